This is an optimization exercise on Yosys and OpenROAD, whose aim is small area and a short achievable clock period, not a production implementation. RTL that was checked went through simulation tests only; none was proved equivalent to the original. Order is by start time. A run may have started before the one above it ended, and the first run may already hold edits. Some runs may be left out. An edit can pass the tests and still lose a function that they never use. The RTL of runs 11, 12, 15 to 22, 32, 42 and 43 was laid out without a check of its function. Power and IR drop assume default switching activity.

--- flow/run.sh ---
#!/bin/bash
# synth_recipe.tcl (not shown) runs the flow's synth.tcl, then flattens the netlist and writes it again
# the make line also repeats each setting of config.mk as NAME=value (left out here)
make -C /OpenROAD-flow-scripts/flow DESIGN_CONFIG=/design/flow/config.mk WORK_HOME=/design/flow/orfs CLKGATE_MAP_FILE= SYNTH_SCRIPT=/design/flow/synth_recipe.tcl finish
--- flow/design.v ---
module PID
# (parameter fast_sim=1)
(
input clk, rst_n, 
input vld, pwr_up, rider_off,
input logic signed [15:0] ptch,
input logic signed [15:0] ptch_rt,
output logic signed [11:0] PID_cntrl,
output logic [7:0] ss_tmr 
);
wire signed [9:0]  ptch_err_sat;
wire signed [12:0] differential_err;
wire signed [14:0] P_term;
wire signed [14:0] I_term;
wire signed [12:0] D_term;
wire signed [15:0] PID_sum;
reg signed [17:0] integrator;
wire signed [17:0] ptch_err_sat_extend;
wire signed [17:0] sum_integrator;
wire signed [17:0] integrator_in;
wire ov;
localparam P_COEFF = 5'h09;
assign ptch_err_sat = (!ptch[15] && |ptch[14:9]) ? 10'h1FF : 
                      (ptch[15] && !( &ptch[14:9])) ? 10'h200 : 
                        ptch[9:0];
assign P_term = ptch_err_sat*$signed(P_COEFF);
assign ptch_err_sat_extend = {{8{ptch_err_sat[9]}},ptch_err_sat[9:0]};
assign sum_integrator = ptch_err_sat_extend[17:0] + integrator[17:0];
assign ov = (integrator[17] ^ ptch_err_sat_extend[17]) ? 0 : integrator[17] ^ sum_integrator[17];
assign integrator_in = rider_off ? 18'h00000 : 
                       (vld & ~(ov)) ? sum_integrator : 
                       integrator;
always_ff @(posedge clk, negedge rst_n) begin
  if (!rst_n)
    integrator <= 18'h00000;
  else
    integrator <= integrator_in;
end
wire signed [14:0] I_term_fast_sim;
assign I_term_fast_sim = (!integrator[17] && |integrator[17:15]) ? 15'h3FFF :
                         (integrator[17] && !(&integrator[17:15])) ? 15'h4000 :
                         integrator[15:1];
generate
    if (fast_sim) begin : USE_FAST
        assign I_term = I_term_fast_sim;
    end else begin : USE_SLOW
        assign I_term = {{3{integrator[17]}}, integrator[17:6]};
    end
endgenerate
assign differential_err={{3{ptch_rt[15]}},ptch_rt[15:6]};
assign D_term = ~differential_err+1'b1;
assign PID_sum = {{1{P_term[14]}},P_term[14:0]} + 
                 {{1{I_term[14]}},I_term[14:0]} +
                 {{3{D_term[12]}},D_term[12:0]};
assign PID_cntrl = (!PID_sum[15] && |PID_sum[14:11]) ? 12'h7FF : 
                    (PID_sum[15] && !( &PID_sum[14:11])) ? 12'h800 : 
                    PID_sum[11:0]; 
reg [26:0] long_tmr;
logic [26:0] add_term;
generate if (fast_sim) begin :USE_FAST_ss
    assign add_term = 27'd256;
end
else begin: USE_SLOW_ss
    assign add_term = 27'd1;
end
endgenerate
always_ff @(posedge clk, negedge rst_n) begin
  if (!rst_n)
    long_tmr <= 27'h0000000;
  else 
    long_tmr <= ~(pwr_up) ? 27'h0000000 :
                &(long_tmr[26:19]) ? long_tmr [26:0] : 
                long_tmr + add_term;
end
assign ss_tmr = long_tmr[26:19];
endmodule
module SegwayMath(
    input logic signed [11:0] PID_cntrl,
    input logic [7:0] ss_tmr,
    input logic [11:0] steer_pot,
    input logic en_steer,
    input logic pwr_up,
    output logic signed [11:0] lft_spd,
    output logic signed [11:0] rght_spd,
    output logic too_fast
);
wire signed [19:0] PID_soft;
wire signed [11:0] PID_ss;
wire signed [12:0] PID_ss_extend;
wire signed [12:0] lft_torque;
wire signed [12:0] rght_torque;
wire [11:0] steer_pot_limit;
wire signed [11:0] steer_pot_sig;
wire signed [11:0] steering_input;
wire signed [12:0] steering_input_extend;
wire signed[12:0] lft_unit;
wire signed [12:0] rght_unit;
localparam MIN_DUTY = 13'h0A8;
localparam LOW_TORQUE_BAND = 7'h2A;
localparam GAIN_MULT = 4'h4;
assign PID_soft = PID_cntrl*($signed({1'b0,ss_tmr}));
assign PID_ss = PID_soft>>>8;
assign steer_pot_limit = (steer_pot > 12'hE00) ? 12'hE00 :
                         (steer_pot < 12'h200) ? 12'h200 :
                         steer_pot;
assign steer_pot_sig= $signed(steer_pot_limit)-$signed(12'h7FF);
assign steering_input= (steer_pot_sig>>>3) + (steer_pot_sig>>>4);  
assign steering_input_extend = {steering_input[11],steering_input};  
assign PID_ss_extend = {PID_ss[11],PID_ss[11:0]};  
assign lft_unit = PID_ss_extend + steering_input_extend ;
assign rght_unit = PID_ss_extend - steering_input_extend ;
assign lft_torque = en_steer ? lft_unit : PID_ss_extend;
assign rght_torque = en_steer ? rght_unit : PID_ss_extend;
wire signed [12:0] left_torque_comp;
wire signed [12:0] right_torque_comp;
wire [12:0] abs_torque_lft;
wire [12:0] abs_torque_rght;
wire signed [12:0] left_torque_inter;
wire signed [12:0] right_torque_inter;
wire signed [12:0] lft_shaped;
wire signed [12:0] rght_shaped;
assign left_torque_comp = lft_torque[12] ? lft_torque - MIN_DUTY : lft_torque + MIN_DUTY;
assign abs_torque_lft = lft_torque[12] ? -lft_torque : lft_torque;                                 
assign left_torque_inter = (abs_torque_lft > LOW_TORQUE_BAND) ? left_torque_comp : lft_torque * $signed(GAIN_MULT);
assign lft_shaped = pwr_up ? left_torque_inter : 13'h0000;
assign right_torque_comp = rght_torque[12] ? rght_torque - MIN_DUTY : rght_torque + MIN_DUTY;
assign abs_torque_rght = rght_torque[12] ? -rght_torque : rght_torque;                                 
assign right_torque_inter = (abs_torque_rght > LOW_TORQUE_BAND) ? right_torque_comp : rght_torque * $signed(GAIN_MULT);
assign rght_shaped = pwr_up ? right_torque_inter : 13'h0000;
assign lft_spd = (~lft_shaped[12] & lft_shaped[11]) ? 12'h7FF : 
                 (lft_shaped[12] & ~lft_shaped[11])  ? 12'h800 : 
                 lft_shaped[11:0];
assign rght_spd = (~rght_shaped[12] & rght_shaped[11]) ? 12'h7FF : 
                 (rght_shaped[12] & ~rght_shaped[11])  ? 12'h800 : 
                 rght_shaped[11:0];
assign too_fast = (lft_spd>$signed(12'd1536)) | (rght_spd>$signed(12'd1536));
endmodule
module balance_cntrl
# (parameter fast_sim=1)
(
input clk, rst_n, 
input vld, pwr_up, rider_off,
input logic signed [15:0] ptch,
input logic signed [15:0] ptch_rt,
input logic [11:0] steer_pot,
input logic en_steer,
output logic signed [11:0] lft_spd,
output logic signed [11:0] rght_spd,
output logic too_fast
);
logic signed [11:0] PID_cntrl;
logic [7:0] ss_tmr;
PID #(.fast_sim(fast_sim)) PID_balance ( .clk (clk), .rst_n(rst_n), .vld(vld), .pwr_up(pwr_up), .rider_off(rider_off),
           .ptch(ptch), .ptch_rt(ptch_rt), .PID_cntrl(PID_cntrl), .ss_tmr(ss_tmr) );
SegwayMath SegwayMath_balance ( .PID_cntrl(PID_cntrl), .ss_tmr(ss_tmr), .steer_pot(steer_pot), .en_steer(en_steer),
                  .pwr_up(pwr_up), .lft_spd(lft_spd), .rght_spd(rght_spd),.too_fast(too_fast));
endmodule
--- flow/config.mk ---
export PLATFORM = sky130hd
export DESIGN_NAME = balance_cntrl
export DESIGN_NICKNAME = balance_cntrl
export VERILOG_FILES = /design/flow/design.v
export SDC_FILE = /design/flow/constraint.sdc
export NUM_CORES = 4
export LEC_CHECK = 0
export CAP_MARGIN = 20
export CORE_MARGIN = 2
export CORE_UTILIZATION = 40
export SLEW_MARGIN = 20
--- flow/constraint.sdc ---
create_clock -name core_clock -period 35.0 [get_ports {clk}]
set_input_delay 7.0000 -clock core_clock [delete_from_list [all_inputs] [get_ports {clk}]]
set_output_delay 7.0000 -clock core_clock [all_outputs]
set_load 0.01 [all_outputs]
==> results.json, run 1 <==
{
  "skew_ps": 3.946,
  "cts_root_buffer": "clkbuf_16",
  "crit_required_ps": 28000,
  "clkTransAtPathRegs_ps": 50,
  "grt-ovfl-total": 0,
  "max_slew.worst_pin.slew_ps": 1039,
  "die-area_sq_mm": 0.03165,
  "cts_max_level": 2,
  "critPathMaxStageDelay_ps": 900,
  "die_w_um": 177.9,
  "regArea_sq_um": 925.9,
  "placedCellCount": 1995,
  "crit_path_end_kind": "output pin",
  "numCtsBuffers": 5,
  "synth.avg_cell_area_sq_um": 7.618,
  "cts_hold_buf": 0,
  "cts.sinks": 37,
  "hp-class": "reg2reg",
  "synth_seq_area_share": 0.07654,
  "synth_edf_count": 0,
  "coreArea_sq_mm": 0.02972,
  "startpoint_type": "input pin",
  "fin_crit_sh": 0.9110,
  "clock_latency_ps": 280,
  "initial_utilization": 0.4071,
  "grt_pass1_vias": 10451,
  "fin_setup_tns_ps": 0,
  "synth_nets": 1888,
  "synthTopCellsByArea": "fa_1 (17%), ha_1 (15%), dfrtp_1 (7.7%), inv_1 (6.3%), a21oi_1 (4.7%)",
  "syn2layout_area_growth_pct": 9.123,
  "report.final.slew_viol_count": 0,
  "maxCapViolCount": 0,
  "rows": 63,
  "crit_top_cell": "inv_1",
  "postRouteAntennaNets": 0,
  "wirelength_um": 30070,
  "instances_no_fill": 2001,
  "cts_tree": "yes",
  "total_power_uw": 525.9,
  "vias": 10773,
  "vias_per_cell": 5.384,
  "setup_violations": 0,
  "yosysTopAreaCellShare": 0.1705,
  "final_layout_size_suffix_gt1_frac": 0.03476,
  "multi_input_area_sq_mm": 0.01019,
  "slew_headroom": 0.2896,
  "antenna_found_initial": 0,
  "grt_max_degree": 47,
  "gp_congestion": 0.8682,
  "ys_warn_count": 1,
  "synth_common_cells": "inv_1 (204), ha_1 (147), nand2_1 (145), nor2_1 (145), a21oi_1 (114)",
  "power_density_mw_per_mm2": 39.84,
  "power.leakage_nw": 6.386,
  "dp_slack_ps": 3257,
  "dr.pass1.iters": 5,
  "holdWs_ps": 534.7,
  "synthArstFlopShare": 1.000,
  "nets": 1912,
  "dieHeight_um": 177.9,
  "period_needed_ps": 31890,
  "track_usage": 0.1957,
  "grt_pass1_wl_um": 50980,
  "slowest_stage": "clkdlybuf4s50_1",
  "dp_hpwl_um": 24620,
  "path_max_fanout": 19,
  "ir_drop_v": 0.00005521,
  "synthCells": 1588,
  "num_antenna_cells": 0,
  "fmax_mhz": 31.36,
  "wl_per_cell_um": 15.03,
  "yosys.cell_types.count": 88,
  "syn_area_sq_mm": 0.01210,
  "drcViolationCount": 0,
  "cp_data_arrival_time_ps": 24890,
  "first_iter_violations": 643,
  "ios": 75,
  "yosysMostFrequentCell": "inv_1",
  "io_buffers": 68,
  "ctsResizeCount": 0,
  "synthFlopType": "dfrtp_1",
  "status": "no timing/DRC/antenna violations",
  "rsz0062_at_grt": "false",
  "synth_top_area_cell": "fa_1",
  "finalHoldViolCount": 0,
  "cts_buffer_depth": 2,
  "ys_ff_latch": 37,
  "cts_setup_buffers": 0,
  "fill_cells": 2982,
  "finalWorstSetupSlack_ps": 3113,
  "path_class": "in2out"
}
[kinds of logic after synthesis]
kind of cell,count (synthesis),share of synthesized area
flops,37,0.07654
buf+inv,261,0.08347
mux,27,0.02338
compound gates,378,0.2075
xor+xnor,93,0.06796
fa+ha+maj,250,0.3225
simple gates,542,0.2187
[worst max-delay path, delay by kind of cell]
kind,cells,cell delay (ps)
compound gates,27,7380
xor+xnor,1,710
buf+inv,9,1920
fa+ha+maj,12,5130
simple gates,12,2710
[cell type report]
type	instances	area share
clock buffers	5	0.009479
clock inverters	1	0.0003791
inverters	207	0.05886
multi-input cells	1290	0.7717
flip-flops and latches	37	0.07014
well taps	390	0.03697
repair buffers	71	0.05251
[flip-flops by register name, indices dropped and copies added, names as in the netlist]
register,count
PID_balance.long_tmr,19
PID_balance.integrator,18
[placed cells by master, fill, tap and decap left out, types with 4 or more instances in the layout]
cell type        Yosys  final
a21oi_1            114    114
fa_1               103    103
nor3_1              35     35
mux2i_1             20     20
and3_1              18     18
o21ai_0             73     73
ha_1               147    147
o31a_1               5      5
nor2_1             145    145
clkbuf_16            0      5
nor3b_1              4      4
xor2_1              29     29
and2_1              57     57
nand2_1            145    145
nor2b_1             21     21
nor4_1               9      9
a211o_1              8      8
dfrtp_1             37     37
a31oi_1             16     16
o21bai_1            14     14
or3_1                8      8
a21boi_0            13     13
o21a_1              26     26
inv_1              204    204
or2_2                4      4
mux2_2               6      6
o211ai_1            12     12
a21o_1              27     27
o21ai_1              4      4
a21boi_1             4      4
xnor2_1             63     63
clkdlybuf4s50_1      0     66
a211oi_1            18     18
nand4_1             15     15
nand2b_1            24     24
nand3_1             37     37
[layer usage]
metal	vias up	global-route usage	part of all wire
met1	5109	0.2951	0.51
li1	5448	-	-
met2	204	0.3182	0.44
met3	12	0.008141	0.036
met5	-	0	0
met4	0	0.02186	0.0049
[worst paths after layout]
kind / from / endpoint / slack (ps) / depth (start not counted)
setup / recovery: ptch[15] / too_fast / 3110 / 61
hold / removal: PID_balance.integrator[0] / PID_balance.integrator[0] / 530 / 2
setup reg to reg: PID_balance.integrator[1] / PID_balance.integrator[8] / 30380 / 18
hold reg to reg: PID_balance.integrator[0] / PID_balance.integrator[0] / 530 / 2
min in group asynchronous: rst_n / PID_balance.long_tmr[9] / 6840 / 1
max in group asynchronous: rst_n / PID_balance.integrator[11] / 27610 / 1
[stage by stage]
stage	cell area, sq um	util
final	13200	0.4442
after global routing	13200	0.4442
after CTS	13190	0.4439
after detailed placement	13060	0.4396
after global placement	13060	0.4396
after floorplan	12100	-
[power by group]
part	internal (mW)	switching, mW
Combinational	0.158	0.273
Sequential	0.0464	0.00670
Clock	0.0254	0.0156
==> run 2, diff against run 1 <==
==> flow/design.v (replaced) <==
module PID(
input clk, rst_n,
input pwr_up,
input logic [17:0] integrator_in,
output logic signed [17:0] integrator,
output logic [7:0] ss_tmr
);
logic [10:0] pre;
logic [10:0] pre_inc;
logic [7:0] ss_inc;
logic [11:0] pc;
logic [8:0] sc;
always_comb begin
  pc[0] = 1'b1;
  for (int k = 0; k < 11; k++) begin
    pre_inc[k] = pre[k] ^ pc[k];
    pc[k+1] = pc[k] & pre[k];
  end
  sc[0] = pc[11] & !(&ss_tmr);
  for (int k = 0; k < 8; k++) begin
    ss_inc[k] = ss_tmr[k] ^ sc[k];
    sc[k+1] = sc[k] & ss_tmr[k];
  end
end
always_ff @(posedge clk, negedge rst_n) begin
  if (!rst_n)
    integrator <= 18'h00000;
  else
    integrator <= integrator_in;
end
always_ff @(posedge clk, negedge rst_n) begin
  if (!rst_n) begin
    pre <= 11'h000;
    ss_tmr <= 8'h00;
  end else if (!pwr_up) begin
    pre <= 11'h000;
    ss_tmr <= 8'h00;
  end else begin
    pre <= pre_inc;
    ss_tmr <= ss_inc;
  end
end
endmodule
module SegwayMath(
input vld, pwr_up, rider_off,
input logic signed [15:0] ptch,
input logic signed [15:0] ptch_rt,
input logic [11:0] steer_pot,
input logic en_steer,
input logic signed [17:0] integrator,
input logic [7:0] ss_tmr,
output logic [17:0] integrator_in,
output logic signed [11:0] lft_spd,
output logic signed [11:0] rght_spd,
output logic too_fast
);
wire e_pos = !ptch[15] && |ptch[14:9];
wire e_neg = ptch[15] && !(&ptch[14:9]);
wire [9:0] e = e_pos ? 10'h1FF : e_neg ? 10'h200 : ptch[9:0];
wire [17:0] isum;
wire ov = (integrator[17] == e[9]) && (isum[17] != integrator[17]);
assign integrator_in = rider_off ? 18'h00000 : (vld && !ov) ? isum : integrator;
wire i_pos = !integrator[17] && |integrator[16:15];
wire i_neg = integrator[17] && !(&integrator[16:15]);
wire [14:0] I_term = i_pos ? 15'h3FFF : i_neg ? 15'h4000 : integrator[15:1];
wire [9:0] r = ptch_rt[15:6];
wire pot_hi = (&steer_pot[11:9]) && (|steer_pot[8:0]);
wire pot_lo = !(|steer_pot[11:9]);
wire [11:0] lim = pot_hi ? 12'hE00 : pot_lo ? 12'h200 : steer_pot;
wire [9:0] st3;
wire [9:0] st = en_steer ? st3 : 10'h000;
wire [15:0] PID_sum;
wire pos_sat = !PID_sum[15] && |PID_sum[14:11];
wire neg_sat = PID_sum[15] && !(&PID_sum[14:11]);
wire [11:0] X = pos_sat ? 12'h7FF : neg_sat ? 12'h800 : PID_sum[11:0];
wire [12:0] lt, rt;
wire [8:0] lap, lam, rap, ram;
wire l_hi, l_pos, l_sm, l_lo, l_fast, r_hi, r_pos, r_sm, r_lo, r_fast;
wire n1 = integrator[0] ^ e[0];
wire n2 = integrator[0] & e[0];
wire n3 = integrator[1] ^ e[1] ^ n2;
wire n4 = (integrator[1] & e[1]) | (integrator[1] & n2) | (e[1] & n2);
wire n5 = integrator[2] ^ e[2] ^ n4;
wire n6 = (integrator[2] & e[2]) | (integrator[2] & n4) | (e[2] & n4);
wire n7 = integrator[3] ^ e[3] ^ n6;
wire n8 = (integrator[3] & e[3]) | (integrator[3] & n6) | (e[3] & n6);
wire n9 = integrator[4] ^ e[4] ^ n8;
wire n10 = (integrator[4] & e[4]) | (integrator[4] & n8) | (e[4] & n8);
wire n11 = integrator[5] ^ e[5] ^ n10;
wire n12 = (integrator[5] & e[5]) | (integrator[5] & n10) | (e[5] & n10);
wire n13 = integrator[6] ^ e[6] ^ n12;
wire n14 = (integrator[6] & e[6]) | (integrator[6] & n12) | (e[6] & n12);
wire n15 = integrator[7] ^ e[7] ^ n14;
wire n16 = (integrator[7] & e[7]) | (integrator[7] & n14) | (e[7] & n14);
wire n17 = integrator[8] ^ e[8] ^ n16;
wire n18 = (integrator[8] & e[8]) | (integrator[8] & n16) | (e[8] & n16);
wire n19 = integrator[9] ^ e[9] ^ n18;
wire n20 = (integrator[9] & e[9]) | (integrator[9] & n18) | (e[9] & n18);
wire n21 = integrator[10] ^ e[9] ^ n20;
wire n22 = (integrator[10] & e[9]) | (integrator[10] & n20) | (e[9] & n20);
wire n23 = integrator[11] ^ e[9] ^ n22;
wire n24 = (integrator[11] & e[9]) | (integrator[11] & n22) | (e[9] & n22);
wire n25 = integrator[12] ^ e[9] ^ n24;
wire n26 = (integrator[12] & e[9]) | (integrator[12] & n24) | (e[9] & n24);
wire n27 = integrator[13] ^ e[9] ^ n26;
wire n28 = (integrator[13] & e[9]) | (integrator[13] & n26) | (e[9] & n26);
wire n29 = integrator[14] ^ e[9] ^ n28;
wire n30 = (integrator[14] & e[9]) | (integrator[14] & n28) | (e[9] & n28);
wire n31 = integrator[15] ^ e[9] ^ n30;
wire n32 = (integrator[15] & e[9]) | (integrator[15] & n30) | (e[9] & n30);
wire n33 = integrator[16] ^ e[9] ^ n32;
wire n34 = (integrator[16] & e[9]) | (integrator[16] & n32) | (e[9] & n32);
wire n35 = integrator[17] ^ e[9] ^ n34;
wire n36 = (integrator[17] & e[9]) | (integrator[17] & n34) | (e[9] & n34);
wire n37 = I_term[0] ^ e[0];
wire n38 = I_term[0] | e[0];
wire n39 = I_term[1] ^ e[1] ^ n38;
wire n40 = (I_term[1] & e[1]) | (I_term[1] & n38) | (e[1] & n38);
wire n41 = ~r[2];
wire n42 = I_term[2] ^ n41 ^ e[2];
wire n43 = (I_term[2] & n41) | (I_term[2] & e[2]) | (n41 & e[2]);
wire n44 = I_term[3] ^ e[3] ^ e[0];
wire n45 = (I_term[3] & e[3]) | (I_term[3] & e[0]) | (e[3] & e[0]);
wire n46 = ~r[3];
wire n47 = n46 ^ n43 ^ n44;
wire n48 = (n46 & n43) | (n46 & n44) | (n43 & n44);
wire n49 = I_term[4] ^ e[4] ^ e[1];
wire n50 = (I_term[4] & e[4]) | (I_term[4] & e[1]) | (e[4] & e[1]);
wire n51 = ~r[4];
wire n52 = n51 ^ n45 ^ n49;
wire n53 = (n51 & n45) | (n51 & n49) | (n45 & n49);
wire n54 = I_term[5] ^ e[5] ^ e[2];
wire n55 = (I_term[5] & e[5]) | (I_term[5] & e[2]) | (e[5] & e[2]);
wire n56 = ~r[5];
wire n57 = n56 ^ n50 ^ n54;
wire n58 = (n56 & n50) | (n56 & n54) | (n50 & n54);
wire n59 = I_term[6] ^ e[6] ^ e[3];
wire n60 = (I_term[6] & e[6]) | (I_term[6] & e[3]) | (e[6] & e[3]);
wire n61 = ~r[6];
wire n62 = n61 ^ n55 ^ n59;
wire n63 = (n61 & n55) | (n61 & n59) | (n55 & n59);
wire n64 = I_term[7] ^ e[7] ^ e[4];
wire n65 = (I_term[7] & e[7]) | (I_term[7] & e[4]) | (e[7] & e[4]);
wire n66 = ~r[7];
wire n67 = n66 ^ n60 ^ n64;
wire n68 = (n66 & n60) | (n66 & n64) | (n60 & n64);
wire n69 = I_term[8] ^ e[8] ^ e[5];
wire n70 = (I_term[8] & e[8]) | (I_term[8] & e[5]) | (e[8] & e[5]);
wire n71 = ~r[8];
wire n72 = n71 ^ n65 ^ n69;
wire n73 = (n71 & n65) | (n71 & n69) | (n65 & n69);
wire n74 = I_term[9] ^ r[9] ^ e[6];
wire n75 = (I_term[9] & r[9]) | (I_term[9] & e[6]) | (r[9] & e[6]);
wire n76 = ~e[9];
wire n77 = n76 ^ n70 ^ n74;
wire n78 = (n76 & n70) | (n76 & n74) | (n70 & n74);
wire n79 = I_term[10] ^ e[7];
wire n80 = I_term[10] | e[7];
wire n81 = ~n79;
wire n82 = n81 ^ n75 ^ n78;
wire n83 = (n81 & n75) | (n81 & n78) | (n75 & n78);
wire n84 = I_term[11] ^ e[8];
wire n85 = I_term[11] | e[8];
wire n86 = ~n84;
wire n87 = n80 ^ n86 ^ n83;
wire n88 = (n80 & n86) | (n80 & n83) | (n86 & n83);
wire n89 = ~e[9];
wire n90 = I_term[12] ^ n89 ^ n85;
wire n91 = (I_term[12] & n89) | (I_term[12] & n85) | (n89 & n85);
wire n92 = I_term[13] ^ n91;
wire n93 = I_term[13] | n91;
wire n94 = r[0] ^ n37;
wire n95 = ~r[0] & ~n37;
wire n96 = r[1] ^ n39;
wire n97 = ~r[1] & n39;
wire n98 = n40 ^ n42;
wire n99 = n40 & n42;
wire n100 = n48 ^ n52;
wire n101 = n48 & n52;
wire n102 = n53 ^ n57;
wire n103 = n53 & n57;
wire n104 = n58 ^ n62;
wire n105 = n58 & n62;
wire n106 = n63 ^ n67;
wire n107 = n63 & n67;
wire n108 = n68 ^ n72;
wire n109 = n68 & n72;
wire n110 = n73 ^ n77;
wire n111 = n73 & n77;
wire n112 = n88 ^ n90;
wire n113 = n88 & n90;
wire n114 = I_term[14] ^ n93;
wire n115 = ~I_term[14] & n93;
wire n116 = n98 & n97;
wire n117 = n99 | n116;
wire n118 = n98 & ~n96;
wire n119 = n100 & n47;
wire n120 = n104 & n103;
wire n121 = n105 | n120;
wire n122 = n104 & n102;
wire n123 = n108 & n107;
wire n124 = n109 | n123;
wire n125 = n108 & n106;
wire n126 = n82 & n111;
wire n127 = n82 & n110;
wire n128 = n112 & n87;
wire n129 = ~n114 & ~n92;
wire n130 = ~n96 & n95;
wire n131 = n97 | n130;
wire n132 = n118 & n95;
wire n133 = n117 | n132;
wire n134 = n102 & n101;
wire n135 = n103 | n134;
wire n136 = n102 & n119;
wire n137 = n122 & n101;
wire n138 = n121 | n137;
wire n139 = n122 & n119;
wire n140 = n110 & n124;
wire n141 = n111 | n140;
wire n142 = n110 & n125;
wire n143 = n127 & n124;
wire n144 = n126 | n143;
wire n145 = n127 & n125;
wire n146 = ~n92 & n113;
wire n147 = ~n92 & n128;
wire n148 = n129 & n113;
wire n149 = n115 | n148;
wire n150 = n129 & n128;
wire n151 = n47 & n133;
wire n152 = n119 & n133;
wire n153 = n101 | n152;
wire n154 = n136 & n133;
wire n155 = n135 | n154;
wire n156 = n139 & n133;
wire n157 = n138 | n156;
wire n158 = n87 & n144;
wire n159 = n87 & n145;
wire n160 = n128 & n144;
wire n161 = n113 | n160;
wire n162 = n128 & n145;
wire n163 = n147 & n144;
wire n164 = n146 | n163;
wire n165 = n147 & n145;
wire n166 = n150 & n144;
wire n167 = n149 | n166;
wire n168 = n150 & n145;
wire n169 = n106 & n157;
wire n170 = n107 | n169;
wire n171 = n125 & n157;
wire n172 = n124 | n171;
wire n173 = n142 & n157;
wire n174 = n141 | n173;
wire n175 = n145 & n157;
wire n176 = n144 | n175;
wire n177 = n159 & n157;
wire n178 = n158 | n177;
wire n179 = n162 & n157;
wire n180 = n161 | n179;
wire n181 = n165 & n157;
wire n182 = n164 | n181;
wire n183 = n168 & n157;
wire n184 = n167 | n183;
wire n185 = n96 ^ n95;
wire n186 = n98 ^ n131;
wire n187 = n47 ^ n133;
wire n188 = n100 ^ n151;
wire n189 = n102 ^ n153;
wire n190 = n104 ^ n155;
wire n191 = n106 ^ n157;
wire n192 = n108 ^ n170;
wire n193 = n110 ^ n172;
wire n194 = n82 ^ n174;
wire n195 = n87 ^ n176;
wire n196 = n112 ^ n178;
wire n197 = n92 ^ n180;
wire n198 = n114 ^ n182;
wire n199 = ~(ss_tmr[0] & X[0]);
wire n200 = ~(ss_tmr[0] & X[1]);
wire n201 = ~(ss_tmr[0] & X[2]);
wire n202 = ~(ss_tmr[0] & X[3]);
wire n203 = ~(ss_tmr[0] & X[4]);
wire n204 = ~(ss_tmr[0] & X[5]);
wire n205 = ~(ss_tmr[0] & X[6]);
wire n206 = ~(ss_tmr[0] & X[7]);
wire n207 = ~(ss_tmr[0] & X[8]);
wire n208 = ~(ss_tmr[0] & X[9]);
wire n209 = ~(ss_tmr[0] & X[10]);
wire n210 = ~(ss_tmr[0] & X[11]);
wire n211 = ~(ss_tmr[1] & X[0]);
wire n212 = ~(ss_tmr[1] & X[1]);
wire n213 = ~(ss_tmr[1] & X[2]);
wire n214 = ~(ss_tmr[1] & X[3]);
wire n215 = ~(ss_tmr[1] & X[4]);
wire n216 = ~(ss_tmr[1] & X[5]);
wire n217 = ~(ss_tmr[1] & X[6]);
wire n218 = ~(ss_tmr[1] & X[7]);
wire n219 = ~(ss_tmr[1] & X[8]);
wire n220 = ~(ss_tmr[1] & X[9]);
wire n221 = ~(ss_tmr[1] & X[10]);
wire n222 = ~(ss_tmr[1] & X[11]);
wire n223 = ~(ss_tmr[2] & X[0]);
wire n224 = ~(ss_tmr[2] & X[1]);
wire n225 = ~(ss_tmr[2] & X[2]);
wire n226 = ~(ss_tmr[2] & X[3]);
wire n227 = ~(ss_tmr[2] & X[4]);
wire n228 = ~(ss_tmr[2] & X[5]);
wire n229 = ~(ss_tmr[2] & X[6]);
wire n230 = ~(ss_tmr[2] & X[7]);
wire n231 = ~(ss_tmr[2] & X[8]);
wire n232 = ~(ss_tmr[2] & X[9]);
wire n233 = ~(ss_tmr[2] & X[10]);
wire n234 = ~(ss_tmr[2] & X[11]);
wire n235 = ~(ss_tmr[3] & X[0]);
wire n236 = ~(ss_tmr[3] & X[1]);
wire n237 = ~(ss_tmr[3] & X[2]);
wire n238 = ~(ss_tmr[3] & X[3]);
wire n239 = ~(ss_tmr[3] & X[4]);
wire n240 = ~(ss_tmr[3] & X[5]);
wire n241 = ~(ss_tmr[3] & X[6]);
wire n242 = ~(ss_tmr[3] & X[7]);
wire n243 = ~(ss_tmr[3] & X[8]);
wire n244 = ~(ss_tmr[3] & X[9]);
wire n245 = ~(ss_tmr[3] & X[10]);
wire n246 = ~(ss_tmr[3] & X[11]);
wire n247 = ~(ss_tmr[4] & X[0]);
wire n248 = ~(ss_tmr[4] & X[1]);
wire n249 = ~(ss_tmr[4] & X[2]);
wire n250 = ~(ss_tmr[4] & X[3]);
wire n251 = ~(ss_tmr[4] & X[4]);
wire n252 = ~(ss_tmr[4] & X[5]);
wire n253 = ~(ss_tmr[4] & X[6]);
wire n254 = ~(ss_tmr[4] & X[7]);
wire n255 = ~(ss_tmr[4] & X[8]);
wire n256 = ~(ss_tmr[4] & X[9]);
wire n257 = ~(ss_tmr[4] & X[10]);
wire n258 = ~(ss_tmr[4] & X[11]);
wire n259 = ~(ss_tmr[5] & X[0]);
wire n260 = ~(ss_tmr[5] & X[1]);
wire n261 = ~(ss_tmr[5] & X[2]);
wire n262 = ~(ss_tmr[5] & X[3]);
wire n263 = ~(ss_tmr[5] & X[4]);
wire n264 = ~(ss_tmr[5] & X[5]);
wire n265 = ~(ss_tmr[5] & X[6]);
wire n266 = ~(ss_tmr[5] & X[7]);
wire n267 = ~(ss_tmr[5] & X[8]);
wire n268 = ~(ss_tmr[5] & X[9]);
wire n269 = ~(ss_tmr[5] & X[10]);
wire n270 = ~(ss_tmr[5] & X[11]);
wire n271 = ~(ss_tmr[6] & X[0]);
wire n272 = ~(ss_tmr[6] & X[1]);
wire n273 = ~(ss_tmr[6] & X[2]);
wire n274 = ~(ss_tmr[6] & X[3]);
wire n275 = ~(ss_tmr[6] & X[4]);
wire n276 = ~(ss_tmr[6] & X[5]);
wire n277 = ~(ss_tmr[6] & X[6]);
wire n278 = ~(ss_tmr[6] & X[7]);
wire n279 = ~(ss_tmr[6] & X[8]);
wire n280 = ~(ss_tmr[6] & X[9]);
wire n281 = ~(ss_tmr[6] & X[10]);
wire n282 = ~(ss_tmr[6] & X[11]);
wire n283 = ~(ss_tmr[7] & X[0]);
wire n284 = ~(ss_tmr[7] & X[1]);
wire n285 = ~(ss_tmr[7] & X[2]);
wire n286 = ~(ss_tmr[7] & X[3]);
wire n287 = ~(ss_tmr[7] & X[4]);
wire n288 = ~(ss_tmr[7] & X[5]);
wire n289 = ~(ss_tmr[7] & X[6]);
wire n290 = ~(ss_tmr[7] & X[7]);
wire n291 = ~(ss_tmr[7] & X[8]);
wire n292 = ~(ss_tmr[7] & X[9]);
wire n293 = ~(ss_tmr[7] & X[10]);
wire n294 = ~(ss_tmr[7] & X[11]);
wire n295 = n201 ^ n212 ^ n223;
wire n296 = (n201 & n212) | (n201 & n223) | (n212 & n223);
wire n297 = n202 ^ n213 ^ n224;
wire n298 = (n202 & n213) | (n202 & n224) | (n213 & n224);
wire n299 = n235 ^ n296 ^ n297;
wire n300 = (n235 & n296) | (n235 & n297) | (n296 & n297);
wire n301 = n203 ^ n214 ^ n225;
wire n302 = (n203 & n214) | (n203 & n225) | (n214 & n225);
wire n303 = n236 ^ n247 ^ n298;
wire n304 = (n236 & n247) | (n236 & n298) | (n247 & n298);
wire n305 = n301 ^ n300 ^ n303;
wire n306 = (n301 & n300) | (n301 & n303) | (n300 & n303);
wire n307 = n204 ^ n215 ^ n226;
wire n308 = (n204 & n215) | (n204 & n226) | (n215 & n226);
wire n309 = n237 ^ n248 ^ n259;
wire n310 = (n237 & n248) | (n237 & n259) | (n248 & n259);
wire n311 = n302 ^ n307 ^ n309;
wire n312 = (n302 & n307) | (n302 & n309) | (n307 & n309);
wire n313 = n304 ^ n311 ^ n306;
wire n314 = (n304 & n311) | (n304 & n306) | (n311 & n306);
wire n315 = n205 ^ n216 ^ n227;
wire n316 = (n205 & n216) | (n205 & n227) | (n216 & n227);
wire n317 = n238 ^ n249 ^ n260;
wire n318 = (n238 & n249) | (n238 & n260) | (n249 & n260);
wire n319 = n271 ^ n308 ^ n310;
wire n320 = (n271 & n308) | (n271 & n310) | (n308 & n310);
wire n321 = n315 ^ n317 ^ n312;
wire n322 = (n315 & n317) | (n315 & n312) | (n317 & n312);
wire n323 = n319 ^ n321 ^ n314;
wire n324 = (n319 & n321) | (n319 & n314) | (n321 & n314);
wire n325 = n206 ^ n217 ^ n228;
wire n326 = (n206 & n217) | (n206 & n228) | (n217 & n228);
wire n327 = n239 ^ n250 ^ n261;
wire n328 = (n239 & n250) | (n239 & n261) | (n250 & n261);
wire n329 = n272 ^ n283 ^ n316;
wire n330 = (n272 & n283) | (n272 & n316) | (n283 & n316);
wire n331 = n318 ^ n325 ^ n327;
wire n332 = (n318 & n325) | (n318 & n327) | (n325 & n327);
wire n333 = n320 ^ n329 ^ n331;
wire n334 = (n320 & n329) | (n320 & n331) | (n329 & n331);
wire n335 = n322 ^ n333 ^ n324;
wire n336 = (n322 & n333) | (n322 & n324) | (n333 & n324);
wire n337 = n200 ^ n211;
wire n338 = ~n200 & ~n211;
wire n339 = ~n295 & n338;
wire n340 = ~n295 & n337;
wire n341 = ~n305 & ~n299;
wire n342 = ~n323 & ~n313;
wire n343 = n342 & n341;
wire n344 = n343 & n339;
wire n345 = ~n335 & n344;
wire n346 = lim[1] & lim[0];
wire n347 = lim[2] & n346;
wire n348 = lim[3] & n347;
wire n349 = lim[4] & n348;
wire n350 = lim[5] & n349;
wire n351 = lim[6] & n350;
wire n352 = lim[7] & n351;
wire n353 = lim[8] & n352;
wire n354 = lim[9] & n353;
wire n355 = lim[10] & n354;
wire n356 = lim[11] & n355;
wire n357 = lim[1] ^ lim[0];
wire n358 = lim[2] ^ n346;
wire n359 = lim[3] ^ n347;
wire n360 = lim[4] ^ n348;
wire n361 = lim[5] ^ n349;
wire n362 = lim[6] ^ n350;
wire n363 = lim[7] ^ n351;
wire n364 = lim[8] ^ n352;
wire n365 = lim[9] ^ n353;
wire n366 = lim[10] ^ n354;
wire n367 = lim[11] ^ n355;
wire n368 = n359 ^ n360;
wire n369 = n359 & n360;
wire n370 = n360 ^ n361;
wire n371 = n360 & n361;
wire n372 = n361 ^ n362;
wire n373 = n361 & n362;
wire n374 = n362 ^ n363;
wire n375 = n362 & n363;
wire n376 = n363 ^ n364;
wire n377 = n363 & n364;
wire n378 = n364 ^ n365;
wire n379 = n364 & n365;
wire n380 = n365 ^ n366;
wire n381 = n365 & n366;
wire n382 = n366 ^ n367;
wire n383 = n366 & ~n367;
wire n384 = n367 ^ n367;
wire n385 = ~n367 & ~n367;
wire n386 = n367 ^ n367;
wire n387 = ~n367 & ~n367;
wire n388 = n370 & n369;
wire n389 = n371 | n388;
wire n390 = n372 & n389;
wire n391 = n373 | n390;
wire n392 = n374 & n391;
wire n393 = n375 | n392;
wire n394 = n376 & n393;
wire n395 = n377 | n394;
wire n396 = n378 & n395;
wire n397 = n379 | n396;
wire n398 = n380 & n397;
wire n399 = n381 | n398;
wire n400 = ~n382 & n399;
wire n401 = n383 | n400;
wire n402 = n384 & n401;
wire n403 = n385 | n402;
wire n404 = n386 & n403;
wire n405 = n387 | n404;
wire n406 = n370 ^ n369;
wire n407 = n372 ^ n389;
wire n408 = n374 ^ n391;
wire n409 = n376 ^ n393;
wire n410 = n378 ^ n395;
wire n411 = n380 ^ n397;
wire n412 = n382 ^ n399;
wire n413 = n384 ^ n401;
wire n414 = n386 ^ n403;
wire n415 = n207 ^ n218 ^ n229;
wire n416 = (n207 & n218) | (n207 & n229) | (n218 & n229);
wire n417 = n240 ^ n251 ^ n262;
wire n418 = (n240 & n251) | (n240 & n262) | (n251 & n262);
wire n419 = n273 ^ n284 ^ n326;
wire n420 = (n273 & n284) | (n273 & n326) | (n284 & n326);
wire n421 = ~st[0];
wire n422 = n421 ^ n328 ^ n415;
wire n423 = (n421 & n328) | (n421 & n415) | (n328 & n415);
wire n424 = n417 ^ n330 ^ n332;
wire n425 = (n417 & n330) | (n417 & n332) | (n330 & n332);
wire n426 = n419 ^ n422 ^ n334;
wire n427 = (n419 & n422) | (n419 & n334) | (n422 & n334);
wire n428 = n424 ^ n426 ^ n336;
wire n429 = (n424 & n426) | (n424 & n336) | (n426 & n336);
wire n430 = n208 ^ n219 ^ n230;
wire n431 = (n208 & n219) | (n208 & n230) | (n219 & n230);
wire n432 = n241 ^ n252 ^ n263;
wire n433 = (n241 & n252) | (n241 & n263) | (n252 & n263);
wire n434 = n274 ^ n285 ^ n416;
wire n435 = (n274 & n285) | (n274 & n416) | (n285 & n416);
wire n436 = ~st[1];
wire n437 = n436 ^ n418 ^ n430;
wire n438 = (n436 & n418) | (n436 & n430) | (n418 & n430);
wire n439 = n432 ^ n420 ^ n423;
wire n440 = (n432 & n420) | (n432 & n423) | (n420 & n423);
wire n441 = n434 ^ n437 ^ n425;
wire n442 = (n434 & n437) | (n434 & n425) | (n437 & n425);
wire n443 = n439 ^ n427 ^ n441;
wire n444 = (n439 & n427) | (n439 & n441) | (n427 & n441);
wire n445 = n209 ^ n220 ^ n231;
wire n446 = (n209 & n220) | (n209 & n231) | (n220 & n231);
wire n447 = n242 ^ n253 ^ n264;
wire n448 = (n242 & n253) | (n242 & n264) | (n253 & n264);
wire n449 = n275 ^ n286 ^ n431;
wire n450 = (n275 & n286) | (n275 & n431) | (n286 & n431);
wire n451 = ~st[2];
wire n452 = n451 ^ n433 ^ n445;
wire n453 = (n451 & n433) | (n451 & n445) | (n433 & n445);
wire n454 = n447 ^ n435 ^ n438;
wire n455 = (n447 & n435) | (n447 & n438) | (n435 & n438);
wire n456 = n449 ^ n452 ^ n440;
wire n457 = (n449 & n452) | (n449 & n440) | (n452 & n440);
wire n458 = n454 ^ n442 ^ n456;
wire n459 = (n454 & n442) | (n454 & n456) | (n442 & n456);
wire n460 = n210 ^ n221;
wire n461 = n210 | ~n221;
wire n462 = n232 ^ n243 ^ n254;
wire n463 = (n232 & n243) | (n232 & n254) | (n243 & n254);
wire n464 = n265 ^ n276 ^ n287;
wire n465 = (n265 & n276) | (n265 & n287) | (n276 & n287);
wire n466 = ~n446;
wire n467 = n460 ^ st[3] ^ n466;
wire n468 = (n460 & st[3]) | (n460 & n466) | (st[3] & n466);
wire n469 = n448 ^ n462 ^ n464;
wire n470 = (n448 & n462) | (n448 & n464) | (n462 & n464);
wire n471 = n450 ^ n453 ^ n469;
wire n472 = (n450 & n453) | (n450 & n469) | (n453 & n469);
wire n473 = ~n467;
wire n474 = n473 ^ n455 ^ n471;
wire n475 = (n473 & n455) | (n473 & n471) | (n455 & n471);
wire n476 = n457 ^ n474 ^ n459;
wire n477 = (n457 & n474) | (n457 & n459) | (n474 & n459);
wire n478 = ~n222;
wire n479 = n478 ^ n233 ^ n244;
wire n480 = (n478 & n233) | (n478 & n244) | (n233 & n244);
wire n481 = n255 ^ n266 ^ n277;
wire n482 = (n255 & n266) | (n255 & n277) | (n266 & n277);
wire n483 = n288 ^ n463 ^ n465;
wire n484 = (n288 & n463) | (n288 & n465) | (n463 & n465);
wire n485 = ~n481;
wire n486 = n461 ^ st[4] ^ n485;
wire n487 = (n461 & st[4]) | (n461 & n485) | (st[4] & n485);
wire n488 = n479 ^ n470 ^ n483;
wire n489 = (n479 & n470) | (n479 & n483) | (n470 & n483);
wire n490 = ~n472;
wire n491 = n468 ^ n486 ^ n490;
wire n492 = (n468 & n486) | (n468 & n490) | (n486 & n490);
wire n493 = ~n491;
wire n494 = n488 ^ n475 ^ n493;
wire n495 = (n488 & n475) | (n488 & n493) | (n475 & n493);
wire n496 = ~n234;
wire n497 = n496 ^ n245 ^ n256;
wire n498 = (n496 & n245) | (n496 & n256) | (n245 & n256);
wire n499 = n267 ^ n278 ^ n289;
wire n500 = (n267 & n278) | (n267 & n289) | (n278 & n289);
wire n501 = ~st[5];
wire n502 = n501 ^ n482 ^ n499;
wire n503 = (n501 & n482) | (n501 & n499) | (n482 & n499);
wire n504 = n480 ^ n497 ^ n484;
wire n505 = (n480 & n497) | (n480 & n484) | (n497 & n484);
wire n506 = n502 ^ n489 ^ n504;
wire n507 = (n502 & n489) | (n502 & n504) | (n489 & n504);
wire n508 = ~n506;
wire n509 = n487 ^ n508 ^ n492;
wire n510 = (n487 & n508) | (n487 & n492) | (n508 & n492);
wire n511 = ~n246;
wire n512 = n511 ^ n257 ^ n268;
wire n513 = (n511 & n257) | (n511 & n268) | (n257 & n268);
wire n514 = n279 ^ n290 ^ n500;
wire n515 = (n279 & n290) | (n279 & n500) | (n290 & n500);
wire n516 = ~st[6];
wire n517 = n516 ^ n498 ^ n512;
wire n518 = (n516 & n498) | (n516 & n512) | (n498 & n512);
wire n519 = n503 ^ n514 ^ n517;
wire n520 = (n503 & n514) | (n503 & n517) | (n514 & n517);
wire n521 = n505 ^ n519 ^ n507;
wire n522 = (n505 & n519) | (n505 & n507) | (n519 & n507);
wire n523 = ~n258;
wire n524 = n523 ^ n269 ^ n280;
wire n525 = (n523 & n269) | (n523 & n280) | (n269 & n280);
wire n526 = n291 ^ n513 ^ n524;
wire n527 = (n291 & n513) | (n291 & n524) | (n513 & n524);
wire n528 = ~st[7];
wire n529 = n528 ^ n515 ^ n518;
wire n530 = (n528 & n515) | (n528 & n518) | (n515 & n518);
wire n531 = n526 ^ n520 ^ n529;
wire n532 = (n526 & n520) | (n526 & n529) | (n520 & n529);
wire n533 = ~n270;
wire n534 = n533 ^ n281 ^ n292;
wire n535 = (n533 & n281) | (n533 & n292) | (n281 & n292);
wire n536 = ~st[8];
wire n537 = n536 ^ n525 ^ n534;
wire n538 = (n536 & n525) | (n536 & n534) | (n525 & n534);
wire n539 = n527 ^ n537 ^ n530;
wire n540 = (n527 & n537) | (n527 & n530) | (n537 & n530);
wire n541 = n282 ^ n293;
wire n542 = n282 | ~n293;
wire n543 = ~n541;
wire n544 = n543 ^ st[9] ^ n535;
wire n545 = (n543 & st[9]) | (n543 & n535) | (st[9] & n535);
wire n546 = n538 ^ n544 ^ n540;
wire n547 = (n538 & n544) | (n538 & n540) | (n544 & n540);
wire n548 = n294 ^ n542;
wire n549 = n294 | n542;
wire n550 = n548 ^ n545 ^ n547;
wire n551 = (n548 & n545) | (n548 & n547) | (n545 & n547);
wire n552 = n345 ^ n428;
wire n553 = n345 & ~n428;
wire n554 = n429 ^ n443;
wire n555 = ~n429 & ~n443;
wire n556 = n444 ^ n458;
wire n557 = ~n444 & ~n458;
wire n558 = n477 ^ n494;
wire n559 = ~n477 & ~n494;
wire n560 = n495 ^ n509;
wire n561 = ~n495 & n509;
wire n562 = n510 ^ n521;
wire n563 = n510 & ~n521;
wire n564 = n522 ^ n531;
wire n565 = ~n522 & ~n531;
wire n566 = n532 ^ n539;
wire n567 = ~n532 & ~n539;
wire n568 = n549 ^ n551;
wire n569 = n549 & ~n551;
wire n570 = n554 & n553;
wire n571 = n555 | n570;
wire n572 = n556 & n571;
wire n573 = n557 | n572;
wire n574 = ~n476 & n573;
wire n575 = n558 & n574;
wire n576 = n559 | n575;
wire n577 = ~n560 & n576;
wire n578 = n561 | n577;
wire n579 = ~n562 & n578;
wire n580 = n563 | n579;
wire n581 = n564 & n580;
wire n582 = n565 | n581;
wire n583 = n566 & n582;
wire n584 = n567 | n583;
wire n585 = ~n546 & n584;
wire n586 = ~n550 & n585;
wire n587 = ~n568 & n586;
wire n588 = n569 | n587;
wire n589 = n554 ^ n553;
wire n590 = n556 ^ n571;
wire n591 = n476 ^ n573;
wire n592 = n558 ^ n574;
wire n593 = n560 ^ n576;
wire n594 = n562 ^ n578;
wire n595 = n564 ^ n580;
wire n596 = n566 ^ n582;
wire n597 = n546 ^ n584;
wire n598 = n550 ^ n585;
wire n599 = n568 ^ n586;
wire n600 = lt[4] & lt[3];
wire n601 = ~lt[5] & n600;
wire n602 = lt[5] | n601;
wire n603 = lt[6] & n602;
wire n604 = ~lt[7] & n603;
wire n605 = lt[7] | n604;
wire n606 = lt[8] & n605;
wire n607 = lt[9] & n606;
wire n608 = lt[10] & n607;
wire n609 = lt[11] & n608;
wire n610 = lt[4] ^ lt[3];
wire n611 = lt[5] ^ n600;
wire n612 = lt[6] ^ n602;
wire n613 = lt[7] ^ n603;
wire n614 = lt[8] ^ n605;
wire n615 = lt[9] ^ n606;
wire n616 = lt[10] ^ n607;
wire n617 = lt[11] ^ n608;
wire n618 = ~lt[4] & lt[3];
wire n619 = lt[4] | n618;
wire n620 = lt[5] & n619;
wire n621 = ~lt[6] & n620;
wire n622 = lt[6] | n621;
wire n623 = lt[7] & n622;
wire n624 = ~lt[8] & n623;
wire n625 = lt[8] | n624;
wire n626 = ~lt[9] & n625;
wire n627 = lt[9] | n626;
wire n628 = ~lt[10] & n627;
wire n629 = lt[10] | n628;
wire n630 = ~lt[11] & n629;
wire n631 = lt[11] | n630;
wire n632 = lt[4] ^ lt[3];
wire n633 = lt[5] ^ n619;
wire n634 = lt[6] ^ n620;
wire n635 = lt[7] ^ n622;
wire n636 = lt[8] ^ n623;
wire n637 = lt[9] ^ n625;
wire n638 = lt[10] ^ n627;
wire n639 = lt[11] ^ n629;
wire n640 = (lt[9] & (lt[8] & (lt[7] | (lt[6] & (lt[5] | (lt[4] & lt[3]))))));
wire n641 = (lt[6] | (lt[5] & (lt[4] | (lt[3] & (lt[2] | (lt[1] & lt[0]))))));
wire n642 = (lt[7] & (lt[6] & (lt[5] | (lt[4] & (lt[3] | (lt[2] & lt[1]))))));
wire n643 = (lt[9] | (lt[8] | (lt[7] & (lt[6] | (lt[5] & (lt[4] | lt[3]))))));
wire n644 = (lt[6] & (lt[5] | (lt[4] & (lt[3] & (lt[2] | (lt[1] | lt[0]))))));
wire n645 = n207 ^ n218;
wire n646 = ~n207 | ~n218;
wire n647 = n229 ^ n240 ^ n251;
wire n648 = (n229 & n240) | (n229 & n251) | (n240 & n251);
wire n649 = n262 ^ n273 ^ n284;
wire n650 = (n262 & n273) | (n262 & n284) | (n273 & n284);
wire n651 = n645 ^ st[0] ^ n326;
wire n652 = (n645 & st[0]) | (n645 & n326) | (st[0] & n326);
wire n653 = n328 ^ n647 ^ n649;
wire n654 = (n328 & n647) | (n328 & n649) | (n647 & n649);
wire n655 = n330 ^ n332 ^ n651;
wire n656 = (n330 & n332) | (n330 & n651) | (n332 & n651);
wire n657 = n653 ^ n334 ^ n655;
wire n658 = (n653 & n334) | (n653 & n655) | (n334 & n655);
wire n659 = ~n345;
wire n660 = n657 ^ n336 ^ n659;
wire n661 = (n657 & n336) | (n657 & n659) | (n336 & n659);
wire n662 = n208 ^ n219 ^ n230;
wire n663 = (n208 & n219) | (n208 & n230) | (n219 & n230);
wire n664 = n241 ^ n252 ^ n263;
wire n665 = (n241 & n252) | (n241 & n263) | (n252 & n263);
wire n666 = n274 ^ n285 ^ st[1];
wire n667 = (n274 & n285) | (n274 & st[1]) | (n285 & st[1]);
wire n668 = ~n646;
wire n669 = n668 ^ n648 ^ n650;
wire n670 = (n668 & n648) | (n668 & n650) | (n648 & n650);
wire n671 = n662 ^ n664 ^ n666;
wire n672 = (n662 & n664) | (n662 & n666) | (n664 & n666);
wire n673 = n652 ^ n654 ^ n669;
wire n674 = (n652 & n654) | (n652 & n669) | (n654 & n669);
wire n675 = n671 ^ n656 ^ n673;
wire n676 = (n671 & n656) | (n671 & n673) | (n656 & n673);
wire n677 = n658 ^ n675 ^ n661;
wire n678 = (n658 & n675) | (n658 & n661) | (n675 & n661);
wire n679 = n209 ^ n220 ^ n231;
wire n680 = (n209 & n220) | (n209 & n231) | (n220 & n231);
wire n681 = n242 ^ n253 ^ n264;
wire n682 = (n242 & n253) | (n242 & n264) | (n253 & n264);
wire n683 = n275 ^ n286 ^ st[2];
wire n684 = (n275 & n286) | (n275 & st[2]) | (n286 & st[2]);
wire n685 = n663 ^ n665 ^ n679;
wire n686 = (n663 & n665) | (n663 & n679) | (n665 & n679);
wire n687 = n681 ^ n667 ^ n683;
wire n688 = (n681 & n667) | (n681 & n683) | (n667 & n683);
wire n689 = n670 ^ n685 ^ n672;
wire n690 = (n670 & n685) | (n670 & n672) | (n685 & n672);
wire n691 = n687 ^ n674 ^ n689;
wire n692 = (n687 & n674) | (n687 & n689) | (n674 & n689);
wire n693 = n676 ^ n691 ^ n678;
wire n694 = (n676 & n691) | (n676 & n678) | (n691 & n678);
wire n695 = n210 ^ n221;
wire n696 = n210 | ~n221;
wire n697 = n232 ^ n243 ^ n254;
wire n698 = (n232 & n243) | (n232 & n254) | (n243 & n254);
wire n699 = n265 ^ n276 ^ n287;
wire n700 = (n265 & n276) | (n265 & n287) | (n276 & n287);
wire n701 = ~n695;
wire n702 = n701 ^ st[3] ^ n680;
wire n703 = (n701 & st[3]) | (n701 & n680) | (st[3] & n680);
wire n704 = n682 ^ n697 ^ n699;
wire n705 = (n682 & n697) | (n682 & n699) | (n697 & n699);
wire n706 = n684 ^ n686 ^ n702;
wire n707 = (n684 & n686) | (n684 & n702) | (n686 & n702);
wire n708 = n704 ^ n688 ^ n706;
wire n709 = (n704 & n688) | (n704 & n706) | (n688 & n706);
wire n710 = n690 ^ n708 ^ n692;
wire n711 = (n690 & n708) | (n690 & n692) | (n708 & n692);
wire n712 = ~n222;
wire n713 = n712 ^ n233 ^ n244;
wire n714 = (n712 & n233) | (n712 & n244) | (n233 & n244);
wire n715 = n255 ^ n266 ^ n277;
wire n716 = (n255 & n266) | (n255 & n277) | (n266 & n277);
wire n717 = n288 ^ st[4] ^ n698;
wire n718 = (n288 & st[4]) | (n288 & n698) | (st[4] & n698);
wire n719 = ~n696;
wire n720 = n719 ^ n700 ^ n715;
wire n721 = (n719 & n700) | (n719 & n715) | (n700 & n715);
wire n722 = n713 ^ n703 ^ n705;
wire n723 = (n713 & n703) | (n713 & n705) | (n703 & n705);
wire n724 = n717 ^ n720 ^ n707;
wire n725 = (n717 & n720) | (n717 & n707) | (n720 & n707);
wire n726 = n722 ^ n709 ^ n724;
wire n727 = (n722 & n709) | (n722 & n724) | (n709 & n724);
wire n728 = ~n234;
wire n729 = n728 ^ n245 ^ n256;
wire n730 = (n728 & n245) | (n728 & n256) | (n245 & n256);
wire n731 = n267 ^ n278 ^ n289;
wire n732 = (n267 & n278) | (n267 & n289) | (n278 & n289);
wire n733 = st[5] ^ n716 ^ n731;
wire n734 = (st[5] & n716) | (st[5] & n731) | (n716 & n731);
wire n735 = n714 ^ n729 ^ n718;
wire n736 = (n714 & n729) | (n714 & n718) | (n729 & n718);
wire n737 = n721 ^ n733 ^ n723;
wire n738 = (n721 & n733) | (n721 & n723) | (n733 & n723);
wire n739 = n735 ^ n725 ^ n737;
wire n740 = (n735 & n725) | (n735 & n737) | (n725 & n737);
wire n741 = ~n246;
wire n742 = n741 ^ n257 ^ n268;
wire n743 = (n741 & n257) | (n741 & n268) | (n257 & n268);
wire n744 = n279 ^ n290 ^ st[6];
wire n745 = (n279 & n290) | (n279 & st[6]) | (n290 & st[6]);
wire n746 = n732 ^ n730 ^ n742;
wire n747 = (n732 & n730) | (n732 & n742) | (n730 & n742);
wire n748 = n744 ^ n734 ^ n746;
wire n749 = (n744 & n734) | (n744 & n746) | (n734 & n746);
wire n750 = n736 ^ n748 ^ n738;
wire n751 = (n736 & n748) | (n736 & n738) | (n748 & n738);
wire n752 = ~n258;
wire n753 = n752 ^ n269 ^ n280;
wire n754 = (n752 & n269) | (n752 & n280) | (n269 & n280);
wire n755 = n291 ^ st[7] ^ n743;
wire n756 = (n291 & st[7]) | (n291 & n743) | (st[7] & n743);
wire n757 = n753 ^ n745 ^ n747;
wire n758 = (n753 & n745) | (n753 & n747) | (n745 & n747);
wire n759 = n755 ^ n749 ^ n757;
wire n760 = (n755 & n749) | (n755 & n757) | (n749 & n757);
wire n761 = ~n270;
wire n762 = n761 ^ n281 ^ n292;
wire n763 = (n761 & n281) | (n761 & n292) | (n281 & n292);
wire n764 = st[8] ^ n754 ^ n762;
wire n765 = (st[8] & n754) | (st[8] & n762) | (n754 & n762);
wire n766 = n756 ^ n764 ^ n758;
wire n767 = (n756 & n764) | (n756 & n758) | (n764 & n758);
wire n768 = n282 ^ n293;
wire n769 = n282 | ~n293;
wire n770 = ~n763;
wire n771 = n768 ^ st[9] ^ n770;
wire n772 = (n768 & st[9]) | (n768 & n770) | (st[9] & n770);
wire n773 = ~n771;
wire n774 = n765 ^ n773 ^ n767;
wire n775 = (n765 & n773) | (n765 & n767) | (n773 & n767);
wire n776 = n294 ^ n769;
wire n777 = n294 | n769;
wire n778 = ~n772;
wire n779 = n776 ^ n778 ^ n775;
wire n780 = (n776 & n778) | (n776 & n775) | (n778 & n775);
wire n781 = n694 ^ n710;
wire n782 = ~n694 & ~n710;
wire n783 = n711 ^ n726;
wire n784 = ~n711 & ~n726;
wire n785 = n727 ^ n739;
wire n786 = ~n727 & ~n739;
wire n787 = n740 ^ n750;
wire n788 = ~n740 & ~n750;
wire n789 = n751 ^ n759;
wire n790 = ~n751 & ~n759;
wire n791 = n760 ^ n766;
wire n792 = ~n760 & ~n766;
wire n793 = n777 ^ n780;
wire n794 = n777 & ~n780;
wire n795 = n783 & n782;
wire n796 = n784 | n795;
wire n797 = n785 & n796;
wire n798 = n786 | n797;
wire n799 = n787 & n798;
wire n800 = n788 | n799;
wire n801 = n789 & n800;
wire n802 = n790 | n801;
wire n803 = n791 & n802;
wire n804 = n792 | n803;
wire n805 = ~n774 & n804;
wire n806 = ~n779 & n805;
wire n807 = ~n793 & n806;
wire n808 = n794 | n807;
wire n809 = n783 ^ n782;
wire n810 = n785 ^ n796;
wire n811 = n787 ^ n798;
wire n812 = n789 ^ n800;
wire n813 = n791 ^ n802;
wire n814 = n774 ^ n804;
wire n815 = n779 ^ n805;
wire n816 = n793 ^ n806;
wire n817 = rt[4] & rt[3];
wire n818 = ~rt[5] & n817;
wire n819 = rt[5] | n818;
wire n820 = rt[6] & n819;
wire n821 = ~rt[7] & n820;
wire n822 = rt[7] | n821;
wire n823 = rt[8] & n822;
wire n824 = rt[9] & n823;
wire n825 = rt[10] & n824;
wire n826 = rt[11] & n825;
wire n827 = rt[4] ^ rt[3];
wire n828 = rt[5] ^ n817;
wire n829 = rt[6] ^ n819;
wire n830 = rt[7] ^ n820;
wire n831 = rt[8] ^ n822;
wire n832 = rt[9] ^ n823;
wire n833 = rt[10] ^ n824;
wire n834 = rt[11] ^ n825;
wire n835 = ~rt[4] & rt[3];
wire n836 = rt[4] | n835;
wire n837 = rt[5] & n836;
wire n838 = ~rt[6] & n837;
wire n839 = rt[6] | n838;
wire n840 = rt[7] & n839;
wire n841 = ~rt[8] & n840;
wire n842 = rt[8] | n841;
wire n843 = ~rt[9] & n842;
wire n844 = rt[9] | n843;
wire n845 = ~rt[10] & n844;
wire n846 = rt[10] | n845;
wire n847 = ~rt[11] & n846;
wire n848 = rt[11] | n847;
wire n849 = rt[4] ^ rt[3];
wire n850 = rt[5] ^ n836;
wire n851 = rt[6] ^ n837;
wire n852 = rt[7] ^ n839;
wire n853 = rt[8] ^ n840;
wire n854 = rt[9] ^ n842;
wire n855 = rt[10] ^ n844;
wire n856 = rt[11] ^ n846;
wire n857 = (rt[9] & (rt[8] & (rt[7] | (rt[6] & (rt[5] | (rt[4] & rt[3]))))));
wire n858 = (rt[6] | (rt[5] & (rt[4] | (rt[3] & (rt[2] | (rt[1] & rt[0]))))));
wire n859 = (rt[7] & (rt[6] & (rt[5] | (rt[4] & (rt[3] | (rt[2] & rt[1]))))));
wire n860 = (rt[9] | (rt[8] | (rt[7] & (rt[6] | (rt[5] & (rt[4] | rt[3]))))));
wire n861 = (rt[6] & (rt[5] | (rt[4] & (rt[3] & (rt[2] | (rt[1] | rt[0]))))));
assign isum[0] = n1;
assign isum[1] = n3;
assign isum[2] = n5;
assign isum[3] = n7;
assign isum[4] = n9;
assign isum[5] = n11;
assign isum[6] = n13;
assign isum[7] = n15;
assign isum[8] = n17;
assign isum[9] = n19;
assign isum[10] = n21;
assign isum[11] = n23;
assign isum[12] = n25;
assign isum[13] = n27;
assign isum[14] = n29;
assign isum[15] = n31;
assign isum[16] = n33;
assign isum[17] = n35;
assign PID_sum[0] = n94;
assign PID_sum[1] = ~n185;
assign PID_sum[2] = n186;
assign PID_sum[3] = n187;
assign PID_sum[4] = n188;
assign PID_sum[5] = n189;
assign PID_sum[6] = n190;
assign PID_sum[7] = n191;
assign PID_sum[8] = n192;
assign PID_sum[9] = n193;
assign PID_sum[10] = n194;
assign PID_sum[11] = n195;
assign PID_sum[12] = n196;
assign PID_sum[13] = ~n197;
assign PID_sum[14] = ~n198;
assign PID_sum[15] = ~n184;
assign st3[0] = n368;
assign st3[1] = n406;
assign st3[2] = n407;
assign st3[3] = n408;
assign st3[4] = n409;
assign st3[5] = n410;
assign st3[6] = n411;
assign st3[7] = ~n412;
assign st3[8] = n413;
assign st3[9] = n414;
assign lt[0] = ~n552;
assign lt[1] = n589;
assign lt[2] = n590;
assign lt[3] = ~n591;
assign lt[4] = n592;
assign lt[5] = ~n593;
assign lt[6] = ~n594;
assign lt[7] = n595;
assign lt[8] = n596;
assign lt[9] = ~n597;
assign lt[10] = ~n598;
assign lt[11] = ~n599;
assign lt[12] = ~n588;
assign lap[0] = ~lt[3];
assign lam[0] = ~lt[3];
assign lap[1] = n610;
assign lam[1] = ~n632;
assign lap[2] = ~n611;
assign lam[2] = n633;
assign lap[3] = n612;
assign lam[3] = ~n634;
assign lap[4] = ~n613;
assign lam[4] = n635;
assign lap[5] = n614;
assign lam[5] = ~n636;
assign lap[6] = n615;
assign lam[6] = ~n637;
assign lap[7] = n616;
assign lam[7] = ~n638;
assign lap[8] = n617;
assign lam[8] = ~n639;
assign l_hi = (lt[11] | (lt[10] & n640));
assign l_pos = (lt[11] | (lt[10] | (lt[9] | (lt[8] | (lt[7] | n641)))));
assign l_sm = (lt[11] & (lt[10] & (lt[9] & (lt[8] & n642))));
assign l_lo = (lt[11] & (lt[10] | n643));
assign l_fast = (lt[11] | (lt[10] & (lt[9] | (lt[8] & (lt[7] | n644)))));
assign rt[0] = ~n660;
assign rt[1] = ~n677;
assign rt[2] = ~n693;
assign rt[3] = n781;
assign rt[4] = n809;
assign rt[5] = n810;
assign rt[6] = n811;
assign rt[7] = n812;
assign rt[8] = n813;
assign rt[9] = ~n814;
assign rt[10] = ~n815;
assign rt[11] = ~n816;
assign rt[12] = ~n808;
assign rap[0] = ~rt[3];
assign ram[0] = ~rt[3];
assign rap[1] = n827;
assign ram[1] = ~n849;
assign rap[2] = ~n828;
assign ram[2] = n850;
assign rap[3] = n829;
assign ram[3] = ~n851;
assign rap[4] = ~n830;
assign ram[4] = n852;
assign rap[5] = n831;
assign ram[5] = ~n853;
assign rap[6] = n832;
assign ram[6] = ~n854;
assign rap[7] = n833;
assign ram[7] = ~n855;
assign rap[8] = n834;
assign ram[8] = ~n856;
assign r_hi = (rt[11] | (rt[10] & n857));
assign r_pos = (rt[11] | (rt[10] | (rt[9] | (rt[8] | (rt[7] | n858)))));
assign r_sm = (rt[11] & (rt[10] & (rt[9] & (rt[8] & n859))));
assign r_lo = (rt[11] & (rt[10] | n860));
assign r_fast = (rt[11] | (rt[10] & (rt[9] | (rt[8] & (rt[7] | n861)))));
wire [11:0] l_y = !lt[12] ? (l_hi ? 12'h7FF : l_pos ? {lap, lt[2:0]} : {lt[9:0], 2'b00})
                          : (l_sm ? {lt[9:0], 2'b00} : l_lo ? {lam, lt[2:0]} : 12'h800);
wire [11:0] r_y = !rt[12] ? (r_hi ? 12'h7FF : r_pos ? {rap, rt[2:0]} : {rt[9:0], 2'b00})
                          : (r_sm ? {rt[9:0], 2'b00} : r_lo ? {ram, rt[2:0]} : 12'h800);
assign lft_spd = pwr_up ? l_y : 12'h000;
assign rght_spd = pwr_up ? r_y : 12'h000;
assign too_fast = pwr_up && ((!lt[12] && l_fast) || (!rt[12] && r_fast));
endmodule
module balance_cntrl
# (parameter fast_sim=1)
(
input clk, rst_n,
input vld, pwr_up, rider_off,
input logic signed [15:0] ptch,
input logic signed [15:0] ptch_rt,
input logic [11:0] steer_pot,
input logic en_steer,
output logic signed [11:0] lft_spd,
output logic signed [11:0] rght_spd,
output logic too_fast
);
logic signed [17:0] integrator;
logic [17:0] integrator_in;
logic [7:0] ss_tmr;
PID PID_balance (.clk(clk), .rst_n(rst_n), .pwr_up(pwr_up), .integrator_in(integrator_in),
                 .integrator(integrator), .ss_tmr(ss_tmr));
SegwayMath SegwayMath_balance (.vld(vld), .pwr_up(pwr_up), .rider_off(rider_off), .ptch(ptch),
                 .ptch_rt(ptch_rt), .steer_pot(steer_pot), .en_steer(en_steer),
                 .integrator(integrator), .ss_tmr(ss_tmr), .integrator_in(integrator_in),
                 .lft_spd(lft_spd), .rght_spd(rght_spd), .too_fast(too_fast));
endmodule
--- a/flow/config.mk
+++ b/flow/config.mk
@@ -7,2 +7,3 @@
 export LEC_CHECK = 0
+export ABC_AREA = 1
 export CAP_MARGIN = 20
==> run 2 against run 1 <==
  * Still clean on timing, DRC and antenna
  * Area after synthesis fell by 24%
  * Clock skew rose by 2.8 ps
  * Count of clock-buffer cells in the layout rose by 1
  * Worst hold slack got worse by 94 ps
  * Synthesized cell count fell by 28%
==> results.json, run 2 <==
{
  "cts_setup_buffers": 0,
  "yosysMostFrequentCell": "inv_1",
  "finalInstanceArea_sq_mm": 0.01027,
  "yosys.cell_types.count": 43,
  "cts.sinks": 37,
  "reg2regPathDepth": 28,
  "hp-class": "reg2reg",
  "rrSetupSlack_ps": 27590,
  "synth_nets": 1448,
  "synthFlopType": "dfrtp_1",
  "fin_setup_tns_ps": 0,
  "rsz0062_at_grt": "false",
  "maxCapViolCount": 0,
  "yosysTopAreaCellShare": 0.3814,
  "syn2layout_area_growth_pct": 11.82,
  "max_slew.worst_pin.slew_ps": 873.2,
  "antenna_found_initial": 0,
  "cp_data_arrival_time_ps": 20910,
  "track_usage": 0.1803,
  "fin_crit_sh": 0.7973,
  "coreArea_sq_mm": 0.02257,
  "path_max_fanout": 13,
  "p_comb_frac": 0.831,
  "crit_start": "ptch[15]",
  "fmax_mhz": 35.83,
  "dieHeight_um": 155.5,
  "ios": 75,
  "status": "no timing/DRC/antenna violations",
  "ir_drop_v": 0.00004639,
  "die-area_sq_mm": 0.02419,
  "report.final.slew_viol_count": 0,
  "first_iter_violations": 433,
  "power.leakage_nw": 5.352,
  "nets": 1502,
  "dpl_cell_area_sq_mm": 0.01012,
  "synth_seq_area_share": 0.1008,
  "synth_common_cells": "inv_1 (330), nand2_1 (180), fa_1 (175), ha_1 (82), nor2_1 (62)",
  "final_layout_size_suffix_gt1_frac": 0.04181,
  "cts_root_buffer": "clkbuf_16",
  "dp_slack_ps": 6975,
  "fill_cells": 2263,
  "cts_hold_buf": 0,
  "pwr-share-seq": 0.087,
  "wl_per_cell_um": 13.73,
  "synth.avg_cell_area_sq_um": 8.051,
  "dp_hpwl_um": 17530,
  "grt_max_degree": 38,
  "initial_utilization": 0.4070,
  "ys_ff_latch": 37,
  "critPathMaxStageDelay_ps": 750,
  "crit_required_ps": 28000,
  "layout_common_cells": "inv_1 (330), nand2_1 (180), fa_1 (175)",
  "ys_warn_count": 1,
  "crit_path_end_kind": "output pin",
  "p_int_uw": 244.8,
  "gp_congestion": 0.8604,
  "cts_tree": "yes",
  "path_class": "in2out",
  "rows": 55,
  "largest_reg_flops": 18,
  "slew_headroom": 0.4179,
  "grt_pass1_wl_um": 35650,
  "postRouteAntennaNets": 0,
  "synthTopCellsByArea": "fa_1 (38%), inv_1 (13%), ha_1 (11%), dfrtp_1 (10%), nand2_1 (7.4%)",
  "finalHoldViolCount": 0,
  "finalWorstSetupSlack_ps": 7094,
  "clock_latency_ps": 280,
  "regArea_sq_um": 925.9,
  "clockPowerShare": 0.082,
  "num_antenna_cells": 0,
  "syn_area_sq_mm": 0.009186,
  "io_buffers": 68,
  "die_w_um": 155.5,
  "power_density_mw_per_mm2": 54.25,
  "cts_buffer_depth": 2,
  "crit_top_cell": "fa_1",
  "drcViolationCount": 0,
  "numCtsBuffers": 5,
  "vias": 7129,
  "grt_pass1_vias": 7512,
  "p_switching_uw": 312.5,
  "wirelength_um": 20330,
  "multi_input_area_sq_mm": 0.006893,
  "layout_commonest_cell": "inv_1",
  "cts_max_level": 2,
  "slowest_stage": "clkdlybuf4s50_1",
  "r2r-start": "PID_balance.integrator[0]",
  "grt-ovfl-total": 0,
  "vias_per_cell": 4.814,
  "ctsResizeCount": 0,
  "rr_endpoint": "PID_balance.integrator[12]",
  "top_register": "PID_balance.integrator",
  "cp-endpoint": "lft_spd[3]",
  "clkTransAtPathRegs_ps": 60,
  "synthCells": 1141,
  "dr.pass1.iters": 5,
  "skew_ps": 6.737,
  "synth_edf_count": 0,
  "synth_top_area_cell": "fa_1",
  "setup_violations": 0,
  "switching_share": 0.5607,
  "reg.largest.list": "PID_balance.integrator x18, PID_balance.pre x11, PID_balance.ss_tmr x8",
  "startpoint_type": "input pin",
  "synthArstFlopShare": 1.000,
  "period_needed_ps": 27910
}
[run 2: power groups by stage]
stage	clock network, mW	registers, mW	logic, mW
after detailed placement	0	0.0493	0.460
after global placement	0	0.0491	0.456
after global routing	0.0487	0.0490	0.529
after CTS	0.0470	0.0485	0.464
final	0.0458	0.0484	0.463
after floorplan	0	0.0487	0.340
[run 2: cell families after synthesis]
family	count (synthesis)	synth area share
XOR/XNOR	9	0.008581
flip-flops	37	0.1008
AO/OA/AOI/OAI	151	0.09289
adder cells (fa/ha/maj)	257	0.4931
buffers and inverters	358	0.1489
AND/OR/NAND/NOR	329	0.1558
[run 2: through the flow]
stage | power, mW | cells | hold WS [ps] | utilization
after floorplan | 0.3884 | 1141 | 409.9 | -
after CTS | 0.5597 | 1481 | 446.4 | 0.4551
after detailed placement | 0.5097 | 1473 | 434.2 | 0.4483
after global routing | 0.6262 | 1481 | 461.3 | 0.4551
final | 0.5572 | 1481 | 440.8 | 0.4551
after global placement | 0.5056 | 1473 | 422.7 | 0.4483
[run 2: area by class of cell]
type                            instances  share of cell area
Clock buffer                            6             0.01352
Clock inverter                          2            0.001340
Inverter                              336              0.1228
Multi-Input combinational cell        746              0.6710
Sequential cell                        37             0.09013
Tap cell                              285             0.03471
Timing Repair Buffer                   69             0.06650
[run 2: worst min-delay path by stage]
stage	from	endpoint	slack, ps	depth (start not counted)
after global placement	PID_balance.pre[0]	PID_balance.pre[0]	420	1
after floorplan	PID_balance.pre[0]	PID_balance.pre[0]	410	1
final	PID_balance.pre[0]	PID_balance.pre[0]	440	1
after detailed placement	PID_balance.pre[0]	PID_balance.pre[0]	430	1
after CTS	PID_balance.pre[0]	PID_balance.pre[0]	450	1
after global routing	PID_balance.pre[0]	PID_balance.pre[0]	460	1
[run 2: critical path: cells and delay by family]
kind                     cells  cell delay (ps)
buffers and inverters       15             2560
AND/OR/NAND/NOR             13             1840
adder cells (fa/ha/maj)     22             7300
AO/OA/AOI/OAI                6             2190
[run 2: metal layers]
metal  vias to the layer above  share of wire  wire (um)  global-route usage
li1                       3521              -          -                   -
met4                         0         0.0040         82             0.01616
met5                         -              0          0                   0
met2                       150           0.49       9913              0.3224
met1                      3452           0.47       9571              0.2495
met3                         6          0.038        766             0.01444
==> run 3, diff against run 2 <==
==> flow/flow/run.sh (new file) <==
#!/bin/bash
# Standard layout with a larger setup-repair target (repair_timing -setup_margin).
bash standard.sh SETUP_SLACK_MARGIN=14 finish > standard.log 2>&1
==> flow/standard.sh (new file) <==
#!/bin/bash
# synth_recipe.tcl (not shown) runs the flow's synth.tcl, then flattens the netlist and writes it again
# the make line also repeats each setting of config.mk as NAME=value (left out here)
make -C /OpenROAD-flow-scripts/flow DESIGN_CONFIG=/design/flow/config.mk WORK_HOME=/design/flow/orfs CLKGATE_MAP_FILE= SYNTH_SCRIPT=/design/flow/synth_recipe.tcl "${@:-finish}"
removed: flow/run.sh
==> run 3 against run 2 <==
  * Maximum frequency is 12% higher
  * Count of clock-buffer cells in the layout is 1 lower
  * Critical path depth is 7 higher
  * Worst hold slack worse by 6.0 ps
  * Via count is 5.6% higher
  * Critical path type unchanged
==> results.json, run 3 <==
{
  "wirelength_um": 22430,
  "instances_no_fill": 1535,
  "cts_hold_buf": 0,
  "track_usage": 0.1983,
  "multi_input_area_sq_mm": 0.007704,
  "syn_area_sq_mm": 0.009186,
  "startpoint_type": "input pin",
  "maxCapViolCount": 0,
  "synthArstFlopShare": 1.000,
  "die_w_um": 155.5,
  "num_antenna_cells": 0,
  "antenna_found_initial": 0,
  "synthCells": 1141,
  "drt-met1-wl_um": 10570,
  "ir_drop_v": 0.00003490,
  "clkTransAtPathRegs_ps": 60,
  "fin_crit_sh": 0.7101,
  "die-area_sq_mm": 0.02419,
  "ys_ff_latch": 37,
  "path_class": "in2out",
  "finalHoldViolCount": 0,
  "coreArea_sq_mm": 0.02257,
  "cts_tree": "yes",
  "dp_hpwl_um": 18120,
  "critPathMaxStageDelay_ps": 570,
  "synth_edf_count": 0,
  "rsz0062_at_grt": "true",
  "initial_utilization": 0.4070,
  "wl_met2_um": 10880,
  "final_util": 0.5067,
  "yosysTopAreaCellShare": 0.3814,
  "layout_commonest_cell": "inv_1",
  "synth.avg_cell_area_sq_um": 8.051,
  "crit_top_cell": "fa_2",
  "synth_common_cells": "inv_1 (330), nand2_1 (180), fa_1 (175), ha_1 (82), nor2_1 (62)",
  "grt_pass1_wl_um": 38870,
  "gp_congestion": 0.8831,
  "dr.pass1.iters": 5,
  "reg.largest.list": "PID_balance.integrator x18, PID_balance.pre x11, PID_balance.ss_tmr x8",
  "nets": 1556,
  "layout_common_cells": "inv_1 (300), nand2_1 (158), fa_1 (146)",
  "clock_latency_ps": 280,
  "numCtsBuffers": 5,
  "hold_start": "PID_balance.pre[0]",
  "fin_setup_tns_ps": 0,
  "fill_cells": 2186,
  "reg2regPathDepth": 28,
  "power_density_mw_per_mm2": 62.59,
  "holdWs_ps": 434.9,
  "regArea_sq_um": 925.9,
  "synth_nets": 1448,
  "syn2layout_area_growth_pct": 24.50,
  "vias_per_cell": 4.903,
  "top_layer_used": "met4",
  "report.final.slew_viol_count": 0,
  "slew_headroom": 0.3883,
  "cts.sinks": 37,
  "wl_met3_um": 827,
  "status": "no timing/DRC/antenna violations",
  "grt_pass1_vias": 8114,
  "placedCellCount": 1473,
  "synth_seq_area_share": 0.1008,
  "power.leakage_nw": 5.759,
  "crit_required_ps": 28000,
  "fmax_mhz": 40.24,
  "synthTopCellsByArea": "fa_1 (38%), inv_1 (13%), ha_1 (11%), dfrtp_1 (10%), nand2_1 (7.4%)",
  "skew_ps": 2.614,
  "cp_data_arrival_time_ps": 17850,
  "cts_root_buffer": "clkbuf_16",
  "hold_end": "PID_balance.pre[0]",
  "hp-class": "reg2reg",
  "synthFlopType": "dfrtp_1",
  "period_needed_ps": 24850,
  "cts_buffer_depth": 2,
  "max_slew.worst_pin.slew_ps": 912.0,
  "final_layout_size_suffix_gt1_frac": 0.2392,
  "finalWorstSetupSlack_ps": 10150,
  "largest_reg_flops": 18,
  "grt-ovfl-total": 0,
  "wl_per_cell_um": 14.61,
  "setup_violations": 0,
  "vias": 7526,
  "postRouteAntennaNets": 0,
  "dieHeight_um": 155.5,
  "rr_endpoint": "PID_balance.integrator[1]",
  "ys_warn_count": 1,
  "grt_max_degree": 38,
  "top_register": "PID_balance.integrator",
  "cts_max_level": 2,
  "yosysMostFrequentCell": "inv_1",
  "io_buffers": 68,
  "yosys.cell_types.count": 43,
  "r2r-start": "PID_balance.integrator[0]",
  "slowest_stage": "fa_1",
  "drcViolationCount": 0,
  "crit_path_end_kind": "output pin",
  "dp_slack_ps": 7566,
  "holdPathStages": 1,
  "rrSetupSlack_ps": 27590,
  "rows": 55,
  "path_max_fanout": 7,
  "synth_top_area_cell": "fa_1",
  "first_iter_violations": 376,
  "ios": 75
}
==> run 3: power by group <==
| part | switching (mW) | total [mW] | internal [mW] |
|---|---|---|---|
| sequential | 0.00204 | 0.0485 | 0.0464 |
| combinational | 0.375 | 0.624 | 0.249 |
| clock | 0.0177 | 0.0438 | 0.0261 |
==> run 3: per-stage QoR <==
step | instance area [sq um] | power, mW
6_report | 11440 | 0.7159
5_1_grt | 11440 | 0.7887
4_1_cts | 11180 | 0.6767
3_5_place_dp | 10490 | 0.5480
3_3_place_gp | 10490 | 0.5427
2_1_floorplan | 9579 | 0.4228
==> run 3: what timing repair did <==
item	4_1_cts	5_1_grt
gates cloned	1	1
buffers inserted	43	9
resized for setup	235	41
setup endpoints to repair	25	25
pin swaps	59	24
endpoints found under the hold margin	0	0
==> run 3: worst max path at each step <==
stage          startpoint          end  slack [ps]  cells past startpoint
6_report         ptch[13]  rght_spd[4]       10150                     63
5_1_grt          ptch[13]  rght_spd[4]        9700                     62
4_1_cts          ptch[14]   lft_spd[4]       10150                     59
3_5_place_dp     ptch[15]   lft_spd[3]        7570                     58
3_3_place_gp     ptch[15]   lft_spd[3]        7640                     56
2_1_floorplan    ptch[14]  rght_spd[4]       10810                     58
==> run 3: layer usage <==
metal  vias up  global-route usage
met5         -                   0
met4         0             0.02534
met3        17             0.01972
met2       152              0.3422
met1      3714              0.2795
li1       3643                   -
==> run 3: kinds of logic (layout without fill, tap and decap cells) <==
family / count (synthesis) / after routing / share of synthesized area
adders and majority gates: 257 / 257 / 0.4931
DFF: 37 / 37 / 0.1008
AOI/OAI and AO/OA: 151 / 151 / 0.09289
xor gates and xnor gates: 9 / 9 / 0.008581
and+or+nand+nor: 329 / 330 / 0.1558
buffers and inverters: 358 / 466 / 0.1489
==> run 3: final cells by class <==
type	instances	area share
clock buffers	5	0.01094
clock inverters	3	0.001532
inverters	336	0.1126
multi-input cells	747	0.6736
flip-flops and latches	37	0.08095
well taps	285	0.03118
repair buffers	122	0.08927
==> run 3: critical path, delay by kind of cell <==
kind                     cells  cell delay [ps]
AO/OA/AOI/OAI                5              860
adder cells (fa/ha/maj)     21             6760
buffers and inverters       19             1550
AND/OR/NAND/NOR             18             1660
==> run 4, diff against run 3 <==
==> flow/flow/run.sh (replaced) <==
#!/bin/bash
# Standard layout with a larger setup-repair target (repair_timing -setup_margin).
bash standard.sh SETUP_SLACK_MARGIN=10 finish > standard.log 2>&1
==> run 4 against run 3 <==
  * First-iteration DRC count fell by 9.6%
  * Sequential power hardly changed
  * Clock power up 4.6%
  * Worst hold slack better by 5.6 ps
  * Combinational power up 5.4%
  * Die area is the same
  * Design area increased by 0.45%
  * Sequential cell count unchanged
  * Non-clock buffer count rose by 6
  * Power is 5.1% higher
  * Wire length decreased by 1.9%
==> results.json, run 4 <==
{
  "holdWs_ps": 440.5,
  "cp-endpoint": "lft_spd[2]",
  "final_util": 0.5090,
  "clkTransAtPathRegs_ps": 60,
  "grt-ovfl-total": 0,
  "r2r-start": "PID_balance.integrator[0]",
  "ys_ff_latch": 37,
  "crit_top_cell": "fa_2",
  "hp-class": "reg2reg",
  "wirelength_um": 21990,
  "synth.avg_cell_area_sq_um": 8.051,
  "first_iter_violations": 340,
  "gp_congestion": 0.8604,
  "die_w_um": 155.5,
  "antenna_found_initial": 0,
  "io_buffers": 68,
  "synth_top_area_cell": "fa_1",
  "period_needed_ps": 25020,
  "report.final.slew_viol_count": 0,
  "ios": 75,
  "cts_root_buffer": "clkbuf_16",
  "max_slew.worst_pin.slew_ps": 869.4,
  "vias": 7517,
  "nets": 1562,
  "postRouteAntennaNets": 0,
  "startpoint_type": "input pin",
  "initial_utilization": 0.4070,
  "skew_ps": 5.560,
  "synth_edf_count": 0,
  "cts_tree": "yes",
  "final_layout_size_suffix_gt1_frac": 0.2333,
  "critPathMaxStageDelay_ps": 540,
  "crit_start": "ptch[13]",
  "layout_commonest_cell": "inv_1",
  "rsz0062_at_grt": "true",
  "clock_latency_ps": 280,
  "synthFlopType": "dfrtp_1",
  "fin_crit_sh": 0.7150,
  "cts_hold_buf": 0,
  "syn2layout_area_growth_pct": 25.06,
  "status": "no timing/DRC/antenna violations",
  "synthCells": 1141,
  "coreArea_sq_mm": 0.02257,
  "die-area_sq_mm": 0.02419,
  "ys_warn_count": 1,
  "path_max_fanout": 5,
  "synth_common_cells": "inv_1 (330), nand2_1 (180), fa_1 (175), ha_1 (82), nor2_1 (62)",
  "dp_hpwl_um": 17530,
  "drcViolationCount": 0,
  "syn_area_sq_mm": 0.009186,
  "yosys.cell_types.count": 43,
  "largest_reg_flops": 18,
  "path_class": "in2out",
  "layout_common_cells": "inv_1 (300), nand2_1 (151), fa_1 (146)",
  "fin_setup_tns_ps": 0,
  "yosysTopAreaCellShare": 0.3814,
  "slowest_stage": "fa_1",
  "wl_per_cell_um": 14.27,
  "top_register": "PID_balance.integrator",
  "vias_per_cell": 4.878,
  "num_antenna_cells": 0,
  "power.leakage_nw": 5.787,
  "power_density_mw_per_mm2": 65.51,
  "reg.largest.list": "PID_balance.integrator x18, PID_balance.pre x11, PID_balance.ss_tmr x8",
  "dieHeight_um": 155.5,
  "crit_required_ps": 28000,
  "track_usage": 0.1910,
  "rr_endpoint": "PID_balance.integrator[12]",
  "slew_headroom": 0.4204,
  "synthTopCellsByArea": "fa_1 (38%), inv_1 (13%), ha_1 (11%), dfrtp_1 (10%), nand2_1 (7.4%)",
  "grt_pass1_wl_um": 37700,
  "reg2regPathDepth": 28,
  "synth_seq_area_share": 0.1008,
  "rows": 55,
  "cp_data_arrival_time_ps": 18020,
  "dr.pass1.iters": 5,
  "rrSetupSlack_ps": 27600,
  "maxCapViolCount": 0,
  "synthArstFlopShare": 1.000,
  "ir_drop_v": 0.00005575,
  "cts.sinks": 37,
  "fmax_mhz": 39.96,
  "grt_max_degree": 38,
  "yosysMostFrequentCell": "inv_1",
  "cts_buffer_depth": 2,
  "numCtsBuffers": 5,
  "grt_pass1_vias": 7953,
  "cts_max_level": 2,
  "synth_nets": 1448,
  "crit_path_end_kind": "output pin",
  "finalHoldViolCount": 0,
  "setup_violations": 0
}
==> run 4: cell counts after synthesis <==
No cell type changed its count.
==> run 4: worst max-delay path: cells and delay by family <==
kind / cells / cell delay [ps]
AND/OR/NAND/NOR: 12 / 1150
buffers and inverters: 17 / 1440
AO/OA/AOI/OAI: 6 / 1030
adder cells (fa/ha/maj): 23 / 7390
==> run 4: kinds of logic (layout without fill, tap and decap cells) <==
| logic type | Yosys count | after routing | synth area share |
|---|---|---|---|
| buffers and inverters | 358 | 472 | 0.1489 |
| and+or+nand+nor | 329 | 330 | 0.1558 |
| adders and majority gates | 257 | 257 | 0.4931 |
| AOI/OAI and AO/OA | 151 | 151 | 0.09289 |
| DFF | 37 | 37 | 0.1008 |
| xor gates and xnor gates | 9 | 9 | 0.008581 |
==> run 4: how the worst min path moves through the flow <==
| stage | from | end | slack [ps] | cells after the start |
|---|---|---|---|---|
| 6_report | PID_balance.pre[0] | PID_balance.pre[0] | 440 | 1 |
| 3_5_place_dp | PID_balance.pre[0] | PID_balance.pre[0] | 430 | 1 |
| 4_1_cts | PID_balance.pre[0] | PID_balance.pre[0] | 450 | 1 |
| 3_3_place_gp | PID_balance.pre[0] | PID_balance.pre[0] | 420 | 1 |
| 2_1_floorplan | PID_balance.pre[0] | PID_balance.pre[0] | 410 | 1 |
| 5_1_grt | PID_balance.pre[0] | PID_balance.pre[0] | 460 | 1 |
==> run 4: area by class of cell <==
class / instances / area [sq um]
clock buffers: 6 / 138.9
clock inverters: 2 / 13.76
fillers: 2143 / 11080
inverters: 336 / 1280
multi-input cells: 747 / 7649
flip-flops and latches: 37 / 925.9
well taps: 285 / 356.6
repair buffers: 128 / 1125
==> run 4: metal layers <==
metal,part of all wire,wire [um],up-vias,global-route usage
li1,-,-,3653,-
met4,0.0085,188,0,0.02490
met3,0.034,758,17,0.01694
met5,0,0,-,0
met1,0.46,10170,3699,0.2621
met2,0.49,10870,148,0.3390
==> run 4: where the power goes <==
group	switching (mW)	internal (mW)	total, mW
registers	0.00202	0.0464	0.0485
logic	0.380	0.278	0.658
clock network	0.0175	0.0283	0.0458
total	0.400	0.353	0.753
==> run 4: through the flow <==
| stage | worst slack (ps) | total power, mW | instance area [sq um] | instances |
|---|---|---|---|---|
| 6_report | 9976 | 0.7526 | 11490 | 1541 |
| 4_1_cts | 9879 | 0.6880 | 11070 | 1529 |
| 3_3_place_gp | 7051 | 0.5056 | 10120 | 1473 |
| 3_5_place_dp | 6975 | 0.5097 | 10120 | 1473 |
| 5_1_grt | 9559 | 0.8268 | 11490 | 1541 |
| 2_1_floorplan | 10090 | 0.3884 | 9186 | 1141 |
==> run 4: what timing repair did <==
item	4_1_cts	5_1_grt
cloned	2	0
setup endpoints to repair	25	25
pin swaps	70	72
gates resized for setup	254	127
buffers inserted	46	12
## Run 5: large edit since run 4, in outline
flow/design.v: 1086 -> 983 lines; modules unchanged: 2
  SegwayMath: edited, 1020 -> 917 lines, shown in part
==> module SegwayMath as of run 5, first 42 of 917 lines <==
module SegwayMath(
input vld, pwr_up, rider_off,
input logic signed [15:0] ptch,
input logic signed [15:0] ptch_rt,
input logic [11:0] steer_pot,
input logic en_steer,
input logic signed [17:0] integrator,
input logic [7:0] ss_tmr,
output logic [17:0] integrator_in,
output logic signed [11:0] lft_spd,
output logic signed [11:0] rght_spd,
output logic too_fast
);
wire e_pos = !ptch[15] && |ptch[14:9];
wire e_neg = ptch[15] && !(&ptch[14:9]);
wire [9:0] e = e_pos ? 10'h1FF : e_neg ? 10'h200 : ptch[9:0];
wire [17:0] isum;
wire ov = (integrator[17] == e[9]) && (isum[17] != integrator[17]);
assign integrator_in = rider_off ? 18'h00000 : (vld && !ov) ? isum : integrator;
wire i_pos = !integrator[17] && |integrator[16:15];
wire i_neg = integrator[17] && !(&integrator[16:15]);
wire [14:0] I_term = i_pos ? 15'h3FFF : i_neg ? 15'h4000 : integrator[15:1];
wire [9:0] r = ptch_rt[15:6];
wire pot_hi = (&steer_pot[11:9]) && (|steer_pot[8:0]);
wire pot_lo = !(|steer_pot[11:9]);
wire [11:0] lim = pot_hi ? 12'hE00 : pot_lo ? 12'h200 : steer_pot;
wire [9:0] st3;
wire [9:0] st = en_steer ? st3 : 10'h000;
wire [15:0] PID_sum;
wire pos_sat = !PID_sum[15] && |PID_sum[14:11];
wire neg_sat = PID_sum[15] && !(&PID_sum[14:11]);
wire [11:0] X = pos_sat ? 12'h7FF : neg_sat ? 12'h800 : PID_sum[11:0];
wire [12:0] lt, rt;
wire [8:0] lap, lam, rap, ram;
wire l_hi, l_pos, l_sm, l_lo, l_fast, r_hi, r_pos, r_sm, r_lo, r_fast;
wire n1 = integrator[0] ^ e[0];
wire n2 = integrator[0] & e[0];
wire n3 = integrator[1] ^ e[1] ^ n2;
wire n4 = (integrator[1] & e[1]) | (integrator[1] & n2) | (e[1] & n2);
wire n5 = integrator[2] ^ e[2] ^ n4;
wire n6 = (integrator[2] & e[2]) | (integrator[2] & n4) | (e[2] & n4);
wire n7 = integrator[3] ^ e[3] ^ n6;
removed: flow/flow/run.sh
removed: flow/standard.sh
==> flow/run.sh (new file) <==
#!/bin/bash
# synth_recipe.tcl (not shown) runs the flow's synth.tcl, then flattens the netlist and writes it again
# the make line also repeats each setting of config.mk as NAME=value (left out here)
make -C /OpenROAD-flow-scripts/flow DESIGN_CONFIG=/design/flow/config.mk WORK_HOME=/design/flow/orfs CLKGATE_MAP_FILE= SYNTH_SCRIPT=/design/flow/synth_recipe.tcl finish
==> run 5 against run 4 <==
  * Still clean
  * Clock skew is 3.7 ps higher
  * Power decreased by 15%
  * Sequential power increased by 6.6%
  * Design area fell by 17%
  * Utilization decreased by 5.3 points
  * Maximum frequency down 10%
  * Global-route usage decreased by 1.2 points
==> results.json, run 5 <==
{
  "status": "no timing/DRC/antenna violations",
  "total_power_uw": 636.9,
  "cp_data_arrival_time_ps": 20910,
  "vias": 6785,
  "clkTransAtPathRegs_ps": 60,
  "cts_root_buffer": "clkbuf_16",
  "p_comb_frac": 0.843,
  "synth_top_area_cell": "fa_1",
  "p_int_uw": 257.9,
  "maxCapViolCount": 0,
  "grt_max_degree": 43,
  "clock_latency_ps": 280,
  "grt_pass1_wl_um": 32340,
  "path_max_fanout": 13,
  "dieHeight_um": 149.2,
  "fin_crit_sh": 0.7974,
  "synth.avg_cell_area_sq_um": 7.948,
  "ctsResizeCount": 0,
  "synthTopCellsByArea": "fa_1 (34%), ha_1 (12%), inv_1 (12%), dfrtp_1 (11%), nand2_1 (7.6%)",
  "path_delay_family": "adder cells",
  "layout_commonest_cell": "inv_1",
  "slowest_stage": "clkdlybuf4s50_1",
  "ys_warn_count": 1,
  "postRouteAntennaNets": 0,
  "dpl_cell_area_sq_mm": 0.009360,
  "pwr-share-seq": 0.081,
  "hp-class": "reg2reg",
  "initial_utilization": 0.4037,
  "skew_ps": 9.302,
  "antenna_found_initial": 0,
  "dr.pass1.iters": 5,
  "cts_setup_buffers": 0,
  "rsz0062_at_grt": "false",
  "period_needed_ps": 27910,
  "yosys.cell_types.count": 39,
  "track_usage": 0.1792,
  "slew_headroom": 0.4203,
  "cp.buffers_inverters": 16,
  "coreArea_sq_mm": 0.02089,
  "first_iter_violations": 303,
  "ios": 75,
  "synth_seq_area_share": 0.1098,
  "dp_hpwl_um": 15640,
  "die_w_um": 149.2,
  "syn_area_sq_mm": 0.008433,
  "synthFlopType": "dfrtp_1",
  "reg.largest.list": "PID_balance.integrator x18, PID_balance.pre x11, PID_balance.ss_tmr x8",
  "crit_top_cell": "fa_1",
  "vias_per_cell": 4.878,
  "largest_reg_flops": 18,
  "power_density_mw_per_mm2": 66.89,
  "startpoint_type": "input pin",
  "regArea_sq_um": 925.9,
  "report.final.slew_viol_count": 0,
  "wl_per_cell_um": 13.32,
  "multi_input_area_sq_mm": 0.006375,
  "critPathMaxStageDelay_ps": 720,
  "numCtsBuffers": 5,
  "final_layout_size_suffix_gt1_frac": 0.03763,
  "drcViolationCount": 0,
  "fmax_mhz": 35.83,
  "synth_nets": 1339,
  "crit_required_ps": 28000,
  "wirelength_um": 18530,
  "cts.sinks": 37,
  "synthCells": 1061,
  "cts_buffer_depth": 2,
  "clockPowerShare": 0.076,
  "die-area_sq_mm": 0.02226,
  "synthArstFlopShare": 1.000,
  "path_class": "in2out",
  "io_buffers": 68,
  "grt-ovfl-total": 0,
  "fin_setup_tns_ps": 0,
  "syn2layout_area_growth_pct": 12.91,
  "switching_share": 0.5951,
  "max_slew.worst_pin.slew_ps": 869.6,
  "setup_violations": 0,
  "rows": 53,
  "top_register": "PID_balance.integrator",
  "fill_cells": 2150,
  "gp_congestion": 0.8784,
  "cts_hold_buf": 0,
  "crit_path_end_kind": "output pin",
  "yosysTopAreaCellShare": 0.3418,
  "finalInstanceArea_sq_mm": 0.009522,
  "cts_tree": "yes",
  "holdWs_ps": 441.2,
  "grt_pass1_vias": 6851,
  "cts_max_level": 2,
  "synth_common_cells": "inv_1 (272), nand2_1 (171), fa_1 (144), ha_1 (84), nor2_1 (70)",
  "finalHoldViolCount": 0,
  "synth_edf_count": 0,
  "num_antenna_cells": 0,
  "nets": 1393,
  "layout_common_cells": "inv_1 (272), nand2_1 (171), fa_1 (144)",
  "p_switching_uw": 379.0,
  "yosysMostFrequentCell": "inv_1",
  "ir_drop_v": 0.00004479,
  "power.leakage_nw": 4.721,
  "ys_ff_latch": 37,
  "final_util": 0.4558
}
## run 5: cell types whose count changed in the layout (fill, tap and decap cells not counted), moves of 26 or more
| cell | change |
|---|---|
| buf_2 | -26 |
| fa_2 | -29 |
| clkdlybuf4s50_1 | +32 |
| buf_4 | -39 |
| inv_2 | -28 |
| inv_1 | -28 |
## run 5: layout make-up
cell class | count | area share
multi-input combinational | 728 | 0.6695
inverter | 273 | 0.1076
sequential | 37 | 0.09724
timing repair buffer | 70 | 0.07254
tap | 275 | 0.03614
clock buffer | 7 | 0.01603
clock inverter | 1 | 0.0009198
## run 5: final timing paths
kind | slack (ps) | start | end | cells past startpoint
setup reg to reg | 27310 | PID_balance.integrator[0] | PID_balance.integrator[8] | 30
max in group asynchronous | 27620 | rst_n | PID_balance.ss_tmr[0] | 1
setup / recovery | 7090 | ptch[15] | rght_spd[6] | 59
hold / removal | 440 | PID_balance.pre[0] | PID_balance.pre[0] | 1
hold reg to reg | 440 | PID_balance.pre[0] | PID_balance.pre[0] | 1
min in group asynchronous | 6830 | rst_n | PID_balance.integrator[17] | 1
## run 5: cells by family (layout without fill, tap and decap cells)
family | Yosys count | in the layout | synth area share
AO/OA/AOI/OAI | 151 | 151 | 0.1022
XOR/XNOR | 13 | 13 | 0.01350
adder cells (fa/ha/maj) | 228 | 228 | 0.4665
buffers and inverters | 296 | 351 | 0.1343
flip-flops | 37 | 37 | 0.1098
AND/OR/NAND/NOR | 336 | 336 | 0.1737
## run 5: per-layer routing
metal | track usage | routed length [um] | share of wire | vias to the layer above
met1 | 0.2335 | 8316 | 0.45 | 3245
met3 | 0.01223 | 701 | 0.038 | 20
li1 | - | - | - | 3361
met4 | 0.04238 | 333 | 0.018 | 0
met5 | 0 | 0 | 0 | -
met2 | 0.3258 | 9179 | 0.50 | 159
## run 5: worst reg2reg max path: cells and delay by family (launching register included)
family | cells | cell delay, ps
and+or+nand+nor | 10 | 1390
DFF | 1 | 350
AOI/OAI and AO/OA | 2 | 450
adders and majority gates | 15 | 5240
buffers and inverters | 3 | 220
## run 5: per-stage QoR
stage          setup slack, ps  cells
6_report                  7089   1391
5_1_grt                   5990   1391
4_1_cts                   7039   1391
3_5_place_dp              7073   1383
3_3_place_gp              7171   1383
2_1_floorplan             9734   1061
## run 5: power by group through the flow
stage / sequential, mW / clock (mW) / combinational (mW)
global route: 0.0524 / 0.0522 / 0.615
global placement: 0.0523 / 0 / 0.531
CTS: 0.0519 / 0.0505 / 0.538
finish: 0.0517 / 0.0484 / 0.537
floorplan: 0.0516 / 0 / 0.416
detailed placement: 0.0527 / 0 / 0.534
==> run 6: too many edits to list; what changed since run 5 <==
flow/design.v: 983 -> 960 lines; modules unchanged: 2
  SegwayMath: edited, 917 -> 894 lines, shown in part
==> module SegwayMath as of run 6, first 42 of 894 lines <==
module SegwayMath(
input vld, pwr_up, rider_off,
input logic signed [15:0] ptch,
input logic signed [15:0] ptch_rt,
input logic [11:0] steer_pot,
input logic en_steer,
input logic signed [17:0] integrator,
input logic [7:0] ss_tmr,
output logic [17:0] integrator_in,
output logic signed [11:0] lft_spd,
output logic signed [11:0] rght_spd,
output logic too_fast
);
wire e_pos = !ptch[15] && |ptch[14:9];
wire e_neg = ptch[15] && !(&ptch[14:9]);
wire [9:0] e = e_pos ? 10'h1FF : e_neg ? 10'h200 : ptch[9:0];
wire [17:0] isum;
wire ov = (integrator[17] == e[9]) && (isum[17] != integrator[17]);
assign integrator_in = rider_off ? 18'h00000 : (vld && !ov) ? isum : integrator;
wire i_pos = !integrator[17] && |integrator[16:15];
wire i_neg = integrator[17] && !(&integrator[16:15]);
wire [14:0] I_term = i_pos ? 15'h3FFF : i_neg ? 15'h4000 : integrator[15:1];
wire [9:0] r = ptch_rt[15:6];
wire pot_hi = (&steer_pot[11:9]) && (|steer_pot[8:0]);
wire pot_lo = !(|steer_pot[11:9]);
wire [11:0] lim = pot_hi ? 12'hE00 : pot_lo ? 12'h200 : steer_pot;
wire [9:0] st3;
wire [9:0] st = en_steer ? st3 : 10'h000;
wire [15:0] PID_sum;
wire pos_sat = !PID_sum[15] && |PID_sum[14:11];
wire neg_sat = PID_sum[15] && !(&PID_sum[14:11]);
wire [11:0] X = pos_sat ? 12'h7FF : neg_sat ? 12'h800 : PID_sum[11:0];
wire [12:0] lt, rt;
wire [8:0] lap, lam, rap, ram;
wire l_hi, l_pos, l_sm, l_lo, l_fast, r_hi, r_pos, r_sm, r_lo, r_fast;
wire n1 = integrator[0] ^ e[0];
wire n2 = integrator[0] & e[0];
wire n3 = integrator[1] ^ e[1] ^ n2;
wire n4 = (integrator[1] & e[1]) | (integrator[1] & n2) | (e[1] & n2);
wire n5 = integrator[2] ^ e[2] ^ n4;
wire n6 = (integrator[2] & e[2]) | (integrator[2] & n4) | (e[2] & n4);
wire n7 = integrator[3] ^ e[3] ^ n6;
==> run 6 against run 5 <==
  * Still clean
  * Combinational power is 2% lower
  * Count of clock-buffer cells in the layout is 2 lower
  * Sequential cell count stayed put
  * Power is 0.66% lower
  * Clock power is 7.6% higher
  * Maximum frequency is 0.47% higher
  * Global-route usage is 0.31 points lower
  * Critical endpoint is now lft_spd[6]
  * Largest cell class unchanged
  * Largest power group unchanged
==> results.json, run 6 <==
{
  "slowest_stage": "clkdlybuf4s50_1",
  "fin_setup_tns_ps": 0,
  "rows": 53,
  "max_slew.worst_pin.slew_ps": 847.5,
  "power.leakage_nw": 4.908,
  "cp_data_arrival_time_ps": 20780,
  "rrSetupSlack_ps": 27500,
  "busiest_layer": "met2",
  "synth_edf_count": 0,
  "top_register": "PID_balance.integrator",
  "synth_top_area_cell": "fa_1",
  "fin_crit_sh": 0.7937,
  "track_usage": 0.1761,
  "synth_top_family_by_area": "adder cells",
  "num_antenna_cells": 0,
  "crit_path_end_kind": "output pin",
  "cts_buffer_depth": 2,
  "power_density_mw_per_mm2": 65.88,
  "grt_pass1_wl_um": 32380,
  "gp_congestion": 0.8541,
  "dr.pass1.iters": 5,
  "cts_tree": "yes",
  "startpoint_type": "input pin",
  "vias": 6852,
  "synthFlopType": "dfrtp_1",
  "use_met1": 0.2400,
  "path_max_fanout": 28,
  "reg.largest.list": "PID_balance.integrator x18, PID_balance.pre x11, PID_balance.ss_tmr x8",
  "regArea_sq_um": 925.9,
  "yosysMostFrequentCell": "inv_1",
  "grt_pass1_vias": 7017,
  "hp-class": "reg2reg",
  "largest_reg_flops": 18,
  "grt_use_met3": 0.007317,
  "initial_utilization": 0.4057,
  "multi_input_area_sq_mm": 0.006432,
  "cts.sinks": 37,
  "drcViolationCount": 0,
  "crit_required_ps": 28000,
  "synth_xor_area_frac": 0.01030,
  "synthSimpleGateAreaFrac": 0.1759,
  "cts_hold_buf": 0,
  "grt_max_degree": 38,
  "synth_nets": 1369,
  "final_layout_size_suffix_gt1_frac": 0.03062,
  "fmax_mhz": 36.00,
  "status": "no timing/DRC/antenna violations",
  "cts_root_buffer": "clkbuf_16",
  "io_buffers": 68,
  "syn_area_sq_mm": 0.008501,
  "syn2layout_area_growth_pct": 12.98,
  "layout_common_cells": "inv_1 (275), nand2_1 (175), fa_1 (137)",
  "ys_warn_count": 1,
  "critPathMaxStageDelay_ps": 630,
  "rr_endpoint": "PID_balance.integrator[7]",
  "rsz0062_at_grt": "false",
  "maxCapViolCount": 0,
  "nets": 1425,
  "wl_per_cell_um": 12.96,
  "numCtsBuffers": 5,
  "dp_hpwl_um": 15630,
  "synth-compound-area-share": 0.1066,
  "synth_common_cells": "inv_1 (275), nand2_1 (175), fa_1 (137), nor2_1 (97), ha_1 (96)",
  "period_needed_ps": 27780,
  "grt-ovfl-total": 0,
  "hold_start": "PID_balance.pre[0]",
  "die_w_um": 149.8,
  "layout_commonest_cell": "inv_1",
  "wirelength_um": 18380,
  "clkTransAtPathRegs_ps": 60,
  "finalHoldViolCount": 0,
  "synth.avg_cell_area_sq_um": 7.827,
  "crit_start": "ptch[15]",
  "grtUsageMet2": 0.3158,
  "ys_ff_latch": 37,
  "reg2regPathDepth": 28,
  "clock_latency_ps": 290,
  "synthAdderAreaFrac": 0.4639,
  "dieHeight_um": 149.8,
  "fill_cells": 2164,
  "antenna_found_initial": 0,
  "ir_drop_v": 0.00004886,
  "path_class": "in2out",
  "synthCells": 1086,
  "skew_ps": 4.645,
  "hold_end": "PID_balance.pre[0]",
  "cts_setup_buffers": 0,
  "synthMuxAreaShare": 0,
  "synthTopCellsByArea": "fa_1 (32%), ha_1 (14%), inv_1 (12%), dfrtp_1 (11%), nand2_1 (7.7%)",
  "die-area_sq_mm": 0.02243,
  "report.final.slew_viol_count": 0,
  "yosysTopAreaCellShare": 0.3226,
  "r2r-start": "PID_balance.integrator[0]",
  "vias_per_cell": 4.832,
  "cts_max_level": 2,
  "yosys.cell_types.count": 41,
  "slew_headroom": 0.4350,
  "crit_top_cell": "fa_1",
  "postRouteAntennaNets": 0,
  "synth_seq_area_share": 0.1089,
  "ios": 75,
  "setup_violations": 0,
  "holdWs_ps": 434.5,
  "synthArstFlopShare": 1.000,
  "ctsResizeCount": 0,
  "coreArea_sq_mm": 0.02096,
  "first_iter_violations": 288,
  "holdPathStages": 1
}
==> run 6: where the power goes <==
part	internal [mW]	total (mW)	switching (mW)	leakage [nW]
Clock	0.0337	0.0521	0.0184	0.0800
Combinational	0.184	0.528	0.345	4.33
Sequential	0.0490	0.0524	0.00340	0.501
==> run 6: per-layer routing <==
layer	vias up	wire length (um)
met5	-	0
met4	0	182
met3	14	633
met2	130	9034
met1	3264	8532
li1	3444	-
==> run 6: worst max-delay path by stage <==
stage                       to  cells after the start
finish              lft_spd[6]                     57
global route        lft_spd[6]                     55
CTS                 lft_spd[6]                     55
detailed placement  lft_spd[5]                     53
global placement    lft_spd[6]                     55
floorplan           lft_spd[4]                     55
==> run 6: critical path: cells and delay by family <==
family / cells / cell delay (ps)
compound gates: 3 / 890
fa+ha+maj: 22 / 7730
simple gates: 16 / 2250
buf+inv: 16 / 2880
==> run 6: logic make-up after synthesis <==
family                   Yosys count
flip-flops                        37
XOR/XNOR                          10
adder cells (fa/ha/maj)          233
AO/OA/AOI/OAI                    153
AND/OR/NAND/NOR                  353
buffers and inverters            300
==> run 6: final cells by class <==
class	instances	area share
Multi-Input combinational cell	749	0.6698
Sequential cell	37	0.09640
Inverter	281	0.1098
Timing Repair Buffer	68	0.07035
Tap cell	275	0.03583
Clock buffer	5	0.01303
Clock inverter	3	0.004820
==> run 6: per-stage QoR <==
step,util,cells,power (mW),instance area (sq um),setup WS (ps)
final,0.4583,1418,0.6327,9604,7220
after global routing,0.4583,1418,0.7149,9604,6182
after CTS,0.4583,1418,0.6365,9604,7153
after detailed placement,0.4501,1410,0.5805,9433,7078
after global placement,0.4501,1410,0.5756,9433,7189
after floorplan,-,1086,0.4563,8501,9864
==> run 7, diff against run 6 <==
==> flow/design.v: back to that of run 5 <==
==> flow/flow/run.sh (new file) <==
#!/bin/bash
# Layout flow: the standard synthesis, then an inverter clean-up around the
# full-adder cells (polarity.py) and a re-map of the remaining gates
# (remap.tcl, ABC area script), then the standard layout steps.
set -euo pipefail
MARGIN=8
R=orfs/results/sky130hd/balance_cntrl/base
bash standard.sh synth > 1_standard_synth.log 2>&1
cp $R/1_2_yosys.v std_1_2_yosys.v
python3 flow/polarity.py std_1_2_yosys.v pol.v > 2_polarity.log 2>&1
export REMAP_IN=pol.v REMAP_OUT=remap.v
export REMAP_LIB=$FLOW_HOME/platforms/sky130hd/lib/sky130_fd_sc_hd__tt_025C_1v80.lib
export REMAP_ABC_SCRIPT=$FLOW_HOME/scripts/abc_area.script
export REMAP_DONT_USE="$(sed -n '/DONT_USE_CELLS += /,/^$/p' $FLOW_HOME/platforms/sky130hd/config.mk | grep -o 'sky130_fd_sc_hd__[a-z0-9_]*' | tr '\n' ' ')"
yosys -c flow/remap.tcl > 3_remap.log 2>&1
cp remap.v $R/1_2_yosys.v
rm -f $R/1_synth.odb $R/1_synth.sdc
if [ "$MARGIN" = "none" ]; then
  bash standard.sh finish > 4_standard_finish.log 2>&1
else
  bash standard.sh SETUP_SLACK_MARGIN=$MARGIN finish > 4_standard_finish.log 2>&1
fi
==> flow/flow/polarity.py (new file) <==
#!/usr/bin/env python3
"""Inverter clean-up around full adders in a flat sky130 gate netlist.

A full adder is self-dual: FA(~a, ~b, ~c) = (~sum, ~cout).  Each fa cell may
therefore run in inverted polarity.  This pass picks a polarity per fa cell
that needs the fewest inverters, removes the design's free inverters and adds
back one inverter per net whose complement some pin still needs.
Usage: polarity.py in.v out.v"""
import re, sys, collections

src = open(sys.argv[1]).read()
INV = re.compile(r'sky130_fd_sc_hd__(inv|clkinv)_\d+$')
FA = re.compile(r'sky130_fd_sc_hd__fa_\d+$')
OUTP = {'X', 'Y', 'Q', 'Q_N', 'SUM', 'COUT', 'HI', 'LO'}

m = re.search(r'\bmodule\s+(\w+)\s*\((.*?)\);(.*)\bendmodule', src, re.S)
top, portlist, body = m.group(1), m.group(2), m.group(3)
stmts = [s.strip() for s in body.split(';')]
cells = []      # [typ, name, {pin: net}]
other = []      # non-cell statements, kept verbatim
cre = re.compile(r'^(sky130_fd_sc_hd__\w+)\s+(\S+)\s*\((.*)\)$', re.S)
for s in stmts:
    if not s:
        continue
    mm = cre.match(s)
    if mm:
        pins = {p: n.strip() for p, n in re.findall(r'\.(\w+)\(([^()]*)\)', mm.group(3))}
        cells.append([mm.group(1), mm.group(2), pins])
    else:
        other.append(s)

# nets used by non-cell statements (assigns, ports) stay fixed
fixed_nets = set()
for s in other:
    if s.startswith('assign'):
        for tok in re.findall(r'\\\S+|[A-Za-z_][\w$]*(?:\[\d+\])?', s[len('assign'):]):
            fixed_nets.add(tok)
ports = set()
for s in other:
    mm = re.match(r'^(input|output|inout)\s*(\[(\d+):(\d+)\])?\s*(.*)$', s, re.S)
    if mm:
        names = [x.strip() for x in mm.group(5).split(',')]
        for n in names:
            if mm.group(2):
                a, b = int(mm.group(3)), int(mm.group(4))
                for i in range(min(a, b), max(a, b) + 1):
                    ports.add('%s[%d]' % (n, i))
            ports.add(n)
fixed_nets |= ports

driver = {}
for c in cells:
    for p, n in c[2].items():
        if p in OUTP:
            driver[n] = c

def is_free_inv(c):
    return INV.match(c[0]) and c[2]['Y'] not in fixed_nets

def root(n):
    par = 0
    seen = 0
    while n in driver and is_free_inv(driver[n]) and seen < 100:
        n = driver[n][2]['A']
        par ^= 1
        seen += 1
    return n, par

fas = [c for c in cells if FA.match(c[0])]
fa_idx = {c[1]: i for i, c in enumerate(fas)}
out_of = {}    # net -> fa index (physical driver)
for i, c in enumerate(fas):
    out_of[c[2]['SUM']] = i
    out_of[c[2]['COUT']] = i

# consumers: (cell, pin, root, parity, fa_index or None)
cons = []
for c in cells:
    if is_free_inv(c):
        continue
    for p, n in c[2].items():
        if p in OUTP:
            continue
        r, k = root(n)
        cons.append((c, p, r, k, fa_idx.get(c[1]) if FA.match(c[0]) else None))

f = [0] * len(fas)
def need(ci):
    c, p, r, k, w = cons[ci]
    ph = f[out_of[r]] if r in out_of else 0
    return k ^ ph ^ (f[w] if w is not None else 0)

by_root = collections.defaultdict(list)
for i, cc in enumerate(cons):
    by_root[cc[2]].append(i)
touch = collections.defaultdict(set)
for i, cc in enumerate(cons):
    if cc[4] is not None:
        touch[cc[4]].add(cc[2])
for i, c in enumerate(fas):
    touch[i].add(c[2]['SUM'])
    touch[i].add(c[2]['COUT'])

def cost_root(r):
    return 1 if any(need(i) for i in by_root[r]) else 0

def total():
    return sum(cost_root(r) for r in by_root)

before = total()
improved = True
it = 0
while improved and it < 50:
    improved = False
    it += 1
    for i in range(len(fas)):
        rs = touch[i]
        c0 = sum(cost_root(r) for r in rs)
        f[i] ^= 1
        c1 = sum(cost_root(r) for r in rs)
        if c1 < c0:
            improved = True
        else:
            f[i] ^= 1
after = total()

# rebuild
new_cells = [c for c in cells if not is_free_inv(c)]
old_inv = len(cells) - len(new_cells)
inv_net = {}
extra = []
wires = []
k = 0
for i, cc in enumerate(cons):
    c, p, r, par, w = cc
    if need(i):
        if r not in inv_net:
            k += 1
            nn = 'polinv_%d' % k
            inv_net[r] = nn
            wires.append(nn)
            extra.append(['sky130_fd_sc_hd__inv_1', 'polinv_cell_%d' % k, {'A': r, 'Y': nn}])
        c[2][p] = inv_net[r]
    else:
        c[2][p] = r

def emit(c):
    pins = ',\n'.join('    .%s(%s)' % (p, n + (' ' if n.startswith('\\') else '')) for p, n in c[2].items())
    return '  %s %s (\n%s\n  );' % (c[0], c[1], pins)

out = ['module %s(%s);' % (top, portlist)]
for s in other:
    out.append('  ' + s + ' ;')
for w_ in wires:
    out.append('  wire %s;' % w_)
for c in new_cells + extra:
    out.append(emit(c))
out.append('endmodule')
head = src[:m.start()]
open(sys.argv[2], 'w').write(head + '\n'.join(out) + '\n')
sys.stderr.write('polarity: %d fa cells, %d flipped, inverters %d -> %d (cost %d -> %d)\n'
                 % (len(fas), sum(f), old_inv, len(extra), before, after))
==> flow/flow/remap.tcl (new file) <==
# Re-map the random logic around the kept adder cells and flip-flops.
# env: REMAP_IN, REMAP_OUT, REMAP_LIB, REMAP_ABC_SCRIPT, REMAP_DONT_USE
yosys -import
set L $::env(REMAP_LIB)
read_liberty -ignore_miss_func -ignore_buses $L
read_verilog -defer $::env(REMAP_IN)
hierarchy -top balance_cntrl
foreach c {fa_1 fa_2 fa_4 dfrtp_1 dfrtp_2 dfrtp_4 dfxtp_1 conb_1} {
  catch { blackbox sky130_fd_sc_hd__$c }
}
flatten
opt_clean -purge
techmap
opt -fast
set dont_use {}
foreach c $::env(REMAP_DONT_USE) { lappend dont_use -dont_use $c }
abc -script $::env(REMAP_ABC_SCRIPT) -liberty $L {*}$dont_use
opt_clean -purge

stat -liberty $L
write_verilog -noattr -noexpr -nohex -nodec -selected $::env(REMAP_OUT)
==> flow/standard.sh (new file) <==
#!/bin/bash
# synth_recipe.tcl (not shown) runs the flow's synth.tcl, then flattens the netlist and writes it again
# the make line also repeats each setting of config.mk as NAME=value (left out here)
make -C /OpenROAD-flow-scripts/flow DESIGN_CONFIG=/design/flow/config.mk WORK_HOME=/design/flow/orfs CLKGATE_MAP_FILE= SYNTH_SCRIPT=/design/flow/synth_recipe.tcl "${@:-finish}"
removed: flow/run.sh
==> run 7 against run 6 <==
  * Maximum frequency is 5.5% higher
  * Clock power is 11% lower
  * Synthesized cell count is 5.6% lower
  * Worst hold slack better by 23 ps
  * Area after synthesis is 8.7% lower
  * Sequential power is 1% lower
  * Utilization is 3.1 points higher
  * Largest power group unchanged
  * First-iteration DRC count is 43% higher
  * Sequential cell count stayed put
  * Power is 8.5% lower
  * Global-route usage is 2.7 points higher
  * Worst setup slack better by 1500 ps
==> results.json, run 7 <==
{
  "cts_root_buffer": "clkbuf_16",
  "critPathMaxStageDelay_ps": 570,
  "coreArea_sq_mm": 0.01889,
  "wl_per_cell_um": 14.09,
  "placedCellCount": 1347,
  "power.leakage_nw": 3.961,
  "reg2regPathDepth": 28,
  "slowest_stage": "clkdlybuf4s50_1",
  "path_class": "in2out",
  "die-area_sq_mm": 0.02054,
  "slew_headroom": 0.3477,
  "crit_path_end_kind": "output pin",
  "numCtsBuffers": 5,
  "grt_pass1_wl_um": 33380,
  "cts_max_level": 2,
  "dieHeight_um": 143.3,
  "synthCells": 1025,
  "startpoint_type": "input pin",
  "fill_cells": 1943,
  "status": "no timing/DRC/antenna violations",
  "initial_utilization": 0.4109,
  "ir_drop_v": 0.00004058,
  "report.final.slew_viol_count": 0,
  "syn2layout_area_growth_pct": 19.12,
  "hold_end": "PID_balance.pre[6]",
  "fin_crit_sh": 0.7521,
  "grt_pass1_vias": 6980,
  "gp_congestion": 0.9143,
  "rsz0062_at_grt": "true",
  "period_needed_ps": 26320,
  "vias": 6851,
  "die_w_um": 143.3,
  "wirelength_um": 19440,
  "rrSetupSlack_ps": 27210,
  "instances_no_fill": 1379,
  "cts_tree": "yes",
  "clock_latency_ps": 290,
  "synth.avg_cell_area_sq_um": 7.573,
  "nets": 1312,
  "maxCapViolCount": 0,
  "cts_buffer_depth": 2,
  "dp_hpwl_um": 16130,
  "fin_setup_tns_ps": 0,
  "antenna_found_initial": 0,
  "clkTransAtPathRegs_ps": 60,
  "layout_common_cells": "nand2_1 (204), inv_1 (188), fa_1 (132)",
  "crit_top_cell": "fa_1",
  "dp_slack_ps": 6344,
  "rr_endpoint": "PID_balance.integrator[5]",
  "largest_reg_flops": 18,
  "track_usage": 0.2029,
  "io_buffers": 68,
  "multi_input_area_sq_mm": 0.006215,
  "cts_hold_buf": 0,
  "crit_start": "ptch[11]",
  "syn_area_sq_mm": 0.007762,
  "first_iter_violations": 413,
  "holdWs_ps": 457.3,
  "setup_violations": 0,
  "power_density_mw_per_mm2": 62.62,
  "ys_warn_count": 1,
  "finalWorstSetupSlack_ps": 8675,
  "grt-ovfl-total": 0,
  "reg.largest.list": "PID_balance.integrator x18, PID_balance.pre x11, PID_balance.ss_tmr x8",
  "final_layout_size_suffix_gt1_frac": 0.1224,
  "dr.pass1.iters": 7,
  "cts.sinks": 37,
  "rows": 50,
  "drcViolationCount": 0,
  "cp_data_arrival_time_ps": 19320,
  "total_power_uw": 579.0,
  "layout_commonest_cell": "nand2_1",
  "crit_required_ps": 28000,
  "r2r-start": "PID_balance.integrator[0]",
  "num_antenna_cells": 0,
  "holdPathStages": 1,
  "regArea_sq_um": 925.9,
  "postRouteAntennaNets": 0,
  "hold_start": "PID_balance.pre[6]",
  "path_max_fanout": 5,
  "max_slew.worst_pin.slew_ps": 968.2,
  "skew_ps": 7.546,
  "vias_per_cell": 4.968,
  "fmax_mhz": 37.99,
  "top_register": "PID_balance.integrator",
  "grt_max_degree": 38,
  "hp-class": "reg2reg",
  "finalHoldViolCount": 0,
  "ios": 75,
  "synth_nets": 1219
}
==> run 7: cell count changes in the layout (fill, tap and decap cells not counted), moves of 14 or more <==
cell	before	now
nand2_2	6	28
buf_4	0	24
ha_1	96	0
clkdlybuf4s50_1	67	53
nor2_1	97	114
nand2_1	175	204
inv_1	275	188
==> run 7: how the worst max path moves through the flow <==
stage	cells after the start	to
floorplan	53	rght_spd[2]
global placement	59	rght_spd[5]
detailed placement	59	rght_spd[2]
CTS	58	rght_spd[3]
global route	60	rght_spd[6]
finish	57	lft_spd[8]
==> run 7: critical path, delay by kind of cell <==
family                     cells  cell delay (ps)
buffers and inverters          9             1650
AOI/OAI and AO/OA              2              210
and+or+nand+nor               27             2800
adders and majority gates     19             7630
==> run 7: power breakdown <==
group	switching [mW]	internal, mW	total [mW]
sequential	0.00372	0.0481	0.0518
combinational	0.303	0.178	0.481
clock	0.0199	0.0265	0.0464
==> run 7: final cells by class <==
| cell class | count | share of cell area |
|---|---|---|
| Clock inverter | 3 | 0.002300 |
| Inverter | 199 | 0.08200 |
| Tap cell | 260 | 0.03518 |
| Clock buffer | 5 | 0.01353 |
| Timing Repair Buffer | 93 | 0.09472 |
| Sequential cell | 37 | 0.1001 |
| Multi-Input combinational cell | 782 | 0.6721 |
==> run 7: metrics by stage <==
step | util | instance area, sq um
2_1_floorplan | - | 7762
3_3_place_gp | 0.4617 | 8722
3_5_place_dp | 0.4617 | 8722
4_1_cts | 0.4768 | 9009
5_1_grt | 0.4894 | 9246
6_report | 0.4894 | 9246
==> run 7: routing by layer <==
metal / up-vias / track usage / wire [um]
met5: - / 0 / 0
met4: 0 / 0.03612 / 143
met3: 11 / 0.02799 / 1110
met2: 167 / 0.3201 / 8791
met1: 3284 / 0.3025 / 9390
li1: 3389 / - / -
==> run 7: repair_timing <==
action	4_1_cts	5_1_grt
gates cloned	0	0
buffers inserted	11	13
pin swaps	4	17
setup endpoints to repair	24	23
resized for setup	22	52
==> run 8, diff against run 7 <==
--- a/flow/flow/run.sh
+++ b/flow/flow/run.sh
@@ -5,3 +5,3 @@
 set -euo pipefail
-MARGIN=8
+MARGIN=none
 R=orfs/results/sky130hd/balance_cntrl/base
==> run 8 against run 7 <==
  * Still clean
  * Sequential cell count unchanged
  * First-iteration DRC count down 4.8%
  * Worst hold slack got worse by 0.57 ps
  * Largest cell class unchanged
  * Largest power group unchanged
==> results.json, run 8 <==
{
  "status": "no timing/DRC/antenna violations",
  "startpoint_type": "input pin",
  "skew_ps": 7.399,
  "cp.buffers_inverters": 12,
  "crit_start": "ptch[15]",
  "wl_per_cell_um": 13.97,
  "dieHeight_um": 143.3,
  "grt_pass1_vias": 6888,
  "fmax_mhz": 34.95,
  "placedCellCount": 1347,
  "syn2layout_area_growth_pct": 14.25,
  "instances_no_fill": 1355,
  "slew_headroom": 0.3472,
  "largest_reg_flops": 18,
  "ys_warn_count": 1,
  "maxCapViolCount": 0,
  "clkTransAtPathRegs_ps": 60,
  "fin_crit_sh": 0.8174,
  "crit_path_end_kind": "output pin",
  "setup_violations": 0,
  "gp_congestion": 0.9143,
  "hold_start": "PID_balance.pre[6]",
  "grt-ovfl-total": 0,
  "cts_root_buffer": "clkbuf_16",
  "final_layout_size_suffix_gt1_frac": 0.06301,
  "cts_setup_buffers": 0,
  "path_max_fanout": 13,
  "cts_tree": "yes",
  "report.final.slew_viol_count": 0,
  "layout_common_cells": "nand2_1 (211), inv_1 (191), fa_1 (144)",
  "antenna_found_initial": 0,
  "synth.avg_cell_area_sq_um": 7.573,
  "track_usage": 0.2003,
  "syn_area_sq_mm": 0.007762,
  "max_slew.worst_pin.slew_ps": 969.0,
  "grt_max_degree": 38,
  "path_class": "in2out",
  "ir_drop_v": 0.00003837,
  "clock_latency_ps": 290,
  "cts_buffer_depth": 2,
  "path_delay_family": "adder cells",
  "io_buffers": 68,
  "power_density_mw_per_mm2": 59.61,
  "layout_commonest_cell": "nand2_1",
  "synth_nets": 1219,
  "cts_hold_buf": 0,
  "first_iter_violations": 393,
  "crit_required_ps": 28000,
  "die_w_um": 143.3,
  "ios": 75,
  "drcViolationCount": 0,
  "die-area_sq_mm": 0.02054,
  "nets": 1288,
  "dr.pass1.iters": 5,
  "numCtsBuffers": 5,
  "wirelength_um": 18930,
  "vias_per_cell": 4.978,
  "coreArea_sq_mm": 0.01889,
  "cts_max_level": 2,
  "period_needed_ps": 28610,
  "num_antenna_cells": 0,
  "ctsResizeCount": 0,
  "fin_setup_tns_ps": 0,
  "power.leakage_nw": 3.694,
  "dp_hpwl_um": 16130,
  "reg.largest.list": "PID_balance.integrator x18, PID_balance.pre x11, PID_balance.ss_tmr x8",
  "crit_top_cell": "fa_1",
  "critPathMaxStageDelay_ps": 630,
  "cp_data_arrival_time_ps": 21610,
  "top_register": "PID_balance.integrator",
  "vias": 6745,
  "rsz0062_at_grt": "false",
  "slowest_stage": "clkdlybuf4s50_1",
  "postRouteAntennaNets": 0,
  "finalHoldViolCount": 0,
  "r2r-start": "PID_balance.integrator[0]",
  "initial_utilization": 0.4109,
  "synthCells": 1025,
  "rows": 50,
  "hp-class": "reg2reg",
  "cts.sinks": 37,
  "grt_pass1_wl_um": 32970
}
==> run 8: area by class of cell <==
cell class                      count  area (sq um)
Timing Repair Buffer               69         683.2
Sequential cell                    37         925.9
Fill cell                        1962         10020
Tap cell                          260         325.3
Clock inverter                      3         21.27
Clock buffer                        5         125.1
Inverter                          199         752.0
Multi-Input combinational cell    782          6036
==> run 8: worst paths after layout <==
check | endpoint | slack (ps) | cells after the start
setup / recovery | rght_spd[5] | 6390 | 59
hold / removal | PID_balance.pre[6] | 460 | 1
setup reg to reg | PID_balance.integrator[5] | 27170 | 28
hold reg to reg | PID_balance.pre[6] | 460 | 1
max in group asynchronous | PID_balance.ss_tmr[0] | 27620 | 1
min in group asynchronous | PID_balance.integrator[15] | 6830 | 1
==> run 8: worst reg2reg max path, delay by kind of cell, from the launching register on <==
| kind | cells | cell delay (ps) |
|---|---|---|
| AOI/OAI and AO/OA | 5 | 750 |
| adders and majority gates | 14 | 5280 |
| buffers and inverters | 3 | 230 |
| DFF | 1 | 360 |
| and+or+nand+nor | 6 | 1130 |
==> run 8: report_power, final <==
part           switching [mW]  internal (mW)
clock                  0.0198         0.0265
combinational           0.284          0.147
sequential            0.00365         0.0481
==> run 8: through the flow <==
step	hold slack [ps]	setup slack (ps)	util	power, mW	cell area, sq um
after floorplan	433.0	9139	-	0.3879	7762
after global placement	445.2	6388	0.4617	0.4795	8722
after detailed placement	451.7	6344	0.4617	0.4827	8722
after CTS	460.2	6398	0.4694	0.5310	8869
after global routing	483.7	5265	0.4694	0.5961	8869
final	456.8	6390	0.4694	0.5287	8869
==> run 8: layer usage <==
metal	track usage	vias to the layer above	part of all wire
met1	0.2985	3261	0.50
met5	0	-	0
met2	0.3181	132	0.45
met4	0.03096	0	0.0063
met3	0.02832	9	0.045
li1	-	3343	-
==> run 9, diff against run 8 <==
--- a/flow/flow/run.sh
+++ b/flow/flow/run.sh
@@ -5,3 +5,3 @@
 set -euo pipefail
-MARGIN=none
+MARGIN=12
 R=orfs/results/sky130hd/balance_cntrl/base
==> run 9 against run 8 <==
  * Utilization increased by 5.7 points
  * First-iteration DRC count increased by 23%
  * Critical endpoint is now rght_spd[2]
  * Highest routed layer unchanged
  * Still clean
  * Synthesized cell count unchanged
  * Largest cell class unchanged
  * Clock power decreased by 2%
  * Non-clock buffer count increased by 64
==> results.json, run 9 <==
{
  "status": "no timing/DRC/antenna violations",
  "dp_hpwl_um": 16130,
  "fin_crit_sh": 0.7181,
  "final_layout_size_suffix_gt1_frac": 0.2657,
  "reg.largest.list": "PID_balance.integrator x18, PID_balance.pre x11, PID_balance.ss_tmr x8",
  "die_w_um": 143.3,
  "ir_drop_v": 0.00004907,
  "io_buffers": 68,
  "crit_path_end_kind": "output pin",
  "clkTransAtPathRegs_ps": 60,
  "rsz0062_at_grt": "true",
  "gp_congestion": 0.9038,
  "path_class": "in2out",
  "layout_common_cells": "nand2_1 (191), inv_1 (173), fa_1 (114)",
  "layout_commonest_cell": "nand2_1",
  "clock_latency_ps": 290,
  "startpoint_type": "input pin",
  "coreArea_sq_mm": 0.01889,
  "postRouteAntennaNets": 0,
  "dr.pass1.iters": 5,
  "wl_per_cell_um": 14.48,
  "cts_buffer_depth": 2,
  "total_power_uw": 663.6,
  "nets": 1352,
  "hp-class": "reg2reg",
  "path_max_fanout": 5,
  "ys_warn_count": 1,
  "slowest_stage": "fa_2",
  "largest_reg_flops": 18,
  "synthCells": 1025,
  "fmax_mhz": 39.79,
  "crit_required_ps": 28000,
  "synth_nets": 1219,
  "synth.avg_cell_area_sq_um": 7.573,
  "grt_pass1_wl_um": 34150,
  "vias": 7113,
  "vias_per_cell": 5.013,
  "die-area_sq_mm": 0.02054,
  "rows": 50,
  "setup_violations": 0,
  "power_density_mw_per_mm2": 66.77,
  "fin_setup_tns_ps": 0,
  "track_usage": 0.2072,
  "max_slew.worst_pin.slew_ps": 926.9,
  "crit_top_cell": "fa_2",
  "critPathMaxStageDelay_ps": 590,
  "cts_root_buffer": "clkbuf_16",
  "first_iter_violations": 483,
  "initial_utilization": 0.4109,
  "numCtsBuffers": 5,
  "num_antenna_cells": 0,
  "dieHeight_um": 143.3,
  "maxCapViolCount": 0,
  "cts.sinks": 37,
  "drcViolationCount": 0,
  "fill_cells": 1848,
  "grt_max_degree": 38,
  "skew_ps": 8.270,
  "top_register": "PID_balance.integrator",
  "grt-ovfl-total": 0,
  "report.final.slew_viol_count": 0,
  "cts_max_level": 2,
  "syn_area_sq_mm": 0.007762,
  "period_needed_ps": 25130,
  "slew_headroom": 0.3755,
  "cp_data_arrival_time_ps": 18130,
  "finalHoldViolCount": 0,
  "final_util": 0.5260,
  "power.leakage_nw": 4.153,
  "cts_tree": "yes",
  "ios": 75,
  "grt_pass1_vias": 7092,
  "antenna_found_initial": 0,
  "wirelength_um": 20550,
  "holdWs_ps": 457.1,
  "syn2layout_area_growth_pct": 28.03
}
-- run 9: critical path: cells and delay by family --
family,cells,cell delay (ps)
AO/OA/AOI/OAI,4,630
AND/OR/NAND/NOR,26,2360
adder cells (fa/ha/maj),19,7340
buffers and inverters,7,800
-- run 9: report_power, final --
part           internal [mW]  leakage [nW]  switching, mW
Sequential            0.0481         0.502        0.00383
Clock                 0.0265        0.0738         0.0190
Combinational          0.219          3.58          0.347
Total                  0.294          4.15          0.370
-- run 9: worst paths after layout --
check                      slack [ps]                    endpoint  depth (start not counted)                      start
max in group asynchronous       27600       PID_balance.ss_tmr[0]                          1                      rst_n
hold reg to reg                   460          PID_balance.pre[6]                          1         PID_balance.pre[6]
min in group asynchronous        6830  PID_balance.integrator[15]                          1                      rst_n
setup reg to reg                27200   PID_balance.integrator[5]                         28  PID_balance.integrator[0]
setup / recovery                 9870                 rght_spd[2]                         56                   ptch[12]
hold / removal                    460          PID_balance.pre[6]                          1         PID_balance.pre[6]
-- run 9: final cells by class --
type | instances | area, sq um | share of cell area
Multi-Input combinational cell | 782 | 6675 | 0.6717
Timing Repair Buffer | 133 | 1096 | 0.1103
Sequential cell | 37 | 925.9 | 0.09316
Inverter | 199 | 768.2 | 0.07730
Tap cell | 260 | 325.3 | 0.03273
Clock buffer | 5 | 125.1 | 0.01259
Clock inverter | 3 | 22.52 | 0.002266
-- run 9: per-layer routing --
metal / GRT usage / wire length (um)
met2: 0.3314 / 9493
met5: 0 / 0
met4: 0.02477 / 133
met1: 0.3129 / 9865
met3: 0.02466 / 1060
-- run 9: what timing repair did --
action,in CTS,in global routing
setup endpoints to repair,25,25
gates resized for setup,156,93
pin swaps,41,33
hold buffers,0,0
hold endpoints to repair,0,0
setup buffers,44,20
-- run 9: metrics by stage --
stage | setup WS, ps | area [sq um] | instances
2_1_floorplan | 10330 | 8021 | 1025
3_3_place_gp | 7664 | 8981 | 1347
3_5_place_dp | 7543 | 8981 | 1347
4_1_cts | 9512 | 9609 | 1399
5_1_grt | 9339 | 9938 | 1419
6_report | 9866 | 9938 | 1419
==> run 10, diff against run 9 <==
--- a/flow/flow/run.sh
+++ b/flow/flow/run.sh
@@ -5,3 +5,3 @@
 set -euo pipefail
-MARGIN=12
+MARGIN=10
 R=orfs/results/sky130hd/balance_cntrl/base
==> run 10 against run 9 <==
  * Still clean on timing, DRC and antenna
  * Clock power up 0.9%
  * Die area is the same
  * Critical path type unchanged
  * Largest power group unchanged
  * Combinational power grew 11%
  * Highest routed layer unchanged
  * Maximum frequency fell by 0.32%
  * Cell count barely moved
  * Non-clock buffer count shrank 2
  * First-iteration DRC count is 9.3% lower
==> results.json, run 10 <==
{
  "crit_path_end_kind": "output pin",
  "finalInstanceArea_sq_mm": 0.009977,
  "wl_per_cell_um": 14.17,
  "dp_hpwl_um": 15970,
  "coreArea_sq_mm": 0.01889,
  "top_register": "PID_balance.integrator",
  "gp_congestion": 0.9044,
  "slowest_stage": "fa_1",
  "die-area_sq_mm": 0.02054,
  "first_iter_violations": 438,
  "nets": 1351,
  "die_w_um": 143.3,
  "crit_required_ps": 28000,
  "grt_use_met3": 0.02666,
  "maxCapViolCount": 0,
  "startpoint_type": "input pin",
  "grt_pass1_vias": 7089,
  "setup_violations": 0,
  "power.leakage_nw": 4.175,
  "antenna_found_initial": 0,
  "synth_nets": 1219,
  "finalHoldViolCount": 0,
  "postRouteAntennaNets": 0,
  "grt-ovfl-total": 0,
  "fill_cells": 1846,
  "cts_hold_buf": 0,
  "cts_root_buffer": "clkbuf_16",
  "io_buffers": 68,
  "syn_area_sq_mm": 0.007762,
  "vias": 7208,
  "hp-class": "reg2reg",
  "total_power_uw": 726.4,
  "wirelength_um": 20090,
  "final_layout_size_suffix_gt1_frac": 0.2478,
  "numCtsBuffers": 5,
  "power_density_mw_per_mm2": 72.81,
  "drcViolationCount": 0,
  "holdWs_ps": 461.2,
  "crit_top_cell": "fa_2",
  "cts_buffer_depth": 2,
  "vias_per_cell": 5.083,
  "layout_commonest_cell": "nand2_1",
  "synthCells": 1025,
  "path_class": "in2out",
  "cts_tree": "yes",
  "num_antenna_cells": 0,
  "clkTransAtPathRegs_ps": 60,
  "cts.sinks": 37,
  "largest_reg_flops": 18,
  "r2r-start": "PID_balance.integrator[0]",
  "fin_setup_tns_ps": 0,
  "critPathMaxStageDelay_ps": 520,
  "hold_start": "PID_balance.pre[6]",
  "period_needed_ps": 25210,
  "ir_drop_v": 0.00005546,
  "track_usage": 0.2062,
  "fin_crit_sh": 0.7204,
  "layout_common_cells": "nand2_1 (183), inv_1 (176), fa_1 (119)",
  "max_slew.worst_pin.slew_ps": 938.1,
  "use_met1": 0.3120,
  "synth.avg_cell_area_sq_um": 7.573,
  "final_util": 0.5281,
  "grt_pass1_wl_um": 34050,
  "fmax_mhz": 39.66,
  "rsz0062_at_grt": "true",
  "cts_max_level": 2,
  "dr.pass1.iters": 5,
  "grtUsageMet2": 0.3296,
  "busiest_layer": "met2",
  "status": "no timing/DRC/antenna violations",
  "skew_ps": 7.345,
  "cp_data_arrival_time_ps": 18210,
  "clock_latency_ps": 280,
  "dpl_cell_area_sq_mm": 0.008818,
  "report.final.slew_viol_count": 0,
  "ios": 75,
  "path_max_fanout": 6,
  "grt_max_degree": 38,
  "slew_headroom": 0.3680,
  "dieHeight_um": 143.3,
  "syn2layout_area_growth_pct": 28.53,
  "rows": 50,
  "ys_warn_count": 1,
  "reg.largest.list": "PID_balance.integrator x18, PID_balance.pre x11, PID_balance.ss_tmr x8",
  "crit_start": "ptch_rt[15]",
  "initial_utilization": 0.4109
}
==> run 10: cell type report <==
| cell class | instances | area, sq um | share of cell area |
|---|---|---|---|
| clock buffer | 5 | 125.1 | 0.01254 |
| clock inverter | 3 | 21.27 | 0.002132 |
| inverter | 199 | 763.2 | 0.07650 |
| multi-input combinational | 783 | 6665 | 0.6680 |
| sequential | 37 | 925.9 | 0.09280 |
| tap | 260 | 325.3 | 0.03261 |
| timing repair buffer | 131 | 1151 | 0.1154 |
==> run 10: through the flow <==
stage	worst slack (ps)	cells
floorplan	10020	1025
global route	9258	1418
CTS	9449	1397
global placement	7418	1347
detailed placement	7373	1347
finish	9785	1418
==> run 10: per-layer routing <==
| metal | up-vias | routed length, um |
|---|---|---|
| met3 | 14 | 1048 |
| li1 | 3477 | - |
| met4 | 0 | 123 |
| met1 | 3533 | 9651 |
| met2 | 184 | 9271 |
| met5 | - | 0 |
==> run 10: path summary, 6_finish.rpt <==
kind,slack [ps],to,depth (start not counted)
max,9790,rght_spd[2],53
min,460,PID_balance.pre[6],1
max reg2reg,27210,PID_balance.integrator[5],28
min reg2reg,460,PID_balance.pre[6],1
max in group asynchronous,27620,PID_balance.integrator[5],1
min in group asynchronous,6830,PID_balance.integrator[14],1
==> run 10: power breakdown <==
| group | switching (mW) | internal, mW | total, mW | leakage (nW) |
|---|---|---|---|---|
| sequential | 0.00368 | 0.0481 | 0.0518 | 0.502 |
| combinational | 0.369 | 0.259 | 0.629 | 3.60 |
| clock | 0.0193 | 0.0265 | 0.0459 | 0.0702 |
==> run 10: critical path, delay by kind of cell <==
family	cells	cell delay [ps]
AO/OA/AOI/OAI	4	520
adder cells (fa/ha/maj)	19	7280
buffers and inverters	8	1160
AND/OR/NAND/NOR	22	2270
==> run 10: repair_timing <==
item / in CTS / in global routing
endpoints found under the setup margin: 25 / 24
pin swaps: 47 / 55
gates resized for setup: 198 / 79
gates cloned: 1 / 0
buffers inserted: 41 / 21
--- run 11: outline of the changes from run 10 ---
flow/design.v: 983 -> 1094 lines; modules unchanged: 2
  SegwayMath: edited, 917 -> 1028 lines, shown in part
==> module SegwayMath as of run 11, first 42 of 1028 lines <==
module SegwayMath(
input vld, pwr_up, rider_off,
input logic signed [15:0] ptch,
input logic signed [15:0] ptch_rt,
input logic [11:0] steer_pot,
input logic en_steer,
input logic signed [17:0] integrator,
input logic [7:0] ss_tmr,
output logic [17:0] integrator_in,
output logic signed [11:0] lft_spd,
output logic signed [11:0] rght_spd,
output logic too_fast
);
wire e_pos = !ptch[15] && |ptch[14:9];
wire e_neg = ptch[15] && !(&ptch[14:9]);
wire [9:0] e = e_pos ? 10'h1FF : e_neg ? 10'h200 : ptch[9:0];
wire [17:0] isum;
wire ov = (integrator[17] == e[9]) && (isum[17] != integrator[17]);
assign integrator_in = rider_off ? 18'h00000 : (vld && !ov) ? isum : integrator;
wire i_pos = !integrator[17] && |integrator[16:15];
wire i_neg = integrator[17] && !(&integrator[16:15]);
wire [14:0] I_term = i_pos ? 15'h3FFF : i_neg ? 15'h4000 : integrator[15:1];
wire [9:0] r = ptch_rt[15:6];
wire pot_hi = (&steer_pot[11:9]) && (|steer_pot[8:0]);
wire pot_lo = !(|steer_pot[11:9]);
wire [11:0] lim = pot_hi ? 12'hE00 : pot_lo ? 12'h200 : steer_pot;
wire [9:0] st3;
wire [9:0] st = en_steer ? st3 : 10'h000;
wire [15:0] PID_sum;
wire pos_sat = !PID_sum[15] && |PID_sum[14:11];
wire neg_sat = PID_sum[15] && !(&PID_sum[14:11]);
wire [11:0] X = pos_sat ? 12'h7FF : neg_sat ? 12'h800 : PID_sum[11:0];
wire [12:0] lt, rt;
wire [8:0] lap, lam, rap, ram;
wire l_hi, l_pos, l_sm, l_lo, l_fast, r_hi, r_pos, r_sm, r_lo, r_fast;
wire n1 = integrator[0] ^ e[0];
wire n2 = integrator[0] & e[0];
wire n3 = integrator[1] ^ e[1] ^ n2;
wire n4 = (integrator[1] & e[1]) | (integrator[1] & n2) | (e[1] & n2);
wire n5 = integrator[2] ^ e[2] ^ n4;
wire n6 = (integrator[2] & e[2]) | (integrator[2] & n4) | (e[2] & n4);
wire n7 = integrator[3] ^ e[3] ^ n6;
==> run 11 against run 10 <==
  * Worst setup slack gained 960 ps
  * Critical path type unchanged
  * Die area grew 13%
  * Sequential cell count is the same
  * Register-to-register slack gained 280 ps
  * Maximum frequency grew 4.0%
  * Largest cell class unchanged
  * Non-clock buffer count shrank 51
  * Sequential power shrank 2%
  * Clock skew shrank 2.9 ps
  * Cell count grew 20%
  * Wire length grew 6.6%
==> results.json, run 11 <==
{
  "crit_top_cell": "fa_1",
  "syn_area_sq_mm": 0.008816,
  "maxCapViolCount": 0,
  "fmax_mhz": 41.23,
  "clock_latency_ps": 280,
  "synth_nets": 1511,
  "drcViolationCount": 0,
  "cts_tree": "yes",
  "largest_reg_flops": 18,
  "power_density_mw_per_mm2": 56.55,
  "cts_hold_buf": 0,
  "layout_commonest_cell": "nand2_1",
  "r2r-start": "PID_balance.integrator[0]",
  "num_antenna_cells": 0,
  "ir_drop_v": 0.00004151,
  "use_met1": 0.2617,
  "p_comb_frac": 0.809,
  "cts_max_level": 2,
  "ios": 75,
  "dp_slack_ps": 9500,
  "syn2layout_area_growth_pct": 15.70,
  "coreArea_sq_mm": 0.02176,
  "cts.sinks": 37,
  "skew_ps": 4.406,
  "rsz0062_at_grt": "false",
  "postRouteAntennaNets": 0,
  "crit_start": "ptch[10]",
  "fin_setup_tns_ps": 0,
  "final_util": 0.4688,
  "dp_hpwl_um": 17680,
  "wirelength_um": 21420,
  "grt_max_degree": 44,
  "reg.largest.list": "PID_balance.integrator x18, PID_balance.pre x11, PID_balance.ss_tmr x8",
  "slowest_stage": "fa_1",
  "critPathMaxStageDelay_ps": 610,
  "final_layout_size_suffix_gt1_frac": 0.1070,
  "status": "no timing/DRC/antenna violations",
  "first_iter_violations": 355,
  "grtUsageMet2": 0.3293,
  "initial_utilization": 0.4052,
  "holdPathStages": 1,
  "placedCellCount": 1682,
  "synth.avg_cell_area_sq_um": 6.584,
  "fill_cells": 2265,
  "dpl_cell_area_sq_mm": 0.009816,
  "finalWorstSetupSlack_ps": 10750,
  "cts_buffer_depth": 2,
  "grt-ovfl-total": 0,
  "nets": 1592,
  "reg2regPathDepth": 28,
  "wl_per_cell_um": 12.59,
  "layout_common_cells": "nand2_1 (315), inv_1 (231), nor2_1 (218)",
  "crit_path_end_kind": "output pin",
  "busiest_layer": "met2",
  "power.leakage_nw": 5.121,
  "p_switching_uw": 322.5,
  "path_class": "in2out",
  "antenna_found_initial": 0,
  "cp_data_arrival_time_ps": 17250,
  "rows": 54,
  "gp_congestion": 0.8605,
  "grt_pass1_vias": 8175,
  "grt_use_met3": 0.01365,
  "ys_warn_count": 1,
  "p_int_uw": 254.4,
  "fin_crit_sh": 0.6929,
  "dr.pass1.iters": 4,
  "switching_share": 0.5590,
  "cts_root_buffer": "clkbuf_16",
  "slew_headroom": 0.4255,
  "die-area_sq_mm": 0.02324,
  "die_w_um": 152.5,
  "top_register": "PID_balance.integrator",
  "hold_start": "PID_balance.pre[0]",
  "finalHoldViolCount": 0,
  "io_buffers": 68,
  "vias_per_cell": 4.917,
  "path_max_fanout": 8,
  "synthCells": 1339,
  "numCtsBuffers": 5,
  "dieHeight_um": 152.5,
  "startpoint_type": "input pin",
  "clockPowerShare": 0.103,
  "report.final.slew_viol_count": 0,
  "instances_no_fill": 1701,
  "finalInstanceArea_sq_mm": 0.01020,
  "setup_violations": 0,
  "hp-class": "reg2reg",
  "crit_required_ps": 28000,
  "track_usage": 0.1873,
  "grt_pass1_wl_um": 37200,
  "clkTransAtPathRegs_ps": 60,
  "period_needed_ps": 24250,
  "pwr-share-seq": 0.088,
  "vias": 8363,
  "max_slew.worst_pin.slew_ps": 861.8
}
-- run 11: final timing paths --
kind                                              endpoint  slack, ps
worst max register to register   PID_balance.integrator[0]      27490
worst max-delay path                           rght_spd[5]      10750
min in group asynchronous        PID_balance.integrator[0]       6820
max in group asynchronous       PID_balance.integrator[11]      27630
worst min-delay path                    PID_balance.pre[0]        460
worst min register to register          PID_balance.pre[0]        460
-- run 11: worst max-delay path, delay by kind of cell --
kind | cells | cell delay, ps
adder cells (fa/ha/maj) | 9 | 4260
XOR/XNOR | 1 | 300
AND/OR/NAND/NOR | 17 | 2430
buffers and inverters | 10 | 1750
AO/OA/AOI/OAI | 8 | 1490
-- run 11: cell type report --
type                            count  area, sq um  area share
Clock buffer                        5        125.1     0.01227
Clock inverter                      3        65.06    0.006379
Inverter                          250        964.7     0.09458
Multi-Input combinational cell   1046         7008      0.6871
Sequential cell                    37        925.9     0.09078
Tap cell                          280        350.3     0.03435
Timing Repair Buffer               80        760.7     0.07458
-- run 11: power by group through the flow --
stage               combinational, mW  clock (mW)  sequential, mW
global placement                0.428           0          0.0516
floorplan                       0.334           0          0.0509
CTS                             0.435      0.0602          0.0511
global route                    0.528      0.0615          0.0516
finish                          0.466      0.0594          0.0510
detailed placement              0.432           0          0.0518
-- run 11: stage by stage --
stage / power, mW / hold slack (ps)
floorplan: 0.3850 / 420.5
global placement: 0.4800 / 438.8
detailed placement: 0.4838 / 443.9
CTS: 0.5460 / 460.2
global route: 0.6411 / 476.1
finish: 0.5768 / 457.9
-- run 11: routing by layer --
layer  vias to the layer above  share of wire
met1                      3956           0.49
met4                         0         0.0088
met5                         -              0
met3                        14          0.032
li1                       4261              -
met2                       132           0.47
-- run 11: timing repair --
action                     in CTS  in global routing
setup endpoints to repair      23                 23
resized for setup               4                 23
pin swaps                       0                  6
setup buffers                   1                  9
cloned                          0                  1
--- run 12: outline of the changes from run 11 ---
flow/design.v: 1094 -> 960 lines; modules unchanged: 2
  SegwayMath: edited, 1028 -> 894 lines, shown in part
==> module SegwayMath, changes in run 12, first 68 of 630 lines <==
@@ -594,312 +594,178 @@
 wire n559 = ~n526 & n481;
-wire n560 = n529 ^ n527;
-wire n561 = ~n529 & ~n527;
-wire n562 = n532 ^ n530;
-wire n563 = ~n532 & ~n530;
-wire n564 = n535 ^ n533;
-wire n565 = ~n535 & ~n533;
-wire n566 = n538 ^ n536;
-wire n567 = ~n538 & ~n536;
-wire n568 = n541 ^ n539;
-wire n569 = n541 & ~n539;
-wire n570 = n544 ^ n542;
-wire n571 = n544 & n542;
-wire n572 = n547 ^ n545;
-wire n573 = ~n547 & n545;
-wire n574 = n550 ^ n548;
-wire n575 = ~n550 & ~n548;
-wire n576 = n553 ^ n551;
-wire n577 = ~n553 & ~n551;
-wire n578 = n556 ^ n554;
-wire n579 = n556 & ~n554;
-wire n580 = st[9] ^ n557;
-wire n581 = ~st[9] & n557;
-wire n582 = st[9] ^ st[9];
-wire n583 = ~st[9] & st[9];
-wire n584 = n562 & n561;
-wire n585 = n563 | n584;
-wire n586 = n562 & n560;
-wire n587 = n566 & n565;
-wire n588 = n567 | n587;
-wire n589 = n566 & n564;
-wire n590 = n570 & n569;
-wire n591 = n571 | n590;
-wire n592 = n570 & ~n568;
-wire n593 = n574 & n573;
-wire n594 = n575 | n593;
-wire n595 = n574 & ~n572;
-wire n596 = ~n578 & n577;
-wire n597 = n579 | n596;
-wire n598 = ~n578 & n576;
-wire n599 = ~n582 & n581;
-wire n600 = n583 | n599;
-wire n601 = ~n582 & ~n580;
-wire n602 = n560 & n559;
-wire n603 = n561 | n602;
-wire n604 = n586 & n559;
-wire n605 = n585 | n604;
-wire n606 = ~n568 & n588;
-wire n607 = n569 | n606;
-wire n608 = ~n568 & n589;
-wire n609 = n592 & n588;
-wire n610 = n591 | n609;
-wire n611 = n592 & n589;
-wire n612 = n576 & n594;
-wire n613 = n577 | n612;
-wire n614 = n576 & n595;
-wire n615 = n598 & n594;
-wire n616 = n597 | n615;
-wire n617 = n598 & n595;
-wire n618 = n564 & n605;
-wire n619 = n565 | n618;
-wire n620 = n589 & n605;
-wire n621 = n588 | n620;
-wire n622 = n608 & n605;
-wire n623 = n607 | n622;
-wire n624 = n611 & n605;
-wire n625 = n610 | n624;
--- a/flow/flow/run.sh
+++ b/flow/flow/run.sh
@@ -5,3 +5,3 @@
 set -euo pipefail
-MARGIN=10
+MARGIN=8
 R=orfs/results/sky130hd/balance_cntrl/base
==> run 12 against run 11 <==
  * Critical path type unchanged
  * Largest cell class unchanged
  * Cell count decreased by 15%
  * First-iteration DRC count decreased by 0.28%
  * Synthesized cell count decreased by 18%
  * Maximum frequency decreased by 7.7%
  * Power decreased by 9.7%
  * Sequential cell count unchanged
  * Worst hold slack got worse by 5.0 ps
  * Count of clock-buffer cells in the layout unchanged
  * Clock power decreased by 22%
==> results.json, run 12 <==
{
  "status": "no timing/DRC/antenna violations",
  "max_slew.worst_pin.slew_ps": 909.6,
  "total_power_uw": 521.1,
  "layout_commonest_cell": "nand2_1",
  "numCtsBuffers": 5,
  "dr.pass1.iters": 5,
  "initial_utilization": 0.4086,
  "path_class": "in2out",
  "fmax_mhz": 38.08,
  "cp_data_arrival_time_ps": 19260,
  "finalHoldViolCount": 0,
  "synth.avg_cell_area_sq_um": 7.272,
  "setup_violations": 0,
  "num_antenna_cells": 0,
  "layout_common_cells": "nand2_1 (214), inv_1 (208), nor2_1 (177)",
  "nets": 1370,
  "wirelength_um": 19760,
  "ios": 75,
  "grt_pass1_wl_um": 34040,
  "grt_pass1_vias": 7218,
  "switching_share": 0.5732,
  "cts.sinks": 37,
  "largest_reg_flops": 18,
  "grt-ovfl-total": 0,
  "slowest_stage": "clkdlybuf4s50_1",
  "grt_max_degree": 38,
  "cts_tree": "yes",
  "gp_congestion": 0.8834,
  "ys_warn_count": 1,
  "hp-class": "reg2reg",
  "crit_path_end_kind": "output pin",
  "path_max_fanout": 12,
  "clockPowerShare": 0.088,
  "fin_crit_sh": 0.7504,
  "holdPathStages": 1,
  "vias": 7069,
  "startpoint_type": "input pin",
  "synth_nets": 1289,
  "dp_hpwl_um": 16310,
  "p_int_uw": 222.4,
  "clkTransAtPathRegs_ps": 60,
  "maxCapViolCount": 0,
  "skew_ps": 8.250,
  "syn2layout_area_growth_pct": 18.10,
  "crit_top_cell": "fa_1",
  "first_iter_violations": 354,
  "p_switching_uw": 298.7,
  "power.leakage_nw": 4.558,
  "top_register": "PID_balance.integrator",
  "die-area_sq_mm": 0.02109,
  "track_usage": 0.1933,
  "power_density_mw_per_mm2": 55.31,
  "slew_headroom": 0.3936,
  "crit_required_ps": 28000,
  "coreArea_sq_mm": 0.01953,
  "period_needed_ps": 26260,
  "postRouteAntennaNets": 0,
  "critPathMaxStageDelay_ps": 590,
  "dieHeight_um": 145.2,
  "die_w_um": 145.2,
  "synthCells": 1097,
  "cts_buffer_depth": 2,
  "fin_setup_tns_ps": 0,
  "reg.largest.list": "PID_balance.integrator x18, PID_balance.pre x11, PID_balance.ss_tmr x8",
  "cts_max_level": 2,
  "cts_hold_buf": 0,
  "report.final.slew_viol_count": 0,
  "wl_per_cell_um": 13.68,
  "final_layout_size_suffix_gt1_frac": 0.1052,
  "rsz0062_at_grt": "true",
  "vias_per_cell": 4.895,
  "p_comb_frac": 0.815,
  "syn_area_sq_mm": 0.007978,
  "cts_root_buffer": "clkbuf_16",
  "clock_latency_ps": 280,
  "pwr-share-seq": 0.097,
  "rows": 51,
  "ir_drop_v": 0.00004531,
  "io_buffers": 68,
  "drcViolationCount": 0,
  "antenna_found_initial": 0,
  "reg2regPathDepth": 28
}
==> run 12: cell type report <==
class	count	area [sq um]
clock buffer	5	125.1
tap	265	331.6
fill	1991	10100
timing repair buffer	81	793.3
multi-input combinational	826	6352
sequential	37	925.9
clock inverter	3	21.27
inverter	227	872.1
==> run 12: critical path, delay by kind of cell <==
kind | cells | cell delay (ps)
adder cells (fa/ha/maj) | 18 | 6870
buffers and inverters | 14 | 2160
AO/OA/AOI/OAI | 4 | 740
AND/OR/NAND/NOR | 21 | 2480
==> run 12: metal layers <==
metal | global-route usage | share of wire | wire length (um) | vias to the layer above
met5 | 0 | 0 | 0 | -
met4 | 0.02598 | 0.0066 | 131 | 0
met3 | 0.02044 | 0.053 | 1046 | 14
met2 | 0.3192 | 0.47 | 9199 | 161
met1 | 0.2825 | 0.47 | 9385 | 3374
li1 | - | - | - | 3520
==> run 12: path summary, 6_finish.rpt <==
check,end,slack (ps),startpoint
setup / recovery,lft_spd[8],8740,ptch[9]
hold / removal,PID_balance.pre[0],450,PID_balance.pre[0]
setup reg to reg,PID_balance.integrator[3],27010,PID_balance.integrator[0]
hold reg to reg,PID_balance.pre[0],450,PID_balance.pre[0]
max in group asynchronous,PID_balance.ss_tmr[5],27580,rst_n
min in group asynchronous,PID_balance.integrator[11],6840,rst_n
==> run 12: power groups by stage <==
stage	Combinational [mW]	Clock, mW	Sequential (mW)
after floorplan	0.302	0	0.0506
after global placement	0.394	0	0.0512
after detailed placement	0.397	0	0.0514
after CTS	0.410	0.0471	0.0506
after global routing	0.483	0.0490	0.0511
final	0.424	0.0461	0.0506
==> run 12: repair_timing <==
item                                    CTS  global route
gates resized for setup                  20            51
endpoints found under the setup margin   24            23
buffers inserted                          6             6
pin swaps                                 2             4
endpoints found under the hold margin     0             0
==> run 12: through the flow <==
stage	instances	setup WS, ps	utilization	instance area, sq um	hold WS (ps)
floorplan	1097	9312	-	7978	420.5
global placement	1424	6908	0.4584	8951	442.2
detailed placement	1424	6761	0.4584	8951	446.1
CTS	1438	8006	0.4711	9199	457.4
global route	1444	7904	0.4825	9422	471.4
finish	1444	8737	0.4825	9422	452.9
==> run 13, diff against run 12 <==
==> flow/design.v: back to that of run 5 <==
--- a/flow/flow/run.sh
+++ b/flow/flow/run.sh
@@ -3,3 +3,4 @@
 # full-adder cells (polarity.py) and a re-map of the remaining gates
-# (remap.tcl, ABC area script), then the standard layout steps.
+# (remap.tcl, ABC area script), then the standard layout steps with plain
+# buf_1 port buffers and a setup-repair target of MARGIN ns.
 set -euo pipefail
@@ -17,6 +18,6 @@
 rm -f $R/1_synth.odb $R/1_synth.sdc
-if [ "$MARGIN" = "none" ]; then
-  bash standard.sh finish > 4_standard_finish.log 2>&1
-else
-  bash standard.sh SETUP_SLACK_MARGIN=$MARGIN finish > 4_standard_finish.log 2>&1
+ARGS=("BUFFER_PORTS_ARGS=-buffer_cell sky130_fd_sc_hd__buf_1")
+if [ "$MARGIN" != "none" ]; then
+  ARGS+=("SETUP_SLACK_MARGIN=$MARGIN")
 fi
+bash standard.sh "${ARGS[@]}" finish > 4_standard_finish.log 2>&1
==> run 13 against run 12 <==
  * Die area is 2.6% lower
  * Highest routed layer unchanged
  * Maximum frequency is 0.47% higher
  * Cell count is 4.6% lower
  * Count of clock-buffer cells in the layout stayed put
  * Worst hold slack better by 5.0 ps
  * Global-route usage is 0.35 points higher
  * Wire length is 3.5% lower
  * Non-clock buffer count is 10 higher
  * First-iteration DRC count is 13% higher
==> results.json, run 13 <==
{
  "status": "no timing/DRC/antenna violations",
  "crit_path_end_kind": "output pin",
  "top_register": "PID_balance.integrator",
  "grt_max_degree": 38,
  "antenna_found_initial": 0,
  "hp-class": "reg2reg",
  "instances_no_fill": 1378,
  "coreArea_sq_mm": 0.01889,
  "largest_reg_flops": 18,
  "grt_pass1_vias": 6913,
  "drcViolationCount": 0,
  "holdPathStages": 1,
  "power_density_mw_per_mm2": 65.62,
  "wl_per_cell_um": 13.84,
  "io_buffers": 68,
  "vias_per_cell": 5.001,
  "cts_tree": "yes",
  "power.leakage_nw": 3.649,
  "critPathMaxStageDelay_ps": 510,
  "wirelength_um": 19070,
  "crit_required_ps": 28000,
  "synth_nets": 1219,
  "startpoint_type": "input pin",
  "placedCellCount": 1347,
  "rows": 50,
  "busiest_layer": "met2",
  "fill_cells": 2029,
  "ir_drop_v": 0.00004367,
  "use_met1": 0.2939,
  "cts_max_level": 2,
  "cts.sinks": 37,
  "cp_data_arrival_time_ps": 19140,
  "dieHeight_um": 143.3,
  "rsz0062_at_grt": "false",
  "synthCells": 1025,
  "gp_congestion": 0.8788,
  "synth.avg_cell_area_sq_um": 7.573,
  "reg.largest.list": "PID_balance.integrator x18, PID_balance.pre x11, PID_balance.ss_tmr x8",
  "cts_buffer_depth": 2,
  "report.final.slew_viol_count": 0,
  "syn2layout_area_growth_pct": 12.83,
  "path_max_fanout": 6,
  "maxCapViolCount": 0,
  "max_slew.worst_pin.slew_ps": 1043,
  "cts_hold_buf": 0,
  "final_layout_size_suffix_gt1_frac": 0.1047,
  "grtUsageMet2": 0.3145,
  "ios": 75,
  "cts_root_buffer": "clkbuf_16",
  "dr.pass1.iters": 5,
  "initial_utilization": 0.4109,
  "setup_violations": 0,
  "ys_warn_count": 1,
  "grt_pass1_wl_um": 32650,
  "dp_hpwl_um": 15740,
  "vias": 6892,
  "track_usage": 0.1968,
  "crit_top_cell": "fa_1",
  "nets": 1311,
  "grt_use_met3": 0.02399,
  "skew_ps": 4.234,
  "num_antenna_cells": 0,
  "postRouteAntennaNets": 0,
  "fin_crit_sh": 0.7469,
  "clock_latency_ps": 290,
  "die-area_sq_mm": 0.02054,
  "period_needed_ps": 26140,
  "grt-ovfl-total": 0,
  "fin_setup_tns_ps": 0,
  "fmax_mhz": 38.25,
  "layout_commonest_cell": "nand2_1",
  "slowest_stage": "fa_1",
  "finalHoldViolCount": 0,
  "die_w_um": 143.3,
  "syn_area_sq_mm": 0.007762,
  "slew_headroom": 0.2976,
  "layout_common_cells": "nand2_1 (207), inv_1 (188), fa_1 (141)",
  "numCtsBuffers": 5,
  "first_iter_violations": 399,
  "clkTransAtPathRegs_ps": 60,
  "reg2regPathDepth": 28,
  "path_class": "in2out"
}
## run 13: cell types whose count changed in the layout (fill, tap and decap cells not counted), moves of 10 or more
| cell | delta |
|---|---|
| buf_1 | +66 |
| dlymetal6s2s_1 | -10 |
| inv_1 | -20 |
| o21ai_0 | +20 |
| nor2_1 | -60 |
| buf_4 | +10 |
| clkdlybuf4s50_1 | -55 |
## run 13: what timing repair did
item | in CTS | in global routing
buffers inserted | 1 | 21
pin swaps | 0 | 7
endpoints found under the setup margin | 22 | 23
cloned | 0 | 1
resized for setup | 6 | 27
## run 13: layout make-up
| type | count | area [sq um] | share of cell area |
|---|---|---|---|
| sequential | 37 | 925.9 | 0.1057 |
| tap | 260 | 325.3 | 0.03714 |
| multi-input combinational | 783 | 6171 | 0.7046 |
| clock buffer | 5 | 125.1 | 0.01429 |
| inverter | 199 | 759.5 | 0.08671 |
| clock inverter | 3 | 21.27 | 0.002429 |
| timing repair buffer | 91 | 430.4 | 0.04914 |
## run 13: path summary, 6_finish.rpt
path,start,end,slack [ps]
worst max-delay path,ptch[15],lft_spd[6],8860
worst min-delay path,PID_balance.pre[6],PID_balance.pre[6],460
worst max register to register,PID_balance.integrator[0],PID_balance.integrator[5],27150
worst min register to register,PID_balance.pre[6],PID_balance.pre[6],460
max in group asynchronous,rst_n,PID_balance.ss_tmr[0],27610
min in group asynchronous,rst_n,PID_balance.integrator[14],6830
## run 13: where the power goes
part,internal (mW),switching [mW]
logic,0.170,0.306
registers,0.0481,0.00369
clock network,0.0265,0.0199
## run 13: per-stage QoR
stage               utilization  hold slack [ps]  cell area, sq um  power (mW)  setup WS (ps)
finish                   0.4636            457.9              8758      0.5747           8859
global route             0.4636            496.1              8758      0.6426           7944
CTS                      0.4491            464.9              8486      0.5220           8033
detailed placement       0.4395            461.8              8303      0.4706           7082
global placement         0.4395            447.3              8303      0.4673           7176
floorplan                     -            433.0              7762      0.3879           9139
## run 13: critical path, delay by kind of cell
kind	cells	cell delay, ps
AO/OA/AOI/OAI	8	970
adder cells (fa/ha/maj)	18	7460
buffers and inverters	12	1370
AND/OR/NAND/NOR	20	2340
## run 13: layer usage
layer / routed length, um / share of wire
met1: 9095 / 0.48
met5: 0 / 0
met3: 1046 / 0.055
met4: 158 / 0.0083
met2: 8768 / 0.46
==> run 14, diff against run 13 <==
--- a/flow/config.mk
+++ b/flow/config.mk
@@ -10,3 +10,3 @@
 export CORE_MARGIN = 2
-export CORE_UTILIZATION = 40
+export CORE_UTILIZATION = 65
 export SLEW_MARGIN = 20
==> run 14 against run 13 <==
  * Still clean
  * Sequential power is essentially flat
  * Power down 2.2%
  * Die area decreased by 38%
==> results.json, run 14 <==
{
  "ir_drop_v": 0.00004911,
  "instances_no_fill": 1248,
  "first_iter_violations": 669,
  "grt_use_met3": 0.04874,
  "cts_tree": "yes",
  "status": "no timing/DRC/antenna violations",
  "startpoint_type": "input pin",
  "placedCellCount": 1230,
  "cts_max_level": 2,
  "finalHoldViolCount": 0,
  "slowest_stage": "fa_1",
  "cts_root_buffer": "clkbuf_16",
  "dr.pass1.iters": 8,
  "num_antenna_cells": 0,
  "cp_data_arrival_time_ps": 19270,
  "power_density_mw_per_mm2": 66.05,
  "numCtsBuffers": 5,
  "drcViolationCount": 0,
  "coreArea_sq_mm": 0.01152,
  "clock_latency_ps": 280,
  "grt-ovfl-total": 0,
  "crit_required_ps": 28000,
  "grt_pass1_wl_um": 31330,
  "syn_area_sq_mm": 0.007762,
  "report.final.slew_viol_count": 0,
  "track_usage": 0.3020,
  "crit_top_cell": "fa_1",
  "clkTransAtPathRegs_ps": 50,
  "final_layout_size_suffix_gt1_frac": 0.09321,
  "die_w_um": 113.3,
  "layout_commonest_cell": "nand2_1",
  "grt_pass1_vias": 6825,
  "crit_path_end_kind": "output pin",
  "ys_warn_count": 1,
  "use_met1": 0.4387,
  "holdWs_ps": 465.4,
  "setup_violations": 0,
  "rsz0062_at_grt": "false",
  "antenna_found_initial": 0,
  "largest_reg_flops": 18,
  "cp.buffers_inverters": 9,
  "vias": 6963,
  "dp_hpwl_um": 14800,
  "vias_per_cell": 5.579,
  "path_max_fanout": 12,
  "dieHeight_um": 113.3,
  "max_slew.worst_pin.slew_ps": 950.0,
  "fmax_mhz": 38.07,
  "synth.avg_cell_area_sq_um": 7.573,
  "path_delay_family": "adder cells",
  "nets": 1298,
  "grt_max_degree": 38,
  "io_buffers": 68,
  "path_class": "in2out",
  "power.leakage_nw": 3.591,
  "slew_headroom": 0.3600,
  "maxCapViolCount": 0,
  "grtUsageMet2": 0.4958,
  "wirelength_um": 18090,
  "critPathMaxStageDelay_ps": 590,
  "top_register": "PID_balance.integrator",
  "total_power_uw": 562.2,
  "gp_congestion": 0.9689,
  "layout_common_cells": "nand2_1 (207), inv_1 (187), fa_1 (142)",
  "final_util": 0.7391,
  "ios": 75,
  "initial_utilization": 0.6741,
  "reg.largest.list": "PID_balance.integrator x18, PID_balance.pre x11, PID_balance.ss_tmr x8",
  "hp-class": "reg2reg",
  "cts.sinks": 37,
  "skew_ps": 3.943,
  "period_needed_ps": 26270,
  "syn2layout_area_growth_pct": 9.655,
  "fin_crit_sh": 0.7505,
  "fin_setup_tns_ps": 0,
  "die-area_sq_mm": 0.01283,
  "synth_nets": 1219,
  "cts_buffer_depth": 2,
  "wl_per_cell_um": 14.50,
  "busiest_layer": "met2",
  "postRouteAntennaNets": 0,
  "rows": 39,
  "synthCells": 1025
}
[run 14: metal layers]
layer  wire length [um]  up-vias
li1                   -     3350
met2               8425      310
met5                  0        -
met4                162        0
met3               1532       18
met1               7972     3285
[run 14: report_power, final]
group          total [mW]  internal [mW]  switching [mW]
Clock              0.0534         0.0355          0.0178
Combinational       0.457          0.156           0.301
Sequential         0.0519         0.0481         0.00375
[run 14: worst paths after layout]
kind,depth (start not counted),startpoint,slack (ps),end
worst max register to register,28,PID_balance.integrator[0],27270,PID_balance.integrator[5]
worst min-delay path,1,PID_balance.pre[0],470,PID_balance.pre[0]
max in group asynchronous,1,rst_n,27620,PID_balance.pre[0]
min in group asynchronous,1,rst_n,6820,PID_balance.integrator[3]
worst max-delay path,59,ptch[11],8730,rght_spd[6]
worst min register to register,1,PID_balance.pre[0],470,PID_balance.pre[0]
[run 14: repair_timing]
action / in CTS / in global routing
buffers inserted: 3 / 7
resized for setup: 6 / 24
setup endpoints to repair: 21 / 23
hold buffers: 0 / 0
pin swaps: 0 / 5
[run 14: cell type report]
cell class	instances	area (sq um)
clock buffers	6	138.9
clock inverters	2	37.54
fillers	935	3004
inverters	199	755.7
multi-input cells	782	6131
flip-flops and latches	37	925.9
well taps	143	178.9
repair buffers	79	344.1
[run 14: metrics by stage]
step	setup WS (ps)	area [sq um]
after detailed placement	7033	8157
after CTS	8005	8382
after global routing	7982	8512
final	8733	8512
after floorplan	9139	7762
after global placement	7286	8157
==> run 15: too many edits to list; what changed since run 14 <==
flow/design.v: 983 -> 947 lines; modules unchanged: 2
  SegwayMath: edited, 917 -> 877 lines, shown in part
  fa_cell: new, 4 lines
==> module SegwayMath as of run 15, first 45 of 877 lines <==
module SegwayMath(
input vld, pwr_up, rider_off,
input logic signed [15:0] ptch,
input logic signed [15:0] ptch_rt,
input logic [11:0] steer_pot,
input logic en_steer,
input logic signed [17:0] integrator,
input logic [7:0] ss_tmr,
output logic [17:0] integrator_in,
output logic signed [11:0] lft_spd,
output logic signed [11:0] rght_spd,
output logic too_fast
);
wire e_pos = !ptch[15] && |ptch[14:9];
wire e_neg = ptch[15] && !(&ptch[14:9]);
wire [9:0] e = e_pos ? 10'h1FF : e_neg ? 10'h200 : ptch[9:0];
wire [17:0] isum;
wire ov = (integrator[17] == e[9]) && (isum[17] != integrator[17]);
assign integrator_in = rider_off ? 18'h00000 : (vld && !ov) ? isum : integrator;
wire i_pos = !integrator[17] && |integrator[16:15];
wire i_neg = integrator[17] && !(&integrator[16:15]);
wire [14:0] I_term = i_pos ? 15'h3FFF : i_neg ? 15'h4000 : integrator[15:1];
wire [9:0] r = ptch_rt[15:6];
wire pot_hi = (&steer_pot[11:9]) && (|steer_pot[8:0]);
wire pot_lo = !(|steer_pot[11:9]);
wire [11:0] lim = pot_hi ? 12'hE00 : pot_lo ? 12'h200 : steer_pot;
wire [9:0] st3;
wire [9:0] st = en_steer ? st3 : 10'h000;
wire [15:0] PID_sum;
wire pos_sat = !PID_sum[15] && |PID_sum[14:11];
wire neg_sat = PID_sum[15] && !(&PID_sum[14:11]);
wire [11:0] X = pos_sat ? 12'h7FF : neg_sat ? 12'h800 : PID_sum[11:0];
wire [12:0] lt, rt;
wire [12:0] PID_ss;
wire [8:0] lap, lam, rap, ram;
wire l_hi, l_pos, l_sm, l_lo, l_fast, r_hi, r_pos, r_sm, r_lo, r_fast;
wire n1 = integrator[0] ^ e[0];
wire n2 = integrator[0] & e[0];
wire n3, n4;
fa_cell un3 (.a(integrator[1]), .b(e[1]), .c(n2), .s(n3), .co(n4));
wire n5, n6;
fa_cell un5 (.a(integrator[2]), .b(e[2]), .c(n4), .s(n5), .co(n6));
wire n7, n8;
fa_cell un7 (.a(integrator[3]), .b(e[3]), .c(n6), .s(n7), .co(n8));
wire n9, n10;
==> module fa_cell as of run 15 <==
module fa_cell(input a, b, c, output s, co);
assign s = a ^ b ^ c;
assign co = (a & b) | (a & c) | (b & c);
endmodule
--- a/flow/flow/run.sh
+++ b/flow/flow/run.sh
@@ -8,3 +8,3 @@
 R=orfs/results/sky130hd/balance_cntrl/base
-bash standard.sh synth > 1_standard_synth.log 2>&1
+bash standard.sh SYNTH_KEEP_MODULES=fa_cell synth > 1_standard_synth.log 2>&1
 cp $R/1_2_yosys.v std_1_2_yosys.v
@@ -18,3 +18,3 @@
 rm -f $R/1_synth.odb $R/1_synth.sdc
-ARGS=("BUFFER_PORTS_ARGS=-buffer_cell sky130_fd_sc_hd__buf_1")
+ARGS=(SYNTH_KEEP_MODULES=fa_cell "BUFFER_PORTS_ARGS=-buffer_cell sky130_fd_sc_hd__buf_1")
 if [ "$MARGIN" != "none" ]; then
==> run 15 against run 14 <==
  * Count of clock-buffer cells in the layout decreased by 1
  * Design area up 7.2%
  * Largest power group unchanged
  * Cell count up 1.4%
  * Sequential cell count stayed put
  * Area after synthesis down 1.6%
  * Worst hold slack better by 7.0 ps
  * Register-to-register slack lost 1700 ps
  * Wire length grew 14%
  * Highest routed layer unchanged
  * Combinational power increased by 67%
  * Critical endpoint is now lft_spd[2]
==> results.json, run 15 <==
{
  "path_class": "in2out",
  "syn_area_sq_mm": 0.007641,
  "numCtsBuffers": 5,
  "nets": 1313,
  "clockPowerShare": 0.067,
  "path_max_fanout": 9,
  "initial_utilization": 0.6663,
  "ir_drop_v": 0.0001598,
  "slew_headroom": 0.3232,
  "fmax_mhz": 37.31,
  "ios": 75,
  "cts_tree": "yes",
  "cp.buffers_inverters": 10,
  "max_slew.worst_pin.slew_ps": 1015,
  "slowest_stage": "fa_2",
  "reg.largest.list": "PID_balance.integrator x18, PID_balance.pre x11, PID_balance.ss_tmr x8",
  "crit_required_ps": 28000,
  "synth_nets": 1200,
  "skew_ps": 5.856,
  "synth.avg_cell_area_sq_um": 7.580,
  "die_w_um": 112.4,
  "period_needed_ps": 26800,
  "num_antenna_cells": 0,
  "report.final.slew_viol_count": 0,
  "antenna_found_initial": 0,
  "dp_hpwl_um": 14430,
  "drt-met1-wl_um": 8441,
  "layout_common_cells": "nand2_1 (190), inv_1 (155), nor2_1 (113)",
  "maxCapViolCount": 0,
  "dr.pass1.iters": 6,
  "largest_reg_flops": 18,
  "postRouteAntennaNets": 0,
  "ys_warn_count": 1,
  "fin_crit_sh": 0.7658,
  "syn2layout_area_growth_pct": 19.45,
  "final_layout_size_suffix_gt1_frac": 0.2175,
  "cp_data_arrival_time_ps": 19800,
  "pwr-share-seq": 0.073,
  "synthCells": 1008,
  "vias": 7282,
  "first_iter_violations": 728,
  "switching_share": 0.5922,
  "vias_per_cell": 5.757,
  "finalHoldViolCount": 0,
  "critPathMaxStageDelay_ps": 640,
  "rsz0062_at_grt": "true",
  "path_delay_family": "adder cells",
  "coreArea_sq_mm": 0.01147,
  "clock_latency_ps": 290,
  "status": "no timing/DRC/antenna violations",
  "drcViolationCount": 0,
  "power.leakage_nw": 3.925,
  "top_register": "PID_balance.integrator",
  "p_comb_frac": 0.860,
  "hp-class": "reg2reg",
  "crit_path_end_kind": "output pin",
  "io_buffers": 68,
  "rows": 39,
  "grt-ovfl-total": 0,
  "p_switching_uw": 526.4,
  "gp_congestion": 0.9461,
  "cts_buffer_depth": 2,
  "p_int_uw": 362.4,
  "wl_met3_um": 1349,
  "layout_commonest_cell": "nand2_1",
  "track_usage": 0.3162,
  "grt_pass1_vias": 7036,
  "top_layer_used": "met4",
  "cts_max_level": 2,
  "wirelength_um": 20560,
  "die-area_sq_mm": 0.01264,
  "cts_root_buffer": "clkbuf_16",
  "holdWs_ps": 472.4,
  "crit_top_cell": "fa_2",
  "grt_pass1_wl_um": 32510,
  "grt_max_degree": 38,
  "startpoint_type": "input pin",
  "setup_violations": 0,
  "dieHeight_um": 112.4,
  "power_density_mw_per_mm2": 97.38,
  "fill_cells": 815,
  "fin_setup_tns_ps": 0,
  "clkTransAtPathRegs_ps": 60,
  "cts.sinks": 37,
  "wl_per_cell_um": 16.25,
  "wl_met2_um": 10110
}
==> run 15: power by group through the flow <==
stage	clock [mW]	combinational, mW	sequential [mW]
floorplan	0	0.470	0.0628
global placement	0	0.578	0.0646
detailed placement	0	0.584	0.0649
CTS	0.0597	0.647	0.0644
global route	0.0619	0.833	0.0665
finish	0.0596	0.765	0.0647
==> run 15: worst register-to-register path, delay by kind of cell, from the launching register on <==
kind,cells,cell delay (ps)
adders and majority gates,17,6980
and+or+nand+nor,4,1270
AOI/OAI and AO/OA,2,490
DFF,1,380
buffers and inverters,2,160
==> run 15: timing repair <==
action                                  CTS  global route
pin swaps                                14            34
endpoints found under the setup margin   25            25
setup buffers                            23            25
gates resized for setup                  75           108
hold buffers                              0             0
==> run 15: path summary, 6_finish.rpt <==
| check | start | endpoint | slack, ps | depth (start not counted) |
|---|---|---|---|---|
| hold / removal | PID_balance.pre[9] | PID_balance.pre[9] | 470 | 1 |
| max in group asynchronous | rst_n | PID_balance.ss_tmr[7] | 27490 | 1 |
| setup reg to reg | PID_balance.integrator[0] | PID_balance.integrator[0] | 25610 | 25 |
| hold reg to reg | PID_balance.pre[9] | PID_balance.pre[9] | 470 | 1 |
| min in group asynchronous | rst_n | PID_balance.pre[1] | 6870 | 1 |
| setup / recovery | ptch[11] | lft_spd[2] | 8200 | 63 |
==> run 15: stage by stage <==
stage | setup WS [ps] | total power [mW] | instances | util | area, sq um
4_1_cts | 8000 | 0.7712 | 1240 | 0.7506 | 8607
5_1_grt | 7769 | 0.9610 | 1265 | 0.7960 | 9128
2_1_floorplan | 7985 | 0.5331 | 1008 | - | 7656
3_3_place_gp | 5608 | 0.6428 | 1209 | 0.7013 | 8041
3_5_place_dp | 5545 | 0.6491 | 1209 | 0.7013 | 8041
6_report | 8197 | 0.8889 | 1265 | 0.7960 | 9128
==> run 15: layout make-up <==
cell class,instances,area (sq um),share of cell area
clock buffer,5,125.1,0.01371
clock inverter,3,65.06,0.007128
inverter,183,706.9,0.07745
multi-input combinational,777,6409,0.7021
sequential,37,925.9,0.1014
tap,143,178.9,0.01960
timing repair buffer,117,716.9,0.07855
==> run 15: layer usage <==
| metal | GRT usage | vias to the layer above |
|---|---|---|
| li1 | - | 3392 |
| met3 | 0.03240 | 63 |
| met5 | 0 | - |
| met4 | 0.1033 | 0 |
| met1 | 0.4492 | 3483 |
| met2 | 0.5189 | 344 |
## Run 16: large edit since run 15, in outline
flow/design.v: 947 -> 978 lines; modules unchanged: 1
  PID: edited, 43 -> 38 lines
  SegwayMath: edited, 877 -> 917 lines, not shown
  removed: fa_cell
==> module PID, changes in run 16 <==
@@ -8,13 +8,8 @@
 logic [10:0] pre;
-logic [10:0] pre_inc;
 logic [7:0] ss_inc;
-logic [11:0] pc;
 logic [8:0] sc;
+wire pre_fb = ~(pre[10] ^ pre[8]) ^ (&pre[9:0]);
+wire pre_wrap = pre[10] && !(|pre[9:0]);
 always_comb begin
-  pc[0] = 1'b1;
-  for (int k = 0; k < 11; k++) begin
-    pre_inc[k] = pre[k] ^ pc[k];
-    pc[k+1] = pc[k] & pre[k];
-  end
-  sc[0] = pc[11] & !(&ss_tmr);
+  sc[0] = pre_wrap & !(&ss_tmr);
   for (int k = 0; k < 8; k++) begin
@@ -38,3 +33,3 @@
   end else begin
-    pre <= pre_inc;
+    pre <= {pre[9:0], pre_fb};
     ss_tmr <= ss_inc;
--- a/flow/flow/run.sh
+++ b/flow/flow/run.sh
@@ -8,3 +8,3 @@
 R=orfs/results/sky130hd/balance_cntrl/base
-bash standard.sh SYNTH_KEEP_MODULES=fa_cell synth > 1_standard_synth.log 2>&1
+bash standard.sh  synth > 1_standard_synth.log 2>&1
 cp $R/1_2_yosys.v std_1_2_yosys.v
@@ -18,3 +18,3 @@
 rm -f $R/1_synth.odb $R/1_synth.sdc
-ARGS=(SYNTH_KEEP_MODULES=fa_cell "BUFFER_PORTS_ARGS=-buffer_cell sky130_fd_sc_hd__buf_1")
+ARGS=( "BUFFER_PORTS_ARGS=-buffer_cell sky130_fd_sc_hd__buf_1")
 if [ "$MARGIN" != "none" ]; then
==> run 16 against run 15 <==
  * Die area grew 1.7%
  * Maximum frequency grew 2.3%
  * Critical path depth shrank 4
  * Register-to-register slack gained 1600 ps
  * Area after synthesis grew 1.8%
  * Non-clock buffer count shrank 39
  * Global-route usage shrank 1.5 points
  * Sequential power shrank 22%
  * Critical path type unchanged
  * Largest cell class unchanged
  * Largest power group unchanged
==> results.json, run 16 <==
{
  "report.final.slew_viol_count": 0,
  "ir_drop_v": 0.00006318,
  "clock_latency_ps": 280,
  "power_density_mw_per_mm2": 61.15,
  "fin_setup_tns_ps": 0,
  "startpoint_type": "input pin",
  "skew_ps": 8.227,
  "grt_pass1_wl_um": 31280,
  "vias_per_cell": 5.544,
  "grt_pass1_vias": 6729,
  "vias": 6985,
  "dieHeight_um": 113.4,
  "grt-ovfl-total": 0,
  "finalHoldViolCount": 0,
  "postRouteAntennaNets": 0,
  "cts_buffer_depth": 2,
  "slowest_stage": "fa_1",
  "top_register": "PID_balance.integrator",
  "cts_max_level": 2,
  "numCtsBuffers": 5,
  "hp-class": "reg2reg",
  "slew_headroom": 0.3323,
  "fmax_mhz": 38.15,
  "cts.sinks": 37,
  "gp_congestion": 0.9721,
  "grt_max_degree": 38,
  "critPathMaxStageDelay_ps": 530,
  "syn_area_sq_mm": 0.007776,
  "rsz0062_at_grt": "false",
  "cts_tree": "yes",
  "total_power_uw": 518.9,
  "setup_violations": 0,
  "track_usage": 0.3010,
  "num_antenna_cells": 0,
  "rows": 39,
  "layout_common_cells": "nand2_1 (215), inv_1 (203), fa_1 (143)",
  "path_max_fanout": 11,
  "dp_hpwl_um": 14660,
  "path_class": "in2out",
  "synthCells": 1038,
  "clkTransAtPathRegs_ps": 60,
  "period_needed_ps": 26210,
  "synth_nets": 1232,
  "holdWs_ps": 494.3,
  "io_buffers": 68,
  "crit_path_end_kind": "output pin",
  "layout_commonest_cell": "nand2_1",
  "dp_slack_ps": 7757,
  "wirelength_um": 17950,
  "ios": 75,
  "finalWorstSetupSlack_ps": 8789,
  "power.leakage_nw": 3.750,
  "synth.avg_cell_area_sq_um": 7.492,
  "first_iter_violations": 634,
  "nets": 1310,
  "syn2layout_area_growth_pct": 9.139,
  "maxCapViolCount": 0,
  "crit_top_cell": "fa_1",
  "crit_required_ps": 28000,
  "drcViolationCount": 0,
  "reg.largest.list": "PID_balance.integrator x18, PID_balance.pre x11, PID_balance.ss_tmr x8",
  "wl_per_cell_um": 14.24,
  "status": "no timing/DRC/antenna violations",
  "fin_crit_sh": 0.7489,
  "ys_warn_count": 1,
  "antenna_found_initial": 0,
  "dr.pass1.iters": 5,
  "max_slew.worst_pin.slew_ps": 1001,
  "coreArea_sq_mm": 0.01156,
  "largest_reg_flops": 18,
  "initial_utilization": 0.6724,
  "cts_hold_buf": 0,
  "die-area_sq_mm": 0.01285,
  "die_w_um": 113.4,
  "final_layout_size_suffix_gt1_frac": 0.07878,
  "cts_root_buffer": "clkbuf_16",
  "cp_data_arrival_time_ps": 19210
}
[run 16: what timing repair did]
item | CTS | global route
pin swaps | 0 | 3
buffers inserted | 1 | 8
resized for setup | 1 | 28
setup endpoints to repair | 18 | 23
[run 16: path summary, 6_finish.rpt]
| path | from | to | slack [ps] | cells after the start |
|---|---|---|---|---|
| setup / recovery | ptch[13] | rght_spd[7] | 8790 | 59 |
| hold / removal | PID_balance.pre[7] | PID_balance.pre[8] | 490 | 2 |
| setup reg to reg | PID_balance.integrator[0] | PID_balance.integrator[15] | 27200 | 26 |
| hold reg to reg | PID_balance.pre[7] | PID_balance.pre[8] | 490 | 2 |
| max in group asynchronous | rst_n | PID_balance.ss_tmr[2] | 27510 | 1 |
| min in group asynchronous | rst_n | PID_balance.integrator[15] | 6880 | 1 |
[run 16: critical path: cells and delay by family]
kind | cells | cell delay (ps)
simple gates | 27 | 3210
compound gates | 5 | 590
buf+inv | 8 | 810
fa+ha+maj | 19 | 7580
[run 16: cell type report]
| type | instances | area (sq um) |
|---|---|---|
| Multi-Input combinational cell | 773 | 6051 |
| Fill cell | 985 | 3078 |
| Sequential cell | 37 | 925.9 |
| Inverter | 221 | 849.6 |
| Timing Repair Buffer | 78 | 335.3 |
| Tap cell | 143 | 178.9 |
| Clock buffer | 5 | 125.1 |
| Clock inverter | 3 | 21.27 |
[run 16: per-stage QoR]
| step | util | cell area [sq um] | instances |
|---|---|---|---|
| after global placement | 0.7060 | 8165 | 1243 |
| final | 0.7339 | 8487 | 1260 |
| after detailed placement | 0.7060 | 8165 | 1243 |
| after floorplan | - | 7776 | 1038 |
| after CTS | 0.7197 | 8323 | 1252 |
| after global routing | 0.7339 | 8487 | 1260 |
[run 16: routing by layer]
layer	GRT usage	up-vias	wire length (um)
li1	-	3374	-
met1	0.4583	3354	8085
met2	0.4711	240	8259
met3	0.05101	17	1430
met4	0.04553	0	172
met5	0	-	0
[run 16: report_power, final]
part / total (mW) / switching (mW) / internal (mW)
clock: 0.0459 / 0.0194 / 0.0265
sequential: 0.0504 / 0.00315 / 0.0473
combinational: 0.423 / 0.284 / 0.139
==> run 17, diff against run 16 <==
--- a/flow/flow/run.sh
+++ b/flow/flow/run.sh
@@ -13,3 +13,3 @@
 export REMAP_LIB=$FLOW_HOME/platforms/sky130hd/lib/sky130_fd_sc_hd__tt_025C_1v80.lib
-export REMAP_ABC_SCRIPT=$FLOW_HOME/scripts/abc_area.script
+export REMAP_ABC_SCRIPT=flow/abc.script
 export REMAP_DONT_USE="$(sed -n '/DONT_USE_CELLS += /,/^$/p' $FLOW_HOME/platforms/sky130hd/config.mk | grep -o 'sky130_fd_sc_hd__[a-z0-9_]*' | tr '\n' ' ')"
==> flow/flow/abc.script (new file) <==
strash
dc2
dch -f
map -a
strash
dch -f
map -a
topo
buffer -c
upsize -c
dnsize -c
==> run 17 against run 16 <==
  * Still clean
  * Register-to-register slack lost 550 ps
  * Worst setup slack worse by 210 ps
  * Design area is 1.0% lower
  * Combinational power down 17%
  * Die area shrank 4.3%
  * Power down 12%
  * Via count decreased by 4.0%
  * Sequential power down 3%
  * Sequential share of layout area grew 0.11 points
  * Count of clock-buffer cells in the layout stayed put
  * Critical path depth rose by 4
==> results.json, run 17 <==
{
  "final_layout_size_suffix_gt1_frac": 0.1084,
  "coreArea_sq_mm": 0.01127,
  "fill_cells": 904,
  "setup_violations": 0,
  "dp_hpwl_um": 14260,
  "numCtsBuffers": 5,
  "fin_crit_sh": 0.7550,
  "initial_utilization": 0.6589,
  "fin_setup_tns_ps": 0,
  "antenna_found_initial": 0,
  "track_usage": 0.2984,
  "drcViolationCount": 0,
  "path_class": "in2out",
  "rr_endpoint": "PID_balance.integrator[4]",
  "crit_path_end_kind": "output pin",
  "synthCells": 958,
  "maxCapViolCount": 0,
  "grt-ovfl-total": 0,
  "syn_area_sq_mm": 0.007427,
  "vias": 6705,
  "cts.sinks": 37,
  "period_needed_ps": 26420,
  "ir_drop_v": 0.00005755,
  "dr.pass1.iters": 5,
  "die-area_sq_mm": 0.01230,
  "die_w_um": 110.9,
  "cts_root_buffer": "clkbuf_16",
  "pwr-share-seq": 0.106,
  "vias_per_cell": 5.611,
  "holdPathStages": 2,
  "fmax_mhz": 37.85,
  "syn2layout_area_growth_pct": 13.09,
  "critPathMaxStageDelay_ps": 550,
  "startpoint_type": "input pin",
  "cts_tree": "yes",
  "synth.avg_cell_area_sq_um": 7.753,
  "p_switching_uw": 251.1,
  "slew_headroom": 0.2908,
  "gp_congestion": 0.9423,
  "dieHeight_um": 110.9,
  "crit_top_cell": "fa_1",
  "finalHoldViolCount": 0,
  "first_iter_violations": 510,
  "r2r-start": "PID_balance.integrator[0]",
  "grt_pass1_vias": 6785,
  "power_density_mw_per_mm2": 54.68,
  "rsz0062_at_grt": "false",
  "cts_max_level": 2,
  "grt_max_degree": 38,
  "num_antenna_cells": 0,
  "crit_required_ps": 28000,
  "crit_start": "ptch[12]",
  "regArea_sq_um": 925.9,
  "power.leakage_nw": 3.389,
  "io_buffers": 68,
  "rows": 39,
  "layout_commonest_cell": "inv_1",
  "clkTransAtPathRegs_ps": 60,
  "cp_data_arrival_time_ps": 19420,
  "path_max_fanout": 8,
  "clock_latency_ps": 280,
  "top_register": "PID_balance.integrator",
  "grt_pass1_wl_um": 29950,
  "ys_warn_count": 1,
  "slowest_stage": "fa_1",
  "report.final.slew_viol_count": 0,
  "p_comb_frac": 0.764,
  "largest_reg_flops": 18,
  "p_int_uw": 208.2,
  "clockPowerShare": 0.130,
  "synth_nets": 1152,
  "reg.largest.list": "PID_balance.integrator x18, PID_balance.pre x11, PID_balance.ss_tmr x8",
  "postRouteAntennaNets": 0,
  "cts_buffer_depth": 2,
  "hp-class": "reg2reg",
  "max_slew.worst_pin.slew_ps": 1063,
  "layout_common_cells": "inv_1 (188), nor2_1 (150), fa_1 (139)",
  "skew_ps": 6.599,
  "status": "no timing/DRC/antenna violations",
  "multi_input_area_sq_mm": 0.005868,
  "holdWs_ps": 499.2,
  "wl_per_cell_um": 15.07,
  "wirelength_um": 18000,
  "rrSetupSlack_ps": 26650,
  "switching_share": 0.5467,
  "ios": 75,
  "nets": 1245,
  "hold_end": "PID_balance.pre[10]",
  "total_power_uw": 459.2,
  "reg2regPathDepth": 28,
  "hold_start": "PID_balance.pre[9]"
}
## run 17: worst max-delay path: cells and delay by family
kind	cells	cell delay (ps)
XOR/XNOR	1	170
AND/OR/NAND/NOR	20	2010
buffers and inverters	16	1490
adder cells (fa/ha/maj)	17	7310
AO/OA/AOI/OAI	9	1430
## run 17: worst max-delay path by stage
stage	slack, ps	endpoint
floorplan	9250	lft_spd[2]
global placement	7740	rght_spd[2]
detailed placement	7580	lft_spd[6]
CTS	8040	rght_spd[2]
global route	7910	lft_spd[5]
finish	8580	lft_spd[6]
## run 17: final cells by class
type,count,area share
flip-flops and latches,37,0.1102
multi-input cells,705,0.6986
repair buffers,91,0.05184
clock buffers,5,0.01490
inverters,211,0.09489
clock inverters,3,0.008193
well taps,143,0.02130
## run 17: power by group through the flow
| stage | combinational, mW | clock (mW) | sequential (mW) |
|---|---|---|---|
| 2_1_floorplan | 0.251 | 0 | 0.0486 |
| 3_3_place_gp | 0.315 | 0 | 0.0492 |
| 3_5_place_dp | 0.320 | 0 | 0.0492 |
| 4_1_cts | 0.322 | 0.0607 | 0.0485 |
| 5_1_grt | 0.391 | 0.0622 | 0.0491 |
| 6_report | 0.351 | 0.0597 | 0.0488 |
## run 17: metrics by stage
| step | instance area [sq um] | setup slack (ps) | utilization | std cells |
|---|---|---|---|---|
| floorplan | 7427 | 9245 | - | 958 |
| finish | 8399 | 8576 | 0.7451 | 1195 |
| CTS | 8049 | 8036 | 0.7141 | 1172 |
| global route | 8399 | 7908 | 0.7451 | 1195 |
| global placement | 7844 | 7736 | 0.6959 | 1164 |
| detailed placement | 7844 | 7576 | 0.6959 | 1164 |
## run 17: repair_timing
item                       CTS  global route
gates cloned                 0             0
hold endpoints to repair     0             0
pin swaps                    0            17
setup buffers                0            23
setup endpoints to repair   22            23
hold buffers                 0             0
gates resized for setup      8            44
## run 17: routing by layer
metal / global-route usage / wire (um)
met1: 0.3738 / 7261
met3: 0.02734 / 688
met5: 0 / 0
met4: 0.1117 / 782
met2: 0.5403 / 9272
==> run 18, diff against run 17 <==
==> flow/flow/abc.script (replaced) <==
strash
&get -n
&fraig -x
&put
scorr
dc2
strash
&get -n
&dch -f
&nf -a
&put
==> run 18 against run 17 <==
  * Clock skew increased by 0.63 ps
  * Count of clock-buffer cells in the layout up 1
  * Worst setup slack lost 160 ps
  * Global-route usage increased by 2.2 points
  * Maximum frequency down 0.61%
  * Sequential share of layout area shrank 0.14 points
  * Worst hold slack got worse by 13 ps
  * Critical path type unchanged
==> results.json, run 18 <==
{
  "rrSetupSlack_ps": 27010,
  "fmax_mhz": 37.62,
  "hp-class": "reg2reg",
  "slew_headroom": 0.2810,
  "vias_per_cell": 6.092,
  "report.final.slew_viol_count": 0,
  "p_switching_uw": 279.4,
  "ir_drop_v": 0.00005614,
  "postRouteAntennaNets": 0,
  "first_iter_violations": 509,
  "multi_input_area_sq_mm": 0.006444,
  "fin_crit_sh": 0.7596,
  "ys_warn_count": 1,
  "grt_pass1_wl_um": 30380,
  "die-area_sq_mm": 0.01215,
  "syn_area_sq_mm": 0.007332,
  "ios": 75,
  "placedCellCount": 1047,
  "reg.largest.list": "PID_balance.integrator x18, PID_balance.pre x11, PID_balance.ss_tmr x8",
  "numCtsBuffers": 5,
  "p_comb_frac": 0.809,
  "finalHoldViolCount": 0,
  "top_register": "PID_balance.integrator",
  "wirelength_um": 18600,
  "clock_latency_ps": 290,
  "dieHeight_um": 110.2,
  "maxCapViolCount": 0,
  "crit_path_end_kind": "output pin",
  "layout_common_cells": "fa_1 (132), nand2_1 (129), clkinv_1 (89)",
  "fin_setup_tns_ps": 0,
  "instances_no_fill": 1082,
  "power.leakage_nw": 2.876,
  "syn2layout_area_growth_pct": 16.08,
  "initial_utilization": 0.6705,
  "drcViolationCount": 0,
  "largest_reg_flops": 18,
  "layout_commonest_cell": "fa_1",
  "path_max_fanout": 7,
  "dp_hpwl_um": 14150,
  "vias": 6592,
  "fill_cells": 787,
  "die_w_um": 110.2,
  "p_int_uw": 235.1,
  "status": "no timing/DRC/antenna violations",
  "total_power_uw": 514.5,
  "pwr-share-seq": 0.101,
  "final_layout_size_suffix_gt1_frac": 0.1136,
  "critPathMaxStageDelay_ps": 580,
  "period_needed_ps": 26590,
  "track_usage": 0.3204,
  "startpoint_type": "input pin",
  "cts_tree": "yes",
  "grt_max_degree": 47,
  "coreArea_sq_mm": 0.01094,
  "cts_root_buffer": "clkbuf_16",
  "wl_per_cell_um": 17.19,
  "antenna_found_initial": 0,
  "max_slew.worst_pin.slew_ps": 1074,
  "slowest_stage": "fa_2",
  "dr.pass1.iters": 5,
  "crit_required_ps": 28000,
  "synth.avg_cell_area_sq_um": 8.770,
  "grt-ovfl-total": 0,
  "rsz0062_at_grt": "false",
  "gp_congestion": 0.9450,
  "nets": 1135,
  "path_class": "in2out",
  "clkTransAtPathRegs_ps": 60,
  "cts.sinks": 37,
  "regArea_sq_um": 925.9,
  "grt_pass1_vias": 6697,
  "io_buffers": 68,
  "crit_top_cell": "fa_1",
  "rows": 38,
  "cp_data_arrival_time_ps": 19580,
  "switching_share": 0.5430,
  "synthCells": 836,
  "skew_ps": 7.227,
  "cts_buffer_depth": 2,
  "synth_nets": 1030,
  "setup_violations": 0,
  "num_antenna_cells": 0,
  "cts_max_level": 2,
  "clockPowerShare": 0.090,
  "power_density_mw_per_mm2": 60.46
}
-- run 18: power groups by stage --
stage	clock network (mW)	logic (mW)	registers (mW)
floorplan	0	0.238	0.0512
global placement	0	0.303	0.0523
detailed placement	0	0.314	0.0525
CTS	0.0464	0.376	0.0519
global route	0.0478	0.452	0.0528
finish	0.0462	0.416	0.0522
-- run 18: per-layer routing --
| layer | up-vias | track usage | wire (um) |
|---|---|---|---|
| met1 | 3289 | 0.3933 | 7512 |
| met4 | 0 | 0.1196 | 601 |
| met3 | 52 | 0.03175 | 918 |
| li1 | 3000 | - | - |
| met2 | 251 | 0.5855 | 9566 |
| met5 | - | 0 | 0 |
-- run 18: cell type report --
type                            count  area share
Clock buffer                        6     0.01632
Clock inverter                      2    0.001617
Inverter                           89     0.03925
Multi-Input combinational cell    712      0.7571
Sequential cell                    37      0.1088
Tap cell                          140     0.02058
Timing Repair Buffer               96     0.05631
-- run 18: final timing paths --
path,start,to,cells past startpoint
worst max-delay path,ptch[14],rght_spd[4],44
worst min register to register,PID_balance.pre[10],PID_balance.pre[0],1
min in group asynchronous,rst_n,PID_balance.pre[2],1
worst max register to register,PID_balance.integrator[0],PID_balance.integrator[4],23
max in group asynchronous,rst_n,PID_balance.integrator[16],1
worst min-delay path,PID_balance.pre[10],PID_balance.pre[0],1
-- run 18: per-stage QoR --
stage	setup slack (ps)	hold slack [ps]	util	area (sq um)
after floorplan	8046	439.8	-	7332
after global placement	6365	465.9	0.7120	7786
after detailed placement	5938	486.7	0.7120	7786
after CTS	8004	489.3	0.7529	8233
after global routing	7951	502.7	0.7783	8511
final	8415	486.1	0.7783	8511
-- run 18: worst max-delay path: cells and delay by family --
kind / cells / cell delay, ps
buf+inv: 4 / 600
fa+ha+maj: 19 / 7630
compound gates: 10 / 2220
simple gates: 11 / 2120
-- run 18: what timing repair did --
action | 4_1_cts | 5_1_grt
resized for setup | 51 | 51
hold buffers | 0 | 0
buffers inserted | 12 | 13
endpoints found under the setup margin | 24 | 22
pin swaps | 12 | 21
cloned | 2 | 0
==> run 19, diff against run 18 <==
--- a/flow/flow/run.sh
+++ b/flow/flow/run.sh
@@ -6,3 +6,3 @@
 set -euo pipefail
-MARGIN=8
+MARGIN=6
 R=orfs/results/sky130hd/balance_cntrl/base
==> flow/flow/abc.script (replaced) <==
strash
dc2
dch -f
map -a
strash
dch -f
map -a
topo
buffer -c
upsize -c
dnsize -c
==> run 19 against run 18 <==
  * Die area up 1.3%
  * Sequential cell count unchanged
  * Synthesized cell count up 15%
  * Design area down 5.6%
  * Area after synthesis up 1.3%
  * Combinational power down 23%
  * Critical path depth up 18
  * Clock power up 29%
  * Largest cell class unchanged
==> results.json, run 19 <==
{
  "period_needed_ps": 27460,
  "fill_cells": 970,
  "finalHoldViolCount": 0,
  "report.final.slew_viol_count": 0,
  "layout_commonest_cell": "inv_1",
  "gp_congestion": 0.9423,
  "final_layout_size_suffix_gt1_frac": 0.05928,
  "slew_headroom": 0.3048,
  "rows": 39,
  "top_register": "PID_balance.integrator",
  "dp_hpwl_um": 14260,
  "path_max_fanout": 9,
  "dp_slack_ps": 7576,
  "cp_data_arrival_time_ps": 20460,
  "finalWorstSetupSlack_ps": 7538,
  "synthCells": 958,
  "crit_path_end_kind": "output pin",
  "finalInstanceArea_sq_mm": 0.008038,
  "cts_buffer_depth": 2,
  "reg.largest.list": "PID_balance.integrator x18, PID_balance.pre x11, PID_balance.ss_tmr x8",
  "dieHeight_um": 110.9,
  "first_iter_violations": 409,
  "num_antenna_cells": 0,
  "clockPowerShare": 0.138,
  "maxCapViolCount": 0,
  "cts_root_buffer": "clkbuf_16",
  "cts.sinks": 37,
  "status": "no timing/DRC/antenna violations",
  "p_switching_uw": 238.1,
  "slowest_stage": "fa_1",
  "setup_violations": 0,
  "cts_tree": "yes",
  "ctsResizeCount": 0,
  "drcViolationCount": 0,
  "crit_top_cell": "fa_1",
  "pwr-share-seq": 0.113,
  "syn2layout_area_growth_pct": 8.221,
  "drt-met1-wl_um": 6785,
  "p_comb_frac": 0.749,
  "max_slew.worst_pin.slew_ps": 1042,
  "fin_crit_sh": 0.7846,
  "total_power_uw": 429.9,
  "switching_share": 0.5538,
  "fin_setup_tns_ps": 0,
  "path_class": "in2out",
  "coreArea_sq_mm": 0.01127,
  "synth_nets": 1152,
  "crit_required_ps": 28000,
  "antenna_found_initial": 0,
  "clkTransAtPathRegs_ps": 60,
  "numCtsBuffers": 5,
  "initial_utilization": 0.6589,
  "nets": 1222,
  "io_buffers": 68,
  "cts_max_level": 2,
  "synth.avg_cell_area_sq_um": 7.753,
  "vias_per_cell": 5.581,
  "wl_per_cell_um": 14.45,
  "skew_ps": 4.284,
  "grt_pass1_wl_um": 29810,
  "grt-ovfl-total": 0,
  "dpl_cell_area_sq_mm": 0.007844,
  "grt_pass1_vias": 6756,
  "die_w_um": 110.9,
  "track_usage": 0.2970,
  "startpoint_type": "input pin",
  "wl_met2_um": 8702,
  "ys_warn_count": 1,
  "cts_setup_buffers": 0,
  "power_density_mw_per_mm2": 53.49,
  "largest_reg_flops": 18,
  "dr.pass1.iters": 5,
  "fmax_mhz": 36.41,
  "regArea_sq_um": 925.9,
  "postRouteAntennaNets": 0,
  "ios": 75,
  "layout_common_cells": "inv_1 (191), nor2_1 (157), fa_1 (144)",
  "multi_input_area_sq_mm": 0.005688,
  "ir_drop_v": 0.00005578,
  "hp-class": "reg2reg",
  "grt_max_degree": 38,
  "syn_area_sq_mm": 0.007427,
  "top_layer_used": "met4",
  "die-area_sq_mm": 0.01230,
  "rsz0062_at_grt": "false",
  "wirelength_um": 16930,
  "p_int_uw": 191.8,
  "vias": 6541,
  "cts_hold_buf": 0,
  "wl_met3_um": 845,
  "critPathMaxStageDelay_ps": 650,
  "clock_latency_ps": 280,
  "power.leakage_nw": 3.239
}
-- run 19: critical path, delay by kind of cell --
family	cells	cell delay, ps
AO/OA/AOI/OAI	9	1810
XOR/XNOR	1	200
adder cells (fa/ha/maj)	17	7520
buffers and inverters	15	1350
AND/OR/NAND/NOR	20	2590
-- run 19: path summary, 6_finish.rpt --
path,start,to,slack (ps),cells after the start
min,PID_balance.integrator[8],PID_balance.integrator[8],500,1
max in group asynchronous,rst_n,PID_balance.integrator[13],27540,1
min in group asynchronous,rst_n,PID_balance.pre[10],6860,1
max,ptch[11],lft_spd[6],7540,62
max reg2reg,PID_balance.integrator[0],PID_balance.integrator[15],26860,27
min reg2reg,PID_balance.integrator[8],PID_balance.integrator[8],500,1
-- run 19: layer usage --
| metal | GRT usage | vias to the layer above |
|---|---|---|
| met5 | 0 | - |
| met4 | 0.1100 | 0 |
| met3 | 0.02734 | 37 |
| met2 | 0.5374 | 225 |
| met1 | 0.3727 | 3141 |
| li1 | - | 3138 |
-- run 19: metrics by stage --
stage	hold WS, ps	util	instances
5_1_grt	515.7	0.7131	1172
4_1_cts	489.9	0.7131	1172
3_3_place_gp	472.1	0.6959	1164
3_5_place_dp	477.2	0.6959	1164
6_report	496.3	0.7131	1172
2_1_floorplan	449.8	-	958
-- run 19: power groups by stage --
stage | clock network, mW | registers [mW] | logic (mW)
4_1_cts | 0.0607 | 0.0485 | 0.322
3_3_place_gp | 0 | 0.0492 | 0.315
6_report | 0.0594 | 0.0485 | 0.322
2_1_floorplan | 0 | 0.0486 | 0.251
3_5_place_dp | 0 | 0.0492 | 0.320
5_1_grt | 0.0621 | 0.0489 | 0.363
-- run 19: layout make-up --
cell class,count,area share
repair buffers,68,0.03191
flip-flops and latches,37,0.1152
well taps,143,0.02226
clock inverters,3,0.008562
clock buffers,5,0.01557
inverters,211,0.09885
multi-input cells,705,0.7077
==> run 20, diff against run 19 <==
--- a/flow/flow/run.sh
+++ b/flow/flow/run.sh
@@ -6,3 +6,3 @@
 set -euo pipefail
-MARGIN=6
+MARGIN=10
 R=orfs/results/sky130hd/balance_cntrl/base
==> run 20 against run 19 <==
  * Still clean on timing, DRC and antenna
  * Worst hold slack improved by 3.1 ps
  * First-iteration DRC count up 40%
  * Synthesized cell count stayed put
  * Register-to-register slack worse by 140 ps
  * Wire length is 21% higher
  * Count of clock-buffer cells in the layout up 2
  * Design area increased by 15%
  * Non-clock buffer count is 77 higher
  * Area after synthesis stayed put
  * Sequential share of layout area fell by 1.5 points
  * Global-route usage rose by 3.1 points
  * Critical path type unchanged
  * Largest cell class unchanged
==> results.json, run 20 <==
{
  "status": "no timing/DRC/antenna violations",
  "largest_reg_flops": 18,
  "syn2layout_area_growth_pct": 24.90,
  "grt_pass1_vias": 7285,
  "critPathMaxStageDelay_ps": 620,
  "cp_data_arrival_time_ps": 18790,
  "dpl_cell_area_sq_mm": 0.008071,
  "fmax_mhz": 38.78,
  "clkTransAtPathRegs_ps": 50,
  "clock_latency_ps": 280,
  "num_antenna_cells": 0,
  "nets": 1299,
  "vias": 7194,
  "crit_required_ps": 28000,
  "finalWorstSetupSlack_ps": 9214,
  "finalHoldViolCount": 0,
  "syn_area_sq_mm": 0.007427,
  "io_buffers": 68,
  "period_needed_ps": 25790,
  "fin_crit_sh": 0.7367,
  "cts_buffer_depth": 2,
  "coreArea_sq_mm": 0.01127,
  "maxCapViolCount": 0,
  "initial_utilization": 0.6589,
  "antenna_found_initial": 0,
  "final_layout_size_suffix_gt1_frac": 0.2624,
  "ys_warn_count": 1,
  "fill_cells": 743,
  "cts.sinks": 37,
  "regArea_sq_um": 925.9,
  "power.leakage_nw": 3.785,
  "dr.pass1.iters": 7,
  "cts_tree": "yes",
  "startpoint_type": "input pin",
  "path_class": "in2out",
  "synth.avg_cell_area_sq_um": 7.753,
  "hp-class": "reg2reg",
  "wl_per_cell_um": 16.43,
  "die-area_sq_mm": 0.01230,
  "slew_headroom": 0.3573,
  "vias_per_cell": 5.764,
  "dp_slack_ps": 8516,
  "power_density_mw_per_mm2": 60.29,
  "track_usage": 0.3279,
  "cp.buffers_inverters": 13,
  "layout_commonest_cell": "inv_1",
  "rsz0062_at_grt": "true",
  "rows": 39,
  "setup_violations": 0,
  "wirelength_um": 20500,
  "ir_drop_v": 0.00004921,
  "grt_max_degree": 38,
  "holdWs_ps": 499.3,
  "max_slew.worst_pin.slew_ps": 964.0,
  "grtUsageMet2": 0.5885,
  "crit_path_end_kind": "output pin",
  "cts_root_buffer": "clkbuf_16",
  "gp_congestion": 0.9218,
  "numCtsBuffers": 5,
  "layout_common_cells": "inv_1 (170), nor2_1 (142), nand2_1 (126)",
  "ios": 75,
  "drcViolationCount": 0,
  "postRouteAntennaNets": 0,
  "top_register": "PID_balance.integrator",
  "die_w_um": 110.9,
  "reg.largest.list": "PID_balance.integrator x18, PID_balance.pre x11, PID_balance.ss_tmr x8",
  "fin_setup_tns_ps": 0,
  "dp_hpwl_um": 14700,
  "grt_pass1_wl_um": 32980,
  "dieHeight_um": 110.9,
  "use_met1": 0.4029,
  "cts_max_level": 2,
  "crit_top_cell": "fa_2",
  "grt_use_met3": 0.03827,
  "synth_nets": 1152,
  "slowest_stage": "fa_2",
  "synthCells": 958,
  "skew_ps": 6.120,
  "multi_input_area_sq_mm": 0.006274,
  "path_max_fanout": 8,
  "report.final.slew_viol_count": 0,
  "first_iter_violations": 574,
  "finalInstanceArea_sq_mm": 0.009276,
  "grt-ovfl-total": 0,
  "busiest_layer": "met2",
  "path_delay_family": "adder cells"
}
run 20: final timing paths:
kind                                            from                          to  slack, ps  cells after the start
hold / removal                    PID_balance.pre[9]         PID_balance.pre[10]        500                      2
max in group asynchronous                      rst_n  PID_balance.integrator[13]      27530                      1
setup reg to reg           PID_balance.integrator[0]  PID_balance.integrator[15]      26720                     27
min in group asynchronous                      rst_n   PID_balance.integrator[0]       6860                      1
hold reg to reg                   PID_balance.pre[9]         PID_balance.pre[10]        500                      2
setup / recovery                            ptch[14]                 rght_spd[4]       9210                     62
run 20: worst register-to-register path, cell delays in order (launching register included):
cell and delay (ps):
dfrtp_1 340, nand2_1 90, fa_1 430, fa_1 430
fa_1 460, fa_1 440, nand2_1 100, inv_1 50
o21ai_0 240, fa_1 270, fa_1 190, nor2_1 60
o21bai_1 190, fa_1 430, fa_1 440, fa_1 430
fa_1 420, fa_1 430, fa_1 430, fa_1 400
inv_1 80, fa_1 200, o31ai_1 100, a31oi_1 250
inv_1 160, nor2_1 480, inv_1 390, o22ai_1 240
run 20: final cells by class:
| type | instances | area share |
|---|---|---|
| Multi-Input combinational cell | 705 | 0.6763 |
| Inverter | 211 | 0.08835 |
| Clock buffer | 7 | 0.01538 |
| Timing Repair Buffer | 145 | 0.1009 |
| Tap cell | 143 | 0.01929 |
| Sequential cell | 37 | 0.09981 |
run 20: what timing repair did:
item,4_1_cts,5_1_grt
endpoints found under the hold margin,0,0
endpoints found under the setup margin,25,25
setup buffers,43,33
hold buffers,0,0
resized for setup,109,52
pin swaps,40,21
run 20: layer usage:
layer / vias to the layer above / wire length (um)
met4: 0 / 881
met2: 369 / 10550
met3: 79 / 1392
li1: 3287 / -
met5: - / 0
met1: 3459 / 7683
run 20: power breakdown:
part           switching (mW)  internal, mW  leakage [nW]
logic                   0.279         0.187          3.21
clock network          0.0169        0.0280        0.0700
registers             0.00221        0.0464         0.502
run 20: metrics by stage:
step                      power [mW]  instances    util
after floorplan               0.3117        958       -
after global placement        0.3775       1165  0.7161
after detailed placement      0.3813       1165  0.7161
after CTS                     0.4913       1215  0.7845
after global routing          0.6007       1248  0.8230
final                         0.5593       1248  0.8230
==> run 21, diff against run 20 <==
--- a/flow/design.v
+++ b/flow/design.v
@@ -710,42 +710,42 @@
 wire n637 = lt[11] ^ n627;
-wire n638 = (lt[9] & (lt[8] & (lt[7] | (lt[6] & (lt[5] | (lt[4] & lt[3]))))));
-wire n639 = (lt[6] | (lt[5] & (lt[4] | (lt[3] & (lt[2] | (lt[1] & lt[0]))))));
-wire n640 = (lt[7] & (lt[6] & (lt[5] | (lt[4] & (lt[3] | (lt[2] & lt[1]))))));
-wire n641 = (lt[9] | (lt[8] | (lt[7] & (lt[6] | (lt[5] & (lt[4] | lt[3]))))));
-wire n642 = (lt[6] & (lt[5] | (lt[4] & (lt[3] & (lt[2] | (lt[1] | lt[0]))))));
-wire n643 = st[0] ^ n356;
-wire n644 = ~st[0] | ~n356;
-wire n645 = ~n345;
-wire n646 = n643 ^ n336 ^ n645;
-wire n647 = (n643 & n336) | (n643 & n645) | (n336 & n645);
-wire n648 = st[1] ^ n357 ^ n368;
-wire n649 = (st[1] & n357) | (st[1] & n368) | (n357 & n368);
-wire n650 = ~n644;
-wire n651 = n650 ^ n648 ^ n647;
-wire n652 = (n650 & n648) | (n650 & n647) | (n648 & n647);
-wire n653 = st[2] ^ n369 ^ n380;
-wire n654 = (st[2] & n369) | (st[2] & n380) | (n369 & n380);
-wire n655 = n649 ^ n653 ^ n652;
-wire n656 = (n649 & n653) | (n649 & n652) | (n653 & n652);
-wire n657 = st[3] ^ n395 ^ n654;
-wire n658 = (st[3] & n395) | (st[3] & n654) | (n395 & n654);
-wire n659 = st[4] ^ n396 ^ n409;
-wire n660 = (st[4] & n396) | (st[4] & n409) | (n396 & n409);
-wire n661 = st[5] ^ n420 ^ n410;
-wire n662 = (st[5] & n420) | (st[5] & n410) | (n420 & n410);
-wire n663 = st[6] ^ n421 ^ n429;
-wire n664 = (st[6] & n421) | (st[6] & n429) | (n421 & n429);
-wire n665 = st[7] ^ n436 ^ n430;
-wire n666 = (st[7] & n436) | (st[7] & n430) | (n436 & n430);
-wire n667 = st[8] ^ n441 ^ n437;
-wire n668 = (st[8] & n441) | (st[8] & n437) | (n441 & n437);
-wire n669 = st[9] ^ n444;
-wire n670 = st[9] | ~n444;
-wire n671 = ~n669;
-wire n672 = n671 ^ n442 ^ n668;
-wire n673 = (n671 & n442) | (n671 & n668) | (n442 & n668);
-wire n674 = n294 ^ n670;
-wire n675 = n294 | n670;
-wire n676 = n445 ^ n674 ^ n673;
-wire n677 = (n445 & n674) | (n445 & n673) | (n674 & n673);
+wire n638 = (lt[6] | (lt[5] & (lt[4] | (lt[3] & (lt[2] | (lt[1] & lt[0]))))));
+wire n639 = (lt[7] & (lt[6] & (lt[5] | (lt[4] & (lt[3] | (lt[2] & lt[1]))))));
+wire n640 = (lt[6] & (lt[5] | (lt[4] & (lt[3] & (lt[2] | (lt[1] | lt[0]))))));
+wire n641 = st[0] ^ n356;
+wire n642 = ~st[0] | ~n356;
+wire n643 = ~n345;
+wire n644 = n641 ^ n336 ^ n643;
+wire n645 = (n641 & n336) | (n641 & n643) | (n336 & n643);
+wire n646 = st[1] ^ n357 ^ n368;
+wire n647 = (st[1] & n357) | (st[1] & n368) | (n357 & n368);
+wire n648 = ~n642;
+wire n649 = n648 ^ n646 ^ n645;
+wire n650 = (n648 & n646) | (n648 & n645) | (n646 & n645);
+wire n651 = st[2] ^ n369 ^ n380;
+wire n652 = (st[2] & n369) | (st[2] & n380) | (n369 & n380);
+wire n653 = n647 ^ n651 ^ n650;
+wire n654 = (n647 & n651) | (n647 & n650) | (n651 & n650);
+wire n655 = st[3] ^ n395 ^ n652;
+wire n656 = (st[3] & n395) | (st[3] & n652) | (n395 & n652);
+wire n657 = st[4] ^ n396 ^ n409;
+wire n658 = (st[4] & n396) | (st[4] & n409) | (n396 & n409);
+wire n659 = st[5] ^ n420 ^ n410;
+wire n660 = (st[5] & n420) | (st[5] & n410) | (n420 & n410);
+wire n661 = st[6] ^ n421 ^ n429;
+wire n662 = (st[6] & n421) | (st[6] & n429) | (n421 & n429);
+wire n663 = st[7] ^ n436 ^ n430;
+wire n664 = (st[7] & n436) | (st[7] & n430) | (n436 & n430);
+wire n665 = st[8] ^ n441 ^ n437;
+wire n666 = (st[8] & n441) | (st[8] & n437) | (n441 & n437);
+wire n667 = st[9] ^ n444;
+wire n668 = st[9] | ~n444;
+wire n669 = ~n667;
+wire n670 = n669 ^ n442 ^ n666;
+wire n671 = (n669 & n442) | (n669 & n666) | (n442 & n666);
+wire n672 = n294 ^ n668;
+wire n673 = n294 | n668;
+wire n674 = n445 ^ n672 ^ n671;
+wire n675 = (n445 & n672) | (n445 & n671) | (n672 & n671);
+wire n676 = n654 ^ n655;
+wire n677 = ~n654 & ~n655;
 wire n678 = n656 ^ n657;
@@ -760,7 +760,7 @@
 wire n687 = ~n664 & ~n665;
-wire n688 = n666 ^ n667;
-wire n689 = ~n666 & ~n667;
-wire n690 = n675 ^ n677;
-wire n691 = n675 & ~n677;
-wire n692 = n680 & n679;
+wire n688 = n673 ^ n675;
+wire n689 = n673 & ~n675;
+wire n690 = n678 & n677;
+wire n691 = n679 | n690;
+wire n692 = n680 & n691;
 wire n693 = n681 | n692;
@@ -772,61 +772,57 @@
 wire n699 = n687 | n698;
-wire n700 = n688 & n699;
-wire n701 = n689 | n700;
-wire n702 = ~n672 & n701;
-wire n703 = ~n676 & n702;
-wire n704 = ~n690 & n703;
-wire n705 = n691 | n704;
-wire n706 = n680 ^ n679;
-wire n707 = n682 ^ n693;
-wire n708 = n684 ^ n695;
-wire n709 = n686 ^ n697;
-wire n710 = n688 ^ n699;
-wire n711 = n672 ^ n701;
-wire n712 = n676 ^ n702;
-wire n713 = n690 ^ n703;
-wire n714 = rt[4] & rt[3];
-wire n715 = ~rt[5] & n714;
-wire n716 = rt[5] | n715;
-wire n717 = rt[6] & n716;
-wire n718 = ~rt[7] & n717;
-wire n719 = rt[7] | n718;
-wire n720 = rt[8] & n719;
-wire n721 = rt[9] & n720;
-wire n722 = rt[10] & n721;
-wire n723 = rt[11] & n722;
-wire n724 = rt[4] ^ rt[3];
-wire n725 = rt[5] ^ n714;
-wire n726 = rt[6] ^ n716;
-wire n727 = rt[7] ^ n717;
-wire n728 = rt[8] ^ n719;
-wire n729 = rt[9] ^ n720;
-wire n730 = rt[10] ^ n721;
-wire n731 = rt[11] ^ n722;
-wire n732 = ~rt[4] & rt[3];
-wire n733 = rt[4] | n732;
-wire n734 = rt[5] & n733;
-wire n735 = ~rt[6] & n734;
-wire n736 = rt[6] | n735;
-wire n737 = rt[7] & n736;
-wire n738 = ~rt[8] & n737;
-wire n739 = rt[8] | n738;
-wire n740 = ~rt[9] & n739;
-wire n741 = rt[9] | n740;
-wire n742 = ~rt[10] & n741;
-wire n743 = rt[10] | n742;
-wire n744 = ~rt[11] & n743;
-wire n745 = rt[11] | n744;
-wire n746 = rt[4] ^ rt[3];
-wire n747 = rt[5] ^ n733;
-wire n748 = rt[6] ^ n734;
-wire n749 = rt[7] ^ n736;
-wire n750 = rt[8] ^ n737;
-wire n751 = rt[9] ^ n739;
-wire n752 = rt[10] ^ n741;
-wire n753 = rt[11] ^ n743;
-wire n754 = (rt[9] & (rt[8] & (rt[7] | (rt[6] & (rt[5] | (rt[4] & rt[3]))))));
-wire n755 = (rt[6] | (rt[5] & (rt[4] | (rt[3] & (rt[2] | (rt[1] & rt[0]))))));
-wire n756 = (rt[7] & (rt[6] & (rt[5] | (rt[4] & (rt[3] | (rt[2] & rt[1]))))));
-wire n757 = (rt[9] | (rt[8] | (rt[7] & (rt[6] | (rt[5] & (rt[4] | rt[3]))))));
-wire n758 = (rt[6] & (rt[5] | (rt[4] & (rt[3] & (rt[2] | (rt[1] | rt[0]))))));
+wire n700 = ~n670 & n699;
+wire n701 = ~n674 & n700;
+wire n702 = ~n688 & n701;
+wire n703 = n689 | n702;
+wire n704 = n678 ^ n677;
+wire n705 = n680 ^ n691;
+wire n706 = n682 ^ n693;
+wire n707 = n684 ^ n695;
+wire n708 = n686 ^ n697;
+wire n709 = n670 ^ n699;
+wire n710 = n674 ^ n700;
+wire n711 = n688 ^ n701;
+wire n712 = rt[4] & rt[3];
+wire n713 = ~rt[5] & n712;
+wire n714 = rt[5] | n713;
+wire n715 = rt[6] & n714;
+wire n716 = ~rt[7] & n715;
+wire n717 = rt[7] | n716;
+wire n718 = rt[8] & n717;
+wire n719 = rt[9] & n718;
+wire n720 = rt[10] & n719;
+wire n721 = rt[11] & n720;
+wire n722 = rt[4] ^ rt[3];
+wire n723 = rt[5] ^ n712;
+wire n724 = rt[6] ^ n714;
+wire n725 = rt[7] ^ n715;
+wire n726 = rt[8] ^ n717;
+wire n727 = rt[9] ^ n718;
+wire n728 = rt[10] ^ n719;
+wire n729 = rt[11] ^ n720;
+wire n730 = ~rt[4] & rt[3];
+wire n731 = rt[4] | n730;
+wire n732 = rt[5] & n731;
+wire n733 = ~rt[6] & n732;
+wire n734 = rt[6] | n733;
+wire n735 = rt[7] & n734;
+wire n736 = ~rt[8] & n735;
+wire n737 = rt[8] | n736;
+wire n738 = ~rt[9] & n737;
+wire n739 = rt[9] | n738;
+wire n740 = ~rt[10] & n739;
+wire n741 = rt[10] | n740;
+wire n742 = ~rt[11] & n741;
+wire n743 = rt[11] | n742;
+wire n744 = rt[4] ^ rt[3];
+wire n745 = rt[5] ^ n731;
+wire n746 = rt[6] ^ n732;
+wire n747 = rt[7] ^ n734;
+wire n748 = rt[8] ^ n735;
+wire n749 = rt[9] ^ n737;
+wire n750 = rt[10] ^ n739;
+wire n751 = rt[11] ^ n741;
+wire n752 = (rt[6] | (rt[5] & (rt[4] | (rt[3] & (rt[2] | (rt[1] & rt[0]))))));
+wire n753 = (rt[7] & (rt[6] & (rt[5] | (rt[4] & (rt[3] | (rt[2] & rt[1]))))));
+wire n754 = (rt[6] & (rt[5] | (rt[4] & (rt[3] & (rt[2] | (rt[1] | rt[0]))))));
 assign isum[0] = n1;
@@ -906,43 +902,43 @@
 assign lam[8] = ~n637;
-assign l_hi = (lt[11] | (lt[10] & n638));
-assign l_pos = (lt[11] | (lt[10] | (lt[9] | (lt[8] | (lt[7] | n639)))));
-assign l_sm = (lt[11] & (lt[10] & (lt[9] & (lt[8] & n640))));
-assign l_lo = (lt[11] & (lt[10] | n641));
-assign l_fast = (lt[11] | (lt[10] & (lt[9] | (lt[8] & (lt[7] | n642)))));
-assign rt[0] = ~n646;
-assign rt[1] = ~n651;
-assign rt[2] = ~n655;
-assign rt[3] = n678;
-assign rt[4] = n706;
-assign rt[5] = n707;
-assign rt[6] = n708;
-assign rt[7] = n709;
-assign rt[8] = n710;
-assign rt[9] = ~n711;
-assign rt[10] = ~n712;
-assign rt[11] = ~n713;
-assign rt[12] = ~n705;
+assign l_hi = n615;
+assign l_pos = (lt[11] | (lt[10] | (lt[9] | (lt[8] | (lt[7] | n638)))));
+assign l_sm = (lt[11] & (lt[10] & (lt[9] & (lt[8] & n639))));
+assign l_lo = ~n637;
+assign l_fast = (lt[11] | (lt[10] & (lt[9] | (lt[8] & (lt[7] | n640)))));
+assign rt[0] = ~n644;
+assign rt[1] = ~n649;
+assign rt[2] = ~n653;
+assign rt[3] = n676;
+assign rt[4] = n704;
+assign rt[5] = n705;
+assign rt[6] = n706;
+assign rt[7] = n707;
+assign rt[8] = n708;
+assign rt[9] = ~n709;
+assign rt[10] = ~n710;
+assign rt[11] = ~n711;
+assign rt[12] = ~n703;
 assign rap[0] = ~rt[3];
 assign ram[0] = ~rt[3];
-assign rap[1] = n724;
-assign ram[1] = ~n746;
-assign rap[2] = ~n725;
-assign ram[2] = n747;
-assign rap[3] = n726;
-assign ram[3] = ~n748;
-assign rap[4] = ~n727;
-assign ram[4] = n749;
-assign rap[5] = n728;
-assign ram[5] = ~n750;
-assign rap[6] = n729;
-assign ram[6] = ~n751;
-assign rap[7] = n730;
-assign ram[7] = ~n752;
-assign rap[8] = n731;
-assign ram[8] = ~n753;
-assign r_hi = (rt[11] | (rt[10] & n754));
-assign r_pos = (rt[11] | (rt[10] | (rt[9] | (rt[8] | (rt[7] | n755)))));
-assign r_sm = (rt[11] & (rt[10] & (rt[9] & (rt[8] & n756))));
-assign r_lo = (rt[11] & (rt[10] | n757));
-assign r_fast = (rt[11] | (rt[10] & (rt[9] | (rt[8] & (rt[7] | n758)))));
+assign rap[1] = n722;
+assign ram[1] = ~n744;
+assign rap[2] = ~n723;
+assign ram[2] = n745;
+assign rap[3] = n724;
+assign ram[3] = ~n746;
+assign rap[4] = ~n725;
+assign ram[4] = n747;
+assign rap[5] = n726;
+assign ram[5] = ~n748;
+assign rap[6] = n727;
+assign ram[6] = ~n749;
+assign rap[7] = n728;
+assign ram[7] = ~n750;
+assign rap[8] = n729;
+assign ram[8] = ~n751;
+assign r_hi = n729;
+assign r_pos = (rt[11] | (rt[10] | (rt[9] | (rt[8] | (rt[7] | n752)))));
+assign r_sm = (rt[11] & (rt[10] & (rt[9] & (rt[8] & n753))));
+assign r_lo = ~n751;
+assign r_fast = (rt[11] | (rt[10] & (rt[9] | (rt[8] & (rt[7] | n754)))));
 wire [11:0] l_y = !lt[12] ? (l_hi ? 12'h7FF : l_pos ? {lap, lt[2:0]} : {lt[9:0], 2'b00})
--- a/flow/flow/run.sh
+++ b/flow/flow/run.sh
@@ -6,3 +6,3 @@
 set -euo pipefail
-MARGIN=10
+MARGIN=none
 R=orfs/results/sky130hd/balance_cntrl/base
@@ -11,7 +11,17 @@
 python3 flow/polarity.py std_1_2_yosys.v pol.v > 2_polarity.log 2>&1
-export REMAP_IN=pol.v REMAP_OUT=remap.v
 export REMAP_LIB=$FLOW_HOME/platforms/sky130hd/lib/sky130_fd_sc_hd__tt_025C_1v80.lib
-export REMAP_ABC_SCRIPT=flow/abc.script
 export REMAP_DONT_USE="$(sed -n '/DONT_USE_CELLS += /,/^$/p' $FLOW_HOME/platforms/sky130hd/config.mk | grep -o 'sky130_fd_sc_hd__[a-z0-9_]*' | tr '\n' ' ')"
-yosys -c flow/remap.tcl > 3_remap.log 2>&1
+STA=$(dirname $(command -v openroad))/sta
+best=""; bestm=""
+for s in flow/abc_*.script; do
+  k=$(basename $s .script)
+  REMAP_IN=pol.v REMAP_OUT=remap_$k.v REMAP_ABC_SCRIPT=$s yosys -c flow/remap.tcl > 3_remap_$k.log 2>&1 || continue
+  PICK_NET=remap_$k.v PICK_LIB=$REMAP_LIB PICK_SDC=constraint.sdc $STA -no_init -exit flow/pick.tcl > 3_pick_$k.log 2>&1 || continue
+  line=$(grep '^PICK' 3_pick_$k.log) || continue
+  m=$(echo "$line" | awk '{print $3 * (37.5 - $5 * 1e9)}')
+  echo "$k $line metric $m" >> 3_pick_summary.log
+  if [ -z "$bestm" ] || awk "BEGIN {exit !($m < $bestm)}"; then best=$k; bestm=$m; fi
+done
+echo "chosen $best" >> 3_pick_summary.log
+cp remap_$best.v remap.v
 cp remap.v $R/1_2_yosys.v
==> flow/flow/abc_a.script (new file) <==
strash
dch
map -B 0.9
topo
stime -c
buffer -c
upsize -c
dnsize -c
==> flow/flow/abc_b.script (new file) <==
strash
dc2
dch -f
map -a
strash
dch -f
map -a
topo
buffer -c
upsize -c
dnsize -c
==> flow/flow/abc_c.script (new file) <==
strash
&get -n
&fraig -x
&put
scorr
dc2
dretime
strash
&get -n
&dch -f
&nf -a
&put
buffer -c
upsize -c
dnsize -c
==> flow/flow/abc_e.script (new file) <==
strash
dc2
dch -f
map -a
strash
dc2
dch -f
map -a
strash
dch -f
map -a
topo
buffer -c
upsize -c
dnsize -c
==> flow/flow/abc_f.script (new file) <==
strash
&get -n
&dch -f
&nf -a
&put
strash
dch -f
map -a
topo
buffer -c
upsize -c
dnsize -c
==> flow/flow/pick.tcl (new file) <==
# Report area and worst setup slack of a candidate netlist (no wires).
# env: PICK_NET, PICK_LIB, PICK_SDC
read_liberty $::env(PICK_LIB)
read_verilog $::env(PICK_NET)
link_design balance_cntrl
read_sdc $::env(PICK_SDC)
set area 0.0
foreach inst [get_cells *] {
  set area [expr {$area + [get_property [get_lib_cells -of_objects $inst] area]}]
}
puts "PICK area $area slack [sta::worst_slack_cmd max]"
removed: flow/flow/abc.script
==> run 21 against run 20 <==
  * Design area shrank 13%
  * Critical endpoint is now rght_spd[6]
  * Count of clock-buffer cells in the layout shrank 2
  * Register-to-register slack gained 500 ps
  * Still clean
  * Highest routed layer unchanged
  * Worst setup slack lost 1900 ps
==> results.json, run 21 <==
{
  "rrSetupSlack_ps": 27220,
  "hp-class": "reg2reg",
  "regArea_sq_um": 925.9,
  "slew_headroom": 0.3220,
  "setup_violations": 0,
  "clock_latency_ps": 280,
  "crit_required_ps": 28000,
  "hold_end": "PID_balance.integrator[5]",
  "dp_hpwl_um": 14680,
  "synthCells": 976,
  "max_slew.worst_pin.slew_ps": 1016,
  "coreArea_sq_mm": 0.01132,
  "dr.pass1.iters": 5,
  "syn_area_sq_mm": 0.007482,
  "report.final.slew_viol_count": 0,
  "initial_utilization": 0.6609,
  "cts_setup_buffers": 0,
  "first_iter_violations": 510,
  "ios": 75,
  "num_antenna_cells": 0,
  "rsz0062_at_grt": "false",
  "path_max_fanout": 9,
  "clockPowerShare": 0.101,
  "reg.largest.list": "PID_balance.integrator x18, PID_balance.pre x11, PID_balance.ss_tmr x8",
  "holdWs_ps": 483.2,
  "finalHoldViolCount": 0,
  "cts_hold_buf": 0,
  "postRouteAntennaNets": 0,
  "fin_crit_sh": 0.7910,
  "fmax_mhz": 36.12,
  "pwr-share-seq": 0.113,
  "cts.sinks": 37,
  "period_needed_ps": 27690,
  "switching_share": 0.5874,
  "track_usage": 0.2969,
  "critPathMaxStageDelay_ps": 660,
  "crit_top_cell": "fa_1",
  "rr_endpoint": "PID_balance.integrator[17]",
  "maxCapViolCount": 0,
  "hold_start": "PID_balance.integrator[5]",
  "path_delay_family": "adder cells",
  "antenna_found_initial": 0,
  "reg2regPathDepth": 27,
  "syn2layout_area_growth_pct": 7.575,
  "cp.buffers_inverters": 8,
  "layout_common_cells": "inv_1 (203), nor2_1 (184), fa_1 (144)",
  "fill_cells": 1033,
  "wl_per_cell_um": 14.85,
  "wirelength_um": 17690,
  "io_buffers": 68,
  "r2r-start": "PID_balance.integrator[0]",
  "grt_max_degree": 38,
  "vias_per_cell": 5.589,
  "cts_buffer_depth": 2,
  "drcViolationCount": 0,
  "finalWorstSetupSlack_ps": 7315,
  "final_layout_size_suffix_gt1_frac": 0.04676,
  "grt_pass1_vias": 6719,
  "synth_nets": 1170,
  "fin_setup_tns_ps": 0,
  "multi_input_area_sq_mm": 0.005723,
  "die_w_um": 111.3,
  "ctsResizeCount": 0,
  "power.leakage_nw": 3.310,
  "largest_reg_flops": 18,
  "synth.avg_cell_area_sq_um": 7.666,
  "slowest_stage": "fa_1",
  "crit_path_end_kind": "output pin",
  "die-area_sq_mm": 0.01239,
  "nets": 1241,
  "grt-ovfl-total": 0,
  "holdPathStages": 1,
  "ir_drop_v": 0.00006518,
  "skew_ps": 1.709,
  "cts_tree": "yes",
  "vias": 6656,
  "top_register": "PID_balance.integrator",
  "p_switching_uw": 254.2,
  "cts_root_buffer": "clkbuf_16",
  "clkTransAtPathRegs_ps": 60,
  "path_class": "in2out",
  "cts_max_level": 2,
  "gp_congestion": 0.9729,
  "p_comb_frac": 0.786,
  "dp_slack_ps": 7371,
  "power_density_mw_per_mm2": 53.77,
  "layout_commonest_cell": "inv_1",
  "dieHeight_um": 111.3,
  "ys_warn_count": 1,
  "startpoint_type": "input pin",
  "status": "no timing/DRC/antenna violations",
  "rows": 39,
  "grt_pass1_wl_um": 30090,
  "numCtsBuffers": 5,
  "p_int_uw": 178.6,
  "cp_data_arrival_time_ps": 20690
}
[run 21: cell count changes in the layout (fill, tap and decap cells not counted), moves of 10 or more]
cell | previous run | this run
nand2_2 | 12 | 2
fa_2 | 27 | 0
fa_1 | 117 | 144
buf_2 | 22 | 0
nor2_1 | 142 | 184
inv_1 | 170 | 203
buf_6 | 11 | 0
buf_4 | 65 | 1
buf_1 | 39 | 67
nor2_4 | 17 | 1
a21oi_1 | 36 | 49
inv_2 | 30 | 11
[run 21: layout make-up]
cell class | count | share of cell area
Inverter | 217 | 0.1012
Sequential cell | 37 | 0.1150
Tap cell | 143 | 0.02223
Timing Repair Buffer | 69 | 0.03280
Multi-Input combinational cell | 717 | 0.7110
Clock inverter | 3 | 0.002176
Clock buffer | 5 | 0.01554
[run 21: per-stage QoR]
step	power, mW	util	std cells	cell area [sq um]
6_report	0.4328	0.7110	1191	8049
5_1_grt	0.4776	0.7110	1191	8049
4_1_cts	0.4325	0.7110	1191	8049
3_5_place_dp	0.3856	0.6984	1183	7906
3_3_place_gp	0.3813	0.6984	1183	7906
2_1_floorplan	0.3086	-	976	7482
[run 21: routing by layer]
metal / global-route usage / share of wire / up-vias
met5: 0 / 0 / -
met4: 0.09630 / 0.031 / 0
met3: 0.02952 / 0.051 / 44
met2: 0.5467 / 0.51 / 270
met1: 0.3676 / 0.40 / 3159
li1: - / - / 3183
[run 21: worst max-delay path by stage]
stage | from | slack [ps] | cells past startpoint | end
final | ptch[11] | 7310 | 54 | rght_spd[6]
after CTS | ptch[11] | 7350 | 58 | rght_spd[6]
after floorplan | ptch[9] | 9160 | 55 | rght_spd[5]
after global placement | ptch[11] | 7520 | 58 | rght_spd[4]
after global routing | ptch[11] | 6220 | 58 | rght_spd[3]
after detailed placement | ptch[11] | 7370 | 58 | rght_spd[6]
[run 21: power by group through the flow]
stage	Clock, mW	Sequential (mW)	Combinational, mW
floorplan	0	0.0489	0.260
global placement	0	0.0493	0.332
detailed placement	0	0.0493	0.336
CTS	0.0446	0.0487	0.339
global route	0.0459	0.0492	0.383
finish	0.0438	0.0487	0.340
[run 21: worst register-to-register path, cell delays in order, from the launching register on]
cell and delay, ps:
dfrtp_1 370, nand2_1 80, fa_1 430, fa_1 440, fa_1 450, fa_1 420
nor2_1 150, nor2_1 60, nor2_1 130, fa_1 220, fa_1 210, nor2_1 70
o21bai_1 180, fa_1 450, fa_1 440, fa_1 420, fa_1 430, fa_1 420
fa_1 420, fa_1 390, inv_1 80, fa_1 210, inv_1 60, nand3_1 60
nand2_1 170, inv_1 240, nand2_1 340, o32ai_1 340
==> run 22, diff against run 21 <==
--- a/flow/flow/run.sh
+++ b/flow/flow/run.sh
@@ -6,3 +6,3 @@
 set -euo pipefail
-MARGIN=none
+MARGIN=6
 R=orfs/results/sky130hd/balance_cntrl/base
==> run 22 against run 21 <==
  * Maximum frequency is the same
  * Sequential cell count is the same
  * Design area is the same
  * Area after synthesis is the same
  * Count of clock-buffer cells in the layout is the same
  * Sequential share of layout area is the same
  * Clock power is essentially flat
  * Clock skew is the same
  * First-iteration DRC count is the same
  * Die area is the same
  * Critical path type unchanged
  * Critical endpoint unchanged
  * Largest cell class unchanged
  * Largest power group unchanged
  * Highest routed layer unchanged
==> results.json, run 22 <==
{
  "cts_setup_buffers": 0,
  "ys_warn_count": 1,
  "ir_drop_v": 0.00006518,
  "cts_tree": "yes",
  "cts_hold_buf": 0,
  "synth_nets": 1170,
  "rr_endpoint": "PID_balance.integrator[17]",
  "cp_data_arrival_time_ps": 20690,
  "dieHeight_um": 111.3,
  "postRouteAntennaNets": 0,
  "drcViolationCount": 0,
  "ctsResizeCount": 0,
  "pwr-share-seq": 0.113,
  "path_class": "in2out",
  "layout_commonest_cell": "inv_1",
  "numCtsBuffers": 5,
  "cts_root_buffer": "clkbuf_16",
  "coreArea_sq_mm": 0.01132,
  "p_comb_frac": 0.786,
  "setup_violations": 0,
  "wl_per_cell_um": 14.85,
  "skew_ps": 1.709,
  "synth.avg_cell_area_sq_um": 7.666,
  "hp-class": "reg2reg",
  "io_buffers": 68,
  "power.leakage_nw": 3.310,
  "p_switching_uw": 254.2,
  "top_register": "PID_balance.integrator",
  "p_int_uw": 178.6,
  "clock_latency_ps": 280,
  "die_w_um": 111.3,
  "syn2layout_area_growth_pct": 7.575,
  "slowest_stage": "fa_1",
  "layout_common_cells": "inv_1 (203), nor2_1 (184), fa_1 (144)",
  "rows": 39,
  "path_max_fanout": 9,
  "max_slew.worst_pin.slew_ps": 1016,
  "fin_crit_sh": 0.7910,
  "rrSetupSlack_ps": 27220,
  "die-area_sq_mm": 0.01239,
  "cp.buffers_inverters": 8,
  "fmax_mhz": 36.12,
  "synthCells": 976,
  "crit_required_ps": 28000,
  "period_needed_ps": 27690,
  "final_layout_size_suffix_gt1_frac": 0.04676,
  "reg.largest.list": "PID_balance.integrator x18, PID_balance.pre x11, PID_balance.ss_tmr x8",
  "vias_per_cell": 5.589,
  "crit_top_cell": "fa_1",
  "wirelength_um": 17690,
  "nets": 1241,
  "r2r-start": "PID_balance.integrator[0]",
  "status": "no timing/DRC/antenna violations",
  "cts.sinks": 37,
  "hold_start": "PID_balance.integrator[5]",
  "finalHoldViolCount": 0,
  "clkTransAtPathRegs_ps": 60,
  "clockPowerShare": 0.101,
  "grt_pass1_vias": 6719,
  "path_delay_family": "adder cells",
  "power_density_mw_per_mm2": 53.77,
  "gp_congestion": 0.9729,
  "rsz0062_at_grt": "false",
  "reg2regPathDepth": 27,
  "hold_end": "PID_balance.integrator[5]",
  "crit_path_end_kind": "output pin",
  "holdPathStages": 1,
  "first_iter_violations": 510,
  "syn_area_sq_mm": 0.007482,
  "ios": 75,
  "dp_hpwl_um": 14680,
  "grt_max_degree": 38,
  "finalWorstSetupSlack_ps": 7315,
  "cts_buffer_depth": 2,
  "startpoint_type": "input pin",
  "switching_share": 0.5874,
  "num_antenna_cells": 0,
  "maxCapViolCount": 0,
  "cts_max_level": 2,
  "grt-ovfl-total": 0,
  "initial_utilization": 0.6609,
  "antenna_found_initial": 0,
  "slew_headroom": 0.3220,
  "report.final.slew_viol_count": 0,
  "vias": 6656,
  "dr.pass1.iters": 5,
  "track_usage": 0.2969,
  "dp_slack_ps": 7371,
  "largest_reg_flops": 18,
  "fin_setup_tns_ps": 0,
  "critPathMaxStageDelay_ps": 660,
  "grt_pass1_wl_um": 30090
}
==> run 22: worst max path at each step <==
stage	slack, ps	cells past startpoint	start	end
final	7310	54	ptch[11]	rght_spd[6]
after detailed placement	7370	58	ptch[11]	rght_spd[6]
after CTS	7350	58	ptch[11]	rght_spd[6]
after floorplan	9160	55	ptch[9]	rght_spd[5]
after global routing	6220	58	ptch[11]	rght_spd[3]
after global placement	7520	58	ptch[11]	rght_spd[4]
==> run 22: metrics by stage <==
stage | cell area (sq um) | hold slack (ps) | instances | util | total power [mW]
after floorplan | 7482 | 450.2 | 976 | - | 0.3086
after global placement | 7906 | 474.0 | 1183 | 0.6984 | 0.3813
after detailed placement | 7906 | 474.2 | 1183 | 0.6984 | 0.3856
after CTS | 8049 | 483.0 | 1191 | 0.7110 | 0.4325
after global routing | 8049 | 494.0 | 1191 | 0.7110 | 0.4776
final | 8049 | 483.2 | 1191 | 0.7110 | 0.4328
==> run 22: power by group through the flow <==
| stage | combinational [mW] | clock (mW) | sequential, mW |
|---|---|---|---|
| 5_1_grt | 0.383 | 0.0459 | 0.0492 |
| 3_3_place_gp | 0.332 | 0 | 0.0493 |
| 6_report | 0.340 | 0.0438 | 0.0487 |
| 2_1_floorplan | 0.260 | 0 | 0.0489 |
| 3_5_place_dp | 0.336 | 0 | 0.0493 |
| 4_1_cts | 0.339 | 0.0446 | 0.0487 |
==> run 22: per-layer routing <==
layer	GRT usage	vias up	routed length, um
met5	0	-	0
met4	0.09630	0	554
met3	0.02952	44	903
met2	0.5467	270	9095
met1	0.3676	3159	7132
li1	-	3183	-
==> run 22: layout make-up <==
class                      count  area, sq um
sequential                    37        925.9
timing repair buffer          69        264.0
inverter                     217        814.5
fill                        1033         3272
tap                          143        178.9
clock inverter                 3        17.52
multi-input combinational    717         5723
clock buffer                   5        125.1
==> run 23: too many edits to list; what changed since run 22 <==
flow/design.v: 974 -> 1086 lines; modules unchanged: 2
  SegwayMath: edited, 913 -> 1021 lines, shown in part
  fa_cell: new, 4 lines
==> module SegwayMath, changes in run 23, first 37 of 1844 lines <==
@@ -19,5 +19,5 @@
 assign integrator_in = rider_off ? 18'h00000 : (vld && !ov) ? isum : integrator;
-wire i_pos = !integrator[17] && |integrator[16:15];
-wire i_neg = integrator[17] && !(&integrator[16:15]);
-wire [14:0] I_term = i_pos ? 15'h3FFF : i_neg ? 15'h4000 : integrator[15:1];
+wire i_pos = !integrator[17] && |integrator[16:14];
+wire i_neg = integrator[17] && !(&integrator[16:14]);
+wire [13:0] I_term = i_pos ? 14'h1FFF : i_neg ? 14'h2000 : integrator[14:1];
 wire [9:0] r = ptch_rt[15:6];
@@ -28,8 +28,9 @@
 wire [9:0] st = en_steer ? st3 : 10'h000;
-wire [15:0] PID_sum;
-wire pos_sat = !PID_sum[15] && |PID_sum[14:11];
-wire neg_sat = PID_sum[15] && !(&PID_sum[14:11]);
+wire [14:0] PID_sum;
+wire pos_sat = !PID_sum[14] && |PID_sum[13:11];
+wire neg_sat = PID_sum[14] && !(&PID_sum[13:11]);
 wire [11:0] X = pos_sat ? 12'h7FF : neg_sat ? 12'h800 : PID_sum[11:0];
 wire [12:0] lt, rt;
-wire [8:0] lap, lam, rap, ram;
+wire [12:0] PID_ss;
+wire [8:0] la, ra;
 wire l_hi, l_pos, l_sm, l_lo, l_fast, r_hi, r_pos, r_sm, r_lo, r_fast;
@@ -37,754 +38,880 @@
 wire n2 = integrator[0] & e[0];
-wire n3 = integrator[1] ^ e[1] ^ n2;
-wire n4 = (integrator[1] & e[1]) | (integrator[1] & n2) | (e[1] & n2);
-wire n5 = integrator[2] ^ e[2] ^ n4;
-wire n6 = (integrator[2] & e[2]) | (integrator[2] & n4) | (e[2] & n4);
-wire n7 = integrator[3] ^ e[3] ^ n6;
-wire n8 = (integrator[3] & e[3]) | (integrator[3] & n6) | (e[3] & n6);
-wire n9 = integrator[4] ^ e[4] ^ n8;
-wire n10 = (integrator[4] & e[4]) | (integrator[4] & n8) | (e[4] & n8);
-wire n11 = integrator[5] ^ e[5] ^ n10;
-wire n12 = (integrator[5] & e[5]) | (integrator[5] & n10) | (e[5] & n10);
-wire n13 = integrator[6] ^ e[6] ^ n12;
-wire n14 = (integrator[6] & e[6]) | (integrator[6] & n12) | (e[6] & n12);
==> module fa_cell as of run 23 <==
module fa_cell(input a, b, c, output s, co);
assign s = a ^ b ^ c;
assign co = (a & b) | (a & c) | (b & c);
endmodule
--- a/flow/flow/run.sh
+++ b/flow/flow/run.sh
@@ -6,3 +6,3 @@
 set -euo pipefail
-MARGIN=6
+MARGIN=8
 R=orfs/results/sky130hd/balance_cntrl/base
==> run 23 against run 22 <==
  * Still clean on timing, DRC and antenna
  * Critical path depth grew 5
  * Worst setup slack better by 2000 ps
  * Clock power increased by 3%
  * Power rose by 31%
  * Synthesized cell count rose by 13%
  * Sequential share of layout area down 0.59 points
  * Cell count rose by 11%
  * Wire length up 3.0%
  * Global-route usage down 0.16 points
  * Die area grew 5.1%
  * Register-to-register slack improved by 620 ps
  * Design area grew 5.4%
  * Largest cell class unchanged
==> results.json, run 23 <==
{
  "fin_crit_sh": 0.7330,
  "final_util": 0.7123,
  "grt_pass1_vias": 6848,
  "numCtsBuffers": 5,
  "layout_commonest_cell": "inv_1",
  "ios": 75,
  "die_w_um": 114.1,
  "dr.pass1.iters": 5,
  "path_delay_family": "adder cells",
  "crit_required_ps": 28000,
  "top_register": "PID_balance.integrator",
  "slew_headroom": 0.4320,
  "die-area_sq_mm": 0.01302,
  "ys_warn_count": 1,
  "clkTransAtPathRegs_ps": 60,
  "crit_path_end_kind": "output pin",
  "vias": 7397,
  "antenna_found_initial": 0,
  "fin_setup_tns_ps": 0,
  "hold_start": "PID_balance.pre[0]",
  "rsz0062_at_grt": "false",
  "report.final.slew_viol_count": 0,
  "drcViolationCount": 0,
  "largest_reg_flops": 18,
  "dp_hpwl_um": 14970,
  "io_buffers": 68,
  "status": "no timing/DRC/antenna violations",
  "initial_utilization": 0.6614,
  "finalHoldViolCount": 0,
  "cts.sinks": 37,
  "skew_ps": 5.257,
  "rows": 40,
  "cts_setup_buffers": 0,
  "hp-class": "reg2reg",
  "instances_no_fill": 1319,
  "slowest_stage": "o21ai_0",
  "syn_area_sq_mm": 0.007879,
  "maxCapViolCount": 0,
  "holdPathStages": 2,
  "max_slew.worst_pin.slew_ps": 848.8,
  "layout_common_cells": "inv_1 (190), nor2_1 (187), nand2_1 (185)",
  "wl_per_cell_um": 13.81,
  "startpoint_type": "input pin",
  "vias_per_cell": 5.608,
  "grt-ovfl-total": 0,
  "power_density_mw_per_mm2": 66.94,
  "period_needed_ps": 25650,
  "cts_root_buffer": "clkbuf_16",
  "grt_pass1_wl_um": 31370,
  "placedCellCount": 1309,
  "crit_top_cell": "nand2_1",
  "syn2layout_area_growth_pct": 7.686,
  "clock_latency_ps": 280,
  "cp_data_arrival_time_ps": 18650,
  "synth.avg_cell_area_sq_um": 7.169,
  "num_antenna_cells": 0,
  "rrSetupSlack_ps": 27840,
  "r2r-start": "PID_balance.integrator[0]",
  "reg2regPathDepth": 30,
  "coreArea_sq_mm": 0.01191,
  "power.leakage_nw": 4.004,
  "path_class": "in2out",
  "ir_drop_v": 0.00007050,
  "cts_buffer_depth": 2,
  "dieHeight_um": 114.1,
  "nets": 1336,
  "first_iter_violations": 696,
  "final_layout_size_suffix_gt1_frac": 0.07935,
  "track_usage": 0.2953,
  "synthCells": 1099,
  "setup_violations": 0,
  "postRouteAntennaNets": 0,
  "path_max_fanout": 9,
  "cts_hold_buf": 0,
  "reg.largest.list": "PID_balance.integrator x18, PID_balance.pre x11, PID_balance.ss_tmr x8",
  "synth_nets": 1264,
  "crit_start": "ptch[9]",
  "gp_congestion": 0.9204,
  "ctsResizeCount": 0,
  "rr_endpoint": "PID_balance.integrator[13]",
  "fill_cells": 1066,
  "hold_end": "PID_balance.pre[1]",
  "cts_tree": "yes",
  "critPathMaxStageDelay_ps": 670,
  "cts_max_level": 2,
  "cp.buffers_inverters": 10,
  "fmax_mhz": 38.98,
  "wirelength_um": 18220,
  "grt_max_degree": 38
}
[run 23: routing by layer]
metal / up-vias / share of wire / GRT usage / wire length, um
li1: 3637 / - / - / -
met2: 217 / 0.46 / 0.4698 / 8408
met3: 12 / 0.051 / 0.02541 / 927
met4: 0 / 0.0047 / 0.02764 / 85
met5: - / 0 / 0 / 0
met1: 3531 / 0.48 / 0.4626 / 8797
[run 23: stage by stage]
stage / power [mW] / hold WS [ps] / worst slack [ps] / area, sq um
2_1_floorplan: 0.4001 / 470.7 / 11430 / 7879
3_3_place_gp: 0.5011 / 491.3 / 9732 / 8295
3_5_place_dp: 0.5072 / 499.1 / 9579 / 8295
4_1_cts: 0.5566 / 513.5 / 9494 / 8442
5_1_grt: 0.6216 / 530.5 / 8465 / 8484
6_report: 0.5679 / 516.8 / 9346 / 8484
[run 23: final cells by class]
type / count / area, sq um / area share
Multi-Input combinational cell: 840 / 6102 / 0.7192
Sequential cell: 37 / 925.9 / 0.1091
Inverter: 215 / 812.0 / 0.09571
Timing Repair Buffer: 72 / 314.1 / 0.03702
Tap cell: 147 / 183.9 / 0.02168
Clock buffer: 5 / 125.1 / 0.01475
Clock inverter: 3 / 21.27 / 0.002507
[run 23: worst max path at each step]
stage / endpoint / slack [ps] / cells past startpoint
after CTS: rght_spd[4] / 9490 / 59
after detailed placement: rght_spd[4] / 9580 / 59
after global routing: rght_spd[7] / 8470 / 59
after floorplan: lft_spd[5] / 11430 / 57
final: rght_spd[4] / 9350 / 59
after global placement: rght_spd[4] / 9730 / 59
[run 23: power breakdown]
part | leakage, nW | switching [mW] | total (mW) | internal, mW
clock network | 0.0702 | 0.0187 | 0.0453 | 0.0265
registers | 0.502 | 0.00364 | 0.0504 | 0.0468
logic | 3.43 | 0.334 | 0.472 | 0.138
[run 23: worst register-to-register path: cells and delay by family (launching register included)]
kind,cells,cell delay [ps]
flip-flops,1,390
adder cells (fa/ha/maj),11,3740
AO/OA/AOI/OAI,2,560
AND/OR/NAND/NOR,14,1670
buffers and inverters,3,690
==> run 24, diff against run 23 <==
--- a/flow/flow/run.sh
+++ b/flow/flow/run.sh
@@ -6,3 +6,3 @@
 set -euo pipefail
-MARGIN=8
+MARGIN=11
 R=orfs/results/sky130hd/balance_cntrl/base
--- a/flow/config.mk
+++ b/flow/config.mk
@@ -10,3 +10,3 @@
 export CORE_MARGIN = 2
-export CORE_UTILIZATION = 65
+export CORE_UTILIZATION = 75
 export SLEW_MARGIN = 20
==> run 24 against run 23 <==
  * The flow now stops in 5_1_grt
  * Synthesized cell count stayed put
  * Area after synthesis stayed put
==> results.json, run 24 <==
{
  "cts_buffer_depth": 2,
  "track_usage": 0.8485,
  "dieHeight_um": 106.5,
  "grt-ovfl-total": 126,
  "dp_hpwl_um": 15420,
  "syn_area_sq_mm": 0.007879,
  "initial_utilization": 0.7666,
  "synthCells": 1099,
  "die_w_um": 106.5,
  "numCtsBuffers": 5,
  "worst-endpoint-pin-kind": "output port",
  "gp_congestion": 0.9537,
  "ios": 75,
  "io_buffers": 68,
  "ys_warn_count": 1,
  "grt_max_degree": 38,
  "cts_root_buffer": "clkbuf_8",
  "cts_max_level": 2,
  "synth_nets": 1264,
  "synth.avg_cell_area_sq_um": 7.169,
  "crit_endpoint": "rght_spd[7]",
  "rows": 37,
  "error": "[ERROR GRT-0232] Routing congestion too high. Check the congestion heatmap in the GUI.",
  "status": "did not finish",
  "dp_slack_ps": 9749,
  "stop_stage": "5_1_grt"
}
==> run 24: through the flow <==
step	std cells	hold WS, ps	area [sq um]
after global placement	1297	479.5	8274
after CTS	1332	517.7	8832
after detailed placement	1297	490.7	8274
after floorplan	1099	470.7	7879
==> run 24: worst min-delay path by stage <==
stage                             startpoint                 end  slack, ps
after global placement    PID_balance.pre[6]  PID_balance.pre[7]        480
after CTS                 PID_balance.pre[5]  PID_balance.pre[6]        520
after detailed placement  PID_balance.pre[6]  PID_balance.pre[7]        490
after floorplan           PID_balance.pre[7]  PID_balance.pre[8]        470
==> run 24: timing repair <==
item | in CTS
gates cloned | 0
hold buffers | 0
endpoints found under the setup margin | 25
pin swaps | 32
setup buffers | 27
gates resized for setup | 68
==> run 24: power by group through the flow <==
stage / logic, mW / clock network [mW] / registers, mW
after floorplan: 0.350 / 0 / 0.0504
after global placement: 0.442 / 0 / 0.0511
after detailed placement: 0.457 / 0 / 0.0514
after CTS: 0.602 / 0.0316 / 0.0505
==> run 24: layer usage <==
layer  overflow  global-route usage
met1          0              0.8030
met2         71               1.003
met3          0              0.7124
met4         55              0.9323
met5          0              0.3952
==> run 25, diff against run 24 <==
--- a/flow/flow/run.sh
+++ b/flow/flow/run.sh
@@ -6,3 +6,3 @@
 set -euo pipefail
-MARGIN=11
+MARGIN=12
 R=orfs/results/sky130hd/balance_cntrl/base
--- a/flow/config.mk
+++ b/flow/config.mk
@@ -10,3 +10,3 @@
 export CORE_MARGIN = 2
-export CORE_UTILIZATION = 75
+export CORE_UTILIZATION = 65
 export SLEW_MARGIN = 20
==> run 25 against run 24 <==
  * The run now finishes clean
  * Synthesized cell count unchanged
  * Area after synthesis stayed put
==> results.json, run 25 <==
{
  "path_class": "in2out",
  "placedCellCount": 1310,
  "clock_latency_ps": 280,
  "cts_max_level": 2,
  "gp_congestion": 0.9225,
  "antenna_found_initial": 0,
  "track_usage": 0.3323,
  "final_layout_size_suffix_gt1_frac": 0.2857,
  "initial_utilization": 0.6614,
  "postRouteAntennaNets": 0,
  "hp-class": "reg2reg",
  "instances_no_fill": 1421,
  "p_int_uw": 423.2,
  "syn2layout_area_growth_pct": 29.57,
  "cts_buffer_depth": 2,
  "setup_violations": 0,
  "grt_pass1_vias": 7538,
  "synthCells": 1099,
  "switching_share": 0.5571,
  "vias": 8419,
  "io_buffers": 68,
  "skew_ps": 5.027,
  "crit_path_end_kind": "output pin",
  "finalHoldViolCount": 0,
  "period_needed_ps": 24320,
  "clkTransAtPathRegs_ps": 60,
  "final_util": 0.8570,
  "ys_warn_count": 1,
  "wirelength_um": 24380,
  "critPathMaxStageDelay_ps": 650,
  "status": "no timing/DRC/antenna violations",
  "synth_nets": 1264,
  "grt-ovfl-total": 0,
  "die_w_um": 114.1,
  "layout_common_cells": "inv_1 (167), nand2_1 (163), nor2_1 (160)",
  "report.final.slew_viol_count": 0,
  "nets": 1438,
  "cts_tree": "yes",
  "numCtsBuffers": 5,
  "num_antenna_cells": 0,
  "wl_per_cell_um": 17.15,
  "power_density_mw_per_mm2": 93.61,
  "slew_headroom": 0.3784,
  "ios": 75,
  "syn_area_sq_mm": 0.007879,
  "slowest_stage": "fa_1",
  "dp_hpwl_um": 15170,
  "dieHeight_um": 114.1,
  "cp_data_arrival_time_ps": 17320,
  "vias_per_cell": 5.925,
  "pwr-share-seq": 0.053,
  "grt_pass1_wl_um": 34770,
  "path_delay_family": "adder cells",
  "cts.sinks": 37,
  "first_iter_violations": 1105,
  "fin_crit_sh": 0.6948,
  "startpoint_type": "input pin",
  "cts_hold_buf": 0,
  "maxCapViolCount": 0,
  "fmax_mhz": 41.12,
  "cp.buffers_inverters": 11,
  "clockPowerShare": 0.046,
  "top_register": "PID_balance.integrator",
  "path_max_fanout": 6,
  "p_comb_frac": 0.901,
  "grt_max_degree": 38,
  "largest_reg_flops": 18,
  "crit_required_ps": 28000,
  "dr.pass1.iters": 6,
  "drcViolationCount": 0,
  "ir_drop_v": 0.00009513,
  "p_switching_uw": 532.3,
  "fin_setup_tns_ps": 0,
  "rows": 40,
  "reg.largest.list": "PID_balance.integrator x18, PID_balance.pre x11, PID_balance.ss_tmr x8",
  "die-area_sq_mm": 0.01302,
  "coreArea_sq_mm": 0.01191,
  "crit_top_cell": "inv_2",
  "max_slew.worst_pin.slew_ps": 932.3,
  "layout_commonest_cell": "inv_1",
  "rsz0062_at_grt": "true",
  "synth.avg_cell_area_sq_um": 7.169,
  "cts_root_buffer": "clkbuf_16",
  "power.leakage_nw": 4.728
}
==> run 25: final cells by class <==
class / count / area [sq um]
sequential: 37 / 925.9
tap: 147 / 183.9
fill: 675 / 1703
timing repair buffer: 174 / 1209
multi-input combinational: 840 / 6905
clock buffer: 5 / 125.1
clock inverter: 3 / 17.52
inverter: 215 / 842.1
==> run 25: final timing paths <==
| kind | from | to | slack, ps | cells past startpoint |
|---|---|---|---|---|
| min in group asynchronous | rst_n | PID_balance.integrator[11] | 6850 | 1 |
| worst min register to register | PID_balance.pre[8] | PID_balance.pre[9] | 510 | 2 |
| worst min-delay path | PID_balance.pre[8] | PID_balance.pre[9] | 510 | 2 |
| worst max-delay path | ptch[12] | rght_spd[4] | 10680 | 54 |
| worst max register to register | PID_balance.integrator[0] | PID_balance.integrator[1] | 28020 | 30 |
| max in group asynchronous | rst_n | PID_balance.integrator[0] | 27560 | 1 |
==> run 25: worst register-to-register path: cells and delay by family (launching register included) <==
family          cells  cell delay [ps]
flops               1              390
compound gates      2              420
simple gates       13             1780
fa+ha+maj          11             3760
buf+inv             4              530
==> run 25: through the flow <==
step	hold slack, ps	area [sq um]	setup slack (ps)	total power [mW]
after floorplan	470.7	8084	11940	0.4637
after global placement	491.1	8508	10660	0.5659
after detailed placement	494.0	8508	10430	0.5707
after CTS	513.8	9533	11180	0.8202
after global routing	540.1	10210	10370	1.008
final	513.9	10210	10680	0.9556
==> run 25: power groups by stage <==
stage / logic (mW) / clock network (mW) / registers (mW)
2_1_floorplan: 0.413 / 0 / 0.0504
3_3_place_gp: 0.515 / 0 / 0.0511
3_5_place_dp: 0.519 / 0 / 0.0512
4_1_cts: 0.726 / 0.0438 / 0.0506
5_1_grt: 0.911 / 0.0461 / 0.0512
6_report: 0.861 / 0.0441 / 0.0508
==> run 25: repair_timing <==
item,CTS,global route
pin swaps,78,79
buffers inserted,64,39
gates resized for setup,115,97
endpoints found under the setup margin,25,25
==> run 25: metal layers <==
layer,up-vias,GRT usage,share of wire
met5,-,0,0
met4,0,0.08374,0.035
met3,110,0.04976,0.091
met2,500,0.5421,0.48
met1,3974,0.4713,0.39
li1,3835,-,-
==> run 26, diff against run 25 <==
--- a/flow/flow/run.sh
+++ b/flow/flow/run.sh
@@ -6,3 +6,3 @@
 set -euo pipefail
-MARGIN=12
+MARGIN=10
 R=orfs/results/sky130hd/balance_cntrl/base
==> run 26 against run 25 <==
  * Largest cell class unchanged
  * Non-clock buffer count fell by 92
  * Combinational power fell by 33%
  * Design area fell by 14%
  * Clock power rose by 1%
  * First-iteration DRC count fell by 32%
  * Critical path depth rose by 7
  * Maximum frequency fell by 0.50%
  * Sequential share of layout area rose by 1.4 points
  * Clock skew fell by 1.6 ps
==> results.json, run 26 <==
{
  "cts_root_buffer": "clkbuf_16",
  "grtUsageMet2": 0.4690,
  "max_slew.worst_pin.slew_ps": 858.2,
  "grt_pass1_vias": 6850,
  "ios": 75,
  "busiest_layer": "met2",
  "rows": 40,
  "setup_violations": 0,
  "clock_latency_ps": 280,
  "final_layout_size_suffix_gt1_frac": 0.1074,
  "finalWorstSetupSlack_ps": 10560,
  "die-area_sq_mm": 0.01302,
  "dr.pass1.iters": 6,
  "drcViolationCount": 0,
  "ys_warn_count": 1,
  "num_antenna_cells": 0,
  "vias_per_cell": 5.623,
  "status": "no timing/DRC/antenna violations",
  "slowest_stage": "fa_1",
  "cp_data_arrival_time_ps": 17440,
  "crit_path_end_kind": "output pin",
  "layout_commonest_cell": "inv_1",
  "fin_crit_sh": 0.6983,
  "cp.buffers_inverters": 11,
  "path_max_fanout": 8,
  "maxCapViolCount": 0,
  "skew_ps": 3.447,
  "holdWs_ps": 516.5,
  "cts_tree": "yes",
  "slew_headroom": 0.4257,
  "largest_reg_flops": 18,
  "syn_area_sq_mm": 0.007879,
  "syn2layout_area_growth_pct": 11.85,
  "startpoint_type": "input pin",
  "gp_congestion": 0.9204,
  "nets": 1346,
  "fin_setup_tns_ps": 0,
  "report.final.slew_viol_count": 0,
  "cts.sinks": 37,
  "dp_slack_ps": 9579,
  "cts_buffer_depth": 2,
  "wirelength_um": 18850,
  "clkTransAtPathRegs_ps": 60,
  "top_register": "PID_balance.integrator",
  "postRouteAntennaNets": 0,
  "critPathMaxStageDelay_ps": 570,
  "synthCells": 1099,
  "power.leakage_nw": 4.114,
  "grt_pass1_wl_um": 31350,
  "crit_top_cell": "nand2_1",
  "initial_utilization": 0.6614,
  "dp_hpwl_um": 14970,
  "track_usage": 0.2951,
  "first_iter_violations": 752,
  "final_util": 0.7398,
  "cts_hold_buf": 0,
  "path_delay_family": "adder cells",
  "reg.largest.list": "PID_balance.integrator x18, PID_balance.pre x11, PID_balance.ss_tmr x8",
  "finalHoldViolCount": 0,
  "fmax_mhz": 40.91,
  "synth.avg_cell_area_sq_um": 7.169,
  "crit_required_ps": 28000,
  "synth_nets": 1264,
  "die_w_um": 114.1,
  "numCtsBuffers": 5,
  "antenna_found_initial": 0,
  "use_met1": 0.4626,
  "layout_common_cells": "inv_1 (190), nor2_1 (186), nand2_1 (185)",
  "path_class": "in2out",
  "wl_per_cell_um": 14.19,
  "cts_max_level": 2,
  "grt_max_degree": 38,
  "rsz0062_at_grt": "false",
  "ir_drop_v": 0.00008957,
  "grt_use_met3": 0.02541,
  "coreArea_sq_mm": 0.01191,
  "io_buffers": 68,
  "hp-class": "reg2reg",
  "period_needed_ps": 24440,
  "grt-ovfl-total": 0,
  "vias": 7473,
  "dieHeight_um": 114.1,
  "power_density_mw_per_mm2": 76.43
}
## run 26: path summary, 6_finish.rpt
| path | start | to | slack, ps | depth (start not counted) |
|---|---|---|---|---|
| max | ptch[11] | rght_spd[1] | 10560 | 61 |
| min | PID_balance.pre[0] | PID_balance.pre[1] | 520 | 2 |
| max reg2reg | PID_balance.integrator[0] | PID_balance.integrator[13] | 27880 | 30 |
| min reg2reg | PID_balance.pre[0] | PID_balance.pre[1] | 520 | 2 |
| max in group asynchronous | rst_n | PID_balance.ss_tmr[2] | 27830 | 2 |
| min in group asynchronous | rst_n | PID_balance.integrator[14] | 6680 | 1 |
## run 26: through the flow
step	cells	power [mW]	area, sq um
after floorplan	1099	0.4001	7879
after global placement	1309	0.5011	8295
after detailed placement	1309	0.5072	8295
after CTS	1317	0.5631	8453
after global routing	1329	0.7299	8812
final	1329	0.6735	8812
## run 26: cell type report
class	instances	area, sq um
Timing Repair Buffer	82	404.1
Clock inverter	3	21.27
Clock buffer	5	125.1
Inverter	215	817.0
Sequential cell	37	925.9
Multi-Input combinational cell	840	6335
Tap cell	147	183.9
Fill cell	998	3099
## run 26: where the power goes
| part | switching (mW) | internal, mW | leakage [nW] | total, mW |
|---|---|---|---|---|
| Combinational | 0.389 | 0.189 | 3.54 | 0.578 |
| Sequential | 0.00375 | 0.0468 | 0.502 | 0.0505 |
| Clock | 0.0181 | 0.0265 | 0.0702 | 0.0446 |
| Total | 0.411 | 0.263 | 4.11 | 0.673 |
## run 26: per-layer routing
metal	wire length (um)	part of all wire
met5	0	0
met4	137	0.0073
met3	1050	0.056
met2	8789	0.47
met1	8875	0.47
## run 26: worst min-delay path, delay by kind of cell (launching register included)
kind	cells	cell delay [ps]
flops	1	340
simple gates	1	80
buf+inv	1	50
## run 26: repair_timing
item                       4_1_cts  5_1_grt
buffers inserted                 0       10
setup endpoints to repair       19       23
gates resized for setup         10       47
pin swaps                        0       15
hold endpoints to repair         0        0
==> run 27, diff against run 26 <==
--- a/flow/flow/run.sh
+++ b/flow/flow/run.sh
@@ -6,3 +6,3 @@
 set -euo pipefail
-MARGIN=10
+MARGIN=11
 R=orfs/results/sky130hd/balance_cntrl/base
==> run 27 against run 26 <==
  * Design area is 13% higher
  * Clock power grew 2%
  * Wire length is 18% higher
  * Largest cell class unchanged
  * Critical path depth shrank 8
  * Synthesized cell count stayed put
  * Non-clock buffer count increased by 72
  * Area after synthesis unchanged
  * Power up 27%
  * Critical path type unchanged
  * Register-to-register slack worse by 20 ps
  * Count of clock-buffer cells in the layout is the same
==> results.json, run 27 <==
{
  "initial_utilization": 0.6614,
  "power.leakage_nw": 4.594,
  "cp_data_arrival_time_ps": 17110,
  "maxCapViolCount": 0,
  "skew_ps": 4.588,
  "ys_warn_count": 1,
  "period_needed_ps": 24120,
  "fin_crit_sh": 0.6890,
  "crit_start": "ptch[9]",
  "grt-ovfl-total": 0,
  "report.final.slew_viol_count": 0,
  "grt_use_met3": 0.03494,
  "grt_pass1_vias": 7325,
  "antenna_found_initial": 0,
  "wirelength_um": 22280,
  "use_met1": 0.4748,
  "postRouteAntennaNets": 0,
  "cts_tree": "yes",
  "largest_reg_flops": 18,
  "cts_max_level": 2,
  "wl_per_cell_um": 15.90,
  "critPathMaxStageDelay_ps": 630,
  "gp_congestion": 0.9204,
  "layout_commonest_cell": "inv_1",
  "syn_area_sq_mm": 0.007879,
  "path_max_fanout": 8,
  "rows": 40,
  "cts_hold_buf": 0,
  "coreArea_sq_mm": 0.01191,
  "crit_required_ps": 28000,
  "drcViolationCount": 0,
  "nets": 1418,
  "die-area_sq_mm": 0.01302,
  "crit_top_cell": "nand2_2",
  "rsz0062_at_grt": "true",
  "final_layout_size_suffix_gt1_frac": 0.2616,
  "cts_buffer_depth": 2,
  "max_slew.worst_pin.slew_ps": 893.0,
  "cts.sinks": 37,
  "synthCells": 1099,
  "finalHoldViolCount": 0,
  "numCtsBuffers": 5,
  "die_w_um": 114.1,
  "power_density_mw_per_mm2": 85.71,
  "hold_start": "PID_balance.pre[0]",
  "synth.avg_cell_area_sq_um": 7.169,
  "num_antenna_cells": 0,
  "syn2layout_area_growth_pct": 26.50,
  "reg.largest.list": "PID_balance.integrator x18, PID_balance.pre x11, PID_balance.ss_tmr x8",
  "busiest_layer": "met2",
  "clkTransAtPathRegs_ps": 60,
  "grt_max_degree": 38,
  "first_iter_violations": 818,
  "cp-endpoint": "lft_spd[3]",
  "dr.pass1.iters": 6,
  "fmax_mhz": 41.47,
  "rr_endpoint": "PID_balance.integrator[13]",
  "status": "no timing/DRC/antenna violations",
  "layout_common_cells": "inv_1 (170), nor2_1 (165), nand2_1 (159)",
  "vias": 8111,
  "hp-class": "reg2reg",
  "cts_root_buffer": "clkbuf_16",
  "total_power_uw": 854.3,
  "grtUsageMet2": 0.5131,
  "slew_headroom": 0.4026,
  "vias_per_cell": 5.789,
  "top_register": "PID_balance.integrator",
  "path_class": "in2out",
  "track_usage": 0.3169,
  "reg2regPathDepth": 30,
  "rrSetupSlack_ps": 27860,
  "r2r-start": "PID_balance.integrator[0]",
  "synth_nets": 1264,
  "startpoint_type": "input pin",
  "crit_path_end_kind": "output pin",
  "io_buffers": 68,
  "clock_latency_ps": 280,
  "dp_hpwl_um": 14970,
  "fin_setup_tns_ps": 0,
  "ir_drop_v": 0.00009548,
  "grt_pass1_wl_um": 33540,
  "setup_violations": 0,
  "dieHeight_um": 114.1,
  "holdWs_ps": 512.1,
  "ios": 75,
  "slowest_stage": "fa_2"
}
==> run 27: cell count changes in the layout (fill, tap and decap cells not counted), moves of 13 or more <==
cell,before,now
nand2_2,5,26
nand2_1,185,159
nor2_1,186,165
nor2_2,6,23
inv_1,190,170
buf_1,65,44
inv_2,17,34
buf_2,0,13
buf_4,11,79
==> run 27: timing repair <==
action,in CTS,in global routing
resized for setup,87,156
endpoints found under the setup margin,25,25
setup buffers,33,49
pin swaps,43,69
==> run 27: area by class of cell <==
type / count / area [sq um]
clock buffer: 5 / 125.1
clock inverter: 3 / 21.27
fill: 769 / 1944
inverter: 215 / 843.3
multi-input combinational: 840 / 6848
sequential: 37 / 925.9
tap: 147 / 183.9
timing repair buffer: 154 / 1020
==> run 27: how the worst min path moves through the flow <==
stage,end,cells after the start
final,PID_balance.pre[1],2
after global routing,PID_balance.pre[1],2
after CTS,PID_balance.pre[1],2
after detailed placement,PID_balance.pre[8],2
after global placement,PID_balance.pre[1],2
after floorplan,PID_balance.pre[8],2
==> run 27: layer usage <==
layer	part of all wire	vias up
met5	0	-
met2	0.48	401
li1	-	3793
met4	0.023	0
met1	0.41	3843
met3	0.085	74
==> run 27: through the flow <==
step / cell area (sq um) / util / instances / setup WS, ps
6_report: 9967 / 0.8368 / 1401 / 10890
5_1_grt: 9967 / 0.8368 / 1401 / 10490
4_1_cts: 9012 / 0.7566 / 1350 / 11010
3_5_place_dp: 8295 / 0.6964 / 1309 / 9579
3_3_place_gp: 8295 / 0.6964 / 1309 / 9732
2_1_floorplan: 7879 / - / 1099 / 11430
==> run 27: worst max-delay path: cells and delay by family <==
family | cells | cell delay (ps)
adders and majority gates | 8 | 3860
xor gates and xnor gates | 3 | 680
AOI/OAI and AO/OA | 10 | 1900
buffers and inverters | 11 | 1300
and+or+nand+nor | 21 | 2320
==> run 27: report_power, final <==
group	total (mW)	switching [mW]	internal, mW
registers	0.0506	0.00377	0.0468
logic	0.758	0.465	0.293
clock network	0.0453	0.0187	0.0265
==> run 28, diff against run 27 <==
--- a/flow/flow/run.sh
+++ b/flow/flow/run.sh
@@ -6,3 +6,3 @@
 set -euo pipefail
-MARGIN=11
+MARGIN=9
 R=orfs/results/sky130hd/balance_cntrl/base
==> run 28 against run 27 <==
  * Highest routed layer unchanged
  * Utilization decreased by 12 points
  * Non-clock buffer count down 82
  * Register-to-register slack barely moved
  * Clock skew barely moved
  * Design area is 15% lower
  * Largest cell class unchanged
  * Global-route usage is 2.2 points lower
  * Sequential cell count is the same
  * Maximum frequency decreased by 4.0%
  * Worst setup slack got worse by 1000 ps
  * First-iteration DRC count is 18% lower
  * Sequential share of layout area grew 1.6 points
  * Count of clock-buffer cells in the layout unchanged
==> results.json, run 28 <==
{
  "total_power_uw": 570.7,
  "ios": 75,
  "clock_latency_ps": 280,
  "cts_buffer_depth": 2,
  "final_util": 0.7129,
  "crit_required_ps": 28000,
  "vias_per_cell": 5.605,
  "skew_ps": 4.396,
  "syn_area_sq_mm": 0.007879,
  "die_w_um": 114.1,
  "cp.buffers_inverters": 10,
  "grt_pass1_wl_um": 31370,
  "slowest_stage": "fa_1",
  "die-area_sq_mm": 0.01302,
  "report.final.slew_viol_count": 0,
  "dr.pass1.iters": 5,
  "ys_warn_count": 1,
  "final_layout_size_suffix_gt1_frac": 0.08106,
  "critPathMaxStageDelay_ps": 580,
  "slew_headroom": 0.4315,
  "numCtsBuffers": 5,
  "grt-ovfl-total": 0,
  "hp-class": "reg2reg",
  "num_antenna_cells": 0,
  "syn2layout_area_growth_pct": 7.781,
  "cts_max_level": 2,
  "fill_cells": 1062,
  "grt_max_degree": 38,
  "clkTransAtPathRegs_ps": 60,
  "top_register": "PID_balance.integrator",
  "reg.largest.list": "PID_balance.integrator x18, PID_balance.pre x11, PID_balance.ss_tmr x8",
  "track_usage": 0.2953,
  "fin_crit_sh": 0.7175,
  "synth.avg_cell_area_sq_um": 7.169,
  "first_iter_violations": 669,
  "coreArea_sq_mm": 0.01191,
  "power.leakage_nw": 4.006,
  "initial_utilization": 0.6614,
  "nets": 1336,
  "fmax_mhz": 39.82,
  "grt_pass1_vias": 6848,
  "path_class": "in2out",
  "rsz0062_at_grt": "false",
  "power_density_mw_per_mm2": 67.20,
  "vias": 7393,
  "ir_drop_v": 0.00007166,
  "antenna_found_initial": 0,
  "multi_input_area_sq_mm": 0.006110,
  "postRouteAntennaNets": 0,
  "dp_slack_ps": 9579,
  "dp_hpwl_um": 14970,
  "wirelength_um": 18260,
  "wl_per_cell_um": 13.84,
  "cts_tree": "yes",
  "maxCapViolCount": 0,
  "finalHoldViolCount": 0,
  "layout_commonest_cell": "inv_1",
  "max_slew.worst_pin.slew_ps": 849.7,
  "fin_setup_tns_ps": 0,
  "synthCells": 1099,
  "dieHeight_um": 114.1,
  "status": "no timing/DRC/antenna violations",
  "regArea_sq_um": 925.9,
  "cts.sinks": 37,
  "largest_reg_flops": 18,
  "finalWorstSetupSlack_ps": 9888,
  "cp_data_arrival_time_ps": 18110,
  "cts_root_buffer": "clkbuf_16",
  "io_buffers": 68,
  "gp_congestion": 0.9204,
  "synth_nets": 1264,
  "drcViolationCount": 0,
  "startpoint_type": "input pin",
  "rows": 40,
  "path_delay_family": "adder cells",
  "layout_common_cells": "inv_1 (190), nor2_1 (187), nand2_1 (185)",
  "period_needed_ps": 25110,
  "crit_path_end_kind": "output pin",
  "setup_violations": 0,
  "path_max_fanout": 9
}
## run 28: cell types whose count changed in the layout (fill, tap and decap cells not counted), sizes merged
| cell | delta |
|---|---|
| clkbuf | -8 |
| buf | -74 |
## run 28: worst paths after layout
kind                            depth (start not counted)  slack [ps]                          to                 startpoint
worst max-delay path                                   58        9890                 rght_spd[4]                    ptch[9]
worst min-delay path                                    2         520          PID_balance.pre[1]         PID_balance.pre[0]
worst max register to register                         30       27850  PID_balance.integrator[13]  PID_balance.integrator[0]
worst min register to register                          2         520          PID_balance.pre[1]         PID_balance.pre[0]
max in group asynchronous                               2       27840       PID_balance.ss_tmr[4]                      rst_n
min in group asynchronous                               1        6680  PID_balance.integrator[14]                      rst_n
## run 28: metrics by stage
stage               cell area (sq um)  std cells  hold slack, ps
floorplan                        7879       1099           470.7
global placement                 8295       1309           491.3
detailed placement               8295       1309           499.1
CTS                              8442       1317           513.5
global route                     8492       1319           530.5
finish                           8492       1319           516.8
## run 28: layout make-up
cell class | instances | share of cell area
Multi-Input combinational cell | 840 | 0.7195
Sequential cell | 37 | 0.1090
Inverter | 215 | 0.09562
Timing Repair Buffer | 72 | 0.03698
Tap cell | 147 | 0.02166
Clock buffer | 5 | 0.01473
Clock inverter | 3 | 0.002505
## run 28: metal layers
layer	vias to the layer above	routed length [um]	GRT usage
met2	230	8431	0.4698
li1	3630	-	-
met4	0	74	0.02764
met5	-	0	0
met1	3523	8655	0.4626
met3	10	1098	0.02541
## run 28: report_power, final
part           internal [mW]  switching, mW
combinational          0.140          0.336
clock                 0.0265         0.0187
sequential            0.0468        0.00367
## run 28: timing repair
action / in CTS / in global routing
resized for setup: 0 / 9
hold buffers: 0 / 0
setup endpoints to repair: 0 / 22
setup buffers: 0 / 0
## run 28: worst min-delay path, stage by stage, from the launching register on
cell     delay (ps)
dfrtp_1         340
inv_1            50
nor2_1           80
==> run 29, diff against run 28 <==
--- a/flow/flow/run.sh
+++ b/flow/flow/run.sh
@@ -6,3 +6,3 @@
 set -euo pipefail
-MARGIN=9
+MARGIN=10
 R=orfs/results/sky130hd/balance_cntrl/base
--- a/flow/config.mk
+++ b/flow/config.mk
@@ -10,3 +10,3 @@
 export CORE_MARGIN = 2
-export CORE_UTILIZATION = 65
+export CORE_UTILIZATION = 55
 export SLEW_MARGIN = 20
==> run 29 against run 28 <==
  * Synthesized cell count did not move
  * Sequential share of layout area decreased by 0.56 points
  * Critical endpoint is now rght_spd[6]
  * Maximum frequency increased by 3.1%
  * Die area up 18%
  * Area after synthesis stayed put
  * Power increased by 17%
==> results.json, run 29 <==
{
  "rsz0062_at_grt": "true",
  "top_register": "PID_balance.integrator",
  "dr.pass1.iters": 5,
  "dpl_cell_area_sq_mm": 0.008344,
  "crit_top_cell": "nand2_1",
  "startpoint_type": "input pin",
  "cts_buffer_depth": 2,
  "pwr-share-seq": 0.076,
  "vias_per_cell": 5.463,
  "wirelength_um": 19480,
  "path_class": "in2out",
  "slowest_stage": "fa_2",
  "ir_drop_v": 0.00007122,
  "nets": 1352,
  "clockPowerShare": 0.068,
  "dieHeight_um": 123.7,
  "finalHoldViolCount": 0,
  "track_usage": 0.2624,
  "status": "no timing/DRC/antenna violations",
  "fmax_mhz": 41.06,
  "cts_max_level": 2,
  "crit_required_ps": 28000,
  "dp_hpwl_um": 15780,
  "syn2layout_area_growth_pct": 13.61,
  "hold_start": "PID_balance.pre[3]",
  "grt_pass1_wl_um": 31990,
  "grt_max_degree": 38,
  "rrSetupSlack_ps": 27870,
  "die-area_sq_mm": 0.01530,
  "grt-ovfl-total": 0,
  "max_slew.worst_pin.slew_ps": 973.8,
  "cp_data_arrival_time_ps": 17360,
  "vias": 7473,
  "antenna_found_initial": 0,
  "fill_cells": 1321,
  "synth_nets": 1264,
  "numCtsBuffers": 5,
  "final_layout_size_suffix_gt1_frac": 0.1212,
  "layout_commonest_cell": "inv_1",
  "reg.largest.list": "PID_balance.integrator x18, PID_balance.pre x11, PID_balance.ss_tmr x8",
  "slew_headroom": 0.3508,
  "hp-class": "reg2reg",
  "skew_ps": 5.778,
  "total_power_uw": 665.0,
  "holdWs_ps": 508.1,
  "cts_tree": "yes",
  "cts_root_buffer": "clkbuf_16",
  "initial_utilization": 0.5654,
  "syn_area_sq_mm": 0.007879,
  "rows": 43,
  "p_switching_uw": 402.6,
  "power_density_mw_per_mm2": 74.29,
  "crit_path_end_kind": "output pin",
  "period_needed_ps": 24360,
  "fin_crit_sh": 0.6959,
  "ios": 75,
  "gp_congestion": 0.9364,
  "report.final.slew_viol_count": 0,
  "p_comb_frac": 0.856,
  "holdPathStages": 2,
  "rr_endpoint": "PID_balance.integrator[7]",
  "synthCells": 1099,
  "clkTransAtPathRegs_ps": 60,
  "grt_pass1_vias": 6892,
  "finalInstanceArea_sq_mm": 0.008951,
  "clock_latency_ps": 280,
  "coreArea_sq_mm": 0.01393,
  "fin_setup_tns_ps": 0,
  "first_iter_violations": 545,
  "synth.avg_cell_area_sq_um": 7.169,
  "num_antenna_cells": 0,
  "postRouteAntennaNets": 0,
  "p_int_uw": 262.3,
  "largest_reg_flops": 18,
  "path_max_fanout": 8,
  "switching_share": 0.6055,
  "hold_end": "PID_balance.pre[4]",
  "ys_warn_count": 1,
  "setup_violations": 0,
  "layout_common_cells": "inv_1 (189), nand2_1 (184), nor2_1 (183)",
  "critPathMaxStageDelay_ps": 580,
  "reg2regPathDepth": 30,
  "drcViolationCount": 0,
  "r2r-start": "PID_balance.integrator[0]",
  "io_buffers": 68,
  "wl_per_cell_um": 14.24,
  "power.leakage_nw": 4.153,
  "cts.sinks": 37,
  "die_w_um": 123.7,
  "maxCapViolCount": 0
}
-- run 29: critical path, delay by kind of cell --
family / cells / cell delay [ps]
AO/OA/AOI/OAI: 14 / 1930
XOR/XNOR: 3 / 570
buffers and inverters: 11 / 1070
AND/OR/NAND/NOR: 25 / 3080
adder cells (fa/ha/maj): 8 / 3660
-- run 29: worst max-delay path by stage --
stage | from | endpoint | slack [ps] | cells past startpoint
6_report | ptch[10] | rght_spd[6] | 10640 | 61
4_1_cts | ptch[9] | lft_spd[4] | 10050 | 60
3_5_place_dp | ptch[9] | rght_spd[4] | 9520 | 59
3_3_place_gp | ptch[9] | rght_spd[4] | 9640 | 59
2_1_floorplan | ptch[9] | lft_spd[5] | 11430 | 57
5_1_grt | ptch[10] | lft_spd[9] | 9870 | 62
-- run 29: cell type report --
cell class / instances / area (sq um) / area share
inverters: 215 / 819.5 / 0.09156
clock inverters: 3 / 21.27 / 0.002376
clock buffers: 5 / 125.1 / 0.01398
repair buffers: 88 / 455.4 / 0.05088
multi-input cells: 840 / 6379 / 0.7126
well taps: 180 / 225.2 / 0.02516
flip-flops and latches: 37 / 925.9 / 0.1034
-- run 29: per-stage QoR --
stage,cells,setup slack (ps),util
5_1_grt,1368,9871,0.6424
4_1_cts,1351,10050,0.6109
2_1_floorplan,1099,11430,-
3_3_place_gp,1343,9638,0.5988
3_5_place_dp,1343,9521,0.5988
6_report,1368,10640,0.6424
-- run 29: repair_timing --
item,CTS,global route
resized for setup,12,59
gates cloned,0,0
hold buffers,0,0
setup endpoints to repair,19,23
buffers inserted,0,16
pin swaps,0,15
-- run 29: layer usage --
layer | up-vias | global-route usage | routed length, um
li1 | 3657 | - | -
met1 | 3534 | 0.4012 | 9081
met2 | 244 | 0.4114 | 8912
met3 | 38 | 0.02427 | 1188
met4 | 0 | 0.04616 | 301
met5 | - | 0 | 0
-- run 29: power by group through the flow --
stage / logic [mW] / registers (mW) / clock network [mW]
after detailed placement: 0.463 / 0.0513 / 0
after CTS: 0.475 / 0.0505 / 0.0461
final: 0.569 / 0.0506 / 0.0451
after global placement: 0.462 / 0.0512 / 0
after floorplan: 0.350 / 0.0504 / 0
after global routing: 0.624 / 0.0512 / 0.0473
==> run 30, diff against run 29 <==
--- a/flow/flow/run.sh
+++ b/flow/flow/run.sh
@@ -6,3 +6,3 @@
 set -euo pipefail
-MARGIN=10
+MARGIN=9
 R=orfs/results/sky130hd/balance_cntrl/base
@@ -29,2 +29,7 @@
 ARGS=( "BUFFER_PORTS_ARGS=-buffer_cell sky130_fd_sc_hd__buf_1")
+LATE=1
+if [ "$LATE" = "1" ]; then
+  # floorplan (and its first sizing pass) without the setup-repair target
+  bash standard.sh "${ARGS[@]}" floorplan > 4_standard_floorplan.log 2>&1
+fi
 if [ "$MARGIN" != "none" ]; then
--- a/flow/config.mk
+++ b/flow/config.mk
@@ -10,3 +10,3 @@
 export CORE_MARGIN = 2
-export CORE_UTILIZATION = 55
+export CORE_UTILIZATION = 65
 export SLEW_MARGIN = 20
==> run 30 against run 29 <==
  * Still clean
  * Count of clock-buffer cells in the layout stayed put
  * Utilization increased by 7.1 points
  * Via count decreased by 1.1%
  * Worst hold slack improved by 8.6 ps
  * Critical path depth shrank 3
  * Largest power group unchanged
  * Highest routed layer unchanged
==> results.json, run 30 <==
{
  "status": "no timing/DRC/antenna violations",
  "grt-ovfl-total": 0,
  "crit_required_ps": 28000,
  "dr.pass1.iters": 5,
  "grt_max_degree": 38,
  "top_register": "PID_balance.integrator",
  "io_buffers": 68,
  "cts_tree": "yes",
  "slew_headroom": 0.4315,
  "rr_endpoint": "PID_balance.integrator[13]",
  "cts_max_level": 2,
  "dp_hpwl_um": 14970,
  "path_class": "in2out",
  "total_power_uw": 570.7,
  "largest_reg_flops": 18,
  "ir_drop_v": 0.00007166,
  "cp_data_arrival_time_ps": 18110,
  "cts.sinks": 37,
  "finalWorstSetupSlack_ps": 9888,
  "fin_setup_tns_ps": 0,
  "dp_slack_ps": 9579,
  "syn2layout_area_growth_pct": 7.781,
  "clkTransAtPathRegs_ps": 60,
  "rrSetupSlack_ps": 27850,
  "die_w_um": 114.1,
  "clock_latency_ps": 280,
  "first_iter_violations": 669,
  "die-area_sq_mm": 0.01302,
  "holdPathStages": 2,
  "wl_per_cell_um": 13.84,
  "slowest_stage": "fa_1",
  "crit_path_end_kind": "output pin",
  "startpoint_type": "input pin",
  "reg2regPathDepth": 30,
  "syn_area_sq_mm": 0.007879,
  "dieHeight_um": 114.1,
  "numCtsBuffers": 5,
  "vias_per_cell": 5.605,
  "hp-class": "reg2reg",
  "cts_buffer_depth": 2,
  "grt_pass1_vias": 6848,
  "hold_start": "PID_balance.pre[0]",
  "setup_violations": 0,
  "cp.buffers_inverters": 10,
  "critPathMaxStageDelay_ps": 580,
  "fin_crit_sh": 0.7175,
  "dpl_cell_area_sq_mm": 0.008295,
  "r2r-start": "PID_balance.integrator[0]",
  "reg.largest.list": "PID_balance.integrator x18, PID_balance.pre x11, PID_balance.ss_tmr x8",
  "initial_utilization": 0.6614,
  "period_needed_ps": 25110,
  "nets": 1336,
  "layout_common_cells": "inv_1 (190), nor2_1 (187), nand2_1 (185)",
  "grt_pass1_wl_um": 31370,
  "max_slew.worst_pin.slew_ps": 849.7,
  "drcViolationCount": 0,
  "maxCapViolCount": 0,
  "coreArea_sq_mm": 0.01191,
  "rsz0062_at_grt": "false",
  "vias": 7393,
  "report.final.slew_viol_count": 0,
  "synthCells": 1099,
  "gp_congestion": 0.9204,
  "cts_setup_buffers": 0,
  "power.leakage_nw": 4.006,
  "synth.avg_cell_area_sq_um": 7.169,
  "finalInstanceArea_sq_mm": 0.008492,
  "placedCellCount": 1309,
  "power_density_mw_per_mm2": 67.20,
  "layout_commonest_cell": "inv_1",
  "rows": 40,
  "finalHoldViolCount": 0,
  "cts_root_buffer": "clkbuf_16",
  "hold_end": "PID_balance.pre[1]",
  "postRouteAntennaNets": 0,
  "ios": 75,
  "track_usage": 0.2953,
  "skew_ps": 4.396,
  "final_layout_size_suffix_gt1_frac": 0.08106,
  "path_delay_family": "adder cells",
  "path_max_fanout": 9,
  "synth_nets": 1264,
  "wirelength_um": 18260,
  "ys_warn_count": 1,
  "num_antenna_cells": 0,
  "instances_no_fill": 1319,
  "fmax_mhz": 39.82,
  "antenna_found_initial": 0
}
==> run 30: layer usage <==
layer | part of all wire | global-route usage | vias to the layer above
met3 | 0.060 | 0.02541 | 10
met4 | 0.0041 | 0.02764 | 0
met2 | 0.46 | 0.4698 | 230
met5 | 0 | 0 | -
met1 | 0.47 | 0.4626 | 3523
li1 | - | - | 3630
==> run 30: timing repair <==
| action | 4_1_cts | 5_1_grt |
|---|---|---|
| hold buffers | 0 | 0 |
| gates resized for setup | 0 | 9 |
| endpoints found under the setup margin | 0 | 22 |
==> run 30: worst max path at each step <==
stage | from | end | cells after the start
global placement | ptch[9] | rght_spd[4] | 59
finish | ptch[9] | rght_spd[4] | 58
global route | ptch[9] | lft_spd[5] | 58
detailed placement | ptch[9] | rght_spd[4] | 59
CTS | ptch[9] | rght_spd[4] | 59
floorplan | ptch[9] | lft_spd[5] | 57
==> run 30: stage by stage <==
step | hold slack, ps | utilization
finish | 516.8 | 0.7129
floorplan | 470.7 | -
global placement | 491.3 | 0.6964
global route | 530.5 | 0.7129
detailed placement | 499.1 | 0.6964
CTS | 513.5 | 0.7087
==> run 30: worst reg2reg max path: cells and delay by family, from the launching register on <==
| family | cells | cell delay [ps] |
|---|---|---|
| flops | 1 | 390 |
| fa+ha+maj | 11 | 3750 |
| buf+inv | 3 | 680 |
| simple gates | 14 | 1650 |
| compound gates | 2 | 560 |
==> run 30: final cells by class <==
class,count,area (sq um)
Multi-Input combinational cell,840,6110
Clock buffer,5,125.1
Fill cell,1062,3420
Clock inverter,3,21.27
Timing Repair Buffer,72,314.1
Sequential cell,37,925.9
Tap cell,147,183.9
Inverter,215,812.0
==> run 30: power breakdown <==
group,internal (mW),switching (mW)
Sequential,0.0468,0.00367
Clock,0.0265,0.0187
Combinational,0.140,0.336
==> run 31, diff against run 30 <==
--- a/flow/flow/run.sh
+++ b/flow/flow/run.sh
@@ -29,3 +29,3 @@
 ARGS=( "BUFFER_PORTS_ARGS=-buffer_cell sky130_fd_sc_hd__buf_1")
-LATE=1
+LATE=0
 if [ "$LATE" = "1" ]; then
--- a/flow/config.mk
+++ b/flow/config.mk
@@ -10,3 +10,3 @@
 export CORE_MARGIN = 2
-export CORE_UTILIZATION = 65
+export CORE_UTILIZATION = 70
 export SLEW_MARGIN = 20
==> run 31 against run 30 <==
  * Via count grew 1.4%
  * Still clean
  * Critical endpoint is now rght_spd[7]
  * Non-clock buffer count shrank 2
  * Utilization grew 5.7 points
==> results.json, run 31 <==
{
  "maxCapViolCount": 0,
  "layout_common_cells": "inv_1 (190), nor2_1 (187), nand2_1 (185)",
  "holdPathStages": 2,
  "wl_per_cell_um": 14.39,
  "reg.largest.list": "PID_balance.integrator x18, PID_balance.pre x11, PID_balance.ss_tmr x8",
  "dp_hpwl_um": 15800,
  "grt_max_degree": 38,
  "critPathMaxStageDelay_ps": 590,
  "postRouteAntennaNets": 0,
  "use_met1": 0.4826,
  "slowest_stage": "fa_1",
  "crit_top_cell": "nand2_1",
  "nets": 1334,
  "syn_area_sq_mm": 0.007879,
  "setup_violations": 0,
  "crit_path_end_kind": "output pin",
  "synth_nets": 1264,
  "total_power_uw": 554.3,
  "rsz0062_at_grt": "false",
  "gp_congestion": 0.9429,
  "dieHeight_um": 110.1,
  "grt_use_met3": 0.03057,
  "grtUsageMet2": 0.5491,
  "fmax_mhz": 39.73,
  "track_usage": 0.3301,
  "final_layout_size_suffix_gt1_frac": 0.07863,
  "fill_cells": 882,
  "path_max_fanout": 9,
  "ctsResizeCount": 0,
  "die-area_sq_mm": 0.01212,
  "rrSetupSlack_ps": 27740,
  "ys_warn_count": 1,
  "cts_root_buffer": "clkbuf_8",
  "report.final.slew_viol_count": 0,
  "busiest_layer": "met2",
  "cts_hold_buf": 0,
  "synth.avg_cell_area_sq_um": 7.169,
  "grt_pass1_wl_um": 31600,
  "cts_setup_buffers": 0,
  "vias": 7493,
  "grt-ovfl-total": 0,
  "cts_tree": "yes",
  "fin_crit_sh": 0.7191,
  "cts_max_level": 2,
  "rows": 38,
  "syn2layout_area_growth_pct": 6.368,
  "r2r-start": "PID_balance.integrator[0]",
  "power.leakage_nw": 3.959,
  "holdWs_ps": 521.9,
  "path_class": "in2out",
  "die_w_um": 110.1,
  "cts_buffer_depth": 2,
  "status": "no timing/DRC/antenna violations",
  "rr_endpoint": "PID_balance.integrator[7]",
  "finalWorstSetupSlack_ps": 9831,
  "clock_latency_ps": 300,
  "io_buffers": 68,
  "dr.pass1.iters": 6,
  "ir_drop_v": 0.0001449,
  "period_needed_ps": 25170,
  "layout_commonest_cell": "inv_1",
  "antenna_found_initial": 0,
  "ios": 75,
  "hold_end": "PID_balance.pre[10]",
  "crit_required_ps": 28000,
  "startpoint_type": "input pin",
  "cp_data_arrival_time_ps": 18170,
  "largest_reg_flops": 18,
  "drcViolationCount": 0,
  "cts.sinks": 37,
  "wirelength_um": 18850,
  "first_iter_violations": 695,
  "fin_setup_tns_ps": 0,
  "finalHoldViolCount": 0,
  "numCtsBuffers": 5,
  "slew_headroom": 0.3252,
  "grt_pass1_vias": 7115,
  "power_density_mw_per_mm2": 66.14,
  "skew_ps": 12.66,
  "clkTransAtPathRegs_ps": 90,
  "max_slew.worst_pin.slew_ps": 1006,
  "hold_start": "PID_balance.pre[9]",
  "initial_utilization": 0.7236,
  "num_antenna_cells": 0,
  "vias_per_cell": 5.720,
  "coreArea_sq_mm": 0.01089,
  "hp-class": "reg2reg",
  "reg2regPathDepth": 30,
  "top_register": "PID_balance.integrator",
  "synthCells": 1099,
  "dp_slack_ps": 9586
}
[run 31: changes by cell type in the layout (fill, tap and decap cells not counted), sizes merged]
cell,before,now
buf,71,70
clkbuf,6,5
[run 31: worst max-delay path by stage]
stage,from,endpoint,slack (ps),cells past startpoint
global placement,ptch[9],lft_spd[4],9710,58
CTS,ptch[9],rght_spd[4],9540,59
finish,ptch[9],rght_spd[7],9830,59
floorplan,ptch[9],lft_spd[5],11430,57
detailed placement,ptch[9],rght_spd[4],9590,59
global route,ptch[9],lft_spd[5],9040,60
[run 31: critical path, delay by kind of cell]
family,cells,cell delay (ps)
AOI/OAI and AO/OA,15,2620
xor gates and xnor gates,2,530
adders and majority gates,8,3640
buffers and inverters,10,1160
and+or+nand+nor,24,3230
[run 31: per-layer routing]
metal,vias to the layer above,wire length (um)
met1,3523,8192
met5,-,0
met3,26,1483
li1,3624,-
met2,320,8998
met4,0,176
[run 31: area by class of cell]
| cell class | instances | area (sq um) | share of cell area |
|---|---|---|---|
| clock buffers | 5 | 68.82 | 0.008211 |
| clock inverters | 3 | 21.27 | 0.002538 |
| inverters | 215 | 812.0 | 0.09689 |
| multi-input cells | 840 | 6106 | 0.7286 |
| flip-flops and latches | 37 | 925.9 | 0.1105 |
| well taps | 140 | 175.2 | 0.02090 |
| repair buffers | 70 | 271.5 | 0.03240 |
[run 31: stage by stage]
stage	utilization	instances	area, sq um
final	0.7697	1310	8381
after global routing	0.7697	1310	8381
after CTS	0.7694	1310	8377
after detailed placement	0.7611	1302	8287
after global placement	0.7611	1302	8287
after floorplan	-	1099	7879
[run 31: power breakdown]
group | switching (mW) | internal (mW) | total, mW | leakage (nW)
clock | 0.0170 | 0.0141 | 0.0311 | 0.0445
combinational | 0.333 | 0.140 | 0.473 | 3.41
sequential | 0.00387 | 0.0467 | 0.0506 | 0.502
==> run 32, diff against run 31 <==
--- a/flow/design.v
+++ b/flow/design.v
@@ -780,34 +780,34 @@
 wire n706 = lt[11] ^ n696;
-wire n707 = (lt[9] & (lt[8] & (lt[7] | (lt[6] & (lt[5] | (lt[4] & lt[3]))))));
-wire n708 = (lt[6] | (lt[5] & (lt[4] | (lt[3] & (lt[2] | (lt[1] & lt[0]))))));
-wire n709 = (lt[7] & (lt[6] & (lt[5] | (lt[4] & (lt[3] | (lt[2] & lt[1]))))));
-wire n710 = (lt[9] | (lt[8] | (lt[7] & (lt[6] | (lt[5] & (lt[4] | lt[3]))))));
-wire n711 = (lt[6] & (lt[5] | (lt[4] & (lt[3] & (lt[2] | (lt[1] | lt[0]))))));
+wire n707 = (lt[6] | (lt[5] & (lt[4] | (lt[3] & (lt[2] | (lt[1] & lt[0]))))));
+wire n708 = (lt[7] & (lt[6] & (lt[5] | (lt[4] & (lt[3] | (lt[2] & lt[1]))))));
+wire n709 = (lt[6] & (lt[5] | (lt[4] & (lt[3] & (lt[2] | (lt[1] | lt[0]))))));
+wire n710, n711;
+fa_cell un710 (.a(n437), .b(n439), .c(st[0]), .s(n710), .co(n711));
 wire n712, n713;
-fa_cell un712 (.a(n437), .b(n439), .c(st[0]), .s(n712), .co(n713));
+fa_cell un712 (.a(n440), .b(n441), .c(st[1]), .s(n712), .co(n713));
 wire n714, n715;
-fa_cell un714 (.a(n440), .b(n441), .c(st[1]), .s(n714), .co(n715));
+fa_cell un714 (.a(n442), .b(n443), .c(st[2]), .s(n714), .co(n715));
 wire n716, n717;
-fa_cell un716 (.a(n442), .b(n443), .c(st[2]), .s(n716), .co(n717));
+fa_cell un716 (.a(n444), .b(n446), .c(st[3]), .s(n716), .co(n717));
 wire n718, n719;
-fa_cell un718 (.a(n444), .b(n446), .c(st[3]), .s(n718), .co(n719));
-wire n720, n721;
-fa_cell un720 (.a(n447), .b(n449), .c(st[4]), .s(n720), .co(n721));
-wire n722 = ~n452;
-wire n723, n724;
-fa_cell un723 (.a(n450), .b(n722), .c(st[5]), .s(n723), .co(n724));
-wire n725 = ~n453;
+fa_cell un718 (.a(n447), .b(n449), .c(st[4]), .s(n718), .co(n719));
+wire n720 = ~n452;
+wire n721, n722;
+fa_cell un721 (.a(n450), .b(n720), .c(st[5]), .s(n721), .co(n722));
+wire n723 = ~n453;
+wire n724, n725;
+fa_cell un724 (.a(n723), .b(n454), .c(st[6]), .s(n724), .co(n725));
 wire n726, n727;
-fa_cell un726 (.a(n725), .b(n454), .c(st[6]), .s(n726), .co(n727));
+fa_cell un726 (.a(n455), .b(n456), .c(st[7]), .s(n726), .co(n727));
 wire n728, n729;
-fa_cell un728 (.a(n455), .b(n456), .c(st[7]), .s(n728), .co(n729));
+fa_cell un728 (.a(n457), .b(n458), .c(st[8]), .s(n728), .co(n729));
 wire n730, n731;
-fa_cell un730 (.a(n457), .b(n458), .c(st[8]), .s(n730), .co(n731));
-wire n732, n733;
-fa_cell un732 (.a(n459), .b(n461), .c(st[9]), .s(n732), .co(n733));
-wire n734 = ~n305;
-wire n735, n736;
-fa_cell un735 (.a(n462), .b(n734), .c(st[9]), .s(n735), .co(n736));
-wire n737 = n712 ^ n492;
-wire n738 = ~n712 & n492;
+fa_cell un730 (.a(n459), .b(n461), .c(st[9]), .s(n730), .co(n731));
+wire n732 = ~n305;
+wire n733, n734;
+fa_cell un733 (.a(n462), .b(n732), .c(st[9]), .s(n733), .co(n734));
+wire n735 = n710 ^ n492;
+wire n736 = ~n710 & n492;
+wire n737 = n712 ^ n711;
+wire n738 = ~n712 & ~n711;
 wire n739 = n714 ^ n713;
@@ -818,8 +818,8 @@
 wire n744 = ~n718 & ~n717;
-wire n745 = n720 ^ n719;
-wire n746 = ~n720 & ~n719;
-wire n747 = n723 ^ n721;
-wire n748 = ~n723 & ~n721;
-wire n749 = n726 ^ n724;
-wire n750 = ~n726 & ~n724;
+wire n745 = n721 ^ n719;
+wire n746 = ~n721 & ~n719;
+wire n747 = n724 ^ n722;
+wire n748 = ~n724 & ~n722;
+wire n749 = n726 ^ n725;
+wire n750 = ~n726 & ~n725;
 wire n751 = n728 ^ n727;
@@ -828,128 +828,124 @@
 wire n754 = ~n730 & ~n729;
-wire n755 = n732 ^ n731;
-wire n756 = ~n732 & ~n731;
-wire n757 = n735 ^ n733;
-wire n758 = ~n735 & ~n733;
-wire n759 = st[9] ^ n736;
-wire n760 = st[9] & ~n736;
-wire n761 = st[9] ^ st[9];
-wire n762 = st[9] & ~st[9];
-wire n763 = n738 | ~n737;
-wire n764 = n741 & n740;
-wire n765 = n742 | n764;
-wire n766 = n741 & n739;
-wire n767 = n745 & n744;
-wire n768 = n746 | n767;
-wire n769 = n745 & n743;
-wire n770 = n749 & n748;
-wire n771 = n750 | n770;
-wire n772 = n749 & n747;
-wire n773 = n753 & n752;
-wire n774 = n754 | n773;
-wire n775 = n753 & n751;
-wire n776 = n757 & n756;
-wire n777 = n758 | n776;
-wire n778 = n757 & n755;
-wire n779 = ~n761 & n760;
-wire n780 = n762 | n779;
-wire n781 = ~n761 & ~n759;
-wire n782 = n739 & n763;
-wire n783 = n740 | n782;
-wire n784 = n766 & n763;
-wire n785 = n765 | n784;
-wire n786 = n747 & n768;
-wire n787 = n748 | n786;
-wire n788 = n747 & n769;
-wire n789 = n772 & n768;
-wire n790 = n771 | n789;
-wire n791 = n772 & n769;
-wire n792 = n755 & n774;
-wire n793 = n756 | n792;
-wire n794 = n755 & n775;
-wire n795 = n778 & n774;
-wire n796 = n777 | n795;
-wire n797 = n778 & n775;
-wire n798 = n743 & n785;
-wire n799 = n744 | n798;
-wire n800 = n769 & n785;
-wire n801 = n768 | n800;
-wire n802 = n788 & n785;
-wire n803 = n787 | n802;
-wire n804 = n791 & n785;
-wire n805 = n790 | n804;
-wire n806 = ~n759 & n796;
-wire n807 = n760 | n806;
-wire n808 = ~n759 & n797;
-wire n809 = n781 & n796;
-wire n810 = n780 | n809;
-wire n811 = n781 & n797;
-wire n812 = n751 & n805;
-wire n813 = n752 | n812;
-wire n814 = n775 & n805;
-wire n815 = n774 | n814;
-wire n816 = n794 & n805;
-wire n817 = n793 | n816;
-wire n818 = n797 & n805;
-wire n819 = n796 | n818;
-wire n820 = n808 & n805;
-wire n821 = n807 | n820;
-wire n822 = n811 & n805;
-wire n823 = n810 | n822;
-wire n824 = n739 ^ n763;
-wire n825 = n741 ^ n783;
-wire n826 = n743 ^ n785;
-wire n827 = n745 ^ n799;
-wire n828 = n747 ^ n801;
-wire n829 = n749 ^ n803;
-wire n830 = n751 ^ n805;
-wire n831 = n753 ^ n813;
-wire n832 = n755 ^ n815;
-wire n833 = n757 ^ n817;
-wire n834 = n759 ^ n819;
-wire n835 = n761 ^ n821;
-wire n836 = rt[4] & rt[3];
-wire n837 = ~rt[5] & n836;
-wire n838 = rt[5] | n837;
-wire n839 = rt[6] & n838;
-wire n840 = ~rt[7] & n839;
-wire n841 = rt[7] | n840;
-wire n842 = rt[8] & n841;
-wire n843 = rt[9] & n842;
-wire n844 = rt[10] & n843;
-wire n845 = rt[11] & n844;
-wire n846 = rt[4] ^ rt[3];
-wire n847 = rt[5] ^ n836;
-wire n848 = rt[6] ^ n838;
-wire n849 = rt[7] ^ n839;
-wire n850 = rt[8] ^ n841;
-wire n851 = rt[9] ^ n842;
-wire n852 = rt[10] ^ n843;
-wire n853 = rt[11] ^ n844;
-wire n854 = ~rt[4] & rt[3];
-wire n855 = rt[4] | n854;
-wire n856 = rt[5] & n855;
-wire n857 = ~rt[6] & n856;
-wire n858 = rt[6] | n857;
-wire n859 = rt[7] & n858;
-wire n860 = ~rt[8] & n859;
-wire n861 = rt[8] | n860;
-wire n862 = ~rt[9] & n861;
-wire n863 = rt[9] | n862;
-wire n864 = ~rt[10] & n863;
-wire n865 = rt[10] | n864;
-wire n866 = ~rt[11] & n865;
-wire n867 = rt[11] | n866;
-wire n868 = rt[4] ^ rt[3];
-wire n869 = rt[5] ^ n855;
-wire n870 = rt[6] ^ n856;
-wire n871 = rt[7] ^ n858;
-wire n872 = rt[8] ^ n859;
-wire n873 = rt[9] ^ n861;
-wire n874 = rt[10] ^ n863;
-wire n875 = rt[11] ^ n865;
-wire n876 = (rt[9] & (rt[8] & (rt[7] | (rt[6] & (rt[5] | (rt[4] & rt[3]))))));
-wire n877 = (rt[6] | (rt[5] & (rt[4] | (rt[3] & (rt[2] | (rt[1] & rt[0]))))));
-wire n878 = (rt[7] & (rt[6] & (rt[5] | (rt[4] & (rt[3] | (rt[2] & rt[1]))))));
-wire n879 = (rt[9] | (rt[8] | (rt[7] & (rt[6] | (rt[5] & (rt[4] | rt[3]))))));
-wire n880 = (rt[6] & (rt[5] | (rt[4] & (rt[3] & (rt[2] | (rt[1] | rt[0]))))));
+wire n755 = n733 ^ n731;
+wire n756 = ~n733 & ~n731;
+wire n757 = st[9] ^ n734;
+wire n758 = st[9] & ~n734;
+wire n759 = st[9] ^ st[9];
+wire n760 = st[9] & ~st[9];
+wire n761 = n736 | ~n735;
+wire n762 = n739 & n738;
+wire n763 = n740 | n762;
+wire n764 = n739 & n737;
+wire n765 = n743 & n742;
+wire n766 = n744 | n765;
+wire n767 = n743 & n741;
+wire n768 = n747 & n746;
+wire n769 = n748 | n768;
+wire n770 = n747 & n745;
+wire n771 = n751 & n750;
+wire n772 = n752 | n771;
+wire n773 = n751 & n749;
+wire n774 = n755 & n754;
+wire n775 = n756 | n774;
+wire n776 = n755 & n753;
+wire n777 = ~n759 & n758;
+wire n778 = n760 | n777;
+wire n779 = ~n759 & ~n757;
+wire n780 = n737 & n761;
+wire n781 = n738 | n780;
+wire n782 = n764 & n761;
+wire n783 = n763 | n782;
+wire n784 = n745 & n766;
+wire n785 = n746 | n784;
+wire n786 = n745 & n767;
+wire n787 = n770 & n766;
+wire n788 = n769 | n787;
+wire n789 = n770 & n767;
+wire n790 = n753 & n772;
+wire n791 = n754 | n790;
+wire n792 = n753 & n773;
+wire n793 = n776 & n772;
+wire n794 = n775 | n793;
+wire n795 = n776 & n773;
+wire n796 = n741 & n783;
+wire n797 = n742 | n796;
+wire n798 = n767 & n783;
+wire n799 = n766 | n798;
+wire n800 = n786 & n783;
+wire n801 = n785 | n800;
+wire n802 = n789 & n783;
+wire n803 = n788 | n802;
+wire n804 = ~n757 & n794;
+wire n805 = n758 | n804;
+wire n806 = ~n757 & n795;
+wire n807 = n779 & n794;
+wire n808 = n778 | n807;
+wire n809 = n779 & n795;
+wire n810 = n749 & n803;
+wire n811 = n750 | n810;
+wire n812 = n773 & n803;
+wire n813 = n772 | n812;
+wire n814 = n792 & n803;
+wire n815 = n791 | n814;
+wire n816 = n795 & n803;
+wire n817 = n794 | n816;
+wire n818 = n806 & n803;
+wire n819 = n805 | n818;
+wire n820 = n809 & n803;
+wire n821 = n808 | n820;
+wire n822 = n737 ^ n761;
+wire n823 = n739 ^ n781;
+wire n824 = n741 ^ n783;
+wire n825 = n743 ^ n797;
+wire n826 = n745 ^ n799;
+wire n827 = n747 ^ n801;
+wire n828 = n749 ^ n803;
+wire n829 = n751 ^ n811;
+wire n830 = n753 ^ n813;
+wire n831 = n755 ^ n815;
+wire n832 = n757 ^ n817;
+wire n833 = n759 ^ n819;
+wire n834 = rt[4] & rt[3];
+wire n835 = ~rt[5] & n834;
+wire n836 = rt[5] | n835;
+wire n837 = rt[6] & n836;
+wire n838 = ~rt[7] & n837;
+wire n839 = rt[7] | n838;
+wire n840 = rt[8] & n839;
+wire n841 = rt[9] & n840;
+wire n842 = rt[10] & n841;
+wire n843 = rt[11] & n842;
+wire n844 = rt[4] ^ rt[3];
+wire n845 = rt[5] ^ n834;
+wire n846 = rt[6] ^ n836;
+wire n847 = rt[7] ^ n837;
+wire n848 = rt[8] ^ n839;
+wire n849 = rt[9] ^ n840;
+wire n850 = rt[10] ^ n841;
+wire n851 = rt[11] ^ n842;
+wire n852 = ~rt[4] & rt[3];
+wire n853 = rt[4] | n852;
+wire n854 = rt[5] & n853;
+wire n855 = ~rt[6] & n854;
+wire n856 = rt[6] | n855;
+wire n857 = rt[7] & n856;
+wire n858 = ~rt[8] & n857;
+wire n859 = rt[8] | n858;
+wire n860 = ~rt[9] & n859;
+wire n861 = rt[9] | n860;
+wire n862 = ~rt[10] & n861;
+wire n863 = rt[10] | n862;
+wire n864 = ~rt[11] & n863;
+wire n865 = rt[11] | n864;
+wire n866 = rt[4] ^ rt[3];
+wire n867 = rt[5] ^ n853;
+wire n868 = rt[6] ^ n854;
+wire n869 = rt[7] ^ n856;
+wire n870 = rt[8] ^ n857;
+wire n871 = rt[9] ^ n859;
+wire n872 = rt[10] ^ n861;
+wire n873 = rt[11] ^ n863;
+wire n874 = (rt[6] | (rt[5] & (rt[4] | (rt[3] & (rt[2] | (rt[1] & rt[0]))))));
+wire n875 = (rt[7] & (rt[6] & (rt[5] | (rt[4] & (rt[3] | (rt[2] & rt[1]))))));
+wire n876 = (rt[6] & (rt[5] | (rt[4] & (rt[3] & (rt[2] | (rt[1] | rt[0]))))));
 assign isum[0] = n1;
@@ -1019,34 +1015,34 @@
 assign la[8] = lt[12] ? ~n706 : n684;
-assign l_hi = (lt[11] | (lt[10] & n707));
-assign l_pos = (lt[11] | (lt[10] | (lt[9] | (lt[8] | (lt[7] | n708)))));
-assign l_sm = (lt[11] & (lt[10] & (lt[9] & (lt[8] & n709))));
-assign l_lo = (lt[11] & (lt[10] | n710));
-assign l_fast = (lt[11] | (lt[10] & (lt[9] | (lt[8] & (lt[7] | n711)))));
-assign rt[0] = n737;
-assign rt[1] = n824;
-assign rt[2] = n825;
-assign rt[3] = n826;
-assign rt[4] = n827;
-assign rt[5] = n828;
-assign rt[6] = n829;
-assign rt[7] = n830;
-assign rt[8] = n831;
-assign rt[9] = n832;
-assign rt[10] = n833;
-assign rt[11] = ~n834;
-assign rt[12] = ~n835;
+assign l_hi = n684;
+assign l_pos = (lt[11] | (lt[10] | (lt[9] | (lt[8] | (lt[7] | n707)))));
+assign l_sm = (lt[11] & (lt[10] & (lt[9] & (lt[8] & n708))));
+assign l_lo = ~n706;
+assign l_fast = (lt[11] | (lt[10] & (lt[9] | (lt[8] & (lt[7] | n709)))));
+assign rt[0] = n735;
+assign rt[1] = n822;
+assign rt[2] = n823;
+assign rt[3] = n824;
+assign rt[4] = n825;
+assign rt[5] = n826;
+assign rt[6] = n827;
+assign rt[7] = n828;
+assign rt[8] = n829;
+assign rt[9] = n830;
+assign rt[10] = n831;
+assign rt[11] = ~n832;
+assign rt[12] = ~n833;
 assign ra[0] = rt[12] ? ~rt[3] : ~rt[3];
-assign ra[1] = rt[12] ? ~n868 : n846;
-assign ra[2] = rt[12] ? n869 : ~n847;
-assign ra[3] = rt[12] ? ~n870 : n848;
-assign ra[4] = rt[12] ? n871 : ~n849;
-assign ra[5] = rt[12] ? ~n872 : n850;
-assign ra[6] = rt[12] ? ~n873 : n851;
-assign ra[7] = rt[12] ? ~n874 : n852;
-assign ra[8] = rt[12] ? ~n875 : n853;
-assign r_hi = (rt[11] | (rt[10] & n876));
-assign r_pos = (rt[11] | (rt[10] | (rt[9] | (rt[8] | (rt[7] | n877)))));
-assign r_sm = (rt[11] & (rt[10] & (rt[9] & (rt[8] & n878))));
-assign r_lo = (rt[11] & (rt[10] | n879));
-assign r_fast = (rt[11] | (rt[10] & (rt[9] | (rt[8] & (rt[7] | n880)))));
+assign ra[1] = rt[12] ? ~n866 : n844;
+assign ra[2] = rt[12] ? n867 : ~n845;
+assign ra[3] = rt[12] ? ~n868 : n846;
+assign ra[4] = rt[12] ? n869 : ~n847;
+assign ra[5] = rt[12] ? ~n870 : n848;
+assign ra[6] = rt[12] ? ~n871 : n849;
+assign ra[7] = rt[12] ? ~n872 : n850;
+assign ra[8] = rt[12] ? ~n873 : n851;
+assign r_hi = n851;
+assign r_pos = (rt[11] | (rt[10] | (rt[9] | (rt[8] | (rt[7] | n874)))));
+assign r_sm = (rt[11] & (rt[10] & (rt[9] & (rt[8] & n875))));
+assign r_lo = ~n873;
+assign r_fast = (rt[11] | (rt[10] & (rt[9] | (rt[8] & (rt[7] | n876)))));
 wire [11:0] l_y = !lt[12] ? (l_hi ? 12'h7FF : l_pos ? {la, lt[2:0]} : {lt[9:0], 2'b00})
==> run 32 against run 31 <==
  * Non-clock buffer count up 3
  * Via count down 0.79%
  * Sequential share of layout area down 0.070 points
  * Worst hold slack worse by 12 ps
  * Synthesized cell count up 1.8%
  * Utilization up 0.49 points
  * Register-to-register slack worse by 380 ps
  * Power up 1.8%
  * Count of clock-buffer cells in the layout unchanged
  * Sequential cell count unchanged
  * Cell count up 1.8%
  * Largest power group unchanged
==> results.json, run 32 <==
{
  "status": "no timing/DRC/antenna violations",
  "layout_common_cells": "nor2_1 (210), inv_1 (207), nand2_1 (160)",
  "dp_hpwl_um": 14680,
  "gp_congestion": 0.9227,
  "clkTransAtPathRegs_ps": 80,
  "grt-ovfl-total": 0,
  "fin_setup_tns_ps": 0,
  "startpoint_type": "input pin",
  "switching_share": 0.6340,
  "crit_path_end_kind": "output pin",
  "fmax_mhz": 39.93,
  "initial_utilization": 0.7232,
  "cts.sinks": 37,
  "finalHoldViolCount": 0,
  "layout_commonest_cell": "nor2_1",
  "cts_buffer_depth": 2,
  "antenna_found_initial": 0,
  "period_needed_ps": 25040,
  "syn_area_sq_mm": 0.007874,
  "top_register": "PID_balance.integrator",
  "regArea_sq_um": 925.9,
  "fin_crit_sh": 0.7155,
  "rrSetupSlack_ps": 27360,
  "hold_start": "PID_balance.pre[5]",
  "num_antenna_cells": 0,
  "rr_endpoint": "PID_balance.integrator[4]",
  "finalWorstSetupSlack_ps": 9958,
  "crit_required_ps": 28000,
  "power_density_mw_per_mm2": 66.90,
  "max_slew.worst_pin.slew_ps": 932.1,
  "grt_pass1_vias": 6648,
  "dp_slack_ps": 9488,
  "postRouteAntennaNets": 0,
  "path_max_fanout": 13,
  "path_delay_family": "compound AO/OA/AOI/OAI gates",
  "final_layout_size_suffix_gt1_frac": 0.07041,
  "p_comb_frac": 0.855,
  "synthCells": 1119,
  "nets": 1357,
  "p_switching_uw": 357.8,
  "grt_max_degree": 38,
  "largest_reg_flops": 18,
  "setup_violations": 0,
  "synth.avg_cell_area_sq_um": 7.036,
  "rows": 38,
  "cts_max_level": 2,
  "ir_drop_v": 0.0001044,
  "track_usage": 0.3091,
  "grt_pass1_wl_um": 29720,
  "cts_tree": "yes",
  "path_class": "in2out",
  "holdPathStages": 2,
  "wl_per_cell_um": 13.37,
  "cts_root_buffer": "clkbuf_8",
  "wirelength_um": 17820,
  "slowest_stage": "fa_1",
  "vias_per_cell": 5.577,
  "coreArea_sq_mm": 0.01089,
  "critPathMaxStageDelay_ps": 640,
  "hold_end": "PID_balance.pre[6]",
  "die_w_um": 110.1,
  "drcViolationCount": 0,
  "first_iter_violations": 585,
  "report.final.slew_viol_count": 0,
  "ios": 75,
  "clock_latency_ps": 300,
  "slew_headroom": 0.3786,
  "power.leakage_nw": 4.041,
  "reg.largest.list": "PID_balance.integrator x18, PID_balance.pre x11, PID_balance.ss_tmr x8",
  "dr.pass1.iters": 5,
  "cp_data_arrival_time_ps": 18040,
  "die-area_sq_mm": 0.01211,
  "syn2layout_area_growth_pct": 7.119,
  "rsz0062_at_grt": "false",
  "multi_input_area_sq_mm": 0.006075,
  "dieHeight_um": 110.1,
  "numCtsBuffers": 5,
  "hp-class": "reg2reg",
  "io_buffers": 68,
  "r2r-start": "PID_balance.integrator[0]",
  "pwr-share-seq": 0.090,
  "fill_cells": 867,
  "instances_no_fill": 1333,
  "cts_hold_buf": 0,
  "clockPowerShare": 0.055,
  "cp.buffers_inverters": 10,
  "placedCellCount": 1323,
  "maxCapViolCount": 0,
  "synth_nets": 1284,
  "total_power_uw": 564.3,
  "reg2regPathDepth": 30,
  "ys_warn_count": 1,
  "skew_ps": 8.544,
  "p_int_uw": 206.5,
  "vias": 7434
}
## run 32: area by class of cell
| class | count | area share |
|---|---|---|
| Clock buffer | 5 | 0.008159 |
| Clock inverter | 3 | 0.002522 |
| Inverter | 233 | 0.1037 |
| Multi-Input combinational cell | 842 | 0.7202 |
| Sequential cell | 37 | 0.1098 |
| Tap cell | 140 | 0.02077 |
| Timing Repair Buffer | 73 | 0.03486 |
## run 32: how the worst max path moves through the flow
stage                  end  cells past startpoint  slack [ps]     start
2_1_floorplan  rght_spd[4]                     57       11380   ptch[9]
3_3_place_gp   rght_spd[4]                     62        9760   ptch[9]
3_5_place_dp   rght_spd[7]                     62        9490   ptch[9]
4_1_cts        rght_spd[7]                     62        9440   ptch[9]
5_1_grt        rght_spd[4]                     60        9020  ptch[12]
6_report        lft_spd[7]                     54        9960  ptch[10]
## run 32: routing by layer
metal / share of wire / up-vias / GRT usage / routed length, um
met5: 0 / - / 0 / 0
met4: 0.011 / 0 / 0.05515 / 192
met3: 0.067 / 24 / 0.03175 / 1194
met2: 0.46 / 240 / 0.4917 / 8200
met1: 0.46 / 3506 / 0.4669 / 8236
li1: - / 3664 / - / -
## run 32: tightest hold or removal path, stage by stage, from the launching register on
cell and delay, ps:
dfrtp_1 350, inv_1 50, nor2_1 70
## run 32: repair_timing
| item | 4_1_cts | 5_1_grt |
|---|---|---|
| resized for setup | 0 | 13 |
| endpoints found under the setup margin | 0 | 24 |
| setup buffers | 0 | 2 |
## run 32: per-stage QoR
step / hold WS, ps / utilization / instance area, sq um
after floorplan: 470.9 / - / 7874
after global placement: 483.7 / 0.7621 / 8298
after detailed placement: 491.7 / 0.7621 / 8298
after CTS: 510.2 / 0.7704 / 8388
after global routing: 535.1 / 0.7747 / 8434
final: 509.5 / 0.7747 / 8434
## run 32: power by group through the flow
stage | clock network (mW) | logic (mW) | registers (mW)
2_1_floorplan | 0 | 0.354 | 0.0507
3_3_place_gp | 0 | 0.449 | 0.0515
3_5_place_dp | 0 | 0.460 | 0.0517
4_1_cts | 0.0315 | 0.463 | 0.0508
5_1_grt | 0.0334 | 0.531 | 0.0513
6_report | 0.0309 | 0.483 | 0.0509
==> run 33, diff against run 32 <==
==> flow/design.v: back to that of run 23 <==
--- a/flow/config.mk
+++ b/flow/config.mk
@@ -12 +12,2 @@
 export SLEW_MARGIN = 20
+export TNS_END_PERCENT = 0
==> run 33 against run 32 <==
  * Still clean on timing, DRC and antenna
  * Die area hardly changed
  * Non-clock buffer count is 3 lower
  * Synthesized cell count decreased by 1.8%
  * Worst setup slack got worse by 130 ps
  * Design area is 0.64% lower
  * Sequential cell count unchanged
  * Global-route usage up 2.1 points
  * Area after synthesis about the same
  * Cell count is 1.7% lower
  * Sequential share of layout area up 0.070 points
  * Critical endpoint is now rght_spd[7]
  * Largest cell class unchanged
==> results.json, run 33 <==
{
  "status": "no timing/DRC/antenna violations",
  "slowest_stage": "fa_1",
  "nets": 1334,
  "io_buffers": 68,
  "max_slew.worst_pin.slew_ps": 1006,
  "ctsResizeCount": 0,
  "numCtsBuffers": 5,
  "dr.pass1.iters": 6,
  "rows": 38,
  "crit_path_end_kind": "output pin",
  "layout_commonest_cell": "inv_1",
  "vias": 7493,
  "postRouteAntennaNets": 0,
  "dp_slack_ps": 9586,
  "ir_drop_v": 0.0001449,
  "wirelength_um": 18850,
  "fmax_mhz": 39.73,
  "finalHoldViolCount": 0,
  "grt_max_degree": 38,
  "power.leakage_nw": 3.959,
  "fin_crit_sh": 0.7191,
  "finalInstanceArea_sq_mm": 0.008381,
  "slew_headroom": 0.3252,
  "grt_pass1_vias": 7115,
  "maxCapViolCount": 0,
  "coreArea_sq_mm": 0.01089,
  "drcViolationCount": 0,
  "cts_tree": "yes",
  "track_usage": 0.3301,
  "path_class": "in2out",
  "grt-ovfl-total": 0,
  "setup_violations": 0,
  "largest_reg_flops": 18,
  "grt_pass1_wl_um": 31600,
  "startpoint_type": "input pin",
  "vias_per_cell": 5.720,
  "power_density_mw_per_mm2": 66.14,
  "path_delay_family": "adder cells",
  "antenna_found_initial": 0,
  "cts_hold_buf": 0,
  "ios": 75,
  "crit_top_cell": "nand2_1",
  "synth_nets": 1264,
  "period_needed_ps": 25170,
  "dieHeight_um": 110.1,
  "synth.avg_cell_area_sq_um": 7.169,
  "wl_met2_um": 8998,
  "wl_per_cell_um": 14.39,
  "initial_utilization": 0.7236,
  "num_antenna_cells": 0,
  "top_register": "PID_balance.integrator",
  "gp_congestion": 0.9429,
  "crit_required_ps": 28000,
  "cts_max_level": 2,
  "syn2layout_area_growth_pct": 6.368,
  "reg.largest.list": "PID_balance.integrator x18, PID_balance.pre x11, PID_balance.ss_tmr x8",
  "cp_data_arrival_time_ps": 18170,
  "hp-class": "reg2reg",
  "clkTransAtPathRegs_ps": 90,
  "dpl_cell_area_sq_mm": 0.008287,
  "top_layer_used": "met4",
  "cts_root_buffer": "clkbuf_8",
  "wl_met3_um": 1483,
  "cts_setup_buffers": 0,
  "first_iter_violations": 695,
  "final_layout_size_suffix_gt1_frac": 0.07863,
  "syn_area_sq_mm": 0.007879,
  "report.final.slew_viol_count": 0,
  "layout_common_cells": "inv_1 (190), nor2_1 (187), nand2_1 (185)",
  "critPathMaxStageDelay_ps": 590,
  "rsz0062_at_grt": "false",
  "fin_setup_tns_ps": 0,
  "holdWs_ps": 521.9,
  "path_max_fanout": 9,
  "cts_buffer_depth": 2,
  "drt-met1-wl_um": 8192,
  "cp.buffers_inverters": 10,
  "clock_latency_ps": 300,
  "ys_warn_count": 1,
  "finalWorstSetupSlack_ps": 9831,
  "synthCells": 1099,
  "die_w_um": 110.1,
  "dp_hpwl_um": 15800,
  "skew_ps": 12.66,
  "cts.sinks": 37,
  "die-area_sq_mm": 0.01212,
  "fill_cells": 882
}
## run 33: tightest hold or removal path, delay by kind of cell, from the launching register on
family	cells	cell delay, ps
buf+inv	1	60
flops	1	350
simple gates	1	80
## run 33: area by class of cell
| cell class | instances | area, sq um | area share |
|---|---|---|---|
| clock inverter | 3 | 21.27 | 0.002538 |
| sequential | 37 | 925.9 | 0.1105 |
| inverter | 215 | 812.0 | 0.09689 |
| timing repair buffer | 70 | 271.5 | 0.03240 |
| multi-input combinational | 840 | 6106 | 0.7286 |
| clock buffer | 5 | 68.82 | 0.008211 |
| tap | 140 | 175.2 | 0.02090 |
## run 33: per-layer routing
layer,vias to the layer above,track usage
li1,3624,-
met1,3523,0.4826
met2,320,0.5491
met3,26,0.03057
met4,0,0.05625
met5,-,0
## run 33: per-stage QoR
stage,power [mW],utilization,instances
finish,0.5543,0.7697,1310
global route,0.6045,0.7697,1310
floorplan,0.4001,-,1099
CTS,0.5408,0.7694,1310
detailed placement,0.5077,0.7611,1302
global placement,0.4974,0.7611,1302
## run 33: path summary, 6_finish.rpt
kind                       slack (ps)                       from  cells past startpoint                          to
min reg2reg                       520         PID_balance.pre[9]                      2         PID_balance.pre[10]
max in group asynchronous       27640                      rst_n                      1   PID_balance.integrator[7]
min                               520         PID_balance.pre[9]                      2         PID_balance.pre[10]
max reg2reg                     27740  PID_balance.integrator[0]                     30   PID_balance.integrator[7]
min in group asynchronous        6810                      rst_n                      1  PID_balance.integrator[13]
max                              9830                    ptch[9]                     59                 rght_spd[7]
## run 33: power breakdown
group	switching, mW	internal (mW)	leakage (nW)	total, mW
clock	0.0170	0.0141	0.0445	0.0311
combinational	0.333	0.140	3.41	0.473
sequential	0.00387	0.0467	0.502	0.0506
total	0.354	0.200	3.96	0.554
==> run 34, diff against run 33 <==
--- a/flow/config.mk
+++ b/flow/config.mk
@@ -12,2 +12,2 @@
 export SLEW_MARGIN = 20
-export TNS_END_PERCENT = 0
+export TNS_END_PERCENT = 10
==> run 34 against run 33 <==
  * Worst hold slack did not move
  * Still clean on timing, DRC and antenna
  * Sequential share of layout area stayed put
  * Maximum frequency is the same
  * First-iteration DRC count did not move
  * Critical path depth unchanged
  * Wire length did not move
  * Combinational power about the same
  * Largest power group unchanged
  * Area after synthesis is the same
==> results.json, run 34 <==
{
  "vias_per_cell": 5.720,
  "layout_commonest_cell": "inv_1",
  "hp-class": "reg2reg",
  "skew_ps": 12.66,
  "numCtsBuffers": 5,
  "dp_hpwl_um": 15800,
  "rows": 38,
  "startpoint_type": "input pin",
  "report.final.slew_viol_count": 0,
  "antenna_found_initial": 0,
  "drcViolationCount": 0,
  "cts_root_buffer": "clkbuf_8",
  "grt_max_degree": 38,
  "path_class": "in2out",
  "p_int_uw": 200.4,
  "vias": 7493,
  "p_comb_frac": 0.853,
  "top_register": "PID_balance.integrator",
  "finalHoldViolCount": 0,
  "fin_setup_tns_ps": 0,
  "path_max_fanout": 9,
  "cts_buffer_depth": 2,
  "wl_per_cell_um": 14.39,
  "power.leakage_nw": 3.959,
  "die-area_sq_mm": 0.01212,
  "synth.avg_cell_area_sq_um": 7.169,
  "first_iter_violations": 695,
  "reg.largest.list": "PID_balance.integrator x18, PID_balance.pre x11, PID_balance.ss_tmr x8",
  "synthCells": 1099,
  "track_usage": 0.3301,
  "gp_congestion": 0.9429,
  "fin_crit_sh": 0.7191,
  "switching_share": 0.6384,
  "cts.sinks": 37,
  "syn_area_sq_mm": 0.007879,
  "p_switching_uw": 353.8,
  "cp_data_arrival_time_ps": 18170,
  "grt_pass1_vias": 7115,
  "coreArea_sq_mm": 0.01089,
  "nets": 1334,
  "cts_hold_buf": 0,
  "ys_warn_count": 1,
  "cts_tree": "yes",
  "fill_cells": 882,
  "clock_latency_ps": 300,
  "die_w_um": 110.1,
  "final_layout_size_suffix_gt1_frac": 0.07863,
  "crit_path_end_kind": "output pin",
  "slew_headroom": 0.3252,
  "rsz0062_at_grt": "false",
  "status": "no timing/DRC/antenna violations",
  "placedCellCount": 1302,
  "dr.pass1.iters": 6,
  "setup_violations": 0,
  "ios": 75,
  "grt-ovfl-total": 0,
  "num_antenna_cells": 0,
  "cts_setup_buffers": 0,
  "clkTransAtPathRegs_ps": 90,
  "regArea_sq_um": 925.9,
  "crit_required_ps": 28000,
  "layout_common_cells": "inv_1 (190), nor2_1 (187), nand2_1 (185)",
  "crit_top_cell": "nand2_1",
  "synth_nets": 1264,
  "cts_max_level": 2,
  "fmax_mhz": 39.73,
  "slowest_stage": "fa_1",
  "maxCapViolCount": 0,
  "power_density_mw_per_mm2": 66.14,
  "grt_pass1_wl_um": 31600,
  "wirelength_um": 18850,
  "postRouteAntennaNets": 0,
  "period_needed_ps": 25170,
  "max_slew.worst_pin.slew_ps": 1006,
  "ir_drop_v": 0.0001449,
  "io_buffers": 68,
  "initial_utilization": 0.7236,
  "multi_input_area_sq_mm": 0.006106,
  "dieHeight_um": 110.1,
  "clockPowerShare": 0.056,
  "instances_no_fill": 1310,
  "syn2layout_area_growth_pct": 6.368,
  "largest_reg_flops": 18,
  "critPathMaxStageDelay_ps": 590,
  "pwr-share-seq": 0.091
}
==> run 34: path summary, 6_finish.rpt <==
kind / start / end / slack (ps) / cells after the start
max reg2reg: PID_balance.integrator[0] / PID_balance.integrator[7] / 27740 / 30
max in group asynchronous: rst_n / PID_balance.integrator[7] / 27640 / 1
min reg2reg: PID_balance.pre[9] / PID_balance.pre[10] / 520 / 2
max: ptch[9] / rght_spd[7] / 9830 / 59
min: PID_balance.pre[9] / PID_balance.pre[10] / 520 / 2
min in group asynchronous: rst_n / PID_balance.integrator[13] / 6810 / 1
==> run 34: per-stage QoR <==
step                      hold slack [ps]  cell area, sq um  setup WS, ps  total power, mW  utilization
after floorplan                     470.7              7879         11430           0.4001            -
after global placement              480.8              8287          9714           0.4974       0.7611
after detailed placement            508.5              8287          9586           0.5077       0.7611
after CTS                           524.9              8377          9537           0.5408       0.7694
after global routing                546.3              8381          9045           0.6045       0.7697
final                               521.9              8381          9831           0.5543       0.7697
==> run 34: per-layer routing <==
layer / share of wire / vias up / global-route usage
met4: 0.0093 / 0 / 0.05625
met2: 0.48 / 320 / 0.5491
met5: 0 / - / 0
met1: 0.43 / 3523 / 0.4826
li1: - / 3624 / -
met3: 0.079 / 26 / 0.03057
==> run 34: layout make-up <==
cell class | count | share of cell area
multi-input cells | 840 | 0.7286
well taps | 140 | 0.02090
flip-flops and latches | 37 | 0.1105
inverters | 215 | 0.09689
repair buffers | 70 | 0.03240
clock inverters | 3 | 0.002538
clock buffers | 5 | 0.008211
==> run 34: worst max-delay path, delay by kind of cell <==
family	cells	cell delay, ps
xor+xnor	2	530
simple gates	24	3230
fa+ha+maj	8	3640
buf+inv	10	1160
compound gates	15	2620
==> run 34: repair_timing <==
action	in CTS	in global routing
endpoints found under the setup margin	0	19
resized for setup	0	7
hold endpoints to repair	0	0
==> run 34: power by group through the flow <==
stage / Clock, mW / Combinational, mW / Sequential, mW
after floorplan: 0 / 0.350 / 0.0504
after global placement: 0 / 0.446 / 0.0511
after detailed placement: 0 / 0.456 / 0.0513
after CTS: 0.0313 / 0.459 / 0.0505
after global routing: 0.0333 / 0.520 / 0.0511
final: 0.0311 / 0.473 / 0.0506
==> run 35, diff against run 34 <==
--- a/flow/flow/run.sh
+++ b/flow/flow/run.sh
@@ -6,3 +6,3 @@
 set -euo pipefail
-MARGIN=9
+MARGIN=10
 R=orfs/results/sky130hd/balance_cntrl/base
--- a/flow/config.mk
+++ b/flow/config.mk
@@ -12,2 +12 @@
 export SLEW_MARGIN = 20
-export TNS_END_PERCENT = 10
==> run 35 against run 34 <==
  * Non-clock buffer count up 13
  * Wire length up 7.1%
  * Combinational power up 25%
  * Critical endpoint is now rght_spd[1]
  * Area after synthesis unchanged
  * Clock skew down 5.2 ps
  * Die area unchanged
  * Design area up 4.2%
  * Synthesized cell count unchanged
  * Utilization up 3.3 points
  * Power up 21%
  * Sequential cell count unchanged
  * Still clean
==> results.json, run 35 <==
{
  "status": "no timing/DRC/antenna violations",
  "coreArea_sq_mm": 0.01089,
  "die_w_um": 110.1,
  "io_buffers": 68,
  "setup_violations": 0,
  "synthCells": 1099,
  "ios": 75,
  "synth.avg_cell_area_sq_um": 7.169,
  "cts_max_level": 2,
  "track_usage": 0.3307,
  "p_int_uw": 257.6,
  "reg.largest.list": "PID_balance.integrator x18, PID_balance.pre x11, PID_balance.ss_tmr x8",
  "max_slew.worst_pin.slew_ps": 1041,
  "syn2layout_area_growth_pct": 10.86,
  "dr.pass1.iters": 6,
  "cts_buffer_depth": 2,
  "skew_ps": 7.451,
  "cp_data_arrival_time_ps": 17510,
  "drcViolationCount": 0,
  "report.final.slew_viol_count": 0,
  "p_switching_uw": 414.6,
  "clockPowerShare": 0.047,
  "syn_area_sq_mm": 0.007879,
  "maxCapViolCount": 0,
  "rsz0062_at_grt": "false",
  "dieHeight_um": 110.1,
  "switching_share": 0.6167,
  "num_antenna_cells": 0,
  "top_register": "PID_balance.integrator",
  "layout_commonest_cell": "inv_1",
  "path_class": "in2out",
  "grt_pass1_vias": 7125,
  "cts_tree": "yes",
  "rows": 38,
  "cts_hold_buf": 0,
  "hp-class": "reg2reg",
  "cts_root_buffer": "clkbuf_8",
  "vias_per_cell": 5.819,
  "period_needed_ps": 24510,
  "postRouteAntennaNets": 0,
  "path_max_fanout": 9,
  "ys_warn_count": 1,
  "die-area_sq_mm": 0.01212,
  "dp_hpwl_um": 15800,
  "crit_required_ps": 28000,
  "initial_utilization": 0.7236,
  "crit_path_end_kind": "output pin",
  "startpoint_type": "input pin",
  "ir_drop_v": 0.0001565,
  "clkTransAtPathRegs_ps": 80,
  "layout_common_cells": "inv_1 (190), nand2_1 (185), nor2_1 (184)",
  "power_density_mw_per_mm2": 76.96,
  "clock_latency_ps": 290,
  "pwr-share-seq": 0.075,
  "grt_max_degree": 38,
  "first_iter_violations": 695,
  "total_power_uw": 672.2,
  "synth_nets": 1264,
  "vias": 7705,
  "wl_per_cell_um": 15.25,
  "slowest_stage": "fa_1",
  "critPathMaxStageDelay_ps": 560,
  "fmax_mhz": 40.80,
  "gp_congestion": 0.9429,
  "slew_headroom": 0.3015,
  "fin_setup_tns_ps": 0,
  "finalHoldViolCount": 0,
  "cts.sinks": 37,
  "p_comb_frac": 0.878,
  "numCtsBuffers": 5,
  "final_layout_size_suffix_gt1_frac": 0.1123,
  "grt_pass1_wl_um": 31660,
  "grt-ovfl-total": 0,
  "nets": 1348,
  "antenna_found_initial": 0,
  "wirelength_um": 20190,
  "largest_reg_flops": 18,
  "fin_crit_sh": 0.7003,
  "fill_cells": 799,
  "crit_top_cell": "nand2_1",
  "power.leakage_nw": 4.083
}
-- run 35: path summary, 6_finish.rpt --
| check | cells past startpoint | end | from | slack (ps) |
|---|---|---|---|---|
| worst min-delay path | 2 | PID_balance.pre[10] | PID_balance.pre[9] | 530 |
| max in group asynchronous | 1 | PID_balance.ss_tmr[3] | rst_n | 27630 |
| worst max-delay path | 60 | rght_spd[1] | ptch[10] | 10490 |
| min in group asynchronous | 1 | PID_balance.integrator[13] | rst_n | 6820 |
| worst max register to register | 30 | PID_balance.integrator[1] | PID_balance.integrator[0] | 27670 |
| worst min register to register | 2 | PID_balance.pre[10] | PID_balance.pre[9] | 530 |
-- run 35: per-layer routing --
layer  vias up  routed length (um)  track usage
met5         -                   0            0
met4         0                 221      0.05625
met3        35                1699      0.02998
met2       343                9814       0.5521
met1      3675                8457       0.4822
li1       3652                   -            -
-- run 35: critical path, delay by kind of cell --
family,cells,cell delay (ps)
xor+xnor,1,210
compound gates,16,2520
buf+inv,11,1260
fa+ha+maj,8,3790
simple gates,24,2750
-- run 35: repair_timing --
action	in CTS	in global routing
gates cloned	0	1
setup buffers	0	13
gates resized for setup	9	53
pin swaps	0	16
hold endpoints to repair	0	0
setup endpoints to repair	19	23
-- run 35: power by group through the flow --
stage | clock network, mW | registers, mW | logic (mW)
after floorplan | 0 | 0.0504 | 0.350
after global placement | 0 | 0.0511 | 0.446
after detailed placement | 0 | 0.0513 | 0.456
after CTS | 0.0313 | 0.0505 | 0.462
after global routing | 0.0331 | 0.0511 | 0.639
final | 0.0315 | 0.0506 | 0.590
-- run 35: stage by stage --
stage / utilization / hold slack (ps) / worst slack (ps) / instance area (sq um) / instances
after floorplan: - / 470.7 / 11430 / 7879 / 1099
after global placement: 0.7611 / 480.8 / 9714 / 8287 / 1302
after detailed placement: 0.7611 / 508.5 / 9586 / 8287 / 1302
after CTS: 0.7701 / 524.9 / 10070 / 8384 / 1310
after global routing: 0.8022 / 546.3 / 9802 / 8735 / 1324
final: 0.8022 / 525.4 / 10490 / 8735 / 1324
-- run 35: final cells by class --
type,instances,area [sq um],area share
Clock buffer,5,68.82,0.007879
Clock inverter,3,21.27,0.002435
Inverter,215,819.5,0.09383
Multi-Input combinational cell,841,6339,0.7257
Sequential cell,37,925.9,0.1060
Tap cell,140,175.2,0.02005
Timing Repair Buffer,83,385.4,0.04412
==> run 36, diff against run 35 <==
--- a/flow/flow/run.sh
+++ b/flow/flow/run.sh
@@ -6,3 +6,3 @@
 set -euo pipefail
-MARGIN=10
+MARGIN=8.5
 R=orfs/results/sky130hd/balance_cntrl/base
==> run 36 against run 35 <==
  * Global-route usage decreased by 0.063 points
  * Combinational power is about 20% lower
  * Still clean on timing, DRC and antenna
  * Worst hold slack lost 2.7 ps
  * Count of clock-buffer cells in the layout unchanged
  * Worst setup slack got worse by 1100 ps
  * Non-clock buffer count down 13
  * Cell count fell by 1.1%
  * Sequential cell count unchanged
  * First-iteration DRC count is 10% higher
  * Die area stayed put
  * Utilization is 3.3 points lower
==> results.json, run 36 <==
{
  "hp-class": "reg2reg",
  "cts.sinks": 37,
  "path_max_fanout": 9,
  "antenna_found_initial": 0,
  "ys_warn_count": 1,
  "io_buffers": 68,
  "period_needed_ps": 25590,
  "cts_max_level": 2,
  "reg.largest.list": "PID_balance.integrator x18, PID_balance.pre x11, PID_balance.ss_tmr x8",
  "path_class": "in2out",
  "wl_per_cell_um": 14.40,
  "initial_utilization": 0.7236,
  "placedCellCount": 1302,
  "instances_no_fill": 1310,
  "report.final.slew_viol_count": 0,
  "power.leakage_nw": 3.958,
  "nets": 1334,
  "holdWs_ps": 522.6,
  "cp_data_arrival_time_ps": 18590,
  "wirelength_um": 18860,
  "ir_drop_v": 0.0001433,
  "synthCells": 1099,
  "syn_area_sq_mm": 0.007879,
  "cts_hold_buf": 0,
  "clock_latency_ps": 290,
  "fin_crit_sh": 0.7311,
  "total_power_uw": 551.7,
  "dieHeight_um": 110.1,
  "finalInstanceArea_sq_mm": 0.008377,
  "final_util": 0.7694,
  "critPathMaxStageDelay_ps": 700,
  "synth.avg_cell_area_sq_um": 7.169,
  "max_slew.worst_pin.slew_ps": 1006,
  "synth_nets": 1264,
  "maxCapViolCount": 0,
  "grt_max_degree": 38,
  "largest_reg_flops": 18,
  "drcViolationCount": 0,
  "startpoint_type": "input pin",
  "die-area_sq_mm": 0.01212,
  "track_usage": 0.3301,
  "layout_common_cells": "inv_1 (190), nor2_1 (187), nand2_1 (185)",
  "ios": 75,
  "syn2layout_area_growth_pct": 6.320,
  "skew_ps": 10.60,
  "gp_congestion": 0.9429,
  "dr.pass1.iters": 6,
  "first_iter_violations": 766,
  "rsz0062_at_grt": "false",
  "grt-ovfl-total": 0,
  "grt_pass1_wl_um": 31600,
  "finalHoldViolCount": 0,
  "layout_commonest_cell": "inv_1",
  "num_antenna_cells": 0,
  "dp_slack_ps": 9586,
  "crit_required_ps": 28000,
  "dpl_cell_area_sq_mm": 0.008287,
  "cts_setup_buffers": 0,
  "postRouteAntennaNets": 0,
  "clkTransAtPathRegs_ps": 80,
  "crit_top_cell": "nand2_1",
  "final_layout_size_suffix_gt1_frac": 0.07778,
  "slew_headroom": 0.3249,
  "finalWorstSetupSlack_ps": 9413,
  "setup_violations": 0,
  "ctsResizeCount": 0,
  "vias": 7508,
  "cts_buffer_depth": 2,
  "grt_pass1_vias": 7115,
  "crit_path_end_kind": "output pin",
  "status": "no timing/DRC/antenna violations",
  "top_register": "PID_balance.integrator",
  "numCtsBuffers": 5,
  "cts_root_buffer": "clkbuf_8",
  "coreArea_sq_mm": 0.01089,
  "vias_per_cell": 5.731,
  "rows": 38,
  "slowest_stage": "o21ai_0",
  "cts_tree": "yes",
  "power_density_mw_per_mm2": 65.86,
  "die_w_um": 110.1,
  "fmax_mhz": 39.08,
  "fin_setup_tns_ps": 0,
  "dp_hpwl_um": 15800
}
run 36: layer usage:
metal  GRT usage  up-vias  share of wire
met5           0        -              0
met3     0.03057       30          0.078
met2      0.5491      300           0.47
met4     0.05625        0          0.010
li1            -     3630              -
met1      0.4826     3548           0.44
run 36: report_power, final:
group / switching (mW) / internal [mW] / total (mW)
clock network: 0.0169 / 0.0141 / 0.0310
registers: 0.00387 / 0.0467 / 0.0506
logic: 0.332 / 0.138 / 0.470
total: 0.353 / 0.199 / 0.552
run 36: layout make-up:
cell class              count  area, sq um
repair buffers             70        271.5
clock inverters             3        21.27
fillers                   881         2511
clock buffers               5        68.82
flip-flops and latches     37        925.9
inverters                 215        812.0
multi-input cells         840         6102
well taps                 140        175.2
run 36: final timing paths:
kind	from	end	slack, ps	depth (start not counted)
min	PID_balance.pre[9]	PID_balance.pre[10]	520	2
min reg2reg	PID_balance.pre[9]	PID_balance.pre[10]	520	2
max in group asynchronous	rst_n	PID_balance.integrator[7]	27640	1
max reg2reg	PID_balance.integrator[0]	PID_balance.integrator[7]	27750	30
max	ptch[9]	rght_spd[7]	9410	59
min in group asynchronous	rst_n	PID_balance.integrator[13]	6820	1
run 36: critical path, delay by kind of cell:
| family | cells | cell delay (ps) |
|---|---|---|
| buffers and inverters | 10 | 1170 |
| and+or+nand+nor | 24 | 3130 |
| AOI/OAI and AO/OA | 15 | 3130 |
| adders and majority gates | 8 | 3640 |
| xor gates and xnor gates | 2 | 540 |
==> run 37, diff against run 36 <==
--- a/flow/flow/run.sh
+++ b/flow/flow/run.sh
@@ -6,3 +6,3 @@
 set -euo pipefail
-MARGIN=8.5
+MARGIN=9.5
 R=orfs/results/sky130hd/balance_cntrl/base
==> run 37 against run 36 <==
  * Still clean on timing, DRC and antenna
  * Worst setup slack better by 840 ps
  * Sequential cell count unchanged
  * Clock power about the same
  * Largest power group unchanged
  * Via count about the same
  * Highest routed layer unchanged
==> results.json, run 37 <==
{
  "clockPowerShare": 0.054,
  "cts_tree": "yes",
  "status": "no timing/DRC/antenna violations",
  "startpoint_type": "input pin",
  "wl_per_cell_um": 14.69,
  "ys_warn_count": 1,
  "drt-met1-wl_um": 8194,
  "ios": 75,
  "p_switching_uw": 367.9,
  "vias": 7510,
  "skew_ps": 12.34,
  "grt_pass1_wl_um": 31600,
  "rows": 38,
  "final_layout_size_suffix_gt1_frac": 0.09137,
  "top_register": "PID_balance.integrator",
  "cts_buffer_depth": 2,
  "max_slew.worst_pin.slew_ps": 1045,
  "track_usage": 0.3301,
  "coreArea_sq_mm": 0.01089,
  "synth.avg_cell_area_sq_um": 7.169,
  "clkTransAtPathRegs_ps": 90,
  "syn2layout_area_growth_pct": 7.702,
  "power_density_mw_per_mm2": 67.99,
  "wirelength_um": 19260,
  "cts.sinks": 37,
  "report.final.slew_viol_count": 0,
  "p_comb_frac": 0.858,
  "holdWs_ps": 524.1,
  "slew_headroom": 0.2992,
  "grt-ovfl-total": 0,
  "switching_share": 0.6377,
  "cp_data_arrival_time_ps": 17750,
  "ir_drop_v": 0.0001518,
  "path_max_fanout": 9,
  "wl_met2_um": 9345,
  "grt_pass1_vias": 7115,
  "fin_crit_sh": 0.7071,
  "clock_latency_ps": 300,
  "gp_congestion": 0.9429,
  "cts_hold_buf": 0,
  "fill_cells": 857,
  "maxCapViolCount": 0,
  "cts_root_buffer": "clkbuf_8",
  "p_int_uw": 209.0,
  "largest_reg_flops": 18,
  "fmax_mhz": 40.40,
  "antenna_found_initial": 0,
  "layout_common_cells": "inv_1 (190), nor2_1 (186), nand2_1 (185)",
  "die_w_um": 110.1,
  "die-area_sq_mm": 0.01212,
  "path_class": "in2out",
  "critPathMaxStageDelay_ps": 650,
  "instances_no_fill": 1311,
  "wl_met3_um": 1543,
  "postRouteAntennaNets": 0,
  "numCtsBuffers": 5,
  "crit_top_cell": "inv_1",
  "cts_max_level": 2,
  "placedCellCount": 1302,
  "setup_violations": 0,
  "finalInstanceArea_sq_mm": 0.008486,
  "reg.largest.list": "PID_balance.integrator x18, PID_balance.pre x11, PID_balance.ss_tmr x8",
  "period_needed_ps": 24750,
  "drcViolationCount": 0,
  "synthCells": 1099,
  "vias_per_cell": 5.728,
  "synth_nets": 1264,
  "initial_utilization": 0.7236,
  "path_delay_family": "adder cells",
  "power.leakage_nw": 3.989,
  "layout_commonest_cell": "inv_1",
  "dieHeight_um": 110.1,
  "grt_max_degree": 38,
  "dr.pass1.iters": 6,
  "num_antenna_cells": 0,
  "dpl_cell_area_sq_mm": 0.008287,
  "first_iter_violations": 748,
  "nets": 1335,
  "slowest_stage": "fa_2",
  "pwr-share-seq": 0.088,
  "total_power_uw": 576.9,
  "crit_required_ps": 28000,
  "syn_area_sq_mm": 0.007879,
  "rsz0062_at_grt": "false",
  "cp.buffers_inverters": 12,
  "io_buffers": 68,
  "dp_hpwl_um": 15800,
  "top_layer_used": "met4",
  "fin_setup_tns_ps": 0,
  "crit_path_end_kind": "output pin",
  "hp-class": "reg2reg",
  "finalHoldViolCount": 0
}
run 37: worst paths after layout:
check | from | end | slack, ps | cells after the start
max | ptch[9] | rght_spd[7] | 10250 | 57
min | PID_balance.pre[9] | PID_balance.pre[10] | 520 | 2
max reg2reg | PID_balance.integrator[0] | PID_balance.integrator[1] | 27710 | 30
min reg2reg | PID_balance.pre[9] | PID_balance.pre[10] | 520 | 2
max in group asynchronous | rst_n | PID_balance.integrator[7] | 27650 | 1
min in group asynchronous | rst_n | PID_balance.integrator[13] | 6800 | 1
run 37: repair_timing:
item	in CTS	in global routing
buffers inserted	0	1
gates resized for setup	0	27
setup endpoints to repair	0	23
run 37: area by class of cell:
| type | instances | area [sq um] | area share |
|---|---|---|---|
| clock buffer | 5 | 68.82 | 0.008110 |
| clock inverter | 3 | 21.27 | 0.002507 |
| inverter | 215 | 812.0 | 0.09569 |
| multi-input combinational | 840 | 6191 | 0.7296 |
| sequential | 37 | 925.9 | 0.1091 |
| tap | 140 | 175.2 | 0.02064 |
| timing repair buffer | 71 | 291.5 | 0.03436 |
run 37: power by group through the flow:
stage | Sequential [mW] | Clock, mW | Combinational, mW
after global placement | 0.0511 | 0 | 0.446
after CTS | 0.0505 | 0.0313 | 0.459
after detailed placement | 0.0513 | 0 | 0.456
final | 0.0506 | 0.0313 | 0.495
after floorplan | 0.0504 | 0 | 0.350
after global routing | 0.0512 | 0.0336 | 0.545
run 37: metal layers:
metal,global-route usage,vias up
li1,-,3628
met1,0.4826,3554
met2,0.5491,300
met3,0.03057,28
met4,0.05625,0
met5,0,-
run 37: through the flow:
stage	util	setup slack (ps)
6_report	0.7794	10250
2_1_floorplan	-	11430
3_3_place_gp	0.7611	9714
4_1_cts	0.7694	9537
5_1_grt	0.7794	9479
3_5_place_dp	0.7611	9586
run 37: worst register-to-register path: cells and delay by family, from the launching register on:
family / cells / cell delay [ps]
adders and majority gates: 11 / 3880
and+or+nand+nor: 13 / 1880
buffers and inverters: 4 / 600
AOI/OAI and AO/OA: 2 / 430
DFF: 1 / 410
==> run 38, diff against run 37 <==
--- a/flow/config.mk
+++ b/flow/config.mk
@@ -11,2 +11,3 @@
 export CORE_UTILIZATION = 70
+export PLACE_DENSITY = 0.8
 export SLEW_MARGIN = 20
==> run 38 against run 37 <==
  * Synthesized cell count stayed put
  * Via count unchanged
  * Die area unchanged
  * First-iteration DRC count did not move
  * Clock skew stayed put
  * Still clean on timing, DRC and antenna
  * Utilization stayed put
  * Sequential power about the same
  * Non-clock buffer count did not move
  * Worst hold slack is the same
  * Wire length did not move
  * Maximum frequency is the same
  * Sequential share of layout area is the same
==> results.json, run 38 <==
{
  "reg.largest.list": "PID_balance.integrator x18, PID_balance.pre x11, PID_balance.ss_tmr x8",
  "use_met1": 0.4826,
  "period_needed_ps": 24750,
  "cts_tree": "yes",
  "grtUsageMet2": 0.5491,
  "cts_root_buffer": "clkbuf_8",
  "ir_drop_v": 0.0001518,
  "first_iter_violations": 748,
  "skew_ps": 12.34,
  "path_depth": 57,
  "hp-class": "reg2reg",
  "cp_data_arrival_time_ps": 17750,
  "drcViolationCount": 0,
  "rsz0062_at_grt": "false",
  "critPathMaxStageDelay_ps": 650,
  "vias": 7510,
  "slew_headroom": 0.2992,
  "crit_top_cell": "inv_1",
  "slowest_stage": "fa_2",
  "dr.pass1.iters": 6,
  "grt_pass1_wl_um": 31600,
  "startpoint_type": "input pin",
  "dieHeight_um": 110.1,
  "final_layout_size_suffix_gt1_frac": 0.09137,
  "syn_area_sq_mm": 0.007879,
  "setup_violations": 0,
  "rr_endpoint": "PID_balance.integrator[1]",
  "die_w_um": 110.1,
  "cts.sinks": 37,
  "path_class": "in2out",
  "gp_congestion": 0.9429,
  "io_buffers": 68,
  "dp_hpwl_um": 15800,
  "report.final.slew_viol_count": 0,
  "synth_nets": 1264,
  "fin_setup_tns_ps": 0,
  "wl_per_cell_um": 14.69,
  "dp_slack_ps": 9586,
  "rrSetupSlack_ps": 27710,
  "numCtsBuffers": 5,
  "grt_use_met3": 0.03057,
  "grt_pass1_vias": 7115,
  "power_density_mw_per_mm2": 67.99,
  "largest_reg_flops": 18,
  "num_antenna_cells": 0,
  "grt_max_degree": 38,
  "cts_max_level": 2,
  "power.leakage_nw": 3.989,
  "coreArea_sq_mm": 0.01089,
  "grt-ovfl-total": 0,
  "fmax_mhz": 40.40,
  "finalHoldViolCount": 0,
  "finalWorstSetupSlack_ps": 10250,
  "synth.avg_cell_area_sq_um": 7.169,
  "clock_latency_ps": 300,
  "layout_commonest_cell": "inv_1",
  "crit_required_ps": 28000,
  "path_max_fanout": 9,
  "placedCellCount": 1302,
  "initial_utilization": 0.7236,
  "fin_crit_sh": 0.7071,
  "instances_no_fill": 1311,
  "wirelength_um": 19260,
  "die-area_sq_mm": 0.01212,
  "path_delay_family": "adder cells",
  "hold_start": "PID_balance.pre[9]",
  "maxCapViolCount": 0,
  "r2r-start": "PID_balance.integrator[0]",
  "reg2regPathDepth": 30,
  "postRouteAntennaNets": 0,
  "rows": 38,
  "crit_start": "ptch[9]",
  "synthCells": 1099,
  "max_slew.worst_pin.slew_ps": 1045,
  "busiest_layer": "met2",
  "track_usage": 0.3301,
  "ys_warn_count": 1,
  "nets": 1335,
  "total_power_uw": 576.9,
  "cp-endpoint": "rght_spd[7]",
  "cts_buffer_depth": 2,
  "status": "no timing/DRC/antenna violations",
  "vias_per_cell": 5.728,
  "ios": 75,
  "crit_path_end_kind": "output pin",
  "antenna_found_initial": 0,
  "clkTransAtPathRegs_ps": 90,
  "layout_common_cells": "inv_1 (190), nor2_1 (186), nand2_1 (185)",
  "syn2layout_area_growth_pct": 7.702,
  "cp.buffers_inverters": 12,
  "top_register": "PID_balance.integrator"
}
## run 38: layer usage
metal / part of all wire / up-vias
li1: - / 3628
met1: 0.43 / 3554
met2: 0.49 / 300
met3: 0.080 / 28
met4: 0.0089 / 0
met5: 0 / -
## run 38: where the power goes
part	internal, mW	switching, mW	leakage [nW]
combinational	0.148	0.347	3.44
clock	0.0141	0.0172	0.0445
sequential	0.0467	0.00392	0.502
## run 38: cell type report
| class | count | area, sq um |
|---|---|---|
| clock buffer | 5 | 68.82 |
| clock inverter | 3 | 21.27 |
| fill | 857 | 2402 |
| inverter | 215 | 812.0 |
| multi-input combinational | 840 | 6191 |
| sequential | 37 | 925.9 |
| tap | 140 | 175.2 |
| timing repair buffer | 71 | 291.5 |
## run 38: worst min-delay path by stage
stage                          endpoint  slack (ps)  cells past startpoint
finish              PID_balance.pre[10]         520                      2
global route         PID_balance.pre[6]         550                      2
CTS                  PID_balance.pre[8]         520                      2
detailed placement   PID_balance.pre[8]         510                      2
global placement     PID_balance.pre[4]         480                      2
floorplan            PID_balance.pre[8]         470                      2
## run 38: timing repair
item,in CTS,in global routing
resized for setup,0,27
endpoints found under the setup margin,0,23
buffers inserted,0,1
hold buffers,0,0
## run 38: metrics by stage
stage / util / cell area (sq um) / hold WS (ps)
after floorplan: - / 7879 / 470.7
after global placement: 0.7611 / 8287 / 480.8
final: 0.7794 / 8486 / 524.1
after CTS: 0.7694 / 8377 / 524.9
after global routing: 0.7794 / 8486 / 546.3
after detailed placement: 0.7611 / 8287 / 508.5
## run 38: tightest hold or removal path, stage by stage (launching register included)
cell	delay, ps
dfrtp_1	350
inv_1	60
nor2_1	80
==> run 39, diff against run 38 <==
--- a/flow/config.mk
+++ b/flow/config.mk
@@ -10,3 +10,3 @@
 export CORE_MARGIN = 2
-export CORE_UTILIZATION = 70
+export CORE_UTILIZATION = 60
 export PLACE_DENSITY = 0.8
==> run 39 against run 38 <==
  * Still clean on timing, DRC and antenna
  * Utilization fell by 10 points
  * First-iteration DRC count rose by 21%
  * Synthesized cell count stayed put
  * Register-to-register slack better by 110 ps
  * Highest routed layer unchanged
==> results.json, run 39 <==
{
  "status": "no timing/DRC/antenna violations",
  "top_register": "PID_balance.integrator",
  "synth_nets": 1264,
  "ys_warn_count": 1,
  "postRouteAntennaNets": 0,
  "antenna_found_initial": 0,
  "layout_commonest_cell": "inv_1",
  "reg.largest.list": "PID_balance.integrator x18, PID_balance.pre x11, PID_balance.ss_tmr x8",
  "io_buffers": 68,
  "cts_tree": "yes",
  "max_slew.worst_pin.slew_ps": 1023,
  "synth.avg_cell_area_sq_um": 7.169,
  "startpoint_type": "input pin",
  "drcViolationCount": 0,
  "die-area_sq_mm": 0.01406,
  "period_needed_ps": 24710,
  "vias": 7470,
  "coreArea_sq_mm": 0.01272,
  "fin_crit_sh": 0.7061,
  "holdPathStages": 2,
  "drt-met1-wl_um": 8019,
  "numCtsBuffers": 5,
  "top_layer_used": "met4",
  "crit_top_cell": "nand2_1",
  "first_iter_violations": 908,
  "grt_max_degree": 38,
  "finalInstanceArea_sq_mm": 0.008600,
  "largest_reg_flops": 18,
  "wl_met3_um": 1593,
  "maxCapViolCount": 0,
  "dpl_cell_area_sq_mm": 0.008327,
  "die_w_um": 118.6,
  "final_layout_size_suffix_gt1_frac": 0.08967,
  "synthCells": 1099,
  "nets": 1335,
  "grt_pass1_vias": 7122,
  "cts_root_buffer": "clkbuf_16",
  "clkTransAtPathRegs_ps": 60,
  "gp_congestion": 0.9335,
  "wl_met2_um": 8486,
  "syn2layout_area_growth_pct": 9.147,
  "fmax_mhz": 40.46,
  "grt-ovfl-total": 0,
  "rrSetupSlack_ps": 27820,
  "ios": 75,
  "num_antenna_cells": 0,
  "power_density_mw_per_mm2": 68.11,
  "hp-class": "reg2reg",
  "ir_drop_v": 0.00008523,
  "fin_setup_tns_ps": 0,
  "cp_data_arrival_time_ps": 17710,
  "path_class": "in2out",
  "skew_ps": 4.164,
  "reg2regPathDepth": 30,
  "critPathMaxStageDelay_ps": 590,
  "track_usage": 0.2654,
  "report.final.slew_viol_count": 0,
  "dieHeight_um": 118.6,
  "grt_pass1_wl_um": 31280,
  "setup_violations": 0,
  "vias_per_cell": 5.562,
  "crit_path_end_kind": "output pin",
  "syn_area_sq_mm": 0.007879,
  "dr.pass1.iters": 6,
  "power.leakage_nw": 4.025,
  "cts.sinks": 37,
  "initial_utilization": 0.6193,
  "rows": 41,
  "rsz0062_at_grt": "false",
  "dp_hpwl_um": 14850,
  "path_max_fanout": 9,
  "wirelength_um": 18350,
  "cts_buffer_depth": 2,
  "crit_required_ps": 28000,
  "finalHoldViolCount": 0,
  "slew_headroom": 0.3138,
  "clock_latency_ps": 280,
  "instances_no_fill": 1343,
  "cts_max_level": 2,
  "placedCellCount": 1334,
  "layout_common_cells": "inv_1 (190), nor2_1 (186), nand2_1 (185)",
  "wl_per_cell_um": 13.66,
  "slowest_stage": "fa_1"
}
## run 39: cell types whose count changed in the layout (fill, tap and decap cells not counted), sizes merged
cell / previous run / this run
clkbuf: 5 / 7
buf: 71 / 70
bufinv: 0 / 1
inv: 211 / 210
clkinvlp: 1 / 0
## run 39: per-layer routing
| metal | track usage | up-vias |
|---|---|---|
| met5 | 0 | - |
| met4 | 0.04985 | 0 |
| met3 | 0.03282 | 36 |
| met2 | 0.4343 | 305 |
| met1 | 0.3835 | 3494 |
| li1 | - | 3635 |
## run 39: cell type report
type	instances	area, sq um
flip-flops and latches	37	925.9
well taps	172	215.2
fillers	1125	4123
inverters	215	812.0
multi-input cells	840	6187
repair buffers	71	291.5
clock buffers	6	128.9
clock inverters	2	38.79
## run 39: power breakdown
group / internal (mW) / switching (mW)
clock: 0.0337 / 0.0174
combinational: 0.150 / 0.334
sequential: 0.0468 / 0.00389
total: 0.231 / 0.355
## run 39: through the flow
step / utilization / worst slack (ps) / total power, mW / hold slack [ps]
after global routing: 0.6759 / 9542 / 0.6405 / 533.3
after CTS: 0.6677 / 9638 / 0.5581 / 515.3
final: 0.6759 / 10290 / 0.5858 / 514.1
after global placement: 0.6545 / 9842 / 0.4982 / 489.5
after detailed placement: 0.6545 / 9684 / 0.5019 / 498.9
after floorplan: - / 11430 / 0.4001 / 470.7
## run 39: what timing repair did
item | 4_1_cts | 5_1_grt
buffers inserted | 0 | 1
setup endpoints to repair | 0 | 23
hold buffers | 0 | 0
gates resized for setup | 0 | 25
## run 39: worst max-delay path, delay by kind of cell
kind            cells  cell delay [ps]
fa+ha+maj           8             3790
compound gates     15             2830
simple gates       23             2740
buf+inv            11             1140
xor+xnor            1              190
## run 39: final timing paths
check | to | start
min reg2reg | PID_balance.pre[2] | PID_balance.pre[1]
max in group asynchronous | PID_balance.ss_tmr[3] | rst_n
min in group asynchronous | PID_balance.integrator[14] | rst_n
max | lft_spd[4] | ptch[9]
min | PID_balance.pre[2] | PID_balance.pre[1]
max reg2reg | PID_balance.integrator[7] | PID_balance.integrator[0]
==> run 40, diff against run 39 <==
--- a/flow/flow/run.sh
+++ b/flow/flow/run.sh
@@ -28,3 +28,3 @@
 rm -f $R/1_synth.odb $R/1_synth.sdc
-ARGS=( "BUFFER_PORTS_ARGS=-buffer_cell sky130_fd_sc_hd__buf_1")
+ARGS=( "BUFFER_PORTS_ARGS=-buffer_cell sky130_fd_sc_hd__buf_1" RECOVER_POWER=100)
 LATE=0
--- a/flow/config.mk
+++ b/flow/config.mk
@@ -10,4 +10,3 @@
 export CORE_MARGIN = 2
-export CORE_UTILIZATION = 60
-export PLACE_DENSITY = 0.8
+export CORE_UTILIZATION = 70
 export SLEW_MARGIN = 20
==> run 40 against run 39 <==
  * Now fails the layout checks on capacitance limit, slew limit
  * Global-route usage up 6.5 points
  * Sequential power about the same
  * Area after synthesis unchanged
  * Critical path type unchanged
  * Critical path depth down 1
  * Die area down 14%
  * Clock skew up 2.2 ps
  * Non-clock buffer count unchanged
  * Design area down 2.8%
  * Maximum frequency down 7.4%
  * Via count up 1.0%
  * Sequential share of layout area up 0.31 points
==> results.json, run 40 <==
{
  "grt-ovfl-total": 0,
  "layout_common_cells": "inv_1 (193), nor2_1 (189), nand2_1 (188)",
  "vias_per_cell": 5.757,
  "syn_area_sq_mm": 0.007879,
  "numCtsBuffers": 5,
  "cts_max_level": 2,
  "crit_path_end_kind": "output pin",
  "hold_start": "PID_balance.pre[7]",
  "r2r-start": "PID_balance.integrator[0]",
  "die_w_um": 110.1,
  "rr_endpoint": "PID_balance.integrator[1]",
  "synth_nets": 1264,
  "cp_data_arrival_time_ps": 19690,
  "maxCapViolCount": 1,
  "hold_end": "PID_balance.pre[8]",
  "rows": 38,
  "clkTransAtPathRegs_ps": 80,
  "p_comb_frac": 0.856,
  "fin_crit_sh": 0.7625,
  "clock_latency_ps": 290,
  "vias": 7548,
  "setup_violations": 0,
  "finalHoldViolCount": 0,
  "antenna_found_initial": 0,
  "reg2regPathDepth": 30,
  "multi_input_area_sq_mm": 0.006063,
  "track_usage": 0.3301,
  "io_buffers": 68,
  "syn2layout_area_growth_pct": 6.066,
  "report.final.slew_viol_count": 38,
  "rrSetupSlack_ps": 27690,
  "p_switching_uw": 362.8,
  "power.leakage_nw": 3.953,
  "num_antenna_cells": 0,
  "max_slew.worst_pin.slew_ps": 2041,
  "regArea_sq_um": 925.9,
  "synthCells": 1099,
  "final_layout_size_suffix_gt1_frac": 0.06832,
  "path_class": "in2out",
  "grt_max_degree": 38,
  "cts_buffer_depth": 2,
  "synth.avg_cell_area_sq_um": 7.169,
  "violations": "capacitance limit, slew limit",
  "ios": 75,
  "hp-class": "reg2reg",
  "status": "failed layout checks",
  "dr.pass1.iters": 5,
  "ir_drop_v": 0.0001508,
  "slowest_stage": "o21ai_0",
  "dieHeight_um": 110.1,
  "switching_share": 0.6401,
  "gp_congestion": 0.9429,
  "fill_cells": 890,
  "coreArea_sq_mm": 0.01089,
  "cts.sinks": 37,
  "largest_reg_flops": 18,
  "nets": 1335,
  "reg.largest.list": "PID_balance.integrator x18, PID_balance.pre x11, PID_balance.ss_tmr x8",
  "rsz0062_at_grt": "false",
  "die-area_sq_mm": 0.01212,
  "initial_utilization": 0.7236,
  "top_register": "PID_balance.integrator",
  "drcViolationCount": 0,
  "fmax_mhz": 37.47,
  "cts_root_buffer": "clkbuf_8",
  "power_density_mw_per_mm2": 67.83,
  "dp_hpwl_um": 15800,
  "period_needed_ps": 26690,
  "postRouteAntennaNets": 0,
  "crit_top_cell": "inv_1",
  "crit_required_ps": 28000,
  "pwr-share-seq": 0.089,
  "ys_warn_count": 1,
  "grt_pass1_wl_um": 31600,
  "holdPathStages": 2,
  "final_util": 0.7675,
  "layout_commonest_cell": "inv_1",
  "p_int_uw": 204.0,
  "fin_setup_tns_ps": 0,
  "wl_per_cell_um": 14.69,
  "slew_headroom": -0.3606,
  "cts_tree": "yes",
  "skew_ps": 6.413,
  "first_iter_violations": 773,
  "wirelength_um": 19260,
  "path_max_fanout": 9,
  "startpoint_type": "input pin",
  "critPathMaxStageDelay_ps": 700,
  "clockPowerShare": 0.055,
  "grt_pass1_vias": 7115
}
[run 40: per-stage QoR]
stage	setup WS (ps)	area, sq um	total power [mW]	cells	hold WS, ps
floorplan	11430	7879	0.4001	1099	470.7
detailed placement	9586	8287	0.5077	1302	508.5
global placement	9714	8287	0.4974	1302	480.8
global route	7440	8357	0.6176	1311	546.3
CTS	9537	8377	0.5408	1310	524.9
finish	8313	8357	0.5668	1311	527.9
[run 40: layer usage]
layer	vias up	routed length (um)	global-route usage	part of all wire
met5	-	0	0	0
met4	0	213	0.05625	0.011
met3	32	1496	0.03057	0.078
met2	317	9266	0.5491	0.48
met1	3571	8281	0.4826	0.43
li1	3628	-	-	-
[run 40: worst max-delay path: cells and delay by family]
family	cells	cell delay, ps
adder cells (fa/ha/maj)	8	4000
buffers and inverters	13	1680
AND/OR/NAND/NOR	19	3040
AO/OA/AOI/OAI	17	3930
[run 40: worst max path at each step]
stage,from,to,cells past startpoint,slack [ps]
2_1_floorplan,ptch[9],lft_spd[5],57,11430
3_3_place_gp,ptch[9],lft_spd[4],58,9710
3_5_place_dp,ptch[9],rght_spd[4],59,9590
4_1_cts,ptch[9],rght_spd[4],59,9540
5_1_grt,ptch[9],rght_spd[7],57,7440
6_report,ptch[9],rght_spd[4],57,8310
[run 40: what timing repair did]
item	4_1_cts	5_1_grt
hold buffers	0	0
resized for setup	0	27
buffers inserted	0	1
endpoints found under the setup margin	0	23
[run 40: final cells by class]
| class | instances | share of cell area |
|---|---|---|
| clock buffer | 5 | 0.008235 |
| tap | 140 | 0.02096 |
| timing repair buffer | 71 | 0.03474 |
| clock inverter | 3 | 0.002545 |
| multi-input combinational | 840 | 0.7256 |
| sequential | 37 | 0.1108 |
| inverter | 215 | 0.09717 |
[run 40: power by group through the flow]
stage | registers, mW | logic (mW) | clock network [mW]
after detailed placement | 0.0513 | 0.456 | 0
after CTS | 0.0505 | 0.459 | 0.0313
after global routing | 0.0512 | 0.533 | 0.0336
after floorplan | 0.0504 | 0.350 | 0
final | 0.0506 | 0.485 | 0.0313
after global placement | 0.0511 | 0.446 | 0
==> run 41, diff against run 40 <==
--- a/flow/flow/run.sh
+++ b/flow/flow/run.sh
@@ -28,3 +28,3 @@
 rm -f $R/1_synth.odb $R/1_synth.sdc
-ARGS=( "BUFFER_PORTS_ARGS=-buffer_cell sky130_fd_sc_hd__buf_1" RECOVER_POWER=100)
+ARGS=( "BUFFER_PORTS_ARGS=-buffer_cell sky130_fd_sc_hd__buf_1" RECOVER_POWER=50)
 LATE=0
==> run 41 against run 40 <==
  * Still fails the layout checks on capacitance limit, slew limit
  * Sequential power about the same
  * Worst hold slack worse by 4.4 ps
  * Maximum frequency grew 7.8%
  * Via count is 0.13% lower
  * Global-route usage is the same
  * Sequential share of layout area decreased by 0.17 points
  * Critical path type unchanged
  * Largest cell class unchanged
==> results.json, run 41 <==
{
  "clkTransAtPathRegs_ps": 80,
  "largest_reg_flops": 18,
  "slowest_stage": "fa_2",
  "crit_top_cell": "inv_1",
  "hp-class": "reg2reg",
  "cts.sinks": 37,
  "finalInstanceArea_sq_mm": 0.008484,
  "track_usage": 0.3301,
  "io_buffers": 68,
  "cts_hold_buf": 0,
  "syn_area_sq_mm": 0.007879,
  "cts_tree": "yes",
  "p_comb_frac": 0.859,
  "use_met1": 0.4826,
  "maxCapViolCount": 1,
  "rr_endpoint": "PID_balance.integrator[1]",
  "top_register": "PID_balance.integrator",
  "holdPathStages": 2,
  "drcViolationCount": 0,
  "cp.buffers_inverters": 12,
  "p_int_uw": 209.0,
  "fill_cells": 858,
  "crit_required_ps": 28000,
  "wirelength_um": 19260,
  "report.final.slew_viol_count": 38,
  "grt_max_degree": 38,
  "clockPowerShare": 0.054,
  "startpoint_type": "input pin",
  "vias": 7538,
  "wl_per_cell_um": 14.69,
  "rsz0062_at_grt": "false",
  "grt_pass1_wl_um": 31600,
  "initial_utilization": 0.7236,
  "switching_share": 0.6384,
  "power_density_mw_per_mm2": 68.13,
  "die_w_um": 110.1,
  "vias_per_cell": 5.750,
  "ir_drop_v": 0.0001518,
  "cts_max_level": 2,
  "dpl_cell_area_sq_mm": 0.008287,
  "reg.largest.list": "PID_balance.integrator x18, PID_balance.pre x11, PID_balance.ss_tmr x8",
  "finalHoldViolCount": 0,
  "critPathMaxStageDelay_ps": 650,
  "fin_crit_sh": 0.7073,
  "synthCells": 1099,
  "ios": 75,
  "fin_setup_tns_ps": 0,
  "holdWs_ps": 523.5,
  "cts_root_buffer": "clkbuf_8",
  "grt-ovfl-total": 0,
  "p_switching_uw": 369.0,
  "pwr-share-seq": 0.088,
  "period_needed_ps": 24750,
  "hold_end": "PID_balance.pre[10]",
  "numCtsBuffers": 5,
  "cts_buffer_depth": 2,
  "grtUsageMet2": 0.5491,
  "gp_congestion": 0.9429,
  "reg2regPathDepth": 30,
  "antenna_found_initial": 0,
  "dieHeight_um": 110.1,
  "r2r-start": "PID_balance.integrator[0]",
  "layout_common_cells": "inv_1 (190), nor2_1 (186), nand2_1 (185)",
  "path_class": "in2out",
  "rows": 38,
  "path_max_fanout": 9,
  "status": "failed layout checks",
  "max_slew.worst_pin.slew_ps": 2036,
  "layout_commonest_cell": "inv_1",
  "violations": "capacitance limit, slew limit",
  "skew_ps": 10.72,
  "clock_latency_ps": 290,
  "syn2layout_area_growth_pct": 7.686,
  "ys_warn_count": 1,
  "dp_hpwl_um": 15800,
  "cp_data_arrival_time_ps": 17750,
  "grt_use_met3": 0.03057,
  "setup_violations": 0,
  "grt_pass1_vias": 7115,
  "hold_start": "PID_balance.pre[9]",
  "nets": 1335,
  "power.leakage_nw": 3.987,
  "synth_nets": 1264,
  "path_delay_family": "adder cells",
  "final_layout_size_suffix_gt1_frac": 0.09052,
  "synth.avg_cell_area_sq_um": 7.169,
  "num_antenna_cells": 0,
  "slew_headroom": -0.3571,
  "die-area_sq_mm": 0.01212,
  "dr.pass1.iters": 6,
  "fmax_mhz": 40.40,
  "busiest_layer": "met2",
  "postRouteAntennaNets": 0,
  "first_iter_violations": 748,
  "coreArea_sq_mm": 0.01089,
  "crit_path_end_kind": "output pin",
  "rrSetupSlack_ps": 27710
}
## run 41: timing repair
action	4_1_cts	5_1_grt
buffers inserted	0	1
gates resized for setup	0	27
endpoints found under the setup margin	0	23
## run 41: how the worst max path moves through the flow
stage	startpoint	endpoint	slack, ps	cells past startpoint
final	ptch[9]	rght_spd[7]	10250	57
after global placement	ptch[9]	lft_spd[4]	9710	58
after global routing	ptch[9]	lft_spd[5]	9480	60
after floorplan	ptch[9]	lft_spd[5]	11430	57
after CTS	ptch[9]	rght_spd[4]	9540	59
after detailed placement	ptch[9]	rght_spd[4]	9590	59
## run 41: final cells by class
type                       count  area (sq um)  share of cell area
multi-input combinational    840          6191              0.7297
sequential                    37         925.9              0.1091
inverter                     215         812.0             0.09571
timing repair buffer          71         290.3             0.03421
tap                          140         175.2             0.02065
clock buffer                   5         68.82            0.008111
clock inverter                 3         21.27            0.002507
## run 41: power by group through the flow
stage	registers [mW]	logic, mW	clock network, mW
floorplan	0.0504	0.350	0
global route	0.0512	0.545	0.0336
detailed placement	0.0513	0.456	0
finish	0.0506	0.496	0.0310
global placement	0.0511	0.446	0
CTS	0.0505	0.459	0.0313
## run 41: through the flow
step,total power [mW],std cells,worst slack (ps),utilization
detailed placement,0.5077,1302,9586,0.7611
global placement,0.4974,1302,9714,0.7611
floorplan,0.4001,1099,11430,-
finish,0.5780,1311,10250,0.7792
global route,0.6302,1311,9479,0.7792
CTS,0.5408,1310,9537,0.7694
## run 41: routing by layer
| metal | vias up | wire (um) |
|---|---|---|
| li1 | 3628 | - |
| met1 | 3566 | 8207 |
| met2 | 312 | 9333 |
| met3 | 32 | 1529 |
| met4 | 0 | 184 |
| met5 | - | 0 |
## run 41: worst min-delay path, stage by stage, from the launching register on
cell	delay (ps)
dfrtp_1	350
inv_1	60
nor2_1	80
==> run 42: too many edits to list; what changed since run 41 <==
flow/design.v: 1086 -> 1136 lines; modules unchanged: 3
  SegwayMath: edited, 1021 -> 1071 lines, shown in part
==> module SegwayMath as of run 42, first 45 of 1071 lines <==
module SegwayMath(
input vld, pwr_up, rider_off,
input logic signed [15:0] ptch,
input logic signed [15:0] ptch_rt,
input logic [11:0] steer_pot,
input logic en_steer,
input logic signed [17:0] integrator,
input logic [7:0] ss_tmr,
output logic [17:0] integrator_in,
output logic signed [11:0] lft_spd,
output logic signed [11:0] rght_spd,
output logic too_fast
);
wire e_pos = !ptch[15] && |ptch[14:9];
wire e_neg = ptch[15] && !(&ptch[14:9]);
wire [9:0] e = e_pos ? 10'h1FF : e_neg ? 10'h200 : ptch[9:0];
wire [17:0] isum;
wire ov = (integrator[17] == e[9]) && (isum[17] != integrator[17]);
assign integrator_in = rider_off ? 18'h00000 : (vld && !ov) ? isum : integrator;
wire i_pos = !integrator[17] && |integrator[16:14];
wire i_neg = integrator[17] && !(&integrator[16:14]);
wire [13:0] I_term = i_pos ? 14'h1FFF : i_neg ? 14'h2000 : integrator[14:1];
wire [9:0] r = ptch_rt[15:6];
wire pot_hi = (&steer_pot[11:9]) && (|steer_pot[8:0]);
wire pot_lo = !(|steer_pot[11:9]);
wire [11:0] lim = pot_hi ? 12'hE00 : pot_lo ? 12'h200 : steer_pot;
wire [9:0] st3;
wire [9:0] st = en_steer ? st3 : 10'h000;
wire [14:0] PID_sum;
wire pos_sat = !PID_sum[14] && |PID_sum[13:11];
wire neg_sat = PID_sum[14] && !(&PID_sum[13:11]);
wire [11:0] X = pos_sat ? 12'h7FF : neg_sat ? 12'h800 : PID_sum[11:0];
wire [12:0] lt, rt;
wire [12:0] PID_ss;
wire [8:0] la, ra;
wire l_hi, l_pos, l_sm, l_lo, l_fast, r_hi, r_pos, r_sm, r_lo, r_fast;
wire n1 = integrator[0] ^ e[0];
wire n2 = integrator[0] & e[0];
wire n3, n4;
fa_cell un3 (.a(integrator[1]), .b(e[1]), .c(n2), .s(n3), .co(n4));
wire n5, n6;
fa_cell un5 (.a(integrator[2]), .b(e[2]), .c(n4), .s(n5), .co(n6));
wire n7, n8;
fa_cell un7 (.a(integrator[3]), .b(e[3]), .c(n6), .s(n7), .co(n8));
wire n9, n10;
--- a/flow/flow/run.sh
+++ b/flow/flow/run.sh
@@ -28,3 +28,3 @@
 rm -f $R/1_synth.odb $R/1_synth.sdc
-ARGS=( "BUFFER_PORTS_ARGS=-buffer_cell sky130_fd_sc_hd__buf_1" RECOVER_POWER=50)
+ARGS=( "BUFFER_PORTS_ARGS=-buffer_cell sky130_fd_sc_hd__buf_1")
 LATE=0
==> run 42 against run 41 <==
  * The run now finishes clean
  * Combinational power up 6.5%
  * First-iteration DRC count grew 2.5%
  * Via count up 2.3%
  * Critical path depth increased by 14
  * Clock skew down 6.4 ps
  * Sequential share of layout area decreased by 0.24 points
  * Maximum frequency rose by 0.21%
  * Die area up 0.62%
  * Utilization rose by 1.4 points
  * Sequential power increased by 3%
  * Highest routed layer unchanged
==> results.json, run 42 <==
{
  "slowest_stage": "fa_2",
  "p_switching_uw": 392.6,
  "p_int_uw": 233.7,
  "grt-ovfl-total": 0,
  "clock_latency_ps": 290,
  "io_buffers": 68,
  "cts_tree": "yes",
  "rows": 38,
  "fin_setup_tns_ps": 0,
  "coreArea_sq_mm": 0.01094,
  "clkTransAtPathRegs_ps": 60,
  "die_w_um": 110.4,
  "layout_commonest_cell": "inv_1",
  "initial_utilization": 0.7251,
  "finalInstanceArea_sq_mm": 0.008678,
  "vias_per_cell": 5.615,
  "max_slew.worst_pin.slew_ps": 1007,
  "hp-class": "reg2reg",
  "path_class": "in2out",
  "syn2layout_area_growth_pct": 9.452,
  "synth.avg_cell_area_sq_um": 6.847,
  "track_usage": 0.3207,
  "cts_buffer_depth": 2,
  "crit_path_end_kind": "output pin",
  "period_needed_ps": 24700,
  "grt_pass1_vias": 7310,
  "cts_hold_buf": 0,
  "final_layout_size_suffix_gt1_frac": 0.08435,
  "drcViolationCount": 0,
  "power.leakage_nw": 4.113,
  "cp_data_arrival_time_ps": 17700,
  "status": "no timing/DRC/antenna violations",
  "dr.pass1.iters": 6,
  "crit_top_cell": "nand2_1",
  "crit_required_ps": 28000,
  "dieHeight_um": 110.4,
  "power_density_mw_per_mm2": 72.17,
  "die-area_sq_mm": 0.01219,
  "grt_pass1_wl_um": 32530,
  "layout_common_cells": "inv_1 (215), nand2_1 (212), nor2_1 (211)",
  "fmax_mhz": 40.48,
  "fin_crit_sh": 0.7058,
  "cts_max_level": 2,
  "ios": 75,
  "maxCapViolCount": 0,
  "largest_reg_flops": 18,
  "cts_root_buffer": "clkbuf_16",
  "grt_max_degree": 38,
  "reg.largest.list": "PID_balance.integrator x18, PID_balance.pre x11, PID_balance.ss_tmr x8",
  "setup_violations": 0,
  "num_antenna_cells": 0,
  "dpl_cell_area_sq_mm": 0.008341,
  "vias": 7710,
  "rsz0062_at_grt": "false",
  "numCtsBuffers": 5,
  "clockPowerShare": 0.074,
  "skew_ps": 4.298,
  "ys_warn_count": 1,
  "startpoint_type": "input pin",
  "antenna_found_initial": 0,
  "syn_area_sq_mm": 0.007929,
  "first_iter_violations": 767,
  "dp_hpwl_um": 15320,
  "pwr-share-seq": 0.083,
  "cts.sinks": 37,
  "wirelength_um": 19210,
  "slew_headroom": 0.3260,
  "p_comb_frac": 0.843,
  "report.final.slew_viol_count": 0,
  "postRouteAntennaNets": 0,
  "nets": 1393,
  "placedCellCount": 1359,
  "gp_congestion": 0.9658,
  "top_register": "PID_balance.integrator",
  "critPathMaxStageDelay_ps": 650,
  "finalHoldViolCount": 0,
  "synth_nets": 1319,
  "path_max_fanout": 9,
  "instances_no_fill": 1373,
  "switching_share": 0.6268,
  "wl_per_cell_um": 13.99,
  "final_util": 0.7936,
  "ir_drop_v": 0.0001413,
  "synthCells": 1158
}
-- run 42: changes by cell type in the layout (fill, tap and decap cells not counted), sizes merged, moves of 5 or more --
cell,delta
nor2,+28
nor4,-5
a21oi,-5
nand3,+14
a22o,-7
o22ai,-5
buf,+6
nand2,+23
xor2,+5
inv,+21
xnor2,+6
-- run 42: final cells by class --
type	instances	area [sq um]
Multi-Input combinational cell	877	6191
Clock inverter	3	21.27
Clock buffer	5	125.1
Fill cell	814	2257
Inverter	235	895.9
Timing Repair Buffer	76	344.1
Sequential cell	37	925.9
Tap cell	140	175.2
-- run 42: timing repair --
item	in CTS	in global routing
buffers inserted	0	5
gates resized for setup	1	39
pin swaps	0	2
setup endpoints to repair	9	25
-- run 42: path summary, 6_finish.rpt --
check,depth (start not counted),slack [ps],to,startpoint
setup / recovery,71,10300,lft_spd[5],ptch[11]
hold / removal,2,510,PID_balance.pre[8],PID_balance.pre[7]
setup reg to reg,32,27370,PID_balance.integrator[7],PID_balance.integrator[0]
hold reg to reg,2,510,PID_balance.pre[8],PID_balance.pre[7]
max in group asynchronous,2,27870,PID_balance.pre[10],rst_n
min in group asynchronous,1,6650,PID_balance.integrator[16],rst_n
-- run 42: worst max-delay path: cells and delay by family --
family / cells / cell delay (ps)
AND/OR/NAND/NOR: 33 / 3780
XOR/XNOR: 3 / 550
adder cells (fa/ha/maj): 6 / 2950
AO/OA/AOI/OAI: 15 / 2250
buffers and inverters: 14 / 1190
-- run 42: layer usage --
| layer | track usage | routed length, um |
|---|---|---|
| met5 | 0 | 0 |
| met4 | 0.08083 | 410 |
| met3 | 0.05379 | 1526 |
| met2 | 0.5145 | 8973 |
| met1 | 0.4586 | 8299 |
-- run 42: stage by stage --
step	hold slack [ps]	power (mW)	worst slack [ps]
2_1_floorplan	455.8	0.4220	11200
3_3_place_gp	475.2	0.5158	9691
3_5_place_dp	494.6	0.5261	9498
4_1_cts	505.8	0.5775	9554
5_1_grt	535.3	0.6816	9463
6_report	508.3	0.6263	10300
-- run 42: power by group through the flow --
| stage | registers (mW) | clock network, mW | logic (mW) |
|---|---|---|---|
| floorplan | 0.0515 | 0 | 0.370 |
| global placement | 0.0524 | 0 | 0.463 |
| detailed placement | 0.0526 | 0 | 0.474 |
| CTS | 0.0518 | 0.0465 | 0.479 |
| global route | 0.0524 | 0.0485 | 0.581 |
| finish | 0.0520 | 0.0464 | 0.528 |
==> run 43, diff against run 42 <==
--- a/flow/flow/run.sh
+++ b/flow/flow/run.sh
@@ -6,3 +6,3 @@
 set -euo pipefail
-MARGIN=9.5
+MARGIN=10.5
 R=orfs/results/sky130hd/balance_cntrl/base
==> run 43 against run 42 <==
  * Synthesized cell count unchanged
  * Non-clock buffer count grew 59
  * Sequential power is essentially flat
  * Largest power group unchanged
  * Worst hold slack improved by 8.7 ps
  * Utilization is 11 points higher
  * Global-route usage up 0.49 points
  * Cell count rose by 4.3%
  * Count of clock-buffer cells in the layout unchanged
  * Largest cell class unchanged
  * Critical path depth down 2
  * Clock skew grew 4.1 ps
  * Combinational power is 54% higher
  * Sequential cell count did not move
==> results.json, run 43 <==
{
  "antenna_found_initial": 0,
  "wl_per_cell_um": 18.80,
  "ir_drop_v": 0.0001452,
  "critPathMaxStageDelay_ps": 560,
  "vias_per_cell": 6.318,
  "cp.buffers_inverters": 18,
  "dp_slack_ps": 9498,
  "grt_pass1_vias": 7469,
  "period_needed_ps": 24860,
  "final_layout_size_suffix_gt1_frac": 0.2593,
  "gp_congestion": 0.9658,
  "skew_ps": 8.383,
  "layout_commonest_cell": "inv_1",
  "power.leakage_nw": 4.600,
  "cts_hold_buf": 0,
  "max_slew.worst_pin.slew_ps": 1057,
  "slowest_stage": "fa_1",
  "wirelength_um": 26920,
  "hold_start": "PID_balance.pre[4]",
  "cts_buffer_depth": 2,
  "dr.pass1.iters": 8,
  "dieHeight_um": 110.4,
  "hp-class": "reg2reg",
  "die-area_sq_mm": 0.01219,
  "final_util": 0.9026,
  "slew_headroom": 0.2926,
  "path_max_fanout": 7,
  "grt-ovfl-total": 0,
  "numCtsBuffers": 5,
  "die_w_um": 110.4,
  "report.final.slew_viol_count": 0,
  "synth.avg_cell_area_sq_um": 6.847,
  "reg.largest.list": "PID_balance.integrator x18, PID_balance.pre x11, PID_balance.ss_tmr x8",
  "power_density_mw_per_mm2": 92.52,
  "fin_setup_tns_ps": 0,
  "synthCells": 1158,
  "startpoint_type": "input pin",
  "instances_no_fill": 1432,
  "r2r-start": "PID_balance.integrator[0]",
  "crit_start": "ptch[12]",
  "syn2layout_area_growth_pct": 24.49,
  "crit_required_ps": 28000,
  "finalHoldViolCount": 0,
  "drcViolationCount": 0,
  "cp_data_arrival_time_ps": 17860,
  "first_iter_violations": 1622,
  "nets": 1452,
  "coreArea_sq_mm": 0.01094,
  "crit_path_end_kind": "output pin",
  "synth_nets": 1319,
  "cts_root_buffer": "clkbuf_16",
  "track_usage": 0.3256,
  "cts.sinks": 37,
  "fin_crit_sh": 0.7104,
  "finalWorstSetupSlack_ps": 10140,
  "largest_reg_flops": 18,
  "syn_area_sq_mm": 0.007929,
  "path_class": "in2out",
  "num_antenna_cells": 0,
  "cts_tree": "yes",
  "dp_hpwl_um": 15320,
  "rrSetupSlack_ps": 26930,
  "io_buffers": 68,
  "cts_max_level": 2,
  "postRouteAntennaNets": 0,
  "grt_max_degree": 38,
  "clock_latency_ps": 300,
  "layout_common_cells": "inv_1 (190), nand2_1 (180), nor2_1 (177)",
  "crit_top_cell": "inv_2",
  "grt_pass1_wl_um": 33020,
  "path_delay_family": "simple AND/OR/NAND/NOR gates",
  "ys_warn_count": 1,
  "fmax_mhz": 40.22,
  "total_power_uw": 913.2,
  "initial_utilization": 0.7251,
  "top_register": "PID_balance.integrator",
  "status": "no timing/DRC/antenna violations",
  "rows": 38,
  "rsz0062_at_grt": "true",
  "setup_violations": 0,
  "maxCapViolCount": 0,
  "ios": 75,
  "clkTransAtPathRegs_ps": 60,
  "vias": 9047,
  "placedCellCount": 1359
}
==> run 43: path summary, 6_finish.rpt <==
kind                                              end  depth (start not counted)
max                                       rght_spd[1]                         69
max reg2reg                 PID_balance.integrator[7]                         32
min                                PID_balance.pre[5]                          2
min reg2reg                        PID_balance.pre[5]                          2
max in group asynchronous         PID_balance.pre[10]                          1
min in group asynchronous  PID_balance.integrator[15]                          1
==> run 43: timing repair <==
action / CTS / global route
pin swaps: 3 / 85
endpoints found under the setup margin: 25 / 25
hold endpoints to repair: 0 / 0
buffers inserted: 5 / 60
resized for setup: 37 / 266
==> run 43: worst register-to-register path, delay by kind of cell (launching register included) <==
kind	cells	cell delay, ps
fa+ha+maj	11	4540
buf+inv	6	1030
compound gates	6	1000
simple gates	9	970
flops	1	380
==> run 43: per-stage QoR <==
step	instance area, sq um	hold WS (ps)
final	9871	517.0
after global routing	9871	533.6
after CTS	8633	505.8
after detailed placement	8341	494.6
after global placement	8341	475.2
after floorplan	7929	455.8
==> run 43: report_power, final <==
group | switching, mW | internal (mW) | total, mW
registers | 0.00520 | 0.0470 | 0.0522
logic | 0.506 | 0.308 | 0.813
clock network | 0.0210 | 0.0266 | 0.0476
==> run 43: layout make-up <==
cell class                 instances  area (sq um)
timing repair buffer             135         827.0
multi-input combinational        877          6879
inverter                         235         917.1
fill                             516          1065
clock buffer                       5         125.1
clock inverter                     3         21.27
sequential                        37         925.9
tap                              140         175.2
==> run 43: per-layer routing <==
layer / vias to the layer above / share of wire / GRT usage / routed length [um]
met4: 0 / 0.058 / 0.09417 / 1558
li1: 3845 / - / - / -
met2: 772 / 0.48 / 0.5231 / 12800
met1: 4198 / 0.35 / 0.4560 / 9352
met3: 232 / 0.12 / 0.05982 / 3211
met5: - / 0 / 0 / 0

port drivers added, routing unchanged:
The flow's constraints put no driver on any port. The routed layouts listed below were extracted and timed again, unchanged, in two steps.
Step 1 (the two cells are an assumption about what drives the block):
set clk [get_ports {clk}]
set_driving_cell -lib_cell sky130_fd_sc_hd__clkbuf_16 $clk
set_driving_cell -lib_cell sky130_fd_sc_hd__buf_2 [delete_from_list [all_inputs] $clk]
Step 2 moves the port delays by t, midway between the first and last clock arrival at a register: inputs arrive t later, outputs are due t later. That takes back most of the time a late clock gives input paths.
Slacks: ideal / step 1 / step 2; pairs: ideal / step 1.
run	t (ns)	slack for setup (ns)	worst register clock-pin slew, ns	worst slew at a driven data input, ns	cell pins on the clock port's net
run 1	0.308	3.113 / 3.089 / 3.089	0.05 / 0.05	0.04	1
run 2	0.309	7.094 / 7.072 / 7.072	0.06 / 0.06	0.04	1
run 3	0.312	10.147 / 10.112 / 10.112	0.06 / 0.06	0.04	1
run 4	0.310	9.976 / 9.943 / 9.943	0.06 / 0.06	0.04	1
run 5	0.314	7.089 / 7.066 / 7.066	0.06 / 0.06	0.04	1
run 6	0.317	7.220 / 7.198 / 7.198	0.06 / 0.06	0.03	1
run 7	0.328	8.675 / 8.649 / 8.649	0.06 / 0.06	0.04	1
run 8	0.326	6.390 / 6.361 / 6.361	0.07 / 0.07	0.04	1
run 9	0.319	9.866 / 9.827 / 9.827	0.06 / 0.06	0.05	1
run 10	0.315	9.785 / 9.749 / 9.749	0.06 / 0.06	0.05	1
run 11	0.314	10.748 / 10.727 / 10.727	0.06 / 0.06	0.03	1
run 12	0.311	8.737 / 8.716 / 8.716	0.06 / 0.06	0.03	1
run 13	0.324	8.859 / 8.832 / 8.832	0.06 / 0.06	0.04	1
run 14	0.320	8.733 / 8.712 / 8.712	0.06 / 0.06	0.03	1
run 15	0.323	8.197 / 8.159 / 8.159	0.06 / 0.06	0.07	1
run 16	0.314	8.789 / 8.767 / 8.767	0.06 / 0.06	0.03	1
run 17	0.316	8.576 / 8.555 / 8.555	0.06 / 0.06	0.04	1
run 18	0.312	8.415 / 8.386 / 8.386	0.06 / 0.06	0.04	1
run 19	0.314	7.538 / 7.514 / 7.514	0.06 / 0.06	0.03	1
run 20	0.315	9.214 / 9.191 / 9.191	0.06 / 0.06	0.05	1
run 21	0.314	7.315 / 7.288 / 7.288	0.06 / 0.06	0.03	1
run 22	0.314	7.315 / 7.288 / 7.288	0.06 / 0.06	0.03	1
run 23	0.308	9.346 / 9.325 / 9.325	0.06 / 0.06	0.03	1
run 25	0.310	10.681 / 10.643 / 10.643	0.06 / 0.06	0.05	1
run 26	0.307	10.559 / 10.513 / 10.513	0.06 / 0.06	0.05	1
run 27	0.309	10.885 / 10.844 / 10.844	0.06 / 0.06	0.05	1
run 28	0.308	9.888 / 9.867 / 9.867	0.06 / 0.06	0.03	1
run 29	0.314	10.645 / 10.623 / 10.623	0.06 / 0.06	0.03	1
run 30	0.308	9.888 / 9.867 / 9.867	0.06 / 0.06	0.03	1
run 31	0.316	9.831 / 9.806 / 9.806	0.09 / 0.09	0.03	1
run 32	0.322	9.958 / 9.927 / 9.927	0.08 / 0.08	0.05	1
run 33	0.316	9.831 / 9.806 / 9.806	0.09 / 0.09	0.03	1
run 34	0.316	9.831 / 9.806 / 9.806	0.09 / 0.09	0.03	1
run 35	0.316	10.490 / 10.471 / 10.471	0.08 / 0.08	0.04	1
run 36	0.315	9.413 / 9.388 / 9.388	0.08 / 0.08	0.03	1
run 37	0.316	10.250 / 10.224 / 10.224	0.09 / 0.09	0.03	1
run 38	0.316	10.250 / 10.224 / 10.224	0.09 / 0.09	0.03	1
run 39	0.307	10.286 / 10.266 / 10.266	0.06 / 0.06	0.03	1
run 40	0.315	8.313 / 8.288 / 8.288	0.08 / 0.08	0.03	1
run 41	0.313	10.246 / 10.220 / 10.220	0.08 / 0.08	0.03	1
run 42	0.325	10.298 / 10.277 / 10.277	0.06 / 0.06	0.04	1
run 43	0.331	10.138 / 10.099 / 10.099	0.07 / 0.07	0.05	1
The setup slack of run 26, which loses most, moves by -0.046 ns with the drivers and by -0.046 ns with both steps.
